This design comes from an exercise in tuning for small area, a short achievable clock period and few clock cycles per item on the open sky130 flow, not from production work.
Where RTL was checked, it was by simulation tests only, not by an equivalence proof against the original.
Order is by start time. A run may have started before the one above it ended, and the first run may already hold edits.
The series may have gaps, and a smaller design here may also do less where the tests do not look.
Only the layout flow was run in runs 3 to 6, 8, 10 to 15 and 27 to 29; the RTL was not checked for function there.

===== config.mk =====
export PLATFORM = sky130hd
export DESIGN_NAME = circ
export DESIGN_NICKNAME = circ
export VERILOG_FILES = /design/flow/design.v
export SDC_FILE = /design/flow/constraint.sdc
export NUM_CORES = 4
export LEC_CHECK = 0
export CAP_MARGIN = 20
export CORE_MARGIN = 2
export CORE_UTILIZATION = 40
export SLEW_MARGIN = 20

===== run.sh =====
#!/bin/bash
# synth_recipe.tcl (not shown) runs the flow's synth.tcl, then flattens the netlist and writes it again
# the make line also repeats each setting of config.mk as NAME=value (left out here)
make -C /OpenROAD-flow-scripts/flow DESIGN_CONFIG=/design/flow/config.mk WORK_HOME=/design/flow/orfs CLKGATE_MAP_FILE= SYNTH_SCRIPT=/design/flow/synth_recipe.tcl finish

===== constraint.sdc =====
create_clock -name core_clock -period 14.0 [get_ports {clk}]
set_input_delay 2.8000 -clock core_clock [delete_from_list [all_inputs] [get_ports {clk}]]
set_output_delay 2.8000 -clock core_clock [all_outputs]
set_load 0.01 [all_outputs]

===== design.v =====
module magnitudeFinder( circuitInput, magnitude);
	input wire [7:0] circuitInput;
	output wire [7:0] magnitude;
	wire [7:0] twosComp;
	assign twosComp = ~circuitInput +1'b1;
	assign magnitude = (circuitInput[7]) ? twosComp : circuitInput[7:0];
endmodule
module negativeBoolModule(clk,signBit0,signBit1, load_Initial, negativeProductFlag);
    input wire clk;
    input wire signBit0;
    input wire signBit1;
    input wire load_Initial;
    output reg negativeProductFlag;
    always @(posedge clk) begin
      if(load_Initial)
        negativeProductFlag <= signBit0  ^ signBit1 ;
    end
endmodule 
module multiplier( clk, inMC, inMP, load_Initial, zeroFlag, product);
    input wire clk;
    input wire [7:0] inMC;
    input wire [7:0] inMP;
    input wire load_Initial;
    output wire zeroFlag;
    output reg [15:0] product;
    reg [15:0] SHLReg;
    reg [7:0] SHRReg;
    reg [15:0] nextp;
    wire LSB_SHRReg;
    always @(posedge clk)
    begin
        if(load_Initial)
        begin
        SHRReg <=inMP;
        SHLReg[15:0] <={8'b0,inMC};
        product <= 16'b0;
        end else
        begin
            SHLReg <= SHLReg <<1;
            SHRReg <= SHRReg >>1;
            if(LSB_SHRReg)
            begin
                product<= SHLReg+product; 
            end
        end
    end
    assign LSB_SHRReg = SHRReg[0];
    assign zeroFlag = ~|SHRReg;
endmodule
module controlUnit(clk,rst,zeroFlag, buttonRight, buttonCenter, buttonLeft, load_Initial, displayControlSignal, calculatingFlag);
    input wire clk;
    input wire rst;
    input wire zeroFlag;
    input wire buttonRight; 
    input wire buttonCenter; 
    input wire buttonLeft;
    output reg load_Initial;
    output wire [1:0] displayControlSignal;
    output reg calculatingFlag;
    reg [1:0] displayNextState;
    reg [1:0] displayState;
    localparam [1:0] right = 2'b01, middle = 2'b10, left = 2'b11;
    always @(*)
    begin
        case(displayState)
            right: if(buttonLeft) displayNextState = middle;
                   else displayNextState = right;
            middle: if(buttonLeft) displayNextState = left;
                    else if(buttonRight) displayNextState = right;
                    else displayNextState = middle;
            left: if(buttonRight) displayNextState = middle;
                  else displayNextState = left;
            default: displayNextState = right;
        endcase
    end
    always @(posedge clk)
    begin
        if(rst | load_Initial)
            displayState <= right;
        else
            displayState <= displayNextState;
    end
    always @(posedge clk)
    begin
        load_Initial <= buttonCenter & ~rst;
    end
    always @(posedge clk)
    begin
            if(rst)
                calculatingFlag <= 0;
            else if(buttonCenter)
            begin
                calculatingFlag <= 1; 
            end
    end
    assign displayControlSignal = (calculatingFlag & zeroFlag & ~load_Initial) ? displayState : 2'b00;
endmodule
module binaryToBCD (binary, BCDOutput);
  input wire [15:0] binary; 
  output wire [19:0] BCDOutput;
  reg [20:0] BCD;
  integer i,j;
  always @(binary) begin
      BCD = 21'b0;
      BCD[15:0] = binary;
      for(i = 0; i <= 12; i = i+1)
        for(j = 0; j <= i/3; j = j+1)
          if (BCD[16-i+4*j -: 4] > 4)
            BCD[16-i+4*j -: 4] = BCD[16-i+4*j -: 4] + 4'd3;
  end
  assign BCDOutput = BCD [19:0];
endmodule
module display( displayControlSignal, bcdProduct, segBCD3, segBCD2, segBCD1);
  input wire [1:0]displayControlSignal;
  input wire [19:0]bcdProduct;
  output reg [3:0] segBCD3;
  output reg [3:0] segBCD2;
  output reg [3:0] segBCD1;
  localparam [1:0] start=2'b00, right=2'b01,middle=2'b10,left=2'b11;
  localparam [3:0] underScore = 4'b1111;
  always @(*)
  begin
    case(displayControlSignal)
      start: begin
        segBCD1 = underScore;
        segBCD2 = underScore;
        segBCD3 = underScore;
      end
      right: begin
        segBCD1 = bcdProduct[3:0];
        segBCD2 = bcdProduct[7:4];
        segBCD3 = bcdProduct[11:8];
      end
      middle: begin
        segBCD1 = bcdProduct[7:4];
        segBCD2 = bcdProduct[11:8];
        segBCD3 = bcdProduct[15:12];
      end
      left: begin
        segBCD1 = bcdProduct[11:8];
        segBCD2 = bcdProduct[15:12];
        segBCD3 = bcdProduct[19:16];
      end
    endcase
  end
endmodule
module counterModN (clk,reset,en,count);
    parameter x=4, n=3;
    input clk;
    input reset;
    input en;
    output reg [x-1:0] count;
    always @(posedge clk) 
    begin
        if (reset)
        begin 
            count <= 0;
        end else if(en) 
        begin
            if(count == n-1)
            begin
                count <= 0;
            end else
            begin 
                count <= count + 1;
            end
        end
    end
endmodule
module SevenSegDisplay(clk,rst,segBCD3,segBCD2,segBCD1,product,negativeProductFlag,anode_active,segments);
    input wire clk;
    input wire rst;
    input wire [3:0] segBCD3;
    input wire [3:0] segBCD2;
    input wire [3:0] segBCD1;
    input wire [15:0] product;
    input wire negativeProductFlag;
    output reg [3:0] anode_active;
    output reg [6:0] segments;
    wire [1:0] toggle;
    wire enOn = 1'b1;
    counterModN #(2,4) binCounter2 (.clk(clk),.reset(rst),.en(enOn), .count(toggle));
    reg [3:0] numToDisplay;
    localparam [3:0]  nothing = 4'b1101, negative =4'b1110, underscore = 4'b1111;
    always @(*)
    begin
      case(toggle)
        0: numToDisplay <= segBCD1;
        1: numToDisplay <= segBCD2;
        2: numToDisplay <= segBCD3;
        3:begin
            if(product==0)numToDisplay <=nothing; 
            else numToDisplay <= negativeProductFlag? negative : nothing;
        end
      endcase 
    end
    always @(*) begin
        case(toggle)
            2'b00: anode_active = 4'b1110;
            2'b01: anode_active = 4'b1101;
            2'b10: anode_active = 4'b1011;
            2'b11: anode_active = 4'b0111;
        endcase
    end
    always @(*) begin
      case(numToDisplay )
        0: segments = 7'b0000001;
        1: segments = 7'b1001111;
        2: segments = 7'b0010010;
        3: segments = 7'b0000110;
        4: segments = 7'b1001100;
        5: segments = 7'b0100100;
        6: segments = 7'b0100000;
        7: segments = 7'b0001111;
        8: segments = 7'b0000000;
        9: segments = 7'b0000100;
        nothing: segments =7'b1111111;
        negative: segments =7'b1111110;
        underscore: segments =7'b1110111;
        default: segments=7'b1110111;
      endcase
    end
endmodule 
module circ(clk,rst,buttonRight,buttonCenter,buttonLeft,inputMultiplier,inputMultiplicand,segments,anode_active,doneFlag);
    input wire clk;
    input wire rst;
    input wire buttonRight;
    input wire buttonCenter;
    input wire buttonLeft;
    input wire [7:0] inputMultiplier; 
    input wire [7:0] inputMultiplicand;
    output wire [6:0] segments;
    output wire [3:0] anode_active;
    output wire doneFlag;
    wire [7:0] magnitudeMP;
    wire [7:0] magnitudeMC;
    magnitudeFinder MPMagnitudeFinder(.circuitInput(inputMultiplier),.magnitude(magnitudeMP));
    magnitudeFinder MCMagnitudeFinder(.circuitInput(inputMultiplicand),.magnitude(magnitudeMC));
    wire negativeProductFlag;
    wire load_Initial;
    negativeBoolModule SignFlagModule(.clk(clk),.signBit0(inputMultiplier[7]),.signBit1(inputMultiplicand[7]), .load_Initial(load_Initial), .negativeProductFlag(negativeProductFlag));
    wire zeroFlag; 
    wire [1:0] displayControlSignal;  
    wire [15:0] product;
    multiplier mult(.clk(clk),.inMP(magnitudeMP),.inMC(magnitudeMC),.load_Initial(load_Initial),.zeroFlag(zeroFlag),.product(product));
    wire calculatingFlag;
    controlUnit CU(.clk(clk),.rst(rst),.zeroFlag(zeroFlag),.buttonRight(buttonRight),.buttonCenter(buttonCenter),.buttonLeft(buttonLeft),.load_Initial(load_Initial),.displayControlSignal(displayControlSignal),.calculatingFlag(calculatingFlag));
    assign doneFlag = calculatingFlag & zeroFlag & ~load_Initial;
    wire [19:0] bcdProduct;
    binaryToBCD binaryToBCDCirc(.binary(product),.BCDOutput(bcdProduct));
    wire [3:0] segBCD3,segBCD2,segBCD1;
    display disp(.displayControlSignal(displayControlSignal),.bcdProduct(bcdProduct), .segBCD3(segBCD3), .segBCD2(segBCD2), .segBCD1(segBCD1));
    SevenSegDisplay BCDtoDisplay(.clk(clk),.rst(rst),.segBCD3(segBCD3),.segBCD2(segBCD2),.segBCD1(segBCD1),.product(product),.negativeProductFlag(negativeProductFlag),.anode_active(anode_active),.segments(segments));
endmodule

==> results.py, run 1 <==
metrics = {
    "drt": {
        "vias_per_cell": 6.23,
        "drtAntennaViolNets": 0,
        "drc": 0,
        "routed_wl_um": 27500,
        "dr.pass1.iters": 5,
        "vias": 10500,
        "drtIter0Drc": 921,
        "wire_per_inst_um": 16.3,
    },
    "timing": {
        "fmax_mhz": 73.9,
        "post-route-min-period_ns": 13.53,
        "setup_viol_count_final": 0,
        "fin_skew_ns": 0.00560,
        "tightest_slew_ns": 0.945,
        "finalSetupTns_ns": 0,
        "drv_slew": 0,
        "finalCritPeriodShare_pct": 96.7,
        "slew_headroom_pct": 37.0,
        "hold_violations": 0,
    },
    "cells_and_area": {
        "fin_util_pct": 47.2,
        "layoutNonFillerInstCount": 1680,
        "final_cell_mix": "nor2_1 (117), nand2_1 (97), a21oi_1 (79)",
        "antenna_cells": 0,
        "layout_commonest_cell": "nor2_1",
        "drive_above_1_share_pct": 19.9,
        "nNetsFinal": 1448,
        "syn2layout_area_growth_pct": 16.9,
    },
    "global_routing": {
        "grt_overflow": 0,
        "antenna_found_initial": 0,
        "grt_pass1_wl_um": 44800,
        "grt_start_max_net_pins": 56,
        "grt_pass1_vias": 9310,
        "grt.total_usage_pct": 20.1,
    },
    "clocking": {
        "clockRootBuffer": "clkbuf_16",
        "cts_buffers": 5,
        "cts_num_sinks": 47,
        "clk_pin_slew_ns": 0.06,
        "htreeDepth": 2,
        "clk_latency_ns": 0.29,
        "cts_tree": "done",
        "cts_hold_buf": 0,
        "clockBufferDepth": 2,
    },
    "logic_synthesis": {
        "postSynth.asyncResetShare_pct": 0,
        "yosys_warnings": 7,
        "synth.net_count": 1407,
        "synth.area.top_cells": "dfxtp_1 (9.4%), ha_1 (9.0%), nor2_1 (4.7%), mux2i_1 (4.5%), a21oi_1 (4.4%)",
        "ys_seq_area_share_pct": 9.74,
        "synth_seq_cells": 47,
        "synth_cells": 1315,
        "synth_top_area_share_pct": 9.43,
        "synth-main-ff-cell": "dfxtp_1",
        "syn_avg_cell_area_um2": 7.43,
        "yosysUniqueCellTypes": 130,
        "synth_largest_area_cell": "dfxtp_1",
        "synth_edf_count": 1,
        "syn-cell-area_um2": 9760,
    },
    "floorplanning": {
        "row_count": 57,
        "dieArea_um2": 25700,
        "core-area_um2": 24200,
        "ios": 33,
        "start_util_pct": 40.4,
        "die_h_um": 160,
        "die_x_um": 160,
    },
    "setup_path": {
        "path_class": "reg2out",
        "reg2reg_to": "mult.product[15]",
        "crit_path_max_incr_delay_ns": 0.55,
        "critPathLaunchType": "flip-flop",
        "rrSetupSlack_ns": 10.30,
        "crit_buf_inv": 13,
        "critPathArrivalTime_ns": 10.73,
        "r2r.worst_path.cells": 19,
        "r2r_start": "mult.product[1]",
        "critPathMaxFanout": 13,
        "crit_family": "compound AO/OA/AOI/OAI gates",
        "endpoint_kind": "primary output",
        "crit_top_cell": "inv_1",
        "slowest_stage": "clkdlybuf4s50_1",
        "crit_required_ns": 11.20,
    },
    "worst_hold_path": {
        "min_path_cells": 1,
        "hp-class": "reg2reg",
        "whs_endpoint": "mult.SHLReg[10]",
        "min-delay-start": "mult.SHLReg[9]",
    },
    "outcome": {
        "status": "complete, no violations",
    },
    "place": {
        "post-place-cells": 1651,
        "io_buffers": 32,
        "place_hpwl_um": 20300,
        "gp_congestion": 0.949,
    },
    "job": {
        "cap_violations": 0,
    },
}
[final cells by class]
type,count,area (um2)
clock buffer,6,129
tap,324,405
fill,2346,12800
sequential,47,952
multi-input combinational,1120,8730
timing repair buffer,112,935
clock inverter,1,7.51
inverter,70,263
[cell usage after synthesis (22+ instances only)]
cell type  number
a211oi_1       22
a21oi_1        85
clkbuf_1       38
dfxtp_1        46
ha_1           70
inv_1          66
mux2i_1        44
nand2_1        99
nand3_1        41
nor2_1        122
nor3_1         46
o21ai_0        46
xnor2_1        27
[layer usage]
metal / share of wire [%] / wire, um / vias up / track usage, %
met2: 46 / 12700 / 339 / 33.4
met4: 1.8 / 505 / 0 / 5.12
met1: 47 / 12800 / 4956 / 27.8
met5: 0 / 0 / - / 0
li1: - / - / 5132 / -
met3: 5.1 / 1400 / 36 / 1.95
[worst reg2reg max path, cell delays in order (launching register included)]
cell      delay [ns]
dfxtp_1         0.51
ha_1            0.30
a21o_1          0.18
a21o_1          0.19
a21o_1          0.18
a21oi_1         0.22
o21bai_1        0.09
a21oi_1         0.23
o21bai_1        0.09
a21oi_1         0.22
o21bai_1        0.10
a21oi_1         0.23
o21bai_1        0.09
a21oi_1         0.23
o21bai_1        0.10
a21oi_1         0.17
xnor2_1         0.15
nand2_1         0.09
xor2_1          0.17
nor2_1          0.05
[cells by family after synthesis]
logic type | after synthesis | synth area share [%]
AND/OR/NAND/NOR | 471 | 24.9
multiplexers | 57 | 6.04
XOR/XNOR | 52 | 5.41
adder cells (fa/ha/maj) | 71 | 9.17
AO/OA/AOI/OAI | 469 | 38.0
flip-flops | 47 | 9.74
buffers and inverters | 148 | 6.73
[metrics by stage]
stage	setup slack (ns)	area [um2]	hold slack, ns
3_5_place_dp	-0.189	10500	0.461
6_report	0.467	11400	0.471
3_3_place_gp	0.0720	10500	0.454
5_1_grt	-0.133	11400	0.490
4_1_cts	0.00137	10700	0.475
2_1_floorplan	0.887	9760	0.430
[timing repair]
item,in CTS,in global routing
setup buffers,1,21
pin swaps,1,15
gates resized for setup,15,98
endpoints found under the setup margin,7,7
[state kept, by name (all words and copies together), names as in the netlist]
register	flops
mult.SHLReg	16
CU.displayState	2
CU.load_Initial	1
CU.calculatingFlag	1
SignFlagModule.negativeProductFlag	1
mult.SHRReg	8
BCDtoDisplay.binCounter2.count	2
mult.product	16
[how the worst max path moves through the flow]
| stage | to | cells past startpoint | start | slack (ns) |
|---|---|---|---|---|
| final | segments[0] | 52 | mult.product[13] | 0.47 |
| after global routing | segments[0] | 51 | mult.product[13] | -0.13 |
| after CTS | segments[3] | 54 | mult.product[13] | 0.001 |
| after detailed placement | segments[0] | 56 | mult.product[13] | -0.19 |
| after global placement | segments[0] | 56 | mult.product[13] | 0.07 |
| after floorplan | segments[0] | 58 | mult.product[13] | 0.89 |
Testbench counts, summed over its fixed seeds: cycles 64,412, items 8,000.
Power of run 1 is not shown: default switching activity piles up to over one toggle a cycle in this logic, so the estimate is an artifact.
==> inputs of run 2 (changes only) <==
==> design.v (replaced) <==
module circ(clk,rst,buttonRight,buttonCenter,buttonLeft,inputMultiplier,inputMultiplicand,segments,anode_active,doneFlag);
    input wire clk;
    input wire rst;
    input wire buttonRight;
    input wire buttonCenter;
    input wire buttonLeft;
    input wire [7:0] inputMultiplier;
    input wire [7:0] inputMultiplicand;
    output reg [6:0] segments;
    output wire [3:0] anode_active;
    output wire doneFlag;
    wire sa = inputMultiplier[7];
    wire sb = inputMultiplicand[7];
    wire [6:0] a = inputMultiplier[6:0] ^ {7{sa}};
    wire [6:0] b = inputMultiplicand[6:0] ^ {7{sb}};
    wire [14:0] mag = a * b + (sa ? {8'd0, b} : 15'd0) + (sb ? {8'd0, a} : 15'd0) + {14'd0, sa & sb};
    wire minus = (sa & ~sb & |inputMultiplicand[6:0]) | (sb & ~sa & |inputMultiplier[6:0]);
    reg [14:0] product;
    reg negative;
    reg done;
    reg [1:0] phase;
    reg [1:0] view;
    always @(posedge clk) begin
        if (buttonCenter) begin
            product <= mag;
            negative <= minus;
        end
    end
    always @(posedge clk) done <= ~rst & (done | buttonCenter);
    assign doneFlag = done;
    always @(posedge clk) phase <= rst ? 2'd0 : phase + 2'd1;
    assign anode_active = ~(4'b0001 << phase);
    always @(posedge clk) begin
        if (buttonCenter) view <= 2'd0;
        else case (view)
            2'd0: if (buttonLeft) view <= 2'd1;
            2'd1: if (buttonLeft) view <= 2'd2; else if (buttonRight) view <= 2'd0;
            2'd2: if (buttonRight) view <= 2'd1;
            default: view <= view;
        endcase
    end
    function [3:0] add3;
        input [3:0] x;
        case (x)
            4'd5: add3 = 4'd8;
            4'd6: add3 = 4'd9;
            4'd7: add3 = 4'd10;
            4'd8: add3 = 4'd11;
            4'd9: add3 = 4'd12;
            default: add3 = x;
        endcase
    endfunction
    reg [19:0] bcd;
    integer i, j;
    always @(*) begin
        bcd = 20'd0;
        for (i = 14; i >= 0; i = i - 1) begin
            for (j = 0; j < 5; j = j + 1)
                bcd[4*j +: 4] = add3(bcd[4*j +: 4]);
            bcd = {bcd[18:0], product[i]};
        end
    end
    wire [2:0] k = {1'b0, view} + {1'b0, phase};
    reg [3:0] digit;
    always @(*) begin
        case (k)
            3'd0: digit = bcd[3:0];
            3'd1: digit = bcd[7:4];
            3'd2: digit = bcd[11:8];
            3'd3: digit = bcd[15:12];
            default: digit = bcd[19:16];
        endcase
    end
    always @(*) begin
        if (phase == 2'd3) segments = negative ? 7'b1111110 : 7'b1111111;
        else case (digit)
            4'd0: segments = 7'b0000001;
            4'd1: segments = 7'b1001111;
            4'd2: segments = 7'b0010010;
            4'd3: segments = 7'b0000110;
            4'd4: segments = 7'b1001100;
            4'd5: segments = 7'b0100100;
            4'd6: segments = 7'b0100000;
            4'd7: segments = 7'b0001111;
            4'd8: segments = 7'b0000000;
            default: segments = 7'b0000100;
        endcase
    end
endmodule
==> run 2 against run 1 <==
  * Cell area down 31%
  * Die area down 23%
  * First-iteration DRC count down 41%
  * Synthesized area down 23%
  * Core utilization down 4.6 points
  * Sequential cell count down 26
  * Clock-buffer cell count down 3
  * Clock skew down 0.0055 ns
  * Critical path depth down 30
  * Non-clock buffer count down 74
  * Still clean on timing, DRC and antenna
  * Highest routed layer unchanged
  * Register-to-register slack better by 2.0 ns
  * Critical path type unchanged
  * Sequential share of layout area down 0.98 points
==> results.py, run 2 <==
metrics = {
    "global_routing": {
        "grt_overflow": 0,
        "grt.total_usage_pct": 18.9,
        "grt_start_max_net_pins": 36,
        "grt_pass1_wl_um": 32400,
        "antenna_found_initial": 0,
        "grt_pass1_vias": 6559,
    },
    "setup_path": {
        "path_class": "reg2out",
        "cp_cell_sequence": "nor4bb_1 -> a221oi_2 -> a31oi_2 -> a211oi_4 -> maj3_1 -> a211o_1 -> nand2_1 -> maj3_2 -> a211oi_2 -> o22ai_1 -> a211oi_2 -> nand4_1 -> a221oi_4 -> nand4b_1 -> o31ai_1 -> a2111oi_4 -> nor2_1 -> ha_1 -> inv_1 -> mux2i_1 -> o21ai_1 -> clkdlybuf4s50_1",
        "critPathLaunchType": "flip-flop",
        "slowest_stage": "edfxtp_1",
        "cp-endpoint": "segments[3]",
        "crit_required_ns": 11.20,
        "reg2reg_to": "view[1]",
        "crit_top_cell": "a211oi_2",
        "critPathArrivalTime_ns": 8.10,
        "endpoint_kind": "primary output",
        "r2r.worst_path.cells": 8,
        "rrSetupSlack_ns": 12.30,
        "cp-startpoint": "product[12]",
        "crit_path_max_incr_delay_ns": 1.04,
        "critPathMaxFanout": 35,
        "r2r_start": "view[1]",
    },
    "timing": {
        "fin_skew_ns": 0.0000648,
        "finalSetupTns_ns": 0,
        "tightest_slew_ns": 1.05,
        "setup_ws_ns": 3.10,
        "post-route-min-period_ns": 10.90,
        "hold_violations": 0,
        "slew_headroom_pct": 30.3,
        "drv_slew": 0,
        "finalCritPeriodShare_pct": 77.9,
        "fmax_mhz": 91.7,
        "rsz0062_at_grt": "no",
        "setup_viol_count_final": 0,
    },
    "clocking": {
        "cts_setup_buffers": 0,
        "cts_hold_buf": 0,
        "clk_latency_ns": 0.26,
        "cts_resized": 0,
        "clk_pin_slew_ns": 0.05,
        "clockRootBuffer": "clkbuf_16",
        "cts_num_sinks": 21,
        "clockBufferDepth": 2,
        "cts_tree": "done",
        "cts_buffers": 3,
        "htreeDepth": 1,
    },
    "logic_synthesis": {
        "synth_largest_area_cell": "fa_1",
        "ys_seq_area_share_pct": 7.76,
        "yosys.cell_count.top_type": "nand2_1",
        "synthTopCellsByCount": "nand2_1 (104), nor2_1 (87), inv_1 (83)",
        "synth_top_area_share_pct": 10.7,
        "syn-cell-area_um2": 7490,
        "synth_seq_cells": 21,
        "yosysUniqueCellTypes": 107,
        "syn_avg_cell_area_um2": 7.35,
        "synth_edf_count": 16,
        "synth_cells": 1018,
        "postSynth.asyncResetShare_pct": 0,
        "synth-main-ff-cell": "edfxtp_1",
        "yosys_warnings": 1,
        "synth.area.top_cells": "fa_1 (11%), ha_1 (8.2%), edfxtp_1 (6.4%), nand2_1 (5.2%), a21oi_1 (4.4%)",
        "synth.net_count": 1128,
    },
    "floorplanning": {
        "ios": 33,
        "start_util_pct": 40.4,
        "die_x_um": 141,
        "die_h_um": 141,
        "dieArea_um2": 19800,
        "core-area_um2": 18500,
        "row_count": 50,
    },
    "cells_and_area": {
        "n_fill_cell": 1881,
        "multi_input_area_um2": 6250,
        "reg_top3": "product: 15 flops, phase: 2 flops, view: 2 flops",
        "top_register": "product",
        "finish.instance_area_um2": 7890,
        "syn2layout_area_growth_pct": 5.35,
        "final_cell_mix": "nand2_1 (104), nor2_1 (87), inv_1 (83)",
        "nNetsFinal": 1101,
        "drive_above_1_share_pct": 6.16,
        "layout_commonest_cell": "nand2_1",
        "ff_latch_area_um2": 581,
        "largest_reg_flops": 15,
        "antenna_cells": 0,
        "layoutNonFillerInstCount": 1224,
    },
    "drt": {
        "vias": 7331,
        "vias_per_cell": 5.99,
        "drtIter0Drc": 543,
        "drtAntennaViolNets": 0,
        "wire_per_inst_um": 15.4,
        "drc": 0,
        "routed_wl_um": 18900,
        "dr.pass1.iters": 5,
    },
    "place": {
        "io_buffers": 32,
        "gp_congestion": 0.858,
        "place_hpwl_um": 14600,
        "post-place-cells": 1220,
        "placed_area_um2": 7810,
        "dp_slack_ns": 3.51,
    },
    "outcome": {
        "status": "complete, no violations",
    },
    "job": {
        "cap_violations": 0,
    },
    "worst_hold_path": {
        "hp-class": "reg2reg",
    },
}
-- run 2: critical path, delay by kind of cell (launching register included) --
| family | cells | cell delay (ns) |
|---|---|---|
| AND/OR/NAND/NOR | 5 | 1.07 |
| multiplexers | 1 | 0.06 |
| buffers and inverters | 2 | 0.60 |
| AO/OA/AOI/OAI | 11 | 4.05 |
| adder cells (fa/ha/maj) | 3 | 1.03 |
| flip-flops | 1 | 1.04 |
-- run 2: cell type report --
| type | count | area share, % |
|---|---|---|
| flip-flops and latches | 21 | 7.36 |
| repair buffers | 38 | 4.63 |
| multi-input cells | 842 | 79.2 |
| well taps | 234 | 3.71 |
| inverters | 85 | 4.05 |
| clock inverters | 1 | 0.0635 |
| clock buffers | 3 | 0.952 |
-- run 2: per-stage QoR --
step                utilization [%]  hold slack, ns
CTS                            42.6           0.471
global route                   42.6           0.491
floorplan                         -           0.448
global placement               42.2           0.452
finish                         42.6           0.468
detailed placement             42.2           0.457
-- run 2: layer usage --
layer / track usage [%] / vias up / share of wire (%)
li1: - / 3664 / -
met1: 27.9 / 3466 / 48
met2: 31.6 / 188 / 48
met3: 0.577 / 13 / 3.8
met4: 3.00 / 0 / 1.0
met5: 0 / - / 0
-- run 2: worst min-delay path by stage --
stage	from	depth (start not counted)	slack (ns)	endpoint
finish	done	2	0.47	done
global route	done	2	0.49	done
CTS	done	2	0.47	done
detailed placement	done	2	0.46	done
global placement	done	2	0.45	done
floorplan	phase[0]	1	0.45	phase[0]
-- run 2: cells by family after synthesis --
logic type	synth area share [%]
and+or+nand+nor	25.5
AOI/OAI and AO/OA	30.7
buffers and inverters	8.77
adders and majority gates	19.5
xor gates and xnor gates	5.26
DFF	7.76
muxes	2.47
Testbench counts for the RTL of run 2, summed over its fixed seeds: cycles 8,000, items 8,000.
Power of run 2 is left out for the same reason.
==> inputs of run 3 (changes only) <==
--- a/design.v
+++ b/design.v
@@ -41,14 +41,12 @@
     end
     function [3:0] add3;
         input [3:0] x;
-        case (x)
-            4'd5: add3 = 4'd8;
-            4'd6: add3 = 4'd9;
-            4'd7: add3 = 4'd10;
-            4'd8: add3 = 4'd11;
-            4'd9: add3 = 4'd12;
-            default: add3 = x;
-        endcase
+        begin
+            add3[3] = x[3] | (x[2] & (x[1] | x[0]));
+            add3[2] = (x[3] & x[0]) | (x[2] & ~x[1] & ~x[0]);
+            add3[1] = (x[1] & (~x[2] | x[0])) | (x[3] & ~x[0]);
+            add3[0] = (~x[3] & ~x[2] & x[0]) | (x[2] & x[1] & ~x[0]) | (x[3] & ~x[0]);
+        end
     endfunction
     reg [19:0] bcd;
     integer i, j;
--- a/config.mk
+++ b/config.mk
@@ -5,7 +5,9 @@
 export SDC_FILE = /design/flow/constraint.sdc
 export NUM_CORES = 4
 export LEC_CHECK = 0
+export ABC_AREA = 1
 export CAP_MARGIN = 20
 export CORE_MARGIN = 2
-export CORE_UTILIZATION = 40
+export CORE_UTILIZATION = 70
+export SETUP_SLACK_MARGIN = 5
 export SLEW_MARGIN = 20
==> run 3 against run 2 <==
  * Clock-buffer cell count is the same
  * Cell count is 17% lower
  * Non-clock buffer count down 6
  * First-iteration DRC count shrank 42%
  * Die area shrank 56%
  * Sequential share of layout area grew 2.1 points
  * Fmax grew 29%
  * Register-to-register slack improved by 0.25 ns
  * Critical endpoint is now product[14]
  * Still clean
  * Global-route usage grew 12 points
==> results.py, run 3 <==
metrics = {
    "outcome": {
        "status": "complete, no violations",
    },
    "job": {
        "cap_violations": 0,
    },
    "timing": {
        "setup_viol_count_final": 0,
        "finalCritPeriodShare_pct": 60.3,
        "hold_violations": 0,
        "rsz0062_at_grt": "no",
        "fmax_mhz": 118,
        "fin_skew_ns": 0.0000415,
        "post-route-min-period_ns": 8.44,
        "slew_headroom_pct": 39.5,
        "drv_slew": 0,
        "tightest_slew_ns": 0.904,
        "finalSetupTns_ns": 0,
    },
    "logic_synthesis": {
        "synthTopCellsByCount": "nand2_1 (243), inv_1 (144), nand3_1 (81)",
        "postSynth.asyncResetShare_pct": 0,
        "synth_edf_count": 16,
        "synth_cells": 887,
        "synth.net_count": 997,
        "syn-cell-area_um2": 5650,
        "yosysUniqueCellTypes": 40,
        "synth.area.top_cells": "nand2_1 (16%), fa_1 (14%), ha_1 (11%), inv_1 (9.6%), edfxtp_1 (8.5%)",
        "synth_top_area_share_pct": 16.2,
        "syn_avg_cell_area_um2": 6.37,
        "yosys_warnings": 1,
        "ys_seq_area_share_pct": 10.3,
        "yosys.cell_count.top_type": "nand2_1",
        "synth-main-ff-cell": "edfxtp_1",
        "synth_largest_area_cell": "nand2_1",
        "synth_seq_cells": 21,
    },
    "setup_path": {
        "critPathLaunchType": "input port",
        "critPathMaxFanout": 15,
        "critPathArrivalTime_ns": 8.46,
        "r2r.worst_path.cells": 7,
        "path_class": "in2reg",
        "slowest_stage": "clkdlybuf4s50_1",
        "crit_path_max_incr_delay_ns": 0.76,
        "crit_required_ns": 14.02,
        "cp_cell_sequence": "clkdlybuf4s50_1 -> xnor2_1 -> inv_1 -> nand2_1 -> fa_1 -> fa_1 -> inv_1 -> ha_1 -> inv_1 -> fa_1 -> fa_1 -> nand3b_1 -> and2_1 -> inv_1 -> a21oi_1 -> o21bai_1 -> a21oi_1 -> o21bai_1 -> a21oi_1 -> inv_1 -> a21oi_1 -> o21ai_0 -> a21oi_1 -> xnor2_1",
        "endpoint_kind": "flip-flop",
    },
    "drt": {
        "drtIter0Drc": 314,
        "routed_wl_um": 12700,
        "drc": 0,
        "vias": 5618,
        "wire_per_inst_um": 12.5,
        "drtAntennaViolNets": 0,
        "vias_per_cell": 5.50,
        "dr.pass1.iters": 5,
    },
    "cells_and_area": {
        "n_fill_cell": 548,
        "final_cell_mix": "nand2_1 (243), inv_1 (144), nand3_1 (81)",
        "drive_above_1_share_pct": 11.5,
        "antenna_cells": 0,
        "layoutNonFillerInstCount": 1021,
        "reg_top3": "product: 15 flops, phase: 2 flops, view: 2 flops",
        "largest_reg_flops": 15,
        "nNetsFinal": 1030,
        "syn2layout_area_growth_pct": 8.49,
        "top_register": "product",
        "layout_commonest_cell": "nand2_1",
        "fin_util_pct": 78.9,
    },
    "global_routing": {
        "grt_overflow": 0,
        "grt_pass1_wl_um": 22600,
        "grt_pass1_vias": 5471,
        "use_met3_pct": 2.33,
        "busiest_layer": "met2",
        "antenna_found_initial": 0,
        "grt_start_max_net_pins": 20,
        "met1_usage_pct": 37.5,
        "gr-usage-met2_pct": 58.2,
        "grt.total_usage_pct": 30.8,
    },
    "floorplanning": {
        "die_h_um": 93.8,
        "core-area_um2": 7770,
        "start_util_pct": 72.7,
        "ios": 33,
        "die_x_um": 93.8,
        "dieArea_um2": 8800,
        "row_count": 32,
    },
    "clocking": {
        "cts_setup_buffers": 0,
        "cts_hold_buf": 0,
        "cts_buffers": 3,
        "clockRootBuffer": "clkbuf_8",
        "clk_pin_slew_ns": 0.08,
        "cts_resized": 0,
        "clk_latency_ns": 0.27,
        "htreeDepth": 1,
        "clockBufferDepth": 2,
        "cts_tree": "done",
        "cts_num_sinks": 21,
    },
    "place": {
        "gp_congestion": 0.925,
        "place_hpwl_um": 10800,
        "io_buffers": 32,
        "post-place-cells": 1017,
    },
    "worst_hold_path": {
        "min_path_cells": 2,
        "hp-class": "reg2reg",
    },
}
## run 3: cell count changes after synthesis, moves of 15 or more
cell	previous run	this run
nand3_1	36	81
a21oi_1	66	33
clkbuf_1	34	3
inv_2	1	20
nor3_1	35	7
nand2_1	104	243
nand2_2	1	40
inv_1	83	144
o21ai_0	46	16
buf_2	21	0
a31oi_1	17	1
and2_1	16	1
## run 3: layout make-up
| cell class | count | area (um2) | share of cell area (%) |
|---|---|---|---|
| repair buffers | 32 | 320 | 5.23 |
| clock inverters | 1 | 5.00 | 0.0817 |
| clock buffers | 3 | 41.3 | 0.674 |
| inverters | 164 | 616 | 10.0 |
| multi-input cells | 698 | 4440 | 72.4 |
| flip-flops and latches | 21 | 581 | 9.48 |
| well taps | 102 | 128 | 2.08 |
## run 3: routing by layer
layer	up-vias	routed length, um
met2	159	6480
met4	0	294
met3	35	516
li1	2863	-
met5	-	0
met1	2561	5440
## run 3: kinds of logic after synthesis
| kind of cell | Yosys count | share of synthesized area [%] |
|---|---|---|
| simple gates | 507 | 41.6 |
| buf+inv | 168 | 11.2 |
| fa+ha+maj | 89 | 25.0 |
| compound gates | 78 | 8.15 |
| xor+xnor | 24 | 3.72 |
| flops | 21 | 10.3 |
## run 3: worst max-delay path, delay by kind of cell
family / cells / cell delay (ns)
adders and majority gates: 5 / 2.22
xor gates and xnor gates: 2 / 0.72
AOI/OAI and AO/OA: 8 / 1.07
and+or+nand+nor: 3 / 0.50
buffers and inverters: 6 / 1.12
## run 3: per-stage QoR
stage | worst slack, ns | area [um2] | hold slack (ns)
after global placement | 5.62 | 6080 | 0.448
after detailed placement | 5.31 | 6080 | 0.465
after global routing | 5.02 | 6130 | 0.508
after CTS | 5.63 | 6130 | 0.491
final | 5.56 | 6130 | 0.487
after floorplan | 6.28 | 5650 | 0.448
## run 3: worst paths after layout
check | startpoint | slack (ns) | to
min | done | 0.49 | done
min reg2reg | done | 0.49 | done
max reg2reg | view[1] | 12.55 | view[1]
max | inputMultiplicand[7] | 5.56 | product[14]
Power of run 3 is left out for the same reason.
==> inputs of run 4 (changes only) <==
--- a/config.mk
+++ b/config.mk
@@ -9,5 +9,4 @@
 export CAP_MARGIN = 20
 export CORE_MARGIN = 2
 export CORE_UTILIZATION = 70
-export SETUP_SLACK_MARGIN = 5
 export SLEW_MARGIN = 20
==> run 4 against run 3 <==
  * Cell area unchanged
  * Die area unchanged
  * Fmax unchanged
  * Sequential cell count unchanged
  * Critical path type unchanged
  * Routed wire length unchanged
  * Synthesized area unchanged
  * Highest routed layer unchanged
  * Cell count unchanged
  * Worst setup slack unchanged
==> results.py, run 4 <==
metrics = {
    "logic_synthesis": {
        "synth-main-ff-cell": "edfxtp_1",
        "postSynth.asyncResetShare_pct": 0,
        "syn-cell-area_um2": 5650,
        "yosys_warnings": 1,
        "synth.net_count": 997,
        "synth_cells": 887,
        "synth_largest_area_cell": "nand2_1",
        "ys_seq_area_share_pct": 10.3,
        "synth.area.top_cells": "nand2_1 (16%), fa_1 (14%), ha_1 (11%), inv_1 (9.6%), edfxtp_1 (8.5%)",
        "syn_avg_cell_area_um2": 6.37,
        "yosys.cell_count.top_type": "nand2_1",
        "yosysUniqueCellTypes": 40,
        "synth_edf_count": 16,
        "synth_top_area_share_pct": 16.2,
        "synthTopCellsByCount": "nand2_1 (243), inv_1 (144), nand3_1 (81)",
        "synth_seq_cells": 21,
    },
    "clocking": {
        "clk_latency_ns": 0.27,
        "clockRootBuffer": "clkbuf_8",
        "cts_num_sinks": 21,
        "clk_pin_slew_ns": 0.08,
        "cts_hold_buf": 0,
        "htreeDepth": 1,
        "cts_resized": 0,
        "cts_tree": "done",
        "cts_setup_buffers": 0,
        "clockBufferDepth": 2,
        "cts_buffers": 3,
    },
    "global_routing": {
        "grt_start_max_net_pins": 20,
        "grt_overflow": 0,
        "grt_pass1_vias": 5471,
        "grt_pass1_wl_um": 22600,
        "grt.total_usage_pct": 30.8,
        "antenna_found_initial": 0,
    },
    "floorplanning": {
        "dieArea_um2": 8800,
        "ios": 33,
        "die_x_um": 93.8,
        "die_h_um": 93.8,
        "core-area_um2": 7770,
        "row_count": 32,
        "start_util_pct": 72.7,
    },
    "drt": {
        "drc": 0,
        "dr.pass1.iters": 5,
        "vias_per_cell": 5.50,
        "drtIter0Drc": 314,
        "wire_per_inst_um": 12.5,
        "routed_wl_um": 12700,
        "vias": 5618,
        "drtAntennaViolNets": 0,
    },
    "cells_and_area": {
        "nNetsFinal": 1030,
        "multi_input_area_um2": 4440,
        "finish.instance_area_um2": 6130,
        "final_cell_mix": "nand2_1 (243), inv_1 (144), nand3_1 (81)",
        "drive_above_1_share_pct": 11.5,
        "ff_latch_area_um2": 581,
        "n_fill_cell": 548,
        "layout_commonest_cell": "nand2_1",
        "reg_top3": "product: 15 flops, phase: 2 flops, view: 2 flops",
        "syn2layout_area_growth_pct": 8.49,
        "top_register": "product",
        "largest_reg_flops": 15,
        "antenna_cells": 0,
    },
    "setup_path": {
        "reg2reg_to": "view[1]",
        "path_depth": 24,
        "crit_family": "adder cells",
        "r2r_start": "view[1]",
        "slowest_stage": "clkdlybuf4s50_1",
        "path_class": "in2reg",
        "critPathMaxFanout": 15,
        "r2r.worst_path.cells": 7,
        "cp_cell_sequence": "clkdlybuf4s50_1 -> xnor2_1 -> inv_1 -> nand2_1 -> fa_1 -> fa_1 -> inv_1 -> ha_1 -> inv_1 -> fa_1 -> fa_1 -> nand3b_1 -> and2_1 -> inv_1 -> a21oi_1 -> o21bai_1 -> a21oi_1 -> o21bai_1 -> a21oi_1 -> inv_1 -> a21oi_1 -> o21ai_0 -> a21oi_1 -> xnor2_1",
        "critPathLaunchType": "input port",
        "endpoint_kind": "flip-flop",
        "crit_required_ns": 14.02,
        "critPathArrivalTime_ns": 8.46,
        "rrSetupSlack_ns": 12.55,
        "crit_buf_inv": 6,
        "crit_path_max_incr_delay_ns": 0.76,
    },
    "timing": {
        "tightest_slew_ns": 0.904,
        "rsz0062_at_grt": "no",
        "fin_skew_ns": 0.0000415,
        "slew_headroom_pct": 39.5,
        "finalCritPeriodShare_pct": 60.3,
        "setup_viol_count_final": 0,
        "drv_slew": 0,
        "hold_violations": 0,
        "post-route-min-period_ns": 8.44,
        "finalSetupTns_ns": 0,
        "holdWs_ns": 0.487,
        "fmax_mhz": 118,
    },
    "place": {
        "place_hpwl_um": 10800,
        "placed_area_um2": 6080,
        "io_buffers": 32,
        "gp_congestion": 0.925,
    },
    "job": {
        "cap_violations": 0,
    },
    "worst_hold_path": {
        "min-delay-start": "done",
        "min_path_cells": 2,
        "whs_endpoint": "done",
        "hp-class": "reg2reg",
    },
    "outcome": {
        "status": "complete, no violations",
    },
}
run 4: routing by layer:
layer,vias up,GRT usage [%],part of all wire [%]
met5,-,0,0
met4,0,8.57,2.3
met3,35,2.33,4.1
met2,159,58.2,51
met1,2561,37.5,43
li1,2863,-,-
run 4: cell type report:
class	instances	share of cell area [%]
multi-input combinational	698	72.4
inverter	164	10.0
sequential	21	9.48
timing repair buffer	32	5.23
tap	102	2.08
clock buffer	3	0.674
clock inverter	1	0.0817
run 4: worst max path at each step:
stage	start	to
2_1_floorplan	inputMultiplicand[7]	product[14]
3_3_place_gp	inputMultiplicand[7]	product[14]
3_5_place_dp	inputMultiplicand[7]	product[14]
4_1_cts	inputMultiplicand[7]	product[14]
5_1_grt	product[14]	segments[3]
6_report	inputMultiplicand[7]	product[14]
run 4: logic make-up (layout without fill, tap and decap cells):
family | after synthesis | in the layout | synth area share, %
simple gates | 507 | 507 | 41.6
buf+inv | 168 | 200 | 11.2
fa+ha+maj | 89 | 89 | 25.0
compound gates | 78 | 78 | 8.15
xor+xnor | 24 | 24 | 3.72
flops | 21 | 21 | 10.3
run 4: metrics by stage:
stage	cells	setup slack [ns]	util [%]
6_report	1021	5.56	78.9
2_1_floorplan	887	6.28	-
3_3_place_gp	1017	5.62	78.3
4_1_cts	1021	5.63	78.9
3_5_place_dp	1017	5.31	78.3
5_1_grt	1021	5.02	78.9
run 4: worst register-to-register path: cells and delay by family, from the launching register on:
kind	cells	cell delay (ns)
adder cells (fa/ha/maj)	1	0.20
buffers and inverters	1	0.08
flip-flops	1	0.42
AO/OA/AOI/OAI	3	0.44
AND/OR/NAND/NOR	2	0.23
Power of run 4 is left out for the same reason.
==> inputs of run 5 (changes only) <==
==> flow/run.sh (new file) <==
#!/bin/bash
# Standard layout, with timing repair asked to leave extra setup slack.
set -euo pipefail
export SETUP_SLACK_MARGIN=10
bash standard.sh > standard_flow.log 2>&1
==> standard.sh (new file) <==
#!/bin/bash
# synth_recipe.tcl (not shown) runs the flow's synth.tcl, then flattens the netlist and writes it again
# the make line also repeats each setting of config.mk as NAME=value (left out here)
make -C /OpenROAD-flow-scripts/flow DESIGN_CONFIG=/design/flow/config.mk WORK_HOME=/design/flow/orfs CLKGATE_MAP_FILE= SYNTH_SCRIPT=/design/flow/synth_recipe.tcl "${@:-finish}"
removed: run.sh
==> run 5 against run 4 <==
  * The run now fails in 4_1_cts
  * Synthesized area unchanged
  * Synthesized cell count unchanged
==> results.py, run 5 <==
metrics = {
    "logic_synthesis": {
        "synth.net_count": 997,
        "synth_seq_cells": 21,
        "postSynth.asyncResetShare_pct": 0,
        "syn_avg_cell_area_um2": 6.37,
        "synth-main-ff-cell": "edfxtp_1",
        "synthTopCellsByCount": "nand2_1 (243), inv_1 (144), nand3_1 (81)",
        "yosysUniqueCellTypes": 40,
        "synth_largest_area_cell": "nand2_1",
        "synth_top_area_share_pct": 16.2,
        "synth_cells": 887,
        "yosys_warnings": 1,
        "synth.area.top_cells": "nand2_1 (16%), fa_1 (14%), ha_1 (11%), inv_1 (9.6%), edfxtp_1 (8.5%)",
        "ys_seq_area_share_pct": 10.3,
        "yosys.cell_count.top_type": "nand2_1",
        "synth_edf_count": 16,
        "syn-cell-area_um2": 5650,
    },
    "clocking": {
        "clockBufferDepth": 2,
        "cts_hold_buf": 0,
        "cts_buffers": 3,
        "cts_resized": 307,
        "cts_num_sinks": 21,
        "cts_setup_buffers": 77,
        "htreeDepth": 1,
        "clockRootBuffer": "clkbuf_8",
    },
    "floorplanning": {
        "start_util_pct": 72.7,
        "die_x_um": 93.8,
        "row_count": 32,
        "die_h_um": 93.8,
        "ios": 33,
    },
    "place": {
        "gp_congestion": 0.921,
        "placed_area_um2": 6420,
        "io_buffers": 32,
        "place_hpwl_um": 11900,
    },
    "outcome": {
        "failed_stage": "4_1_cts",
        "tool.error": "[ERROR DPL-0038] Utilization greater than 100%, impossible to legalize",
        "status": "stopped before the end",
    },
}
## run 5: cell counts after synthesis
Identical to the previous run, type by type.
## run 5: worst max path at each step
stage	endpoint	slack [ns]	depth (start not counted)	from
2_1_floorplan	product[14]	6.81	24	inputMultiplicand[7]
3_3_place_gp	product[14]	5.62	23	inputMultiplicand[7]
3_5_place_dp	product[14]	5.39	23	inputMultiplicand[7]
## run 5: cell families after synthesis
logic type | share of synthesized area [%]
buffers and inverters | 11.2
adders and majority gates | 25.0
and+or+nand+nor | 41.6
xor gates and xnor gates | 3.72
AOI/OAI and AO/OA | 8.15
DFF | 10.3
## run 5: stage by stage
stage	cells	worst slack [ns]	hold WS (ns)
2_1_floorplan	887	6.81	0.448
3_3_place_gp	1017	5.62	0.449
3_5_place_dp	1017	5.39	0.476
==> inputs of run 6 (changes only) <==
==> flow/run.sh (replaced) <==
#!/bin/bash
# Standard layout, with timing repair asked to leave extra setup slack.
set -euo pipefail
export SETUP_SLACK_MARGIN=8
bash standard.sh > standard_flow.log 2>&1
==> run 6 against run 5 <==
  * The flow again stops in 4_1_cts
  * Synthesized cell count is the same
  * Synthesized area did not move
==> results.py, run 6 <==
metrics = {
    "outcome": {
        "status": "stopped before the end",
        "failed_stage": "4_1_cts",
        "tool.error": "[ERROR DPL-0038] Utilization greater than 100%, impossible to legalize",
    },
    "floorplanning": {
        "ios": 33,
        "die_x_um": 93.8,
        "start_util_pct": 72.7,
        "die_h_um": 93.8,
        "row_count": 32,
    },
    "logic_synthesis": {
        "synth-main-ff-cell": "edfxtp_1",
        "yosys.cell_count.top_type": "nand2_1",
        "syn_avg_cell_area_um2": 6.37,
        "synth_largest_area_cell": "nand2_1",
        "synth_cells": 887,
        "postSynth.asyncResetShare_pct": 0,
        "synth_top_area_share_pct": 16.2,
        "synth_edf_count": 16,
        "ys_seq_area_share_pct": 10.3,
        "synth_seq_cells": 21,
        "yosysUniqueCellTypes": 40,
        "synth.net_count": 997,
        "synthTopCellsByCount": "nand2_1 (243), inv_1 (144), nand3_1 (81)",
        "synth.area.top_cells": "nand2_1 (16%), fa_1 (14%), ha_1 (11%), inv_1 (9.6%), edfxtp_1 (8.5%)",
        "yosys_warnings": 1,
        "syn-cell-area_um2": 5650,
    },
    "clocking": {
        "htreeDepth": 1,
        "cts_resized": 286,
        "cts_setup_buffers": 78,
        "cts_hold_buf": 0,
        "clockRootBuffer": "clkbuf_8",
        "clockBufferDepth": 2,
        "cts_buffers": 3,
        "cts_num_sinks": 21,
    },
    "place": {
        "post-place-cells": 1017,
        "io_buffers": 32,
        "place_hpwl_um": 11700,
        "placed_area_um2": 6420,
        "gp_congestion": 0.919,
    },
}
==> run 6: stage by stage <==
stage                     setup slack, ns  hold WS, ns  util (%)
after floorplan                      6.81        0.448         -
after global placement               5.62        0.449      82.7
after detailed placement             5.30        0.484      82.7
==> run 6: kinds of logic after synthesis <==
family | count (synthesis) | share of synthesized area [%]
XOR/XNOR | 24 | 3.72
buffers and inverters | 168 | 11.2
AO/OA/AOI/OAI | 78 | 8.15
adder cells (fa/ha/maj) | 89 | 25.0
flip-flops | 21 | 10.3
AND/OR/NAND/NOR | 507 | 41.6
==> run 6: worst max path at each step <==
stage	slack (ns)	from	to	cells after the start
2_1_floorplan	6.81	inputMultiplicand[7]	product[14]	24
3_3_place_gp	5.62	inputMultiplicand[7]	product[14]	23
3_5_place_dp	5.30	inputMultiplicand[7]	product[14]	23
==> inputs of run 7 (changes only) <==
--- a/design.v
+++ b/design.v
@@ -13,8 +13,120 @@
     wire sb = inputMultiplicand[7];
     wire [6:0] a = inputMultiplier[6:0] ^ {7{sa}};
     wire [6:0] b = inputMultiplicand[6:0] ^ {7{sb}};
-    wire [14:0] mag = a * b + (sa ? {8'd0, b} : 15'd0) + (sb ? {8'd0, a} : 15'd0) + {14'd0, sa & sb};
     wire minus = (sa & ~sb & |inputMultiplicand[6:0]) | (sb & ~sa & |inputMultiplier[6:0]);
+    wire [48:0] pp;
+    genvar gi, gj;
+    generate for (gi = 0; gi < 7; gi = gi + 1) begin : g_pp
+        for (gj = 0; gj < 7; gj = gj + 1) begin : g_ppj
+            assign pp[gi*7+gj] = a[gi] & b[gj];
+        end
+    end endgenerate
+    wire [6:0] ca = b & {7{sa}};
+    wire [6:0] cb = a & {7{sb}};
+    wire sab = sa & sb;
+    wire t1 = pp[4] ^ pp[10];
+    wire t2 = pp[4] & pp[10];
+    wire t3 = pp[5] ^ pp[11] ^ pp[17];
+    wire t4 = (pp[5] & pp[11]) | (pp[5] & pp[17]) | (pp[11] & pp[17]);
+    wire t5 = pp[23] ^ pp[29];
+    wire t6 = pp[23] & pp[29];
+    wire t7 = pp[6] ^ pp[12] ^ pp[18];
+    wire t8 = (pp[6] & pp[12]) | (pp[6] & pp[18]) | (pp[12] & pp[18]);
+    wire t9 = pp[24] ^ pp[30] ^ pp[36];
+    wire t10 = (pp[24] & pp[30]) | (pp[24] & pp[36]) | (pp[30] & pp[36]);
+    wire t11 = pp[42] ^ ca[6];
+    wire t12 = pp[42] & ca[6];
+    wire t13 = pp[13] ^ pp[19] ^ pp[25];
+    wire t14 = (pp[13] & pp[19]) | (pp[13] & pp[25]) | (pp[19] & pp[25]);
+    wire t15 = pp[31] ^ pp[37];
+    wire t16 = pp[31] & pp[37];
+    wire t17 = pp[20] ^ pp[26];
+    wire t18 = pp[20] & pp[26];
+    wire t19 = pp[2] ^ pp[8];
+    wire t20 = pp[2] & pp[8];
+    wire t21 = pp[3] ^ pp[9] ^ pp[15];
+    wire t22 = (pp[3] & pp[9]) | (pp[3] & pp[15]) | (pp[9] & pp[15]);
+    wire t23 = pp[21] ^ ca[3];
+    wire t24 = pp[21] & ca[3];
+    wire t25 = pp[16] ^ pp[22] ^ pp[28];
+    wire t26 = (pp[16] & pp[22]) | (pp[16] & pp[28]) | (pp[22] & pp[28]);
+    wire t27 = ca[4] ^ cb[4] ^ t1;
+    wire t28 = (ca[4] & cb[4]) | (ca[4] & t1) | (cb[4] & t1);
+    wire t29 = pp[35] ^ ca[5] ^ cb[5];
+    wire t30 = (pp[35] & ca[5]) | (pp[35] & cb[5]) | (ca[5] & cb[5]);
+    wire t31 = t3 ^ t5 ^ t2;
+    wire t32 = (t3 & t5) | (t3 & t2) | (t5 & t2);
+    wire t33 = cb[6] ^ t7 ^ t9;
+    wire t34 = (cb[6] & t7) | (cb[6] & t9) | (t7 & t9);
+    wire t35 = t11 ^ t4 ^ t6;
+    wire t36 = (t11 & t4) | (t11 & t6) | (t4 & t6);
+    wire t37 = pp[43] ^ t13 ^ t15;
+    wire t38 = (pp[43] & t13) | (pp[43] & t15) | (t13 & t15);
+    wire t39 = t8 ^ t10 ^ t12;
+    wire t40 = (t8 & t10) | (t8 & t12) | (t10 & t12);
+    wire t41 = pp[32] ^ pp[38] ^ pp[44];
+    wire t42 = (pp[32] & pp[38]) | (pp[32] & pp[44]) | (pp[38] & pp[44]);
+    wire t43 = t17 ^ t14 ^ t16;
+    wire t44 = (t17 & t14) | (t17 & t16) | (t14 & t16);
+    wire t45 = pp[27] ^ pp[33] ^ pp[39];
+    wire t46 = (pp[27] & pp[33]) | (pp[27] & pp[39]) | (pp[33] & pp[39]);
+    wire t47 = pp[45] ^ t18;
+    wire t48 = pp[45] & t18;
+    wire t49 = pp[34] ^ pp[40];
+    wire t50 = pp[34] & pp[40];
+    wire t51 = pp[0] ^ ca[0];
+    wire t52 = pp[0] & ca[0];
+    wire t53 = pp[1] ^ pp[7] ^ ca[1];
+    wire t54 = (pp[1] & pp[7]) | (pp[1] & ca[1]) | (pp[7] & ca[1]);
+    wire t55 = pp[14] ^ ca[2] ^ cb[2];
+    wire t56 = (pp[14] & ca[2]) | (pp[14] & cb[2]) | (ca[2] & cb[2]);
+    wire t57 = cb[3] ^ t21 ^ t23;
+    wire t58 = (cb[3] & t21) | (cb[3] & t23) | (t21 & t23);
+    wire t59 = t25 ^ t27 ^ t22;
+    wire t60 = (t25 & t27) | (t25 & t22) | (t27 & t22);
+    wire t61 = t29 ^ t31 ^ t26;
+    wire t62 = (t29 & t31) | (t29 & t26) | (t31 & t26);
+    wire t63 = t33 ^ t35 ^ t30;
+    wire t64 = (t33 & t35) | (t33 & t30) | (t35 & t30);
+    wire t65 = t37 ^ t39 ^ t34;
+    wire t66 = (t37 & t39) | (t37 & t34) | (t39 & t34);
+    wire t67 = t41 ^ t43 ^ t38;
+    wire t68 = (t41 & t43) | (t41 & t38) | (t43 & t38);
+    wire t69 = t45 ^ t47 ^ t42;
+    wire t70 = (t45 & t47) | (t45 & t42) | (t47 & t42);
+    wire t71 = pp[46] ^ t49 ^ t46;
+    wire t72 = (pp[46] & t49) | (pp[46] & t46) | (t49 & t46);
+    wire t73 = pp[41] ^ pp[47];
+    wire t74 = pp[41] & pp[47];
+    wire t75 = cb[0] ^ sab;
+    wire t76 = cb[0] & sab;
+    wire t77 = cb[1] ^ t53 ^ t52;
+    wire t78 = (cb[1] & t53) | (cb[1] & t52) | (t53 & t52);
+    wire t79 = t19 ^ t55 ^ t54;
+    wire t80 = (t19 & t55) | (t19 & t54) | (t55 & t54);
+    wire t81 = t20 ^ t57 ^ t56;
+    wire t82 = (t20 & t57) | (t20 & t56) | (t57 & t56);
+    wire t83 = t24 ^ t59 ^ t58;
+    wire t84 = (t24 & t59) | (t24 & t58) | (t59 & t58);
+    wire t85 = t28 ^ t61 ^ t60;
+    wire t86 = (t28 & t61) | (t28 & t60) | (t61 & t60);
+    wire t87 = t32 ^ t63 ^ t62;
+    wire t88 = (t32 & t63) | (t32 & t62) | (t63 & t62);
+    wire t89 = t36 ^ t65 ^ t64;
+    wire t90 = (t36 & t65) | (t36 & t64) | (t65 & t64);
+    wire t91 = t40 ^ t67 ^ t66;
+    wire t92 = (t40 & t67) | (t40 & t66) | (t67 & t66);
+    wire t93 = t44 ^ t69 ^ t68;
+    wire t94 = (t44 & t69) | (t44 & t68) | (t69 & t68);
+    wire t95 = t48 ^ t71 ^ t70;
+    wire t96 = (t48 & t71) | (t48 & t70) | (t71 & t70);
+    wire t97 = t50 ^ t73 ^ t72;
+    wire t98 = (t50 & t73) | (t50 & t72) | (t73 & t72);
+    wire t99 = pp[48] ^ t74;
+    wire t100 = pp[48] & t74;
+    wire [13:0] ra = {t100, t99, t97, t95, t93, t91, t89, t87, t85, t83, t81, t79, t77, t51};
+    wire [13:0] rb = {1'b0, t98, t96, t94, t92, t90, t88, t86, t84, t82, t80, t78, t76, t75};
+    wire [14:0] mag = ra + rb;
     reg [14:0] product;
     reg negative;
     reg done;
@@ -48,16 +160,17 @@
             add3[0] = (~x[3] & ~x[2] & x[0]) | (x[2] & x[1] & ~x[0]) | (x[3] & ~x[0]);
         end
     endfunction
-    reg [19:0] bcd;
+    reg [19:0] bcd14;
     integer i, j;
     always @(*) begin
-        bcd = 20'd0;
-        for (i = 14; i >= 0; i = i - 1) begin
+        bcd14 = 20'd0;
+        for (i = 13; i >= 0; i = i - 1) begin
             for (j = 0; j < 5; j = j + 1)
-                bcd[4*j +: 4] = add3(bcd[4*j +: 4]);
-            bcd = {bcd[18:0], product[i]};
-        end
-    end
+                bcd14[4*j +: 4] = add3(bcd14[4*j +: 4]);
+            bcd14 = {bcd14[18:0], product[i]};
+        end
+    end
+    wire [19:0] bcd = bcd14 | (product[14] ? 20'h16384 : 20'h0);
     wire [2:0] k = {1'b0, view} + {1'b0, phase};
     reg [3:0] digit;
     always @(*) begin
==> run.sh (new file) <==
#!/bin/bash
# synth_recipe.tcl (not shown) runs the flow's synth.tcl, then flattens the netlist and writes it again
# the make line also repeats each setting of config.mk as NAME=value (left out here)
make -C /OpenROAD-flow-scripts/flow DESIGN_CONFIG=/design/flow/config.mk WORK_HOME=/design/flow/orfs CLKGATE_MAP_FILE= SYNTH_SCRIPT=/design/flow/synth_recipe.tcl finish
removed: flow/run.sh
removed: standard.sh
==> run 7 against run 6 <==
  * Now clean on timing, DRC and antenna
  * Synthesized cell count fell by 13%
  * Synthesized area decreased by 8.9%
==> results.py, run 7 <==
metrics = {
    "logic_synthesis": {
        "synth_cells": 768,
        "synth_edf_count": 16,
        "syn-cell-area_um2": 5140,
        "synthXorXnorAreaFrac_pct": 4.43,
        "yosysUniqueCellTypes": 44,
        "synth_top_family_by_area": "simple AND/OR/NAND/NOR gates",
        "postSynth.asyncResetShare_pct": 0,
        "synth.net_count": 866,
        "synthTopCellsByCount": "nand2_1 (169), inv_1 (113), nor2_1 (105)",
        "yosys.area_share.simple_pct": 40.8,
        "synth-main-ff-cell": "edfxtp_1",
        "synthAdderAreaFrac_pct": 24.4,
        "synth.area.top_cells": "fa_1 (15%), nand2_1 (12%), edfxtp_1 (9.3%), ha_1 (9.2%), inv_1 (8.2%)",
        "synth_seq_cells": 21,
        "synth.area.mux_share_pct": 0,
        "yosys_warnings": 1,
        "synth_top_area_share_pct": 15.2,
        "syn_avg_cell_area_um2": 6.70,
        "synth_compound_area_share_pct": 9.98,
        "ys_seq_area_share_pct": 11.3,
        "yosys.cell_count.top_type": "nand2_1",
        "synth_largest_area_cell": "fa_1",
    },
    "cells_and_area": {
        "reg_top3": "product: 15 flops, phase: 2 flops, view: 2 flops",
        "antenna_cells": 0,
        "drive_above_1_share_pct": 12.6,
        "nNetsFinal": 901,
        "top_register": "product",
        "syn2layout_area_growth_pct": 9.37,
        "layout_commonest_cell": "nand2_1",
        "fin_util_pct": 78.4,
        "final_cell_mix": "nand2_1 (169), inv_1 (113), nor2_1 (105)",
        "largest_reg_flops": 15,
    },
    "timing": {
        "post-route-min-period_ns": 8.13,
        "finalSetupTns_ns": 0,
        "hold_violations": 0,
        "drv_slew": 0,
        "tightest_slew_ns": 0.900,
        "fmax_mhz": 123,
        "fin_skew_ns": 0.000194,
        "slew_headroom_pct": 39.8,
        "setup_viol_count_final": 0,
        "rsz0062_at_grt": "no",
        "finalCritPeriodShare_pct": 58.0,
    },
    "global_routing": {
        "grt_pass1_vias": 4896,
        "antenna_found_initial": 0,
        "grt_start_max_net_pins": 20,
        "grt_overflow": 0,
        "grt_pass1_wl_um": 20000,
        "grt.total_usage_pct": 28.7,
    },
    "floorplanning": {
        "core-area_um2": 7180,
        "dieArea_um2": 8050,
        "row_count": 31,
        "die_x_um": 89.7,
        "start_util_pct": 71.7,
        "die_h_um": 89.7,
        "ios": 33,
    },
    "drt": {
        "drtAntennaViolNets": 0,
        "drc": 0,
        "vias_per_cell": 5.48,
        "drtIter0Drc": 230,
        "vias": 4933,
        "routed_wl_um": 11300,
        "dr.pass1.iters": 5,
        "wire_per_inst_um": 12.6,
    },
    "clocking": {
        "cts_num_sinks": 21,
        "clockBufferDepth": 2,
        "htreeDepth": 1,
        "cts_tree": "done",
        "clockRootBuffer": "clkbuf_8",
        "cts_hold_buf": 0,
        "clk_latency_ns": 0.26,
        "cts_buffers": 3,
        "cts_resized": 0,
        "cts_setup_buffers": 0,
        "clk_pin_slew_ns": 0.08,
    },
    "setup_path": {
        "crit_top_cell": "fa_1",
        "crit_path_max_incr_delay_ns": 0.73,
        "endpoint_kind": "flip-flop",
        "cp_cell_sequence": "clkdlybuf4s50_1 -> xnor2_1 -> nor2_1 -> fa_1 -> fa_1 -> inv_1 -> fa_1 -> inv_1 -> fa_1 -> ha_1 -> nand2_1 -> o21ai_0 -> a21oi_1 -> inv_1 -> a21oi_1 -> o21ai_0 -> a21oi_1 -> o21bai_1 -> nand2_1 -> a21boi_0",
        "critPathLaunchType": "input port",
        "critPathArrivalTime_ns": 8.23,
        "slowest_stage": "xnor2_1",
        "crit_family": "adder cells",
        "critPathMaxFanout": 9,
        "cp-startpoint": "inputMultiplier[7]",
        "path_class": "in2reg",
        "r2r_start": "view[1]",
        "crit_buf_inv": 4,
        "crit_required_ns": 14.11,
    },
    "place": {
        "io_buffers": 32,
        "place_hpwl_um": 9550,
        "gp_congestion": 0.910,
    },
    "job": {
        "cap_violations": 0,
    },
    "outcome": {
        "status": "complete, no violations",
    },
    "worst_hold_path": {
        "min-delay-start": "done",
        "hp-class": "reg2reg",
    },
}
-- run 7: area by class of cell --
class                      instances  area, um2
clock buffer                       4       45.0
fill                             559       1550
inverter                         122        458
multi-input combinational        623       4100
sequential                        21        581
tap                               99        124
timing repair buffer              32        320
-- run 7: kinds of logic after synthesis --
logic type / count (synthesis)
buf+inv: 124
fa+ha+maj: 77
xor+xnor: 26
compound gates: 83
simple gates: 437
flops: 21
-- run 7: final timing paths --
check | to | slack (ns) | cells after the start
worst max-delay path | product[14] | 5.87 | 20
worst min-delay path | done | 0.48 | 2
worst max register to register | view[1] | 12.48 | 6
worst min register to register | done | 0.48 | 2
-- run 7: worst register-to-register path: stages, from the launching register on --
cell,delay (ns)
dfxtp_1,0.43
inv_1,0.10
ha_1,0.29
o221ai_1,0.28
nor2_1,0.10
a22oi_1,0.15
nor2_1,0.05
-- run 7: per-layer routing --
| layer | vias up | global-route usage (%) | wire length [um] |
|---|---|---|---|
| li1 | 2528 | - | - |
| met1 | 2274 | 34.6 | 4980 |
| met2 | 106 | 55.2 | 5750 |
| met3 | 25 | 1.68 | 349 |
| met4 | 0 | 7.82 | 240 |
| met5 | - | 0 | 0 |
-- run 7: stage by stage --
stage	cell area (um2)	hold WS (ns)	setup WS, ns	cells
floorplan	5140	0.448	6.61	768
global placement	5580	0.448	5.90	897
detailed placement	5580	0.466	5.67	897
CTS	5620	0.484	5.92	901
global route	5620	0.498	5.55	901
finish	5620	0.479	5.87	901
Testbench counts for the RTL of run 7, summed over its fixed seeds: cycles 8,000, items 8,000.
Power of run 7 is left out for the same reason.
==> inputs of run 8 (changes only) <==
==> design.v: back to that of run 3 <==
==> flow/run.sh (new file) <==
#!/bin/bash
# Standard layout, with stronger port buffers.
set -euo pipefail
export BUFFER_PORTS_ARGS="-buffer_cell sky130_fd_sc_hd__buf_2"
bash standard.sh > standard_flow.log 2>&1
==> standard.sh (new file) <==
#!/bin/bash
# synth_recipe.tcl (not shown) runs the flow's synth.tcl, then flattens the netlist and writes it again
# the make line also repeats each setting of config.mk as NAME=value (left out here)
make -C /OpenROAD-flow-scripts/flow DESIGN_CONFIG=/design/flow/config.mk WORK_HOME=/design/flow/orfs CLKGATE_MAP_FILE= SYNTH_SCRIPT=/design/flow/synth_recipe.tcl "${@:-finish}"
removed: run.sh
==> run 8 against run 7 <==
  * Routed wire length grew 6.4%
  * Clock-buffer cell count unchanged
  * Clock skew hardly changed
  * Non-clock buffer count did not move
  * Fmax increased by 2.8%
  * Cell area grew 6.1%
  * Die area grew 9.4%
  * Sequential cell count unchanged
  * First-iteration DRC count is 18% higher
  * Sequential share of layout area decreased by 0.59 points
  * Critical path type is now reg2out
  * Critical endpoint is now segments[3]
==> results.py, run 8 <==
metrics = {
    "place": {
        "place_hpwl_um": 10600,
        "io_buffers": 32,
        "post-place-cells": 1017,
        "gp_congestion": 0.901,
    },
    "setup_path": {
        "critPathArrivalTime_ns": 5.11,
        "crit_path_max_incr_delay_ns": 0.51,
        "endpoint_kind": "primary output",
        "path_class": "reg2out",
        "crit_top_cell": "nand2_1",
        "crit_required_ns": 11.20,
        "critPathLaunchType": "flip-flop",
        "slowest_stage": "edfxtp_1",
        "critPathMaxFanout": 7,
    },
    "drt": {
        "drtIter0Drc": 271,
        "dr.pass1.iters": 7,
        "vias_per_cell": 5.46,
        "routed_wl_um": 12000,
        "drc": 0,
        "wire_per_inst_um": 11.8,
        "drtAntennaViolNets": 0,
        "vias": 5574,
    },
    "floorplanning": {
        "ios": 33,
        "die_h_um": 93.8,
        "core-area_um2": 7770,
        "start_util_pct": 72.7,
        "row_count": 32,
        "die_x_um": 93.8,
        "dieArea_um2": 8800,
    },
    "cells_and_area": {
        "drive_above_1_share_pct": 14.9,
        "syn2layout_area_growth_pct": 5.63,
        "nNetsFinal": 1030,
        "antenna_cells": 0,
        "layoutNonFillerInstCount": 1021,
        "layout_commonest_cell": "nand2_1",
        "final_cell_mix": "nand2_1 (243), inv_1 (144), nand3_1 (81)",
        "reg_top3": "product: 15 flops, phase: 2 flops, view: 2 flops",
        "top_register": "product",
        "largest_reg_flops": 15,
        "n_fill_cell": 608,
    },
    "timing": {
        "setup_viol_count_final": 0,
        "fmax_mhz": 126,
        "fin_skew_ns": 0.0000469,
        "slew_headroom_pct": 61.8,
        "drv_slew": 0,
        "tightest_slew_ns": 0.569,
        "rsz0062_at_grt": "no",
        "post-route-min-period_ns": 7.91,
        "holdWs_ns": 0.484,
        "finalCritPeriodShare_pct": 56.5,
        "finalSetupTns_ns": 0,
        "hold_violations": 0,
    },
    "clocking": {
        "clk_latency_ns": 0.26,
        "clockBufferDepth": 2,
        "cts_num_sinks": 21,
        "htreeDepth": 1,
        "cts_tree": "done",
        "clockRootBuffer": "clkbuf_8",
        "cts_resized": 0,
        "cts_setup_buffers": 0,
        "cts_hold_buf": 0,
        "cts_buffers": 3,
        "clk_pin_slew_ns": 0.07,
    },
    "job": {
        "cap_violations": 0,
    },
    "logic_synthesis": {
        "synth.net_count": 997,
        "synth_edf_count": 16,
        "synth_largest_area_cell": "nand2_1",
        "synth.area.top_cells": "nand2_1 (16%), fa_1 (14%), ha_1 (11%), inv_1 (9.6%), edfxtp_1 (8.5%)",
        "yosysUniqueCellTypes": 40,
        "synth_seq_cells": 21,
        "synthTopCellsByCount": "nand2_1 (243), inv_1 (144), nand3_1 (81)",
        "synth_cells": 887,
        "ys_seq_area_share_pct": 10.3,
        "yosys_warnings": 1,
        "syn-cell-area_um2": 5650,
        "yosys.cell_count.top_type": "nand2_1",
        "syn_avg_cell_area_um2": 6.37,
        "synth_top_area_share_pct": 16.2,
        "synth-main-ff-cell": "edfxtp_1",
        "postSynth.asyncResetShare_pct": 0,
    },
    "global_routing": {
        "grt.total_usage_pct": 29.4,
        "antenna_found_initial": 0,
        "grt_pass1_wl_um": 21500,
        "grt_start_max_net_pins": 20,
        "grt_pass1_vias": 5291,
        "grt_overflow": 0,
    },
    "outcome": {
        "status": "complete, no violations",
    },
    "worst_hold_path": {
        "hp-class": "reg2reg",
    },
}
-- run 8: cell types whose count changed in the layout (fill, tap and decap cells not counted), sizes merged, moves of 5 or more --
cell / before / now
buf: 0 / 32
nor2: 121 / 91
ha: 38 / 49
clkdlybuf4s50: 32 / 0
nand2: 208 / 288
inv: 122 / 164
nand3: 70 / 94
or2: 8 / 2
a21oi: 41 / 36
-- run 8: stage by stage --
stage	instance area (um2)	setup slack, ns	util [%]
floorplan	5650	6.28	-
detailed placement	5920	6.06	76.2
global placement	5920	6.27	76.2
CTS	5960	6.15	76.8
finish	5960	6.09	76.8
global route	5960	5.41	76.8
-- run 8: cell families after synthesis --
| family | count (synthesis) | synth area share [%] |
|---|---|---|
| and+or+nand+nor | 507 | 41.6 |
| DFF | 21 | 10.3 |
| buffers and inverters | 168 | 11.2 |
| AOI/OAI and AO/OA | 78 | 8.15 |
| xor gates and xnor gates | 24 | 3.72 |
| adders and majority gates | 89 | 25.0 |
-- run 8: path summary, 6_finish.rpt --
kind | slack (ns) | start | end | cells after the start
worst max-delay path | 6.09 | product[14] | segments[3] | 41
worst min-delay path | 0.48 | done | done | 2
worst max register to register | 12.53 | view[1] | view[1] | 7
worst min register to register | 0.48 | done | done | 2
-- run 8: per-layer routing --
layer / global-route usage, % / part of all wire (%) / vias up
met3: 1.52 / 3.8 / 24
met5: 0 / 0 / -
met2: 54.0 / 49 / 152
met1: 37.5 / 45 / 2534
met4: 7.49 / 1.8 / 0
li1: - / - / 2864
-- run 8: critical path: cells and delay by family (launching register included) --
| family | cells | cell delay, ns |
|---|---|---|
| AND/OR/NAND/NOR | 31 | 3.21 |
| flip-flops | 1 | 0.51 |
| buffers and inverters | 7 | 0.55 |
| AO/OA/AOI/OAI | 2 | 0.26 |
| adder cells (fa/ha/maj) | 1 | 0.30 |
-- run 8: final cells by class --
cell class / count / area [um2] / share of cell area [%]
tap: 102 / 128 / 2.14
timing repair buffer: 32 / 160 / 2.69
multi-input combinational: 698 / 4440 / 74.4
sequential: 21 / 581 / 9.73
clock buffer: 4 / 45.0 / 0.755
inverter: 164 / 616 / 10.3
Power of run 8 is left out for the same reason.
==> inputs of run 9 (changes only) <==
==> design.v: back to that of run 7 <==
==> run 9 against run 8 <==
  * Routed wire length down 5.7%
  * Clock-buffer cell count unchanged
  * Fmax up 4.0%
  * Critical endpoint is now product[14]
  * Global-route usage down 0.20 points
  * First-iteration DRC count down 9.6%
  * Non-clock buffer count unchanged
  * Synthesized cell count down 13%
  * Register-to-register slack worse by 0.04 ns
==> results.py, run 9 <==
metrics = {
    "outcome": {
        "status": "complete, no violations",
    },
    "global_routing": {
        "grt.total_usage_pct": 29.1,
        "grt_pass1_vias": 4875,
        "grt_overflow": 0,
        "antenna_found_initial": 0,
        "grt_pass1_wl_um": 20200,
        "grt_start_max_net_pins": 20,
    },
    "setup_path": {
        "path_class": "in2reg",
        "crit_top_cell": "fa_1",
        "critPathLaunchType": "input port",
        "crit_family": "adder cells",
        "rrSetupSlack_ns": 12.49,
        "r2r.worst_path.cells": 6,
        "slowest_stage": "xnor2_1",
        "endpoint_kind": "flip-flop",
        "critPathMaxFanout": 9,
        "critPathArrivalTime_ns": 7.70,
        "cp_cell_sequence": "buf_2 -> xnor2_1 -> nor2_1 -> fa_1 -> fa_1 -> inv_1 -> fa_1 -> inv_1 -> fa_1 -> ha_1 -> nand2_1 -> o21ai_0 -> a21oi_1 -> inv_1 -> a21oi_1 -> o21ai_0 -> a21oi_1 -> o21bai_1 -> nand2_1 -> a21boi_0",
        "crit_required_ns": 14.09,
        "r2r_start": "view[1]",
        "crit_buf_inv": 4,
        "reg2reg_to": "view[1]",
        "crit_path_max_incr_delay_ns": 0.60,
    },
    "cells_and_area": {
        "top_register": "product",
        "nNetsFinal": 901,
        "ff_latch_area_um2": 581,
        "multi_input_area_um2": 4100,
        "layout_commonest_cell": "nand2_1",
        "syn2layout_area_growth_pct": 6.25,
        "n_fill_cell": 566,
        "final_cell_mix": "nand2_1 (169), inv_1 (113), nor2_1 (105)",
        "reg_top3": "product: 15 flops, phase: 2 flops, view: 2 flops",
        "drive_above_1_share_pct": 16.6,
        "antenna_cells": 0,
        "largest_reg_flops": 15,
    },
    "timing": {
        "post-route-min-period_ns": 7.60,
        "slew_headroom_pct": 45.6,
        "setup_viol_count_final": 0,
        "fmax_mhz": 131,
        "hold_violations": 0,
        "finalSetupTns_ns": 0,
        "rsz0062_at_grt": "no",
        "finalCritPeriodShare_pct": 54.3,
        "fin_skew_ns": 0.000787,
        "tightest_slew_ns": 0.811,
        "drv_slew": 0,
    },
    "clocking": {
        "cts_setup_buffers": 0,
        "cts_buffers": 3,
        "cts_tree": "done",
        "clockBufferDepth": 2,
        "clockRootBuffer": "clkbuf_8",
        "htreeDepth": 1,
        "cts_hold_buf": 0,
        "clk_latency_ns": 0.26,
        "clk_pin_slew_ns": 0.08,
        "cts_num_sinks": 21,
        "cts_resized": 0,
    },
    "logic_synthesis": {
        "synth_largest_area_cell": "fa_1",
        "yosys_warnings": 1,
        "synth_cells": 768,
        "ys_seq_area_share_pct": 11.3,
        "postSynth.asyncResetShare_pct": 0,
        "synth_seq_cells": 21,
        "synth.net_count": 866,
        "synth_edf_count": 16,
        "synth_top_area_share_pct": 15.2,
        "synth.area.top_cells": "fa_1 (15%), nand2_1 (12%), edfxtp_1 (9.3%), ha_1 (9.2%), inv_1 (8.2%)",
        "synthTopCellsByCount": "nand2_1 (169), inv_1 (113), nor2_1 (105)",
        "yosys.cell_count.top_type": "nand2_1",
        "syn-cell-area_um2": 5140,
        "syn_avg_cell_area_um2": 6.70,
        "yosysUniqueCellTypes": 44,
        "synth-main-ff-cell": "edfxtp_1",
    },
    "place": {
        "io_buffers": 32,
        "gp_congestion": 0.899,
        "place_hpwl_um": 9570,
    },
    "drt": {
        "dr.pass1.iters": 5,
        "drtIter0Drc": 245,
        "routed_wl_um": 11400,
        "drtAntennaViolNets": 0,
        "vias_per_cell": 5.59,
        "drc": 0,
        "wire_per_inst_um": 12.6,
        "vias": 5037,
    },
    "floorplanning": {
        "row_count": 31,
        "ios": 33,
        "dieArea_um2": 8050,
        "core-area_um2": 7180,
        "die_h_um": 89.7,
        "start_util_pct": 71.7,
        "die_x_um": 89.7,
    },
    "worst_hold_path": {
        "whs_endpoint": "done",
        "hp-class": "reg2reg",
        "min_path_cells": 2,
        "min-delay-start": "done",
    },
    "job": {
        "cap_violations": 0,
    },
}
-- run 9: cell types whose count changed after synthesis, moves of 3 or more --
cell	before	now
ha_1	49	38
inv_1	144	113
inv_2	20	9
nand2_1	243	169
nand2_2	40	35
nand3_1	81	56
nand4_1	21	17
nor2_1	78	105
nor2_4	2	6
o21ai_0	16	10
o21ai_1	10	14
or2_2	2	5
-- run 9: routing by layer --
layer  vias up  track usage [%]  share of wire, %  routed length (um)
li1       2522                -                 -                   -
met3        24             1.17               3.3                 376
met4         0             7.82               2.1                 243
met5         -                0                 0                   0
met1      2362             35.8                44                4980
met2       129             55.8                51                5750
-- run 9: worst reg2reg max path: cells and delay by family (launching register included) --
family | cells | cell delay (ns)
flops | 1 | 0.43
simple gates | 2 | 0.15
fa+ha+maj | 1 | 0.28
buf+inv | 1 | 0.10
compound gates | 2 | 0.43
-- run 9: area by class of cell --
cell class                      instances  share of cell area [%]
Timing Repair Buffer                   32                    2.93
Sequential cell                        21                    10.6
Multi-Input combinational cell        623                    75.0
Tap cell                               99                    2.27
Clock buffer                            4                   0.824
Inverter                              122                    8.38
-- run 9: stage by stage --
step | utilization, % | area, um2 | worst slack, ns | hold WS [ns] | std cells
finish | 76.1 | 5460 | 6.40 | 0.482 | 901
global route | 76.1 | 5460 | 6.02 | 0.546 | 901
CTS | 76.1 | 5460 | 6.45 | 0.482 | 901
detailed placement | 75.5 | 5420 | 6.19 | 0.460 | 897
global placement | 75.5 | 5420 | 6.42 | 0.441 | 897
floorplan | - | 5140 | 6.61 | 0.448 | 768
-- run 9: how the worst max path moves through the flow --
| stage | start | to | slack [ns] | depth (start not counted) |
|---|---|---|---|---|
| CTS | inputMultiplier[7] | product[14] | 6.45 | 20 |
| detailed placement | inputMultiplier[7] | product[14] | 6.19 | 20 |
| finish | inputMultiplier[7] | product[14] | 6.40 | 20 |
| global route | inputMultiplier[7] | product[14] | 6.02 | 20 |
| global placement | inputMultiplier[7] | product[14] | 6.42 | 20 |
| floorplan | inputMultiplier[7] | product[13] | 6.61 | 18 |
-- run 9: logic make-up (layout without fill, tap and decap cells) --
| group | count (synthesis) | count (layout) | synth area share (%) |
|---|---|---|---|
| flip-flops | 21 | 21 | 11.3 |
| XOR/XNOR | 26 | 26 | 4.43 |
| buffers and inverters | 124 | 158 | 9.05 |
| AO/OA/AOI/OAI | 83 | 83 | 9.98 |
| adder cells (fa/ha/maj) | 77 | 77 | 24.4 |
| AND/OR/NAND/NOR | 437 | 437 | 40.8 |
Testbench counts for the RTL of run 9, summed over its fixed seeds: cycles 8,000, items 8,000.
Power of run 9 is left out for the same reason.
==> inputs of run 10 (changes only) <==
--- a/design.v
+++ b/design.v
@@ -126,7 +126,60 @@
     wire t100 = pp[48] & t74;
     wire [13:0] ra = {t100, t99, t97, t95, t93, t91, t89, t87, t85, t83, t81, t79, t77, t51};
     wire [13:0] rb = {1'b0, t98, t96, t94, t92, t90, t88, t86, t84, t82, t80, t78, t76, t75};
-    wire [14:0] mag = ra + rb;
+    wire [14:0] mag;
+    wire [13:0] cg0 = ra & rb;
+    wire [13:0] cp0 = ra ^ rb;
+    wire cg1_1 = cg0[1] | (cp0[1] & cg0[0]);
+    wire cp1_1 = cp0[1] & cp0[0];
+    wire cg1_3 = cg0[3] | (cp0[3] & cg0[2]);
+    wire cp1_3 = cp0[3] & cp0[2];
+    wire cg1_5 = cg0[5] | (cp0[5] & cg0[4]);
+    wire cp1_5 = cp0[5] & cp0[4];
+    wire cg1_7 = cg0[7] | (cp0[7] & cg0[6]);
+    wire cp1_7 = cp0[7] & cp0[6];
+    wire cg1_9 = cg0[9] | (cp0[9] & cg0[8]);
+    wire cp1_9 = cp0[9] & cp0[8];
+    wire cg1_11 = cg0[11] | (cp0[11] & cg0[10]);
+    wire cp1_11 = cp0[11] & cp0[10];
+    wire cg1_13 = cg0[13] | (cp0[13] & cg0[12]);
+    wire cp1_13 = cp0[13] & cp0[12];
+    wire cg2_2 = cg0[2] | (cp0[2] & cg1_1);
+    wire cp2_2 = cp0[2] & cp1_1;
+    wire cg2_3 = cg1_3 | (cp1_3 & cg1_1);
+    wire cp2_3 = cp1_3 & cp1_1;
+    wire cg2_6 = cg0[6] | (cp0[6] & cg1_5);
+    wire cp2_6 = cp0[6] & cp1_5;
+    wire cg2_7 = cg1_7 | (cp1_7 & cg1_5);
+    wire cp2_7 = cp1_7 & cp1_5;
+    wire cg2_10 = cg0[10] | (cp0[10] & cg1_9);
+    wire cp2_10 = cp0[10] & cp1_9;
+    wire cg2_11 = cg1_11 | (cp1_11 & cg1_9);
+    wire cp2_11 = cp1_11 & cp1_9;
+    wire cg3_4 = cg0[4] | (cp0[4] & cg2_3);
+    wire cp3_4 = cp0[4] & cp2_3;
+    wire cg3_5 = cg1_5 | (cp1_5 & cg2_3);
+    wire cp3_5 = cp1_5 & cp2_3;
+    wire cg3_6 = cg2_6 | (cp2_6 & cg2_3);
+    wire cp3_6 = cp2_6 & cp2_3;
+    wire cg3_7 = cg2_7 | (cp2_7 & cg2_3);
+    wire cp3_7 = cp2_7 & cp2_3;
+    wire cg3_12 = cg0[12] | (cp0[12] & cg2_11);
+    wire cp3_12 = cp0[12] & cp2_11;
+    wire cg3_13 = cg1_13 | (cp1_13 & cg2_11);
+    wire cp3_13 = cp1_13 & cp2_11;
+    wire cg4_8 = cg0[8] | (cp0[8] & cg3_7);
+    wire cp4_8 = cp0[8] & cp3_7;
+    wire cg4_9 = cg1_9 | (cp1_9 & cg3_7);
+    wire cp4_9 = cp1_9 & cp3_7;
+    wire cg4_10 = cg2_10 | (cp2_10 & cg3_7);
+    wire cp4_10 = cp2_10 & cp3_7;
+    wire cg4_11 = cg2_11 | (cp2_11 & cg3_7);
+    wire cp4_11 = cp2_11 & cp3_7;
+    wire cg4_12 = cg3_12 | (cp3_12 & cg3_7);
+    wire cp4_12 = cp3_12 & cp3_7;
+    wire cg4_13 = cg3_13 | (cp3_13 & cg3_7);
+    wire cp4_13 = cp3_13 & cp3_7;
+    assign mag = {cg4_13, cp0[13] ^ cg4_12, cp0[12] ^ cg4_11, cp0[11] ^ cg4_10, cp0[10] ^ cg4_9, cp0[9] ^ cg4_8, cp0[8] ^ cg3_7, cp0[7] ^ cg3_6, cp0[6] ^ cg3_5, cp0[5] ^ cg3_4, cp0[4] ^ cg2_3, cp0[3] ^ cg2_2, cp0[2] ^ cg1_1, cp0[1] ^ cg0[0], cp0[0]};
     reg [14:0] product;
     reg negative;
     reg done;
==> flow/run.sh (replaced) <==
#!/bin/bash
# Standard layout with three changes: stronger port buffers, full adders left
# to ABC instead of fixed adder cells, and an ABC mapping script with a real
# delay target (the ORFS area script has none).
set -euo pipefail
cp -r "$FLOW_HOME/scripts" scripts_abc
cat > scripts_abc/abc_area.script <<'EOS'
strash
dc2
dch
map -D 4000
topo
stime -c
buffer -c
upsize -c -D 4000
dnsize -c -D 4000
EOS
export SCRIPTS_DIR="$PWD/scripts_abc"
export ADDER_MAP_FILE=
export BUFFER_PORTS_ARGS="-buffer_cell sky130_fd_sc_hd__buf_2"
bash standard.sh > standard_flow.log 2>&1
==> run 10 against run 9 <==
  * Still clean
  * Worst setup slack lost 0.48 ns
  * Via count up 7.6%
  * Global-route usage grew 1.7 points
  * Core utilization fell by 0.81 points
  * Routed wire length rose by 0.85%
  * Largest cell class unchanged
==> results.py, run 10 <==
metrics = {
    "global_routing": {
        "antenna_found_initial": 0,
        "grt.total_usage_pct": 30.8,
        "grt_pass1_vias": 4839,
        "grt_pass1_wl_um": 19400,
        "grt_overflow": 0,
        "grt_start_max_net_pins": 20,
    },
    "cells_and_area": {
        "layout_commonest_cell": "nand2_1",
        "top_register": "product",
        "finish.instance_area_um2": 5030,
        "antenna_cells": 0,
        "reg_top3": "product: 15 flops, phase: 2 flops, view: 2 flops",
        "final_cell_mix": "nand2_1 (208), nor2_1 (144), inv_1 (133)",
        "largest_reg_flops": 15,
        "fin_util_pct": 75.3,
        "n_fill_cell": 577,
        "drive_above_1_share_pct": 14.4,
        "nNetsFinal": 913,
        "syn2layout_area_growth_pct": 5.90,
    },
    "floorplanning": {
        "start_util_pct": 71.1,
        "die_h_um": 86.4,
        "dieArea_um2": 7470,
        "ios": 33,
        "die_x_um": 86.4,
        "core-area_um2": 6680,
        "row_count": 30,
    },
    "timing": {
        "drv_slew": 0,
        "holdWs_ns": 0.478,
        "slew_headroom_pct": 59.0,
        "finalCritPeriodShare_pct": 57.7,
        "post-route-min-period_ns": 8.08,
        "setup_viol_count_final": 0,
        "fmax_mhz": 124,
        "finalSetupTns_ns": 0,
        "hold_violations": 0,
        "tightest_slew_ns": 0.613,
        "rsz0062_at_grt": "no",
        "fin_skew_ns": 0.00186,
    },
    "drt": {
        "topRoutingLayerUsed": "met4",
        "drc": 0,
        "wire_per_inst_um": 11.8,
        "vias_per_cell": 5.58,
        "dr.pass1.iters": 5,
        "drtIter0Drc": 287,
        "routed_wl_um": 11400,
        "vias": 5419,
        "drtAntennaViolNets": 0,
        "wl_met2_um": 5860,
        "drt-met1-wl_um": 4680,
        "dr_wl_met3_um": 492,
    },
    "clocking": {
        "cts_resized": 0,
        "cts_num_sinks": 21,
        "htreeDepth": 1,
        "clk_latency_ns": 0.26,
        "clockRootBuffer": "clkbuf_8",
        "clockBufferDepth": 2,
        "cts_tree": "done",
        "cts_hold_buf": 0,
        "clk_pin_slew_ns": 0.08,
        "cts_buffers": 3,
        "cts_setup_buffers": 0,
    },
    "outcome": {
        "status": "complete, no violations",
    },
    "worst_hold_path": {
        "hp-class": "reg2reg",
    },
    "place": {
        "io_buffers": 32,
        "place_hpwl_um": 9820,
        "gp_congestion": 0.950,
        "placed_area_um2": 4990,
    },
    "logic_synthesis": {
        "synth_compound_area_share_pct": 23.6,
        "synth-main-ff-cell": "edfxtp_1",
        "syn-cell-area_um2": 4750,
        "ys_seq_area_share_pct": 12.2,
        "synth_cells": 859,
        "synthTopCellsByCount": "nand2_1 (208), nor2_1 (144), inv_1 (133)",
        "synth_largest_area_cell": "nand2_1",
        "yosys.cell_count.top_type": "nand2_1",
        "syn_avg_cell_area_um2": 5.53,
        "synthAdderAreaFrac_pct": 0,
        "synth.area.mux_share_pct": 0,
        "synth_seq_cells": 21,
        "synth_top_area_share_pct": 16.4,
        "postSynth.asyncResetShare_pct": 0,
        "synth_top_family_by_area": "simple AND/OR/NAND/NOR gates",
        "yosysUniqueCellTypes": 57,
        "synth.area.top_cells": "nand2_1 (16%), nor2_1 (11%), inv_1 (11%), edfxtp_1 (10%), xor2_1 (8.7%)",
        "yosys.area_share.simple_pct": 40.7,
        "synthXorXnorAreaFrac_pct": 10.5,
        "synth.net_count": 880,
        "yosys_warnings": 1,
        "synth_edf_count": 16,
    },
    "setup_path": {
        "crit_family": "compound AO/OA/AOI/OAI gates",
        "critPathLaunchType": "flip-flop",
        "crit_buf_inv": 6,
        "endpoint_kind": "primary output",
        "crit_required_ns": 11.20,
        "slowest_stage": "o311ai_2",
        "critPathMaxFanout": 4,
        "crit_top_cell": "nor2_1",
        "critPathArrivalTime_ns": 5.28,
        "path_class": "reg2out",
        "crit_path_max_incr_delay_ns": 0.47,
    },
    "job": {
        "cap_violations": 0,
    },
}
-- run 10: cell count changes after synthesis, sizes merged, moves of 8 or more --
cell / previous run / this run
ha: 38 / 0
a31oi: 1 / 9
nand4: 18 / 6
fa: 39 / 0
inv: 122 / 154
o21ai: 29 / 65
o22ai: 2 / 13
xor2: 8 / 47
nor2: 121 / 158
or2: 8 / 23
nand3: 70 / 34
xnor2: 18 / 10
-- run 10: metal layers --
layer  track usage [%]  vias up
li1                  -     2811
met1              33.3     2386
met2              60.9      177
met3              2.19       45
met4              12.8        0
met5                 0        -
-- run 10: logic make-up after synthesis --
kind of cell	count (synthesis)
AOI/OAI and AO/OA	166
xor gates and xnor gates	57
buffers and inverters	162
DFF	21
and+or+nand+nor	453
-- run 10: area by class of cell --
type / instances / area, um2 / share of cell area (%)
clock buffer: 4 / 45.0 / 0.895
inverter: 158 / 593 / 11.8
multi-input combinational: 676 / 3550 / 70.6
sequential: 21 / 581 / 11.5
tap: 80 / 100 / 1.99
timing repair buffer: 32 / 160 / 3.18
-- run 10: path summary, 6_finish.rpt --
check,slack (ns),start,cells after the start,end
worst min register to register,0.48,done,2,done
worst max register to register,12.92,view[0],5,view[0]
worst max-delay path,5.92,product[11],32,segments[6]
worst min-delay path,0.48,done,2,done
-- run 10: stage by stage --
step / worst slack [ns] / cells
after global placement: 6.63 / 967
after floorplan: 6.99 / 859
final: 5.92 / 971
after CTS: 6.01 / 971
after global routing: 5.28 / 971
after detailed placement: 6.31 / 967
-- run 10: worst reg2reg max path, delay by kind of cell (launching register included) --
kind            cells  cell delay [ns]
flops               1             0.43
compound gates      2             0.29
simple gates        2             0.16
buf+inv             1             0.09
Power of run 10 is left out for the same reason.
==> inputs of run 11 (changes only) <==
--- a/flow/run.sh
+++ b/flow/run.sh
@@ -8,12 +8,12 @@
 strash
 dc2
 dch
-map -D 4000
+map -D 3000
 topo
 stime -c
 buffer -c
-upsize -c -D 4000
-dnsize -c -D 4000
+upsize -c -D 3000
+dnsize -c -D 3000
 EOS
 export SCRIPTS_DIR="$PWD/scripts_abc"
 export ADDER_MAP_FILE=
==> run 11 against run 10 <==
  * Cell count rose by 3.3%
  * Sequential share of layout area fell by 0.75 points
  * Register-to-register slack barely moved
  * Synthesized area rose by 6.9%
  * Clock-buffer cell count did not move
  * Routed wire length rose by 15%
==> results.py, run 11 <==
metrics = {
    "floorplanning": {
        "die_x_um": 89.2,
        "dieArea_um2": 7960,
        "die_h_um": 89.2,
        "start_util_pct": 71.2,
        "core-area_um2": 7140,
        "row_count": 31,
        "ios": 33,
    },
    "global_routing": {
        "antenna_found_initial": 0,
        "busiest_layer": "met2",
        "met1_usage_pct": 36.7,
        "grt_overflow": 0,
        "grt.total_usage_pct": 33.0,
        "grt_pass1_wl_um": 21800,
        "grt_start_max_net_pins": 20,
        "gr-usage-met2_pct": 63.6,
        "grt_pass1_vias": 5415,
        "use_met3_pct": 2.49,
    },
    "job": {
        "cap_violations": 0,
    },
    "cells_and_area": {
        "fin_util_pct": 75.4,
        "drive_above_1_share_pct": 12.8,
        "top_register": "product",
        "syn2layout_area_growth_pct": 5.91,
        "largest_reg_flops": 15,
        "final_cell_mix": "nand2_1 (274), inv_1 (91), nor2_1 (82)",
        "layout_commonest_cell": "nand2_1",
        "nNetsFinal": 926,
        "antenna_cells": 0,
        "layoutNonFillerInstCount": 1003,
        "finish.instance_area_um2": 5380,
        "reg_top3": "product: 15 flops, phase: 2 flops, view: 2 flops",
    },
    "setup_path": {
        "reg2reg_to": "view[0]",
        "crit_required_ns": 11.20,
        "crit_top_cell": "nand2_1",
        "slowest_stage": "edfxtp_1",
        "critPathArrivalTime_ns": 5.04,
        "r2r.worst_path.cells": 5,
        "cp-endpoint": "segments[0]",
        "r2r_start": "view[0]",
        "critPathLaunchType": "flip-flop",
        "crit_buf_inv": 2,
        "endpoint_kind": "primary output",
        "crit_family": "simple AND/OR/NAND/NOR gates",
        "rrSetupSlack_ns": 12.91,
        "path_depth": 29,
        "critPathMaxFanout": 5,
        "crit_path_max_incr_delay_ns": 0.44,
        "path_class": "reg2out",
        "cp-startpoint": "product[13]",
    },
    "drt": {
        "vias_per_cell": 5.98,
        "drtIter0Drc": 364,
        "routed_wl_um": 13200,
        "drc": 0,
        "vias": 5999,
        "wire_per_inst_um": 13.2,
        "dr.pass1.iters": 5,
        "drtAntennaViolNets": 0,
    },
    "logic_synthesis": {
        "syn-cell-area_um2": 5080,
        "syn_avg_cell_area_um2": 5.82,
        "postSynth.asyncResetShare_pct": 0,
        "synth_seq_cells": 21,
        "yosys_warnings": 1,
        "synth_top_area_share_pct": 20.2,
        "synth_largest_area_cell": "nand2_1",
        "synthTopCellsByCount": "nand2_1 (274), inv_1 (91), nor2_1 (82)",
        "synth_edf_count": 16,
        "synth.area.top_cells": "nand2_1 (20%), edfxtp_1 (9.5%), nand3_1 (7.1%), inv_1 (6.7%), nor2_1 (6.1%)",
        "yosys.cell_count.top_type": "nand2_1",
        "synth_cells": 873,
        "synth.net_count": 894,
        "yosysUniqueCellTypes": 60,
        "synth-main-ff-cell": "edfxtp_1",
        "ys_seq_area_share_pct": 11.4,
    },
    "clocking": {
        "cts_hold_buf": 0,
        "cts_buffers": 3,
        "cts_tree": "done",
        "clk_pin_slew_ns": 0.07,
        "htreeDepth": 1,
        "clockRootBuffer": "clkbuf_8",
        "cts_num_sinks": 21,
        "cts_setup_buffers": 0,
        "clockBufferDepth": 2,
        "clk_latency_ns": 0.26,
        "cts_resized": 0,
    },
    "worst_hold_path": {
        "hp-class": "reg2reg",
    },
    "place": {
        "io_buffers": 32,
        "place_hpwl_um": 10900,
        "gp_congestion": 1.03,
        "post-place-cells": 999,
        "placed_area_um2": 5340,
    },
    "timing": {
        "finalCritPeriodShare_pct": 56.0,
        "slew_headroom_pct": 38.1,
        "hold_violations": 0,
        "rsz0062_at_grt": "no",
        "finalSetupTns_ns": 0,
        "setup_viol_count_final": 0,
        "post-route-min-period_ns": 7.84,
        "fmax_mhz": 128,
        "fin_skew_ns": 0.000701,
        "drv_slew": 0,
        "tightest_slew_ns": 0.922,
    },
    "outcome": {
        "status": "complete, no violations",
    },
}
-- run 11: cell count changes in the layout (fill, tap and decap cells not counted), moves of 7 or more --
cell and change:
inv_2 -18, nor2_1 -62, nand2_1 +66, nand3_1 +40
xor2_1 -12, inv_1 -42, o21ai_0 -9, a22oi_1 +9
nand4_1 +15, xnor2_1 +16, a21oi_1 -7
-- run 11: worst min-delay path by stage --
stage | start | endpoint | depth (start not counted)
after floorplan | phase[0] | phase[0] | 1
after global placement | done | done | 2
after detailed placement | done | done | 2
after CTS | done | done | 2
after global routing | phase[0] | phase[0] | 1
final | done | done | 2
-- run 11: logic make-up (layout without fill, tap and decap cells) --
kind of cell | after synthesis | count (layout) | share of synthesized area [%]
AOI/OAI and AO/OA | 178 | 178 | 25.3
and+or+nand+nor | 509 | 509 | 44.4
xor gates and xnor gates | 63 | 63 | 11.1
buffers and inverters | 102 | 133 | 7.73
DFF | 21 | 21 | 11.4
-- run 11: area by class of cell --
cell class                      count  area, um2
Fill cell                         614       1750
Tap cell                           99        124
Sequential cell                    21        581
Multi-Input combinational cell    750       4110
Timing Repair Buffer               32        160
Inverter                           97        364
Clock buffer                        4       45.0
-- run 11: worst min-delay path: cells and delay by family, from the launching register on --
kind,cells,cell delay [ns]
simple gates,2,0.12
flops,1,0.31
-- run 11: through the flow --
stage	hold WS [ns]	setup slack, ns
final	0.471	6.16
after global routing	0.505	5.62
after CTS	0.473	6.31
after detailed placement	0.457	6.60
after global placement	0.443	6.90
after floorplan	0.437	7.32
-- run 11: layer usage --
metal | up-vias | wire (um)
li1 | 3005 | -
met3 | 49 | 610
met4 | 0 | 393
met1 | 2712 | 5340
met2 | 233 | 6870
met5 | - | 0
Power of run 11 is left out for the same reason.
==> inputs of run 12 (changes only) <==
--- a/design.v
+++ b/design.v
@@ -204,25 +204,107 @@
             default: view <= view;
         endcase
     end
-    function [3:0] add3;
-        input [3:0] x;
-        begin
-            add3[3] = x[3] | (x[2] & (x[1] | x[0]));
-            add3[2] = (x[3] & x[0]) | (x[2] & ~x[1] & ~x[0]);
-            add3[1] = (x[1] & (~x[2] | x[0])) | (x[3] & ~x[0]);
-            add3[0] = (~x[3] & ~x[2] & x[0]) | (x[2] & x[1] & ~x[0]) | (x[3] & ~x[0]);
-        end
-    endfunction
-    reg [19:0] bcd14;
-    integer i, j;
-    always @(*) begin
-        bcd14 = 20'd0;
-        for (i = 13; i >= 0; i = i - 1) begin
-            for (j = 0; j < 5; j = j + 1)
-                bcd14[4*j +: 4] = add3(bcd14[4*j +: 4]);
-            bcd14 = {bcd14[18:0], product[i]};
-        end
-    end
+    wire dd1_0 = (product[11] & ~product[13]) | (~product[11] & product[12] & product[13]);
+    wire dd1_1 = (product[11] & product[12]) | (product[12] & ~product[13]);
+    wire dd1_2 = (~product[11] & ~product[12] & product[13]);
+    wire dd1_3 = (product[11] & product[13]) | (product[12] & product[13]);
+    wire dd2_0 = (product[10] & ~dd1_1 & ~dd1_2) | (~product[10] & dd1_2) | (~product[10] & dd1_0 & dd1_1);
+    wire dd2_1 = (dd1_0 & ~dd1_1) | (~product[10] & dd1_2) | (product[10] & dd1_0);
+    wire dd2_2 = (product[10] & dd1_2) | (~product[10] & ~dd1_0 & dd1_1);
+    wire dd2_3 = (dd1_2) | (product[10] & dd1_1) | (dd1_0 & dd1_1);
+    wire dd3_0 = (product[9] & ~dd2_1 & ~dd2_2) | (~product[9] & dd2_2) | (~product[9] & dd2_0 & dd2_1);
+    wire dd3_1 = (dd2_0 & ~dd2_1) | (~product[9] & dd2_2) | (product[9] & dd2_0);
+    wire dd3_2 = (product[9] & dd2_2) | (~product[9] & ~dd2_0 & dd2_1);
+    wire dd3_3 = (dd2_2) | (product[9] & dd2_1) | (dd2_0 & dd2_1);
+    wire dd4_0 = (product[8] & ~dd3_1 & ~dd3_2) | (~product[8] & dd3_2) | (~product[8] & dd3_0 & dd3_1);
+    wire dd4_1 = (dd3_0 & ~dd3_1) | (~product[8] & dd3_2) | (product[8] & dd3_0);
+    wire dd4_2 = (product[8] & dd3_2) | (~product[8] & ~dd3_0 & dd3_1);
+    wire dd4_3 = (dd3_2) | (product[8] & dd3_1) | (dd3_0 & dd3_1);
+    wire dd5_0 = (dd3_3 & ~dd1_3) | (dd2_3 & dd1_3);
+    wire dd5_1 = (dd2_3 & ~dd1_3);
+    wire dd5_2 = (~dd3_3 & ~dd2_3 & dd1_3);
+    wire dd5_3 = (dd3_3 & dd1_3) | (dd2_3 & dd1_3);
+    wire dd6_0 = (product[7] & ~dd4_1 & ~dd4_2) | (~product[7] & dd4_2) | (~product[7] & dd4_0 & dd4_1);
+    wire dd6_1 = (dd4_0 & ~dd4_1) | (~product[7] & dd4_2) | (product[7] & dd4_0);
+    wire dd6_2 = (product[7] & dd4_2) | (~product[7] & ~dd4_0 & dd4_1);
+    wire dd6_3 = (dd4_2) | (product[7] & dd4_1) | (dd4_0 & dd4_1);
+    wire dd7_0 = (dd4_3 & ~dd5_1 & ~dd5_2) | (~dd4_3 & dd5_2) | (~dd4_3 & dd5_0 & dd5_1);
+    wire dd7_1 = (dd5_0 & ~dd5_1) | (~dd4_3 & dd5_2) | (dd4_3 & dd5_0);
+    wire dd7_2 = (dd4_3 & dd5_2) | (~dd4_3 & ~dd5_0 & dd5_1);
+    wire dd7_3 = (dd5_2) | (dd4_3 & dd5_1) | (dd5_0 & dd5_1);
+    wire dd8_0 = (product[6] & ~dd6_1 & ~dd6_2) | (~product[6] & dd6_2) | (~product[6] & dd6_0 & dd6_1);
+    wire dd8_1 = (dd6_0 & ~dd6_1) | (~product[6] & dd6_2) | (product[6] & dd6_0);
+    wire dd8_2 = (product[6] & dd6_2) | (~product[6] & ~dd6_0 & dd6_1);
+    wire dd8_3 = (dd6_2) | (product[6] & dd6_1) | (dd6_0 & dd6_1);
+    wire dd9_0 = (dd6_3 & ~dd7_1 & ~dd7_2) | (~dd6_3 & dd7_2) | (~dd6_3 & dd7_0 & dd7_1);
+    wire dd9_1 = (dd7_0 & ~dd7_1) | (~dd6_3 & dd7_2) | (dd6_3 & dd7_0);
+    wire dd9_2 = (dd6_3 & dd7_2) | (~dd6_3 & ~dd7_0 & dd7_1);
+    wire dd9_3 = (dd7_2) | (dd6_3 & dd7_1) | (dd7_0 & dd7_1);
+    wire dd10_0 = (product[5] & ~dd8_1 & ~dd8_2) | (~product[5] & dd8_2) | (~product[5] & dd8_0 & dd8_1);
+    wire dd10_1 = (dd8_0 & ~dd8_1) | (~product[5] & dd8_2) | (product[5] & dd8_0);
+    wire dd10_2 = (product[5] & dd8_2) | (~product[5] & ~dd8_0 & dd8_1);
+    wire dd10_3 = (dd8_2) | (product[5] & dd8_1) | (dd8_0 & dd8_1);
+    wire dd11_0 = (dd8_3 & ~dd9_1 & ~dd9_2) | (~dd8_3 & dd9_2) | (~dd8_3 & dd9_0 & dd9_1);
+    wire dd11_1 = (dd9_0 & ~dd9_1) | (~dd8_3 & dd9_2) | (dd8_3 & dd9_0);
+    wire dd11_2 = (dd8_3 & dd9_2) | (~dd8_3 & ~dd9_0 & dd9_1);
+    wire dd11_3 = (dd9_2) | (dd8_3 & dd9_1) | (dd9_0 & dd9_1);
+    wire dd12_0 = (dd9_3 & ~dd5_3);
+    wire dd12_1 = (dd7_3);
+    wire dd12_2 = (~dd9_3 & dd5_3);
+    wire dd12_3 = (dd9_3 & dd5_3);
+    wire dd13_0 = (product[4] & ~dd10_1 & ~dd10_2) | (~product[4] & dd10_2) | (~product[4] & dd10_0 & dd10_1);
+    wire dd13_1 = (dd10_0 & ~dd10_1) | (~product[4] & dd10_2) | (product[4] & dd10_0);
+    wire dd13_2 = (product[4] & dd10_2) | (~product[4] & ~dd10_0 & dd10_1);
+    wire dd13_3 = (dd10_2) | (product[4] & dd10_1) | (dd10_0 & dd10_1);
+    wire dd14_0 = (dd10_3 & ~dd11_1 & ~dd11_2) | (~dd10_3 & dd11_2) | (~dd10_3 & dd11_0 & dd11_1);
+    wire dd14_1 = (dd11_0 & ~dd11_1) | (~dd10_3 & dd11_2) | (dd10_3 & dd11_0);
+    wire dd14_2 = (dd10_3 & dd11_2) | (~dd10_3 & ~dd11_0 & dd11_1);
+    wire dd14_3 = (dd11_2) | (dd10_3 & dd11_1) | (dd11_0 & dd11_1);
+    wire dd15_0 = (dd11_3 & ~dd12_1 & ~dd12_2) | (~dd11_3 & dd12_2) | (~dd11_3 & dd12_0 & dd12_1);
+    wire dd15_1 = (dd12_0 & ~dd12_1) | (~dd11_3 & dd12_2) | (dd11_3 & dd12_0);
+    wire dd15_2 = (dd11_3 & dd12_2) | (~dd11_3 & ~dd12_0 & dd12_1);
+    wire dd15_3 = (dd12_2) | (dd11_3 & dd12_1) | (dd12_0 & dd12_1);
+    wire dd16_0 = (product[3] & ~dd13_1 & ~dd13_2) | (~product[3] & dd13_2) | (~product[3] & dd13_0 & dd13_1);
+    wire dd16_1 = (dd13_0 & ~dd13_1) | (~product[3] & dd13_2) | (product[3] & dd13_0);
+    wire dd16_2 = (product[3] & dd13_2) | (~product[3] & ~dd13_0 & dd13_1);
+    wire dd16_3 = (dd13_2) | (product[3] & dd13_1) | (dd13_0 & dd13_1);
+    wire dd17_0 = (dd13_3 & ~dd14_1 & ~dd14_2) | (~dd13_3 & dd14_2) | (~dd13_3 & dd14_0 & dd14_1);
+    wire dd17_1 = (dd14_0 & ~dd14_1) | (~dd13_3 & dd14_2) | (dd13_3 & dd14_0);
+    wire dd17_2 = (dd13_3 & dd14_2) | (~dd13_3 & ~dd14_0 & dd14_1);
+    wire dd17_3 = (dd14_2) | (dd13_3 & dd14_1) | (dd14_0 & dd14_1);
+    wire dd18_0 = (dd14_3 & ~dd15_1 & ~dd15_2) | (~dd14_3 & dd15_2) | (~dd14_3 & dd15_0 & dd15_1);
+    wire dd18_1 = (dd15_0 & ~dd15_1) | (~dd14_3 & dd15_2) | (dd14_3 & dd15_0);
+    wire dd18_2 = (dd14_3 & dd15_2) | (~dd14_3 & ~dd15_0 & dd15_1);
+    wire dd18_3 = (dd15_2) | (dd14_3 & dd15_1) | (dd15_0 & dd15_1);
+    wire dd19_0 = (product[2] & ~dd16_1 & ~dd16_2) | (~product[2] & dd16_2) | (~product[2] & dd16_0 & dd16_1);
+    wire dd19_1 = (dd16_0 & ~dd16_1) | (~product[2] & dd16_2) | (product[2] & dd16_0);
+    wire dd19_2 = (product[2] & dd16_2) | (~product[2] & ~dd16_0 & dd16_1);
+    wire dd19_3 = (dd16_2) | (product[2] & dd16_1) | (dd16_0 & dd16_1);
+    wire dd20_0 = (dd16_3 & ~dd17_1 & ~dd17_2) | (~dd16_3 & dd17_2) | (~dd16_3 & dd17_0 & dd17_1);
+    wire dd20_1 = (dd17_0 & ~dd17_1) | (~dd16_3 & dd17_2) | (dd16_3 & dd17_0);
+    wire dd20_2 = (dd16_3 & dd17_2) | (~dd16_3 & ~dd17_0 & dd17_1);
+    wire dd20_3 = (dd17_2) | (dd16_3 & dd17_1) | (dd17_0 & dd17_1);
+    wire dd21_0 = (dd17_3 & ~dd18_1 & ~dd18_2) | (~dd17_3 & dd18_2) | (~dd17_3 & dd18_0 & dd18_1);
+    wire dd21_1 = (dd18_0 & ~dd18_1) | (~dd17_3 & dd18_2) | (dd17_3 & dd18_0);
+    wire dd21_2 = (dd17_3 & dd18_2) | (~dd17_3 & ~dd18_0 & dd18_1);
+    wire dd21_3 = (dd18_2) | (dd17_3 & dd18_1) | (dd18_0 & dd18_1);
+    wire dd22_0 = (product[1] & ~dd19_1 & ~dd19_2) | (~product[1] & dd19_2) | (~product[1] & dd19_0 & dd19_1);
+    wire dd22_1 = (dd19_0 & ~dd19_1) | (~product[1] & dd19_2) | (product[1] & dd19_0);
+    wire dd22_2 = (product[1] & dd19_2) | (~product[1] & ~dd19_0 & dd19_1);
+    wire dd22_3 = (dd19_2) | (product[1] & dd19_1) | (dd19_0 & dd19_1);
+    wire dd23_0 = (dd19_3 & ~dd20_1 & ~dd20_2) | (~dd19_3 & dd20_2) | (~dd19_3 & dd20_0 & dd20_1);
+    wire dd23_1 = (dd20_0 & ~dd20_1) | (~dd19_3 & dd20_2) | (dd19_3 & dd20_0);
+    wire dd23_2 = (dd19_3 & dd20_2) | (~dd19_3 & ~dd20_0 & dd20_1);
+    wire dd23_3 = (dd20_2) | (dd19_3 & dd20_1) | (dd20_0 & dd20_1);
+    wire dd24_0 = (dd20_3 & ~dd21_1 & ~dd21_2) | (~dd20_3 & dd21_2) | (~dd20_3 & dd21_0 & dd21_1);
+    wire dd24_1 = (dd21_0 & ~dd21_1) | (~dd20_3 & dd21_2) | (dd20_3 & dd21_0);
+    wire dd24_2 = (dd20_3 & dd21_2) | (~dd20_3 & ~dd21_0 & dd21_1);
+    wire dd24_3 = (dd21_2) | (dd20_3 & dd21_1) | (dd21_0 & dd21_1);
+    wire dd25_0 = (dd21_3 & ~dd15_3) | (dd12_3) | (~dd21_3 & dd18_3 & dd15_3);
+    wire dd25_1 = (dd21_3 & dd18_3) | (dd12_3) | (dd18_3 & ~dd15_3);
+    wire dd25_2 = (~dd21_3 & ~dd18_3 & dd15_3);
+    wire dd25_3 = (dd21_3 & dd15_3) | (dd12_3) | (dd18_3 & dd15_3);
+    wire [19:0] bcd14 = {1'b0, 1'b0, 1'b0, dd25_3, dd25_2, dd25_1, dd25_0, dd24_3, dd24_2, dd24_1, dd24_0, dd23_3, dd23_2, dd23_1, dd23_0, dd22_3, dd22_2, dd22_1, dd22_0, product[0]};
     wire [19:0] bcd = bcd14 | (product[14] ? 20'h16384 : 20'h0);
     wire [2:0] k = {1'b0, view} + {1'b0, phase};
     reg [3:0] digit;
--- a/flow/run.sh
+++ b/flow/run.sh
@@ -8,12 +8,12 @@
 strash
 dc2
 dch
-map -D 3000
+map -D 4000
 topo
 stime -c
 buffer -c
-upsize -c -D 3000
-dnsize -c -D 3000
+upsize -c -D 4000
+dnsize -c -D 4000
 EOS
 export SCRIPTS_DIR="$PWD/scripts_abc"
 export ADDER_MAP_FILE=
--- a/config.mk
+++ b/config.mk
@@ -8,5 +8,5 @@
 export ABC_AREA = 1
 export CAP_MARGIN = 20
 export CORE_MARGIN = 2
-export CORE_UTILIZATION = 70
+export CORE_UTILIZATION = 85
 export SLEW_MARGIN = 20
==> run 12 against run 11 <==
  * The flow now stops in 3_1_place_gp_skip_io
  * Synthesized area is 6.0% lower
  * Synthesized cell count shrank 0.80%
==> results.py, run 12 <==
metrics = {
    "outcome": {
        "status": "stopped before the end",
        "tool.error": "[ERROR GPL-0301] Utilization 102.315 % exceeds 100%.",
        "failed_stage": "3_1_place_gp_skip_io",
    },
    "logic_synthesis": {
        "synth_cells": 866,
        "yosys.cell_count.top_type": "nand2_1",
        "yosysUniqueCellTypes": 57,
        "synthTopCellsByCount": "nand2_1 (227), nor2_1 (151), inv_1 (126)",
        "syn-cell-area_um2": 4780,
        "syn_avg_cell_area_um2": 5.52,
        "synth_largest_area_cell": "nand2_1",
        "synth.area.top_cells": "nand2_1 (18%), nor2_1 (12%), edfxtp_1 (10%), inv_1 (9.9%), xor2_1 (7.7%)",
        "synth-main-ff-cell": "edfxtp_1",
        "synth_top_area_share_pct": 17.8,
        "postSynth.asyncResetShare_pct": 0,
        "ys_seq_area_share_pct": 12.2,
        "synth.net_count": 887,
        "synth_edf_count": 16,
        "yosys_warnings": 1,
        "synth_seq_cells": 21,
    },
    "floorplanning": {
        "die_h_um": 79.0,
        "die_x_um": 79.0,
        "row_count": 27,
        "start_util_pct": 87.3,
    },
}
[run 12: cell count changes after synthesis, moves of 6 or more]
cell and delta:
nand3_1 -41, o22ai_1 -8, o21ai_2 -8, nor2_1 +69
nand2_1 -47, a21oi_1 +10, xor2_1 +7, inv_1 +35
or2_1 +8, nor3_1 +6, inv_2 +27, o21a_1 -7
xnor2_1 -14, nand4_1 -14
[run 12: logic make-up after synthesis]
group                      Yosys count  share of synthesized area, %
DFF                                 21                          12.2
and+or+nand+nor                    481                          42.6
adders and majority gates            2                         0.471
AOI/OAI and AO/OA                  142                          20.7
buffers and inverters              164                          13.3
xor gates and xnor gates            56                          10.8
==> inputs of run 13 (changes only) <==
--- a/config.mk
+++ b/config.mk
@@ -8,5 +8,5 @@
 export ABC_AREA = 1
 export CAP_MARGIN = 20
 export CORE_MARGIN = 2
-export CORE_UTILIZATION = 85
+export CORE_UTILIZATION = 70
 export SLEW_MARGIN = 20
==> run 13 against run 12 <==
  * Now clean on timing, DRC and antenna
  * Synthesized area unchanged
  * Synthesized cell count unchanged
==> results.py, run 13 <==
metrics = {
    "outcome": {
        "status": "complete, no violations",
    },
    "logic_synthesis": {
        "yosys_warnings": 1,
        "synth_largest_area_cell": "nand2_1",
        "syn_avg_cell_area_um2": 5.52,
        "synth.area.top_cells": "nand2_1 (18%), nor2_1 (12%), edfxtp_1 (10%), inv_1 (9.9%), xor2_1 (7.7%)",
        "synth.net_count": 887,
        "synthTopCellsByCount": "nand2_1 (227), nor2_1 (151), inv_1 (126)",
        "synth_seq_cells": 21,
        "syn-cell-area_um2": 4780,
        "postSynth.asyncResetShare_pct": 0,
        "synth-main-ff-cell": "edfxtp_1",
        "yosysUniqueCellTypes": 57,
        "yosys.cell_count.top_type": "nand2_1",
        "synth_cells": 866,
        "synth_edf_count": 16,
        "synth_top_area_share_pct": 17.8,
        "ys_seq_area_share_pct": 12.2,
    },
    "clocking": {
        "cts_num_sinks": 21,
        "clk_latency_ns": 0.25,
        "cts_resized": 0,
        "cts_tree": "done",
        "clockRootBuffer": "clkbuf_8",
        "clockBufferDepth": 2,
        "clk_pin_slew_ns": 0.08,
        "htreeDepth": 1,
        "cts_setup_buffers": 0,
        "cts_hold_buf": 0,
        "cts_buffers": 3,
    },
    "global_routing": {
        "antenna_found_initial": 0,
        "grt_overflow": 0,
        "grt.total_usage_pct": 33.1,
        "grt_pass1_vias": 5137,
        "grt_pass1_wl_um": 20800,
        "grt_start_max_net_pins": 20,
    },
    "setup_path": {
        "r2r.worst_path.cells": 6,
        "rrSetupSlack_ns": 12.89,
        "crit_path_max_incr_delay_ns": 0.45,
        "slowest_stage": "edfxtp_1",
        "r2r_start": "view[1]",
        "endpoint_kind": "primary output",
        "critPathArrivalTime_ns": 5.63,
        "crit_top_cell": "inv_2",
        "critPathMaxFanout": 4,
        "reg2reg_to": "view[0]",
        "critPathLaunchType": "flip-flop",
        "crit_required_ns": 11.20,
        "path_class": "reg2out",
    },
    "cells_and_area": {
        "multi_input_area_um2": 3560,
        "nNetsFinal": 920,
        "largest_reg_flops": 15,
        "reg_top3": "product: 15 flops, phase: 2 flops, view: 2 flops",
        "final_cell_mix": "nand2_1 (227), nor2_1 (151), inv_1 (126)",
        "antenna_cells": 0,
        "ff_latch_area_um2": 581,
        "drive_above_1_share_pct": 14.9,
        "syn2layout_area_growth_pct": 5.74,
        "n_fill_cell": 549,
        "layout_commonest_cell": "nand2_1",
        "top_register": "product",
    },
    "worst_hold_path": {
        "min-delay-start": "phase[0]",
        "min_path_cells": 1,
        "whs_endpoint": "phase[0]",
        "hp-class": "reg2reg",
    },
    "timing": {
        "setup_viol_count_final": 0,
        "hold_violations": 0,
        "rsz0062_at_grt": "no",
        "drv_slew": 0,
        "finalCritPeriodShare_pct": 60.2,
        "post-route-min-period_ns": 8.43,
        "finalSetupTns_ns": 0,
        "tightest_slew_ns": 0.508,
        "fmax_mhz": 119,
        "slew_headroom_pct": 65.8,
        "fin_skew_ns": 0.0000770,
    },
    "floorplanning": {
        "ios": 33,
        "dieArea_um2": 7500,
        "die_x_um": 86.6,
        "start_util_pct": 71.5,
        "row_count": 30,
        "die_h_um": 86.6,
        "core-area_um2": 6680,
    },
    "drt": {
        "wire_per_inst_um": 12.5,
        "vias": 5502,
        "drtAntennaViolNets": 0,
        "drc": 0,
        "dr.pass1.iters": 5,
        "drtIter0Drc": 337,
        "vias_per_cell": 5.63,
        "routed_wl_um": 12200,
    },
    "place": {
        "gp_congestion": 0.999,
        "io_buffers": 32,
        "place_hpwl_um": 10200,
    },
    "job": {
        "cap_violations": 0,
    },
}
run 13: cell counts after synthesis:
No cell type changed its count.
run 13: logic make-up (layout without fill, tap and decap cells):
| family | Yosys count | after routing | share of synthesized area [%] |
|---|---|---|---|
| adder cells (fa/ha/maj) | 2 | 2 | 0.471 |
| AO/OA/AOI/OAI | 142 | 142 | 20.7 |
| AND/OR/NAND/NOR | 481 | 481 | 42.6 |
| flip-flops | 21 | 21 | 12.2 |
| XOR/XNOR | 56 | 56 | 10.8 |
| buffers and inverters | 164 | 196 | 13.3 |
run 13: worst max-delay path by stage:
| stage | end | cells past startpoint | from | slack [ns] |
|---|---|---|---|---|
| 2_1_floorplan | segments[3] | 33 | product[11] | 6.86 |
| 3_3_place_gp | segments[6] | 33 | product[11] | 6.40 |
| 3_5_place_dp | segments[3] | 33 | product[11] | 5.98 |
| 4_1_cts | segments[3] | 33 | product[11] | 5.68 |
| 5_1_grt | segments[6] | 35 | product[11] | 5.03 |
| 6_report | segments[3] | 33 | product[11] | 5.57 |
run 13: critical path: cells and delay by family (launching register included):
kind / cells / cell delay [ns]
AOI/OAI and AO/OA: 12 / 2.39
and+or+nand+nor: 13 / 1.84
buffers and inverters: 8 / 0.72
DFF: 1 / 0.45
run 13: area by class of cell:
| type | count | area share [%] |
|---|---|---|
| clock buffers | 4 | 0.892 |
| well taps | 80 | 1.98 |
| flip-flops and latches | 21 | 11.5 |
| inverters | 160 | 11.9 |
| multi-input cells | 681 | 70.5 |
| repair buffers | 32 | 3.17 |
run 13: layer usage:
metal	up-vias	wire length [um]	track usage, %
li1	2800	-	-
met2	208	6240	63.2
met3	60	644	3.43
met4	0	439	14.9
met1	2434	4920	36.5
met5	-	0	0
run 13: through the flow:
stage	utilization [%]	setup slack [ns]	cells	hold WS, ns	instance area, um2
2_1_floorplan	-	6.86	866	0.437	4780
3_3_place_gp	74.9	6.40	974	0.443	5010
3_5_place_dp	74.9	5.98	974	0.465	5010
4_1_cts	75.6	5.68	978	0.481	5050
5_1_grt	75.6	5.03	978	0.539	5050
6_report	75.6	5.57	978	0.480	5050
Power of run 13 is left out for the same reason.
==> inputs of run 14 (changes only) <==
==> design.v: back to that of run 10 <==
--- a/flow/run.sh
+++ b/flow/run.sh
@@ -17,5 +17,6 @@
 EOS
 export SCRIPTS_DIR="$PWD/scripts_abc"
 export ADDER_MAP_FILE=
+export SETUP_SLACK_MARGIN=7
 export BUFFER_PORTS_ARGS="-buffer_cell sky130_fd_sc_hd__buf_2"
 bash standard.sh > standard_flow.log 2>&1
==> run 14 against run 13 <==
  * The flow now stops in 5_1_grt
  * Synthesized area shrank 0.50%
  * Synthesized cell count shrank 0.81%
==> results.py, run 14 <==
metrics = {
    "outcome": {
        "status": "stopped before the end",
        "failed_stage": "5_1_grt",
        "tool.error": "[ERROR GRT-0232] Routing congestion too high. Check the congestion heatmap in the GUI.",
    },
    "place": {
        "placed_area_um2": 4990,
        "io_buffers": 32,
        "place_hpwl_um": 9820,
        "gp_congestion": 0.950,
        "post-place-cells": 967,
    },
    "logic_synthesis": {
        "ys_seq_area_share_pct": 12.2,
        "synth-main-ff-cell": "edfxtp_1",
        "synth.area.top_cells": "nand2_1 (16%), nor2_1 (11%), inv_1 (11%), edfxtp_1 (10%), xor2_1 (8.7%)",
        "synth.net_count": 880,
        "synth_seq_cells": 21,
        "synth_top_area_share_pct": 16.4,
        "synth_cells": 859,
        "postSynth.asyncResetShare_pct": 0,
        "yosys.cell_count.top_type": "nand2_1",
        "synth_largest_area_cell": "nand2_1",
        "yosysUniqueCellTypes": 57,
        "synthTopCellsByCount": "nand2_1 (208), nor2_1 (144), inv_1 (133)",
        "synth_edf_count": 16,
        "yosys_warnings": 1,
        "syn_avg_cell_area_um2": 5.53,
        "syn-cell-area_um2": 4750,
    },
    "floorplanning": {
        "row_count": 30,
        "die_x_um": 86.4,
        "start_util_pct": 71.1,
        "ios": 33,
        "die_h_um": 86.4,
    },
    "clocking": {
        "clockRootBuffer": "clkbuf_8",
        "cts_num_sinks": 21,
        "htreeDepth": 1,
        "clockBufferDepth": 2,
        "cts_hold_buf": 0,
        "cts_buffers": 3,
    },
    "global_routing": {
        "grt_overflow": 877,
        "grt.total_usage_pct": 103,
        "grt_start_max_net_pins": 20,
    },
    "timing": {
        "worst_endpoint_kind": "top-level output",
        "postGrtWorstEndpoint": "segments[3]",
    },
}
[run 14: how the worst max path moves through the flow]
| stage | startpoint | endpoint | slack [ns] | cells past startpoint |
|---|---|---|---|---|
| 4_1_cts | product[13] | segments[6] | 6.21 | 36 |
| 3_5_place_dp | product[11] | segments[6] | 6.31 | 29 |
| 3_3_place_gp | inputMultiplicand[7] | product[13] | 6.63 | 29 |
| 2_1_floorplan | product[13] | segments[3] | 6.99 | 32 |
[run 14: timing repair]
action | in CTS
setup buffers | 19
endpoints found under the setup margin | 11
pin swaps | 23
gates resized for setup | 69
[run 14: stage by stage]
| step | hold slack [ns] | setup WS [ns] |
|---|---|---|
| 2_1_floorplan | 0.437 | 6.99 |
| 3_3_place_gp | 0.443 | 6.63 |
| 3_5_place_dp | 0.463 | 6.31 |
| 4_1_cts | 0.478 | 6.21 |
[run 14: cells by family after synthesis]
logic type | count (synthesis) | share of synthesized area [%]
compound gates | 166 | 23.6
xor+xnor | 57 | 10.5
buf+inv | 162 | 13.0
flops | 21 | 12.2
simple gates | 453 | 40.7
[run 14: layer usage]
metal / track usage, % / GRT overflow
met5: 24.5 / 0
met4: 120 / 173
met3: 67.0 / 3
met1: 87.8 / 4
met2: 148 / 697
==> inputs of run 15 (changes only) <==
--- a/flow/run.sh
+++ b/flow/run.sh
@@ -17,6 +17,6 @@
 EOS
 export SCRIPTS_DIR="$PWD/scripts_abc"
 export ADDER_MAP_FILE=
-export SETUP_SLACK_MARGIN=7
+export SETUP_SLACK_MARGIN=6.5
 export BUFFER_PORTS_ARGS="-buffer_cell sky130_fd_sc_hd__buf_2"
 bash standard.sh > standard_flow.log 2>&1
==> run 15 against run 14 <==
  * The run again fails in 5_1_grt
  * Synthesized area is the same
  * Synthesized cell count did not move
==> results.py, run 15 <==
metrics = {
    "outcome": {
        "status": "stopped before the end",
        "failed_stage": "5_1_grt",
        "tool.error": "[ERROR GRT-0232] Routing congestion too high. Check the congestion heatmap in the GUI.",
    },
    "floorplanning": {
        "start_util_pct": 71.1,
        "die_x_um": 86.4,
        "ios": 33,
        "row_count": 30,
        "die_h_um": 86.4,
    },
    "clocking": {
        "cts_num_sinks": 21,
        "clockBufferDepth": 2,
        "clockRootBuffer": "clkbuf_8",
        "cts_hold_buf": 0,
        "htreeDepth": 1,
        "cts_buffers": 3,
    },
    "logic_synthesis": {
        "yosys_warnings": 1,
        "syn-cell-area_um2": 4750,
        "syn_avg_cell_area_um2": 5.53,
        "synthTopCellsByCount": "nand2_1 (208), nor2_1 (144), inv_1 (133)",
        "synth.net_count": 880,
        "synth_seq_cells": 21,
        "synth_largest_area_cell": "nand2_1",
        "synth_cells": 859,
        "synth_edf_count": 16,
        "yosysUniqueCellTypes": 57,
        "synth_top_area_share_pct": 16.4,
        "postSynth.asyncResetShare_pct": 0,
        "synth.area.top_cells": "nand2_1 (16%), nor2_1 (11%), inv_1 (11%), edfxtp_1 (10%), xor2_1 (8.7%)",
        "ys_seq_area_share_pct": 12.2,
        "synth-main-ff-cell": "edfxtp_1",
        "yosys.cell_count.top_type": "nand2_1",
    },
    "global_routing": {
        "grt_overflow": 9,
        "grt.total_usage_pct": 76.7,
        "grt_start_max_net_pins": 20,
    },
    "place": {
        "gp_congestion": 0.950,
        "place_hpwl_um": 9820,
        "post-place-cells": 967,
        "io_buffers": 32,
    },
    "timing": {
        "postGrtWorstEndpoint": "segments[5]",
        "worst_endpoint_kind": "top-level output",
    },
}
run 15: cell counts after synthesis:
Identical to the previous run, type by type.
run 15: what timing repair did:
action	in CTS
gates cloned	0
pin swaps	21
endpoints found under the setup margin	7
gates resized for setup	54
buffers inserted	13
run 15: how the worst max path moves through the flow:
stage,from,end,slack [ns]
after global placement,inputMultiplicand[7],product[13],6.63
after detailed placement,product[11],segments[6],6.31
after CTS,product[13],segments[6],6.21
after floorplan,product[13],segments[3],6.99
run 15: logic make-up after synthesis:
| family | count (synthesis) | synth area share (%) |
|---|---|---|
| and+or+nand+nor | 453 | 40.7 |
| DFF | 21 | 12.2 |
| AOI/OAI and AO/OA | 166 | 23.6 |
| xor gates and xnor gates | 57 | 10.5 |
| buffers and inverters | 162 | 13.0 |
run 15: routing by layer:
| metal | GRT usage, % | GRT overflow |
|---|---|---|
| met1 | 74.1 | 0 |
| met2 | 92.7 | 2 |
| met3 | 64.1 | 0 |
| met4 | 76.6 | 7 |
| met5 | 39.9 | 0 |
run 15: metrics by stage:
step	instance area, um2	setup WS [ns]	utilization, %	hold WS, ns
2_1_floorplan	4750	6.99	-	0.437
3_3_place_gp	4990	6.63	74.7	0.443
3_5_place_dp	4990	6.31	74.7	0.463
4_1_cts	5350	6.21	80.1	0.478
==> inputs of run 16 (changes only) <==
==> design.v (replaced) <==
module circ(clk,rst,buttonRight,buttonCenter,buttonLeft,inputMultiplier,inputMultiplicand,segments,anode_active,doneFlag);
    input wire clk;
    input wire rst;
    input wire buttonRight;
    input wire buttonCenter;
    input wire buttonLeft;
    input wire [7:0] inputMultiplier;
    input wire [7:0] inputMultiplicand;
    output reg [6:0] segments;
    output wire [3:0] anode_active;
    output wire doneFlag;
    wire sa = inputMultiplier[7];
    wire sb = inputMultiplicand[7];
    wire [6:0] a = inputMultiplier[6:0] ^ {7{sa}};
    wire [6:0] b = inputMultiplicand[6:0] ^ {7{sb}};
    wire minus = (sa & ~sb & |inputMultiplicand[6:0]) | (sb & ~sa & |inputMultiplier[6:0]);
    wire [6:0] alpha = a + {6'd0, sa};
    wire [6:0] beta = b + {6'd0, sb};
    wire fa = sa & ~|inputMultiplier[6:0];
    wire fb = sb & ~|inputMultiplicand[6:0];
    wire [48:0] pp;
    genvar gi, gj;
    generate for (gi = 0; gi < 7; gi = gi + 1) begin : g_pp
        for (gj = 0; gj < 7; gj = gj + 1) begin : g_ppj
            assign pp[gi*7+gj] = alpha[gi] & beta[gj];
        end
    end endgenerate
    wire t1 = pp[6] ^ pp[12];
    wire t2 = pp[6] & pp[12];
    wire t3 = pp[13] ^ pp[19];
    wire t4 = pp[13] & pp[19];
    wire t5 = pp[4] ^ pp[10];
    wire t6 = pp[4] & pp[10];
    wire t7 = pp[5] ^ pp[11] ^ pp[17];
    wire t8 = (pp[5] & pp[11]) | (pp[5] & pp[17]) | (pp[11] & pp[17]);
    wire t9 = pp[23] ^ pp[29];
    wire t10 = pp[23] & pp[29];
    wire t11 = pp[18] ^ pp[24] ^ pp[30];
    wire t12 = (pp[18] & pp[24]) | (pp[18] & pp[30]) | (pp[24] & pp[30]);
    wire t13 = pp[36] ^ pp[42] ^ t1;
    wire t14 = (pp[36] & pp[42]) | (pp[36] & t1) | (pp[42] & t1);
    wire t15 = pp[25] ^ pp[31] ^ pp[37];
    wire t16 = (pp[25] & pp[31]) | (pp[25] & pp[37]) | (pp[31] & pp[37]);
    wire t17 = pp[43] ^ t3 ^ t2;
    wire t18 = (pp[43] & t3) | (pp[43] & t2) | (t3 & t2);
    wire t19 = pp[20] ^ pp[26] ^ pp[32];
    wire t20 = (pp[20] & pp[26]) | (pp[20] & pp[32]) | (pp[26] & pp[32]);
    wire t21 = pp[38] ^ pp[44] ^ t4;
    wire t22 = (pp[38] & pp[44]) | (pp[38] & t4) | (pp[44] & t4);
    wire t23 = pp[27] ^ pp[33] ^ pp[39];
    wire t24 = (pp[27] & pp[33]) | (pp[27] & pp[39]) | (pp[33] & pp[39]);
    wire t25 = pp[3] ^ pp[9];
    wire t26 = pp[3] & pp[9];
    wire t27 = pp[16] ^ pp[22] ^ pp[28];
    wire t28 = (pp[16] & pp[22]) | (pp[16] & pp[28]) | (pp[22] & pp[28]);
    wire t29 = pp[35] ^ t7 ^ t9;
    wire t30 = (pp[35] & t7) | (pp[35] & t9) | (t7 & t9);
    wire t31 = t11 ^ t13 ^ t8;
    wire t32 = (t11 & t13) | (t11 & t8) | (t13 & t8);
    wire t33 = t15 ^ t17 ^ t12;
    wire t34 = (t15 & t17) | (t15 & t12) | (t17 & t12);
    wire t35 = t19 ^ t21 ^ t16;
    wire t36 = (t19 & t21) | (t19 & t16) | (t21 & t16);
    wire t37 = pp[45] ^ t23 ^ t20;
    wire t38 = (pp[45] & t23) | (pp[45] & t20) | (t23 & t20);
    wire t39 = pp[34] ^ pp[40] ^ pp[46];
    wire t40 = (pp[34] & pp[40]) | (pp[34] & pp[46]) | (pp[40] & pp[46]);
    wire t41 = pp[2] ^ pp[8];
    wire t42 = pp[2] & pp[8];
    wire t43 = pp[15] ^ pp[21] ^ t25;
    wire t44 = (pp[15] & pp[21]) | (pp[15] & t25) | (pp[21] & t25);
    wire t45 = t5 ^ t27 ^ t26;
    wire t46 = (t5 & t27) | (t5 & t26) | (t27 & t26);
    wire t47 = t6 ^ t29 ^ t28;
    wire t48 = (t6 & t29) | (t6 & t28) | (t29 & t28);
    wire t49 = t10 ^ t31 ^ t30;
    wire t50 = (t10 & t31) | (t10 & t30) | (t31 & t30);
    wire t51 = t14 ^ t33 ^ t32;
    wire t52 = (t14 & t33) | (t14 & t32) | (t33 & t32);
    wire t53 = t18 ^ t35 ^ t34;
    wire t54 = (t18 & t35) | (t18 & t34) | (t35 & t34);
    wire t55 = t22 ^ t37 ^ t36;
    wire t56 = (t22 & t37) | (t22 & t36) | (t37 & t36);
    wire t57 = t24 ^ t39 ^ t38;
    wire t58 = (t24 & t39) | (t24 & t38) | (t39 & t38);
    wire t59 = pp[41] ^ pp[47] ^ t40;
    wire t60 = (pp[41] & pp[47]) | (pp[41] & t40) | (pp[47] & t40);
    wire [12:0] ra = {pp[48], t59, t57, t55, t53, t51, t49, t47, t45, t43, pp[14], pp[1], pp[0]};
    wire [12:0] rb = {t60, t58, t56, t54, t52, t50, t48, t46, t44, t42, t41, pp[7], 1'b0};
    wire [13:0] ab;
    wire [12:0] cg0 = ra & rb;
    wire [12:0] cp0 = ra ^ rb;
    wire cg1_1 = cg0[1] | (cp0[1] & cg0[0]);
    wire cp1_1 = cp0[1] & cp0[0];
    wire cg1_3 = cg0[3] | (cp0[3] & cg0[2]);
    wire cp1_3 = cp0[3] & cp0[2];
    wire cg1_5 = cg0[5] | (cp0[5] & cg0[4]);
    wire cp1_5 = cp0[5] & cp0[4];
    wire cg1_7 = cg0[7] | (cp0[7] & cg0[6]);
    wire cp1_7 = cp0[7] & cp0[6];
    wire cg1_9 = cg0[9] | (cp0[9] & cg0[8]);
    wire cp1_9 = cp0[9] & cp0[8];
    wire cg1_11 = cg0[11] | (cp0[11] & cg0[10]);
    wire cp1_11 = cp0[11] & cp0[10];
    wire cg2_2 = cg0[2] | (cp0[2] & cg1_1);
    wire cp2_2 = cp0[2] & cp1_1;
    wire cg2_3 = cg1_3 | (cp1_3 & cg1_1);
    wire cp2_3 = cp1_3 & cp1_1;
    wire cg2_6 = cg0[6] | (cp0[6] & cg1_5);
    wire cp2_6 = cp0[6] & cp1_5;
    wire cg2_7 = cg1_7 | (cp1_7 & cg1_5);
    wire cp2_7 = cp1_7 & cp1_5;
    wire cg2_10 = cg0[10] | (cp0[10] & cg1_9);
    wire cp2_10 = cp0[10] & cp1_9;
    wire cg2_11 = cg1_11 | (cp1_11 & cg1_9);
    wire cp2_11 = cp1_11 & cp1_9;
    wire cg3_4 = cg0[4] | (cp0[4] & cg2_3);
    wire cp3_4 = cp0[4] & cp2_3;
    wire cg3_5 = cg1_5 | (cp1_5 & cg2_3);
    wire cp3_5 = cp1_5 & cp2_3;
    wire cg3_6 = cg2_6 | (cp2_6 & cg2_3);
    wire cp3_6 = cp2_6 & cp2_3;
    wire cg3_7 = cg2_7 | (cp2_7 & cg2_3);
    wire cp3_7 = cp2_7 & cp2_3;
    wire cg3_12 = cg0[12] | (cp0[12] & cg2_11);
    wire cp3_12 = cp0[12] & cp2_11;
    wire cg4_8 = cg0[8] | (cp0[8] & cg3_7);
    wire cp4_8 = cp0[8] & cp3_7;
    wire cg4_9 = cg1_9 | (cp1_9 & cg3_7);
    wire cp4_9 = cp1_9 & cp3_7;
    wire cg4_10 = cg2_10 | (cp2_10 & cg3_7);
    wire cp4_10 = cp2_10 & cp3_7;
    wire cg4_11 = cg2_11 | (cp2_11 & cg3_7);
    wire cp4_11 = cp2_11 & cp3_7;
    wire cg4_12 = cg3_12 | (cp3_12 & cg3_7);
    wire cp4_12 = cp3_12 & cp3_7;
    assign ab = {cg4_12, cp0[12] ^ cg4_11, cp0[11] ^ cg4_10, cp0[10] ^ cg4_9, cp0[9] ^ cg4_8, cp0[8] ^ cg3_7, cp0[7] ^ cg3_6, cp0[6] ^ cg3_5, cp0[5] ^ cg3_4, cp0[4] ^ cg2_3, cp0[3] ^ cg2_2, cp0[2] ^ cg1_1, cp0[1] ^ cg0[0], cp0[0]};
    wire [14:0] mag = {1'b0, ab} | (fa ? {fb, beta, 7'd0} : 15'd0) | (fb ? {fa, alpha, 7'd0} : 15'd0);
    reg [14:0] product;
    reg negative;
    reg done;
    reg [1:0] phase;
    reg [1:0] view;
    always @(posedge clk) begin
        if (buttonCenter) begin
            product <= mag;
            negative <= minus;
        end
    end
    always @(posedge clk) done <= ~rst & (done | buttonCenter);
    assign doneFlag = done;
    always @(posedge clk) phase <= rst ? 2'd0 : phase + 2'd1;
    assign anode_active = ~(4'b0001 << phase);
    always @(posedge clk) begin
        if (buttonCenter) view <= 2'd0;
        else case (view)
            2'd0: if (buttonLeft) view <= 2'd1;
            2'd1: if (buttonLeft) view <= 2'd2; else if (buttonRight) view <= 2'd0;
            2'd2: if (buttonRight) view <= 2'd1;
            default: view <= view;
        endcase
    end
    wire dd1_0 = (product[11] & ~product[13]) | (~product[11] & product[12] & product[13]);
    wire dd1_1 = (product[11] & product[12]) | (product[12] & ~product[13]);
    wire dd1_2 = (~product[11] & ~product[12] & product[13]);
    wire dd1_3 = (product[11] & product[13]) | (product[12] & product[13]);
    wire dd2_0 = (product[10] & ~dd1_1 & ~dd1_2) | (~product[10] & dd1_2) | (~product[10] & dd1_0 & dd1_1);
    wire dd2_1 = (dd1_0 & ~dd1_1) | (~product[10] & dd1_2) | (product[10] & dd1_0);
    wire dd2_2 = (product[10] & dd1_2) | (~product[10] & ~dd1_0 & dd1_1);
    wire dd2_3 = (dd1_2) | (product[10] & dd1_1) | (dd1_0 & dd1_1);
    wire dd3_0 = (product[9] & ~dd2_1 & ~dd2_2) | (~product[9] & dd2_2) | (~product[9] & dd2_0 & dd2_1);
    wire dd3_1 = (dd2_0 & ~dd2_1) | (~product[9] & dd2_2) | (product[9] & dd2_0);
    wire dd3_2 = (product[9] & dd2_2) | (~product[9] & ~dd2_0 & dd2_1);
    wire dd3_3 = (dd2_2) | (product[9] & dd2_1) | (dd2_0 & dd2_1);
    wire dd4_0 = (product[8] & ~dd3_1 & ~dd3_2) | (~product[8] & dd3_2) | (~product[8] & dd3_0 & dd3_1);
    wire dd4_1 = (dd3_0 & ~dd3_1) | (~product[8] & dd3_2) | (product[8] & dd3_0);
    wire dd4_2 = (product[8] & dd3_2) | (~product[8] & ~dd3_0 & dd3_1);
    wire dd4_3 = (dd3_2) | (product[8] & dd3_1) | (dd3_0 & dd3_1);
    wire dd5_0 = (dd3_3 & ~dd1_3) | (dd2_3 & dd1_3);
    wire dd5_1 = (dd2_3 & ~dd1_3);
    wire dd5_2 = (~dd3_3 & ~dd2_3 & dd1_3);
    wire dd5_3 = (dd3_3 & dd1_3) | (dd2_3 & dd1_3);
    wire dd6_0 = (product[7] & ~dd4_1 & ~dd4_2) | (~product[7] & dd4_2) | (~product[7] & dd4_0 & dd4_1);
    wire dd6_1 = (dd4_0 & ~dd4_1) | (~product[7] & dd4_2) | (product[7] & dd4_0);
    wire dd6_2 = (product[7] & dd4_2) | (~product[7] & ~dd4_0 & dd4_1);
    wire dd6_3 = (dd4_2) | (product[7] & dd4_1) | (dd4_0 & dd4_1);
    wire dd7_0 = (dd4_3 & ~dd5_1 & ~dd5_2) | (~dd4_3 & dd5_2) | (~dd4_3 & dd5_0 & dd5_1);
    wire dd7_1 = (dd5_0 & ~dd5_1) | (~dd4_3 & dd5_2) | (dd4_3 & dd5_0);
    wire dd7_2 = (dd4_3 & dd5_2) | (~dd4_3 & ~dd5_0 & dd5_1);
    wire dd7_3 = (dd5_2) | (dd4_3 & dd5_1) | (dd5_0 & dd5_1);
    wire dd8_0 = (product[6] & ~dd6_1 & ~dd6_2) | (~product[6] & dd6_2) | (~product[6] & dd6_0 & dd6_1);
    wire dd8_1 = (dd6_0 & ~dd6_1) | (~product[6] & dd6_2) | (product[6] & dd6_0);
    wire dd8_2 = (product[6] & dd6_2) | (~product[6] & ~dd6_0 & dd6_1);
    wire dd8_3 = (dd6_2) | (product[6] & dd6_1) | (dd6_0 & dd6_1);
    wire dd9_0 = (dd6_3 & ~dd7_1 & ~dd7_2) | (~dd6_3 & dd7_2) | (~dd6_3 & dd7_0 & dd7_1);
    wire dd9_1 = (dd7_0 & ~dd7_1) | (~dd6_3 & dd7_2) | (dd6_3 & dd7_0);
    wire dd9_2 = (dd6_3 & dd7_2) | (~dd6_3 & ~dd7_0 & dd7_1);
    wire dd9_3 = (dd7_2) | (dd6_3 & dd7_1) | (dd7_0 & dd7_1);
    wire dd10_0 = (product[5] & ~dd8_1 & ~dd8_2) | (~product[5] & dd8_2) | (~product[5] & dd8_0 & dd8_1);
    wire dd10_1 = (dd8_0 & ~dd8_1) | (~product[5] & dd8_2) | (product[5] & dd8_0);
    wire dd10_2 = (product[5] & dd8_2) | (~product[5] & ~dd8_0 & dd8_1);
    wire dd10_3 = (dd8_2) | (product[5] & dd8_1) | (dd8_0 & dd8_1);
    wire dd11_0 = (dd8_3 & ~dd9_1 & ~dd9_2) | (~dd8_3 & dd9_2) | (~dd8_3 & dd9_0 & dd9_1);
    wire dd11_1 = (dd9_0 & ~dd9_1) | (~dd8_3 & dd9_2) | (dd8_3 & dd9_0);
    wire dd11_2 = (dd8_3 & dd9_2) | (~dd8_3 & ~dd9_0 & dd9_1);
    wire dd11_3 = (dd9_2) | (dd8_3 & dd9_1) | (dd9_0 & dd9_1);
    wire dd12_0 = (dd9_3 & ~dd5_3);
    wire dd12_1 = (dd7_3);
    wire dd12_2 = (~dd9_3 & dd5_3);
    wire dd12_3 = (dd9_3 & dd5_3);
    wire dd13_0 = (product[4] & ~dd10_1 & ~dd10_2) | (~product[4] & dd10_2) | (~product[4] & dd10_0 & dd10_1);
    wire dd13_1 = (dd10_0 & ~dd10_1) | (~product[4] & dd10_2) | (product[4] & dd10_0);
    wire dd13_2 = (product[4] & dd10_2) | (~product[4] & ~dd10_0 & dd10_1);
    wire dd13_3 = (dd10_2) | (product[4] & dd10_1) | (dd10_0 & dd10_1);
    wire dd14_0 = (dd10_3 & ~dd11_1 & ~dd11_2) | (~dd10_3 & dd11_2) | (~dd10_3 & dd11_0 & dd11_1);
    wire dd14_1 = (dd11_0 & ~dd11_1) | (~dd10_3 & dd11_2) | (dd10_3 & dd11_0);
    wire dd14_2 = (dd10_3 & dd11_2) | (~dd10_3 & ~dd11_0 & dd11_1);
    wire dd14_3 = (dd11_2) | (dd10_3 & dd11_1) | (dd11_0 & dd11_1);
    wire dd15_0 = (dd11_3 & ~dd12_1 & ~dd12_2) | (~dd11_3 & dd12_2) | (~dd11_3 & dd12_0 & dd12_1);
    wire dd15_1 = (dd12_0 & ~dd12_1) | (~dd11_3 & dd12_2) | (dd11_3 & dd12_0);
    wire dd15_2 = (dd11_3 & dd12_2) | (~dd11_3 & ~dd12_0 & dd12_1);
    wire dd15_3 = (dd12_2) | (dd11_3 & dd12_1) | (dd12_0 & dd12_1);
    wire dd16_0 = (product[3] & ~dd13_1 & ~dd13_2) | (~product[3] & dd13_2) | (~product[3] & dd13_0 & dd13_1);
    wire dd16_1 = (dd13_0 & ~dd13_1) | (~product[3] & dd13_2) | (product[3] & dd13_0);
    wire dd16_2 = (product[3] & dd13_2) | (~product[3] & ~dd13_0 & dd13_1);
    wire dd16_3 = (dd13_2) | (product[3] & dd13_1) | (dd13_0 & dd13_1);
    wire dd17_0 = (dd13_3 & ~dd14_1 & ~dd14_2) | (~dd13_3 & dd14_2) | (~dd13_3 & dd14_0 & dd14_1);
    wire dd17_1 = (dd14_0 & ~dd14_1) | (~dd13_3 & dd14_2) | (dd13_3 & dd14_0);
    wire dd17_2 = (dd13_3 & dd14_2) | (~dd13_3 & ~dd14_0 & dd14_1);
    wire dd17_3 = (dd14_2) | (dd13_3 & dd14_1) | (dd14_0 & dd14_1);
    wire dd18_0 = (dd14_3 & ~dd15_1 & ~dd15_2) | (~dd14_3 & dd15_2) | (~dd14_3 & dd15_0 & dd15_1);
    wire dd18_1 = (dd15_0 & ~dd15_1) | (~dd14_3 & dd15_2) | (dd14_3 & dd15_0);
    wire dd18_2 = (dd14_3 & dd15_2) | (~dd14_3 & ~dd15_0 & dd15_1);
    wire dd18_3 = (dd15_2) | (dd14_3 & dd15_1) | (dd15_0 & dd15_1);
    wire dd19_0 = (product[2] & ~dd16_1 & ~dd16_2) | (~product[2] & dd16_2) | (~product[2] & dd16_0 & dd16_1);
    wire dd19_1 = (dd16_0 & ~dd16_1) | (~product[2] & dd16_2) | (product[2] & dd16_0);
    wire dd19_2 = (product[2] & dd16_2) | (~product[2] & ~dd16_0 & dd16_1);
    wire dd19_3 = (dd16_2) | (product[2] & dd16_1) | (dd16_0 & dd16_1);
    wire dd20_0 = (dd16_3 & ~dd17_1 & ~dd17_2) | (~dd16_3 & dd17_2) | (~dd16_3 & dd17_0 & dd17_1);
    wire dd20_1 = (dd17_0 & ~dd17_1) | (~dd16_3 & dd17_2) | (dd16_3 & dd17_0);
    wire dd20_2 = (dd16_3 & dd17_2) | (~dd16_3 & ~dd17_0 & dd17_1);
    wire dd20_3 = (dd17_2) | (dd16_3 & dd17_1) | (dd17_0 & dd17_1);
    wire dd21_0 = (dd17_3 & ~dd18_1 & ~dd18_2) | (~dd17_3 & dd18_2) | (~dd17_3 & dd18_0 & dd18_1);
    wire dd21_1 = (dd18_0 & ~dd18_1) | (~dd17_3 & dd18_2) | (dd17_3 & dd18_0);
    wire dd21_2 = (dd17_3 & dd18_2) | (~dd17_3 & ~dd18_0 & dd18_1);
    wire dd21_3 = (dd18_2) | (dd17_3 & dd18_1) | (dd18_0 & dd18_1);
    wire dd22_0 = (product[1] & ~dd19_1 & ~dd19_2) | (~product[1] & dd19_2) | (~product[1] & dd19_0 & dd19_1);
    wire dd22_1 = (dd19_0 & ~dd19_1) | (~product[1] & dd19_2) | (product[1] & dd19_0);
    wire dd22_2 = (product[1] & dd19_2) | (~product[1] & ~dd19_0 & dd19_1);
    wire dd22_3 = (dd19_2) | (product[1] & dd19_1) | (dd19_0 & dd19_1);
    wire dd23_0 = (dd19_3 & ~dd20_1 & ~dd20_2) | (~dd19_3 & dd20_2) | (~dd19_3 & dd20_0 & dd20_1);
    wire dd23_1 = (dd20_0 & ~dd20_1) | (~dd19_3 & dd20_2) | (dd19_3 & dd20_0);
    wire dd23_2 = (dd19_3 & dd20_2) | (~dd19_3 & ~dd20_0 & dd20_1);
    wire dd23_3 = (dd20_2) | (dd19_3 & dd20_1) | (dd20_0 & dd20_1);
    wire dd24_0 = (dd20_3 & ~dd21_1 & ~dd21_2) | (~dd20_3 & dd21_2) | (~dd20_3 & dd21_0 & dd21_1);
    wire dd24_1 = (dd21_0 & ~dd21_1) | (~dd20_3 & dd21_2) | (dd20_3 & dd21_0);
    wire dd24_2 = (dd20_3 & dd21_2) | (~dd20_3 & ~dd21_0 & dd21_1);
    wire dd24_3 = (dd21_2) | (dd20_3 & dd21_1) | (dd21_0 & dd21_1);
    wire dd25_0 = (dd21_3 & ~dd15_3) | (dd12_3) | (~dd21_3 & dd18_3 & dd15_3);
    wire dd25_1 = (dd21_3 & dd18_3) | (dd12_3) | (dd18_3 & ~dd15_3);
    wire dd25_2 = (~dd21_3 & ~dd18_3 & dd15_3);
    wire dd25_3 = (dd21_3 & dd15_3) | (dd12_3) | (dd18_3 & dd15_3);
    wire [19:0] bcd14 = {1'b0, 1'b0, 1'b0, dd25_3, dd25_2, dd25_1, dd25_0, dd24_3, dd24_2, dd24_1, dd24_0, dd23_3, dd23_2, dd23_1, dd23_0, dd22_3, dd22_2, dd22_1, dd22_0, product[0]};
    wire [19:0] bcd = bcd14 | (product[14] ? 20'h16384 : 20'h0);
    wire [2:0] k = {1'b0, view} + {1'b0, phase};
    reg [3:0] digit;
    always @(*) begin
        case (k)
            3'd0: digit = bcd[3:0];
            3'd1: digit = bcd[7:4];
            3'd2: digit = bcd[11:8];
            3'd3: digit = bcd[15:12];
            default: digit = bcd[19:16];
        endcase
    end
    always @(*) begin
        if (phase == 2'd3) segments = negative ? 7'b1111110 : 7'b1111111;
        else case (digit)
            4'd0: segments = 7'b0000001;
            4'd1: segments = 7'b1001111;
            4'd2: segments = 7'b0010010;
            4'd3: segments = 7'b0000110;
            4'd4: segments = 7'b1001100;
            4'd5: segments = 7'b0100100;
            4'd6: segments = 7'b0100000;
            4'd7: segments = 7'b0001111;
            4'd8: segments = 7'b0000000;
            default: segments = 7'b0000100;
        endcase
    end
endmodule
--- a/flow/run.sh
+++ b/flow/run.sh
@@ -17,6 +17,5 @@
 EOS
 export SCRIPTS_DIR="$PWD/scripts_abc"
 export ADDER_MAP_FILE=
-export SETUP_SLACK_MARGIN=6.5
 export BUFFER_PORTS_ARGS="-buffer_cell sky130_fd_sc_hd__buf_2"
 bash standard.sh > standard_flow.log 2>&1
--- a/config.mk
+++ b/config.mk
@@ -8,5 +8,5 @@
 export ABC_AREA = 1
 export CAP_MARGIN = 20
 export CORE_MARGIN = 2
-export CORE_UTILIZATION = 70
+export CORE_UTILIZATION = 78
 export SLEW_MARGIN = 20
==> run 16 against run 15 <==
  * Now clean on timing, DRC and antenna
  * Synthesized area is 8.2% lower
  * Synthesized cell count fell by 12%
==> results.py, run 16 <==
metrics = {
    "logic_synthesis": {
        "synth_cells": 758,
        "postSynth.asyncResetShare_pct": 0,
        "synth_edf_count": 16,
        "yosysUniqueCellTypes": 55,
        "synth_seq_cells": 21,
        "yosys_warnings": 1,
        "ys_seq_area_share_pct": 13.3,
        "synth_top_area_share_pct": 17.1,
        "syn_avg_cell_area_um2": 5.75,
        "synth-main-ff-cell": "edfxtp_1",
        "synthTopCellsByCount": "nand2_1 (199), inv_1 (101), nor2_1 (99)",
        "synth.net_count": 779,
        "yosys.cell_count.top_type": "nand2_1",
        "synth.area.top_cells": "nand2_1 (17%), edfxtp_1 (11%), inv_1 (8.7%), nor2_1 (8.5%), xor2_1 (6.2%)",
        "syn-cell-area_um2": 4360,
        "synth_largest_area_cell": "nand2_1",
    },
    "setup_path": {
        "crit_family": "simple AND/OR/NAND/NOR gates",
        "slowest_stage": "edfxtp_1",
        "crit_required_ns": 11.20,
        "critPathMaxFanout": 5,
        "crit_top_cell": "nand2_1",
        "critPathArrivalTime_ns": 5.29,
        "rrSetupSlack_ns": 12.93,
        "critPathLaunchType": "flip-flop",
        "crit_buf_inv": 6,
        "crit_path_max_incr_delay_ns": 0.46,
        "path_class": "reg2out",
        "r2r_start": "view[1]",
        "endpoint_kind": "primary output",
        "r2r.worst_path.cells": 6,
        "reg2reg_to": "view[0]",
    },
    "clocking": {
        "cts_buffers": 3,
        "cts_tree": "done",
        "cts_setup_buffers": 0,
        "cts_num_sinks": 21,
        "htreeDepth": 1,
        "cts_hold_buf": 0,
        "clockBufferDepth": 2,
        "clk_latency_ns": 0.26,
        "clockRootBuffer": "clkbuf_8",
        "cts_resized": 0,
        "clk_pin_slew_ns": 0.07,
    },
    "drt": {
        "wire_per_inst_um": 12.2,
        "drtIter0Drc": 281,
        "vias": 4980,
        "drtAntennaViolNets": 0,
        "drc": 0,
        "dr.pass1.iters": 6,
        "routed_wl_um": 10500,
        "vias_per_cell": 5.77,
    },
    "global_routing": {
        "grt_pass1_wl_um": 17500,
        "antenna_found_initial": 0,
        "grt.total_usage_pct": 33.3,
        "grt_overflow": 0,
        "grt_pass1_vias": 4499,
        "grt_start_max_net_pins": 20,
    },
    "timing": {
        "rsz0062_at_grt": "no",
        "fmax_mhz": 124,
        "finalCritPeriodShare_pct": 57.8,
        "finalSetupTns_ns": 0,
        "post-route-min-period_ns": 8.09,
        "hold_violations": 0,
        "tightest_slew_ns": 0.602,
        "fin_skew_ns": 0.000108,
        "setup_viol_count_final": 0,
        "slew_headroom_pct": 59.4,
        "drv_slew": 0,
    },
    "cells_and_area": {
        "layout_commonest_cell": "nand2_1",
        "nNetsFinal": 813,
        "fin_util_pct": 85.3,
        "syn2layout_area_growth_pct": 6.43,
        "n_fill_cell": 364,
        "reg_top3": "product: 15 flops, phase: 2 flops, view: 2 flops",
        "largest_reg_flops": 15,
        "top_register": "product",
        "antenna_cells": 0,
        "drive_above_1_share_pct": 17.7,
        "final_cell_mix": "nand2_1 (199), inv_1 (101), nor2_1 (99)",
    },
    "place": {
        "place_hpwl_um": 8590,
        "gp_congestion": 0.919,
        "io_buffers": 32,
    },
    "job": {
        "cap_violations": 0,
    },
    "floorplanning": {
        "row_count": 27,
        "dieArea_um2": 6210,
        "start_util_pct": 80.2,
        "die_h_um": 78.8,
        "die_x_um": 78.8,
        "ios": 33,
        "core-area_um2": 5440,
    },
    "outcome": {
        "status": "complete, no violations",
    },
    "worst_hold_path": {
        "min_path_cells": 2,
        "min-delay-start": "done",
        "hp-class": "reg2reg",
        "whs_endpoint": "done",
    },
}
==> run 16: changes by cell type after synthesis, moves of 8 or more <==
cell and delta:
nor2_1 -45, nand2_1 -9, xor2_1 -16, or2_2 -8, inv_1 -32, o21ai_0 -17, inv_2 +11
==> run 16: kinds of logic (layout without fill, tap and decap cells) <==
| logic type | Yosys count | in the layout | share of synthesized area (%) |
|---|---|---|---|
| flops | 21 | 21 | 13.3 |
| buf+inv | 141 | 174 | 12.2 |
| fa+ha+maj | 5 | 5 | 1.23 |
| simple gates | 401 | 401 | 40.1 |
| xor+xnor | 47 | 47 | 9.44 |
| compound gates | 143 | 143 | 23.7 |
==> run 16: layout make-up <==
cell class	instances	area, um2	area share (%)
clock inverter	1	5.00	0.108
clock buffer	3	41.3	0.889
inverter	138	518	11.2
multi-input combinational	596	3250	69.9
tap	72	90.1	1.94
sequential	21	581	12.5
timing repair buffer	32	160	3.45
==> run 16: worst register-to-register path, cell delays in order, from the launching register on <==
cell,delay [ns]
dfxtp_1,0.34
inv_1,0.11
nand2_1,0.09
a21oi_1,0.20
nor2_1,0.06
nor2_1,0.09
nor3_1,0.05
==> run 16: stage by stage <==
stage,instances,area [um2],worst slack (ns),hold WS (ns)
detailed placement,859,4600,6.33,0.456
global route,863,4640,5.41,0.501
finish,863,4640,5.91,0.471
global placement,859,4600,6.62,0.443
floorplan,758,4360,6.91,0.437
CTS,863,4640,6.01,0.475
==> run 16: worst max-delay path by stage <==
stage	from	slack (ns)	to	cells after the start
floorplan	product[11]	6.91	segments[1]	31
global placement	product[11]	6.62	segments[0]	37
detailed placement	product[11]	6.33	segments[0]	35
CTS	product[11]	6.01	segments[5]	31
global route	product[11]	5.41	segments[3]	36
finish	product[11]	5.91	segments[0]	35
==> run 16: per-layer routing <==
layer	global-route usage, %	part of all wire [%]	up-vias	routed length, um
met5	0	0	-	0
met4	11.8	2.0	0	215
met3	3.64	6.3	32	662
met2	63.5	49	201	5160
met1	38.1	43	2226	4480
li1	-	-	2521	-
Testbench counts for the RTL of run 16, summed over its fixed seeds: cycles 8,000, items 8,000.
Power of run 16 is left out for the same reason.
==> inputs of run 17 (changes only) <==
--- a/config.mk
+++ b/config.mk
@@ -8,5 +8,5 @@
 export ABC_AREA = 1
 export CAP_MARGIN = 20
 export CORE_MARGIN = 2
-export CORE_UTILIZATION = 78
+export CORE_UTILIZATION = 70
 export SLEW_MARGIN = 20
==> run 17 against run 16 <==
  * Cell area hardly changed
  * Clock skew is essentially flat
  * First-iteration DRC count shrank 6.8%
  * Largest cell class unchanged
  * Highest routed layer unchanged
==> results.py, run 17 <==
metrics = {
    "worst_hold_path": {
        "hp-class": "reg2reg",
        "whs_endpoint": "phase[0]",
        "min-delay-start": "phase[0]",
        "min_path_cells": 1,
    },
    "timing": {
        "setup_viol_count_final": 0,
        "rsz0062_at_grt": "no",
        "slew_headroom_pct": 61.7,
        "tightest_slew_ns": 0.569,
        "finalCritPeriodShare_pct": 57.9,
        "hold_violations": 0,
        "fmax_mhz": 123,
        "finalSetupTns_ns": 0,
        "drv_slew": 0,
        "fin_skew_ns": 0.000109,
        "post-route-min-period_ns": 8.10,
        "setup_ws_ns": 5.90,
    },
    "logic_synthesis": {
        "syn_avg_cell_area_um2": 5.75,
        "syn-cell-area_um2": 4360,
        "yosys.cell_count.top_type": "nand2_1",
        "postSynth.asyncResetShare_pct": 0,
        "synth-main-ff-cell": "edfxtp_1",
        "ys_seq_area_share_pct": 13.3,
        "synthXorXnorAreaFrac_pct": 9.44,
        "synth.area.mux_share_pct": 0,
        "yosysUniqueCellTypes": 55,
        "synth_edf_count": 16,
        "synth_largest_area_cell": "nand2_1",
        "synth_compound_area_share_pct": 23.7,
        "synth_seq_cells": 21,
        "yosys.area_share.simple_pct": 40.1,
        "synth_top_area_share_pct": 17.1,
        "synth_top_family_by_area": "simple AND/OR/NAND/NOR gates",
        "synth.net_count": 779,
        "synth_cells": 758,
        "synth.area.top_cells": "nand2_1 (17%), edfxtp_1 (11%), inv_1 (8.7%), nor2_1 (8.5%), xor2_1 (6.2%)",
        "synthTopCellsByCount": "nand2_1 (199), inv_1 (101), nor2_1 (99)",
        "yosys_warnings": 1,
        "synthAdderAreaFrac_pct": 1.23,
    },
    "setup_path": {
        "slowest_stage": "edfxtp_1",
        "crit_path_max_incr_delay_ns": 0.46,
        "endpoint_kind": "primary output",
        "path_class": "reg2out",
        "critPathLaunchType": "flip-flop",
        "r2r_start": "view[0]",
        "crit_top_cell": "nand2_1",
        "r2r.worst_path.cells": 5,
        "critPathArrivalTime_ns": 5.30,
        "reg2reg_to": "view[0]",
        "rrSetupSlack_ns": 12.92,
        "critPathMaxFanout": 5,
        "crit_required_ns": 11.20,
    },
    "global_routing": {
        "grt_pass1_vias": 4554,
        "grt.total_usage_pct": 30.5,
        "grt_start_max_net_pins": 20,
        "grt_overflow": 0,
        "grt_pass1_wl_um": 18400,
        "antenna_found_initial": 0,
    },
    "floorplanning": {
        "core-area_um2": 5960,
        "ios": 33,
        "start_util_pct": 73.2,
        "die_h_um": 82.9,
        "row_count": 28,
        "dieArea_um2": 6880,
        "die_x_um": 82.9,
    },
    "cells_and_area": {
        "nNetsFinal": 813,
        "layout_commonest_cell": "nand2_1",
        "reg_top3": "product: 15 flops, phase: 2 flops, view: 2 flops",
        "final_cell_mix": "nand2_1 (199), inv_1 (101), nor2_1 (99)",
        "drive_above_1_share_pct": 17.6,
        "antenna_cells": 0,
        "fin_util_pct": 78.0,
        "top_register": "product",
        "syn2layout_area_growth_pct": 6.48,
        "largest_reg_flops": 15,
    },
    "place": {
        "dp_slack_ns": 6.28,
        "io_buffers": 32,
        "place_hpwl_um": 8690,
        "gp_congestion": 0.913,
    },
    "clocking": {
        "cts_resized": 0,
        "cts_buffers": 3,
        "cts_hold_buf": 0,
        "clockRootBuffer": "clkbuf_8",
        "cts_tree": "done",
        "clk_pin_slew_ns": 0.08,
        "cts_setup_buffers": 0,
        "htreeDepth": 1,
        "clockBufferDepth": 2,
        "clk_latency_ns": 0.26,
        "cts_num_sinks": 21,
    },
    "drt": {
        "drtIter0Drc": 262,
        "dr.pass1.iters": 5,
        "wire_per_inst_um": 12.2,
        "routed_wl_um": 10500,
        "vias": 4838,
        "drtAntennaViolNets": 0,
        "vias_per_cell": 5.59,
        "drc": 0,
    },
    "outcome": {
        "status": "complete, no violations",
    },
    "job": {
        "cap_violations": 0,
    },
}
==> run 17: metrics by stage <==
step | instance area, um2 | std cells | hold WS (ns)
CTS | 4640 | 866 | 0.477
floorplan | 4360 | 758 | 0.437
global route | 4640 | 866 | 0.504
global placement | 4600 | 862 | 0.442
detailed placement | 4600 | 862 | 0.460
finish | 4640 | 866 | 0.477
==> run 17: worst max-delay path by stage <==
stage,start,endpoint,slack [ns],cells after the start
6_report,product[11],segments[3],5.90,33
5_1_grt,product[11],segments[1],5.29,32
4_1_cts,product[11],segments[3],5.98,33
3_5_place_dp,product[11],segments[0],6.28,35
3_3_place_gp,product[12],segments[0],6.56,40
2_1_floorplan,product[11],segments[1],6.91,31
==> run 17: area by class of cell <==
class / instances / area (um2)
repair buffers: 32 / 160
clock buffers: 4 / 45.0
well taps: 75 / 93.8
inverters: 138 / 518
fillers: 485 / 1310
flip-flops and latches: 21 / 581
multi-input cells: 596 / 3250
==> run 17: layer usage <==
| metal | global-route usage [%] | vias up | share of wire (%) |
|---|---|---|---|
| li1 | - | 2510 | - |
| met1 | 36.8 | 2146 | 43 |
| met2 | 57.3 | 163 | 50 |
| met5 | 0 | - | 0 |
| met4 | 8.64 | 0 | 1.7 |
| met3 | 2.39 | 19 | 5.1 |
==> run 17: critical path, delay by kind of cell (launching register included) <==
family | cells | cell delay, ns
buffers and inverters | 6 | 0.66
AOI/OAI and AO/OA | 8 | 1.34
DFF | 1 | 0.46
and+or+nand+nor | 19 | 2.59
==> run 17: logic make-up (layout without fill, tap and decap cells) <==
family                   Yosys count  count (layout)
AO/OA/AOI/OAI                    143             143
XOR/XNOR                          47              47
adder cells (fa/ha/maj)            5               5
buffers and inverters            141             174
flip-flops                        21              21
AND/OR/NAND/NOR                  401             401
Power of run 17 is left out for the same reason.
==> inputs of run 18 (changes only) <==
--- a/design.v
+++ b/design.v
@@ -136,14 +136,28 @@
     wire cp4_12 = cp3_12 & cp3_7;
     assign ab = {cg4_12, cp0[12] ^ cg4_11, cp0[11] ^ cg4_10, cp0[10] ^ cg4_9, cp0[9] ^ cg4_8, cp0[8] ^ cg3_7, cp0[7] ^ cg3_6, cp0[6] ^ cg3_5, cp0[5] ^ cg3_4, cp0[4] ^ cg2_3, cp0[3] ^ cg2_2, cp0[2] ^ cg1_1, cp0[1] ^ cg0[0], cp0[0]};
     wire [14:0] mag = {1'b0, ab} | (fa ? {fb, beta, 7'd0} : 15'd0) | (fb ? {fa, alpha, 7'd0} : 15'd0);
-    reg [14:0] product;
+    wire dd1_0 = (mag[11] & ~mag[13]) | (~mag[11] & mag[12] & mag[13]);
+    wire dd1_1 = (mag[11] & mag[12]) | (mag[12] & ~mag[13]);
+    wire dd1_2 = (~mag[11] & ~mag[12] & mag[13]);
+    wire dd1_3 = (mag[11] & mag[13]) | (mag[12] & mag[13]);
+    wire dd2_0 = (mag[10] & ~dd1_1 & ~dd1_2) | (~mag[10] & dd1_2) | (~mag[10] & dd1_0 & dd1_1);
+    wire dd2_1 = (dd1_0 & ~dd1_1) | (~mag[10] & dd1_2) | (mag[10] & dd1_0);
+    wire dd2_2 = (mag[10] & dd1_2) | (~mag[10] & ~dd1_0 & dd1_1);
+    wire dd2_3 = (dd1_2) | (mag[10] & dd1_1) | (dd1_0 & dd1_1);
+    wire dd3_0 = (mag[9] & ~dd2_1 & ~dd2_2) | (~mag[9] & dd2_2) | (~mag[9] & dd2_0 & dd2_1);
+    wire dd3_1 = (dd2_0 & ~dd2_1) | (~mag[9] & dd2_2) | (mag[9] & dd2_0);
+    wire dd3_2 = (mag[9] & dd2_2) | (~mag[9] & ~dd2_0 & dd2_1);
+    wire dd3_3 = (dd2_2) | (mag[9] & dd2_1) | (dd2_0 & dd2_1);
+    wire [6:0] mid_d = {dd1_3, dd2_3, dd3_3, dd3_2, dd3_1, dd3_0, mag[8]};
+    wire [15:0] held = {mag[14], mid_d, mag[7:0]};
+    reg [15:0] product;
     reg negative;
     reg done;
     reg [1:0] phase;
     reg [1:0] view;
     always @(posedge clk) begin
         if (buttonCenter) begin
-            product <= mag;
+            product <= held;
             negative <= minus;
         end
     end
@@ -160,26 +174,14 @@
             default: view <= view;
         endcase
     end
-    wire dd1_0 = (product[11] & ~product[13]) | (~product[11] & product[12] & product[13]);
-    wire dd1_1 = (product[11] & product[12]) | (product[12] & ~product[13]);
-    wire dd1_2 = (~product[11] & ~product[12] & product[13]);
-    wire dd1_3 = (product[11] & product[13]) | (product[12] & product[13]);
-    wire dd2_0 = (product[10] & ~dd1_1 & ~dd1_2) | (~product[10] & dd1_2) | (~product[10] & dd1_0 & dd1_1);
-    wire dd2_1 = (dd1_0 & ~dd1_1) | (~product[10] & dd1_2) | (product[10] & dd1_0);
-    wire dd2_2 = (product[10] & dd1_2) | (~product[10] & ~dd1_0 & dd1_1);
-    wire dd2_3 = (dd1_2) | (product[10] & dd1_1) | (dd1_0 & dd1_1);
-    wire dd3_0 = (product[9] & ~dd2_1 & ~dd2_2) | (~product[9] & dd2_2) | (~product[9] & dd2_0 & dd2_1);
-    wire dd3_1 = (dd2_0 & ~dd2_1) | (~product[9] & dd2_2) | (product[9] & dd2_0);
-    wire dd3_2 = (product[9] & dd2_2) | (~product[9] & ~dd2_0 & dd2_1);
-    wire dd3_3 = (dd2_2) | (product[9] & dd2_1) | (dd2_0 & dd2_1);
-    wire dd4_0 = (product[8] & ~dd3_1 & ~dd3_2) | (~product[8] & dd3_2) | (~product[8] & dd3_0 & dd3_1);
-    wire dd4_1 = (dd3_0 & ~dd3_1) | (~product[8] & dd3_2) | (product[8] & dd3_0);
-    wire dd4_2 = (product[8] & dd3_2) | (~product[8] & ~dd3_0 & dd3_1);
-    wire dd4_3 = (dd3_2) | (product[8] & dd3_1) | (dd3_0 & dd3_1);
-    wire dd5_0 = (dd3_3 & ~dd1_3) | (dd2_3 & dd1_3);
-    wire dd5_1 = (dd2_3 & ~dd1_3);
-    wire dd5_2 = (~dd3_3 & ~dd2_3 & dd1_3);
-    wire dd5_3 = (dd3_3 & dd1_3) | (dd2_3 & dd1_3);
+    wire dd4_0 = (product[8] & ~product[10] & ~product[11]) | (~product[8] & product[11]) | (~product[8] & product[9] & product[10]);
+    wire dd4_1 = (product[9] & ~product[10]) | (~product[8] & product[11]) | (product[8] & product[9]);
+    wire dd4_2 = (product[8] & product[11]) | (~product[8] & ~product[9] & product[10]);
+    wire dd4_3 = (product[11]) | (product[8] & product[10]) | (product[9] & product[10]);
+    wire dd5_0 = (product[12] & ~product[14]) | (product[13] & product[14]);
+    wire dd5_1 = (product[13] & ~product[14]);
+    wire dd5_2 = (~product[12] & ~product[13] & product[14]);
+    wire dd5_3 = (product[12] & product[14]) | (product[13] & product[14]);
     wire dd6_0 = (product[7] & ~dd4_1 & ~dd4_2) | (~product[7] & dd4_2) | (~product[7] & dd4_0 & dd4_1);
     wire dd6_1 = (dd4_0 & ~dd4_1) | (~product[7] & dd4_2) | (product[7] & dd4_0);
     wire dd6_2 = (product[7] & dd4_2) | (~product[7] & ~dd4_0 & dd4_1);
@@ -261,7 +263,7 @@
     wire dd25_2 = (~dd21_3 & ~dd18_3 & dd15_3);
     wire dd25_3 = (dd21_3 & dd15_3) | (dd12_3) | (dd18_3 & dd15_3);
     wire [19:0] bcd14 = {1'b0, 1'b0, 1'b0, dd25_3, dd25_2, dd25_1, dd25_0, dd24_3, dd24_2, dd24_1, dd24_0, dd23_3, dd23_2, dd23_1, dd23_0, dd22_3, dd22_2, dd22_1, dd22_0, product[0]};
-    wire [19:0] bcd = bcd14 | (product[14] ? 20'h16384 : 20'h0);
+    wire [19:0] bcd = bcd14 | (product[15] ? 20'h16384 : 20'h0);
     wire [2:0] k = {1'b0, view} + {1'b0, phase};
     reg [3:0] digit;
     always @(*) begin
--- a/flow/run.sh
+++ b/flow/run.sh
@@ -8,12 +8,12 @@
 strash
 dc2
 dch
-map -D 4000
+map -D 3500
 topo
 stime -c
 buffer -c
-upsize -c -D 4000
-dnsize -c -D 4000
+upsize -c -D 3500
+dnsize -c -D 3500
 EOS
 export SCRIPTS_DIR="$PWD/scripts_abc"
 export ADDER_MAP_FILE=
==> run 18 against run 17 <==
  * Core utilization increased by 0.17 points
  * Worst setup slack improved by 0.24 ns
  * Clock skew is essentially flat
  * Die area is 1.5% higher
  * Cell count increased by 1.6%
  * Global-route usage increased by 1.5 points
  * Critical path depth decreased by 3
  * Synthesized cell count is 1.8% higher
  * Via count grew 4.0%
  * Clock-buffer cell count unchanged
  * Critical endpoint is now segments[0]
==> results.py, run 18 <==
metrics = {
    "setup_path": {
        "critPathArrivalTime_ns": 5.06,
        "path_class": "reg2out",
        "endpoint_kind": "primary output",
        "crit_required_ns": 11.20,
        "crit_top_cell": "nor2_1",
        "critPathLaunchType": "flip-flop",
        "crit_buf_inv": 7,
        "crit_family": "compound AO/OA/AOI/OAI gates",
        "critPathMaxFanout": 5,
        "slowest_stage": "edfxtp_1",
        "rrSetupSlack_ns": 12.92,
        "crit_path_max_incr_delay_ns": 0.44,
    },
    "place": {
        "gp_congestion": 0.972,
        "place_hpwl_um": 9320,
        "placed_area_um2": 4660,
        "io_buffers": 32,
    },
    "cells_and_area": {
        "layout_commonest_cell": "nand2_1",
        "antenna_cells": 0,
        "drive_above_1_share_pct": 12.9,
        "top_register": "product",
        "final_cell_mix": "nand2_1 (203), nor2_1 (119), inv_1 (110)",
        "reg_top3": "product: 16 flops, phase: 2 flops, view: 2 flops",
        "largest_reg_flops": 16,
        "finish.instance_area_um2": 4710,
        "syn2layout_area_growth_pct": 6.36,
        "nNetsFinal": 827,
    },
    "global_routing": {
        "grt_pass1_vias": 4723,
        "antenna_found_initial": 0,
        "busiest_layer": "met2",
        "grt_overflow": 0,
        "gr-usage-met2_pct": 61.1,
        "met1_usage_pct": 36.1,
        "use_met3_pct": 2.77,
        "grt.total_usage_pct": 32.0,
        "grt_pass1_wl_um": 19300,
        "grt_start_max_net_pins": 21,
    },
    "floorplanning": {
        "start_util_pct": 73.5,
        "die_x_um": 83.5,
        "ios": 33,
        "dieArea_um2": 6980,
        "core-area_um2": 6030,
        "die_h_um": 83.5,
        "row_count": 28,
    },
    "drt": {
        "dr.pass1.iters": 5,
        "routed_wl_um": 11100,
        "vias_per_cell": 5.72,
        "vias": 5033,
        "drtIter0Drc": 305,
        "wire_per_inst_um": 12.6,
        "drtAntennaViolNets": 0,
        "drc": 0,
    },
    "logic_synthesis": {
        "synth.area.mux_share_pct": 0,
        "ys_seq_area_share_pct": 13.8,
        "syn-cell-area_um2": 4430,
        "synth_top_family_by_area": "simple AND/OR/NAND/NOR gates",
        "synth_edf_count": 17,
        "yosys.cell_count.top_type": "nand2_1",
        "synth_cells": 772,
        "synth.net_count": 793,
        "synthTopCellsByCount": "nand2_1 (203), nor2_1 (119), inv_1 (110)",
        "postSynth.asyncResetShare_pct": 0,
        "yosys_warnings": 1,
        "synthXorXnorAreaFrac_pct": 9.24,
        "synth_compound_area_share_pct": 20.5,
        "synth_largest_area_cell": "nand2_1",
        "syn_avg_cell_area_um2": 5.74,
        "synth_seq_cells": 22,
        "synth_top_area_share_pct": 17.2,
        "synth-main-ff-cell": "edfxtp_1",
        "yosysUniqueCellTypes": 60,
        "synthAdderAreaFrac_pct": 0.226,
        "yosys.area_share.simple_pct": 46.1,
        "synth.area.top_cells": "nand2_1 (17%), edfxtp_1 (12%), nor2_1 (10%), inv_1 (9.3%), xor2_1 (5.1%)",
    },
    "clocking": {
        "cts_hold_buf": 0,
        "clk_latency_ns": 0.26,
        "clk_pin_slew_ns": 0.08,
        "cts_tree": "done",
        "clockBufferDepth": 2,
        "cts_buffers": 3,
        "htreeDepth": 1,
        "cts_resized": 0,
        "cts_num_sinks": 22,
        "clockRootBuffer": "clkbuf_8",
        "cts_setup_buffers": 0,
    },
    "timing": {
        "tightest_slew_ns": 0.569,
        "setup_viol_count_final": 0,
        "finalSetupTns_ns": 0,
        "drv_slew": 0,
        "slew_headroom_pct": 61.9,
        "fin_skew_ns": 0.000139,
        "finalCritPeriodShare_pct": 56.1,
        "post-route-min-period_ns": 7.86,
        "hold_violations": 0,
        "rsz0062_at_grt": "no",
        "fmax_mhz": 127,
    },
    "worst_hold_path": {
        "hp-class": "reg2reg",
    },
    "outcome": {
        "status": "complete, no violations",
    },
    "job": {
        "cap_violations": 0,
    },
}
==> run 18: worst paths after layout <==
path                    from     endpoint  depth (start not counted)
hold / removal          done         done                          2
hold reg to reg         done         done                          2
setup reg to reg     view[1]      view[0]                          6
setup / recovery  product[8]  segments[0]                         30
==> run 18: cells by family after synthesis <==
family	Yosys count
and+or+nand+nor	444
AOI/OAI and AO/OA	142
buffers and inverters	118
xor gates and xnor gates	45
DFF	22
adders and majority gates	1
==> run 18: worst register-to-register path, cell delays in order, from the launching register on <==
cell and delay [ns]:
dfxtp_1 0.33, inv_1 0.13, nand2_1 0.10, a21oi_1 0.20, nor2_1 0.06, nor2_1 0.09
nor3_1 0.05
==> run 18: final cells by class <==
type,count,area [um2]
Timing Repair Buffer,32,160
Multi-Input combinational cell,632,3370
Tap cell,75,93.8
Clock buffer,4,45.0
Inverter,115,432
Sequential cell,22,611
Fill cell,507,1320
==> run 18: per-layer routing <==
metal  vias up  routed length, um
li1       2599                  -
met1      2239               4520
met2       160               5710
met3        35                521
met4         0                356
met5         -                  0
==> run 18: per-stage QoR <==
| stage | instances | util [%] | hold WS [ns] | worst slack, ns |
|---|---|---|---|---|
| after floorplan | 772 | - | 0.437 | 7.29 |
| after global placement | 876 | 77.4 | 0.443 | 6.77 |
| after detailed placement | 876 | 77.4 | 0.449 | 6.50 |
| after CTS | 880 | 78.2 | 0.470 | 6.22 |
| after global routing | 880 | 78.2 | 0.506 | 5.33 |
| final | 880 | 78.2 | 0.466 | 6.14 |
Testbench counts for the RTL of run 18, summed over its fixed seeds: cycles 8,000, items 8,000.
Power of run 18 is left out for the same reason.
==> inputs of run 19 (changes only) <==
--- a/flow/run.sh
+++ b/flow/run.sh
@@ -8,12 +8,12 @@
 strash
 dc2
 dch
-map -D 3500
+map -D 4000
 topo
 stime -c
 buffer -c
-upsize -c -D 3500
-dnsize -c -D 3500
+upsize -c -D 4000
+dnsize -c -D 4000
 EOS
 export SCRIPTS_DIR="$PWD/scripts_abc"
 export ADDER_MAP_FILE=
==> run 19 against run 18 <==
  * Still clean on timing, DRC and antenna
  * First-iteration DRC count up 0.98%
  * Clock-buffer cell count unchanged
  * Non-clock buffer count unchanged
  * Via count down 0.95%
  * Fmax down 2.0%
  * Clock skew about the same
  * Routed wire length down 3.1%
  * Sequential cell count unchanged
  * Register-to-register slack better by 0.04 ns
  * Synthesized cell count down 0.26%
  * Critical endpoint unchanged
==> results.py, run 19 <==
metrics = {
    "timing": {
        "rsz0062_at_grt": "no",
        "drv_slew": 0,
        "finalSetupTns_ns": 0,
        "finalCritPeriodShare_pct": 57.3,
        "post-route-min-period_ns": 8.02,
        "slew_headroom_pct": 66.0,
        "setup_viol_count_final": 0,
        "fmax_mhz": 125,
        "hold_violations": 0,
        "tightest_slew_ns": 0.504,
        "fin_skew_ns": 0.000123,
    },
    "drt": {
        "wire_per_inst_um": 12.2,
        "vias_per_cell": 5.67,
        "drtIter0Drc": 308,
        "routed_wl_um": 10800,
        "vias": 4985,
        "dr.pass1.iters": 5,
        "drtAntennaViolNets": 0,
        "drc": 0,
    },
    "floorplanning": {
        "start_util_pct": 71.9,
        "dieArea_um2": 6680,
        "core-area_um2": 5890,
        "ios": 33,
        "row_count": 28,
        "die_h_um": 81.7,
        "die_x_um": 81.7,
    },
    "logic_synthesis": {
        "yosys_warnings": 1,
        "synth.net_count": 791,
        "ys_seq_area_share_pct": 14.4,
        "yosysUniqueCellTypes": 49,
        "synth_top_area_share_pct": 18.1,
        "synth_seq_cells": 22,
        "synth.area.top_cells": "nand2_1 (18%), edfxtp_1 (12%), nor2_1 (12%), inv_1 (11%), xor2_1 (5.4%)",
        "synth_cells": 770,
        "synthTopCellsByCount": "nand2_1 (204), nor2_1 (131), inv_1 (125)",
        "syn-cell-area_um2": 4230,
        "synth_largest_area_cell": "nand2_1",
        "synth_edf_count": 17,
        "postSynth.asyncResetShare_pct": 0,
        "synth-main-ff-cell": "edfxtp_1",
        "syn_avg_cell_area_um2": 5.49,
        "yosys.cell_count.top_type": "nand2_1",
    },
    "global_routing": {
        "grt_overflow": 0,
        "antenna_found_initial": 0,
        "grt_start_max_net_pins": 21,
        "grt_pass1_vias": 4438,
        "grt.total_usage_pct": 32.8,
        "grt_pass1_wl_um": 17700,
    },
    "setup_path": {
        "crit_top_cell": "nor2_1",
        "rrSetupSlack_ns": 12.96,
        "slowest_stage": "edfxtp_1",
        "crit_path_max_incr_delay_ns": 0.44,
        "path_class": "reg2out",
        "critPathArrivalTime_ns": 5.22,
        "critPathMaxFanout": 5,
        "endpoint_kind": "primary output",
        "crit_required_ns": 11.20,
        "critPathLaunchType": "flip-flop",
    },
    "cells_and_area": {
        "largest_reg_flops": 16,
        "n_fill_cell": 500,
        "syn2layout_area_growth_pct": 7.22,
        "top_register": "product",
        "drive_above_1_share_pct": 9.83,
        "nNetsFinal": 826,
        "reg_top3": "product: 16 flops, phase: 2 flops, view: 2 flops",
        "layout_commonest_cell": "nand2_1",
        "final_cell_mix": "nand2_1 (204), nor2_1 (131), inv_1 (125)",
        "antenna_cells": 0,
    },
    "outcome": {
        "status": "complete, no violations",
    },
    "clocking": {
        "htreeDepth": 1,
        "clockRootBuffer": "clkbuf_8",
        "cts_resized": 0,
        "cts_buffers": 3,
        "clk_pin_slew_ns": 0.08,
        "clk_latency_ns": 0.27,
        "clockBufferDepth": 2,
        "cts_num_sinks": 22,
        "cts_tree": "done",
        "cts_setup_buffers": 0,
        "cts_hold_buf": 0,
    },
    "place": {
        "place_hpwl_um": 8850,
        "gp_congestion": 1.04,
        "io_buffers": 32,
    },
    "job": {
        "cap_violations": 0,
    },
    "worst_hold_path": {
        "hp-class": "reg2reg",
    },
}
==> run 19: cell count changes in the layout (fill, tap and decap cells not counted), sizes merged, moves of 2 or more <==
cell / delta
inv: +14
nand2: -11
nor2: +8
nand3: -6
o21ai: -6
nor3: +4
a22oi: -2
a32oi: +2
nand3b: -2
o22ai: +2
o31ai: +2
or2: -2
==> run 19: final timing paths <==
path / startpoint / endpoint / cells past startpoint
setup / recovery: product[8] / segments[0] / 30
hold reg to reg: phase[0] / phase[0] / 1
setup reg to reg: view[0] / view[0] / 5
hold / removal: phase[0] / phase[0] / 1
==> run 19: kinds of logic after synthesis <==
| group | share of synthesized area (%) |
|---|---|
| AND/OR/NAND/NOR | 43.9 |
| AO/OA/AOI/OAI | 20.2 |
| buffers and inverters | 11.8 |
| XOR/XNOR | 9.11 |
| flip-flops | 14.4 |
| adder cells (fa/ha/maj) | 0.503 |
==> run 19: stage by stage <==
| stage | util, % | cell area (um2) | cells | setup WS (ns) | hold slack (ns) |
|---|---|---|---|---|---|
| 6_report | 77.0 | 4530 | 879 | 5.98 | 0.471 |
| 5_1_grt | 77.0 | 4530 | 879 | 5.35 | 0.519 |
| 4_1_cts | 77.0 | 4530 | 879 | 6.14 | 0.478 |
| 3_5_place_dp | 75.9 | 4470 | 875 | 6.25 | 0.458 |
| 3_3_place_gp | 75.9 | 4470 | 875 | 6.47 | 0.443 |
| 2_1_floorplan | - | 4230 | 770 | 6.99 | 0.437 |
==> run 19: critical path, delay by kind of cell (launching register included) <==
family	cells	cell delay, ns
simple gates	15	2.29
compound gates	9	1.66
flops	1	0.44
buf+inv	6	0.55
==> run 19: layer usage <==
layer  vias to the layer above  routed length (um)  share of wire, %  track usage (%)
met5                         -                   0                 0                0
met4                         0                 263               2.4             13.0
met3                        31                 530               4.9             2.75
met2                       176                5520                51             62.3
met1                      2212                4460                41             37.4
li1                       2566                   -                 -                -
==> run 19: area by class of cell <==
type	count	area (um2)	share of cell area, %
multi-input combinational	617	3120	68.8
sequential	22	611	13.5
inverter	129	484	10.7
timing repair buffer	32	160	3.53
tap	75	93.8	2.07
clock buffer	4	66.3	1.46
Power of run 19 is left out for the same reason.
==> inputs of run 20 (changes only) <==
--- a/config.mk
+++ b/config.mk
@@ -9,4 +9,6 @@
 export CAP_MARGIN = 20
 export CORE_MARGIN = 2
 export CORE_UTILIZATION = 70
+export CTS_CLUSTER_DIAMETER = 200
+export CTS_CLUSTER_SIZE = 30
 export SLEW_MARGIN = 20
==> run 20 against run 19 <==
  * Critical path type unchanged
  * Clock skew is the same
  * Global-route usage stayed put
  * Register-to-register slack about the same
  * Hold slack unchanged
  * Die area unchanged
  * Still clean
  * First-iteration DRC count unchanged
  * Critical endpoint unchanged
  * Fmax unchanged
==> results.py, run 20 <==
metrics = {
    "place": {
        "place_hpwl_um": 8850,
        "io_buffers": 32,
        "placed_area_um2": 4470,
        "gp_congestion": 1.04,
    },
    "timing": {
        "slew_headroom_pct": 66.0,
        "tightest_slew_ns": 0.504,
        "hold_violations": 0,
        "finalCritPeriodShare_pct": 57.3,
        "fmax_mhz": 125,
        "rsz0062_at_grt": "no",
        "finalSetupTns_ns": 0,
        "setup_viol_count_final": 0,
        "fin_skew_ns": 0.000123,
        "post-route-min-period_ns": 8.02,
        "drv_slew": 0,
        "holdWs_ns": 0.471,
    },
    "clocking": {
        "clockBufferDepth": 2,
        "clk_latency_ns": 0.27,
        "htreeDepth": 1,
        "cts_hold_buf": 0,
        "cts_buffers": 3,
        "cts_tree": "done",
        "cts_resized": 0,
        "cts_num_sinks": 22,
        "clk_pin_slew_ns": 0.08,
        "cts_setup_buffers": 0,
        "clockRootBuffer": "clkbuf_8",
    },
    "setup_path": {
        "path_class": "reg2out",
        "slowest_stage": "edfxtp_1",
        "crit_required_ns": 11.20,
        "r2r.worst_path.cells": 5,
        "rrSetupSlack_ns": 12.96,
        "r2r_start": "view[0]",
        "critPathMaxFanout": 5,
        "crit_top_cell": "nor2_1",
        "cp-startpoint": "product[8]",
        "critPathArrivalTime_ns": 5.22,
        "reg2reg_to": "view[0]",
        "critPathLaunchType": "flip-flop",
        "crit_path_max_incr_delay_ns": 0.44,
        "endpoint_kind": "primary output",
    },
    "logic_synthesis": {
        "synth.net_count": 791,
        "synth_seq_cells": 22,
        "synth_cells": 770,
        "yosysUniqueCellTypes": 49,
        "yosys.cell_count.top_type": "nand2_1",
        "syn_avg_cell_area_um2": 5.49,
        "synthTopCellsByCount": "nand2_1 (204), nor2_1 (131), inv_1 (125)",
        "synth.area.top_cells": "nand2_1 (18%), edfxtp_1 (12%), nor2_1 (12%), inv_1 (11%), xor2_1 (5.4%)",
        "ys_seq_area_share_pct": 14.4,
        "syn-cell-area_um2": 4230,
        "yosys_warnings": 1,
        "synth-main-ff-cell": "edfxtp_1",
        "synth_top_area_share_pct": 18.1,
        "synth_edf_count": 17,
        "synth_largest_area_cell": "nand2_1",
        "postSynth.asyncResetShare_pct": 0,
    },
    "worst_hold_path": {
        "min-delay-start": "phase[0]",
        "hp-class": "reg2reg",
        "whs_endpoint": "phase[0]",
        "min_path_cells": 1,
    },
    "drt": {
        "drtIter0Drc": 308,
        "routed_wl_um": 10800,
        "wire_per_inst_um": 12.2,
        "drc": 0,
        "vias": 4985,
        "vias_per_cell": 5.67,
        "drtAntennaViolNets": 0,
        "dr.pass1.iters": 5,
    },
    "cells_and_area": {
        "nNetsFinal": 826,
        "finish.instance_area_um2": 4530,
        "final_cell_mix": "nand2_1 (204), nor2_1 (131), inv_1 (125)",
        "fin_util_pct": 77.0,
        "largest_reg_flops": 16,
        "reg_top3": "product: 16 flops, phase: 2 flops, view: 2 flops",
        "syn2layout_area_growth_pct": 7.22,
        "drive_above_1_share_pct": 9.83,
        "layout_commonest_cell": "nand2_1",
        "antenna_cells": 0,
        "top_register": "product",
    },
    "floorplanning": {
        "start_util_pct": 71.9,
        "row_count": 28,
        "ios": 33,
        "dieArea_um2": 6680,
        "die_h_um": 81.7,
        "core-area_um2": 5890,
        "die_x_um": 81.7,
    },
    "global_routing": {
        "antenna_found_initial": 0,
        "grt_pass1_vias": 4438,
        "grt_overflow": 0,
        "grt_start_max_net_pins": 21,
        "grt.total_usage_pct": 32.8,
        "grt_pass1_wl_um": 17700,
    },
    "outcome": {
        "status": "complete, no violations",
    },
    "job": {
        "cap_violations": 0,
    },
}
[run 20: cell counts after synthesis]
Identical to the previous run, type by type.
[run 20: worst max path at each step]
stage,end,slack (ns),cells after the start
final,segments[0],5.98,30
after CTS,segments[0],6.14,30
after global placement,product[9],6.47,34
after global routing,segments[0],5.35,30
after detailed placement,product[9],6.25,34
after floorplan,product[9],6.99,32
[run 20: cell families after synthesis]
| logic type | after synthesis | synth area share, % |
|---|---|---|
| simple gates | 433 | 43.9 |
| fa+ha+maj | 2 | 0.503 |
| flops | 22 | 14.4 |
| xor+xnor | 44 | 9.11 |
| buf+inv | 131 | 11.8 |
| compound gates | 138 | 20.2 |
[run 20: critical path, delay by kind of cell (launching register included)]
family | cells | cell delay (ns)
and+or+nand+nor | 15 | 2.29
AOI/OAI and AO/OA | 9 | 1.66
buffers and inverters | 6 | 0.55
DFF | 1 | 0.44
[run 20: cell type report]
cell class | instances | area, um2
Multi-Input combinational cell | 617 | 3120
Fill cell | 500 | 1350
Sequential cell | 22 | 611
Inverter | 129 | 484
Timing Repair Buffer | 32 | 160
Tap cell | 75 | 93.8
Clock buffer | 4 | 66.3
[run 20: layer usage]
metal	wire (um)	GRT usage, %	vias up
met5	0	0	-
met3	530	2.75	31
met4	263	13.0	0
li1	-	-	2566
met2	5520	62.3	176
met1	4460	37.4	2212
[run 20: stage by stage]
| step | cells | worst slack (ns) |
|---|---|---|
| after floorplan | 770 | 6.99 |
| after global placement | 875 | 6.47 |
| after detailed placement | 875 | 6.25 |
| after CTS | 879 | 6.14 |
| after global routing | 879 | 5.35 |
| final | 879 | 5.98 |
Power of run 20 is left out for the same reason.
==> inputs of run 21 (changes only) <==
--- a/flow/run.sh
+++ b/flow/run.sh
@@ -7,6 +7,11 @@
 cat > scripts_abc/abc_area.script <<'EOS'
 strash
 dc2
+if -g
+strash
+dc2
+if -g
+strash
 dch
 map -D 4000
 topo
--- a/config.mk
+++ b/config.mk
@@ -9,6 +9,4 @@
 export CAP_MARGIN = 20
 export CORE_MARGIN = 2
 export CORE_UTILIZATION = 70
-export CTS_CLUSTER_DIAMETER = 200
-export CTS_CLUSTER_SIZE = 30
 export SLEW_MARGIN = 20
==> run 21 against run 20 <==
  * Still clean
  * Non-clock buffer count unchanged
  * Sequential cell count unchanged
  * Global-route usage is 0.91 points higher
  * First-iteration DRC count grew 19%
  * Cell count rose by 4.0%
  * Via count increased by 4.9%
  * Worst setup slack improved by 0.021 ns
  * Synthesized cell count increased by 4.4%
  * Clock-buffer cell count stayed put
  * Synthesized area increased by 0.56%
  * Register-to-register slack worse by 0.08 ns
  * Cell area increased by 0.50%
==> results.py, run 21 <==
metrics = {
    "outcome": {
        "status": "complete, no violations",
    },
    "logic_synthesis": {
        "synth_top_area_share_pct": 17.7,
        "synth_top_family_by_area": "simple AND/OR/NAND/NOR gates",
        "synthTopCellsByCount": "nand2_1 (200), inv_1 (162), nor2_1 (146)",
        "synth-main-ff-cell": "edfxtp_1",
        "syn-cell-area_um2": 4250,
        "synthXorXnorAreaFrac_pct": 7.21,
        "synth_edf_count": 17,
        "yosys.area_share.simple_pct": 42.3,
        "syn_avg_cell_area_um2": 5.29,
        "postSynth.asyncResetShare_pct": 0,
        "synth_largest_area_cell": "nand2_1",
        "synth_compound_area_share_pct": 21.0,
        "yosys_warnings": 1,
        "ys_seq_area_share_pct": 14.4,
        "synth_cells": 804,
        "yosys.cell_count.top_type": "nand2_1",
        "synth.area.top_cells": "nand2_1 (18%), inv_1 (14%), nor2_1 (13%), edfxtp_1 (12%), nand3_1 (5.3%)",
        "yosysUniqueCellTypes": 47,
        "synth.area.mux_share_pct": 0,
        "synth_seq_cells": 22,
        "synth.net_count": 825,
        "synthAdderAreaFrac_pct": 0.235,
    },
    "global_routing": {
        "grt_start_max_net_pins": 21,
        "antenna_found_initial": 0,
        "grt.total_usage_pct": 33.7,
        "met1_usage_pct": 37.8,
        "grt_pass1_wl_um": 18300,
        "use_met3_pct": 2.75,
        "gr-usage-met2_pct": 64.1,
        "grt_pass1_vias": 4563,
        "grt_overflow": 0,
        "busiest_layer": "met2",
    },
    "drt": {
        "drtAntennaViolNets": 0,
        "wire_per_inst_um": 12.3,
        "vias": 5229,
        "drc": 0,
        "routed_wl_um": 11200,
        "vias_per_cell": 5.72,
        "dr.pass1.iters": 6,
        "drtIter0Drc": 368,
    },
    "timing": {
        "hold_violations": 0,
        "tightest_slew_ns": 0.612,
        "rsz0062_at_grt": "no",
        "fin_skew_ns": 0.000257,
        "slew_headroom_pct": 59.2,
        "drv_slew": 0,
        "post-route-min-period_ns": 8.00,
        "finalSetupTns_ns": 0,
        "setup_viol_count_final": 0,
        "finalCritPeriodShare_pct": 57.1,
        "fmax_mhz": 125,
    },
    "floorplanning": {
        "die_x_um": 81.9,
        "ios": 33,
        "core-area_um2": 5890,
        "die_h_um": 81.9,
        "start_util_pct": 72.3,
        "row_count": 28,
        "dieArea_um2": 6710,
    },
    "clocking": {
        "clk_pin_slew_ns": 0.08,
        "cts_resized": 0,
        "clockBufferDepth": 2,
        "cts_setup_buffers": 0,
        "clockRootBuffer": "clkbuf_8",
        "cts_tree": "done",
        "htreeDepth": 1,
        "cts_hold_buf": 0,
        "cts_buffers": 3,
        "cts_num_sinks": 22,
        "clk_latency_ns": 0.26,
    },
    "cells_and_area": {
        "nNetsFinal": 861,
        "largest_reg_flops": 16,
        "drive_above_1_share_pct": 6.67,
        "final_cell_mix": "nand2_1 (200), inv_1 (162), nor2_1 (146)",
        "syn2layout_area_growth_pct": 7.15,
        "ff_latch_area_um2": 611,
        "top_register": "product",
        "antenna_cells": 0,
        "reg_top3": "product: 16 flops, phase: 2 flops, view: 2 flops",
        "multi_input_area_um2": 3010,
        "n_fill_cell": 491,
        "layout_commonest_cell": "nand2_1",
    },
    "setup_path": {
        "slowest_stage": "edfxtp_1",
        "endpoint_kind": "primary output",
        "critPathMaxFanout": 5,
        "r2r_start": "phase[0]",
        "crit_buf_inv": 8,
        "critPathLaunchType": "flip-flop",
        "crit_top_cell": "inv_1",
        "reg2reg_to": "phase[1]",
        "r2r.worst_path.cells": 3,
        "crit_required_ns": 11.20,
        "crit_family": "compound AO/OA/AOI/OAI gates",
        "rrSetupSlack_ns": 12.88,
        "path_class": "reg2out",
        "critPathArrivalTime_ns": 5.20,
        "crit_path_max_incr_delay_ns": 0.46,
    },
    "worst_hold_path": {
        "hp-class": "reg2reg",
        "min-delay-start": "done",
        "whs_endpoint": "done",
        "min_path_cells": 2,
    },
    "place": {
        "io_buffers": 32,
        "place_hpwl_um": 9270,
        "gp_congestion": 1.08,
    },
    "job": {
        "cap_violations": 0,
    },
}
==> run 21: cell types whose count changed in the layout (fill, tap and decap cells not counted), moves of 6 or more <==
cell	delta
a21oi_1	+7
inv_1	+37
nand2_2	-11
nand3_1	+9
nor2_1	+15
xor2_1	-6
==> run 21: stage by stage <==
step / setup WS, ns / hold slack, ns / area, um2 / std cells / utilization, %
6_report: 6.00 / 0.478 / 4560 / 914 / 77.4
2_1_floorplan: 7.22 / 0.448 / 4250 / 804 / -
5_1_grt: 5.35 / 0.538 / 4560 / 914 / 77.4
4_1_cts: 6.13 / 0.476 / 4560 / 914 / 77.4
3_3_place_gp: 6.76 / 0.446 / 4500 / 910 / 76.5
3_5_place_dp: 6.46 / 0.464 / 4500 / 910 / 76.5
==> run 21: cells by family (layout without fill, tap and decap cells) <==
logic type	after synthesis	count (layout)
AOI/OAI and AO/OA	144	144
xor gates and xnor gates	35	35
buffers and inverters	169	204
DFF	22	22
adders and majority gates	1	1
and+or+nand+nor	433	433
==> run 21: per-layer routing <==
metal  vias up  share of wire (%)
li1       2657                  -
met1      2285                 41
met2       237                 48
met3        50                6.4
met4         0                3.9
met5         -                  0
==> run 21: final cells by class <==
| cell class | count | area share [%] |
|---|---|---|
| Multi-Input combinational cell | 613 | 66.0 |
| Sequential cell | 22 | 13.4 |
| Clock buffer | 4 | 1.21 |
| Tap cell | 75 | 2.06 |
| Inverter | 168 | 13.8 |
| Timing Repair Buffer | 32 | 3.51 |
==> run 21: tightest hold or removal path, cell delays in order, from the launching register on <==
cell and delay [ns]:
dfxtp_1 0.32, nor2_1 0.08, nor2_1 0.04
==> run 21: how the worst max path moves through the flow <==
| stage | start | end | cells after the start |
|---|---|---|---|
| 2_1_floorplan | product[8] | segments[5] | 27 |
| 3_3_place_gp | product[8] | segments[3] | 28 |
| 3_5_place_dp | product[8] | segments[5] | 28 |
| 4_1_cts | product[8] | segments[5] | 28 |
| 5_1_grt | product[8] | segments[5] | 26 |
| 6_report | product[8] | segments[5] | 28 |
Power of run 21 is left out for the same reason.
==> inputs of run 22 (changes only) <==
--- a/flow/run.sh
+++ b/flow/run.sh
@@ -7,11 +7,10 @@
 cat > scripts_abc/abc_area.script <<'EOS'
 strash
 dc2
-if -g
+dch
+map -D 4000
 strash
 dc2
-if -g
-strash
 dch
 map -D 4000
 topo
==> run 22 against run 21 <==
  * Global-route usage fell by 1.3 points
  * Sequential share of layout area barely moved
  * Die area barely moved
  * Hold slack got worse by 0.0014 ns
  * Routed wire length fell by 7.5%
  * Fmax rose by 2.6%
  * Core utilization barely moved
  * Worst setup slack improved by 0.20 ns
  * Clock skew rose by 0.00053 ns
  * First-iteration DRC count fell by 38%
  * Cell count fell by 3.7%
  * Critical path type unchanged
==> results.py, run 22 <==
metrics = {
    "drt": {
        "dr.pass1.iters": 6,
        "vias_per_cell": 5.66,
        "drc": 0,
        "vias": 4982,
        "drtAntennaViolNets": 0,
        "routed_wl_um": 10400,
        "wire_per_inst_um": 11.8,
        "drtIter0Drc": 228,
    },
    "job": {
        "cap_violations": 0,
    },
    "floorplanning": {
        "row_count": 28,
        "die_h_um": 82.0,
        "die_x_um": 82.0,
        "start_util_pct": 72.3,
        "core-area_um2": 5890,
        "dieArea_um2": 6720,
        "ios": 33,
    },
    "cells_and_area": {
        "reg_top3": "product: 16 flops, phase: 2 flops, view: 2 flops",
        "drive_above_1_share_pct": 9.94,
        "final_cell_mix": "nand2_1 (179), inv_1 (133), nor2_1 (130)",
        "syn2layout_area_growth_pct": 7.03,
        "largest_reg_flops": 16,
        "layout_commonest_cell": "nand2_1",
        "nNetsFinal": 827,
        "antenna_cells": 0,
        "top_register": "product",
    },
    "timing": {
        "slew_headroom_pct": 60.7,
        "setup_viol_count_final": 0,
        "finalSetupTns_ns": 0,
        "tightest_slew_ns": 0.584,
        "finalCritPeriodShare_pct": 55.7,
        "fin_skew_ns": 0.000788,
        "hold_violations": 0,
        "fmax_mhz": 128,
        "rsz0062_at_grt": "no",
        "drv_slew": 0,
        "post-route-min-period_ns": 7.80,
    },
    "setup_path": {
        "crit_top_cell": "inv_1",
        "crit_required_ns": 11.20,
        "crit_buf_inv": 7,
        "crit_family": "compound AO/OA/AOI/OAI gates",
        "slowest_stage": "edfxtp_1",
        "critPathMaxFanout": 6,
        "r2r_start": "phase[0]",
        "endpoint_kind": "primary output",
        "crit_path_max_incr_delay_ns": 0.40,
        "reg2reg_to": "phase[1]",
        "rrSetupSlack_ns": 13.07,
        "r2r.worst_path.cells": 3,
        "critPathLaunchType": "flip-flop",
        "critPathArrivalTime_ns": 5.00,
        "cp_cell_sequence": "inv_1 -> nor2_1 -> a31oi_1 -> nand2_1 -> a31oi_1 -> nor2_1 -> o21ai_0 -> nand2_1 -> a31oi_1 -> inv_1 -> o21ai_0 -> nand2_1 -> a21oi_1 -> inv_1 -> a21oi_1 -> inv_1 -> nor2_1 -> o21ai_0 -> nand4_1 -> inv_1 -> o21ai_0 -> inv_1 -> o31ai_1 -> buf_2",
        "path_class": "reg2out",
    },
    "logic_synthesis": {
        "synth_cells": 773,
        "synth_edf_count": 17,
        "synth_seq_cells": 22,
        "synth.net_count": 794,
        "syn-cell-area_um2": 4260,
        "synthTopCellsByCount": "nand2_1 (179), inv_1 (133), nor2_1 (130)",
        "synth.area.top_cells": "nand2_1 (16%), edfxtp_1 (12%), inv_1 (12%), nor2_1 (11%), o21ai_0 (6.1%)",
        "yosys.cell_count.top_type": "nand2_1",
        "yosys_warnings": 1,
        "syn_avg_cell_area_um2": 5.50,
        "synth-main-ff-cell": "edfxtp_1",
        "ys_seq_area_share_pct": 14.3,
        "postSynth.asyncResetShare_pct": 0,
        "synth_top_area_share_pct": 15.8,
        "yosysUniqueCellTypes": 52,
        "synth_largest_area_cell": "nand2_1",
    },
    "worst_hold_path": {
        "whs_endpoint": "done",
        "min-delay-start": "done",
        "hp-class": "reg2reg",
        "min_path_cells": 2,
    },
    "place": {
        "place_hpwl_um": 8590,
        "gp_congestion": 0.897,
        "io_buffers": 32,
    },
    "clocking": {
        "clk_pin_slew_ns": 0.08,
        "cts_buffers": 3,
        "cts_resized": 0,
        "clockBufferDepth": 2,
        "clockRootBuffer": "clkbuf_8",
        "cts_hold_buf": 0,
        "cts_num_sinks": 22,
        "cts_setup_buffers": 0,
        "clk_latency_ns": 0.27,
        "cts_tree": "done",
        "htreeDepth": 1,
    },
    "global_routing": {
        "grt_pass1_vias": 4495,
        "antenna_found_initial": 0,
        "grt.total_usage_pct": 32.4,
        "grt_overflow": 0,
        "grt_pass1_wl_um": 17600,
        "grt_start_max_net_pins": 21,
    },
    "outcome": {
        "status": "complete, no violations",
    },
}
-- run 22: cell types whose count changed in the layout (fill, tap and decap cells not counted), sizes merged, moves of 4 or more --
cell / delta
o21ai: +23
o21a: +4
nor2: -17
xor2: +4
inv: -27
nand3: -7
a211oi: -5
or2: +6
a21boi: +4
nand2: -10
-- run 22: routing by layer --
layer / track usage [%] / vias to the layer above / wire length, um / share of wire, %
met5: 0 / - / 0 / 0
met4: 18.0 / 0 / 415 / 4.0
met3: 4.51 / 46 / 466 / 4.5
met2: 63.3 / 153 / 5460 / 53
met1: 32.3 / 2219 / 4050 / 39
li1: - / 2564 / - / -
-- run 22: worst min-delay path, stage by stage (launching register included) --
cell and delay [ns]:
dfxtp_1 0.31, nor2_1 0.08, nor2_1 0.05
-- run 22: layout make-up --
cell class | count | area, um2
inverter | 141 | 529
timing repair buffer | 32 | 160
multi-input combinational | 606 | 3090
fill | 476 | 1330
sequential | 22 | 611
tap | 75 | 93.8
clock buffer | 4 | 66.3
-- run 22: through the flow --
stage | cell area [um2] | cells | setup WS (ns) | util, % | hold WS, ns
4_1_cts | 4550 | 880 | 6.31 | 77.4 | 0.480
6_report | 4550 | 880 | 6.20 | 77.4 | 0.477
3_3_place_gp | 4490 | 876 | 6.66 | 76.3 | 0.442
2_1_floorplan | 4260 | 773 | 7.22 | - | 0.460
3_5_place_dp | 4490 | 876 | 6.55 | 76.3 | 0.465
5_1_grt | 4550 | 880 | 5.39 | 77.4 | 0.493
-- run 22: kinds of logic (layout without fill, tap and decap cells) --
family | count (synthesis) | after routing | share of synthesized area [%]
flops | 22 | 22 | 14.3
buf+inv | 145 | 177 | 12.9
simple gates | 402 | 402 | 40.5
fa+ha+maj | 1 | 1 | 0.235
compound gates | 161 | 161 | 22.6
xor+xnor | 42 | 42 | 9.35
-- run 22: how the worst max path moves through the flow --
stage | from | to | slack (ns) | cells after the start
floorplan | product[8] | segments[5] | 7.22 | 22
global placement | inputMultiplicand[0] | product[10] | 6.66 | 38
detailed placement | inputMultiplicand[0] | product[10] | 6.55 | 38
CTS | product[10] | segments[3] | 6.31 | 28
global route | product[8] | segments[5] | 5.39 | 24
finish | product[8] | segments[5] | 6.20 | 24
Power of run 22 is left out for the same reason.
==> inputs of run 23 (changes only) <==
==> flow/run.sh (replaced) <==
#!/bin/bash
# Standard layout with three changes: stronger port buffers, full adders left
# to ABC instead of fixed adder cells, and an ABC mapping script with a real
# delay target (the ORFS area script has none); the post-CTS timing repair
# aims for extra setup slack.
set -euo pipefail
cp -r "$FLOW_HOME/scripts" scripts_abc
cat > scripts_abc/abc_area.script <<'EOS'
strash
dc2
dch
map -D 4000
topo
stime -c
buffer -c
upsize -c -D 4000
dnsize -c -D 4000
EOS
export SCRIPTS_DIR="$PWD/scripts_abc"
export ADDER_MAP_FILE=
export BUFFER_PORTS_ARGS="-buffer_cell sky130_fd_sc_hd__buf_2"
# timing repair after clock-tree synthesis aims for 6.0 ns of extra setup slack
SETUP_SLACK_MARGIN=6.0 bash standard.sh cts > standard_flow_to_cts.log 2>&1
bash standard.sh > standard_flow.log 2>&1
==> run 23 against run 22 <==
  * Sequential cell count unchanged
  * Cell area fell by 0.44%
  * Clock skew down 0.00066 ns
  * Clock-buffer cell count stayed put
  * Non-clock buffer count did not move
  * Fmax is 2.8% lower
  * First-iteration DRC count grew 35%
  * Critical path type unchanged
  * Register-to-register slack got worse by 0.11 ns
  * Sequential share of layout area rose by 0.059 points
  * Worst setup slack got worse by 0.22 ns
  * Highest routed layer unchanged
  * Critical endpoint is now segments[0]
  * Cell count down 0.11%
  * Synthesized area shrank 0.62%
==> results.py, run 23 <==
metrics = {
    "outcome": {
        "status": "complete, no violations",
    },
    "logic_synthesis": {
        "yosysUniqueCellTypes": 49,
        "yosys.cell_count.top_type": "nand2_1",
        "postSynth.asyncResetShare_pct": 0,
        "syn-cell-area_um2": 4230,
        "synth_edf_count": 17,
        "synthTopCellsByCount": "nand2_1 (204), nor2_1 (131), inv_1 (125)",
        "ys_seq_area_share_pct": 14.4,
        "synth-main-ff-cell": "edfxtp_1",
        "synth_seq_cells": 22,
        "syn_avg_cell_area_um2": 5.49,
        "synth_cells": 770,
        "synth_top_area_share_pct": 18.1,
        "yosys_warnings": 1,
        "synth.area.top_cells": "nand2_1 (18%), edfxtp_1 (12%), nor2_1 (12%), inv_1 (11%), xor2_1 (5.4%)",
        "synth.net_count": 791,
        "synth_largest_area_cell": "nand2_1",
    },
    "drt": {
        "drtAntennaViolNets": 0,
        "drc": 0,
        "vias": 4985,
        "vias_per_cell": 5.67,
        "routed_wl_um": 10800,
        "dr.pass1.iters": 5,
        "drtIter0Drc": 308,
        "wire_per_inst_um": 12.2,
    },
    "global_routing": {
        "grt_pass1_vias": 4438,
        "grt_start_max_net_pins": 21,
        "gr-usage-met2_pct": 62.3,
        "use_met3_pct": 2.75,
        "grt.total_usage_pct": 32.8,
        "grt_pass1_wl_um": 17700,
        "busiest_layer": "met2",
        "met1_usage_pct": 37.4,
        "grt_overflow": 0,
        "antenna_found_initial": 0,
    },
    "timing": {
        "finalCritPeriodShare_pct": 57.3,
        "rsz0062_at_grt": "no",
        "post-route-min-period_ns": 8.02,
        "hold_violations": 0,
        "fin_skew_ns": 0.000123,
        "slew_headroom_pct": 66.0,
        "tightest_slew_ns": 0.504,
        "fmax_mhz": 125,
        "setup_viol_count_final": 0,
        "drv_slew": 0,
        "holdWs_ns": 0.471,
        "finalSetupTns_ns": 0,
    },
    "cells_and_area": {
        "final_cell_mix": "nand2_1 (204), nor2_1 (131), inv_1 (125)",
        "layoutNonFillerInstCount": 879,
        "antenna_cells": 0,
        "top_register": "product",
        "layout_commonest_cell": "nand2_1",
        "n_fill_cell": 500,
        "drive_above_1_share_pct": 9.83,
        "largest_reg_flops": 16,
        "nNetsFinal": 826,
        "syn2layout_area_growth_pct": 7.22,
        "reg_top3": "product: 16 flops, phase: 2 flops, view: 2 flops",
    },
    "clocking": {
        "cts_setup_buffers": 0,
        "cts_hold_buf": 0,
        "cts_num_sinks": 22,
        "clk_latency_ns": 0.27,
        "clockBufferDepth": 2,
        "cts_buffers": 3,
        "cts_resized": 0,
        "clk_pin_slew_ns": 0.08,
        "clockRootBuffer": "clkbuf_8",
        "htreeDepth": 1,
        "cts_tree": "done",
    },
    "setup_path": {
        "crit_family": "simple AND/OR/NAND/NOR gates",
        "crit_top_cell": "nor2_1",
        "crit_path_max_incr_delay_ns": 0.44,
        "slowest_stage": "edfxtp_1",
        "path_class": "reg2out",
        "critPathLaunchType": "flip-flop",
        "critPathMaxFanout": 5,
        "crit_buf_inv": 6,
        "crit_required_ns": 11.20,
        "endpoint_kind": "primary output",
        "critPathArrivalTime_ns": 5.22,
    },
    "floorplanning": {
        "start_util_pct": 71.9,
        "die_h_um": 81.7,
        "row_count": 28,
        "dieArea_um2": 6680,
        "ios": 33,
        "die_x_um": 81.7,
        "core-area_um2": 5890,
    },
    "job": {
        "cap_violations": 0,
    },
    "worst_hold_path": {
        "hp-class": "reg2reg",
    },
    "place": {
        "post-place-cells": 875,
        "gp_congestion": 1.04,
        "io_buffers": 32,
        "place_hpwl_um": 8850,
    },
}
## run 23: cell types whose count changed in the layout (fill, tap and decap cells not counted), moves of 4 or more
cell and change:
a21oi_1 -4, inv_1 -8, o22ai_1 +4, o21ai_1 -6, nand2_1 +25, o21ai_0 -15
## run 23: layout make-up
class,instances,area [um2],share of cell area [%]
tap,75,93.8,2.07
sequential,22,611,13.5
clock buffer,4,66.3,1.46
inverter,129,484,10.7
multi-input combinational,617,3120,68.8
timing repair buffer,32,160,3.53
## run 23: path summary, 6_finish.rpt
check | startpoint | to | slack, ns | cells past startpoint
max | product[8] | segments[0] | 5.98 | 30
min | phase[0] | phase[0] | 0.47 | 1
max reg2reg | view[0] | view[0] | 12.96 | 5
min reg2reg | phase[0] | phase[0] | 0.47 | 1
## run 23: routing by layer
metal | part of all wire [%] | vias to the layer above
met3 | 4.9 | 31
met5 | 0 | -
met4 | 2.4 | 0
met2 | 51 | 176
li1 | - | 2566
met1 | 41 | 2212
## run 23: metrics by stage
step	setup WS (ns)	area [um2]	util, %
2_1_floorplan	6.99	4230	-
3_3_place_gp	6.47	4470	75.9
3_5_place_dp	6.25	4470	75.9
4_1_cts	6.14	4530	77.0
5_1_grt	5.35	4530	77.0
6_report	5.98	4530	77.0
## run 23: logic make-up (layout without fill, tap and decap cells)
group                    after synthesis  after routing  synth area share (%)
AND/OR/NAND/NOR                      433            433                  43.9
adder cells (fa/ha/maj)                2              2                 0.503
XOR/XNOR                              44             44                  9.11
buffers and inverters                131            165                  11.8
AO/OA/AOI/OAI                        138            138                  20.2
flip-flops                            22             22                  14.4
Power of run 23 is left out for the same reason.
==> inputs of run 24 (changes only) <==
--- a/flow/run.sh
+++ b/flow/run.sh
@@ -19,6 +19,6 @@
 export SCRIPTS_DIR="$PWD/scripts_abc"
 export ADDER_MAP_FILE=
 export BUFFER_PORTS_ARGS="-buffer_cell sky130_fd_sc_hd__buf_2"
-# timing repair after clock-tree synthesis aims for 6.0 ns of extra setup slack
-SETUP_SLACK_MARGIN=6.0 bash standard.sh cts > standard_flow_to_cts.log 2>&1
+# timing repair after clock-tree synthesis aims for 7.2 ns of extra setup slack
+SETUP_SLACK_MARGIN=7.2 bash standard.sh cts > standard_flow_to_cts.log 2>&1
 bash standard.sh > standard_flow.log 2>&1
==> run 24 against run 23 <==
  * The flow now stops in 4_1_cts
  * Synthesized cell count stayed put
  * Synthesized area stayed put
==> results.py, run 24 <==
metrics = {
    "outcome": {
        "status": "stopped before the end",
        "failed_stage": "4_1_cts",
        "tool.error": "[ERROR DPL-0038] Utilization greater than 100%, impossible to legalize",
    },
    "floorplanning": {
        "start_util_pct": 71.9,
        "ios": 33,
        "row_count": 28,
        "die_h_um": 81.7,
        "die_x_um": 81.7,
    },
    "logic_synthesis": {
        "synth_seq_cells": 22,
        "synth_top_area_share_pct": 18.1,
        "synth_edf_count": 17,
        "synth_largest_area_cell": "nand2_1",
        "synth.net_count": 791,
        "postSynth.asyncResetShare_pct": 0,
        "ys_seq_area_share_pct": 14.4,
        "syn-cell-area_um2": 4230,
        "yosys_warnings": 1,
        "synth_cells": 770,
        "syn_avg_cell_area_um2": 5.49,
        "synth.area.top_cells": "nand2_1 (18%), edfxtp_1 (12%), nor2_1 (12%), inv_1 (11%), xor2_1 (5.4%)",
        "yosys.cell_count.top_type": "nand2_1",
        "synth-main-ff-cell": "edfxtp_1",
        "synthTopCellsByCount": "nand2_1 (204), nor2_1 (131), inv_1 (125)",
        "yosysUniqueCellTypes": 49,
    },
    "clocking": {
        "cts_setup_buffers": 95,
        "cts_resized": 211,
        "clockBufferDepth": 2,
        "cts_buffers": 3,
        "cts_num_sinks": 22,
        "clockRootBuffer": "clkbuf_8",
        "cts_hold_buf": 0,
        "htreeDepth": 1,
    },
    "place": {
        "placed_area_um2": 4570,
        "gp_congestion": 1.01,
        "place_hpwl_um": 9190,
        "io_buffers": 32,
    },
}
[run 24: cell counts after synthesis]
Identical to the previous run, type by type.
[run 24: worst max path at each step]
stage | cells after the start | startpoint | slack (ns) | end
after floorplan | 32 | inputMultiplier[7] | 7.04 | product[9]
after global placement | 32 | inputMultiplicand[0] | 6.51 | product[9]
after detailed placement | 33 | inputMultiplicand[0] | 6.25 | product[9]
[run 24: logic make-up after synthesis]
kind of cell	after synthesis	share of synthesized area, %
xor gates and xnor gates	44	9.11
and+or+nand+nor	433	43.9
adders and majority gates	2	0.503
DFF	22	14.4
AOI/OAI and AO/OA	138	20.2
buffers and inverters	131	11.8
[run 24: metrics by stage]
stage / std cells / setup WS (ns)
2_1_floorplan: 770 / 7.04
3_3_place_gp: 875 / 6.51
3_5_place_dp: 875 / 6.25
==> inputs of run 25 (changes only) <==
--- a/flow/run.sh
+++ b/flow/run.sh
@@ -6,6 +6,10 @@
 set -euo pipefail
 cp -r "$FLOW_HOME/scripts" scripts_abc
 cat > scripts_abc/abc_area.script <<'EOS'
+strash
+dc2
+dch
+map -D 4000
 strash
 dc2
 dch
@@ -19,6 +23,6 @@
 export SCRIPTS_DIR="$PWD/scripts_abc"
 export ADDER_MAP_FILE=
 export BUFFER_PORTS_ARGS="-buffer_cell sky130_fd_sc_hd__buf_2"
-# timing repair after clock-tree synthesis aims for 7.2 ns of extra setup slack
-SETUP_SLACK_MARGIN=7.2 bash standard.sh cts > standard_flow_to_cts.log 2>&1
+# timing repair after clock-tree synthesis aims for 6.6 ns of extra setup slack
+SETUP_SLACK_MARGIN=6.6 bash standard.sh cts > standard_flow_to_cts.log 2>&1
 bash standard.sh > standard_flow.log 2>&1
==> run 25 against run 24 <==
  * The run now finishes clean
  * Synthesized cell count is 0.39% higher
  * Synthesized area grew 0.62%
==> results.py, run 25 <==
metrics = {
    "setup_path": {
        "reg2reg_to": "phase[1]",
        "crit_path_max_incr_delay_ns": 0.47,
        "crit_required_ns": 11.20,
        "rrSetupSlack_ns": 13.06,
        "critPathArrivalTime_ns": 4.88,
        "endpoint_kind": "primary output",
        "path_class": "reg2out",
        "crit_family": "compound AO/OA/AOI/OAI gates",
        "critPathLaunchType": "flip-flop",
        "critPathMaxFanout": 6,
        "crit_top_cell": "a21oi_1",
        "r2r.worst_path.cells": 3,
        "crit_buf_inv": 4,
        "r2r_start": "phase[0]",
        "slowest_stage": "o21ai_0",
    },
    "logic_synthesis": {
        "syn_avg_cell_area_um2": 5.50,
        "synth-main-ff-cell": "edfxtp_1",
        "synth.net_count": 794,
        "postSynth.asyncResetShare_pct": 0,
        "synth_largest_area_cell": "nand2_1",
        "yosysUniqueCellTypes": 52,
        "yosys.cell_count.top_type": "nand2_1",
        "syn-cell-area_um2": 4260,
        "synth_cells": 773,
        "synth_seq_cells": 22,
        "yosys_warnings": 1,
        "synth_edf_count": 17,
        "synth_top_area_share_pct": 15.8,
        "ys_seq_area_share_pct": 14.3,
        "synthTopCellsByCount": "nand2_1 (179), inv_1 (133), nor2_1 (130)",
        "synth.area.top_cells": "nand2_1 (16%), edfxtp_1 (12%), inv_1 (12%), nor2_1 (11%), o21ai_0 (6.1%)",
    },
    "timing": {
        "hold_violations": 0,
        "slew_headroom_pct": 59.9,
        "rsz0062_at_grt": "no",
        "post-route-min-period_ns": 7.68,
        "tightest_slew_ns": 0.597,
        "drv_slew": 0,
        "setup_viol_count_final": 0,
        "finalCritPeriodShare_pct": 54.9,
        "finalSetupTns_ns": 0,
        "fmax_mhz": 130,
        "fin_skew_ns": 0.000826,
    },
    "floorplanning": {
        "die_x_um": 82.0,
        "row_count": 28,
        "ios": 33,
        "dieArea_um2": 6720,
        "core-area_um2": 5890,
        "start_util_pct": 72.3,
        "die_h_um": 82.0,
    },
    "worst_hold_path": {
        "min_path_cells": 2,
        "min-delay-start": "done",
        "whs_endpoint": "done",
        "hp-class": "reg2reg",
    },
    "outcome": {
        "status": "complete, no violations",
    },
    "drt": {
        "drc": 0,
        "drt-met1-wl_um": 4230,
        "dr_wl_met3_um": 512,
        "topRoutingLayerUsed": "met4",
        "wire_per_inst_um": 12.4,
        "routed_wl_um": 10900,
        "drtAntennaViolNets": 0,
        "vias_per_cell": 5.72,
        "wl_met2_um": 5740,
        "dr.pass1.iters": 5,
        "vias": 5041,
        "drtIter0Drc": 274,
    },
    "place": {
        "place_hpwl_um": 8590,
        "gp_congestion": 0.897,
        "post-place-cells": 876,
        "placed_area_um2": 4490,
        "io_buffers": 32,
    },
    "global_routing": {
        "grt_overflow": 0,
        "grt.total_usage_pct": 34.4,
        "grt_pass1_wl_um": 18500,
        "antenna_found_initial": 0,
        "grt_pass1_vias": 4615,
        "grt_start_max_net_pins": 21,
    },
    "clocking": {
        "htreeDepth": 1,
        "clockRootBuffer": "clkbuf_8",
        "clk_pin_slew_ns": 0.09,
        "clockBufferDepth": 2,
        "cts_num_sinks": 22,
        "cts_hold_buf": 0,
        "cts_buffers": 3,
        "clk_latency_ns": 0.27,
        "cts_tree": "done",
    },
    "cells_and_area": {
        "top_register": "product",
        "layout_commonest_cell": "nand2_1",
        "antenna_cells": 0,
        "nNetsFinal": 828,
        "finish.instance_area_um2": 4650,
        "drive_above_1_share_pct": 12.2,
        "fin_util_pct": 78.9,
        "layoutNonFillerInstCount": 881,
        "reg_top3": "product: 16 flops, phase: 2 flops, view: 2 flops",
        "final_cell_mix": "nand2_1 (179), inv_1 (132), nor2_1 (129)",
        "largest_reg_flops": 16,
        "syn2layout_area_growth_pct": 9.17,
    },
    "job": {
        "cap_violations": 0,
    },
}
[run 25: changes by cell type after synthesis, sizes merged, moves of 4 or more]
cell   previous run  this run
nand2           215       190
o21ai            39        60
inv             128       139
a21oi            34        39
o22ai            21        16
a22oi             6        10
[run 25: layout make-up]
class,instances,area [um2]
Clock buffer,4,66.3
Fill cell,458,1240
Inverter,141,529
Multi-Input combinational cell,606,3180
Sequential cell,22,611
Tap cell,75,93.8
Timing Repair Buffer,33,168
[run 25: cell families (layout without fill, tap and decap cells)]
logic type	count (synthesis)	after routing	share of synthesized area (%)
AND/OR/NAND/NOR	402	402	40.5
AO/OA/AOI/OAI	161	161	22.6
buffers and inverters	145	178	12.9
adder cells (fa/ha/maj)	1	1	0.235
flip-flops	22	22	14.3
XOR/XNOR	42	42	9.35
[run 25: worst max-delay path by stage]
stage / from / slack, ns / to / depth (start not counted)
2_1_floorplan: product[8] / 7.22 / segments[5] / 22
5_1_grt: product[10] / 5.73 / segments[5] / 31
4_1_cts: product[10] / 6.60 / segments[5] / 31
3_5_place_dp: inputMultiplicand[0] / 6.55 / product[10] / 38
3_3_place_gp: inputMultiplicand[0] / 6.66 / product[10] / 38
6_report: product[8] / 6.32 / segments[3] / 25
[run 25: metal layers]
| layer | global-route usage (%) | up-vias |
|---|---|---|
| met3 | 3.52 | 46 |
| met2 | 65.9 | 182 |
| met4 | 19.5 | 0 |
| li1 | - | 2561 |
| met5 | 0 | - |
| met1 | 35.9 | 2252 |
[run 25: what timing repair did]
action,in CTS,in global routing
resized for setup,28,0
buffers inserted,1,0
endpoints found under the setup margin,7,0
[run 25: stage by stage]
stage               hold slack (ns)  worst slack [ns]
floorplan                     0.460              7.22
global placement              0.442              6.66
detailed placement            0.465              6.55
CTS                           0.480              6.60
global route                  0.493              5.73
finish                        0.477              6.32
[run 25: worst register-to-register path: stages (launching register included)]
cell	delay [ns]
dfxtp_1	0.44
inv_1	0.10
nor2_1	0.23
nor3_1	0.07
Power of run 25 is left out for the same reason.
==> inputs of run 26 (changes only) <==
--- a/flow/run.sh
+++ b/flow/run.sh
@@ -6,10 +6,6 @@
 set -euo pipefail
 cp -r "$FLOW_HOME/scripts" scripts_abc
 cat > scripts_abc/abc_area.script <<'EOS'
-strash
-dc2
-dch
-map -D 4000
 strash
 dc2
 dch
@@ -23,6 +19,6 @@
 export SCRIPTS_DIR="$PWD/scripts_abc"
 export ADDER_MAP_FILE=
 export BUFFER_PORTS_ARGS="-buffer_cell sky130_fd_sc_hd__buf_2"
-# timing repair after clock-tree synthesis aims for 6.6 ns of extra setup slack
-SETUP_SLACK_MARGIN=6.6 bash standard.sh cts > standard_flow_to_cts.log 2>&1
+# timing repair after clock-tree synthesis aims for 6.4 ns of extra setup slack
+SETUP_SLACK_MARGIN=6.4 bash standard.sh cts > standard_flow_to_cts.log 2>&1
 bash standard.sh > standard_flow.log 2>&1
==> run 26 against run 25 <==
  * Still clean
  * Routed wire length fell by 1.1%
  * Synthesized cell count fell by 0.39%
  * Core utilization fell by 1.2 points
  * Critical path type unchanged
  * Largest cell class unchanged
  * Highest routed layer unchanged
==> results.py, run 26 <==
metrics = {
    "outcome": {
        "status": "complete, no violations",
    },
    "logic_synthesis": {
        "synth.net_count": 791,
        "yosys_warnings": 1,
        "ys_seq_area_share_pct": 14.4,
        "syn_avg_cell_area_um2": 5.49,
        "synth_largest_area_cell": "nand2_1",
        "yosys.cell_count.top_type": "nand2_1",
        "yosysUniqueCellTypes": 49,
        "synth_seq_cells": 22,
        "synth.area.top_cells": "nand2_1 (18%), edfxtp_1 (12%), nor2_1 (12%), inv_1 (11%), xor2_1 (5.4%)",
        "synth_edf_count": 17,
        "yosys.area_share.simple_pct": 43.9,
        "synthTopCellsByCount": "nand2_1 (204), nor2_1 (131), inv_1 (125)",
        "synth.area.mux_share_pct": 0,
        "synth_top_family_by_area": "simple AND/OR/NAND/NOR gates",
        "postSynth.asyncResetShare_pct": 0,
        "synth-main-ff-cell": "edfxtp_1",
        "synth_cells": 770,
        "synth_top_area_share_pct": 18.1,
        "synth_compound_area_share_pct": 20.2,
        "synthXorXnorAreaFrac_pct": 9.11,
        "synthAdderAreaFrac_pct": 0.503,
        "syn-cell-area_um2": 4230,
    },
    "timing": {
        "tightest_slew_ns": 0.498,
        "finalCritPeriodShare_pct": 55.0,
        "fmax_mhz": 130,
        "rsz0062_at_grt": "no",
        "slew_headroom_pct": 66.5,
        "post-route-min-period_ns": 7.70,
        "setup_viol_count_final": 0,
        "fin_skew_ns": 0.000124,
        "finalSetupTns_ns": 0,
        "drv_slew": 0,
        "hold_violations": 0,
    },
    "clocking": {
        "clockRootBuffer": "clkbuf_8",
        "clk_pin_slew_ns": 0.08,
        "cts_buffers": 3,
        "htreeDepth": 1,
        "clockBufferDepth": 2,
        "cts_tree": "done",
        "cts_num_sinks": 22,
        "clk_latency_ns": 0.27,
    },
    "setup_path": {
        "critPathLaunchType": "flip-flop",
        "path_class": "reg2out",
        "endpoint_kind": "primary output",
        "critPathArrivalTime_ns": 4.90,
        "crit_required_ns": 11.20,
        "critPathMaxFanout": 5,
    },
    "cells_and_area": {
        "multi_input_area_um2": 3160,
        "drive_above_1_share_pct": 10.9,
        "antenna_cells": 0,
        "syn2layout_area_growth_pct": 8.17,
        "reg_top3": "product: 16 flops, phase: 2 flops, view: 2 flops",
        "ff_latch_area_um2": 611,
        "nNetsFinal": 826,
        "final_cell_mix": "nand2_1 (204), nor2_1 (130), inv_1 (125)",
        "n_fill_cell": 489,
        "largest_reg_flops": 16,
        "top_register": "product",
        "layout_commonest_cell": "nand2_1",
    },
    "job": {
        "cap_violations": 0,
    },
    "floorplanning": {
        "dieArea_um2": 6680,
        "die_x_um": 81.7,
        "start_util_pct": 71.9,
        "ios": 33,
        "row_count": 28,
        "core-area_um2": 5890,
        "die_h_um": 81.7,
    },
    "drt": {
        "drtIter0Drc": 329,
        "dr.pass1.iters": 5,
        "vias": 4983,
        "drc": 0,
        "vias_per_cell": 5.67,
        "wire_per_inst_um": 12.3,
        "drtAntennaViolNets": 0,
        "routed_wl_um": 10800,
    },
    "global_routing": {
        "use_met3_pct": 3.52,
        "busiest_layer": "met2",
        "grt.total_usage_pct": 33.1,
        "grt_start_max_net_pins": 21,
        "met1_usage_pct": 37.2,
        "grt_overflow": 0,
        "gr-usage-met2_pct": 62.0,
        "grt_pass1_vias": 4482,
        "antenna_found_initial": 0,
        "grt_pass1_wl_um": 17900,
    },
    "place": {
        "io_buffers": 32,
        "gp_congestion": 1.04,
        "place_hpwl_um": 8850,
    },
    "worst_hold_path": {
        "hp-class": "reg2reg",
    },
}
## run 26: cell count changes after synthesis, moves of 4 or more
cell,delta
o22ai_1,+4
inv_1,-8
o21ai_0,-15
a21oi_1,-4
o21ai_1,-6
nand2_1,+25
## run 26: worst max-delay path, stage by stage (launching register included)
cell and delay, ns:
edfxtp_1 0.44, inv_1 0.09, nor2_1 0.06, a21oi_1 0.26
o211ai_1 0.25, nor2_1 0.19, inv_1 0.05, o21ai_1 0.22
inv_1 0.11, nor2_1 0.19, inv_1 0.06, a31oi_1 0.27
nor2_1 0.11, o21ai_2 0.21, nor2_1 0.08, a22oi_1 0.31
nand2_1 0.15, xor2_1 0.18, nand2_1 0.09, nor2_1 0.06
o31ai_1 0.35, nand3_1 0.14, o31ai_1 0.17, nand2_1 0.18
nor2_1 0.16, a32oi_1 0.11, buf_2 0.16
## run 26: routing by layer
| layer | vias to the layer above | share of wire [%] |
|---|---|---|
| met3 | 27 | 5.0 |
| met5 | - | 0 |
| met4 | 0 | 2.9 |
| met1 | 2221 | 41 |
| li1 | 2565 | - |
| met2 | 170 | 51 |
## run 26: final timing paths
kind              start           to  slack [ns]  cells after the start
max          product[8]  segments[2]        6.30                     26
min reg2reg    phase[0]     phase[0]        0.47                      1
max reg2reg     view[0]      view[0]       12.96                      5
min            phase[0]     phase[0]        0.47                      1
## run 26: cell families (layout without fill, tap and decap cells)
group	Yosys count	after routing
flip-flops	22	22
adder cells (fa/ha/maj)	2	2
buffers and inverters	131	165
AO/OA/AOI/OAI	138	138
XOR/XNOR	44	44
AND/OR/NAND/NOR	433	433
## run 26: timing repair
item / CTS / global route
setup buffers: 0 / 0
endpoints found under the setup margin: 7 / 0
resized for setup: 16 / 0
hold buffers: 0 / 0
endpoints found under the hold margin: 0 / 0
## run 26: final cells by class
type                            instances  share of cell area [%]
Clock buffer                            4                    1.45
Inverter                              129                    10.6
Multi-Input combinational cell        617                    69.1
Sequential cell                        22                    13.3
Tap cell                               75                    2.05
Timing Repair Buffer                   32                    3.50
## run 26: per-stage QoR
| stage | cell area (um2) | instances | hold slack, ns | worst slack, ns | util, % |
|---|---|---|---|---|---|
| after floorplan | 4230 | 770 | 0.437 | 6.99 | - |
| after global placement | 4470 | 875 | 0.443 | 6.47 | 75.9 |
| after detailed placement | 4470 | 875 | 0.458 | 6.25 | 75.9 |
| after CTS | 4570 | 879 | 0.478 | 6.43 | 77.7 |
| after global routing | 4570 | 879 | 0.519 | 5.73 | 77.7 |
| final | 4570 | 879 | 0.475 | 6.30 | 77.7 |
Power of run 26 is left out for the same reason.
==> inputs of run 27 (changes only) <==
--- a/design.v
+++ b/design.v
@@ -148,9 +148,17 @@
     wire dd3_1 = (dd2_0 & ~dd2_1) | (~mag[9] & dd2_2) | (mag[9] & dd2_0);
     wire dd3_2 = (mag[9] & dd2_2) | (~mag[9] & ~dd2_0 & dd2_1);
     wire dd3_3 = (dd2_2) | (mag[9] & dd2_1) | (dd2_0 & dd2_1);
-    wire [6:0] mid_d = {dd1_3, dd2_3, dd3_3, dd3_2, dd3_1, dd3_0, mag[8]};
-    wire [15:0] held = {mag[14], mid_d, mag[7:0]};
-    reg [15:0] product;
+    wire dd4_0 = (mag[8] & ~dd3_1 & ~dd3_2) | (~mag[8] & dd3_2) | (~mag[8] & dd3_0 & dd3_1);
+    wire dd4_1 = (dd3_0 & ~dd3_1) | (~mag[8] & dd3_2) | (mag[8] & dd3_0);
+    wire dd4_2 = (mag[8] & dd3_2) | (~mag[8] & ~dd3_0 & dd3_1);
+    wire dd4_3 = (dd3_2) | (mag[8] & dd3_1) | (dd3_0 & dd3_1);
+    wire dd5_0 = (dd3_3 & ~dd1_3) | (dd2_3 & dd1_3);
+    wire dd5_1 = (dd2_3 & ~dd1_3);
+    wire dd5_2 = (~dd3_3 & ~dd2_3 & dd1_3);
+    wire dd5_3 = (dd3_3 & dd1_3) | (dd2_3 & dd1_3);
+    wire [8:0] mid_d = {dd5_3, dd5_2, dd5_1, dd5_0, dd4_3, dd4_2, dd4_1, dd4_0, mag[7]};
+    wire [16:0] held = {mag[14], mid_d, mag[6:0]};
+    reg [16:0] product;
     reg negative;
     reg done;
     reg [1:0] phase;
@@ -174,22 +182,14 @@
             default: view <= view;
         endcase
     end
-    wire dd4_0 = (product[8] & ~product[10] & ~product[11]) | (~product[8] & product[11]) | (~product[8] & product[9] & product[10]);
-    wire dd4_1 = (product[9] & ~product[10]) | (~product[8] & product[11]) | (product[8] & product[9]);
-    wire dd4_2 = (product[8] & product[11]) | (~product[8] & ~product[9] & product[10]);
-    wire dd4_3 = (product[11]) | (product[8] & product[10]) | (product[9] & product[10]);
-    wire dd5_0 = (product[12] & ~product[14]) | (product[13] & product[14]);
-    wire dd5_1 = (product[13] & ~product[14]);
-    wire dd5_2 = (~product[12] & ~product[13] & product[14]);
-    wire dd5_3 = (product[12] & product[14]) | (product[13] & product[14]);
-    wire dd6_0 = (product[7] & ~dd4_1 & ~dd4_2) | (~product[7] & dd4_2) | (~product[7] & dd4_0 & dd4_1);
-    wire dd6_1 = (dd4_0 & ~dd4_1) | (~product[7] & dd4_2) | (product[7] & dd4_0);
-    wire dd6_2 = (product[7] & dd4_2) | (~product[7] & ~dd4_0 & dd4_1);
-    wire dd6_3 = (dd4_2) | (product[7] & dd4_1) | (dd4_0 & dd4_1);
-    wire dd7_0 = (dd4_3 & ~dd5_1 & ~dd5_2) | (~dd4_3 & dd5_2) | (~dd4_3 & dd5_0 & dd5_1);
-    wire dd7_1 = (dd5_0 & ~dd5_1) | (~dd4_3 & dd5_2) | (dd4_3 & dd5_0);
-    wire dd7_2 = (dd4_3 & dd5_2) | (~dd4_3 & ~dd5_0 & dd5_1);
-    wire dd7_3 = (dd5_2) | (dd4_3 & dd5_1) | (dd5_0 & dd5_1);
+    wire dd6_0 = (product[7] & ~product[9] & ~product[10]) | (~product[7] & product[10]) | (~product[7] & product[8] & product[9]);
+    wire dd6_1 = (product[8] & ~product[9]) | (~product[7] & product[10]) | (product[7] & product[8]);
+    wire dd6_2 = (product[7] & product[10]) | (~product[7] & ~product[8] & product[9]);
+    wire dd6_3 = (product[10]) | (product[7] & product[9]) | (product[8] & product[9]);
+    wire dd7_0 = (product[11] & ~product[13] & ~product[14]) | (~product[11] & product[14]) | (~product[11] & product[12] & product[13]);
+    wire dd7_1 = (product[12] & ~product[13]) | (~product[11] & product[14]) | (product[11] & product[12]);
+    wire dd7_2 = (product[11] & product[14]) | (~product[11] & ~product[12] & product[13]);
+    wire dd7_3 = (product[14]) | (product[11] & product[13]) | (product[12] & product[13]);
     wire dd8_0 = (product[6] & ~dd6_1 & ~dd6_2) | (~product[6] & dd6_2) | (~product[6] & dd6_0 & dd6_1);
     wire dd8_1 = (dd6_0 & ~dd6_1) | (~product[6] & dd6_2) | (product[6] & dd6_0);
     wire dd8_2 = (product[6] & dd6_2) | (~product[6] & ~dd6_0 & dd6_1);
@@ -206,10 +206,10 @@
     wire dd11_1 = (dd9_0 & ~dd9_1) | (~dd8_3 & dd9_2) | (dd8_3 & dd9_0);
     wire dd11_2 = (dd8_3 & dd9_2) | (~dd8_3 & ~dd9_0 & dd9_1);
     wire dd11_3 = (dd9_2) | (dd8_3 & dd9_1) | (dd9_0 & dd9_1);
-    wire dd12_0 = (dd9_3 & ~dd5_3);
+    wire dd12_0 = (dd9_3 & ~product[15]);
     wire dd12_1 = (dd7_3);
-    wire dd12_2 = (~dd9_3 & dd5_3);
-    wire dd12_3 = (dd9_3 & dd5_3);
+    wire dd12_2 = (~dd9_3 & product[15]);
+    wire dd12_3 = (dd9_3 & product[15]);
     wire dd13_0 = (product[4] & ~dd10_1 & ~dd10_2) | (~product[4] & dd10_2) | (~product[4] & dd10_0 & dd10_1);
     wire dd13_1 = (dd10_0 & ~dd10_1) | (~product[4] & dd10_2) | (product[4] & dd10_0);
     wire dd13_2 = (product[4] & dd10_2) | (~product[4] & ~dd10_0 & dd10_1);
@@ -263,7 +263,7 @@
     wire dd25_2 = (~dd21_3 & ~dd18_3 & dd15_3);
     wire dd25_3 = (dd21_3 & dd15_3) | (dd12_3) | (dd18_3 & dd15_3);
     wire [19:0] bcd14 = {1'b0, 1'b0, 1'b0, dd25_3, dd25_2, dd25_1, dd25_0, dd24_3, dd24_2, dd24_1, dd24_0, dd23_3, dd23_2, dd23_1, dd23_0, dd22_3, dd22_2, dd22_1, dd22_0, product[0]};
-    wire [19:0] bcd = bcd14 | (product[15] ? 20'h16384 : 20'h0);
+    wire [19:0] bcd = bcd14 | (product[16] ? 20'h16384 : 20'h0);
     wire [2:0] k = {1'b0, view} + {1'b0, phase};
     reg [3:0] digit;
     always @(*) begin
==> run 27 against run 26 <==
  * Critical path depth grew 5
  * Sequential cell count is 1 higher
  * Clock skew grew 0.0012 ns
  * Die area grew 4.1%
  * Critical path type unchanged
==> results.py, run 27 <==
metrics = {
    "logic_synthesis": {
        "synth.area.top_cells": "nand2_1 (16%), edfxtp_1 (12%), inv_1 (10%), nor2_1 (9.7%), a21oi_1 (5.3%)",
        "synth_largest_area_cell": "nand2_1",
        "yosys_warnings": 1,
        "syn_avg_cell_area_um2": 5.67,
        "postSynth.asyncResetShare_pct": 0,
        "yosysUniqueCellTypes": 56,
        "yosys.cell_count.top_type": "nand2_1",
        "synth.net_count": 799,
        "synth_cells": 778,
        "synth-main-ff-cell": "edfxtp_1",
        "synthTopCellsByCount": "nand2_1 (190), inv_1 (121), nor2_1 (114)",
        "ys_seq_area_share_pct": 14.5,
        "synth_seq_cells": 23,
        "syn-cell-area_um2": 4410,
        "synth_edf_count": 18,
        "synth_top_area_share_pct": 16.2,
    },
    "cells_and_area": {
        "final_cell_mix": "nand2_1 (190), inv_1 (121), nor2_1 (114)",
        "drive_above_1_share_pct": 12.1,
        "top_register": "product",
        "largest_reg_flops": 17,
        "antenna_cells": 0,
        "syn2layout_area_growth_pct": 6.30,
        "finish.instance_area_um2": 4690,
        "n_fill_cell": 504,
        "layout_commonest_cell": "nand2_1",
        "reg_top3": "product: 17 flops, phase: 2 flops, view: 2 flops",
        "nNetsFinal": 831,
    },
    "timing": {
        "setup_viol_count_final": 0,
        "hold_violations": 0,
        "drv_slew": 0,
        "finalSetupTns_ns": 0,
        "post-route-min-period_ns": 7.73,
        "finalCritPeriodShare_pct": 55.2,
        "rsz0062_at_grt": "no",
        "fin_skew_ns": 0.00129,
        "fmax_mhz": 129,
        "slew_headroom_pct": 60.5,
        "tightest_slew_ns": 0.587,
    },
    "floorplanning": {
        "ios": 33,
        "start_util_pct": 73.6,
        "die_h_um": 83.4,
        "die_x_um": 83.4,
        "dieArea_um2": 6950,
        "core-area_um2": 5990,
        "row_count": 28,
    },
    "clocking": {
        "cts_num_sinks": 23,
        "clk_pin_slew_ns": 0.08,
        "cts_buffers": 3,
        "cts_hold_buf": 0,
        "clockRootBuffer": "clkbuf_8",
        "clockBufferDepth": 2,
        "htreeDepth": 1,
        "cts_setup_buffers": 0,
        "cts_resized": 5,
        "cts_tree": "done",
        "clk_latency_ns": 0.27,
    },
    "setup_path": {
        "critPathMaxFanout": 5,
        "crit_top_cell": "inv_1",
        "crit_path_max_incr_delay_ns": 0.45,
        "critPathArrivalTime_ns": 4.93,
        "endpoint_kind": "primary output",
        "rrSetupSlack_ns": 12.94,
        "path_class": "reg2out",
        "r2r_start": "view[0]",
        "reg2reg_to": "view[0]",
        "critPathLaunchType": "flip-flop",
        "crit_required_ns": 11.20,
        "cp-startpoint": "product[7]",
        "r2r.worst_path.cells": 5,
        "slowest_stage": "edfxtp_1",
    },
    "place": {
        "placed_area_um2": 4630,
        "io_buffers": 32,
        "place_hpwl_um": 8970,
        "gp_congestion": 0.940,
    },
    "global_routing": {
        "grt_start_max_net_pins": 22,
        "grt.total_usage_pct": 31.2,
        "antenna_found_initial": 0,
        "grt_pass1_wl_um": 18900,
        "grt_overflow": 0,
        "grt_pass1_vias": 4713,
    },
    "drt": {
        "drc": 0,
        "dr.pass1.iters": 7,
        "vias_per_cell": 5.82,
        "routed_wl_um": 11000,
        "wire_per_inst_um": 12.5,
        "drtIter0Drc": 343,
        "vias": 5148,
        "drtAntennaViolNets": 0,
    },
    "worst_hold_path": {
        "whs_endpoint": "phase[0]",
        "min_path_cells": 1,
        "hp-class": "reg2reg",
        "min-delay-start": "phase[0]",
    },
    "job": {
        "cap_violations": 0,
    },
    "outcome": {
        "status": "complete, no violations",
    },
}
-- run 27: changes by cell type after synthesis, sizes merged, moves of 5 or more --
| cell | change |
|---|---|
| nor2 | -15 |
| o21ai | +20 |
| nand4 | -7 |
| nand2 | -13 |
| nand3 | +10 |
| o31ai | -5 |
| a21oi | +14 |
-- run 27: worst max-delay path by stage --
stage / endpoint / slack, ns
final: segments[3] / 6.27
after global routing: segments[6] / 5.66
after CTS: segments[3] / 6.46
after detailed placement: product[8] / 6.21
after global placement: product[8] / 6.44
after floorplan: product[8] / 6.90
-- run 27: worst max-delay path, delay by kind of cell, from the launching register on --
kind | cells | cell delay (ns)
buffers and inverters | 9 | 0.90
and+or+nand+nor | 12 | 1.47
AOI/OAI and AO/OA | 10 | 1.83
DFF | 1 | 0.45
-- run 27: cell families (layout without fill, tap and decap cells) --
kind of cell	count (synthesis)	count (layout)	synth area share [%]
xor+xnor	45	45	9.78
flops	23	23	14.5
buf+inv	137	168	12.0
fa+ha+maj	2	2	0.454
compound gates	162	162	22.9
simple gates	409	409	40.4
-- run 27: through the flow --
stage | hold slack [ns] | utilization, % | instances | setup WS [ns]
3_5_place_dp | 0.481 | 77.3 | 880 | 6.21
6_report | 0.500 | 78.3 | 884 | 6.27
2_1_floorplan | 0.448 | - | 778 | 6.90
4_1_cts | 0.498 | 78.3 | 884 | 6.46
3_3_place_gp | 0.444 | 77.3 | 880 | 6.44
5_1_grt | 0.520 | 78.3 | 884 | 5.66
-- run 27: cell type report --
class | instances | area, um2 | share of cell area (%)
flip-flops and latches | 23 | 641 | 13.7
well taps | 75 | 93.8 | 2.00
clock inverters | 1 | 5.00 | 0.107
repair buffers | 32 | 160 | 3.42
multi-input cells | 618 | 3250 | 69.4
clock buffers | 3 | 41.3 | 0.880
inverters | 132 | 495 | 10.6
-- run 27: per-layer routing --
layer | track usage, % | up-vias | part of all wire, %
li1 | - | 2588 | -
met1 | 33.8 | 2281 | 40
met2 | 62.8 | 241 | 53
met3 | 1.39 | 38 | 5.0
met4 | 11.3 | 0 | 2.6
met5 | 0 | - | 0
Power of run 27 is left out for the same reason.
==> inputs of run 28 (changes only) <==
--- a/design.v
+++ b/design.v
@@ -14,82 +14,121 @@
     wire [6:0] a = inputMultiplier[6:0] ^ {7{sa}};
     wire [6:0] b = inputMultiplicand[6:0] ^ {7{sb}};
     wire minus = (sa & ~sb & |inputMultiplicand[6:0]) | (sb & ~sa & |inputMultiplier[6:0]);
-    wire [6:0] alpha = a + {6'd0, sa};
-    wire [6:0] beta = b + {6'd0, sb};
-    wire fa = sa & ~|inputMultiplier[6:0];
-    wire fb = sb & ~|inputMultiplicand[6:0];
     wire [48:0] pp;
     genvar gi, gj;
     generate for (gi = 0; gi < 7; gi = gi + 1) begin : g_pp
         for (gj = 0; gj < 7; gj = gj + 1) begin : g_ppj
-            assign pp[gi*7+gj] = alpha[gi] & beta[gj];
+            assign pp[gi*7+gj] = a[gi] & b[gj];
         end
     end endgenerate
-    wire t1 = pp[6] ^ pp[12];
-    wire t2 = pp[6] & pp[12];
-    wire t3 = pp[13] ^ pp[19];
-    wire t4 = pp[13] & pp[19];
-    wire t5 = pp[4] ^ pp[10];
-    wire t6 = pp[4] & pp[10];
-    wire t7 = pp[5] ^ pp[11] ^ pp[17];
-    wire t8 = (pp[5] & pp[11]) | (pp[5] & pp[17]) | (pp[11] & pp[17]);
-    wire t9 = pp[23] ^ pp[29];
-    wire t10 = pp[23] & pp[29];
-    wire t11 = pp[18] ^ pp[24] ^ pp[30];
-    wire t12 = (pp[18] & pp[24]) | (pp[18] & pp[30]) | (pp[24] & pp[30]);
-    wire t13 = pp[36] ^ pp[42] ^ t1;
-    wire t14 = (pp[36] & pp[42]) | (pp[36] & t1) | (pp[42] & t1);
-    wire t15 = pp[25] ^ pp[31] ^ pp[37];
-    wire t16 = (pp[25] & pp[31]) | (pp[25] & pp[37]) | (pp[31] & pp[37]);
-    wire t17 = pp[43] ^ t3 ^ t2;
-    wire t18 = (pp[43] & t3) | (pp[43] & t2) | (t3 & t2);
-    wire t19 = pp[20] ^ pp[26] ^ pp[32];
-    wire t20 = (pp[20] & pp[26]) | (pp[20] & pp[32]) | (pp[26] & pp[32]);
-    wire t21 = pp[38] ^ pp[44] ^ t4;
-    wire t22 = (pp[38] & pp[44]) | (pp[38] & t4) | (pp[44] & t4);
-    wire t23 = pp[27] ^ pp[33] ^ pp[39];
-    wire t24 = (pp[27] & pp[33]) | (pp[27] & pp[39]) | (pp[33] & pp[39]);
-    wire t25 = pp[3] ^ pp[9];
-    wire t26 = pp[3] & pp[9];
-    wire t27 = pp[16] ^ pp[22] ^ pp[28];
-    wire t28 = (pp[16] & pp[22]) | (pp[16] & pp[28]) | (pp[22] & pp[28]);
-    wire t29 = pp[35] ^ t7 ^ t9;
-    wire t30 = (pp[35] & t7) | (pp[35] & t9) | (t7 & t9);
-    wire t31 = t11 ^ t13 ^ t8;
-    wire t32 = (t11 & t13) | (t11 & t8) | (t13 & t8);
-    wire t33 = t15 ^ t17 ^ t12;
-    wire t34 = (t15 & t17) | (t15 & t12) | (t17 & t12);
-    wire t35 = t19 ^ t21 ^ t16;
-    wire t36 = (t19 & t21) | (t19 & t16) | (t21 & t16);
-    wire t37 = pp[45] ^ t23 ^ t20;
-    wire t38 = (pp[45] & t23) | (pp[45] & t20) | (t23 & t20);
-    wire t39 = pp[34] ^ pp[40] ^ pp[46];
-    wire t40 = (pp[34] & pp[40]) | (pp[34] & pp[46]) | (pp[40] & pp[46]);
-    wire t41 = pp[2] ^ pp[8];
-    wire t42 = pp[2] & pp[8];
-    wire t43 = pp[15] ^ pp[21] ^ t25;
-    wire t44 = (pp[15] & pp[21]) | (pp[15] & t25) | (pp[21] & t25);
-    wire t45 = t5 ^ t27 ^ t26;
-    wire t46 = (t5 & t27) | (t5 & t26) | (t27 & t26);
-    wire t47 = t6 ^ t29 ^ t28;
-    wire t48 = (t6 & t29) | (t6 & t28) | (t29 & t28);
-    wire t49 = t10 ^ t31 ^ t30;
-    wire t50 = (t10 & t31) | (t10 & t30) | (t31 & t30);
-    wire t51 = t14 ^ t33 ^ t32;
-    wire t52 = (t14 & t33) | (t14 & t32) | (t33 & t32);
-    wire t53 = t18 ^ t35 ^ t34;
-    wire t54 = (t18 & t35) | (t18 & t34) | (t35 & t34);
-    wire t55 = t22 ^ t37 ^ t36;
-    wire t56 = (t22 & t37) | (t22 & t36) | (t37 & t36);
-    wire t57 = t24 ^ t39 ^ t38;
-    wire t58 = (t24 & t39) | (t24 & t38) | (t39 & t38);
-    wire t59 = pp[41] ^ pp[47] ^ t40;
-    wire t60 = (pp[41] & pp[47]) | (pp[41] & t40) | (pp[47] & t40);
-    wire [12:0] ra = {pp[48], t59, t57, t55, t53, t51, t49, t47, t45, t43, pp[14], pp[1], pp[0]};
-    wire [12:0] rb = {t60, t58, t56, t54, t52, t50, t48, t46, t44, t42, t41, pp[7], 1'b0};
-    wire [13:0] ab;
-    wire [12:0] cg0 = ra & rb;
-    wire [12:0] cp0 = ra ^ rb;
+    wire [6:0] ca = b & {7{sa}};
+    wire [6:0] cb = a & {7{sb}};
+    wire sab = sa & sb;
+    wire t1 = pp[4] ^ pp[10];
+    wire t2 = pp[4] & pp[10];
+    wire t3 = pp[5] ^ pp[11] ^ pp[17];
+    wire t4 = (pp[5] & pp[11]) | (pp[5] & pp[17]) | (pp[11] & pp[17]);
+    wire t5 = pp[23] ^ pp[29];
+    wire t6 = pp[23] & pp[29];
+    wire t7 = pp[6] ^ pp[12] ^ pp[18];
+    wire t8 = (pp[6] & pp[12]) | (pp[6] & pp[18]) | (pp[12] & pp[18]);
+    wire t9 = pp[24] ^ pp[30] ^ pp[36];
+    wire t10 = (pp[24] & pp[30]) | (pp[24] & pp[36]) | (pp[30] & pp[36]);
+    wire t11 = pp[42] ^ ca[6];
+    wire t12 = pp[42] & ca[6];
+    wire t13 = pp[13] ^ pp[19] ^ pp[25];
+    wire t14 = (pp[13] & pp[19]) | (pp[13] & pp[25]) | (pp[19] & pp[25]);
+    wire t15 = pp[31] ^ pp[37];
+    wire t16 = pp[31] & pp[37];
+    wire t17 = pp[20] ^ pp[26];
+    wire t18 = pp[20] & pp[26];
+    wire t19 = pp[2] ^ pp[8];
+    wire t20 = pp[2] & pp[8];
+    wire t21 = pp[3] ^ pp[9] ^ pp[15];
+    wire t22 = (pp[3] & pp[9]) | (pp[3] & pp[15]) | (pp[9] & pp[15]);
+    wire t23 = pp[21] ^ ca[3];
+    wire t24 = pp[21] & ca[3];
+    wire t25 = pp[16] ^ pp[22] ^ pp[28];
+    wire t26 = (pp[16] & pp[22]) | (pp[16] & pp[28]) | (pp[22] & pp[28]);
+    wire t27 = ca[4] ^ cb[4] ^ t1;
+    wire t28 = (ca[4] & cb[4]) | (ca[4] & t1) | (cb[4] & t1);
+    wire t29 = pp[35] ^ ca[5] ^ cb[5];
+    wire t30 = (pp[35] & ca[5]) | (pp[35] & cb[5]) | (ca[5] & cb[5]);
+    wire t31 = t3 ^ t5 ^ t2;
+    wire t32 = (t3 & t5) | (t3 & t2) | (t5 & t2);
+    wire t33 = cb[6] ^ t7 ^ t9;
+    wire t34 = (cb[6] & t7) | (cb[6] & t9) | (t7 & t9);
+    wire t35 = t11 ^ t4 ^ t6;
+    wire t36 = (t11 & t4) | (t11 & t6) | (t4 & t6);
+    wire t37 = pp[43] ^ t13 ^ t15;
+    wire t38 = (pp[43] & t13) | (pp[43] & t15) | (t13 & t15);
+    wire t39 = t8 ^ t10 ^ t12;
+    wire t40 = (t8 & t10) | (t8 & t12) | (t10 & t12);
+    wire t41 = pp[32] ^ pp[38] ^ pp[44];
+    wire t42 = (pp[32] & pp[38]) | (pp[32] & pp[44]) | (pp[38] & pp[44]);
+    wire t43 = t17 ^ t14 ^ t16;
+    wire t44 = (t17 & t14) | (t17 & t16) | (t14 & t16);
+    wire t45 = pp[27] ^ pp[33] ^ pp[39];
+    wire t46 = (pp[27] & pp[33]) | (pp[27] & pp[39]) | (pp[33] & pp[39]);
+    wire t47 = pp[45] ^ t18;
+    wire t48 = pp[45] & t18;
+    wire t49 = pp[34] ^ pp[40];
+    wire t50 = pp[34] & pp[40];
+    wire t51 = pp[0] ^ ca[0];
+    wire t52 = pp[0] & ca[0];
+    wire t53 = pp[1] ^ pp[7] ^ ca[1];
+    wire t54 = (pp[1] & pp[7]) | (pp[1] & ca[1]) | (pp[7] & ca[1]);
+    wire t55 = pp[14] ^ ca[2] ^ cb[2];
+    wire t56 = (pp[14] & ca[2]) | (pp[14] & cb[2]) | (ca[2] & cb[2]);
+    wire t57 = cb[3] ^ t21 ^ t23;
+    wire t58 = (cb[3] & t21) | (cb[3] & t23) | (t21 & t23);
+    wire t59 = t25 ^ t27 ^ t22;
+    wire t60 = (t25 & t27) | (t25 & t22) | (t27 & t22);
+    wire t61 = t29 ^ t31 ^ t26;
+    wire t62 = (t29 & t31) | (t29 & t26) | (t31 & t26);
+    wire t63 = t33 ^ t35 ^ t30;
+    wire t64 = (t33 & t35) | (t33 & t30) | (t35 & t30);
+    wire t65 = t37 ^ t39 ^ t34;
+    wire t66 = (t37 & t39) | (t37 & t34) | (t39 & t34);
+    wire t67 = t41 ^ t43 ^ t38;
+    wire t68 = (t41 & t43) | (t41 & t38) | (t43 & t38);
+    wire t69 = t45 ^ t47 ^ t42;
+    wire t70 = (t45 & t47) | (t45 & t42) | (t47 & t42);
+    wire t71 = pp[46] ^ t49 ^ t46;
+    wire t72 = (pp[46] & t49) | (pp[46] & t46) | (t49 & t46);
+    wire t73 = pp[41] ^ pp[47];
+    wire t74 = pp[41] & pp[47];
+    wire t75 = cb[0] ^ sab;
+    wire t76 = cb[0] & sab;
+    wire t77 = cb[1] ^ t53 ^ t52;
+    wire t78 = (cb[1] & t53) | (cb[1] & t52) | (t53 & t52);
+    wire t79 = t19 ^ t55 ^ t54;
+    wire t80 = (t19 & t55) | (t19 & t54) | (t55 & t54);
+    wire t81 = t20 ^ t57 ^ t56;
+    wire t82 = (t20 & t57) | (t20 & t56) | (t57 & t56);
+    wire t83 = t24 ^ t59 ^ t58;
+    wire t84 = (t24 & t59) | (t24 & t58) | (t59 & t58);
+    wire t85 = t28 ^ t61 ^ t60;
+    wire t86 = (t28 & t61) | (t28 & t60) | (t61 & t60);
+    wire t87 = t32 ^ t63 ^ t62;
+    wire t88 = (t32 & t63) | (t32 & t62) | (t63 & t62);
+    wire t89 = t36 ^ t65 ^ t64;
+    wire t90 = (t36 & t65) | (t36 & t64) | (t65 & t64);
+    wire t91 = t40 ^ t67 ^ t66;
+    wire t92 = (t40 & t67) | (t40 & t66) | (t67 & t66);
+    wire t93 = t44 ^ t69 ^ t68;
+    wire t94 = (t44 & t69) | (t44 & t68) | (t69 & t68);
+    wire t95 = t48 ^ t71 ^ t70;
+    wire t96 = (t48 & t71) | (t48 & t70) | (t71 & t70);
+    wire t97 = t50 ^ t73 ^ t72;
+    wire t98 = (t50 & t73) | (t50 & t72) | (t73 & t72);
+    wire t99 = pp[48] ^ t74;
+    wire t100 = pp[48] & t74;
+    wire [13:0] ra = {t100, t99, t97, t95, t93, t91, t89, t87, t85, t83, t81, t79, t77, t51};
+    wire [13:0] rb = {1'b0, t98, t96, t94, t92, t90, t88, t86, t84, t82, t80, t78, t76, t75};
+    wire [14:0] mag;
+    wire [13:0] cg0 = ra & rb;
+    wire [13:0] cp0 = ra ^ rb;
     wire cg1_1 = cg0[1] | (cp0[1] & cg0[0]);
     wire cp1_1 = cp0[1] & cp0[0];
     wire cg1_3 = cg0[3] | (cp0[3] & cg0[2]);
@@ -102,6 +141,8 @@
     wire cp1_9 = cp0[9] & cp0[8];
     wire cg1_11 = cg0[11] | (cp0[11] & cg0[10]);
     wire cp1_11 = cp0[11] & cp0[10];
+    wire cg1_13 = cg0[13] | (cp0[13] & cg0[12]);
+    wire cp1_13 = cp0[13] & cp0[12];
     wire cg2_2 = cg0[2] | (cp0[2] & cg1_1);
     wire cp2_2 = cp0[2] & cp1_1;
     wire cg2_3 = cg1_3 | (cp1_3 & cg1_1);
@@ -124,6 +165,8 @@
     wire cp3_7 = cp2_7 & cp2_3;
     wire cg3_12 = cg0[12] | (cp0[12] & cg2_11);
     wire cp3_12 = cp0[12] & cp2_11;
+    wire cg3_13 = cg1_13 | (cp1_13 & cg2_11);
+    wire cp3_13 = cp1_13 & cp2_11;
     wire cg4_8 = cg0[8] | (cp0[8] & cg3_7);
     wire cp4_8 = cp0[8] & cp3_7;
     wire cg4_9 = cg1_9 | (cp1_9 & cg3_7);
@@ -134,8 +177,9 @@
     wire cp4_11 = cp2_11 & cp3_7;
     wire cg4_12 = cg3_12 | (cp3_12 & cg3_7);
     wire cp4_12 = cp3_12 & cp3_7;
-    assign ab = {cg4_12, cp0[12] ^ cg4_11, cp0[11] ^ cg4_10, cp0[10] ^ cg4_9, cp0[9] ^ cg4_8, cp0[8] ^ cg3_7, cp0[7] ^ cg3_6, cp0[6] ^ cg3_5, cp0[5] ^ cg3_4, cp0[4] ^ cg2_3, cp0[3] ^ cg2_2, cp0[2] ^ cg1_1, cp0[1] ^ cg0[0], cp0[0]};
-    wire [14:0] mag = {1'b0, ab} | (fa ? {fb, beta, 7'd0} : 15'd0) | (fb ? {fa, alpha, 7'd0} : 15'd0);
+    wire cg4_13 = cg3_13 | (cp3_13 & cg3_7);
+    wire cp4_13 = cp3_13 & cp3_7;
+    assign mag = {cg4_13, cp0[13] ^ cg4_12, cp0[12] ^ cg4_11, cp0[11] ^ cg4_10, cp0[10] ^ cg4_9, cp0[9] ^ cg4_8, cp0[8] ^ cg3_7, cp0[7] ^ cg3_6, cp0[6] ^ cg3_5, cp0[5] ^ cg3_4, cp0[4] ^ cg2_3, cp0[3] ^ cg2_2, cp0[2] ^ cg1_1, cp0[1] ^ cg0[0], cp0[0]};
     wire dd1_0 = (mag[11] & ~mag[13]) | (~mag[11] & mag[12] & mag[13]);
     wire dd1_1 = (mag[11] & mag[12]) | (mag[12] & ~mag[13]);
     wire dd1_2 = (~mag[11] & ~mag[12] & mag[13]);
@@ -156,8 +200,16 @@
     wire dd5_1 = (dd2_3 & ~dd1_3);
     wire dd5_2 = (~dd3_3 & ~dd2_3 & dd1_3);
     wire dd5_3 = (dd3_3 & dd1_3) | (dd2_3 & dd1_3);
-    wire [8:0] mid_d = {dd5_3, dd5_2, dd5_1, dd5_0, dd4_3, dd4_2, dd4_1, dd4_0, mag[7]};
-    wire [16:0] held = {mag[14], mid_d, mag[6:0]};
+    wire dd6_0 = (mag[7] & ~dd4_1 & ~dd4_2) | (~mag[7] & dd4_2) | (~mag[7] & dd4_0 & dd4_1);
+    wire dd6_1 = (dd4_0 & ~dd4_1) | (~mag[7] & dd4_2) | (mag[7] & dd4_0);
+    wire dd6_2 = (mag[7] & dd4_2) | (~mag[7] & ~dd4_0 & dd4_1);
+    wire dd6_3 = (dd4_2) | (mag[7] & dd4_1) | (dd4_0 & dd4_1);
+    wire dd7_0 = (dd4_3 & ~dd5_1 & ~dd5_2) | (~dd4_3 & dd5_2) | (~dd4_3 & dd5_0 & dd5_1);
+    wire dd7_1 = (dd5_0 & ~dd5_1) | (~dd4_3 & dd5_2) | (dd4_3 & dd5_0);
+    wire dd7_2 = (dd4_3 & dd5_2) | (~dd4_3 & ~dd5_0 & dd5_1);
+    wire dd7_3 = (dd5_2) | (dd4_3 & dd5_1) | (dd5_0 & dd5_1);
+    wire [9:0] mid_d = {dd5_3, dd7_3, dd7_2, dd7_1, dd7_0, dd6_3, dd6_2, dd6_1, dd6_0, mag[6]};
+    wire [16:0] held = {mag[14], mid_d, mag[5:0]};
     reg [16:0] product;
     reg negative;
     reg done;
@@ -182,22 +234,14 @@
             default: view <= view;
         endcase
     end
-    wire dd6_0 = (product[7] & ~product[9] & ~product[10]) | (~product[7] & product[10]) | (~product[7] & product[8] & product[9]);
-    wire dd6_1 = (product[8] & ~product[9]) | (~product[7] & product[10]) | (product[7] & product[8]);
-    wire dd6_2 = (product[7] & product[10]) | (~product[7] & ~product[8] & product[9]);
-    wire dd6_3 = (product[10]) | (product[7] & product[9]) | (product[8] & product[9]);
-    wire dd7_0 = (product[11] & ~product[13] & ~product[14]) | (~product[11] & product[14]) | (~product[11] & product[12] & product[13]);
-    wire dd7_1 = (product[12] & ~product[13]) | (~product[11] & product[14]) | (product[11] & product[12]);
-    wire dd7_2 = (product[11] & product[14]) | (~product[11] & ~product[12] & product[13]);
-    wire dd7_3 = (product[14]) | (product[11] & product[13]) | (product[12] & product[13]);
-    wire dd8_0 = (product[6] & ~dd6_1 & ~dd6_2) | (~product[6] & dd6_2) | (~product[6] & dd6_0 & dd6_1);
-    wire dd8_1 = (dd6_0 & ~dd6_1) | (~product[6] & dd6_2) | (product[6] & dd6_0);
-    wire dd8_2 = (product[6] & dd6_2) | (~product[6] & ~dd6_0 & dd6_1);
-    wire dd8_3 = (dd6_2) | (product[6] & dd6_1) | (dd6_0 & dd6_1);
-    wire dd9_0 = (dd6_3 & ~dd7_1 & ~dd7_2) | (~dd6_3 & dd7_2) | (~dd6_3 & dd7_0 & dd7_1);
-    wire dd9_1 = (dd7_0 & ~dd7_1) | (~dd6_3 & dd7_2) | (dd6_3 & dd7_0);
-    wire dd9_2 = (dd6_3 & dd7_2) | (~dd6_3 & ~dd7_0 & dd7_1);
-    wire dd9_3 = (dd7_2) | (dd6_3 & dd7_1) | (dd7_0 & dd7_1);
+    wire dd8_0 = (product[6] & ~product[8] & ~product[9]) | (~product[6] & product[9]) | (~product[6] & product[7] & product[8]);
+    wire dd8_1 = (product[7] & ~product[8]) | (~product[6] & product[9]) | (product[6] & product[7]);
+    wire dd8_2 = (product[6] & product[9]) | (~product[6] & ~product[7] & product[8]);
+    wire dd8_3 = (product[9]) | (product[6] & product[8]) | (product[7] & product[8]);
+    wire dd9_0 = (product[10] & ~product[12] & ~product[13]) | (~product[10] & product[13]) | (~product[10] & product[11] & product[12]);
+    wire dd9_1 = (product[11] & ~product[12]) | (~product[10] & product[13]) | (product[10] & product[11]);
+    wire dd9_2 = (product[10] & product[13]) | (~product[10] & ~product[11] & product[12]);
+    wire dd9_3 = (product[13]) | (product[10] & product[12]) | (product[11] & product[12]);
     wire dd10_0 = (product[5] & ~dd8_1 & ~dd8_2) | (~product[5] & dd8_2) | (~product[5] & dd8_0 & dd8_1);
     wire dd10_1 = (dd8_0 & ~dd8_1) | (~product[5] & dd8_2) | (product[5] & dd8_0);
     wire dd10_2 = (product[5] & dd8_2) | (~product[5] & ~dd8_0 & dd8_1);
@@ -207,7 +251,7 @@
     wire dd11_2 = (dd8_3 & dd9_2) | (~dd8_3 & ~dd9_0 & dd9_1);
     wire dd11_3 = (dd9_2) | (dd8_3 & dd9_1) | (dd9_0 & dd9_1);
     wire dd12_0 = (dd9_3 & ~product[15]);
-    wire dd12_1 = (dd7_3);
+    wire dd12_1 = (product[14]);
     wire dd12_2 = (~dd9_3 & product[15]);
     wire dd12_3 = (dd9_3 & product[15]);
     wire dd13_0 = (product[4] & ~dd10_1 & ~dd10_2) | (~product[4] & dd10_2) | (~product[4] & dd10_0 & dd10_1);
==> run 28 against run 27 <==
  * Still clean on timing, DRC and antenna
  * Global-route usage is 4.7 points higher
  * Clock skew about the same
  * Die area grew 14%
  * Hold slack lost 0.027 ns
  * Sequential cell count is the same
  * Cell count is 14% higher
  * Sequential share of layout area is 2.2 points lower
  * Core utilization increased by 2.8 points
  * Worst setup slack got worse by 0.050 ns
  * Highest routed layer unchanged
==> results.py, run 28 <==
metrics = {
    "outcome": {
        "status": "complete, no violations",
    },
    "logic_synthesis": {
        "yosys.cell_count.top_type": "nand2_1",
        "synth_largest_area_cell": "nand2_1",
        "postSynth.asyncResetShare_pct": 0,
        "synth_cells": 871,
        "synth_edf_count": 18,
        "synth-main-ff-cell": "edfxtp_1",
        "synth.net_count": 892,
        "synth_top_area_share_pct": 16.7,
        "syn-cell-area_um2": 5050,
        "syn_avg_cell_area_um2": 5.80,
        "synth_seq_cells": 23,
        "synth.area.top_cells": "nand2_1 (17%), edfxtp_1 (11%), inv_1 (9.5%), nor2_1 (7.7%), nand3_1 (5.4%)",
        "synthTopCellsByCount": "nand2_1 (225), inv_1 (128), nor2_1 (104)",
        "yosysUniqueCellTypes": 67,
        "ys_seq_area_share_pct": 12.7,
        "yosys_warnings": 1,
    },
    "clocking": {
        "cts_tree": "done",
        "clk_pin_slew_ns": 0.09,
        "clockRootBuffer": "clkbuf_8",
        "clockBufferDepth": 2,
        "cts_buffers": 3,
        "clk_latency_ns": 0.27,
        "cts_num_sinks": 23,
        "htreeDepth": 1,
    },
    "drt": {
        "drtIter0Drc": 443,
        "wire_per_inst_um": 14.2,
        "routed_wl_um": 14300,
        "vias": 6085,
        "drtAntennaViolNets": 0,
        "vias_per_cell": 6.05,
        "drc": 0,
        "dr.pass1.iters": 10,
    },
    "place": {
        "place_hpwl_um": 11000,
        "io_buffers": 32,
        "gp_congestion": 1.08,
    },
    "timing": {
        "rsz0062_at_grt": "no",
        "tightest_slew_ns": 0.596,
        "fmax_mhz": 129,
        "drv_slew": 0,
        "slew_headroom_pct": 60.1,
        "finalSetupTns_ns": 0,
        "finalCritPeriodShare_pct": 55.6,
        "setup_viol_count_final": 0,
        "post-route-min-period_ns": 7.78,
        "hold_violations": 0,
        "fin_skew_ns": 0.00140,
    },
    "floorplanning": {
        "ios": 33,
        "start_util_pct": 73.2,
        "dieArea_um2": 7910,
        "die_x_um": 89.0,
        "row_count": 30,
        "core-area_um2": 6910,
        "die_h_um": 89.0,
    },
    "setup_path": {
        "crit_family": "simple AND/OR/NAND/NOR gates",
        "crit_buf_inv": 2,
        "r2r.worst_path.cells": 5,
        "path_class": "in2reg",
        "crit_path_max_incr_delay_ns": 0.26,
        "rrSetupSlack_ns": 12.97,
        "critPathLaunchType": "input port",
        "cp-endpoint": "product[8]",
        "slowest_stage": "and2_2",
        "endpoint_kind": "flip-flop",
        "crit_required_ns": 14.02,
        "path_depth": 36,
        "critPathMaxFanout": 15,
        "r2r_start": "view[0]",
        "critPathArrivalTime_ns": 7.81,
        "reg2reg_to": "view[0]",
        "cp-startpoint": "inputMultiplicand[7]",
        "crit_top_cell": "nand2_1",
    },
    "job": {
        "cap_violations": 0,
    },
    "cells_and_area": {
        "antenna_cells": 0,
        "syn2layout_area_growth_pct": 10.8,
        "nNetsFinal": 932,
        "drive_above_1_share_pct": 15.6,
        "n_fill_cell": 530,
        "final_cell_mix": "nand2_1 (222), inv_1 (128), nor2_1 (102)",
        "reg_top3": "product: 17 flops, phase: 2 flops, view: 2 flops",
        "largest_reg_flops": 17,
        "layout_commonest_cell": "nand2_1",
        "top_register": "product",
    },
    "global_routing": {
        "met1_usage_pct": 37.0,
        "grt_start_max_net_pins": 22,
        "grt_pass1_wl_um": 23200,
        "grt.total_usage_pct": 35.9,
        "antenna_found_initial": 0,
        "gr-usage-met2_pct": 69.2,
        "use_met3_pct": 4.16,
        "busiest_layer": "met2",
        "grt_overflow": 0,
        "grt_pass1_vias": 5618,
    },
    "worst_hold_path": {
        "min-delay-start": "done",
        "hp-class": "reg2reg",
    },
}
[run 28: changes by cell type after synthesis, sizes merged, moves of 8 or more]
| cell | delta |
|---|---|
| xnor2 | +8 |
| o21ai | -11 |
| nand3 | +17 |
| inv | +11 |
| nand2 | +30 |
| nand4 | +13 |
[run 28: area by class of cell]
type | count | area, um2 | share of cell area, %
flip-flops and latches | 23 | 641 | 11.4
multi-input cells | 698 | 3970 | 70.9
well taps | 96 | 120 | 2.14
clock buffers | 4 | 45.0 | 0.804
inverters | 142 | 546 | 9.74
repair buffers | 43 | 277 | 4.94
[run 28: layer usage]
layer / vias to the layer above / share of wire, %
met5: - / 0
met1: 2711 / 38
li1: 2954 / -
met2: 337 / 51
met3: 83 / 6.3
met4: 0 / 5.0
[run 28: cell families (layout without fill, tap and decap cells)]
logic type | Yosys count | count (layout) | share of synthesized area, %
simple gates | 472 | 472 | 41.8
buf+inv | 150 | 189 | 12.0
flops | 23 | 23 | 12.7
compound gates | 168 | 168 | 21.9
xor+xnor | 58 | 58 | 11.6
[run 28: metrics by stage]
stage	setup WS (ns)	cell area, um2	hold slack, ns	instances	utilization, %
floorplan	6.71	5050	0.437	871	-
global placement	5.88	5270	0.445	991	76.2
detailed placement	5.63	5270	0.460	991	76.2
CTS	6.41	5600	0.475	1006	81.1
global route	5.76	5600	0.524	1006	81.1
finish	6.22	5600	0.473	1006	81.1
[run 28: worst min-delay path, cell delays in order (launching register included)]
cell     delay (ns)
dfxtp_1        0.32
nor2_1         0.08
nor2_1         0.04
[run 28: worst min path at each step]
| stage | endpoint | slack, ns | cells after the start |
|---|---|---|---|
| 6_report | done | 0.47 | 2 |
| 3_5_place_dp | done | 0.46 | 2 |
| 3_3_place_gp | done | 0.44 | 2 |
| 2_1_floorplan | phase[0] | 0.44 | 1 |
| 4_1_cts | done | 0.47 | 2 |
| 5_1_grt | done | 0.52 | 2 |
[run 28: timing repair]
| action | 4_1_cts | 5_1_grt |
|---|---|---|
| hold buffers | 0 | 0 |
| hold endpoints to repair | 0 | 0 |
| setup buffers | 11 | 0 |
| endpoints found under the setup margin | 9 | 0 |
| resized for setup | 38 | 0 |
Power of run 28 is left out for the same reason.
==> inputs of run 29 (changes only) <==
--- a/design.v
+++ b/design.v
@@ -14,121 +14,82 @@
     wire [6:0] a = inputMultiplier[6:0] ^ {7{sa}};
     wire [6:0] b = inputMultiplicand[6:0] ^ {7{sb}};
     wire minus = (sa & ~sb & |inputMultiplicand[6:0]) | (sb & ~sa & |inputMultiplier[6:0]);
+    wire [6:0] alpha = a + {6'd0, sa};
+    wire [6:0] beta = b + {6'd0, sb};
+    wire fa = sa & ~|inputMultiplier[6:0];
+    wire fb = sb & ~|inputMultiplicand[6:0];
     wire [48:0] pp;
     genvar gi, gj;
     generate for (gi = 0; gi < 7; gi = gi + 1) begin : g_pp
         for (gj = 0; gj < 7; gj = gj + 1) begin : g_ppj
-            assign pp[gi*7+gj] = a[gi] & b[gj];
+            assign pp[gi*7+gj] = alpha[gi] & beta[gj];
         end
     end endgenerate
-    wire [6:0] ca = b & {7{sa}};
-    wire [6:0] cb = a & {7{sb}};
-    wire sab = sa & sb;
-    wire t1 = pp[4] ^ pp[10];
-    wire t2 = pp[4] & pp[10];
-    wire t3 = pp[5] ^ pp[11] ^ pp[17];
-    wire t4 = (pp[5] & pp[11]) | (pp[5] & pp[17]) | (pp[11] & pp[17]);
-    wire t5 = pp[23] ^ pp[29];
-    wire t6 = pp[23] & pp[29];
-    wire t7 = pp[6] ^ pp[12] ^ pp[18];
-    wire t8 = (pp[6] & pp[12]) | (pp[6] & pp[18]) | (pp[12] & pp[18]);
-    wire t9 = pp[24] ^ pp[30] ^ pp[36];
-    wire t10 = (pp[24] & pp[30]) | (pp[24] & pp[36]) | (pp[30] & pp[36]);
-    wire t11 = pp[42] ^ ca[6];
-    wire t12 = pp[42] & ca[6];
-    wire t13 = pp[13] ^ pp[19] ^ pp[25];
-    wire t14 = (pp[13] & pp[19]) | (pp[13] & pp[25]) | (pp[19] & pp[25]);
-    wire t15 = pp[31] ^ pp[37];
-    wire t16 = pp[31] & pp[37];
-    wire t17 = pp[20] ^ pp[26];
-    wire t18 = pp[20] & pp[26];
-    wire t19 = pp[2] ^ pp[8];
-    wire t20 = pp[2] & pp[8];
-    wire t21 = pp[3] ^ pp[9] ^ pp[15];
-    wire t22 = (pp[3] & pp[9]) | (pp[3] & pp[15]) | (pp[9] & pp[15]);
-    wire t23 = pp[21] ^ ca[3];
-    wire t24 = pp[21] & ca[3];
-    wire t25 = pp[16] ^ pp[22] ^ pp[28];
-    wire t26 = (pp[16] & pp[22]) | (pp[16] & pp[28]) | (pp[22] & pp[28]);
-    wire t27 = ca[4] ^ cb[4] ^ t1;
-    wire t28 = (ca[4] & cb[4]) | (ca[4] & t1) | (cb[4] & t1);
-    wire t29 = pp[35] ^ ca[5] ^ cb[5];
-    wire t30 = (pp[35] & ca[5]) | (pp[35] & cb[5]) | (ca[5] & cb[5]);
-    wire t31 = t3 ^ t5 ^ t2;
-    wire t32 = (t3 & t5) | (t3 & t2) | (t5 & t2);
-    wire t33 = cb[6] ^ t7 ^ t9;
-    wire t34 = (cb[6] & t7) | (cb[6] & t9) | (t7 & t9);
-    wire t35 = t11 ^ t4 ^ t6;
-    wire t36 = (t11 & t4) | (t11 & t6) | (t4 & t6);
-    wire t37 = pp[43] ^ t13 ^ t15;
-    wire t38 = (pp[43] & t13) | (pp[43] & t15) | (t13 & t15);
-    wire t39 = t8 ^ t10 ^ t12;
-    wire t40 = (t8 & t10) | (t8 & t12) | (t10 & t12);
-    wire t41 = pp[32] ^ pp[38] ^ pp[44];
-    wire t42 = (pp[32] & pp[38]) | (pp[32] & pp[44]) | (pp[38] & pp[44]);
-    wire t43 = t17 ^ t14 ^ t16;
-    wire t44 = (t17 & t14) | (t17 & t16) | (t14 & t16);
-    wire t45 = pp[27] ^ pp[33] ^ pp[39];
-    wire t46 = (pp[27] & pp[33]) | (pp[27] & pp[39]) | (pp[33] & pp[39]);
-    wire t47 = pp[45] ^ t18;
-    wire t48 = pp[45] & t18;
-    wire t49 = pp[34] ^ pp[40];
-    wire t50 = pp[34] & pp[40];
-    wire t51 = pp[0] ^ ca[0];
-    wire t52 = pp[0] & ca[0];
-    wire t53 = pp[1] ^ pp[7] ^ ca[1];
-    wire t54 = (pp[1] & pp[7]) | (pp[1] & ca[1]) | (pp[7] & ca[1]);
-    wire t55 = pp[14] ^ ca[2] ^ cb[2];
-    wire t56 = (pp[14] & ca[2]) | (pp[14] & cb[2]) | (ca[2] & cb[2]);
-    wire t57 = cb[3] ^ t21 ^ t23;
-    wire t58 = (cb[3] & t21) | (cb[3] & t23) | (t21 & t23);
-    wire t59 = t25 ^ t27 ^ t22;
-    wire t60 = (t25 & t27) | (t25 & t22) | (t27 & t22);
-    wire t61 = t29 ^ t31 ^ t26;
-    wire t62 = (t29 & t31) | (t29 & t26) | (t31 & t26);
-    wire t63 = t33 ^ t35 ^ t30;
-    wire t64 = (t33 & t35) | (t33 & t30) | (t35 & t30);
-    wire t65 = t37 ^ t39 ^ t34;
-    wire t66 = (t37 & t39) | (t37 & t34) | (t39 & t34);
-    wire t67 = t41 ^ t43 ^ t38;
-    wire t68 = (t41 & t43) | (t41 & t38) | (t43 & t38);
-    wire t69 = t45 ^ t47 ^ t42;
-    wire t70 = (t45 & t47) | (t45 & t42) | (t47 & t42);
-    wire t71 = pp[46] ^ t49 ^ t46;
-    wire t72 = (pp[46] & t49) | (pp[46] & t46) | (t49 & t46);
-    wire t73 = pp[41] ^ pp[47];
-    wire t74 = pp[41] & pp[47];
-    wire t75 = cb[0] ^ sab;
-    wire t76 = cb[0] & sab;
-    wire t77 = cb[1] ^ t53 ^ t52;
-    wire t78 = (cb[1] & t53) | (cb[1] & t52) | (t53 & t52);
-    wire t79 = t19 ^ t55 ^ t54;
-    wire t80 = (t19 & t55) | (t19 & t54) | (t55 & t54);
-    wire t81 = t20 ^ t57 ^ t56;
-    wire t82 = (t20 & t57) | (t20 & t56) | (t57 & t56);
-    wire t83 = t24 ^ t59 ^ t58;
-    wire t84 = (t24 & t59) | (t24 & t58) | (t59 & t58);
-    wire t85 = t28 ^ t61 ^ t60;
-    wire t86 = (t28 & t61) | (t28 & t60) | (t61 & t60);
-    wire t87 = t32 ^ t63 ^ t62;
-    wire t88 = (t32 & t63) | (t32 & t62) | (t63 & t62);
-    wire t89 = t36 ^ t65 ^ t64;
-    wire t90 = (t36 & t65) | (t36 & t64) | (t65 & t64);
-    wire t91 = t40 ^ t67 ^ t66;
-    wire t92 = (t40 & t67) | (t40 & t66) | (t67 & t66);
-    wire t93 = t44 ^ t69 ^ t68;
-    wire t94 = (t44 & t69) | (t44 & t68) | (t69 & t68);
-    wire t95 = t48 ^ t71 ^ t70;
-    wire t96 = (t48 & t71) | (t48 & t70) | (t71 & t70);
-    wire t97 = t50 ^ t73 ^ t72;
-    wire t98 = (t50 & t73) | (t50 & t72) | (t73 & t72);
-    wire t99 = pp[48] ^ t74;
-    wire t100 = pp[48] & t74;
-    wire [13:0] ra = {t100, t99, t97, t95, t93, t91, t89, t87, t85, t83, t81, t79, t77, t51};
-    wire [13:0] rb = {1'b0, t98, t96, t94, t92, t90, t88, t86, t84, t82, t80, t78, t76, t75};
-    wire [14:0] mag;
-    wire [13:0] cg0 = ra & rb;
-    wire [13:0] cp0 = ra ^ rb;
+    wire t1 = pp[6] ^ pp[12];
+    wire t2 = pp[6] & pp[12];
+    wire t3 = pp[13] ^ pp[19];
+    wire t4 = pp[13] & pp[19];
+    wire t5 = pp[4] ^ pp[10];
+    wire t6 = pp[4] & pp[10];
+    wire t7 = pp[5] ^ pp[11] ^ pp[17];
+    wire t8 = (pp[5] & pp[11]) | (pp[5] & pp[17]) | (pp[11] & pp[17]);
+    wire t9 = pp[23] ^ pp[29];
+    wire t10 = pp[23] & pp[29];
+    wire t11 = pp[18] ^ pp[24] ^ pp[30];
+    wire t12 = (pp[18] & pp[24]) | (pp[18] & pp[30]) | (pp[24] & pp[30]);
+    wire t13 = pp[36] ^ pp[42] ^ t1;
+    wire t14 = (pp[36] & pp[42]) | (pp[36] & t1) | (pp[42] & t1);
+    wire t15 = pp[25] ^ pp[31] ^ pp[37];
+    wire t16 = (pp[25] & pp[31]) | (pp[25] & pp[37]) | (pp[31] & pp[37]);
+    wire t17 = pp[43] ^ t3 ^ t2;
+    wire t18 = (pp[43] & t3) | (pp[43] & t2) | (t3 & t2);
+    wire t19 = pp[20] ^ pp[26] ^ pp[32];
+    wire t20 = (pp[20] & pp[26]) | (pp[20] & pp[32]) | (pp[26] & pp[32]);
+    wire t21 = pp[38] ^ pp[44] ^ t4;
+    wire t22 = (pp[38] & pp[44]) | (pp[38] & t4) | (pp[44] & t4);
+    wire t23 = pp[27] ^ pp[33] ^ pp[39];
+    wire t24 = (pp[27] & pp[33]) | (pp[27] & pp[39]) | (pp[33] & pp[39]);
+    wire t25 = pp[3] ^ pp[9];
+    wire t26 = pp[3] & pp[9];
+    wire t27 = pp[16] ^ pp[22] ^ pp[28];
+    wire t28 = (pp[16] & pp[22]) | (pp[16] & pp[28]) | (pp[22] & pp[28]);
+    wire t29 = pp[35] ^ t7 ^ t9;
+    wire t30 = (pp[35] & t7) | (pp[35] & t9) | (t7 & t9);
+    wire t31 = t11 ^ t13 ^ t8;
+    wire t32 = (t11 & t13) | (t11 & t8) | (t13 & t8);
+    wire t33 = t15 ^ t17 ^ t12;
+    wire t34 = (t15 & t17) | (t15 & t12) | (t17 & t12);
+    wire t35 = t19 ^ t21 ^ t16;
+    wire t36 = (t19 & t21) | (t19 & t16) | (t21 & t16);
+    wire t37 = pp[45] ^ t23 ^ t20;
+    wire t38 = (pp[45] & t23) | (pp[45] & t20) | (t23 & t20);
+    wire t39 = pp[34] ^ pp[40] ^ pp[46];
+    wire t40 = (pp[34] & pp[40]) | (pp[34] & pp[46]) | (pp[40] & pp[46]);
+    wire t41 = pp[2] ^ pp[8];
+    wire t42 = pp[2] & pp[8];
+    wire t43 = pp[15] ^ pp[21] ^ t25;
+    wire t44 = (pp[15] & pp[21]) | (pp[15] & t25) | (pp[21] & t25);
+    wire t45 = t5 ^ t27 ^ t26;
+    wire t46 = (t5 & t27) | (t5 & t26) | (t27 & t26);
+    wire t47 = t6 ^ t29 ^ t28;
+    wire t48 = (t6 & t29) | (t6 & t28) | (t29 & t28);
+    wire t49 = t10 ^ t31 ^ t30;
+    wire t50 = (t10 & t31) | (t10 & t30) | (t31 & t30);
+    wire t51 = t14 ^ t33 ^ t32;
+    wire t52 = (t14 & t33) | (t14 & t32) | (t33 & t32);
+    wire t53 = t18 ^ t35 ^ t34;
+    wire t54 = (t18 & t35) | (t18 & t34) | (t35 & t34);
+    wire t55 = t22 ^ t37 ^ t36;
+    wire t56 = (t22 & t37) | (t22 & t36) | (t37 & t36);
+    wire t57 = t24 ^ t39 ^ t38;
+    wire t58 = (t24 & t39) | (t24 & t38) | (t39 & t38);
+    wire t59 = pp[41] ^ pp[47] ^ t40;
+    wire t60 = (pp[41] & pp[47]) | (pp[41] & t40) | (pp[47] & t40);
+    wire [12:0] ra = {pp[48], t59, t57, t55, t53, t51, t49, t47, t45, t43, pp[14], pp[1], pp[0]};
+    wire [12:0] rb = {t60, t58, t56, t54, t52, t50, t48, t46, t44, t42, t41, pp[7], 1'b0};
+    wire [13:0] ab;
+    wire [12:0] cg0 = ra & rb;
+    wire [12:0] cp0 = ra ^ rb;
     wire cg1_1 = cg0[1] | (cp0[1] & cg0[0]);
     wire cp1_1 = cp0[1] & cp0[0];
     wire cg1_3 = cg0[3] | (cp0[3] & cg0[2]);
@@ -141,8 +102,6 @@
     wire cp1_9 = cp0[9] & cp0[8];
     wire cg1_11 = cg0[11] | (cp0[11] & cg0[10]);
     wire cp1_11 = cp0[11] & cp0[10];
-    wire cg1_13 = cg0[13] | (cp0[13] & cg0[12]);
-    wire cp1_13 = cp0[13] & cp0[12];
     wire cg2_2 = cg0[2] | (cp0[2] & cg1_1);
     wire cp2_2 = cp0[2] & cp1_1;
     wire cg2_3 = cg1_3 | (cp1_3 & cg1_1);
@@ -165,8 +124,6 @@
     wire cp3_7 = cp2_7 & cp2_3;
     wire cg3_12 = cg0[12] | (cp0[12] & cg2_11);
     wire cp3_12 = cp0[12] & cp2_11;
-    wire cg3_13 = cg1_13 | (cp1_13 & cg2_11);
-    wire cp3_13 = cp1_13 & cp2_11;
     wire cg4_8 = cg0[8] | (cp0[8] & cg3_7);
     wire cp4_8 = cp0[8] & cp3_7;
     wire cg4_9 = cg1_9 | (cp1_9 & cg3_7);
@@ -177,9 +134,8 @@
     wire cp4_11 = cp2_11 & cp3_7;
     wire cg4_12 = cg3_12 | (cp3_12 & cg3_7);
     wire cp4_12 = cp3_12 & cp3_7;
-    wire cg4_13 = cg3_13 | (cp3_13 & cg3_7);
-    wire cp4_13 = cp3_13 & cp3_7;
-    assign mag = {cg4_13, cp0[13] ^ cg4_12, cp0[12] ^ cg4_11, cp0[11] ^ cg4_10, cp0[10] ^ cg4_9, cp0[9] ^ cg4_8, cp0[8] ^ cg3_7, cp0[7] ^ cg3_6, cp0[6] ^ cg3_5, cp0[5] ^ cg3_4, cp0[4] ^ cg2_3, cp0[3] ^ cg2_2, cp0[2] ^ cg1_1, cp0[1] ^ cg0[0], cp0[0]};
+    assign ab = {cg4_12, cp0[12] ^ cg4_11, cp0[11] ^ cg4_10, cp0[10] ^ cg4_9, cp0[9] ^ cg4_8, cp0[8] ^ cg3_7, cp0[7] ^ cg3_6, cp0[6] ^ cg3_5, cp0[5] ^ cg3_4, cp0[4] ^ cg2_3, cp0[3] ^ cg2_2, cp0[2] ^ cg1_1, cp0[1] ^ cg0[0], cp0[0]};
+    wire [14:0] mag = {1'b0, ab} | (fa ? {fb, beta, 7'd0} : 15'd0) | (fb ? {fa, alpha, 7'd0} : 15'd0);
     wire dd1_0 = (mag[11] & ~mag[13]) | (~mag[11] & mag[12] & mag[13]);
     wire dd1_1 = (mag[11] & mag[12]) | (mag[12] & ~mag[13]);
     wire dd1_2 = (~mag[11] & ~mag[12] & mag[13]);
==> run 29 against run 28 <==
  * Still clean
  * First-iteration DRC count is 35% lower
  * Synthesized area is 10% lower
  * Die area is 9.6% lower
  * Global-route usage is 3.0 points lower
  * Register-to-register slack worse by 0.03 ns
  * Cell area is 14% lower
  * Fmax is 1.4% higher
  * Worst setup slack better by 0.11 ns
  * Clock-buffer cell count is 1 lower
  * Largest cell class unchanged
  * Highest routed layer unchanged
==> results.py, run 29 <==
metrics = {
    "cells_and_area": {
        "final_cell_mix": "nand2_1 (182), nor2_1 (120), inv_1 (114)",
        "fin_util_pct": 76.5,
        "largest_reg_flops": 17,
        "layout_commonest_cell": "nand2_1",
        "drive_above_1_share_pct": 14.1,
        "top_register": "product",
        "syn2layout_area_growth_pct": 6.16,
        "layoutNonFillerInstCount": 897,
        "nNetsFinal": 842,
        "reg_top3": "product: 17 flops, phase: 2 flops, view: 2 flops",
        "antenna_cells": 0,
    },
    "clocking": {
        "cts_setup_buffers": 0,
        "clk_latency_ns": 0.27,
        "htreeDepth": 1,
        "cts_buffers": 3,
        "clockBufferDepth": 2,
        "cts_num_sinks": 23,
        "clockRootBuffer": "clkbuf_8",
        "clk_pin_slew_ns": 0.09,
        "cts_tree": "done",
        "cts_hold_buf": 0,
    },
    "logic_synthesis": {
        "yosys.cell_count.top_type": "nand2_1",
        "synth.net_count": 808,
        "yosys_warnings": 1,
        "synth_top_area_share_pct": 15.0,
        "yosysUniqueCellTypes": 60,
        "synth_cells": 787,
        "syn_avg_cell_area_um2": 5.78,
        "synth-main-ff-cell": "edfxtp_1",
        "synthTopCellsByCount": "nand2_1 (182), nor2_1 (120), inv_1 (114)",
        "ys_seq_area_share_pct": 14.1,
        "syn-cell-area_um2": 4550,
        "postSynth.asyncResetShare_pct": 0,
        "synth.area.top_cells": "nand2_1 (15%), edfxtp_1 (12%), nor2_1 (9.9%), inv_1 (9.4%), xor2_1 (5.8%)",
        "synth_edf_count": 18,
        "synth_largest_area_cell": "nand2_1",
        "synth_seq_cells": 23,
    },
    "timing": {
        "fin_skew_ns": 0.00119,
        "finalSetupTns_ns": 0,
        "drv_slew": 0,
        "finalCritPeriodShare_pct": 54.8,
        "slew_headroom_pct": 62.7,
        "fmax_mhz": 130,
        "post-route-min-period_ns": 7.67,
        "hold_violations": 0,
        "setup_viol_count_final": 0,
        "tightest_slew_ns": 0.560,
        "rsz0062_at_grt": "no",
    },
    "setup_path": {
        "crit_required_ns": 14.02,
        "crit_path_max_incr_delay_ns": 0.31,
        "critPathArrivalTime_ns": 7.69,
        "critPathLaunchType": "input port",
        "critPathMaxFanout": 8,
        "endpoint_kind": "flip-flop",
        "slowest_stage": "a31oi_2",
        "path_class": "in2reg",
        "crit_top_cell": "nand2_2",
    },
    "job": {
        "cap_violations": 0,
    },
    "floorplanning": {
        "die_h_um": 84.6,
        "row_count": 29,
        "dieArea_um2": 7160,
        "die_x_um": 84.6,
        "ios": 33,
        "start_util_pct": 72.0,
        "core-area_um2": 6310,
    },
    "outcome": {
        "status": "complete, no violations",
    },
    "place": {
        "post-place-cells": 893,
        "place_hpwl_um": 9540,
        "io_buffers": 32,
        "gp_congestion": 0.941,
    },
    "drt": {
        "drtAntennaViolNets": 0,
        "wire_per_inst_um": 13.0,
        "dr.pass1.iters": 7,
        "vias_per_cell": 5.90,
        "drtIter0Drc": 287,
        "drc": 0,
        "routed_wl_um": 11700,
        "vias": 5295,
    },
    "global_routing": {
        "grt_start_max_net_pins": 22,
        "grt_overflow": 0,
        "grt_pass1_wl_um": 20100,
        "grt_pass1_vias": 5071,
        "antenna_found_initial": 0,
        "grt.total_usage_pct": 32.9,
    },
    "worst_hold_path": {
        "hp-class": "reg2reg",
    },
}
==> run 29: path summary, 6_finish.rpt <==
check,from,endpoint,slack [ns],cells after the start
max,inputMultiplicand[0],product[9],6.33,35
min,phase[0],phase[0],0.49,1
max reg2reg,view[0],view[0],12.94,5
min reg2reg,phase[0],phase[0],0.49,1
==> run 29: per-stage QoR <==
step           hold slack, ns  instance area, um2  setup slack (ns)
2_1_floorplan           0.437                4550              6.78
3_3_place_gp            0.443                4780              6.26
3_5_place_dp            0.474                4780              6.03
4_1_cts                 0.492                4830              6.40
5_1_grt                 0.523                4830              5.81
6_report                0.490                4830              6.33
==> run 29: layer usage <==
layer	vias to the layer above	wire length (um)	track usage (%)	share of wire, %
met5	-	0	0	0
met2	172	6250	65.9	54
met1	2431	4520	34.7	39
li1	2650	-	-	-
met4	0	370	14.9	3.2
met3	42	514	1.77	4.4
==> run 29: area by class of cell <==
type | instances | area [um2]
well taps | 77 | 96.3
clock buffers | 3 | 41.3
multi-input cells | 632 | 3400
clock inverters | 1 | 5.00
inverters | 129 | 484
flip-flops and latches | 23 | 641
fillers | 526 | 1490
repair buffers | 32 | 160
==> run 29: worst max-delay path: cells and delay by family <==
family | cells | cell delay, ns
AOI/OAI and AO/OA | 9 | 1.53
buffers and inverters | 1 | 0.17
and+or+nand+nor | 20 | 2.22
xor gates and xnor gates | 5 | 0.96
==> run 29: timing repair <==
item	in CTS	in global routing
gates resized for setup	1	0
endpoints found under the setup margin	4	0
hold endpoints to repair	0	0
==> run 29: cells by family (layout without fill, tap and decap cells) <==
family          count (synthesis)  after routing  synth area share [%]
compound gates                158            158                  22.0
xor+xnor                       50             50                  10.5
fa+ha+maj                       1              1                 0.248
buf+inv                       132            165                  11.2
flops                          23             23                  14.1
simple gates                  423            423                  42.0
Power of run 29 is left out for the same reason.
==> inputs of run 30 (changes only) <==
==> design.v: back to that of run 18 <==
--- a/flow/run.sh
+++ b/flow/run.sh
@@ -18,7 +18,7 @@
 EOS
 export SCRIPTS_DIR="$PWD/scripts_abc"
 export ADDER_MAP_FILE=
-export BUFFER_PORTS_ARGS="-buffer_cell sky130_fd_sc_hd__buf_2"
+export BUFFER_PORTS_ARGS="-buffer_cell sky130_fd_sc_hd__buf_1"
 # timing repair after clock-tree synthesis aims for 6.4 ns of extra setup slack
 SETUP_SLACK_MARGIN=6.4 bash standard.sh cts > standard_flow_to_cts.log 2>&1
 bash standard.sh > standard_flow.log 2>&1
==> run 30 against run 29 <==
  * Clock-buffer cell count did not move
  * Non-clock buffer count did not move
  * Global-route usage rose by 0.36 points
  * Cell count fell by 2.0%
  * Die area fell by 6.7%
  * Hold slack improved by 0.0030 ns
  * Cell area fell by 6.3%
  * Clock skew fell by 0.0011 ns
  * Still clean on timing, DRC and antenna
  * Synthesized cell count fell by 2.2%
  * Synthesized area fell by 7.0%
==> results.py, run 30 <==
metrics = {
    "logic_synthesis": {
        "syn-cell-area_um2": 4230,
        "synthXorXnorAreaFrac_pct": 9.11,
        "yosys.cell_count.top_type": "nand2_1",
        "postSynth.asyncResetShare_pct": 0,
        "synth.area.mux_share_pct": 0,
        "synth_edf_count": 17,
        "yosysUniqueCellTypes": 49,
        "synthAdderAreaFrac_pct": 0.503,
        "yosys_warnings": 1,
        "synth_compound_area_share_pct": 20.2,
        "synthTopCellsByCount": "nand2_1 (204), nor2_1 (131), inv_1 (125)",
        "synth_seq_cells": 22,
        "synth_cells": 770,
        "synth_top_family_by_area": "simple AND/OR/NAND/NOR gates",
        "yosys.area_share.simple_pct": 43.9,
        "synth.area.top_cells": "nand2_1 (18%), edfxtp_1 (12%), nor2_1 (12%), inv_1 (11%), xor2_1 (5.4%)",
        "synth_top_area_share_pct": 18.1,
        "ys_seq_area_share_pct": 14.4,
        "synth_largest_area_cell": "nand2_1",
        "syn_avg_cell_area_um2": 5.49,
        "synth.net_count": 791,
        "synth-main-ff-cell": "edfxtp_1",
    },
    "cells_and_area": {
        "final_cell_mix": "nand2_1 (204), nor2_1 (130), inv_1 (125)",
        "layout_commonest_cell": "nand2_1",
        "largest_reg_flops": 16,
        "reg_top3": "product: 16 flops, phase: 2 flops, view: 2 flops",
        "drive_above_1_share_pct": 6.72,
        "fin_util_pct": 76.9,
        "top_register": "product",
        "layoutNonFillerInstCount": 879,
        "syn2layout_area_growth_pct": 6.98,
        "antenna_cells": 0,
        "nNetsFinal": 826,
    },
    "clocking": {
        "clockRootBuffer": "clkbuf_8",
        "cts_num_sinks": 22,
        "cts_resized": 9,
        "cts_setup_buffers": 0,
        "htreeDepth": 1,
        "cts_tree": "done",
        "clk_pin_slew_ns": 0.09,
        "cts_buffers": 3,
        "clockBufferDepth": 2,
        "clk_latency_ns": 0.26,
        "cts_hold_buf": 0,
    },
    "floorplanning": {
        "start_util_pct": 71.9,
        "die_x_um": 81.7,
        "die_h_um": 81.7,
        "row_count": 28,
        "dieArea_um2": 6680,
        "ios": 33,
        "core-area_um2": 5890,
    },
    "drt": {
        "wire_per_inst_um": 12.6,
        "vias_per_cell": 5.80,
        "dr.pass1.iters": 6,
        "drtAntennaViolNets": 0,
        "drc": 0,
        "vias": 5097,
        "drtIter0Drc": 363,
        "routed_wl_um": 11100,
    },
    "timing": {
        "rsz0062_at_grt": "no",
        "fin_skew_ns": 0.0000831,
        "finalCritPeriodShare_pct": 55.8,
        "slew_headroom_pct": 31.9,
        "holdWs_ns": 0.493,
        "tightest_slew_ns": 1.02,
        "drv_slew": 0,
        "fmax_mhz": 128,
        "finalSetupTns_ns": 0,
        "post-route-min-period_ns": 7.81,
        "setup_viol_count_final": 0,
        "hold_violations": 0,
    },
    "setup_path": {
        "critPathArrivalTime_ns": 5.01,
        "critPathMaxFanout": 6,
        "endpoint_kind": "primary output",
        "crit_buf_inv": 5,
        "path_class": "reg2out",
        "crit_top_cell": "nor2_1",
        "slowest_stage": "edfxtp_1",
        "crit_family": "simple AND/OR/NAND/NOR gates",
        "crit_path_max_incr_delay_ns": 0.45,
        "crit_required_ns": 11.20,
        "critPathLaunchType": "flip-flop",
    },
    "global_routing": {
        "grt_pass1_wl_um": 18000,
        "grt.total_usage_pct": 33.3,
        "grt_overflow": 0,
        "grt_start_max_net_pins": 21,
        "grt_pass1_vias": 4454,
        "antenna_found_initial": 0,
    },
    "outcome": {
        "status": "complete, no violations",
    },
    "place": {
        "post-place-cells": 875,
        "gp_congestion": 0.920,
        "io_buffers": 32,
        "place_hpwl_um": 8950,
    },
    "worst_hold_path": {
        "hp-class": "reg2reg",
    },
    "job": {
        "cap_violations": 0,
    },
}
-- run 30: changes by cell type after synthesis, moves of 6 or more --
cell     before  now
nand2_1     182  204
nor2_1      120  131
o21ai_2       7    0
o21ai_1       9    2
a21oi_1      42   33
inv_1       114  125
nand3_1      46   36
inv_2        13    3
nor2_2        9    3
-- run 30: worst paths after layout --
path                            startpoint          end  slack [ns]  cells past startpoint
worst min register to register        done         done        0.49                      2
worst max register to register     view[1]      view[0]       12.93                      5
worst min-delay path                  done         done        0.49                      2
worst max-delay path            product[8]  segments[0]        6.19                     29
-- run 30: stage by stage --
step / cell area (um2) / setup slack (ns)
after floorplan: 4230 / 6.99
after global placement: 4430 / 6.20
after detailed placement: 4430 / 6.05
after CTS: 4520 / 6.34
after global routing: 4520 / 5.57
final: 4520 / 6.19
-- run 30: layout make-up --
type / count / area [um2]
repair buffers: 32 / 123
flip-flops and latches: 22 / 611
fillers: 468 / 1360
inverters: 129 / 484
clock inverters: 1 / 30.0
clock buffers: 3 / 41.3
well taps: 75 / 93.8
multi-input cells: 617 / 3140
-- run 30: worst reg2reg max path, cell delays in order, from the launching register on --
cell,delay (ns)
dfxtp_1,0.37
inv_1,0.10
nand2_1,0.09
a21oi_1,0.08
a211oi_1,0.20
nor3_1,0.08
-- run 30: kinds of logic (layout without fill, tap and decap cells) --
group	Yosys count	after routing
and+or+nand+nor	433	433
AOI/OAI and AO/OA	138	138
buffers and inverters	131	165
xor gates and xnor gates	44	44
DFF	22	22
adders and majority gates	2	2
-- run 30: per-layer routing --
metal	global-route usage (%)	vias to the layer above	part of all wire [%]
li1	-	2567	-
met1	36.4	2261	40
met2	66.5	226	51
met3	1.98	43	6.0
met4	11.8	0	3.3
met5	0	-	0
Testbench counts for the RTL of run 30, summed over its fixed seeds: cycles 8,000, items 8,000.
Power of run 30 is left out for the same reason.
==> inputs of run 31 (changes only) <==
--- a/flow/run.sh
+++ b/flow/run.sh
@@ -9,12 +9,12 @@
 strash
 dc2
 dch
-map -D 4000
+map -D 4500
 topo
 stime -c
 buffer -c
-upsize -c -D 4000
-dnsize -c -D 4000
+upsize -c -D 4500
+dnsize -c -D 4500
 EOS
 export SCRIPTS_DIR="$PWD/scripts_abc"
 export ADDER_MAP_FILE=
==> run 31 against run 30 <==
  * Cell area increased by 0.33%
  * Clock skew about the same
  * Routed wire length increased by 4.2%
  * Cell count increased by 1.9%
  * Sequential cell count unchanged
  * Non-clock buffer count increased by 4
  * Clock-buffer cell count increased by 1
  * Synthesized cell count increased by 1.7%
  * Register-to-register slack about the same
  * Die area decreased by 0.70%
  * Worst setup slack got worse by 0.0030 ns
  * Global-route usage increased by 1.8 points
==> results.py, run 31 <==
metrics = {
    "logic_synthesis": {
        "synthTopCellsByCount": "nand2_1 (206), nor2_1 (148), inv_1 (138)",
        "synth_edf_count": 17,
        "ys_seq_area_share_pct": 14.5,
        "synth_seq_cells": 22,
        "yosysUniqueCellTypes": 47,
        "synth_largest_area_cell": "nand2_1",
        "synth_cells": 783,
        "synth-main-ff-cell": "edfxtp_1",
        "synth_top_area_share_pct": 18.4,
        "syn-cell-area_um2": 4200,
        "syn_avg_cell_area_um2": 5.36,
        "yosys.cell_count.top_type": "nand2_1",
        "yosys_warnings": 1,
        "synth.net_count": 804,
        "postSynth.asyncResetShare_pct": 0,
        "synth.area.top_cells": "nand2_1 (18%), nor2_1 (13%), inv_1 (12%), edfxtp_1 (12%), xor2_1 (5.6%)",
    },
    "floorplanning": {
        "start_util_pct": 71.7,
        "dieArea_um2": 6630,
        "die_h_um": 81.4,
        "die_x_um": 81.4,
        "core-area_um2": 5850,
        "row_count": 28,
        "ios": 33,
    },
    "global_routing": {
        "met1_usage_pct": 36.0,
        "use_met3_pct": 3.96,
        "antenna_found_initial": 0,
        "gr-usage-met2_pct": 69.1,
        "busiest_layer": "met2",
        "grt_pass1_wl_um": 18900,
        "grt_overflow": 0,
        "grt_pass1_vias": 4801,
        "grt.total_usage_pct": 35.1,
        "grt_start_max_net_pins": 21,
    },
    "worst_hold_path": {
        "hp-class": "reg2reg",
        "min-delay-start": "phase[0]",
        "whs_endpoint": "phase[0]",
        "min_path_cells": 1,
    },
    "cells_and_area": {
        "reg_top3": "product: 16 flops, phase: 2 flops, view: 2 flops",
        "syn2layout_area_growth_pct": 8.14,
        "final_cell_mix": "nand2_1 (203), nor2_1 (146), inv_1 (137)",
        "top_register": "product",
        "ff_latch_area_um2": 611,
        "nNetsFinal": 843,
        "multi_input_area_um2": 3110,
        "largest_reg_flops": 16,
        "antenna_cells": 0,
        "drive_above_1_share_pct": 5.97,
        "layout_commonest_cell": "nand2_1",
        "n_fill_cell": 499,
    },
    "clocking": {
        "clk_latency_ns": 0.27,
        "cts_num_sinks": 22,
        "htreeDepth": 1,
        "clockBufferDepth": 2,
        "cts_hold_buf": 0,
        "clockRootBuffer": "clkbuf_8",
        "cts_tree": "done",
        "cts_buffers": 3,
        "clk_pin_slew_ns": 0.08,
    },
    "job": {
        "cap_violations": 0,
    },
    "drt": {
        "wire_per_inst_um": 12.9,
        "drtAntennaViolNets": 0,
        "drc": 0,
        "vias_per_cell": 5.77,
        "vias": 5167,
        "routed_wl_um": 11500,
        "drtIter0Drc": 370,
        "dr.pass1.iters": 5,
    },
    "setup_path": {
        "slowest_stage": "edfxtp_1",
        "rrSetupSlack_ns": 12.92,
        "crit_path_max_incr_delay_ns": 0.45,
        "cp-startpoint": "product[8]",
        "critPathArrivalTime_ns": 5.02,
        "reg2reg_to": "view[0]",
        "crit_top_cell": "nor2_1",
        "critPathMaxFanout": 4,
        "endpoint_kind": "primary output",
        "r2r_start": "view[0]",
        "path_class": "reg2out",
        "r2r.worst_path.cells": 5,
        "critPathLaunchType": "flip-flop",
        "crit_required_ns": 11.20,
    },
    "timing": {
        "drv_slew": 0,
        "finalCritPeriodShare_pct": 55.8,
        "setup_viol_count_final": 0,
        "tightest_slew_ns": 1.09,
        "hold_violations": 0,
        "fmax_mhz": 128,
        "slew_headroom_pct": 27.2,
        "fin_skew_ns": 0.000453,
        "rsz0062_at_grt": "no",
        "finalSetupTns_ns": 0,
        "post-route-min-period_ns": 7.82,
    },
    "outcome": {
        "status": "complete, no violations",
    },
    "place": {
        "io_buffers": 32,
        "gp_congestion": 1.01,
        "place_hpwl_um": 9180,
    },
}
-- run 31: changes by cell type in the layout (fill, tap and decap cells not counted), sizes merged, moves of 3 or more --
cell,previous run,this run
nor2,135,151
nand4,9,6
or2,19,22
nand2,215,210
nand3,36,29
inv,128,139
buf,32,36
a31oi,7,10
o22ai,21,16
-- run 31: area by class of cell --
cell class	instances	area share [%]
multi-input cells	619	68.6
clock buffers	4	0.992
well taps	75	2.07
inverters	140	11.6
repair buffers	36	3.36
flip-flops and latches	22	13.5
-- run 31: through the flow --
step	hold WS, ns	instances	worst slack [ns]	util [%]	instance area [um2]
floorplan	0.437	783	6.75	-	4200
global placement	0.448	888	6.04	75.2	4400
detailed placement	0.463	888	5.80	75.2	4400
CTS	0.482	896	6.40	77.6	4540
global route	0.526	896	5.57	77.6	4540
finish	0.482	896	6.18	77.6	4540
-- run 31: timing repair --
action,CTS,global route
setup buffers,4,0
setup endpoints to repair,12,0
gates resized for setup,24,0
endpoints found under the hold margin,0,0
-- run 31: logic make-up (layout without fill, tap and decap cells) --
family / Yosys count / count (layout) / synth area share [%]
adders and majority gates: 1 / 1 / 0.238
DFF: 22 / 22 / 14.5
and+or+nand+nor: 437 / 437 / 43.5
buffers and inverters: 142 / 180 / 12.8
xor gates and xnor gates: 43 / 43 / 8.97
AOI/OAI and AO/OA: 138 / 138 / 19.9
-- run 31: routing by layer --
layer	wire length (um)	share of wire [%]	vias to the layer above
met5	0	0	-
met4	478	4.1	0
met3	664	5.8	53
met2	5850	51	227
met1	4520	39	2299
li1	-	-	2588
-- run 31: worst max-delay path, delay by kind of cell, from the launching register on --
kind,cells,cell delay [ns]
buf+inv,9,0.88
flops,1,0.45
compound gates,8,1.56
simple gates,17,1.85
-- run 31: how the worst max path moves through the flow --
stage | to | slack (ns) | depth (start not counted)
6_report | segments[0] | 6.18 | 34
5_1_grt | segments[0] | 5.57 | 30
3_3_place_gp | product[11] | 6.04 | 34
4_1_cts | segments[0] | 6.40 | 34
3_5_place_dp | product[11] | 5.80 | 34
2_1_floorplan | product[11] | 6.75 | 34
Power of run 31 is left out for the same reason.
==> inputs of run 32 (changes only) <==
--- a/flow/run.sh
+++ b/flow/run.sh
@@ -18,7 +18,7 @@
 EOS
 export SCRIPTS_DIR="$PWD/scripts_abc"
 export ADDER_MAP_FILE=
-export BUFFER_PORTS_ARGS="-buffer_cell sky130_fd_sc_hd__buf_1"
+export BUFFER_PORTS_ARGS="-buffer_cell sky130_fd_sc_hd__buf_2"
 # timing repair after clock-tree synthesis aims for 6.4 ns of extra setup slack
 SETUP_SLACK_MARGIN=6.4 bash standard.sh cts > standard_flow_to_cts.log 2>&1
 bash standard.sh > standard_flow.log 2>&1
==> run 32 against run 31 <==
  * Cell count down 0.45%
  * Via count down 3.5%
  * Sequential share of layout area about the same
  * Die area unchanged
  * Register-to-register slack worse by 0.05 ns
  * Clock skew about the same
  * Clock-buffer cell count unchanged
  * Critical path depth down 8
  * Largest cell class unchanged
  * Non-clock buffer count down 4
==> results.py, run 32 <==
metrics = {
    "global_routing": {
        "grt.total_usage_pct": 33.0,
        "grt_pass1_vias": 4456,
        "grt_overflow": 0,
        "antenna_found_initial": 0,
        "grt_pass1_wl_um": 17800,
        "grt_start_max_net_pins": 21,
    },
    "cells_and_area": {
        "top_register": "product",
        "drive_above_1_share_pct": 8.45,
        "layout_commonest_cell": "nand2_1",
        "nNetsFinal": 839,
        "n_fill_cell": 500,
        "syn2layout_area_growth_pct": 7.75,
        "antenna_cells": 0,
        "reg_top3": "product: 16 flops, phase: 2 flops, view: 2 flops",
        "final_cell_mix": "nand2_1 (204), nor2_1 (148), inv_1 (137)",
        "finish.instance_area_um2": 4520,
        "largest_reg_flops": 16,
    },
    "drt": {
        "vias_per_cell": 5.59,
        "drc": 0,
        "wire_per_inst_um": 11.9,
        "drtIter0Drc": 317,
        "drtAntennaViolNets": 0,
        "routed_wl_um": 10600,
        "dr.pass1.iters": 6,
        "vias": 4987,
    },
    "timing": {
        "post-route-min-period_ns": 7.74,
        "setup_viol_count_final": 0,
        "fin_skew_ns": 0.0000721,
        "finalCritPeriodShare_pct": 55.3,
        "fmax_mhz": 129,
        "rsz0062_at_grt": "no",
        "tightest_slew_ns": 0.686,
        "drv_slew": 0,
        "slew_headroom_pct": 53.9,
        "hold_violations": 0,
        "finalSetupTns_ns": 0,
    },
    "clocking": {
        "cts_tree": "done",
        "clockRootBuffer": "clkbuf_8",
        "cts_hold_buf": 0,
        "clockBufferDepth": 2,
        "cts_buffers": 3,
        "htreeDepth": 1,
        "clk_latency_ns": 0.26,
        "cts_num_sinks": 22,
        "clk_pin_slew_ns": 0.08,
    },
    "place": {
        "gp_congestion": 0.988,
        "io_buffers": 32,
        "place_hpwl_um": 8780,
        "placed_area_um2": 4440,
    },
    "logic_synthesis": {
        "yosys_warnings": 1,
        "synth_cells": 783,
        "yosysUniqueCellTypes": 47,
        "synth_largest_area_cell": "nand2_1",
        "synth_top_area_share_pct": 18.4,
        "synth.area.top_cells": "nand2_1 (18%), nor2_1 (13%), inv_1 (12%), edfxtp_1 (12%), xor2_1 (5.6%)",
        "synth_seq_cells": 22,
        "synth_edf_count": 17,
        "yosys.cell_count.top_type": "nand2_1",
        "synth.net_count": 804,
        "ys_seq_area_share_pct": 14.5,
        "synthTopCellsByCount": "nand2_1 (206), nor2_1 (148), inv_1 (138)",
        "syn-cell-area_um2": 4200,
        "postSynth.asyncResetShare_pct": 0,
        "synth-main-ff-cell": "edfxtp_1",
        "syn_avg_cell_area_um2": 5.36,
    },
    "setup_path": {
        "critPathLaunchType": "flip-flop",
        "endpoint_kind": "primary output",
        "path_class": "reg2out",
        "crit_required_ns": 11.20,
        "critPathArrivalTime_ns": 4.94,
        "critPathMaxFanout": 5,
    },
    "floorplanning": {
        "die_h_um": 81.4,
        "ios": 33,
        "start_util_pct": 71.7,
        "dieArea_um2": 6630,
        "core-area_um2": 5850,
        "die_x_um": 81.4,
        "row_count": 28,
    },
    "job": {
        "cap_violations": 0,
    },
    "outcome": {
        "status": "complete, no violations",
    },
    "worst_hold_path": {
        "hp-class": "reg2reg",
    },
}
## run 32: cell counts after synthesis
No cell type changed its count.
## run 32: worst paths after layout
kind | start | end | slack [ns] | cells past startpoint
worst max-delay path | product[8] | segments[2] | 6.26 | 26
worst min-delay path | phase[0] | phase[0] | 0.48 | 1
worst min register to register | phase[0] | phase[0] | 0.48 | 1
worst max register to register | view[0] | view[0] | 12.87 | 5
## run 32: logic make-up (layout without fill, tap and decap cells)
| group | Yosys count | count (layout) | share of synthesized area, % |
|---|---|---|---|
| AOI/OAI and AO/OA | 138 | 138 | 19.9 |
| buffers and inverters | 142 | 176 | 12.8 |
| DFF | 22 | 22 | 14.5 |
| adders and majority gates | 1 | 1 | 0.238 |
| and+or+nand+nor | 437 | 437 | 43.5 |
| xor gates and xnor gates | 43 | 43 | 8.97 |
## run 32: repair_timing
item / CTS / global route
resized for setup: 12 / 0
buffers inserted: 0 / 0
endpoints found under the setup margin: 11 / 0
## run 32: area by class of cell
class	instances	area, um2	area share [%]
flip-flops and latches	22	611	13.5
clock buffers	4	45.0	0.996
multi-input cells	619	3090	68.3
inverters	140	526	11.6
well taps	75	93.8	2.07
repair buffers	32	160	3.54
## run 32: through the flow
step | hold WS [ns] | std cells | utilization (%) | worst slack (ns)
3_3_place_gp | 0.443 | 888 | 75.9 | 6.15
6_report | 0.477 | 892 | 77.3 | 6.26
5_1_grt | 0.506 | 892 | 77.3 | 5.50
2_1_floorplan | 0.437 | 783 | - | 6.75
4_1_cts | 0.480 | 892 | 77.3 | 6.40
3_5_place_dp | 0.461 | 888 | 75.9 | 5.90
## run 32: layer usage
metal	wire length [um]	global-route usage, %	up-vias
met4	285	11.5	0
met3	516	3.08	33
met1	4430	38.3	2202
li1	-	-	2575
met2	5340	62.5	177
met5	0	0	-
## run 32: worst max-delay path, cell delays in order, from the launching register on
cell and delay [ns]:
edfxtp_1 0.44, inv_1 0.10, nor2_1 0.05, a21oi_1 0.25, o211ai_1 0.25, nor2_1 0.20, inv_1 0.05, o21ai_0 0.28
inv_1 0.12, nor2_1 0.15, inv_1 0.05, a31oi_1 0.28, nor2_1 0.10, o21ai_1 0.29, nor2_1 0.10, a22oi_1 0.29
nand2_1 0.13, xor2_1 0.17, nand2_1 0.09, nor2_1 0.06, o31ai_1 0.33, nand3_1 0.13, o31ai_1 0.15, nand2_1 0.17
nor2_1 0.17, a32oi_1 0.12, buf_2 0.16
Power of run 32 is left out for the same reason.
==> inputs of run 33 (changes only) <==
--- a/flow/run.sh
+++ b/flow/run.sh
@@ -19,6 +19,6 @@
 export SCRIPTS_DIR="$PWD/scripts_abc"
 export ADDER_MAP_FILE=
 export BUFFER_PORTS_ARGS="-buffer_cell sky130_fd_sc_hd__buf_2"
-# timing repair after clock-tree synthesis aims for 6.4 ns of extra setup slack
-SETUP_SLACK_MARGIN=6.4 bash standard.sh cts > standard_flow_to_cts.log 2>&1
+# timing repair after clock-tree synthesis aims for 6.6 ns of extra setup slack
+SETUP_SLACK_MARGIN=6.6 bash standard.sh cts > standard_flow_to_cts.log 2>&1
 bash standard.sh > standard_flow.log 2>&1
==> run 33 against run 32 <==
  * Still clean on timing, DRC and antenna
  * Core utilization increased by 5.1 points
  * Clock-buffer cell count unchanged
  * Synthesized cell count unchanged
  * Routed wire length increased by 9.2%
  * Via count rose by 4.4%
  * Global-route usage is 3.4 points higher
  * Hold slack about the same
  * Register-to-register slack worse by 0.03 ns
  * Worst setup slack gained 0.065 ns
  * Fmax grew 0.85%
==> results.py, run 33 <==
metrics = {
    "setup_path": {
        "critPathMaxFanout": 8,
        "crit_required_ns": 14.00,
        "crit_path_max_incr_delay_ns": 0.29,
        "path_class": "in2reg",
        "slowest_stage": "or2_2",
        "crit_family": "simple AND/OR/NAND/NOR gates",
        "crit_buf_inv": 5,
        "critPathLaunchType": "input port",
        "crit_top_cell": "nand2_1",
        "endpoint_kind": "flip-flop",
        "critPathArrivalTime_ns": 7.68,
    },
    "timing": {
        "tightest_slew_ns": 0.640,
        "finalSetupTns_ns": 0,
        "rsz0062_at_grt": "no",
        "slew_headroom_pct": 57.2,
        "post-route-min-period_ns": 7.68,
        "fmax_mhz": 130,
        "setup_viol_count_final": 0,
        "fin_skew_ns": 0.0000176,
        "setup_ws_ns": 6.32,
        "finalCritPeriodShare_pct": 54.8,
        "drv_slew": 0,
        "hold_violations": 0,
    },
    "global_routing": {
        "grt_pass1_vias": 4808,
        "grt_overflow": 0,
        "grt_start_max_net_pins": 21,
        "antenna_found_initial": 0,
        "grt_pass1_wl_um": 19600,
        "grt.total_usage_pct": 36.4,
    },
    "logic_synthesis": {
        "yosys.cell_count.top_type": "nand2_1",
        "syn-cell-area_um2": 4200,
        "synth_cells": 783,
        "synth_largest_area_cell": "nand2_1",
        "synth.net_count": 804,
        "synth_edf_count": 17,
        "yosys_warnings": 1,
        "ys_seq_area_share_pct": 14.5,
        "synthTopCellsByCount": "nand2_1 (206), nor2_1 (148), inv_1 (138)",
        "synth-main-ff-cell": "edfxtp_1",
        "synth_top_area_share_pct": 18.4,
        "synth.area.top_cells": "nand2_1 (18%), nor2_1 (13%), inv_1 (12%), edfxtp_1 (12%), xor2_1 (5.6%)",
        "synth_seq_cells": 22,
        "postSynth.asyncResetShare_pct": 0,
        "yosysUniqueCellTypes": 47,
        "syn_avg_cell_area_um2": 5.36,
    },
    "cells_and_area": {
        "top_register": "product",
        "nNetsFinal": 861,
        "syn2layout_area_growth_pct": 14.8,
        "largest_reg_flops": 16,
        "reg_top3": "product: 16 flops, phase: 2 flops, view: 2 flops",
        "n_fill_cell": 430,
        "antenna_cells": 0,
        "layout_commonest_cell": "nand2_1",
        "drive_above_1_share_pct": 14.2,
        "finish.instance_area_um2": 4820,
        "final_cell_mix": "nand2_1 (200), nor2_1 (142), inv_1 (135)",
    },
    "floorplanning": {
        "die_h_um": 81.4,
        "row_count": 28,
        "dieArea_um2": 6630,
        "start_util_pct": 71.7,
        "core-area_um2": 5850,
        "ios": 33,
        "die_x_um": 81.4,
    },
    "drt": {
        "drc": 0,
        "routed_wl_um": 11600,
        "drtAntennaViolNets": 0,
        "drtIter0Drc": 431,
        "wire_per_inst_um": 12.6,
        "vias_per_cell": 5.70,
        "dr.pass1.iters": 5,
        "vias": 5206,
    },
    "clocking": {
        "cts_tree": "done",
        "clk_pin_slew_ns": 0.08,
        "clockBufferDepth": 2,
        "htreeDepth": 1,
        "cts_buffers": 3,
        "clockRootBuffer": "clkbuf_8",
        "cts_num_sinks": 22,
        "clk_latency_ns": 0.26,
    },
    "place": {
        "dp_slack_ns": 5.90,
        "gp_congestion": 0.988,
        "placed_area_um2": 4440,
        "place_hpwl_um": 8780,
        "io_buffers": 32,
    },
    "worst_hold_path": {
        "hp-class": "reg2reg",
    },
    "outcome": {
        "status": "complete, no violations",
    },
    "job": {
        "cap_violations": 0,
    },
}
==> run 33: layout make-up <==
class	count	area (um2)	area share (%)
Multi-Input combinational cell	619	3220	66.7
Sequential cell	22	611	12.7
Inverter	140	526	10.9
Tap cell	75	93.8	1.95
Timing Repair Buffer	54	330	6.85
Clock buffer	4	45.0	0.934
==> run 33: repair_timing <==
item,4_1_cts,5_1_grt
endpoints found under the hold margin,0,0
gates resized for setup,53,0
hold buffers,0,0
setup buffers,22,0
setup endpoints to repair,12,0
==> run 33: worst paths after layout <==
kind              cells after the start    endpoint               start  slack (ns)
hold / removal                        1    phase[0]            phase[0]        0.48
setup / recovery                     39  product[9]  inputMultiplier[0]        6.32
setup reg to reg                      5     view[0]             view[0]       12.84
hold reg to reg                       1    phase[0]            phase[0]        0.48
==> run 33: stage by stage <==
| step | hold WS (ns) | std cells | util, % |
|---|---|---|---|
| floorplan | 0.437 | 783 | - |
| global placement | 0.443 | 888 | 75.9 |
| detailed placement | 0.461 | 888 | 75.9 |
| CTS | 0.480 | 914 | 82.4 |
| global route | 0.508 | 914 | 82.4 |
| finish | 0.478 | 914 | 82.4 |
==> run 33: metal layers <==
metal / GRT usage [%] / up-vias / routed length (um)
li1: - / 2627 / -
met1: 41.3 / 2299 / 4760
met2: 67.0 / 222 / 5730
met3: 3.74 / 58 / 563
met4: 18.5 / 0 / 503
met5: 0 / - / 0
==> run 33: worst reg2reg max path: stages, from the launching register on <==
cell,delay (ns)
dfxtp_1,0.43
inv_1,0.08
nand2_1,0.06
a21oi_1,0.09
a211oi_1,0.27
nor3_1,0.09
==> run 33: logic make-up after synthesis <==
kind of cell,share of synthesized area (%)
AOI/OAI and AO/OA,19.9
xor gates and xnor gates,8.97
adders and majority gates,0.238
buffers and inverters,12.8
DFF,14.5
and+or+nand+nor,43.5
Power of run 33 is left out for the same reason.
==> inputs of run 34 (changes only) <==
--- a/flow/run.sh
+++ b/flow/run.sh
@@ -9,16 +9,16 @@
 strash
 dc2
 dch
-map -D 4500
+map -D 5000
 topo
 stime -c
 buffer -c
-upsize -c -D 4500
-dnsize -c -D 4500
+upsize -c -D 5000
+dnsize -c -D 5000
 EOS
 export SCRIPTS_DIR="$PWD/scripts_abc"
 export ADDER_MAP_FILE=
 export BUFFER_PORTS_ARGS="-buffer_cell sky130_fd_sc_hd__buf_2"
-# timing repair after clock-tree synthesis aims for 6.6 ns of extra setup slack
-SETUP_SLACK_MARGIN=6.6 bash standard.sh cts > standard_flow_to_cts.log 2>&1
+# timing repair after clock-tree synthesis aims for 6.4 ns of extra setup slack
+SETUP_SLACK_MARGIN=6.4 bash standard.sh cts > standard_flow_to_cts.log 2>&1
 bash standard.sh > standard_flow.log 2>&1
==> run 34 against run 33 <==
  * Still clean on timing, DRC and antenna
  * Clock-buffer cell count shrank 1
  * Core utilization down 3.7 points
  * Synthesized cell count rose by 1.4%
  * Via count fell by 1.7%
  * Synthesized area is 0.83% lower
  * Worst setup slack worse by 0.049 ns
  * Register-to-register slack better by 0.05 ns
  * Largest cell class unchanged
==> results.py, run 34 <==
metrics = {
    "drt": {
        "drtAntennaViolNets": 0,
        "vias": 5116,
        "routed_wl_um": 11500,
        "vias_per_cell": 5.63,
        "drtIter0Drc": 379,
        "dr.pass1.iters": 6,
        "wire_per_inst_um": 12.7,
        "drc": 0,
    },
    "logic_synthesis": {
        "yosysUniqueCellTypes": 39,
        "synthTopCellsByCount": "nand2_1 (189), nor2_1 (165), inv_1 (155)",
        "syn-cell-area_um2": 4160,
        "syn_avg_cell_area_um2": 5.24,
        "postSynth.asyncResetShare_pct": 0,
        "synth_cells": 794,
        "ys_seq_area_share_pct": 14.7,
        "synth_edf_count": 17,
        "synth_top_area_share_pct": 17.0,
        "synth_seq_cells": 22,
        "yosys_warnings": 1,
        "yosys.cell_count.top_type": "nand2_1",
        "synth.net_count": 815,
        "synth_largest_area_cell": "nand2_1",
        "synth-main-ff-cell": "edfxtp_1",
        "synth.area.top_cells": "nand2_1 (17%), nor2_1 (15%), inv_1 (14%), edfxtp_1 (12%), xor2_1 (5.9%)",
    },
    "timing": {
        "setup_viol_count_final": 0,
        "tightest_slew_ns": 0.753,
        "drv_slew": 0,
        "post-route-min-period_ns": 7.73,
        "fin_skew_ns": 0.000160,
        "fmax_mhz": 129,
        "finalSetupTns_ns": 0,
        "finalCritPeriodShare_pct": 55.2,
        "rsz0062_at_grt": "no",
        "hold_violations": 0,
        "slew_headroom_pct": 49.6,
        "setup_ws_ns": 6.27,
    },
    "place": {
        "placed_area_um2": 4410,
        "gp_congestion": 0.983,
        "post-place-cells": 899,
        "dp_slack_ns": 5.71,
        "io_buffers": 32,
        "place_hpwl_um": 9040,
    },
    "setup_path": {
        "crit_required_ns": 11.20,
        "r2r.worst_path.cells": 6,
        "reg2reg_to": "view[0]",
        "critPathMaxFanout": 5,
        "r2r_start": "view[1]",
        "rrSetupSlack_ns": 12.89,
        "cp-startpoint": "product[8]",
        "critPathLaunchType": "flip-flop",
        "critPathArrivalTime_ns": 4.93,
        "path_class": "reg2out",
        "endpoint_kind": "primary output",
    },
    "global_routing": {
        "grt_start_max_net_pins": 21,
        "grt_overflow": 0,
        "antenna_found_initial": 0,
        "grt_pass1_wl_um": 18700,
        "grt_pass1_vias": 4598,
        "grt.total_usage_pct": 35.4,
    },
    "clocking": {
        "clockBufferDepth": 2,
        "clk_pin_slew_ns": 0.08,
        "clk_latency_ns": 0.27,
        "cts_buffers": 3,
        "htreeDepth": 1,
        "cts_tree": "done",
        "cts_num_sinks": 22,
        "clockRootBuffer": "clkbuf_8",
    },
    "cells_and_area": {
        "multi_input_area_um2": 3030,
        "layout_commonest_cell": "nand2_1",
        "syn2layout_area_growth_pct": 9.98,
        "top_register": "product",
        "nNetsFinal": 855,
        "n_fill_cell": 488,
        "ff_latch_area_um2": 611,
        "antenna_cells": 0,
        "final_cell_mix": "nand2_1 (187), nor2_1 (158), inv_1 (155)",
        "layoutNonFillerInstCount": 908,
        "finish.instance_area_um2": 4580,
        "largest_reg_flops": 16,
        "drive_above_1_share_pct": 8.88,
        "reg_top3": "product: 16 flops, phase: 2 flops, view: 2 flops",
    },
    "worst_hold_path": {
        "min_path_cells": 1,
        "whs_endpoint": "phase[0]",
        "hp-class": "reg2reg",
        "min-delay-start": "phase[0]",
    },
    "floorplanning": {
        "die_h_um": 81.1,
        "row_count": 28,
        "ios": 33,
        "dieArea_um2": 6580,
        "start_util_pct": 71.6,
        "die_x_um": 81.1,
        "core-area_um2": 5820,
    },
    "job": {
        "cap_violations": 0,
    },
    "outcome": {
        "status": "complete, no violations",
    },
}
run 34: changes by cell type in the layout (fill, tap and decap cells not counted), moves of 12 or more:
cell,change
nor2_1,+16
o21ai_0,+12
buf_4,-18
inv_1,+20
nand2_1,-13
run 34: cell type report:
class	count	area share (%)
Multi-Input combinational cell	612	66.2
Sequential cell	22	13.3
Clock buffer	3	0.902
Timing Repair Buffer	37	4.37
Inverter	158	13.0
Clock inverter	1	0.0820
Tap cell	75	2.05
run 34: routing by layer:
layer | part of all wire, % | vias to the layer above | track usage [%]
met4 | 4.6 | 0 | 18.8
met3 | 5.7 | 53 | 3.33
li1 | - | 2603 | -
met1 | 40 | 2239 | 38.6
met5 | 0 | - | 0
met2 | 50 | 221 | 67.2
run 34: worst max-delay path by stage:
| stage | to | slack (ns) |
|---|---|---|
| 2_1_floorplan | product[9] | 6.41 |
| 3_3_place_gp | product[9] | 5.94 |
| 3_5_place_dp | product[11] | 5.71 |
| 4_1_cts | segments[0] | 6.39 |
| 5_1_grt | product[11] | 5.53 |
| 6_report | segments[2] | 6.27 |
run 34: kinds of logic after synthesis:
family	Yosys count	share of synthesized area, %
and+or+nand+nor	421	40.6
buffers and inverters	160	14.5
AOI/OAI and AO/OA	145	20.5
xor gates and xnor gates	45	9.47
DFF	22	14.7
adders and majority gates	1	0.240
run 34: timing repair:
item                                    in CTS  in global routing
endpoints found under the setup margin      12                  0
setup buffers                                5                  0
hold buffers                                 0                  0
endpoints found under the hold margin        0                  0
gates resized for setup                     29                  0
run 34: critical path, stage by stage (launching register included):
cell	delay, ns
edfxtp_1	0.46
inv_1	0.10
nor2_1	0.05
a21oi_1	0.26
o211ai_1	0.26
nor2_1	0.19
inv_1	0.06
o21ai_0	0.25
inv_1	0.13
nor2_1	0.17
inv_1	0.07
a31oi_1	0.27
nor2_1	0.11
o21ai_2	0.21
nor2_1	0.08
o21ai_0	0.33
a21oi_1	0.15
nor2_1	0.17
nor2_1	0.09
o31ai_1	0.32
nand3_1	0.13
o31ai_1	0.17
nand2_1	0.18
nor2_1	0.18
a32oi_1	0.11
buf_2	0.16
run 34: metrics by stage:
stage | hold WS (ns) | utilization, %
after floorplan | 0.437 | -
after global placement | 0.442 | 75.8
after detailed placement | 0.465 | 75.8
after CTS | 0.484 | 78.7
after global routing | 0.498 | 78.7
final | 0.482 | 78.7
Power of run 34 is left out for the same reason.
==> inputs of run 35 (changes only) <==
--- a/flow/run.sh
+++ b/flow/run.sh
@@ -9,16 +9,16 @@
 strash
 dc2
 dch
-map -D 5000
+map -D 4500
 topo
 stime -c
 buffer -c
-upsize -c -D 5000
-dnsize -c -D 5000
+upsize -c -D 4500
+dnsize -c -D 4500
 EOS
 export SCRIPTS_DIR="$PWD/scripts_abc"
 export ADDER_MAP_FILE=
 export BUFFER_PORTS_ARGS="-buffer_cell sky130_fd_sc_hd__buf_2"
-# timing repair after clock-tree synthesis aims for 6.4 ns of extra setup slack
-SETUP_SLACK_MARGIN=6.4 bash standard.sh cts > standard_flow_to_cts.log 2>&1
+# timing repair after clock-tree synthesis aims for 6.5 ns of extra setup slack
+SETUP_SLACK_MARGIN=6.5 bash standard.sh cts > standard_flow_to_cts.log 2>&1
 bash standard.sh > standard_flow.log 2>&1
==> run 35 against run 34 <==
  * Non-clock buffer count shrank 1
  * Synthesized area grew 0.84%
  * Critical path depth grew 2
  * Critical path type unchanged
  * Clock skew is essentially flat
  * Sequential cell count is the same
  * Core utilization shrank 0.11 points
  * Via count shrank 1.9%
  * First-iteration DRC count shrank 16%
  * Clock-buffer cell count grew 1
  * Critical endpoint unchanged
  * Still clean
  * Worst setup slack gained 0.11 ns
==> results.py, run 35 <==
metrics = {
    "place": {
        "place_hpwl_um": 8780,
        "post-place-cells": 888,
        "io_buffers": 32,
        "gp_congestion": 0.988,
        "dp_slack_ns": 5.90,
    },
    "floorplanning": {
        "core-area_um2": 5850,
        "die_h_um": 81.4,
        "dieArea_um2": 6630,
        "start_util_pct": 71.7,
        "row_count": 28,
        "ios": 33,
        "die_x_um": 81.4,
    },
    "clocking": {
        "clockBufferDepth": 2,
        "htreeDepth": 1,
        "cts_hold_buf": 0,
        "cts_num_sinks": 22,
        "clockRootBuffer": "clkbuf_8",
        "clk_latency_ns": 0.26,
        "cts_tree": "done",
        "clk_pin_slew_ns": 0.08,
        "cts_buffers": 3,
    },
    "logic_synthesis": {
        "yosys_warnings": 1,
        "postSynth.asyncResetShare_pct": 0,
        "synth.area.top_cells": "nand2_1 (18%), nor2_1 (13%), inv_1 (12%), edfxtp_1 (12%), xor2_1 (5.6%)",
        "synth_seq_cells": 22,
        "synth_largest_area_cell": "nand2_1",
        "synthTopCellsByCount": "nand2_1 (206), nor2_1 (148), inv_1 (138)",
        "ys_seq_area_share_pct": 14.5,
        "synth-main-ff-cell": "edfxtp_1",
        "synth_cells": 783,
        "synth.net_count": 804,
        "syn-cell-area_um2": 4200,
        "yosys.cell_count.top_type": "nand2_1",
        "yosysUniqueCellTypes": 47,
        "syn_avg_cell_area_um2": 5.36,
        "synth_edf_count": 17,
        "synth_top_area_share_pct": 18.4,
    },
    "drt": {
        "drtAntennaViolNets": 0,
        "drtIter0Drc": 319,
        "wire_per_inst_um": 12.0,
        "drc": 0,
        "routed_wl_um": 10700,
        "dr.pass1.iters": 5,
        "vias": 5020,
        "vias_per_cell": 5.60,
    },
    "timing": {
        "setup_viol_count_final": 0,
        "fmax_mhz": 131,
        "fin_skew_ns": 0.0000710,
        "tightest_slew_ns": 0.691,
        "slew_headroom_pct": 53.6,
        "post-route-min-period_ns": 7.61,
        "drv_slew": 0,
        "hold_violations": 0,
        "finalCritPeriodShare_pct": 54.4,
        "setup_ws_ns": 6.39,
        "finalSetupTns_ns": 0,
        "rsz0062_at_grt": "no",
    },
    "global_routing": {
        "grt.total_usage_pct": 33.3,
        "grt_pass1_vias": 4508,
        "grt_pass1_wl_um": 18000,
        "grt_overflow": 0,
        "antenna_found_initial": 0,
        "grt_start_max_net_pins": 21,
    },
    "setup_path": {
        "critPathArrivalTime_ns": 4.81,
        "reg2reg_to": "view[0]",
        "crit_required_ns": 11.20,
        "path_class": "reg2out",
        "r2r_start": "view[0]",
        "cp-startpoint": "product[8]",
        "endpoint_kind": "primary output",
        "r2r.worst_path.cells": 5,
        "rrSetupSlack_ns": 12.85,
        "critPathMaxFanout": 4,
        "cp-endpoint": "segments[2]",
        "critPathLaunchType": "flip-flop",
    },
    "cells_and_area": {
        "syn2layout_area_growth_pct": 9.57,
        "layout_commonest_cell": "nand2_1",
        "reg_top3": "product: 16 flops, phase: 2 flops, view: 2 flops",
        "top_register": "product",
        "largest_reg_flops": 16,
        "drive_above_1_share_pct": 10.1,
        "n_fill_cell": 487,
        "ff_latch_area_um2": 611,
        "final_cell_mix": "nand2_1 (203), nor2_1 (146), inv_1 (136)",
        "antenna_cells": 0,
        "multi_input_area_um2": 3130,
        "nNetsFinal": 843,
        "layoutNonFillerInstCount": 896,
    },
    "worst_hold_path": {
        "min_path_cells": 1,
        "hp-class": "reg2reg",
    },
    "outcome": {
        "status": "complete, no violations",
    },
    "job": {
        "cap_violations": 0,
    },
}
[run 35: changes by cell type after synthesis, sizes merged, moves of 2 or more]
cell   before  now
nand2     190  210
inv       157  139
nor2      165  151
or2        13   22
o21ai      47   41
a21oi      41   36
nand4       4    6
nor3       16   14
[run 35: how the worst min path moves through the flow]
stage                        start       end  slack [ns]
after floorplan           phase[0]  phase[0]        0.44
after global placement        done      done        0.44
after detailed placement  phase[0]  phase[0]        0.46
after CTS                 phase[0]  phase[0]        0.48
after global routing          done      done        0.51
final                     phase[0]  phase[0]        0.48
[run 35: repair_timing]
item | CTS | global route
endpoints found under the setup margin | 12 | 0
gates resized for setup | 30 | 0
buffers inserted | 4 | 0
[run 35: worst max-delay path, cell delays in order (launching register included)]
cell	delay, ns
edfxtp_1	0.44
nor2_1	0.16
a21oi_1	0.13
or2_2	0.31
o21ai_1	0.16
inv_1	0.12
nand2_1	0.07
nor2_1	0.04
nor2_1	0.21
nand2_1	0.13
o21ai_1	0.30
nand2_1	0.14
nand2_1	0.15
inv_1	0.09
nand3_1	0.07
nand2_1	0.05
a31oi_1	0.24
nor2_1	0.10
nor3_1	0.26
or2_2	0.19
nand3_1	0.05
o21ai_0	0.28
nand3_1	0.13
o31ai_1	0.15
nand2_1	0.16
nor2_1	0.16
a32oi_1	0.11
buf_2	0.16
[run 35: cells by family (layout without fill, tap and decap cells)]
| kind of cell | after synthesis | in the layout | synth area share [%] |
|---|---|---|---|
| compound gates | 138 | 138 | 19.9 |
| fa+ha+maj | 1 | 1 | 0.238 |
| flops | 22 | 22 | 14.5 |
| buf+inv | 142 | 180 | 12.8 |
| xor+xnor | 43 | 43 | 8.97 |
| simple gates | 437 | 437 | 43.5 |
[run 35: stage by stage]
stage	util (%)	area (um2)	hold WS [ns]
6_report	78.6	4600	0.478
5_1_grt	78.6	4600	0.506
4_1_cts	78.6	4600	0.480
3_5_place_dp	75.9	4440	0.461
3_3_place_gp	75.9	4440	0.443
2_1_floorplan	-	4200	0.437
[run 35: per-layer routing]
metal | wire length, um | track usage (%) | vias to the layer above
met4 | 264 | 12.2 | 0
met3 | 487 | 2.97 | 27
met2 | 5410 | 63.0 | 173
met1 | 4550 | 38.7 | 2230
li1 | - | - | 2590
met5 | 0 | 0 | -
[run 35: layout make-up]
| class | instances | area share [%] |
|---|---|---|
| Multi-Input combinational cell | 619 | 68.1 |
| Sequential cell | 22 | 13.3 |
| Inverter | 140 | 11.4 |
| Timing Repair Buffer | 36 | 4.13 |
| Tap cell | 75 | 2.04 |
| Clock buffer | 4 | 0.979 |
Power of run 35 is left out for the same reason.

separate check: timing with driven ports:
In the flow no input, the clock included, has a driving cell. The finished layouts below were timed again as built, in two steps. Step 1 assumes that a clkbuf_16 drives the clock port and a buf_2 every other input. Step 2 adds t to the input delays and takes it off the output delays; t is the mean of the earliest and latest rising clock arrival at the registers after step 1. Input paths then give back, and output paths get back, about the clock's delay inside the block. a / b / c = ideal / step 1 / step 2; a / b = the first two.
run	t (ns)	setup slack, ns	latest minus earliest clock arrival (ns)	slew at the worst register clock pin (ns)	worst slew at a driven data input, ns
run 1	0.325	0.467 / 0.428 / 0.753	0.006 / 0.006	0.06 / 0.06	0.03
run 2	0.289	3.096 / 3.062 / 3.351	0.003 / 0.003	0.05 / 0.05	0.03
run 3	0.292	5.558 / 5.567 / 5.274	0.005 / 0.005	0.08 / 0.08	0.03
run 4	0.292	5.558 / 5.567 / 5.274	0.005 / 0.005	0.08 / 0.08	0.03
run 7	0.287	5.874 / 5.879 / 5.592	0.010 / 0.010	0.08 / 0.08	0.04
run 8	0.290	6.091 / 6.062 / 6.080	0.002 / 0.002	0.07 / 0.07	0.03
run 9	0.285	6.395 / 6.405 / 6.120	0.005 / 0.005	0.08 / 0.08	0.03
run 10	0.283	5.915 / 5.889 / 6.172	0.012 / 0.011	0.08 / 0.08	0.04
run 11	0.282	6.161 / 6.136 / 6.418	0.004 / 0.004	0.07 / 0.07	0.03
run 13	0.287	5.569 / 5.538 / 5.825	0.004 / 0.004	0.08 / 0.08	0.04
run 16	0.285	5.906 / 5.877 / 6.162	0.003 / 0.002	0.07 / 0.07	0.03
run 17	0.288	5.897 / 5.869 / 6.158	0.003 / 0.003	0.08 / 0.08	0.03
run 18	0.287	6.141 / 6.114 / 6.402	0.002 / 0.003	0.08 / 0.08	0.06
run 19	0.295	5.983 / 5.954 / 6.191	0.001 / 0.001	0.08 / 0.08	0.04
run 20	0.295	5.983 / 5.954 / 6.191	0.001 / 0.001	0.08 / 0.08	0.04
run 21	0.290	6.004 / 5.976 / 6.267	0.002 / 0.003	0.08 / 0.08	0.04
run 22	0.294	6.204 / 6.176 / 6.470	0.008 / 0.008	0.08 / 0.08	0.03
run 23	0.295	5.983 / 5.954 / 6.191	0.001 / 0.001	0.08 / 0.08	0.04
run 25	0.299	6.320 / 6.293 / 6.530	0.008 / 0.008	0.09 / 0.09	0.03
run 26	0.294	6.297 / 6.269 / 6.189	0.003 / 0.004	0.08 / 0.08	0.04
run 27	0.290	6.269 / 6.243 / 6.154	0.005 / 0.004	0.08 / 0.08	0.03
run 28	0.298	6.219 / 6.215 / 5.916	0.004 / 0.005	0.09 / 0.09	0.06
run 29	0.297	6.330 / 6.340 / 6.042	0.003 / 0.003	0.09 / 0.09	0.03
run 30	0.293	6.188 / 6.160 / 6.011	0.005 / 0.006	0.09 / 0.09	0.04
run 31	0.295	6.185 / 6.156 / 6.024	0.002 / 0.002	0.08 / 0.08	0.04
run 32	0.285	6.257 / 6.231 / 6.106	0.006 / 0.006	0.08 / 0.08	0.04
run 33	0.283	6.323 / 6.326 / 6.042	0.005 / 0.005	0.08 / 0.08	0.05
run 34	0.296	6.273 / 6.245 / 6.014	0.004 / 0.004	0.08 / 0.08	0.05
run 35	0.285	6.386 / 6.360 / 6.165	0.007 / 0.007	0.08 / 0.08	0.04
After both steps every run listed still meets setup and hold. The setup slack of run 28, which loses most, moves by -0.004 ns with the drivers and by -0.303 ns with both steps.
